This is an optimization exercise on Yosys and OpenROAD, whose aim is small area, not a production implementation. The RTL was checked by simulation tests, not by an equivalence proof against the original design. Order is by start time. A run may have started before the one above it ended, and the first run may already hold edits. The series may have gaps, and a smaller design here may also do less where the tests do not look.

[design.v]
module cordic_update( input wire clk,
                      input wire signed [31:0] wantedAngle,
                      input wire [4:0] iterate,
                      input wire signed [31:0] x,
                      input wire signed [31:0] y,
                      input wire signed [31:0] currentAngle,
                      input wire signed [31:0] atan,
                      output reg signed [31:0] nx,
                      output reg signed [31:0] ny,
                      output reg signed [31:0] nangle);
                always @(posedge clk)
                begin
                      nx <= x - {dir ? -(y >>> iterate) : (y >>> iterate)};
                      ny <= y + {dir ? -(x >>> iterate) : (x >>> iterate)};
                      nangle <= currentAngle - {dir ? -atan : atan};
                end
              wire  [0:0] dir;
              assign dir = (currentAngle < wantedAngle) ;
endmodule
module  cordic  (
	input clk,
	input rst,
	input in_valid,
	input signed [WIDTH-1:0] angle,
	output reg out_valid,
	output reg signed [WIDTH-1:0] cosine,
	output reg signed [WIDTH-1:0] sine,
	output reg signed [WIDTH-1:0] finalAngle
);
parameter WIDTH = 32 ;
parameter FPSHIFT = 28 ;
wire [31:0] atan[0:30] ;
assign atan[00]  = 32'b0001100100100001111110110101010 ;
assign atan[01]  = 32'b0000111011010110001100111000001 ;
assign atan[02]  = 32'b0000011111010110110111010111111 ;
assign atan[03]  = 32'b0000001111111010101101110101001 ;
assign atan[04]  = 32'b0000000111111111010101011011101 ;
assign atan[05]  = 32'b0000000011111111111010101010110 ;
assign atan[06]  = 32'b0000000001111111111111010101010 ;
assign atan[07]  = 32'b0000000000111111111111111010101 ;
assign atan[08]  = 32'b0000000000011111111111111111010 ;
assign atan[09]  = 32'b0000000000001111111111111111111 ;
assign atan[10]  = 32'b0000000000000111111111111111111 ;
assign atan[11]  = 32'b0000000000000011111111111111111 ;
assign atan[12]  = 32'b0000000000000001111111111111111 ;
assign atan[13]  = 32'b0000000000000000111111111111111 ;
assign atan[14]  = 32'b0000000000000000011111111111111 ;
assign atan[15]  = 32'b0000000000000000001111111111111 ;
assign atan[16]  = 32'b0000000000000000000111111111111 ;
assign atan[17]  = 32'b0000000000000000000011111111111 ;
assign atan[18]  = 32'b0000000000000000000001111111111 ;
assign atan[19]  = 32'b0000000000000000000000111111111 ;
assign atan[20]  = 32'b0000000000000000000000011111111 ;
assign atan[21]  = 32'b0000000000000000000000001111111 ;
assign atan[22]  = 32'b0000000000000000000000000111111 ;
assign atan[23]  = 32'b0000000000000000000000000011111 ;
assign atan[24]  = 32'b0000000000000000000000000001111 ;
assign atan[25]  = 32'b0000000000000000000000000000111 ;
assign atan[26]  = 32'b0000000000000000000000000000011 ;
assign atan[27]  = 32'b0000000000000000000000000000010 ;
assign atan[28]  = 32'b0000000000000000000000000000001 ;
assign atan[29]  = 32'b0000000000000000000000000000000 ;
assign atan[30]  = 32'b0000000000000000000000000000000 ;
localparam signed [31:0] finalGainFP = 32'sd163008219 ;
localparam signed [31:0] zeroFP = 32'sd0 ;
wire [1:0] quad ;
wire  signed [31:0] vx,vy,startingAngle ;
wire signed [31:0] startVx, startVy ;
wire  signed [31:0] startingAngles [3:0] ;
wire signed [31:0] startingVx [3:0] ;
wire signed [31:0] startingVy [3:0] ;
assign quad = (angle > 32'sd1264972284 ? 2'd3 : (angle > 32'sd843314856 ? 2'd2 : (angle > 32'sd421657428 ? 2'd1 : 2'd0))) ;
assign startingAngles[0] = 32'sd0 ;
assign startingAngles[1] = 32'sd421657428 ;
assign startingAngles[2] = 32'sd843314857 ;
assign startingAngles[3] = 32'sd1264972285 ;
assign startingVx[0] = zeroFP ;
assign startingVx[1] = finalGainFP ;
assign startingVx[2] = zeroFP;
assign startingVx[3] = -finalGainFP ;
assign startingVy[0] = finalGainFP ;
assign startingVy[1] = zeroFP ;
assign startingVy[2] = -finalGainFP;
assign startingVy[3] = zeroFP ;
assign startVx = startingVx[quad] ;
assign startVy = startingVy[quad] ;
assign startingAngle = startingAngles[quad] ;
wire signed [31:0] x1,x2,x3,x4,x5,x6,x7,x8,x9,x10,x11,x12,x13,x14,x15,x16,x17,x18,x19,x20,x21,x22,x23,x24,x25,x26,x27,x28,x29,x30,x31 ;
wire signed [31:0] y1,y2,y3,y4,y5,y6,y7,y8,y9,y10,y11,y12,y13,y14,y15,y16,y17,y18,y19,y20,y21,y22,y23,y24,y25,y26,y27,y28,y29,y30,y31 ;
wire signed [31:0] angle1,angle2,angle3,angle4,angle5,angle6,angle7,angle8,angle9,angle10,angle11,angle12,angle13,angle14,angle15,angle16,angle17,angle18,angle19,angle20,angle21,angle22,angle23,angle24,angle25,angle26,angle27,angle28,angle29,angle30,angle31 ;
cordic_update cu0 (.clk(clk), .wantedAngle(wanted[0]),.iterate(0), .x(startVx), .y(startVy), .currentAngle(startingAngle), .atan(atan[0]), .nangle(angle1), .nx(x1), .ny(y1)) ;
cordic_update cu1 (.clk(clk), .wantedAngle(wanted[1]),.iterate(1), .x(x1), .y(y1), .currentAngle(angle1), .atan(atan[1]), .nangle(angle2), .nx(x2), .ny(y2)) ;
cordic_update cu2 (.clk(clk), .wantedAngle(wanted[2]),.iterate(2), .x(x2), .y(y2), .currentAngle(angle2), .atan(atan[2]), .nangle(angle3), .nx(x3), .ny(y3)) ;
cordic_update cu3 (.clk(clk), .wantedAngle(wanted[3]),.iterate(3), .x(x3), .y(y3), .currentAngle(angle3), .atan(atan[3]), .nangle(angle4), .nx(x4), .ny(y4)) ;
cordic_update cu4 (.clk(clk), .wantedAngle(wanted[4]),.iterate(4), .x(x4), .y(y4), .currentAngle(angle4), .atan(atan[4]), .nangle(angle5), .nx(x5), .ny(y5)) ;
cordic_update cu5 (.clk(clk), .wantedAngle(wanted[5]),.iterate(5), .x(x5), .y(y5), .currentAngle(angle5), .atan(atan[5]), .nangle(angle6), .nx(x6), .ny(y6)) ;
cordic_update cu6 (.clk(clk), .wantedAngle(wanted[6]),.iterate(6), .x(x6), .y(y6), .currentAngle(angle6), .atan(atan[6]), .nangle(angle7), .nx(x7), .ny(y7)) ;
cordic_update cu7 (.clk(clk), .wantedAngle(wanted[7]),.iterate(7), .x(x7), .y(y7), .currentAngle(angle7), .atan(atan[7]), .nangle(angle8), .nx(x8), .ny(y8)) ;
cordic_update cu8 (.clk(clk), .wantedAngle(wanted[8]),.iterate(8), .x(x8), .y(y8), .currentAngle(angle8), .atan(atan[8]), .nangle(angle9), .nx(x9), .ny(y9)) ;
cordic_update cu9 (.clk(clk), .wantedAngle(wanted[9]),.iterate(9), .x(x9), .y(y9), .currentAngle(angle9), .atan(atan[9]), .nangle(angle10), .nx(x10), .ny(y10)) ;
cordic_update cu10 (.clk(clk), .wantedAngle(wanted[10]),.iterate(10), .x(x10), .y(y10), .currentAngle(angle10), .atan(atan[10]), .nangle(angle11), .nx(x11), .ny(y11)) ;
cordic_update cu11 (.clk(clk), .wantedAngle(wanted[11]),.iterate(11), .x(x11), .y(y11), .currentAngle(angle11), .atan(atan[11]), .nangle(angle12), .nx(x12), .ny(y12)) ;
cordic_update cu12 (.clk(clk), .wantedAngle(wanted[12]),.iterate(12), .x(x12), .y(y12), .currentAngle(angle12), .atan(atan[12]), .nangle(angle13), .nx(x13), .ny(y13)) ;
cordic_update cu13 (.clk(clk), .wantedAngle(wanted[13]),.iterate(13), .x(x13), .y(y13), .currentAngle(angle13), .atan(atan[13]), .nangle(angle14), .nx(x14), .ny(y14)) ;
cordic_update cu14 (.clk(clk), .wantedAngle(wanted[14]),.iterate(14), .x(x14), .y(y14), .currentAngle(angle14), .atan(atan[14]), .nangle(angle15), .nx(x15), .ny(y15)) ;
cordic_update cu15 (.clk(clk), .wantedAngle(wanted[15]),.iterate(15), .x(x15), .y(y15), .currentAngle(angle15), .atan(atan[15]), .nangle(angle16), .nx(x16), .ny(y16)) ;
cordic_update cu16 (.clk(clk), .wantedAngle(wanted[16]),.iterate(16), .x(x16), .y(y16), .currentAngle(angle16), .atan(atan[16]), .nangle(angle17), .nx(x17), .ny(y17)) ;
cordic_update cu17 (.clk(clk), .wantedAngle(wanted[17]),.iterate(17), .x(x17), .y(y17), .currentAngle(angle17), .atan(atan[17]), .nangle(angle18), .nx(x18), .ny(y18)) ;
cordic_update cu18 (.clk(clk), .wantedAngle(wanted[18]),.iterate(18), .x(x18), .y(y18), .currentAngle(angle18), .atan(atan[18]), .nangle(angle19), .nx(x19), .ny(y19)) ;
cordic_update cu19 (.clk(clk), .wantedAngle(wanted[19]),.iterate(19), .x(x19), .y(y19), .currentAngle(angle19), .atan(atan[19]), .nangle(angle20), .nx(x20), .ny(y20)) ;
cordic_update cu20 (.clk(clk), .wantedAngle(wanted[20]),.iterate(20), .x(x20), .y(y20), .currentAngle(angle20), .atan(atan[20]), .nangle(angle21), .nx(x21), .ny(y21)) ;
cordic_update cu21 (.clk(clk), .wantedAngle(wanted[21]),.iterate(21), .x(x21), .y(y21), .currentAngle(angle21), .atan(atan[21]), .nangle(angle22), .nx(x22), .ny(y22)) ;
cordic_update cu22 (.clk(clk), .wantedAngle(wanted[22]),.iterate(22), .x(x22), .y(y22), .currentAngle(angle22), .atan(atan[22]), .nangle(angle23), .nx(x23), .ny(y23)) ;
cordic_update cu23 (.clk(clk), .wantedAngle(wanted[23]),.iterate(23), .x(x23), .y(y23), .currentAngle(angle23), .atan(atan[23]), .nangle(angle24), .nx(x24), .ny(y24)) ;
cordic_update cu24 (.clk(clk), .wantedAngle(wanted[24]),.iterate(24), .x(x24), .y(y24), .currentAngle(angle24), .atan(atan[24]), .nangle(angle25), .nx(x25), .ny(y25)) ;
cordic_update cu25 (.clk(clk), .wantedAngle(wanted[25]),.iterate(25), .x(x25), .y(y25), .currentAngle(angle25), .atan(atan[25]), .nangle(angle26), .nx(x26), .ny(y26)) ;
cordic_update cu26 (.clk(clk), .wantedAngle(wanted[26]),.iterate(26), .x(x26), .y(y26), .currentAngle(angle26), .atan(atan[26]), .nangle(angle27), .nx(x27), .ny(y27)) ;
cordic_update cu27 (.clk(clk), .wantedAngle(wanted[27]),.iterate(27), .x(x27), .y(y27), .currentAngle(angle27), .atan(atan[27]), .nangle(angle28), .nx(x28), .ny(y28)) ;
cordic_update cu28 (.clk(clk), .wantedAngle(wanted[28]),.iterate(28), .x(x28), .y(y28), .currentAngle(angle28), .atan(atan[28]), .nangle(angle29), .nx(x29), .ny(y29)) ;
cordic_update cu29 (.clk(clk), .wantedAngle(wanted[29]),.iterate(29), .x(x29), .y(y29), .currentAngle(angle29), .atan(atan[29]), .nangle(angle30), .nx(x30), .ny(y30)) ;
cordic_update cu30 (.clk(clk), .wantedAngle(wanted[30]),.iterate(30), .x(x30), .y(y30), .currentAngle(angle30), .atan(atan[30]), .nangle(angle31), .nx(x31), .ny(y31)) ;
wire signed [31:0] wanted [0:30] ;
assign wanted[0] = angle ;
genvar gi ;
generate
	for (gi = 1; gi <= 30; gi = gi + 1) begin : wpipe
		reg signed [31:0] w ;
		always @(posedge clk) w <= wanted[gi-1] ;
		assign wanted[gi] = w ;
	end
endgenerate
reg [30:0] vpipe ;
always @(posedge clk)
begin
	if (rst) begin
		vpipe <= 31'd0 ;
		out_valid <= 1'b0 ;
	end else begin
		vpipe <= {vpipe[29:0], in_valid} ;
		out_valid <= vpipe[30] ;
	end
end
always @(posedge clk)
begin
	sine <= x31 ;
	cosine <= y31 ;
	finalAngle <= angle31  ;
end
endmodule
[config.mk]
export PLATFORM = sky130hd
export DESIGN_NAME = cordic
export DESIGN_NICKNAME = cordic
export VERILOG_FILES = /design/flow/design.v
export SDC_FILE = /design/flow/constraint.sdc
export NUM_CORES = 4
export LEC_CHECK = 0
export CAP_MARGIN = 20
export CORE_MARGIN = 2
export CORE_UTILIZATION = 40
export SLEW_MARGIN = 20
[constraint.sdc]
create_clock -name core_clock -period 15.0 [get_ports {clk}]
set_input_delay 3.0000 -clock core_clock [delete_from_list [all_inputs] [get_ports {clk}]]
set_output_delay 3.0000 -clock core_clock [all_outputs]
set_load 0.01 [all_outputs]
[run.sh]
#!/bin/bash
# synth_recipe.tcl (not shown) runs the flow's synth.tcl, then flattens the netlist and writes it again
# the make line also repeats each setting of config.mk as NAME=value (left out here)
make -C /OpenROAD-flow-scripts/flow DESIGN_CONFIG=/design/flow/config.mk WORK_HOME=/design/flow/orfs CLKGATE_MAP_FILE= SYNTH_SCRIPT=/design/flow/synth_recipe.tcl finish
==> results of run 1 <==
[stage by stage]
stage	worst slack (ns)	hold slack, ns	cells
finish	5.47	0.270	37700
global placement	4.01	0.311	36800
CTS	5.40	0.252	37700
global route	4.87	0.263	37700
floorplan	6.21	0.310	28500
detailed placement	4.25	0.312	36800
[placed cells by master, fill, tap and decap left out, types with 1017 or more instances in the layout]
cell and count:
dfxtp_1 4030, ha_1 3874, a21oi_1 2589, xnor2_1 2279, nor2_1 1899, inv_1 1872
nand2_1 1492, o21ai_0 1473, a21o_1 1352, xor2_1 1017
[worst min-delay path by stage]
stage,cells past startpoint,slack [ns],start,to
finish,0,0.27,cu30.nangle[29]$_DFF_P_,finalAngle[29]$_DFF_P_
global route,0,0.26,cu30.nangle[29]$_DFF_P_,finalAngle[29]$_DFF_P_
CTS,0,0.25,cu30.nangle[29]$_DFF_P_,finalAngle[29]$_DFF_P_
detailed placement,0,0.31,cu30.ny[11]$_DFF_P_,cosine[11]$_DFF_P_
global placement,0,0.31,cu30.ny[11]$_DFF_P_,cosine[11]$_DFF_P_
floorplan,0,0.31,cu30.ny[0]$_DFF_P_,cosine[0]$_DFF_P_
[layout make-up]
type                       count  area, um^2
multi-input combinational  22300      167000
inverter                    1882        7060
antenna                        3        7.51
fill                       61500      353000
sequential                  4031       80700
clock inverter               247        3100
tap                         8407       10500
timing repair buffer         215        1940
clock buffer                 595       12800
[cell families after synthesis]
| group | count (synthesis) | share of synthesized area (%) |
|---|---|---|
| buffers and inverters | 2137 | 3.15 |
| AOI/OAI and AO/OA | 8163 | 20.5 |
| DFF | 4031 | 31.6 |
| and+or+nand+nor | 6648 | 12.8 |
| adders and majority gates | 3964 | 19.7 |
| xor gates and xnor gates | 3301 | 11.3 |
| muxes | 212 | 0.872 |
[per-layer routing]
layer	track usage, %	vias to the layer above
li1	-	103000
met3	1.65	995
met1	23.7	93400
met4	6.07	0
met5	0	-
met2	35.3	3184
==> flow_metrics.tcl, run 1 <==
set metrics [dict create \
    seq_area_frac_synth_pct 31.6 \
    fp-row-count 293 \
    reg2reg_depth 22 \
    crit_buf_inv 5 \
    wl_per_cell_um 17.1 \
    critPathCapture "cu0.nangle[16]$_DFF_P_" \
    dr_total_vias 201000 \
    syn_nets 32500 \
    crit_arrival_ns 10.46 \
    clk_pin_slew_ns 0.06 \
    post_cts_buffers 0 \
    worstReg2RegEnd "cu7.ny[30]$_DFF_P_" \
    rrSetupSlack_ns 7.54 \
    largest_reg_flops 960 \
    drt-met1-wl_um 286000 \
    area_growth_pct 10.9 \
    max_slew_margin_pct 28.2 \
    first_global_vias 197000 \
    finalWirelength_um 644000 \
    ctsLongestPathBuffers 4 \
    place.gp.congestion 0.885 \
    setup_tns_ns 0 \
    cts_max_level 5 \
    port_buffers 131 \
    top_register "wpipe.w" \
    synth.avg_cell_area_um2 8.96 \
    async_flop_share_pct 0 \
    yosys.area.top_type_share_pct 31.6 \
    layout-drive-gt1-share_pct 4.16 \
    cts_tree "built" \
    fmax_ghz 0.105 \
    worstPathMaxFanout 25 \
    finish.utilization_pct 44.4 \
    cp.depth 28 \
    crit_path_end_kind "flop" \
    synthFlopType "dfxtp_1" \
    cts-root-buf "clkbuf_16" \
    overflow 0 \
    worstMarginPinSlew_ns 1.06 \
    clock_skew_ns 0.0857 \
    first_iter_violations 10800 \
    place_area_um2 267000 \
    start_kind "input pin" \
    fin_nets 32900 \
    timing.final.crit_share_pct 63.5 \
    coreArea_um2 636000 \
    highest_layer "met4" \
    met2_length_um 316000 \
    ys_types 100 \
    grt_antenna_before_repair 5 \
    slowest_delay_ns 0.60 \
    netlist_instances 28500 \
    worstPathRequired_ns 15.93 \
    crit_path_frequent_cell "o21ai_0" \
    hold_violations 0 \
    maxSlewViolCount 0 \
    synth_warnings 2 \
    setup_viol_count_final 0 \
    avgViaCountPerCell 5.32 \
    worst-setup-path-type "input pin to flop" \
    post_cts_resized 0 \
    clock-sinks 4031 \
    stdcell_area_um2 283000 \
    synthTopCellsByArea "dfxtp_1, ha_1, xnor2_1, a21oi_1, a21o_1" \
    final.min_clock_period_ns 9.53 \
    dieWidth_um 802 \
    ios 132 \
    critPathSlowestCell "clkdlybuf4s50_1" \
    drc_errors 0 \
    wl_met3_um 19500 \
    die_area_um2 644000 \
    clk_latency_ns 1.05 \
    reg2reg_from "cu6.nangle[1]$_DFF_P_" \
    ys_ff_latch 4031 \
    synth_largest_area_cell "dfxtp_1" \
    cts_hold_buffers 0 \
    grt_max_degree 66 \
    synthesis.area_um2 255000 \
    synth_most_common_cell "dfxtp_1" \
    dp_hpwl_um 525000 \
    ant_nets 0 \
    crit_path_start "angle[31]" \
    ys_top_cells_by_count "dfxtp_1, ha_1, a21oi_1" \
    path_delay_family "compound AO/OA/AOI/OAI gates" \
    cts_made_buffers 456 \
    grt_pass1_wl_um 1030000 \
    status "complete, no violations" \
    track_usage_pct 19.2 \
    initial_core_util_pct 40.1 \
    dieHeight_um 802 \
    hold_path.class "flop to flop" \
    synth-edff-count 0 \
    firstDrtPassIters 6 \
    cap_violations 0 \
    rsz0062_at_grt "false" \
]
Power of run 1 is not shown: default switching activity piles up to over one toggle a cycle in this logic, so the estimate is an artifact.
==> run 2: changes to the inputs <==
==> design.v (replaced) <==
module cordic_cia #(parameter N = 30, parameter B = 8) (
	input [N-1:0] a,
	input [N-1:0] b,
	input cin,
	output [N-1:0] s
);
localparam NB = (N + B - 1) / B;
wire [NB:0] bc;           
assign bc[0] = cin;
genvar k, m;
generate
	for (m = 0; m < NB; m = m + 1) begin : blk
		localparam LO = B * m;
		localparam HI = (B * m + B - 1 < N) ? B * m + B - 1 : N - 1;
		localparam W = HI - LO + 1;
		wire [W:0] c;
		wire [W-1:0] s0;
		assign c[0] = (m == 0) ? cin : 1'b0;
		for (k = 0; k < W; k = k + 1) begin : fab
			assign s0[k] = a[LO+k] ^ b[LO+k] ^ c[k];
			assign c[k+1] = (a[LO+k] & b[LO+k]) | (a[LO+k] & c[k]) | (b[LO+k] & c[k]);
		end
		if (m == 0) begin : first
			assign s[HI:LO] = s0;
			assign bc[1] = c[W];
		end else begin : inc
			wire [W:0] p;         
			assign p[0] = 1'b1;
			for (k = 0; k < W; k = k + 1) begin : pa
				assign p[k+1] = p[k] & s0[k];
			end
			for (k = 0; k < W; k = k + 1) begin : sx
				assign s[LO+k] = s0[k] ^ (bc[m] & p[k]);
			end
			assign bc[m+1] = c[W] | (bc[m] & p[W]);
		end
	end
endgenerate
endmodule
module cordic (
	input clk,
	input rst,
	input in_valid,
	input signed [31:0] angle,
	output reg out_valid,
	output signed [31:0] cosine,
	output signed [31:0] sine,
	output signed [31:0] finalAngle
);
wire [30:0] a = angle[30:0];
wire [1:0] q = (a > 31'd1264972284) ? 2'd3 : (a > 31'd843314856) ? 2'd2 : (a > 31'd421657428) ? 2'd1 : 2'd0;
reg [31:0] c0;
always @* begin
	case (q)
	2'd0: c0 = 32'hffffffff;
	2'd1: c0 = 32'he6de04ab;
	2'd2: c0 = 32'hcdbc0956;
	2'd3: c0 = 32'hb49a0e02;
	endcase
end
wire [31:0] w0f = {1'b0, a} + c0;
wire [29:0] w0 = w0f[29:0];
wire [0:0] d0 = ~w0_s1[29];
wire [28:0] w1;
cordic_cia #(29, 8) ua0 (.a({w0_s1[28], w0_s1[27], w0_s1[26], w0_s1[25], w0_s1[24], w0_s1[23], w0_s1[22], w0_s1[21], w0_s1[20], w0_s1[19], w0_s1[18], w0_s1[17], w0_s1[16], w0_s1[15], w0_s1[14], w0_s1[13], w0_s1[12], w0_s1[11], w0_s1[10], w0_s1[9], w0_s1[8], w0_s1[7], w0_s1[6], w0_s1[5], w0_s1[4], w0_s1[3], w0_s1[2], w0_s1[1], w0_s1[0]}), .b({d0, ~d0, ~d0, d0, d0, ~d0, d0, d0, ~d0, d0, d0, d0, d0, ~d0, ~d0, ~d0, ~d0, ~d0, ~d0, d0, ~d0, ~d0, d0, ~d0, d0, ~d0, d0, ~d0, d0}), .cin(d0), .s(w1));
wire [0:0] d1 = ~w1[28];
wire [27:0] w2;
cordic_cia #(28, 8) ua1 (.a({w1[27], w1[26], w1[25], w1[24], w1[23], w1[22], w1[21], w1[20], w1[19], w1[18], w1[17], w1[16], w1[15], w1[14], w1[13], w1[12], w1[11], w1[10], w1[9], w1[8], w1[7], w1[6], w1[5], w1[4], w1[3], w1[2], w1[1], w1[0]}), .b({d1, ~d1, ~d1, ~d1, d1, ~d1, ~d1, d1, ~d1, d1, ~d1, ~d1, d1, d1, d1, ~d1, ~d1, d1, d1, ~d1, ~d1, ~d1, d1, d1, d1, d1, d1, ~d1}), .cin(d1), .s(w2));
wire [0:0] d2 = ~w2_s2[27];
wire [26:0] w3;
cordic_cia #(27, 8) ua2 (.a({w2_s2[26], w2_s2[25], w2_s2[24], w2_s2[23], w2_s2[22], w2_s2[21], w2_s2[20], w2_s2[19], w2_s2[18], w2_s2[17], w2_s2[16], w2_s2[15], w2_s2[14], w2_s2[13], w2_s2[12], w2_s2[11], w2_s2[10], w2_s2[9], w2_s2[8], w2_s2[7], w2_s2[6], w2_s2[5], w2_s2[4], w2_s2[3], w2_s2[2], w2_s2[1], w2_s2[0]}), .b({d2, ~d2, ~d2, ~d2, ~d2, ~d2, d2, ~d2, d2, ~d2, ~d2, d2, ~d2, ~d2, d2, ~d2, ~d2, ~d2, d2, ~d2, d2, ~d2, ~d2, ~d2, ~d2, ~d2, ~d2}), .cin(d2), .s(w3));
wire [0:0] d3 = ~w3[26];
wire [25:0] w4;
cordic_cia #(26, 8) ua3 (.a({w3[25], w3[24], w3[23], w3[22], w3[21], w3[20], w3[19], w3[18], w3[17], w3[16], w3[15], w3[14], w3[13], w3[12], w3[11], w3[10], w3[9], w3[8], w3[7], w3[6], w3[5], w3[4], w3[3], w3[2], w3[1], w3[0]}), .b({d3, ~d3, ~d3, ~d3, ~d3, ~d3, ~d3, ~d3, d3, ~d3, d3, ~d3, d3, ~d3, ~d3, d3, ~d3, ~d3, ~d3, d3, ~d3, d3, ~d3, d3, d3, ~d3}), .cin(d3), .s(w4));
wire [0:0] d4 = ~w4_s3[25];
wire [24:0] w5;
cordic_cia #(25, 8) ua4 (.a({w4_s3[24], w4_s3[23], w4_s3[22], w4_s3[21], w4_s3[20], w4_s3[19], w4_s3[18], w4_s3[17], w4_s3[16], w4_s3[15], w4_s3[14], w4_s3[13], w4_s3[12], w4_s3[11], w4_s3[10], w4_s3[9], w4_s3[8], w4_s3[7], w4_s3[6], w4_s3[5], w4_s3[4], w4_s3[3], w4_s3[2], w4_s3[1], w4_s3[0]}), .b({d4, ~d4, ~d4, ~d4, ~d4, ~d4, ~d4, ~d4, ~d4, ~d4, d4, ~d4, d4, ~d4, d4, ~d4, d4, ~d4, ~d4, d4, ~d4, ~d4, ~d4, d4, ~d4}), .cin(d4), .s(w5));
wire [0:0] d5 = ~w5[24];
wire [23:0] w6;
cordic_cia #(24, 8) ua5 (.a({w5[23], w5[22], w5[21], w5[20], w5[19], w5[18], w5[17], w5[16], w5[15], w5[14], w5[13], w5[12], w5[11], w5[10], w5[9], w5[8], w5[7], w5[6], w5[5], w5[4], w5[3], w5[2], w5[1], w5[0]}), .b({d5, ~d5, ~d5, ~d5, ~d5, ~d5, ~d5, ~d5, ~d5, ~d5, ~d5, ~d5, d5, ~d5, d5, ~d5, d5, ~d5, d5, ~d5, d5, ~d5, ~d5, d5}), .cin(d5), .s(w6));
wire [0:0] d6 = ~w6_s4[23];
wire [22:0] w7;
cordic_cia #(23, 8) ua6 (.a({w6_s4[22], w6_s4[21], w6_s4[20], w6_s4[19], w6_s4[18], w6_s4[17], w6_s4[16], w6_s4[15], w6_s4[14], w6_s4[13], w6_s4[12], w6_s4[11], w6_s4[10], w6_s4[9], w6_s4[8], w6_s4[7], w6_s4[6], w6_s4[5], w6_s4[4], w6_s4[3], w6_s4[2], w6_s4[1], w6_s4[0]}), .b({d6, ~d6, ~d6, ~d6, ~d6, ~d6, ~d6, ~d6, ~d6, ~d6, ~d6, ~d6, ~d6, ~d6, d6, ~d6, d6, ~d6, d6, ~d6, d6, ~d6, d6}), .cin(d6), .s(w7));
wire [0:0] d7 = ~w7[22];
wire [21:0] w8;
cordic_cia #(22, 8) ua7 (.a({w7[21], w7[20], w7[19], w7[18], w7[17], w7[16], w7[15], w7[14], w7[13], w7[12], w7[11], w7[10], w7[9], w7[8], w7[7], w7[6], w7[5], w7[4], w7[3], w7[2], w7[1], w7[0]}), .b({d7, ~d7, ~d7, ~d7, ~d7, ~d7, ~d7, ~d7, ~d7, ~d7, ~d7, ~d7, ~d7, ~d7, ~d7, ~d7, d7, ~d7, d7, ~d7, d7, ~d7}), .cin(d7), .s(w8));
wire [0:0] d8 = ~w8_s5[21];
wire [20:0] w9;
cordic_cia #(21, 8) ua8 (.a({w8_s5[20], w8_s5[19], w8_s5[18], w8_s5[17], w8_s5[16], w8_s5[15], w8_s5[14], w8_s5[13], w8_s5[12], w8_s5[11], w8_s5[10], w8_s5[9], w8_s5[8], w8_s5[7], w8_s5[6], w8_s5[5], w8_s5[4], w8_s5[3], w8_s5[2], w8_s5[1], w8_s5[0]}), .b({d8, ~d8, ~d8, ~d8, ~d8, ~d8, ~d8, ~d8, ~d8, ~d8, ~d8, ~d8, ~d8, ~d8, ~d8, ~d8, ~d8, ~d8, d8, ~d8, d8}), .cin(d8), .s(w9));
wire [0:0] d9 = ~w9[20];
wire [19:0] w10;
cordic_cia #(20, 8) ua9 (.a({w9[19], w9[18], w9[17], w9[16], w9[15], w9[14], w9[13], w9[12], w9[11], w9[10], w9[9], w9[8], w9[7], w9[6], w9[5], w9[4], w9[3], w9[2], w9[1], w9[0]}), .b({d9, ~d9, ~d9, ~d9, ~d9, ~d9, ~d9, ~d9, ~d9, ~d9, ~d9, ~d9, ~d9, ~d9, ~d9, ~d9, ~d9, ~d9, ~d9, ~d9}), .cin(d9), .s(w10));
wire [0:0] d10 = ~w10[19];
wire [18:0] w11;
cordic_cia #(19, 8) ua10 (.a({w10[18], w10[17], w10[16], w10[15], w10[14], w10[13], w10[12], w10[11], w10[10], w10[9], w10[8], w10[7], w10[6], w10[5], w10[4], w10[3], w10[2], w10[1], w10[0]}), .b({d10, ~d10, ~d10, ~d10, ~d10, ~d10, ~d10, ~d10, ~d10, ~d10, ~d10, ~d10, ~d10, ~d10, ~d10, ~d10, ~d10, ~d10, ~d10}), .cin(d10), .s(w11));
wire [0:0] d11 = ~w11_s6[18];
wire [18:0] w12;
cordic_cia #(19, 8) ua11 (.a({w11_s6[18], w11_s6[17], w11_s6[16], w11_s6[15], w11_s6[14], w11_s6[13], w11_s6[12], w11_s6[11], w11_s6[10], w11_s6[9], w11_s6[8], w11_s6[7], w11_s6[6], w11_s6[5], w11_s6[4], w11_s6[3], w11_s6[2], w11_s6[1], w11_s6[0]}), .b({d11, d11, ~d11, ~d11, ~d11, ~d11, ~d11, ~d11, ~d11, ~d11, ~d11, ~d11, ~d11, ~d11, ~d11, ~d11, ~d11, ~d11, ~d11}), .cin(d11), .s(w12));
wire [0:0] d12 = ~w12[18];
wire [17:0] w13;
cordic_cia #(18, 8) ua12 (.a({w12[17], w12[16], w12[15], w12[14], w12[13], w12[12], w12[11], w12[10], w12[9], w12[8], w12[7], w12[6], w12[5], w12[4], w12[3], w12[2], w12[1], w12[0]}), .b({d12, d12, ~d12, ~d12, ~d12, ~d12, ~d12, ~d12, ~d12, ~d12, ~d12, ~d12, ~d12, ~d12, ~d12, ~d12, ~d12, ~d12}), .cin(d12), .s(w13));
wire [0:0] d13 = ~w13[17];
wire [16:0] w14;
cordic_cia #(17, 8) ua13 (.a({w13[16], w13[15], w13[14], w13[13], w13[12], w13[11], w13[10], w13[9], w13[8], w13[7], w13[6], w13[5], w13[4], w13[3], w13[2], w13[1], w13[0]}), .b({d13, d13, ~d13, ~d13, ~d13, ~d13, ~d13, ~d13, ~d13, ~d13, ~d13, ~d13, ~d13, ~d13, ~d13, ~d13, ~d13}), .cin(d13), .s(w14));
wire [0:0] d14 = ~w14_s7[16];
wire [15:0] w15;
cordic_cia #(16, 8) ua14 (.a({w14_s7[15], w14_s7[14], w14_s7[13], w14_s7[12], w14_s7[11], w14_s7[10], w14_s7[9], w14_s7[8], w14_s7[7], w14_s7[6], w14_s7[5], w14_s7[4], w14_s7[3], w14_s7[2], w14_s7[1], w14_s7[0]}), .b({d14, d14, ~d14, ~d14, ~d14, ~d14, ~d14, ~d14, ~d14, ~d14, ~d14, ~d14, ~d14, ~d14, ~d14, ~d14}), .cin(d14), .s(w15));
wire [0:0] d15 = ~w15[15];
wire [14:0] w16;
cordic_cia #(15, 8) ua15 (.a({w15[14], w15[13], w15[12], w15[11], w15[10], w15[9], w15[8], w15[7], w15[6], w15[5], w15[4], w15[3], w15[2], w15[1], w15[0]}), .b({d15, d15, ~d15, ~d15, ~d15, ~d15, ~d15, ~d15, ~d15, ~d15, ~d15, ~d15, ~d15, ~d15, ~d15}), .cin(d15), .s(w16));
wire [0:0] d16 = ~w16[14];
wire [13:0] w17;
cordic_cia #(14, 8) ua16 (.a({w16[13], w16[12], w16[11], w16[10], w16[9], w16[8], w16[7], w16[6], w16[5], w16[4], w16[3], w16[2], w16[1], w16[0]}), .b({d16, d16, ~d16, ~d16, ~d16, ~d16, ~d16, ~d16, ~d16, ~d16, ~d16, ~d16, ~d16, ~d16}), .cin(d16), .s(w17));
wire [0:0] d17 = ~w17_s8[13];
wire [12:0] w18;
cordic_cia #(13, 8) ua17 (.a({w17_s8[12], w17_s8[11], w17_s8[10], w17_s8[9], w17_s8[8], w17_s8[7], w17_s8[6], w17_s8[5], w17_s8[4], w17_s8[3], w17_s8[2], w17_s8[1], w17_s8[0]}), .b({d17, d17, ~d17, ~d17, ~d17, ~d17, ~d17, ~d17, ~d17, ~d17, ~d17, ~d17, ~d17}), .cin(d17), .s(w18));
wire [0:0] d18 = ~w18[12];
wire [11:0] w19;
cordic_cia #(12, 8) ua18 (.a({w18[11], w18[10], w18[9], w18[8], w18[7], w18[6], w18[5], w18[4], w18[3], w18[2], w18[1], w18[0]}), .b({d18, d18, ~d18, ~d18, ~d18, ~d18, ~d18, ~d18, ~d18, ~d18, ~d18, ~d18}), .cin(d18), .s(w19));
wire [0:0] d19 = ~w19[11];
wire [10:0] w20;
cordic_cia #(11, 8) ua19 (.a({w19[10], w19[9], w19[8], w19[7], w19[6], w19[5], w19[4], w19[3], w19[2], w19[1], w19[0]}), .b({d19, d19, ~d19, ~d19, ~d19, ~d19, ~d19, ~d19, ~d19, ~d19, ~d19}), .cin(d19), .s(w20));
wire [0:0] d20 = ~w20_s9[10];
wire [9:0] w21;
cordic_cia #(10, 8) ua20 (.a({w20_s9[9], w20_s9[8], w20_s9[7], w20_s9[6], w20_s9[5], w20_s9[4], w20_s9[3], w20_s9[2], w20_s9[1], w20_s9[0]}), .b({d20, d20, ~d20, ~d20, ~d20, ~d20, ~d20, ~d20, ~d20, ~d20}), .cin(d20), .s(w21));
wire [0:0] d21 = ~w21[9];
wire [8:0] w22;
cordic_cia #(9, 8) ua21 (.a({w21[8], w21[7], w21[6], w21[5], w21[4], w21[3], w21[2], w21[1], w21[0]}), .b({d21, d21, ~d21, ~d21, ~d21, ~d21, ~d21, ~d21, ~d21}), .cin(d21), .s(w22));
wire [0:0] d22 = ~w22[8];
wire [7:0] w23;
cordic_cia #(8, 8) ua22 (.a({w22[7], w22[6], w22[5], w22[4], w22[3], w22[2], w22[1], w22[0]}), .b({d22, d22, ~d22, ~d22, ~d22, ~d22, ~d22, ~d22}), .cin(d22), .s(w23));
wire [0:0] d23 = ~w23[7];
wire [6:0] w24;
cordic_cia #(7, 8) ua23 (.a({w23[6], w23[5], w23[4], w23[3], w23[2], w23[1], w23[0]}), .b({d23, d23, ~d23, ~d23, ~d23, ~d23, ~d23}), .cin(d23), .s(w24));
wire [0:0] d24 = ~w24_s10[6];
wire [5:0] w25;
cordic_cia #(6, 8) ua24 (.a({w24_s10[5], w24_s10[4], w24_s10[3], w24_s10[2], w24_s10[1], w24_s10[0]}), .b({d24, d24, ~d24, ~d24, ~d24, ~d24}), .cin(d24), .s(w25));
wire [0:0] d25 = ~w25[5];
wire [5:0] w26;
cordic_cia #(6, 8) ua25 (.a({w25[5], w25[4], w25[3], w25[2], w25[1], w25[0]}), .b({d25, d25, d25, ~d25, ~d25, ~d25}), .cin(d25), .s(w26));
wire [0:0] d26 = ~w26[5];
wire [5:0] w27;
cordic_cia #(6, 8) ua26 (.a({w26[5], w26[4], w26[3], w26[2], w26[1], w26[0]}), .b({d26, d26, d26, d26, ~d26, ~d26}), .cin(d26), .s(w27));
wire [0:0] d27 = ~w27[5];
wire [5:0] w28;
cordic_cia #(6, 8) ua27 (.a({w27[5], w27[4], w27[3], w27[2], w27[1], w27[0]}), .b({d27, d27, d27, d27, ~d27, d27}), .cin(d27), .s(w28));
wire [0:0] d28 = ~w28[5];
wire [5:0] w29;
cordic_cia #(6, 8) ua28 (.a({w28[5], w28[4], w28[3], w28[2], w28[1], w28[0]}), .b({d28, d28, d28, d28, d28, ~d28}), .cin(d28), .s(w29));
wire [0:0] d29 = ~w29[5];
wire [5:0] w30 = w29;
wire [0:0] d30 = ~w30[5];
wire [5:0] w31 = w30;
wire [5:0] nw31 = ~w31;
wire [30:0] fin = a_s10 + {{25{nw31[5]}}, nw31};
reg [29:0] xF, yF;
always @* begin
	case ({q_s3, d0_s3, d1_s3, d2_s3})
	0: begin xF = 30'h30361fdd; yF = 30'h0136e9db; end
	1: begin xF = 30'h32a3f393; yF = 30'h088064ff; end
	2: begin xF = 30'h377f9b00; yF = 30'h0d5c0c6d; end
	3: begin xF = 30'h3ec91624; yF = 30'h0fc9e025; end
	4: begin xF = 30'h0136e9dc; yF = 30'h0fc9e023; end
	5: begin xF = 30'h08806500; yF = 30'h0d5c0c6d; end
	6: begin xF = 30'h0d5c0c6d; yF = 30'h08806500; end
	7: begin xF = 30'h0fc9e023; yF = 30'h0136e9dc; end
	8: begin xF = 30'h0136e9dc; yF = 30'h0fc9e023; end
	9: begin xF = 30'h08806500; yF = 30'h0d5c0c6d; end
	10: begin xF = 30'h0d5c0c6d; yF = 30'h08806500; end
	11: begin xF = 30'h0fc9e023; yF = 30'h0136e9dc; end
	12: begin xF = 30'h0fc9e025; yF = 30'h3ec91624; end
	13: begin xF = 30'h0d5c0c6d; yF = 30'h377f9b00; end
	14: begin xF = 30'h088064ff; yF = 30'h32a3f393; end
	15: begin xF = 30'h0136e9db; yF = 30'h30361fdd; end
	16: begin xF = 30'h0fc9e025; yF = 30'h3ec91624; end
	17: begin xF = 30'h0d5c0c6d; yF = 30'h377f9b00; end
	18: begin xF = 30'h088064ff; yF = 30'h32a3f393; end
	19: begin xF = 30'h0136e9db; yF = 30'h30361fdd; end
	20: begin xF = 30'h3ec91626; yF = 30'h30361fdb; end
	21: begin xF = 30'h377f9b00; yF = 30'h32a3f393; end
	22: begin xF = 30'h32a3f393; yF = 30'h377f9b00; end
	23: begin xF = 30'h30361fdb; yF = 30'h3ec91626; end
	24: begin xF = 30'h3ec91626; yF = 30'h30361fdb; end
	25: begin xF = 30'h377f9b00; yF = 30'h32a3f393; end
	26: begin xF = 30'h32a3f393; yF = 30'h377f9b00; end
	27: begin xF = 30'h30361fdb; yF = 30'h3ec91626; end
	28: begin xF = 30'h30361fdd; yF = 30'h0136e9db; end
	29: begin xF = 30'h32a3f393; yF = 30'h088064ff; end
	30: begin xF = 30'h377f9b00; yF = 30'h0d5c0c6d; end
	31: begin xF = 30'h3ec91624; yF = 30'h0fc9e025; end
	default: begin xF = 30'h0; yF = 30'h0; end
	endcase
end
wire [0:0] nd3 = ~d3_s3;
wire [29:0] x4;
wire [29:0] y4;
cordic_cia #(30, 8) ux3 (.a(xF), .b({{3{yF[29]}}, yF[29:3]} ^ {30{nd3}}), .cin(nd3), .s(x4));
cordic_cia #(30, 8) uy3 (.a(yF), .b({{3{xF[29]}}, xF[29:3]} ^ {30{d3_s3}}), .cin(d3_s3), .s(y4));
wire [0:0] nd4 = ~d4_s4;
wire [29:0] x5;
wire [29:0] y5;
cordic_cia #(30, 8) ux4 (.a(x4_s4), .b({{4{y4_s4[29]}}, y4_s4[29:4]} ^ {30{nd4}}), .cin(nd4), .s(x5));
cordic_cia #(30, 8) uy4 (.a(y4_s4), .b({{4{x4_s4[29]}}, x4_s4[29:4]} ^ {30{d4_s4}}), .cin(d4_s4), .s(y5));
wire [0:0] nd5 = ~d5_s4;
wire [29:0] x6;
wire [29:0] y6;
cordic_cia #(30, 8) ux5 (.a(x5), .b({{5{y5[29]}}, y5[29:5]} ^ {30{nd5}}), .cin(nd5), .s(x6));
cordic_cia #(30, 8) uy5 (.a(y5), .b({{5{x5[29]}}, x5[29:5]} ^ {30{d5_s4}}), .cin(d5_s4), .s(y6));
wire [0:0] nd6 = ~d6_s5;
wire [29:0] x7;
wire [29:0] y7;
cordic_cia #(30, 8) ux6 (.a(x6_s5), .b({{6{y6_s5[29]}}, y6_s5[29:6]} ^ {30{nd6}}), .cin(nd6), .s(x7));
cordic_cia #(30, 8) uy6 (.a(y6_s5), .b({{6{x6_s5[29]}}, x6_s5[29:6]} ^ {30{d6_s5}}), .cin(d6_s5), .s(y7));
wire [0:0] nd7 = ~d7_s5;
wire [29:0] x8;
wire [29:0] y8;
cordic_cia #(30, 8) ux7 (.a(x7), .b({{7{y7[29]}}, y7[29:7]} ^ {30{nd7}}), .cin(nd7), .s(x8));
cordic_cia #(30, 8) uy7 (.a(y7), .b({{7{x7[29]}}, x7[29:7]} ^ {30{d7_s5}}), .cin(d7_s5), .s(y8));
wire [0:0] nd8 = ~d8_s6;
wire [29:0] x9;
wire [29:0] y9;
cordic_cia #(30, 8) ux8 (.a(x8_s6), .b({{8{y8_s6[29]}}, y8_s6[29:8]} ^ {30{nd8}}), .cin(nd8), .s(x9));
cordic_cia #(30, 8) uy8 (.a(y8_s6), .b({{8{x8_s6[29]}}, x8_s6[29:8]} ^ {30{d8_s6}}), .cin(d8_s6), .s(y9));
wire [0:0] nd9 = ~d9_s6;
wire [29:0] x10;
wire [29:0] y10;
cordic_cia #(30, 8) ux9 (.a(x9), .b({{9{y9[29]}}, y9[29:9]} ^ {30{nd9}}), .cin(nd9), .s(x10));
cordic_cia #(30, 8) uy9 (.a(y9), .b({{9{x9[29]}}, x9[29:9]} ^ {30{d9_s6}}), .cin(d9_s6), .s(y10));
wire [0:0] nd10 = ~d10_s6;
wire [29:0] x11;
wire [29:0] y11;
cordic_cia #(30, 8) ux10 (.a(x10), .b({{10{y10[29]}}, y10[29:10]} ^ {30{nd10}}), .cin(nd10), .s(x11));
cordic_cia #(30, 8) uy10 (.a(y10), .b({{10{x10[29]}}, x10[29:10]} ^ {30{d10_s6}}), .cin(d10_s6), .s(y11));
wire [0:0] nd11 = ~d11_s7;
wire [29:0] x12;
wire [29:0] y12;
cordic_cia #(30, 8) ux11 (.a(x11_s7), .b({{11{y11_s7[29]}}, y11_s7[29:11]} ^ {30{nd11}}), .cin(nd11), .s(x12));
cordic_cia #(30, 8) uy11 (.a(y11_s7), .b({{11{x11_s7[29]}}, x11_s7[29:11]} ^ {30{d11_s7}}), .cin(d11_s7), .s(y12));
wire [0:0] nd12 = ~d12_s7;
wire [29:0] x13;
wire [29:0] y13;
cordic_cia #(30, 8) ux12 (.a(x12), .b({{12{y12[29]}}, y12[29:12]} ^ {30{nd12}}), .cin(nd12), .s(x13));
cordic_cia #(30, 8) uy12 (.a(y12), .b({{12{x12[29]}}, x12[29:12]} ^ {30{d12_s7}}), .cin(d12_s7), .s(y13));
wire [0:0] nd13 = ~d13_s8;
wire [29:0] x14;
wire [29:0] y14;
cordic_cia #(30, 8) ux13 (.a(x13_s8), .b({{13{y13_s8[29]}}, y13_s8[29:13]} ^ {30{nd13}}), .cin(nd13), .s(x14));
cordic_cia #(30, 8) uy13 (.a(y13_s8), .b({{13{x13_s8[29]}}, x13_s8[29:13]} ^ {30{d13_s8}}), .cin(d13_s8), .s(y14));
wire [0:0] nd14 = ~d14_s8;
wire [29:0] x15;
wire [29:0] y15;
cordic_cia #(30, 8) ux14 (.a(x14), .b({{14{y14[29]}}, y14[29:14]} ^ {30{nd14}}), .cin(nd14), .s(x15));
cordic_cia #(30, 8) uy14 (.a(y14), .b({{14{x14[29]}}, x14[29:14]} ^ {30{d14_s8}}), .cin(d14_s8), .s(y15));
wire [0:0] nd15 = ~d15_s9;
wire [29:0] x16;
wire [29:0] y16;
cordic_cia #(30, 8) ux15 (.a(x15_s9), .b({{15{y15_s9[29]}}, y15_s9[29:15]} ^ {30{nd15}}), .cin(nd15), .s(x16));
cordic_cia #(30, 8) uy15 (.a(y15_s9), .b({{15{x15_s9[29]}}, x15_s9[29:15]} ^ {30{d15_s9}}), .cin(d15_s9), .s(y16));
wire [0:0] nd16 = ~d16_s9;
wire [29:0] x17;
wire [29:0] y17;
cordic_cia #(30, 8) ux16 (.a(x16), .b({{16{y16[29]}}, y16[29:16]} ^ {30{nd16}}), .cin(nd16), .s(x17));
cordic_cia #(30, 8) uy16 (.a(y16), .b({{16{x16[29]}}, x16[29:16]} ^ {30{d16_s9}}), .cin(d16_s9), .s(y17));
wire [0:0] nd17 = ~d17_s10;
wire [29:0] x18;
wire [29:0] y18;
cordic_cia #(30, 8) ux17 (.a(x17_s10), .b({{17{y17_s10[29]}}, y17_s10[29:17]} ^ {30{nd17}}), .cin(nd17), .s(x18));
cordic_cia #(30, 8) uy17 (.a(y17_s10), .b({{17{x17_s10[29]}}, x17_s10[29:17]} ^ {30{d17_s10}}), .cin(d17_s10), .s(y18));
wire [0:0] nd18 = ~d18_s10;
wire [29:0] x19;
wire [29:0] y19;
cordic_cia #(30, 8) ux18 (.a(x18), .b({{18{y18[29]}}, y18[29:18]} ^ {30{nd18}}), .cin(nd18), .s(x19));
cordic_cia #(30, 8) uy18 (.a(y18), .b({{18{x18[29]}}, x18[29:18]} ^ {30{d18_s10}}), .cin(d18_s10), .s(y19));
wire [0:0] nd19 = ~d19_s11;
wire [29:0] x20;
wire [29:0] y20;
cordic_cia #(30, 8) ux19 (.a(x19_s11), .b({{19{y19_s11[29]}}, y19_s11[29:19]} ^ {30{nd19}}), .cin(nd19), .s(x20));
cordic_cia #(30, 8) uy19 (.a(y19_s11), .b({{19{x19_s11[29]}}, x19_s11[29:19]} ^ {30{d19_s11}}), .cin(d19_s11), .s(y20));
wire [0:0] nd20 = ~d20_s11;
wire [29:0] x21;
wire [29:0] y21;
cordic_cia #(30, 8) ux20 (.a(x20), .b({{20{y20[29]}}, y20[29:20]} ^ {30{nd20}}), .cin(nd20), .s(x21));
cordic_cia #(30, 8) uy20 (.a(y20), .b({{20{x20[29]}}, x20[29:20]} ^ {30{d20_s11}}), .cin(d20_s11), .s(y21));
wire [0:0] nd21 = ~d21_s12;
wire [29:0] x22;
wire [29:0] y22;
cordic_cia #(30, 8) ux21 (.a(x21_s12), .b({{21{y21_s12[29]}}, y21_s12[29:21]} ^ {30{nd21}}), .cin(nd21), .s(x22));
cordic_cia #(30, 8) uy21 (.a(y21_s12), .b({{21{x21_s12[29]}}, x21_s12[29:21]} ^ {30{d21_s12}}), .cin(d21_s12), .s(y22));
wire [0:0] nd22 = ~d22_s12;
wire [29:0] x23;
wire [29:0] y23;
cordic_cia #(30, 8) ux22 (.a(x22), .b({{22{y22[29]}}, y22[29:22]} ^ {30{nd22}}), .cin(nd22), .s(x23));
cordic_cia #(30, 8) uy22 (.a(y22), .b({{22{x22[29]}}, x22[29:22]} ^ {30{d22_s12}}), .cin(d22_s12), .s(y23));
wire [0:0] nd23 = ~d23_s13;
wire [29:0] x24;
wire [29:0] y24;
cordic_cia #(30, 8) ux23 (.a(x23_s13), .b({{23{y23_s13[29]}}, y23_s13[29:23]} ^ {30{nd23}}), .cin(nd23), .s(x24));
cordic_cia #(30, 8) uy23 (.a(y23_s13), .b({{23{x23_s13[29]}}, x23_s13[29:23]} ^ {30{d23_s13}}), .cin(d23_s13), .s(y24));
wire [0:0] nd24 = ~d24_s13;
wire [29:0] x25;
wire [29:0] y25;
cordic_cia #(30, 8) ux24 (.a(x24), .b({{24{y24[29]}}, y24[29:24]} ^ {30{nd24}}), .cin(nd24), .s(x25));
cordic_cia #(30, 8) uy24 (.a(y24), .b({{24{x24[29]}}, x24[29:24]} ^ {30{d24_s13}}), .cin(d24_s13), .s(y25));
wire [0:0] nd25 = ~d25_s14;
wire [29:0] x26;
wire [29:0] y26;
cordic_cia #(30, 8) ux25 (.a(x25_s14), .b({{25{y25_s14[29]}}, y25_s14[29:25]} ^ {30{nd25}}), .cin(nd25), .s(x26));
cordic_cia #(30, 8) uy25 (.a(y25_s14), .b({{25{x25_s14[29]}}, x25_s14[29:25]} ^ {30{d25_s14}}), .cin(d25_s14), .s(y26));
wire [0:0] nd26 = ~d26_s14;
wire [29:0] x27;
wire [29:0] y27;
cordic_cia #(30, 8) ux26 (.a(x26), .b({{26{y26[29]}}, y26[29:26]} ^ {30{nd26}}), .cin(nd26), .s(x27));
cordic_cia #(30, 8) uy26 (.a(y26), .b({{26{x26[29]}}, x26[29:26]} ^ {30{d26_s14}}), .cin(d26_s14), .s(y27));
wire [0:0] nd27 = ~d27_s15;
wire [29:0] x28;
wire [29:0] y28;
cordic_cia #(30, 8) ux27 (.a(x27_s15), .b({{27{y27_s15[29]}}, y27_s15[29:27]} ^ {30{nd27}}), .cin(nd27), .s(x28));
cordic_cia #(30, 8) uy27 (.a(y27_s15), .b({{27{x27_s15[29]}}, x27_s15[29:27]} ^ {30{d27_s15}}), .cin(d27_s15), .s(y28));
wire [0:0] nd28 = ~d28_s15;
wire [29:0] x29;
wire [29:0] y29;
cordic_cia #(30, 8) ux28 (.a(x28), .b({{28{y28[29]}}, y28[29:28]} ^ {30{nd28}}), .cin(nd28), .s(x29));
cordic_cia #(30, 8) uy28 (.a(y28), .b({{28{x28[29]}}, x28[29:28]} ^ {30{d28_s15}}), .cin(d28_s15), .s(y29));
wire [0:0] nd29 = ~d29_s16;
wire [29:0] x30;
wire [29:0] y30;
cordic_cia #(30, 8) ux29 (.a(x29_s16), .b({30{y29_s16[29]}} ^ {30{nd29}}), .cin(nd29), .s(x30));
cordic_cia #(30, 8) uy29 (.a(y29_s16), .b({30{x29_s16[29]}} ^ {30{d29_s16}}), .cin(d29_s16), .s(y30));
wire [0:0] nd30 = ~d30_s16;
wire [29:0] x31;
wire [29:0] y31;
cordic_cia #(30, 8) ux30 (.a(x30), .b({30{y30[29]}} ^ {30{nd30}}), .cin(nd30), .s(x31));
cordic_cia #(30, 8) uy30 (.a(y30), .b({30{x30[29]}} ^ {30{d30_s16}}), .cin(d30_s16), .s(y31));
assign sine = {{2{x31_s17[29]}}, x31_s17};
assign cosine = {{2{y31_s17[29]}}, y31_s17};
assign finalAngle = {1'b0, fin_s17};
reg [15:0] vpipe;
always @(posedge clk) begin
	if (rst) begin
		vpipe <= 16'd0;
		out_valid <= 1'b0;
	end else begin
		vpipe <= {vpipe[14:0], in_valid};
		out_valid <= vpipe[15];
	end
end
reg [29:0] w0_s1;
always @(posedge clk) w0_s1 <= w0;
reg [27:0] w2_s2;
always @(posedge clk) w2_s2 <= w2;
reg [25:0] w4_s3;
always @(posedge clk) w4_s3 <= w4;
reg [23:0] w6_s4;
always @(posedge clk) w6_s4 <= w6;
reg [21:0] w8_s5;
always @(posedge clk) w8_s5 <= w8;
reg [18:0] w11_s6;
always @(posedge clk) w11_s6 <= w11;
reg [16:0] w14_s7;
always @(posedge clk) w14_s7 <= w14;
reg [13:0] w17_s8;
always @(posedge clk) w17_s8 <= w17;
reg [10:0] w20_s9;
always @(posedge clk) w20_s9 <= w20;
reg [6:0] w24_s10;
always @(posedge clk) w24_s10 <= w24;
reg [30:0] a_s1;
always @(posedge clk) a_s1 <= a;
reg [30:0] a_s2;
always @(posedge clk) a_s2 <= a_s1;
reg [30:0] a_s3;
always @(posedge clk) a_s3 <= a_s2;
reg [30:0] a_s4;
always @(posedge clk) a_s4 <= a_s3;
reg [30:0] a_s5;
always @(posedge clk) a_s5 <= a_s4;
reg [30:0] a_s6;
always @(posedge clk) a_s6 <= a_s5;
reg [30:0] a_s7;
always @(posedge clk) a_s7 <= a_s6;
reg [30:0] a_s8;
always @(posedge clk) a_s8 <= a_s7;
reg [30:0] a_s9;
always @(posedge clk) a_s9 <= a_s8;
reg [30:0] a_s10;
always @(posedge clk) a_s10 <= a_s9;
reg [1:0] q_s1;
always @(posedge clk) q_s1 <= q;
reg [1:0] q_s2;
always @(posedge clk) q_s2 <= q_s1;
reg [1:0] q_s3;
always @(posedge clk) q_s3 <= q_s2;
reg [0:0] d0_s2;
always @(posedge clk) d0_s2 <= d0;
reg [0:0] d0_s3;
always @(posedge clk) d0_s3 <= d0_s2;
reg [0:0] d1_s2;
always @(posedge clk) d1_s2 <= d1;
reg [0:0] d1_s3;
always @(posedge clk) d1_s3 <= d1_s2;
reg [0:0] d2_s3;
always @(posedge clk) d2_s3 <= d2;
reg [0:0] d3_s3;
always @(posedge clk) d3_s3 <= d3;
reg [29:0] x4_s4;
always @(posedge clk) x4_s4 <= x4;
reg [29:0] y4_s4;
always @(posedge clk) y4_s4 <= y4;
reg [0:0] d4_s4;
always @(posedge clk) d4_s4 <= d4;
reg [0:0] d5_s4;
always @(posedge clk) d5_s4 <= d5;
reg [29:0] x6_s5;
always @(posedge clk) x6_s5 <= x6;
reg [29:0] y6_s5;
always @(posedge clk) y6_s5 <= y6;
reg [0:0] d6_s5;
always @(posedge clk) d6_s5 <= d6;
reg [0:0] d7_s5;
always @(posedge clk) d7_s5 <= d7;
reg [29:0] x8_s6;
always @(posedge clk) x8_s6 <= x8;
reg [29:0] y8_s6;
always @(posedge clk) y8_s6 <= y8;
reg [0:0] d8_s6;
always @(posedge clk) d8_s6 <= d8;
reg [0:0] d9_s6;
always @(posedge clk) d9_s6 <= d9;
reg [0:0] d10_s6;
always @(posedge clk) d10_s6 <= d10;
reg [29:0] x11_s7;
always @(posedge clk) x11_s7 <= x11;
reg [29:0] y11_s7;
always @(posedge clk) y11_s7 <= y11;
reg [0:0] d11_s7;
always @(posedge clk) d11_s7 <= d11;
reg [0:0] d12_s7;
always @(posedge clk) d12_s7 <= d12;
reg [29:0] x13_s8;
always @(posedge clk) x13_s8 <= x13;
reg [29:0] y13_s8;
always @(posedge clk) y13_s8 <= y13;
reg [0:0] d13_s7;
always @(posedge clk) d13_s7 <= d13;
reg [0:0] d13_s8;
always @(posedge clk) d13_s8 <= d13_s7;
reg [0:0] d14_s8;
always @(posedge clk) d14_s8 <= d14;
reg [29:0] x15_s9;
always @(posedge clk) x15_s9 <= x15;
reg [29:0] y15_s9;
always @(posedge clk) y15_s9 <= y15;
reg [0:0] d15_s8;
always @(posedge clk) d15_s8 <= d15;
reg [0:0] d15_s9;
always @(posedge clk) d15_s9 <= d15_s8;
reg [0:0] d16_s8;
always @(posedge clk) d16_s8 <= d16;
reg [0:0] d16_s9;
always @(posedge clk) d16_s9 <= d16_s8;
reg [29:0] x17_s10;
always @(posedge clk) x17_s10 <= x17;
reg [29:0] y17_s10;
always @(posedge clk) y17_s10 <= y17;
reg [0:0] d17_s9;
always @(posedge clk) d17_s9 <= d17;
reg [0:0] d17_s10;
always @(posedge clk) d17_s10 <= d17_s9;
reg [0:0] d18_s9;
always @(posedge clk) d18_s9 <= d18;
reg [0:0] d18_s10;
always @(posedge clk) d18_s10 <= d18_s9;
reg [29:0] x19_s11;
always @(posedge clk) x19_s11 <= x19;
reg [29:0] y19_s11;
always @(posedge clk) y19_s11 <= y19;
reg [0:0] d19_s9;
always @(posedge clk) d19_s9 <= d19;
reg [0:0] d19_s10;
always @(posedge clk) d19_s10 <= d19_s9;
reg [0:0] d19_s11;
always @(posedge clk) d19_s11 <= d19_s10;
reg [0:0] d20_s10;
always @(posedge clk) d20_s10 <= d20;
reg [0:0] d20_s11;
always @(posedge clk) d20_s11 <= d20_s10;
reg [29:0] x21_s12;
always @(posedge clk) x21_s12 <= x21;
reg [29:0] y21_s12;
always @(posedge clk) y21_s12 <= y21;
reg [0:0] d21_s10;
always @(posedge clk) d21_s10 <= d21;
reg [0:0] d21_s11;
always @(posedge clk) d21_s11 <= d21_s10;
reg [0:0] d21_s12;
always @(posedge clk) d21_s12 <= d21_s11;
reg [0:0] d22_s10;
always @(posedge clk) d22_s10 <= d22;
reg [0:0] d22_s11;
always @(posedge clk) d22_s11 <= d22_s10;
reg [0:0] d22_s12;
always @(posedge clk) d22_s12 <= d22_s11;
reg [29:0] x23_s13;
always @(posedge clk) x23_s13 <= x23;
reg [29:0] y23_s13;
always @(posedge clk) y23_s13 <= y23;
reg [0:0] d23_s10;
always @(posedge clk) d23_s10 <= d23;
reg [0:0] d23_s11;
always @(posedge clk) d23_s11 <= d23_s10;
reg [0:0] d23_s12;
always @(posedge clk) d23_s12 <= d23_s11;
reg [0:0] d23_s13;
always @(posedge clk) d23_s13 <= d23_s12;
reg [0:0] d24_s11;
always @(posedge clk) d24_s11 <= d24;
reg [0:0] d24_s12;
always @(posedge clk) d24_s12 <= d24_s11;
reg [0:0] d24_s13;
always @(posedge clk) d24_s13 <= d24_s12;
reg [29:0] x25_s14;
always @(posedge clk) x25_s14 <= x25;
reg [29:0] y25_s14;
always @(posedge clk) y25_s14 <= y25;
reg [0:0] d25_s11;
always @(posedge clk) d25_s11 <= d25;
reg [0:0] d25_s12;
always @(posedge clk) d25_s12 <= d25_s11;
reg [0:0] d25_s13;
always @(posedge clk) d25_s13 <= d25_s12;
reg [0:0] d25_s14;
always @(posedge clk) d25_s14 <= d25_s13;
reg [0:0] d26_s11;
always @(posedge clk) d26_s11 <= d26;
reg [0:0] d26_s12;
always @(posedge clk) d26_s12 <= d26_s11;
reg [0:0] d26_s13;
always @(posedge clk) d26_s13 <= d26_s12;
reg [0:0] d26_s14;
always @(posedge clk) d26_s14 <= d26_s13;
reg [29:0] x27_s15;
always @(posedge clk) x27_s15 <= x27;
reg [29:0] y27_s15;
always @(posedge clk) y27_s15 <= y27;
reg [0:0] d27_s11;
always @(posedge clk) d27_s11 <= d27;
reg [0:0] d27_s12;
always @(posedge clk) d27_s12 <= d27_s11;
reg [0:0] d27_s13;
always @(posedge clk) d27_s13 <= d27_s12;
reg [0:0] d27_s14;
always @(posedge clk) d27_s14 <= d27_s13;
reg [0:0] d27_s15;
always @(posedge clk) d27_s15 <= d27_s14;
reg [0:0] d28_s11;
always @(posedge clk) d28_s11 <= d28;
reg [0:0] d28_s12;
always @(posedge clk) d28_s12 <= d28_s11;
reg [0:0] d28_s13;
always @(posedge clk) d28_s13 <= d28_s12;
reg [0:0] d28_s14;
always @(posedge clk) d28_s14 <= d28_s13;
reg [0:0] d28_s15;
always @(posedge clk) d28_s15 <= d28_s14;
reg [29:0] x29_s16;
always @(posedge clk) x29_s16 <= x29;
reg [29:0] y29_s16;
always @(posedge clk) y29_s16 <= y29;
reg [0:0] d29_s11;
always @(posedge clk) d29_s11 <= d29;
reg [0:0] d29_s12;
always @(posedge clk) d29_s12 <= d29_s11;
reg [0:0] d29_s13;
always @(posedge clk) d29_s13 <= d29_s12;
reg [0:0] d29_s14;
always @(posedge clk) d29_s14 <= d29_s13;
reg [0:0] d29_s15;
always @(posedge clk) d29_s15 <= d29_s14;
reg [0:0] d29_s16;
always @(posedge clk) d29_s16 <= d29_s15;
reg [0:0] d30_s11;
always @(posedge clk) d30_s11 <= d30;
reg [0:0] d30_s12;
always @(posedge clk) d30_s12 <= d30_s11;
reg [0:0] d30_s13;
always @(posedge clk) d30_s13 <= d30_s12;
reg [0:0] d30_s14;
always @(posedge clk) d30_s14 <= d30_s13;
reg [0:0] d30_s15;
always @(posedge clk) d30_s15 <= d30_s14;
reg [0:0] d30_s16;
always @(posedge clk) d30_s16 <= d30_s15;
reg [29:0] x31_s17;
always @(posedge clk) x31_s17 <= x31;
reg [29:0] y31_s17;
always @(posedge clk) y31_s17 <= y31;
reg [30:0] fin_s11;
always @(posedge clk) fin_s11 <= fin;
reg [30:0] fin_s12;
always @(posedge clk) fin_s12 <= fin_s11;
reg [30:0] fin_s13;
always @(posedge clk) fin_s13 <= fin_s12;
reg [30:0] fin_s14;
always @(posedge clk) fin_s14 <= fin_s13;
reg [30:0] fin_s15;
always @(posedge clk) fin_s15 <= fin_s14;
reg [30:0] fin_s16;
always @(posedge clk) fin_s16 <= fin_s15;
reg [30:0] fin_s17;
always @(posedge clk) fin_s17 <= fin_s16;
endmodule
==> run 2 against run 1 <==
Still clean on timing, DRC and antenna. Cell count shrank 63%. First-iteration DRC count shrank 81%. Non-clock buffer count up 12. Die area fell by 55%. Design area fell by 55%. Critical path depth increased by 11. Highest routed layer unchanged. Wire length shrank 66%. Synthesized area down 55%.
==> flow_metrics.tcl, run 2 <==
set metrics [dict create \
    dieHeight_um 537 \
    first_global_vias 72500 \
    seq_area_frac_synth_pct 29.7 \
    clk_pin_slew_ns 0.06 \
    port_buffers 129 \
    maxSlewViolCount 0 \
    final.min_clock_period_ns 14.17 \
    critPathSlowestCell "xnor2_1" \
    final_cell_mix "dfxtp_1, fa_1, xnor2_1" \
    layout-drive-gt1-share_pct 6.60 \
    yosys.area.top_type_share_pct 29.7 \
    initial_core_util_pct 40.2 \
    cts_made_buffers 192 \
    cts_max_level 4 \
    overflow 0 \
    ys_top_cells_by_count "dfxtp_1, fa_1, xnor2_1" \
    crit_path_frequent_cell "fa_1" \
    synth_largest_area_cell "dfxtp_1" \
    hold_path.class "flop to flop" \
    worstMarginPinSlew_ns 1.00 \
    critPathCapture "w24_s10[6]$_DFF_P_" \
    synth_adder_area_share_pct 35.9 \
    synth.avg_cell_area_um2 11.5 \
    cts_tree "built" \
    dp_hpwl_um 185000 \
    yosys.area_share.simple_pct 9.11 \
    crit_path_start "w20_s9[10]$_DFF_P_" \
    setup_viol_count_final 0 \
    synth-compound-area-share_pct 3.79 \
    syn_nets 12200 \
    synthTopCellsByArea "dfxtp_1, fa_1, xnor2_1, xor2_1, ha_1" \
    setup_tns_ns 0 \
    avgViaCountPerCell 4.67 \
    die_area_um2 288000 \
    clock-sinks 1687 \
    clock_skew_ns 0.0362 \
    synthesis.area_um2 114000 \
    worstPathMaxFanout 9 \
    async_flop_share_pct 0 \
    finish.utilization_pct 44.9 \
    worstPathRequired_ns 15.68 \
    synth_most_common_cell "dfxtp_1" \
    grt_max_degree 53 \
    netlist_instances 9881 \
    fin_nets 12500 \
    grt_antenna_before_repair 3 \
    grt_pass1_wl_um 369000 \
    reg2reg_from "w20_s9[10]$_DFF_P_" \
    drc_errors 0 \
    max_slew_margin_pct 33.1 \
    final_common_cell "dfxtp_1" \
    worstReg2RegEnd "w24_s10[6]$_DFF_P_" \
    synth_top_family_by_area "adder cells" \
    firstDrtPassIters 5 \
    ant_nets 0 \
    start_kind "flop" \
    cap_violations 0 \
    fmax_ghz 0.0706 \
    area_growth_pct 11.5 \
    place.gp.congestion 0.863 \
    crit_arrival_ns 14.85 \
    hold_violations 0 \
    ios 132 \
    dieWidth_um 537 \
    crit_path_end_kind "flop" \
    wl_per_cell_um 15.6 \
    first_iter_violations 2029 \
    timing.final.crit_share_pct 94.5 \
    coreArea_um2 282000 \
    dr_total_vias 65700 \
    slowest_delay_ns 0.79 \
    track_usage_pct 15.7 \
    synthMuxAreaShare_pct 0.501 \
    finalWirelength_um 220000 \
    ys_ff_latch 1687 \
    rrSetupSlack_ns 0.83 \
    fp-row-count 195 \
    ctsLongestPathBuffers 4 \
    synth_warnings 1 \
    synth-edff-count 0 \
    rsz0062_at_grt "true" \
    clk_latency_ns 0.85 \
    reg2reg_depth 39 \
    synthFlopType "dfxtp_1" \
    cts-root-buf "clkbuf_16" \
    synth-xor-area-share_pct 17.1 \
    post_cts_buffers 0 \
    ys_types 102 \
    worst-setup-path-type "flop to flop" \
    status "complete, no violations" \
]
-- run 2: cell count changes after synthesis, moves of 357 or more --
cell / change
ha_1: -3203
dfxtp_1: -2344
a21o_1: -1333
nor2b_1: -357
xnor2_1: -1112
nand2b_1: -419
nand2_1: -1145
nor3_1: -389
a21oi_1: -2455
nor2_1: -1470
o21a_1: -406
fa_1: +1527
inv_1: -851
o21ai_0: -1362
-- run 2: worst max-delay path: cells and delay by family (launching register included) --
kind / cells / cell delay (ns)
adders and majority gates: 25 / 10.13
buffers and inverters: 6 / 1.23
DFF: 1 / 0.49
xor gates and xnor gates: 8 / 2.12
-- run 2: kinds of logic after synthesis --
| family | Yosys count |
|---|---|
| adder cells (fa/ha/maj) | 2288 |
| XOR/XNOR | 2212 |
| AND/OR/NAND/NOR | 1886 |
| flip-flops | 1687 |
| buffers and inverters | 1151 |
| AO/OA/AOI/OAI | 606 |
| multiplexers | 50 |
| other | 1 |
-- run 2: area by class of cell --
| cell class | instances | area (um^2) |
|---|---|---|
| diodes | 4 | 10.0 |
| clock buffers | 253 | 5440 |
| clock inverters | 99 | 1230 |
| fillers | 25900 | 156000 |
| inverters | 1023 | 3840 |
| multi-input cells | 7043 | 75600 |
| flip-flops and latches | 1687 | 33800 |
| well taps | 3743 | 4680 |
| repair buffers | 227 | 2030 |
-- run 2: how the worst min path moves through the flow --
| stage | start | endpoint | slack, ns | cells past startpoint |
|---|---|---|---|---|
| after detailed placement | a_s9[20]$_DFF_P_ | a_s10[20]$_DFF_P_ | 0.31 | 0 |
| after floorplan | a_s9[0]$_DFF_P_ | a_s10[0]$_DFF_P_ | 0.31 | 0 |
| after global routing | fin_s13[17]$_DFF_P_ | fin_s14[17]$_DFF_P_ | 0.30 | 0 |
| final | fin_s13[17]$_DFF_P_ | fin_s14[17]$_DFF_P_ | 0.30 | 0 |
| after global placement | a_s8[5]$_DFF_P_ | a_s9[5]$_DFF_P_ | 0.31 | 0 |
| after CTS | fin_s13[17]$_DFF_P_ | fin_s14[17]$_DFF_P_ | 0.29 | 0 |
-- run 2: through the flow --
step / setup WS (ns) / hold slack (ns) / instance area [um^2] / instances
6_report: 0.831 / 0.301 / 127000 / 14100
5_1_grt: -0.0447 / 0.304 / 127000 / 14100
4_1_cts: 0.555 / 0.293 / 127000 / 14100
3_5_place_dp: 0.555 / 0.312 / 120000 / 13700
3_3_place_gp: 0.704 / 0.310 / 120000 / 13700
2_1_floorplan: 0.870 / 0.310 / 114000 / 9881
-- run 2: timing repair --
action,in CTS,in global routing
hold buffers,0,0
setup endpoints to repair,0,5
resized for setup,0,3
-- run 2: routing by layer --
| layer | share of wire [%] | wire length [um] | up-vias | track usage, % |
|---|---|---|---|---|
| met5 | 0 | 0 | - | 0 |
| met4 | 3.3 | 7350 | 0 | 5.09 |
| met3 | 2.6 | 5630 | 340 | 1.80 |
| met2 | 53 | 118000 | 667 | 30.1 |
| met1 | 41 | 89600 | 32500 | 18.0 |
| li1 | - | - | 32300 | - |
Power of run 2 is left out for the same reason.
--- run 3: outline of the changes from run 2 ---
design.v: 611 -> 920 lines; modules unchanged: 1
  cordic: edited, 572 -> 881 lines, shown in part
==> module cordic, changes in run 3, first 34 of 1114 lines <==
@@ -20,99 +20,360 @@
 	endcase
 end
-wire [31:0] w0f = {1'b0, a} + c0;
+wire [31:0] w0f;
+cordic_cia #(32, 8) uw0 (.a({1'b0, a}), .b(c0), .cin(1'b0), .s(w0f));
 wire [29:0] w0 = w0f[29:0];
+wire signed [31:0] wx0 = {{2{w0_s1[29]}}, w0_s1};
 wire [0:0] d0 = ~w0_s1[29];
-wire [28:0] w1;
-cordic_cia #(29, 8) ua0 (.a({w0_s1[28], w0_s1[27], w0_s1[26], w0_s1[25], w0_s1[24], w0_s1[23], w0_s1[22], w0_s1[21], w0_s1[20], w0_s1[19], w0_s1[18], w0_s1[17], w0_s1[16], w0_s1[15], w0_s1[14], w0_s1[13], w0_s1[12], w0_s1[11], w0_s1[10], w0_s1[9], w0_s1[8], w0_s1[7], w0_s1[6], w0_s1[5], w0_s1[4], w0_s1[3], w0_s1[2], w0_s1[1], w0_s1[0]}), .b({d0, ~d0, ~d0, d0, d0, ~d0, d0, d0, ~d0, d0, d0, d0, d0, ~d0, ~d0, ~d0, ~d0, ~d0, ~d0, d0, ~d0, ~d0, d0, ~d0, d0, ~d0, d0, ~d0, d0}), .cin(d0), .s(w1));
-wire [0:0] d1 = ~w1[28];
-wire [27:0] w2;
-cordic_cia #(28, 8) ua1 (.a({w1[27], w1[26], w1[25], w1[24], w1[23], w1[22], w1[21], w1[20], w1[19], w1[18], w1[17], w1[16], w1[15], w1[14], w1[13], w1[12], w1[11], w1[10], w1[9], w1[8], w1[7], w1[6], w1[5], w1[4], w1[3], w1[2], w1[1], w1[0]}), .b({d1, ~d1, ~d1, ~d1, d1, ~d1, ~d1, d1, ~d1, d1, ~d1, ~d1, d1, d1, d1, ~d1, ~d1, d1, d1, ~d1, ~d1, ~d1, d1, d1, d1, d1, d1, ~d1}), .cin(d1), .s(w2));
-wire [0:0] d2 = ~w2_s2[27];
+wire [1:0] cm1;
+assign cm1[0] = wx0 >= -32'sd210828714;
+assign cm1[1] = wx0 >= 32'sd210828714;
+wire [0:0] d1 = cm1[{d0}];
+wire [3:0] cm2;
+assign cm2[0] = wx0 >= -32'sd335288171;
+assign cm2[1] = wx0 >= -32'sd86369257;
+assign cm2[2] = wx0 >= 32'sd86369257;
+assign cm2[3] = wx0 >= 32'sd335288171;
+wire [0:0] d2 = cm2[{d0, d1}];
+reg [26:0] kc0;
+always @* begin
+	case ({d0, d1, d2})
+	0: kc0 = 27'h7e7862a;
+	1: kc0 = 27'h10a8ac;
+	2: kc0 = 27'h11152a8;
+	3: kc0 = 27'h13a752a;
+	4: kc0 = 27'h6c58ad6;
+	5: kc0 = 27'h6eead58;
==> run 3 against run 2 <==
Synthesized area shrank 10%. Sequential share of layout area shrank 0.54 points. First-iteration DRC count grew 29%. Largest cell class unchanged. Worst setup slack gained 0.25 ns. Still clean. Global-route usage shrank 0.082 points. Clock skew grew 0.016 ns. Cell count shrank 7.2%. Highest routed layer is now met5. Critical path depth grew 6. Critical endpoint is now y9_s5[29]$_DFF_P_. Synthesized cell count shrank 4.9%.
==> flow_metrics.tcl, run 3 <==
set metrics [dict create \
    status "complete, no violations" \
    hold_violations 0 \
    cts_max_level 4 \
    synthTopCellsByArea "dfxtp_1, fa_1, xnor2_1, xor2_1, ha_1" \
    crit_arrival_ns 14.58 \
    yosys.area.top_type_share_pct 29.0 \
    grt_max_degree 56 \
    firstDrtPassIters 6 \
    clock_skew_ns 0.0521 \
    coreArea_um2 254000 \
    rsz0062_at_grt "false" \
    synth_largest_area_cell "dfxtp_1" \
    synth-edff-count 0 \
    overflow 0 \
    final_common_cell "dfxtp_1" \
    post_cts_resized 0 \
    cts_tree "built" \
    setup_tns_ns 0 \
    syn_nets 11300 \
    track_usage_pct 15.7 \
    max_slew_margin_pct 23.3 \
    crit_buf_inv 7 \
    drc_errors 0 \
    ys_ff_latch 1478 \
    hold_path.class "flop to flop" \
    synthFlopType "dfxtp_1" \
    ys_types 102 \
    synthesis.area_um2 102000 \
    ys_top_cells_by_count "dfxtp_1, fa_1, xnor2_1" \
    critPathSlowestCell "dfxtp_2" \
    die_area_um2 259000 \
    netlist_instances 9398 \
    first_iter_violations 2625 \
    ios 132 \
    fin_ws_ns 1.08 \
    clock-sinks 1478 \
    slowest_delay_ns 0.68 \
    fp-row-count 185 \
    ant_nets 0 \
    crit_path_frequent_cell "fa_1" \
    avgViaCountPerCell 4.77 \
    fillers 23700 \
    synth.avg_cell_area_um2 10.8 \
    grt_pass1_wl_um 332000 \
    grt_antenna_before_repair 10 \
    worst-setup-path-type "flop to flop" \
    setup_viol_count_final 0 \
    post_cts_buffers 0 \
    final_cell_mix "dfxtp_1, fa_1, xnor2_1" \
    dp_hpwl_um 166000 \
    timing.final.crit_share_pct 92.8 \
    worstPathRequired_ns 15.66 \
    crit_path_end_kind "flop" \
    fin_nets 11500 \
    wl_per_cell_um 15.2 \
    final.min_clock_period_ns 13.92 \
    cts-root-buf "clkbuf_16" \
    worstMarginPinSlew_ns 1.14 \
    clk_latency_ns 0.82 \
    area_growth_pct 11.1 \
    synth_warnings 1 \
    cts_made_buffers 162 \
    maxSlewViolCount 0 \
    async_flop_share_pct 0 \
    layout-drive-gt1-share_pct 5.64 \
    dieWidth_um 509 \
    dp_slack_ns 1.07 \
    stdcell_count 13100 \
    initial_core_util_pct 40.2 \
    fmax_ghz 0.0719 \
    clk_pin_slew_ns 0.06 \
    synth_most_common_cell "dfxtp_1" \
    cts_hold_buffers 0 \
    seq_area_frac_synth_pct 29.0 \
    port_buffers 129 \
    finalWirelength_um 198000 \
    place_inst 12800 \
    first_global_vias 66400 \
    ctsLongestPathBuffers 3 \
    dieHeight_um 509 \
    place.gp.congestion 0.837 \
    worstPathMaxFanout 29 \
    start_kind "flop" \
    dr_total_vias 62300 \
    path_delay_family "adder cells" \
    cap_violations 0 \
]
## run 3: cell count changes in the layout (fill, tap and decap cells not counted), sizes merged, moves of 95 or more
cell,before,now
a21oi,143,238
dfxtp,1687,1478
fa,1617,1341
ha,671,557
inv,1039,866
o21ai,117,275
## run 3: worst paths after layout
check	start	to	slack (ns)	depth (start not counted)
min reg2reg	a_s7[24]$_DFF_P_	a_s8[24]$_DFF_P_	0.32	0
min	a_s7[24]$_DFF_P_	a_s8[24]$_DFF_P_	0.32	0
max	d6_s4$_DFF_P_	y9_s5[29]$_DFF_P_	1.08	45
max reg2reg	d6_s4$_DFF_P_	y9_s5[29]$_DFF_P_	1.08	45
## run 3: cell families (layout without fill, tap and decap cells)
logic type,Yosys count,count (layout),share of synthesized area (%)
xor+xnor,2054,2054,17.7
buf+inv,1058,1360,3.93
simple gates,1899,1899,9.41
other cells,1,6,0.00368
fa+ha+maj,1907,1907,33.3
flops,1478,1478,29.0
compound gates,922,922,5.86
mux,79,79,0.811
## run 3: cell type report
type / count / area, um^2 / share of cell area, %
inverter: 857 / 3220 / 2.84
multi-input combinational: 6862 / 68500 / 60.5
clock inverter: 91 / 1330 / 1.17
antenna: 5 / 12.5 / 0.0110
tap: 3366 / 4210 / 3.72
clock buffer: 206 / 4480 / 3.96
sequential: 1478 / 29600 / 26.1
timing repair buffer: 206 / 1870 / 1.65
## run 3: per-layer routing
metal / GRT usage, % / share of wire (%) / vias to the layer above
li1: - / - / 30800
met1: 17.9 / 41 / 30400
met2: 30.3 / 54 / 799
met3: 2.09 / 2.8 / 270
met4: 4.03 / 2.2 / 4
met5: 0 / 0.013 / -
## run 3: through the flow
stage                     hold WS, ns  cell area [um^2]  util (%)
final                           0.322            113000      44.6
after global routing            0.322            113000      44.6
after CTS                       0.321            113000      44.6
after detailed placement        0.312            107000      42.3
after global placement          0.310            107000      42.3
after floorplan                 0.310            102000         -
## run 3: worst reg2reg max path: cells and delay by family (launching register included)
kind | cells | cell delay (ns)
AOI/OAI and AO/OA | 4 | 1.05
DFF | 1 | 0.68
buffers and inverters | 7 | 0.89
and+or+nand+nor | 7 | 2.45
xor gates and xnor gates | 6 | 1.24
adders and majority gates | 21 | 7.52
Power of run 3 is left out for the same reason.
==> run 4: changes to the inputs <==
--- a/config.mk
+++ b/config.mk
@@ -8,4 +8,5 @@
 export CAP_MARGIN = 20
 export CORE_MARGIN = 2
-export CORE_UTILIZATION = 40
+export CORE_UTILIZATION = 65
+export PLACE_DENSITY = 0.75
 export SLEW_MARGIN = 20
==> run 4 against run 3 <==
Still clean. Die area decreased by 38%. Non-clock buffer count is 4 lower. Via count grew 1.5%. Cell count shrank 10%. Count of clock-buffer cells in the layout fell by 16. Hold slack worse by 0.050 ns. Clock skew grew 0.016 ns. Synthesized area stayed put. Wire length fell by 1.2%. Largest cell class unchanged.
==> flow_metrics.tcl, run 4 <==
set metrics [dict create \
    start_kind "flop" \
    worst-setup-path-type "flop to flop" \
    cts-root-buf "clkbuf_16" \
    rsz0062_at_grt "false" \
    synth_warnings 1 \
    clock-sinks 1478 \
    final_cell_mix "dfxtp_1, fa_1, xnor2_1" \
    finalWirelength_um 196000 \
    dr_total_vias 63200 \
    worstMarginPinSlew_ns 1.06 \
    reg2reg_from "d27_s14$_DFF_P_" \
    cts_hold_buffers 0 \
    grt_max_degree 56 \
    stdcell_count 11700 \
    cts_tree "built" \
    avgViaCountPerCell 5.39 \
    final.min_clock_period_ns 14.18 \
    ctsLongestPathBuffers 3 \
    maxSlewViolCount 0 \
    grt_antenna_before_repair 4 \
    crit_path_frequent_cell "fa_1" \
    synth_most_common_cell "dfxtp_1" \
    die_area_um2 160000 \
    ant_nets 0 \
    hold_path.class "flop to flop" \
    path_delay_family "adder cells" \
    place.gp.congestion 0.870 \
    ios 132 \
    coreArea_um2 156000 \
    seq_area_frac_synth_pct 29.0 \
    ys_top_cells_by_count "dfxtp_1, fa_1, xnor2_1" \
    timing.final.crit_share_pct 94.5 \
    crit_path_end_kind "flop" \
    clk_latency_ns 0.81 \
    port_buffers 129 \
    fmax_ghz 0.0705 \
    cap_violations 0 \
    cp.depth 49 \
    initial_core_util_pct 65.3 \
    critPathSlowestCell "or4_1" \
    setup_tns_ns 0 \
    rrSetupSlack_ns 0.82 \
    first_global_vias 67700 \
    setup_viol_count_final 0 \
    clock_skew_ns 0.0681 \
    dieHeight_um 400 \
    crit_arrival_ns 14.77 \
    max_slew_margin_pct 29.0 \
    synthFlopType "dfxtp_1" \
    track_usage_pct 25.3 \
    synth.avg_cell_area_um2 10.8 \
    synthesis.area_um2 102000 \
    wl_per_cell_um 16.7 \
    dp_hpwl_um 158000 \
    overflow 0 \
    critPathCapture "x30_s15[27]$_DFF_P_" \
    syn_nets 11300 \
    area_growth_pct 9.23 \
    worstPathRequired_ns 15.59 \
    crit_buf_inv 5 \
    cts_max_level 4 \
    fp-row-count 145 \
    status "complete, no violations" \
    synth-edff-count 0 \
    fin_nets 11500 \
    synth_largest_area_cell "dfxtp_1" \
    hold_violations 0 \
    ys_types 102 \
    clk_pin_slew_ns 0.06 \
    post_cts_resized 0 \
    yosys.area.top_type_share_pct 29.0 \
    first_iter_violations 2852 \
    finish.utilization_pct 71.4 \
    async_flop_share_pct 0 \
    dieWidth_um 400 \
    layout-drive-gt1-share_pct 5.40 \
    cts_made_buffers 151 \
    synthTopCellsByArea "dfxtp_1, fa_1, xnor2_1, xor2_1, ha_1" \
    ys_ff_latch 1478 \
    worstPathMaxFanout 15 \
    grt_pass1_wl_um 328000 \
    post_cts_buffers 0 \
    firstDrtPassIters 5 \
    final_common_cell "dfxtp_1" \
    reg2reg_depth 49 \
    slowest_delay_ns 0.77 \
    crit_path_start "d27_s14$_DFF_P_" \
    worstReg2RegEnd "x30_s15[27]$_DFF_P_" \
    drc_errors 0 \
    place_inst 11500 \
    netlist_instances 9398 \
]
[run 4: cell counts after synthesis]
Identical to the previous run, type by type.
[run 4: cells by family after synthesis]
logic type,Yosys count,synth area share [%]
xor gates and xnor gates,2054,17.7
and+or+nand+nor,1899,9.41
buffers and inverters,1058,3.93
DFF,1478,29.0
adders and majority gates,1907,33.3
AOI/OAI and AO/OA,922,5.86
muxes,79,0.811
other,1,0.00368
[run 4: cell type report]
class | instances | area [um^2]
well taps | 2058 | 2570
flip-flops and latches | 1478 | 29600
multi-input cells | 6863 | 68600
clock inverters | 88 | 1430
clock buffers | 190 | 4130
repair buffers | 202 | 1850
inverters | 857 | 3220
fillers | 11300 | 44700
diodes | 1 | 2.50
[run 4: how the worst min path moves through the flow]
stage	startpoint	endpoint	cells past startpoint
6_report	fin_s14[17]$_DFF_P_	fin_s15[17]$_DFF_P_	0
4_1_cts	fin_s14[17]$_DFF_P_	fin_s15[17]$_DFF_P_	0
3_3_place_gp	a_s4[30]$_DFF_P_	a_s5[30]$_DFF_P_	0
3_5_place_dp	d11_s5$_DFF_P_	d11_s6$_DFF_P_	0
5_1_grt	fin_s14[17]$_DFF_P_	fin_s15[17]$_DFF_P_	0
2_1_floorplan	a_s1[0]$_DFF_P_	a_s2[0]$_DFF_P_	0
[run 4: stage by stage]
step                hold slack [ns]  worst slack [ns]  cell area (um^2)
finish                        0.271             0.822            111000
global route                  0.264            0.0722            111000
CTS                           0.265             0.645            111000
detailed placement            0.312             0.714            106000
global placement              0.310              1.13            106000
floorplan                     0.310              1.03            102000
[run 4: layer usage]
metal	part of all wire, %	GRT usage, %	vias to the layer above
met5	0.0066	0	-
met4	3.1	8.40	2
met3	3.1	3.10	394
met2	54	47.4	1089
met1	40	29.7	31000
li1	-	-	30800
Power of run 4 is left out for the same reason.
==> run 5: changes to the inputs <==
--- a/config.mk
+++ b/config.mk
@@ -8,5 +8,7 @@
 export CAP_MARGIN = 20
 export CORE_MARGIN = 2
-export CORE_UTILIZATION = 65
-export PLACE_DENSITY = 0.75
+export CORE_UTILIZATION = 40
+export CTS_BUF_LIST = sky130_fd_sc_hd__clkbuf_16
+export CTS_CLUSTER_DIAMETER = 150
+export CTS_CLUSTER_SIZE = 30
 export SLEW_MARGIN = 20
==> run 5 against run 4 <==
Hold slack gained 0.051 ns. Sequential share of layout area is 0.53 points higher. Register-to-register slack gained 0.31 ns. Non-clock buffer count is 4 higher. Via count is 2.9% lower. Flip-flop and latch count unchanged. Fmax increased by 2.2%. First-iteration DRC count decreased by 6.6%. Clock skew is 0.0018 ns lower. Worst setup slack improved by 0.31 ns. Die area up 62%. Highest routed layer unchanged.
==> flow_metrics.tcl, run 5 <==
set metrics [dict create \
    crit_path_start "d6_s4$_DFF_P_" \
    fin_ws_ns 1.13 \
    clk_latency_ns 0.78 \
    met2_length_um 106000 \
    grt_max_degree 56 \
    track_usage_pct 15.4 \
    overflow 0 \
    cts_tree "built" \
    rsz0062_at_grt "false" \
    dp_slack_ns 1.07 \
    ios 132 \
    dieHeight_um 509 \
    crit_path_end_kind "flop" \
    crit_path_frequent_cell "fa_1" \
    ys_ff_latch 1478 \
    critPathSlowestCell "dfxtp_2" \
    worstPathMaxFanout 29 \
    synth_most_common_cell "dfxtp_1" \
    grt_antenna_before_repair 8 \
    coreArea_um2 254000 \
    worstMarginPinSlew_ns 1.11 \
    reg2reg_from "d6_s4$_DFF_P_" \
    avgViaCountPerCell 4.78 \
    initial_core_util_pct 40.2 \
    final.min_clock_period_ns 13.87 \
    worst-setup-path-type "flop to flop" \
    slowest_delay_ns 0.69 \
    ys_types 102 \
    area_growth_pct 7.10 \
    syn_nets 11300 \
    port_buffers 129 \
    die_area_um2 259000 \
    synthFlopType "dfxtp_1" \
    async_flop_share_pct 0 \
    synthesis.area_um2 102000 \
    place.gp.congestion 0.837 \
    dieWidth_um 509 \
    fmax_ghz 0.0721 \
    ctsLongestPathBuffers 3 \
    synth_warnings 1 \
    hold_violations 0 \
    worstPathRequired_ns 15.71 \
    fin_nets 11400 \
    start_kind "flop" \
    first_global_vias 65200 \
    maxSlewViolCount 0 \
    synth_largest_area_cell "dfxtp_1" \
    min_from "a_s4[30]$_DFF_P_" \
    clock-sinks 1478 \
    first_iter_violations 2664 \
    crit_arrival_ns 14.58 \
    netlist_instances 9398 \
    timing.final.crit_share_pct 92.4 \
    clk_pin_slew_ns 0.11 \
    cts_hold_buffers 0 \
    synth-edff-count 0 \
    status "complete, no violations" \
    cts-root-buf "clkbuf_16" \
    final_cell_mix "dfxtp_1, fa_1, xnor2_1" \
    post_cts_resized 0 \
    ys_top_cells_by_count "dfxtp_1, fa_1, xnor2_1" \
    setup_tns_ns 0 \
    finalWirelength_um 196000 \
    firstDrtPassIters 8 \
    dr_total_vias 61400 \
    synth.avg_cell_area_um2 10.8 \
    dp_hpwl_um 166000 \
    cap_violations 0 \
    grt_pass1_wl_um 328000 \
    ant_nets 0 \
    drt-met1-wl_um 80700 \
    post_cts_buffers 0 \
    clock_skew_ns 0.0663 \
    cts_made_buffers 59 \
    wl_per_cell_um 15.2 \
    max_slew_margin_pct 25.0 \
    synthTopCellsByArea "dfxtp_1, fa_1, xnor2_1, xor2_1, ha_1" \
    final_common_cell "dfxtp_1" \
    layout-drive-gt1-share_pct 3.61 \
    yosys.area.top_type_share_pct 29.0 \
    drc_errors 0 \
    wl_met3_um 4930 \
    hold_path.class "flop to flop" \
    highest_layer "met5" \
    fp-row-count 185 \
    cts_max_level 2 \
    setup_viol_count_final 0 \
    seq_area_frac_synth_pct 29.0 \
]
-- run 5: path summary, 6_finish.rpt --
kind | to | slack, ns | depth (start not counted)
max | y9_s5[29]$_DFF_P_ | 1.13 | 45
max reg2reg | y9_s5[29]$_DFF_P_ | 1.13 | 45
min reg2reg | a_s5[30]$_DFF_P_ | 0.32 | 0
min | a_s5[30]$_DFF_P_ | 0.32 | 0
-- run 5: per-layer routing --
layer | vias up | GRT usage (%)
li1 | 30500 | -
met1 | 30100 | 17.8
met2 | 713 | 30.1
met3 | 191 | 1.50
met4 | 2 | 3.20
met5 | - | 0
-- run 5: cell families (layout without fill, tap and decap cells) --
logic type	count (synthesis)	count (layout)	synth area share, %
AND/OR/NAND/NOR	1899	1899	9.41
buffers and inverters	1058	1139	3.93
XOR/XNOR	2054	2054	17.7
flip-flops	1478	1478	29.0
AO/OA/AOI/OAI	922	922	5.86
other	1	6	0.00368
adder cells (fa/ha/maj)	1907	1907	33.3
multiplexers	79	79	0.811
-- run 5: cell type report --
| cell class | instances | area, um^2 |
|---|---|---|
| Fill cell | 24100 | 145000 |
| Clock buffer | 61 | 1530 |
| Inverter | 857 | 3220 |
| Sequential cell | 1478 | 29600 |
| Tap cell | 3366 | 4210 |
| Antenna cell | 5 | 12.5 |
| Clock inverter | 15 | 218 |
| Multi-Input combinational cell | 6862 | 68500 |
| Timing Repair Buffer | 206 | 1870 |
-- run 5: worst max-delay path: cells and delay by family, from the launching register on --
family | cells | cell delay [ns]
compound gates | 4 | 1.04
buf+inv | 7 | 0.88
flops | 1 | 0.69
fa+ha+maj | 21 | 7.52
simple gates | 7 | 2.36
xor+xnor | 6 | 1.30
-- run 5: per-stage QoR --
stage               hold WS, ns  cell area, um^2  utilization [%]  instances
floorplan                 0.310           102000                -       9398
global placement          0.310           107000             42.3      12800
detailed placement        0.312           107000             42.3      12800
CTS                       0.321           109000             43.0      12800
global route              0.318           109000             43.0      12800
finish                    0.322           109000             43.0      12900
Power of run 5 is left out for the same reason.
==> run 6: changes to the inputs <==
--- a/config.mk
+++ b/config.mk
@@ -9,6 +9,6 @@
 export CORE_MARGIN = 2
 export CORE_UTILIZATION = 40
-export CTS_BUF_LIST = sky130_fd_sc_hd__clkbuf_16
-export CTS_CLUSTER_DIAMETER = 150
-export CTS_CLUSTER_SIZE = 30
+export CTS_BUF_LIST = sky130_fd_sc_hd__clkbuf_8
+export CTS_CLUSTER_DIAMETER = 100
+export CTS_CLUSTER_SIZE = 18
 export SLEW_MARGIN = 20
==> run 6 against run 5 <==
Critical endpoint unchanged. Die area unchanged. Still clean on timing, DRC and antenna. Hold slack worse by 0.018 ns. Design area about the same. Wire length about the same.
==> flow_metrics.tcl, run 6 <==
set metrics [dict create \
    ant_nets 0 \
    synth_top_family_by_area "adder cells" \
    syn_nets 11300 \
    crit_path_end_kind "flop" \
    slowest_delay_ns 0.70 \
    synth.avg_cell_area_um2 10.8 \
    maxSlewViolCount 0 \
    timing.final.crit_share_pct 92.7 \
    ys_types 102 \
    final_common_cell "dfxtp_1" \
    synthesis.area_um2 102000 \
    layout-drive-gt1-share_pct 4.15 \
    cts-root-buf "clkbuf_8" \
    synth_adder_area_share_pct 33.3 \
    start_kind "flop" \
    fin_nets 11400 \
    wl_per_cell_um 15.2 \
    path_delay_family "adder cells" \
    avgViaCountPerCell 4.78 \
    finalWirelength_um 196000 \
    clk_pin_slew_ns 0.12 \
    dieHeight_um 509 \
    firstDrtPassIters 8 \
    post_cts_resized 0 \
    coreArea_um2 254000 \
    die_area_um2 259000 \
    ys_top_cells_by_count "dfxtp_1, fa_1, xnor2_1" \
    crit_path_frequent_cell "fa_1" \
    grt_max_degree 56 \
    place_inst 12800 \
    critPathSlowestCell "dfxtp_2" \
    synth_largest_area_cell "dfxtp_1" \
    stdcell_area_um2 109000 \
    cts_hold_buffers 0 \
    dieWidth_um 509 \
    synth-compound-area-share_pct 5.86 \
    cts_max_level 3 \
    worstPathRequired_ns 15.86 \
    fp-row-count 185 \
    setup_viol_count_final 0 \
    cts_tree "built" \
    synthFlopType "dfxtp_1" \
    cts_made_buffers 100 \
    synth-xor-area-share_pct 17.7 \
    port_buffers 129 \
    rsz0062_at_grt "false" \
    fmax_ghz 0.0719 \
    yosys.area.top_type_share_pct 29.0 \
    overflow 0 \
    dr_total_vias 61600 \
    place_area_um2 107000 \
    first_global_vias 65500 \
    worst-setup-path-type "flop to flop" \
    first_iter_violations 2460 \
    synth_most_common_cell "dfxtp_1" \
    place.gp.congestion 0.837 \
    crit_buf_inv 7 \
    ctsLongestPathBuffers 3 \
    area_growth_pct 7.08 \
    synth_warnings 1 \
    stdcell_count 12900 \
    clock-sinks 1478 \
    hold_ws_ns 0.305 \
    yosys.area_share.simple_pct 9.41 \
    post_cts_buffers 0 \
    final_cell_mix "dfxtp_1, fa_1, xnor2_1" \
    clk_latency_ns 0.92 \
    seq_area_frac_synth_pct 29.0 \
    track_usage_pct 15.4 \
    drc_errors 0 \
    ios 132 \
    initial_core_util_pct 40.2 \
    cap_violations 0 \
    hold_path.class "flop to flop" \
    crit_arrival_ns 14.76 \
    worstMarginPinSlew_ns 1.11 \
    synth-edff-count 0 \
    grt_pass1_wl_um 328000 \
    setup_tns_ns 0 \
    async_flop_share_pct 0 \
    synthTopCellsByArea "dfxtp_1, fa_1, xnor2_1, xor2_1, ha_1" \
    final.min_clock_period_ns 13.90 \
    hold_violations 0 \
    max_slew_margin_pct 25.1 \
    worstPathMaxFanout 29 \
    dp_hpwl_um 166000 \
    clock_skew_ns 0.0825 \
    synthMuxAreaShare_pct 0.811 \
    ys_ff_latch 1478 \
    status "complete, no violations" \
    grt_antenna_before_repair 9 \
    netlist_instances 9398 \
    fillers 24200 \
]
-- run 6: routing by layer --
layer	GRT usage, %	routed length (um)	vias to the layer above	share of wire (%)
li1	-	-	30500	-
met2	30.0	106000	769	54
met1	17.8	80700	30100	41
met4	3.78	4340	2	2.2
met3	1.62	4860	234	2.5
met5	0	11	-	0.0056
-- run 6: path summary, 6_finish.rpt --
check,from,endpoint,slack (ns),cells past startpoint
setup / recovery,d6_s4$_DFF_P_,y9_s5[29]$_DFF_P_,1.10,45
hold / removal,fin_s14[9]$_DFF_P_,fin_s15[9]$_DFF_P_,0.30,0
setup reg to reg,d6_s4$_DFF_P_,y9_s5[29]$_DFF_P_,1.10,45
hold reg to reg,fin_s14[9]$_DFF_P_,fin_s15[9]$_DFF_P_,0.30,0
-- run 6: worst reg2reg max path, delay by kind of cell (launching register included) --
kind | cells | cell delay [ns]
AO/OA/AOI/OAI | 4 | 1.05
XOR/XNOR | 6 | 1.29
adder cells (fa/ha/maj) | 21 | 7.51
buffers and inverters | 7 | 0.89
flip-flops | 1 | 0.70
AND/OR/NAND/NOR | 7 | 2.42
-- run 6: cell type report --
cell class / count / area [um^2] / share of cell area, %
timing repair buffer: 206 / 1870 / 1.71
clock inverter: 28 / 325 / 0.298
multi-input combinational: 6862 / 68500 / 62.8
tap: 3366 / 4210 / 3.86
inverter: 857 / 3220 / 2.95
clock buffer: 101 / 1390 / 1.27
antenna: 6 / 15.0 / 0.0138
sequential: 1478 / 29600 / 27.1
-- run 6: through the flow --
step	utilization [%]	worst slack, ns
2_1_floorplan	-	1.03
6_report	43.0	1.10
5_1_grt	43.0	0.0556
4_1_cts	43.0	1.00
3_5_place_dp	42.3	1.07
3_3_place_gp	42.3	1.11
-- run 6: kinds of logic after synthesis --
family | after synthesis
AOI/OAI and AO/OA | 922
xor gates and xnor gates | 2054
adders and majority gates | 1907
buffers and inverters | 1058
DFF | 1478
muxes | 79
other | 1
and+or+nand+nor | 1899
Power of run 6 is left out for the same reason.
==> run 7: changes to the inputs <==
--- a/design.v
+++ b/design.v
@@ -38,4 +38,36 @@
 endgenerate
 endmodule
+module cordic_sx #(parameter N = 30, parameter LO = 10, parameter B = 8) (
+	input [N-1:0] a,
+	input [LO:0] b,           
+	input sgn,
+	input cin,
+	output [N-1:0] s
+);
+wire cl;
+genvar k;
+generate
+	if (LO > 0) begin : lo
+		wire [LO-1:0] sl;
+		cordic_cia #(LO + 1, B) ulo (.a({1'b0, a[LO-1:0]}), .b({1'b0, b[LO-1:0]}), .cin(cin), .s({cl, sl}));
+		assign s[LO-1:0] = sl;
+	end else begin : nolo
+		assign cl = cin;
+	end
+endgenerate
+wire inc = cl & ~sgn;
+wire dec = ~cl & sgn;
+wire [N-LO:0] p1;        
+wire [N-LO:0] p0;        
+assign p1[0] = 1'b1;
+assign p0[0] = 1'b1;
+generate
+	for (k = 0; k < N - LO; k = k + 1) begin : hi
+		assign p1[k+1] = p1[k] & a[LO+k];
+		assign p0[k+1] = p0[k] & ~a[LO+k];
+		assign s[LO+k] = a[LO+k] ^ ((inc & p1[k]) | (dec & p0[k]));
+	end
+endgenerate
+endmodule
 module cordic (
 	input clk,
@@ -89,5 +121,5 @@
 end
 wire [26:0] w3;
-cordic_cia #(27, 8) ua0 (.a(wx0[26:0]), .b(kc0), .cin(1'b0), .s(w3));
+cordic_cia #(27, 32) ua0 (.a(wx0[26:0]), .b(kc0), .cin(1'b0), .s(w3));
 wire signed [31:0] wx3 = {{5{w3_s2[26]}}, w3_s2};
 wire [0:0] d3 = ~w3_s2[26];
@@ -135,5 +167,5 @@
 end
 wire [22:0] w7;
-cordic_cia #(23, 8) ua3 (.a(wx3[22:0]), .b(kc3), .cin(1'b0), .s(w7));
+cordic_cia #(23, 32) ua3 (.a(wx3[22:0]), .b(kc3), .cin(1'b0), .s(w7));
 wire signed [31:0] wx7 = {{9{w7_s3[22]}}, w7_s3};
 wire [0:0] d7 = ~w7_s3[22];
@@ -181,5 +213,5 @@
 end
 wire [18:0] w11;
-cordic_cia #(19, 8) ua7 (.a(wx7[18:0]), .b(kc7), .cin(1'b0), .s(w11));
+cordic_cia #(19, 32) ua7 (.a(wx7[18:0]), .b(kc7), .cin(1'b0), .s(w11));
 wire signed [31:0] wx11 = {{13{w11_s4[18]}}, w11_s4};
 wire [0:0] d11 = ~w11_s4[18];
@@ -227,5 +259,5 @@
 end
 wire [15:0] w15;
-cordic_cia #(16, 8) ua11 (.a(wx11[15:0]), .b(kc11), .cin(1'b0), .s(w15));
+cordic_cia #(16, 32) ua11 (.a(wx11[15:0]), .b(kc11), .cin(1'b0), .s(w15));
 wire signed [31:0] wx15 = {{16{w15_s5[15]}}, w15_s5};
 wire [0:0] d15 = ~w15_s5[15];
@@ -273,5 +305,5 @@
 end
 wire [11:0] w19;
-cordic_cia #(12, 8) ua15 (.a(wx15[11:0]), .b(kc15), .cin(1'b0), .s(w19));
+cordic_cia #(12, 32) ua15 (.a(wx15[11:0]), .b(kc15), .cin(1'b0), .s(w19));
 wire signed [31:0] wx19 = {{20{w19_s6[11]}}, w19_s6};
 wire [0:0] d19 = ~w19_s6[11];
@@ -319,5 +351,5 @@
 end
 wire [7:0] w23;
-cordic_cia #(8, 8) ua19 (.a(wx19[7:0]), .b(kc19), .cin(1'b0), .s(w23));
+cordic_cia #(8, 32) ua19 (.a(wx19[7:0]), .b(kc19), .cin(1'b0), .s(w23));
 wire signed [31:0] wx23 = {{24{w23_s7[7]}}, w23_s7};
 wire [0:0] d23 = ~w23_s7[7];
@@ -365,5 +397,5 @@
 end
 wire [5:0] w27;
-cordic_cia #(6, 8) ua23 (.a(wx23[5:0]), .b(kc23), .cin(1'b0), .s(w27));
+cordic_cia #(6, 32) ua23 (.a(wx23[5:0]), .b(kc23), .cin(1'b0), .s(w27));
 wire signed [31:0] wx27 = {{26{w27_s8[5]}}, w27_s8};
 wire [0:0] d27 = ~w27_s8[5];
@@ -411,5 +443,5 @@
 end
 wire [5:0] w31;
-cordic_cia #(6, 8) ua27 (.a(wx27[5:0]), .b(kc27), .cin(1'b0), .s(w31));
+cordic_cia #(6, 32) ua27 (.a(wx27[5:0]), .b(kc27), .cin(1'b0), .s(w31));
 wire [5:0] nw31 = ~w31;
 wire [30:0] fin;
@@ -456,152 +488,152 @@
 wire [29:0] x4;
 wire [29:0] y4;
-cordic_cia #(30, 8) ux3 (.a(xF), .b({{3{yF[29]}}, yF[29:3]} ^ {30{nd3}}), .cin(nd3), .s(x4));
-cordic_cia #(30, 8) uy3 (.a(yF), .b({{3{xF[29]}}, xF[29:3]} ^ {30{d3_s3}}), .cin(d3_s3), .s(y4));
+cordic_sx #(30, 26, 10) ux3 (.a(xF), .b({1'b0, yF[28:3]} ^ {27{nd3}}), .sgn(yF[29] ^ nd3), .cin(nd3), .s(x4));
+cordic_sx #(30, 26, 10) uy3 (.a(yF), .b({1'b0, xF[28:3]} ^ {27{d3_s3}}), .sgn(xF[29] ^ d3_s3), .cin(d3_s3), .s(y4));
 wire [0:0] nd4 = ~d4_s3;
 wire [29:0] x5;
 wire [29:0] y5;
-cordic_cia #(30, 8) ux4 (.a(x4), .b({{4{y4[29]}}, y4[29:4]} ^ {30{nd4}}), .cin(nd4), .s(x5));
-cordic_cia #(30, 8) uy4 (.a(y4), .b({{4{x4[29]}}, x4[29:4]} ^ {30{d4_s3}}), .cin(d4_s3), .s(y5));
+cordic_sx #(30, 25, 10) ux4 (.a(x4), .b({1'b0, y4[28:4]} ^ {26{nd4}}), .sgn(y4[29] ^ nd4), .cin(nd4), .s(x5));
+cordic_sx #(30, 25, 10) uy4 (.a(y4), .b({1'b0, x4[28:4]} ^ {26{d4_s3}}), .sgn(x4[29] ^ d4_s3), .cin(d4_s3), .s(y5));
 wire [0:0] nd5 = ~d5_s3;
 wire [29:0] x6;
 wire [29:0] y6;
-cordic_cia #(30, 8) ux5 (.a(x5), .b({{5{y5[29]}}, y5[29:5]} ^ {30{nd5}}), .cin(nd5), .s(x6));
-cordic_cia #(30, 8) uy5 (.a(y5), .b({{5{x5[29]}}, x5[29:5]} ^ {30{d5_s3}}), .cin(d5_s3), .s(y6));
+cordic_sx #(30, 24, 10) ux5 (.a(x5), .b({1'b0, y5[28:5]} ^ {25{nd5}}), .sgn(y5[29] ^ nd5), .cin(nd5), .s(x6));
+cordic_sx #(30, 24, 10) uy5 (.a(y5), .b({1'b0, x5[28:5]} ^ {25{d5_s3}}), .sgn(x5[29] ^ d5_s3), .cin(d5_s3), .s(y6));
 wire [0:0] nd6 = ~d6_s4;
 wire [29:0] x7;
 wire [29:0] y7;
-cordic_cia #(30, 8) ux6 (.a(x6_s4), .b({{6{y6_s4[29]}}, y6_s4[29:6]} ^ {30{nd6}}), .cin(nd6), .s(x7));
-cordic_cia #(30, 8) uy6 (.a(y6_s4), .b({{6{x6_s4[29]}}, x6_s4[29:6]} ^ {30{d6_s4}}), .cin(d6_s4), .s(y7));
+cordic_sx #(30, 23, 16) ux6 (.a(x6_s4), .b({1'b0, y6_s4[28:6]} ^ {24{nd6}}), .sgn(y6_s4[29] ^ nd6), .cin(nd6), .s(x7));
+cordic_sx #(30, 23, 16) uy6 (.a(y6_s4), .b({1'b0, x6_s4[28:6]} ^ {24{d6_s4}}), .sgn(x6_s4[29] ^ d6_s4), .cin(d6_s4), .s(y7));
 wire [0:0] nd7 = ~d7_s4;
 wire [29:0] x8;
 wire [29:0] y8;
-cordic_cia #(30, 8) ux7 (.a(x7), .b({{7{y7[29]}}, y7[29:7]} ^ {30{nd7}}), .cin(nd7), .s(x8));
-cordic_cia #(30, 8) uy7 (.a(y7), .b({{7{x7[29]}}, x7[29:7]} ^ {30{d7_s4}}), .cin(d7_s4), .s(y8));
-wire [0:0] nd8 = ~d8_s4;
+cordic_sx #(30, 22, 16) ux7 (.a(x7), .b({1'b0, y7[28:7]} ^ {23{nd7}}), .sgn(y7[29] ^ nd7), .cin(nd7), .s(x8));
+cordic_sx #(30, 22, 16) uy7 (.a(y7), .b({1'b0, x7[28:7]} ^ {23{d7_s4}}), .sgn(x7[29] ^ d7_s4), .cin(d7_s4), .s(y8));
+wire [0:0] nd8 = ~d8_s5;
 wire [29:0] x9;
 wire [29:0] y9;
-cordic_cia #(30, 8) ux8 (.a(x8), .b({{8{y8[29]}}, y8[29:8]} ^ {30{nd8}}), .cin(nd8), .s(x9));
-cordic_cia #(30, 8) uy8 (.a(y8), .b({{8{x8[29]}}, x8[29:8]} ^ {30{d8_s4}}), .cin(d8_s4), .s(y9));
+cordic_sx #(30, 21, 14) ux8 (.a(x8_s5), .b({1'b0, y8_s5[28:8]} ^ {22{nd8}}), .sgn(y8_s5[29] ^ nd8), .cin(nd8), .s(x9));
+cordic_sx #(30, 21, 14) uy8 (.a(y8_s5), .b({1'b0, x8_s5[28:8]} ^ {22{d8_s5}}), .sgn(x8_s5[29] ^ d8_s5), .cin(d8_s5), .s(y9));
 wire [0:0] nd9 = ~d9_s5;
 wire [29:0] x10;
 wire [29:0] y10;
-cordic_cia #(30, 8) ux9 (.a(x9_s5), .b({{9{y9_s5[29]}}, y9_s5[29:9]} ^ {30{nd9}}), .cin(nd9), .s(x10));
-cordic_cia #(30, 8) uy9 (.a(y9_s5), .b({{9{x9_s5[29]}}, x9_s5[29:9]} ^ {30{d9_s5}}), .cin(d9_s5), .s(y10));
-wire [0:0] nd10 = ~d10_s5;
+cordic_sx #(30, 20, 14) ux9 (.a(x9), .b({1'b0, y9[28:9]} ^ {21{nd9}}), .sgn(y9[29] ^ nd9), .cin(nd9), .s(x10));
+cordic_sx #(30, 20, 14) uy9 (.a(y9), .b({1'b0, x9[28:9]} ^ {21{d9_s5}}), .sgn(x9[29] ^ d9_s5), .cin(d9_s5), .s(y10));
+wire [0:0] nd10 = ~d10_s6;
 wire [29:0] x11;
 wire [29:0] y11;
-cordic_cia #(30, 8) ux10 (.a(x10), .b({{10{y10[29]}}, y10[29:10]} ^ {30{nd10}}), .cin(nd10), .s(x11));
-cordic_cia #(30, 8) uy10 (.a(y10), .b({{10{x10[29]}}, x10[29:10]} ^ {30{d10_s5}}), .cin(d10_s5), .s(y11));
+cordic_sx #(30, 19, 14) ux10 (.a(x10_s6), .b({1'b0, y10_s6[28:10]} ^ {20{nd10}}), .sgn(y10_s6[29] ^ nd10), .cin(nd10), .s(x11));
+cordic_sx #(30, 19, 14) uy10 (.a(y10_s6), .b({1'b0, x10_s6[28:10]} ^ {20{d10_s6}}), .sgn(x10_s6[29] ^ d10_s6), .cin(d10_s6), .s(y11));
 wire [0:0] nd11 = ~d11_s6;
 wire [29:0] x12;
 wire [29:0] y12;
-cordic_cia #(30, 8) ux11 (.a(x11_s6), .b({{11{y11_s6[29]}}, y11_s6[29:11]} ^ {30{nd11}}), .cin(nd11), .s(x12));
-cordic_cia #(30, 8) uy11 (.a(y11_s6), .b({{11{x11_s6[29]}}, x11_s6[29:11]} ^ {30{d11_s6}}), .cin(d11_s6), .s(y12));
-wire [0:0] nd12 = ~d12_s6;
+cordic_sx #(30, 18, 14) ux11 (.a(x11), .b({1'b0, y11[28:11]} ^ {19{nd11}}), .sgn(y11[29] ^ nd11), .cin(nd11), .s(x12));
+cordic_sx #(30, 18, 14) uy11 (.a(y11), .b({1'b0, x11[28:11]} ^ {19{d11_s6}}), .sgn(x11[29] ^ d11_s6), .cin(d11_s6), .s(y12));
+wire [0:0] nd12 = ~d12_s7;
 wire [29:0] x13;
 wire [29:0] y13;
-cordic_cia #(30, 8) ux12 (.a(x12), .b({{12{y12[29]}}, y12[29:12]} ^ {30{nd12}}), .cin(nd12), .s(x13));
-cordic_cia #(30, 8) uy12 (.a(y12), .b({{12{x12[29]}}, x12[29:12]} ^ {30{d12_s6}}), .cin(d12_s6), .s(y13));
+cordic_sx #(30, 17, 12) ux12 (.a(x12_s7), .b({1'b0, y12_s7[28:12]} ^ {18{nd12}}), .sgn(y12_s7[29] ^ nd12), .cin(nd12), .s(x13));
+cordic_sx #(30, 17, 12) uy12 (.a(y12_s7), .b({1'b0, x12_s7[28:12]} ^ {18{d12_s7}}), .sgn(x12_s7[29] ^ d12_s7), .cin(d12_s7), .s(y13));
 wire [0:0] nd13 = ~d13_s7;
 wire [29:0] x14;
 wire [29:0] y14;
-cordic_cia #(30, 8) ux13 (.a(x13_s7), .b({{13{y13_s7[29]}}, y13_s7[29:13]} ^ {30{nd13}}), .cin(nd13), .s(x14));
-cordic_cia #(30, 8) uy13 (.a(y13_s7), .b({{13{x13_s7[29]}}, x13_s7[29:13]} ^ {30{d13_s7}}), .cin(d13_s7), .s(y14));
-wire [0:0] nd14 = ~d14_s7;
+cordic_sx #(30, 16, 12) ux13 (.a(x13), .b({1'b0, y13[28:13]} ^ {17{nd13}}), .sgn(y13[29] ^ nd13), .cin(nd13), .s(x14));
+cordic_sx #(30, 16, 12) uy13 (.a(y13), .b({1'b0, x13[28:13]} ^ {17{d13_s7}}), .sgn(x13[29] ^ d13_s7), .cin(d13_s7), .s(y14));
+wire [0:0] nd14 = ~d14_s8;
 wire [29:0] x15;
 wire [29:0] y15;
-cordic_cia #(30, 8) ux14 (.a(x14), .b({{14{y14[29]}}, y14[29:14]} ^ {30{nd14}}), .cin(nd14), .s(x15));
-cordic_cia #(30, 8) uy14 (.a(y14), .b({{14{x14[29]}}, x14[29:14]} ^ {30{d14_s7}}), .cin(d14_s7), .s(y15));
+cordic_sx #(30, 15, 12) ux14 (.a(x14_s8), .b({1'b0, y14_s8[28:14]} ^ {16{nd14}}), .sgn(y14_s8[29] ^ nd14), .cin(nd14), .s(x15));
+cordic_sx #(30, 15, 12) uy14 (.a(y14_s8), .b({1'b0, x14_s8[28:14]} ^ {16{d14_s8}}), .sgn(x14_s8[29] ^ d14_s8), .cin(d14_s8), .s(y15));
 wire [0:0] nd15 = ~d15_s8;
 wire [29:0] x16;
 wire [29:0] y16;
-cordic_cia #(30, 8) ux15 (.a(x15_s8), .b({{15{y15_s8[29]}}, y15_s8[29:15]} ^ {30{nd15}}), .cin(nd15), .s(x16));
-cordic_cia #(30, 8) uy15 (.a(y15_s8), .b({{15{x15_s8[29]}}, x15_s8[29:15]} ^ {30{d15_s8}}), .cin(d15_s8), .s(y16));
-wire [0:0] nd16 = ~d16_s8;
+cordic_sx #(30, 14, 12) ux15 (.a(x15), .b({1'b0, y15[28:15]} ^ {15{nd15}}), .sgn(y15[29] ^ nd15), .cin(nd15), .s(x16));
+cordic_sx #(30, 14, 12) uy15 (.a(y15), .b({1'b0, x15[28:15]} ^ {15{d15_s8}}), .sgn(x15[29] ^ d15_s8), .cin(d15_s8), .s(y16));
+wire [0:0] nd16 = ~d16_s9;
 wire [29:0] x17;
 wire [29:0] y17;
-cordic_cia #(30, 8) ux16 (.a(x16), .b({{16{y16[29]}}, y16[29:16]} ^ {30{nd16}}), .cin(nd16), .s(x17));
-cordic_cia #(30, 8) uy16 (.a(y16), .b({{16{x16[29]}}, x16[29:16]} ^ {30{d16_s8}}), .cin(d16_s8), .s(y17));
+cordic_sx #(30, 13, 10) ux16 (.a(x16_s9), .b({1'b0, y16_s9[28:16]} ^ {14{nd16}}), .sgn(y16_s9[29] ^ nd16), .cin(nd16), .s(x17));
+cordic_sx #(30, 13, 10) uy16 (.a(y16_s9), .b({1'b0, x16_s9[28:16]} ^ {14{d16_s9}}), .sgn(x16_s9[29] ^ d16_s9), .cin(d16_s9), .s(y17));
 wire [0:0] nd17 = ~d17_s9;
 wire [29:0] x18;
 wire [29:0] y18;
-cordic_cia #(30, 8) ux17 (.a(x17_s9), .b({{17{y17_s9[29]}}, y17_s9[29:17]} ^ {30{nd17}}), .cin(nd17), .s(x18));
-cordic_cia #(30, 8) uy17 (.a(y17_s9), .b({{17{x17_s9[29]}}, x17_s9[29:17]} ^ {30{d17_s9}}), .cin(d17_s9), .s(y18));
-wire [0:0] nd18 = ~d18_s9;
+cordic_sx #(30, 12, 10) ux17 (.a(x17), .b({1'b0, y17[28:17]} ^ {13{nd17}}), .sgn(y17[29] ^ nd17), .cin(nd17), .s(x18));
+cordic_sx #(30, 12, 10) uy17 (.a(y17), .b({1'b0, x17[28:17]} ^ {13{d17_s9}}), .sgn(x17[29] ^ d17_s9), .cin(d17_s9), .s(y18));
+wire [0:0] nd18 = ~d18_s10;
 wire [29:0] x19;
 wire [29:0] y19;
-cordic_cia #(30, 8) ux18 (.a(x18), .b({{18{y18[29]}}, y18[29:18]} ^ {30{nd18}}), .cin(nd18), .s(x19));
-cordic_cia #(30, 8) uy18 (.a(y18), .b({{18{x18[29]}}, x18[29:18]} ^ {30{d18_s9}}), .cin(d18_s9), .s(y19));
+cordic_sx #(30, 11, 12) ux18 (.a(x18_s10), .b({1'b0, y18_s10[28:18]} ^ {12{nd18}}), .sgn(y18_s10[29] ^ nd18), .cin(nd18), .s(x19));
+cordic_sx #(30, 11, 12) uy18 (.a(y18_s10), .b({1'b0, x18_s10[28:18]} ^ {12{d18_s10}}), .sgn(x18_s10[29] ^ d18_s10), .cin(d18_s10), .s(y19));
 wire [0:0] nd19 = ~d19_s10;
 wire [29:0] x20;
 wire [29:0] y20;
-cordic_cia #(30, 8) ux19 (.a(x19_s10), .b({{19{y19_s10[29]}}, y19_s10[29:19]} ^ {30{nd19}}), .cin(nd19), .s(x20));
-cordic_cia #(30, 8) uy19 (.a(y19_s10), .b({{19{x19_s10[29]}}, x19_s10[29:19]} ^ {30{d19_s10}}), .cin(d19_s10), .s(y20));
-wire [0:0] nd20 = ~d20_s10;
+cordic_sx #(30, 10, 12) ux19 (.a(x19), .b({1'b0, y19[28:19]} ^ {11{nd19}}), .sgn(y19[29] ^ nd19), .cin(nd19), .s(x20));
+cordic_sx #(30, 10, 12) uy19 (.a(y19), .b({1'b0, x19[28:19]} ^ {11{d19_s10}}), .sgn(x19[29] ^ d19_s10), .cin(d19_s10), .s(y20));
+wire [0:0] nd20 = ~d20_s11;
 wire [29:0] x21;
 wire [29:0] y21;
-cordic_cia #(30, 8) ux20 (.a(x20), .b({{20{y20[29]}}, y20[29:20]} ^ {30{nd20}}), .cin(nd20), .s(x21));
-cordic_cia #(30, 8) uy20 (.a(y20), .b({{20{x20[29]}}, x20[29:20]} ^ {30{d20_s10}}), .cin(d20_s10), .s(y21));
+cordic_sx #(30, 9, 12) ux20 (.a(x20_s11), .b({1'b0, y20_s11[28:20]} ^ {10{nd20}}), .sgn(y20_s11[29] ^ nd20), .cin(nd20), .s(x21));
+cordic_sx #(30, 9, 12) uy20 (.a(y20_s11), .b({1'b0, x20_s11[28:20]} ^ {10{d20_s11}}), .sgn(x20_s11[29] ^ d20_s11), .cin(d20_s11), .s(y21));
 wire [0:0] nd21 = ~d21_s11;
 wire [29:0] x22;
 wire [29:0] y22;
-cordic_cia #(30, 8) ux21 (.a(x21_s11), .b({{21{y21_s11[29]}}, y21_s11[29:21]} ^ {30{nd21}}), .cin(nd21), .s(x22));
-cordic_cia #(30, 8) uy21 (.a(y21_s11), .b({{21{x21_s11[29]}}, x21_s11[29:21]} ^ {30{d21_s11}}), .cin(d21_s11), .s(y22));
-wire [0:0] nd22 = ~d22_s11;
+cordic_sx #(30, 8, 12) ux21 (.a(x21), .b({1'b0, y21[28:21]} ^ {9{nd21}}), .sgn(y21[29] ^ nd21), .cin(nd21), .s(x22));
+cordic_sx #(30, 8, 12) uy21 (.a(y21), .b({1'b0, x21[28:21]} ^ {9{d21_s11}}), .sgn(x21[29] ^ d21_s11), .cin(d21_s11), .s(y22));
+wire [0:0] nd22 = ~d22_s12;
 wire [29:0] x23;
 wire [29:0] y23;
-cordic_cia #(30, 8) ux22 (.a(x22), .b({{22{y22[29]}}, y22[29:22]} ^ {30{nd22}}), .cin(nd22), .s(x23));
-cordic_cia #(30, 8) uy22 (.a(y22), .b({{22{x22[29]}}, x22[29:22]} ^ {30{d22_s11}}), .cin(d22_s11), .s(y23));
+cordic_sx #(30, 7, 14) ux22 (.a(x22_s12), .b({1'b0, y22_s12[28:22]} ^ {8{nd22}}), .sgn(y22_s12[29] ^ nd22), .cin(nd22), .s(x23));
+cordic_sx #(30, 7, 14) uy22 (.a(y22_s12), .b({1'b0, x22_s12[28:22]} ^ {8{d22_s12}}), .sgn(x22_s12[29] ^ d22_s12), .cin(d22_s12), .s(y23));
 wire [0:0] nd23 = ~d23_s12;
 wire [29:0] x24;
 wire [29:0] y24;
-cordic_cia #(30, 8) ux23 (.a(x23_s12), .b({{23{y23_s12[29]}}, y23_s12[29:23]} ^ {30{nd23}}), .cin(nd23), .s(x24));
-cordic_cia #(30, 8) uy23 (.a(y23_s12), .b({{23{x23_s12[29]}}, x23_s12[29:23]} ^ {30{d23_s12}}), .cin(d23_s12), .s(y24));
-wire [0:0] nd24 = ~d24_s12;
+cordic_sx #(30, 6, 14) ux23 (.a(x23), .b({1'b0, y23[28:23]} ^ {7{nd23}}), .sgn(y23[29] ^ nd23), .cin(nd23), .s(x24));
+cordic_sx #(30, 6, 14) uy23 (.a(y23), .b({1'b0, x23[28:23]} ^ {7{d23_s12}}), .sgn(x23[29] ^ d23_s12), .cin(d23_s12), .s(y24));
+wire [0:0] nd24 = ~d24_s13;
 wire [29:0] x25;
 wire [29:0] y25;
-cordic_cia #(30, 8) ux24 (.a(x24), .b({{24{y24[29]}}, y24[29:24]} ^ {30{nd24}}), .cin(nd24), .s(x25));
-cordic_cia #(30, 8) uy24 (.a(y24), .b({{24{x24[29]}}, x24[29:24]} ^ {30{d24_s12}}), .cin(d24_s12), .s(y25));
+cordic_sx #(30, 5, 12) ux24 (.a(x24_s13), .b({1'b0, y24_s13[28:24]} ^ {6{nd24}}), .sgn(y24_s13[29] ^ nd24), .cin(nd24), .s(x25));
+cordic_sx #(30, 5, 12) uy24 (.a(y24_s13), .b({1'b0, x24_s13[28:24]} ^ {6{d24_s13}}), .sgn(x24_s13[29] ^ d24_s13), .cin(d24_s13), .s(y25));
 wire [0:0] nd25 = ~d25_s13;
 wire [29:0] x26;
 wire [29:0] y26;
-cordic_cia #(30, 8) ux25 (.a(x25_s13), .b({{25{y25_s13[29]}}, y25_s13[29:25]} ^ {30{nd25}}), .cin(nd25), .s(x26));
-cordic_cia #(30, 8) uy25 (.a(y25_s13), .b({{25{x25_s13[29]}}, x25_s13[29:25]} ^ {30{d25_s13}}), .cin(d25_s13), .s(y26));
+cordic_sx #(30, 4, 12) ux25 (.a(x25), .b({1'b0, y25[28:25]} ^ {5{nd25}}), .sgn(y25[29] ^ nd25), .cin(nd25), .s(x26));
+cordic_sx #(30, 4, 12) uy25 (.a(y25), .b({1'b0, x25[28:25]} ^ {5{d25_s13}}), .sgn(x25[29] ^ d25_s13), .cin(d25_s13), .s(y26));
 wire [0:0] nd26 = ~d26_s13;
 wire [29:0] x27;
 wire [29:0] y27;
-cordic_cia #(30, 8) ux26 (.a(x26), .b({{26{y26[29]}}, y26[29:26]} ^ {30{nd26}}), .cin(nd26), .s(x27));
-cordic_cia #(30, 8) uy26 (.a(y26), .b({{26{x26[29]}}, x26[29:26]} ^ {30{d26_s13}}), .cin(d26_s13), .s(y27));
+cordic_sx #(30, 3, 12) ux26 (.a(x26), .b({1'b0, y26[28:26]} ^ {4{nd26}}), .sgn(y26[29] ^ nd26), .cin(nd26), .s(x27));
+cordic_sx #(30, 3, 12) uy26 (.a(y26), .b({1'b0, x26[28:26]} ^ {4{d26_s13}}), .sgn(x26[29] ^ d26_s13), .cin(d26_s13), .s(y27));
 wire [0:0] nd27 = ~d27_s14;
 wire [29:0] x28;
 wire [29:0] y28;
-cordic_cia #(30, 8) ux27 (.a(x27_s14), .b({{27{y27_s14[29]}}, y27_s14[29:27]} ^ {30{nd27}}), .cin(nd27), .s(x28));
-cordic_cia #(30, 8) uy27 (.a(y27_s14), .b({{27{x27_s14[29]}}, x27_s14[29:27]} ^ {30{d27_s14}}), .cin(d27_s14), .s(y28));
+cordic_sx #(30, 2, 12) ux27 (.a(x27_s14), .b({1'b0, y27_s14[28:27]} ^ {3{nd27}}), .sgn(y27_s14[29] ^ nd27), .cin(nd27), .s(x28));
+cordic_sx #(30, 2, 12) uy27 (.a(y27_s14), .b({1'b0, x27_s14[28:27]} ^ {3{d27_s14}}), .sgn(x27_s14[29] ^ d27_s14), .cin(d27_s14), .s(y28));
 wire [0:0] nd28 = ~d28_s14;
 wire [29:0] x29;
 wire [29:0] y29;
-cordic_cia #(30, 8) ux28 (.a(x28), .b({{28{y28[29]}}, y28[29:28]} ^ {30{nd28}}), .cin(nd28), .s(x29));
-cordic_cia #(30, 8) uy28 (.a(y28), .b({{28{x28[29]}}, x28[29:28]} ^ {30{d28_s14}}), .cin(d28_s14), .s(y29));
+cordic_sx #(30, 1, 12) ux28 (.a(x28), .b({1'b0, y28[28:28]} ^ {2{nd28}}), .sgn(y28[29] ^ nd28), .cin(nd28), .s(x29));
+cordic_sx #(30, 1, 12) uy28 (.a(y28), .b({1'b0, x28[28:28]} ^ {2{d28_s14}}), .sgn(x28[29] ^ d28_s14), .cin(d28_s14), .s(y29));
 wire [0:0] nd29 = ~d29_s14;
 wire [29:0] x30;
 wire [29:0] y30;
-cordic_cia #(30, 8) ux29 (.a(x29), .b({30{y29[29]}} ^ {30{nd29}}), .cin(nd29), .s(x30));
-cordic_cia #(30, 8) uy29 (.a(y29), .b({30{x29[29]}} ^ {30{d29_s14}}), .cin(d29_s14), .s(y30));
-wire [0:0] nd30 = ~d30_s15;
+cordic_sx #(30, 0, 12) ux29 (.a(x29), .b(1'b0 ^ {1{nd29}}), .sgn(y29[29] ^ nd29), .cin(nd29), .s(x30));
+cordic_sx #(30, 0, 12) uy29 (.a(y29), .b(1'b0 ^ {1{d29_s14}}), .sgn(x29[29] ^ d29_s14), .cin(d29_s14), .s(y30));
+wire [0:0] nd30 = ~d30_s14;
 wire [29:0] x31;
 wire [29:0] y31;
-cordic_cia #(30, 8) ux30 (.a(x30_s15), .b({30{y30_s15[29]}} ^ {30{nd30}}), .cin(nd30), .s(x31));
-cordic_cia #(30, 8) uy30 (.a(y30_s15), .b({30{x30_s15[29]}} ^ {30{d30_s15}}), .cin(d30_s15), .s(y31));
+cordic_sx #(30, 0, 12) ux30 (.a(x30), .b(1'b0 ^ {1{nd30}}), .sgn(y30[29] ^ nd30), .cin(nd30), .s(x31));
+cordic_sx #(30, 0, 12) uy30 (.a(y30), .b(1'b0 ^ {1{d30_s14}}), .sgn(x30[29] ^ d30_s14), .cin(d30_s14), .s(y31));
 assign sine = {{2{x31[29]}}, x31};
 assign cosine = {{2{y31[29]}}, y31};
-assign finalAngle = {1'b0, fin_s15};
-reg [13:0] vpipe;
+assign finalAngle = {1'b0, fin_s14};
+reg [12:0] vpipe;
 always @(posedge clk) begin
 	if (rst) begin
-		vpipe <= 14'd0;
+		vpipe <= 13'd0;
 		out_valid <= 1'b0;
 	end else begin
-		vpipe <= {vpipe[12:0], in_valid};
-		out_valid <= vpipe[13];
+		vpipe <= {vpipe[11:0], in_valid};
+		out_valid <= vpipe[12];
 	end
 end
@@ -672,34 +704,40 @@
 reg [0:0] d7_s4;
 always @(posedge clk) d7_s4 <= d7;
+reg [29:0] x8_s5;
+always @(posedge clk) x8_s5 <= x8;
+reg [29:0] y8_s5;
+always @(posedge clk) y8_s5 <= y8;
 reg [0:0] d8_s4;
 always @(posedge clk) d8_s4 <= d8;
-reg [29:0] x9_s5;
-always @(posedge clk) x9_s5 <= x9;
-reg [29:0] y9_s5;
-always @(posedge clk) y9_s5 <= y9;
+reg [0:0] d8_s5;
+always @(posedge clk) d8_s5 <= d8_s4;
 reg [0:0] d9_s4;
 always @(posedge clk) d9_s4 <= d9;
 reg [0:0] d9_s5;
 always @(posedge clk) d9_s5 <= d9_s4;
+reg [29:0] x10_s6;
+always @(posedge clk) x10_s6 <= x10;
+reg [29:0] y10_s6;
+always @(posedge clk) y10_s6 <= y10;
 reg [0:0] d10_s4;
 always @(posedge clk) d10_s4 <= d10;
 reg [0:0] d10_s5;
 always @(posedge clk) d10_s5 <= d10_s4;
-reg [29:0] x11_s6;
-always @(posedge clk) x11_s6 <= x11;
-reg [29:0] y11_s6;
-always @(posedge clk) y11_s6 <= y11;
+reg [0:0] d10_s6;
+always @(posedge clk) d10_s6 <= d10_s5;
 reg [0:0] d11_s5;
 always @(posedge clk) d11_s5 <= d11;
 reg [0:0] d11_s6;
 always @(posedge clk) d11_s6 <= d11_s5;
+reg [29:0] x12_s7;
+always @(posedge clk) x12_s7 <= x12;
+reg [29:0] y12_s7;
+always @(posedge clk) y12_s7 <= y12;
 reg [0:0] d12_s5;
 always @(posedge clk) d12_s5 <= d12;
 reg [0:0] d12_s6;
 always @(posedge clk) d12_s6 <= d12_s5;
-reg [29:0] x13_s7;
-always @(posedge clk) x13_s7 <= x13;
-reg [29:0] y13_s7;
-always @(posedge clk) y13_s7 <= y13;
+reg [0:0] d12_s7;
+always @(posedge clk) d12_s7 <= d12_s6;
 reg [0:0] d13_s5;
 always @(posedge clk) d13_s5 <= d13;
@@ -708,4 +746,8 @@
 reg [0:0] d13_s7;
 always @(posedge clk) d13_s7 <= d13_s6;
+reg [29:0] x14_s8;
+always @(posedge clk) x14_s8 <= x14;
+reg [29:0] y14_s8;
+always @(posedge clk) y14_s8 <= y14;
 reg [0:0] d14_s5;
 always @(posedge clk) d14_s5 <= d14;
@@ -714,8 +756,6 @@
 reg [0:0] d14_s7;
 always @(posedge clk) d14_s7 <= d14_s6;
-reg [29:0] x15_s8;
-always @(posedge clk) x15_s8 <= x15;
-reg [29:0] y15_s8;
-always @(posedge clk) y15_s8 <= y15;
+reg [0:0] d14_s8;
+always @(posedge clk) d14_s8 <= d14_s7;
 reg [0:0] d15_s6;
 always @(posedge clk) d15_s6 <= d15;
@@ -724,4 +764,8 @@
 reg [0:0] d15_s8;
 always @(posedge clk) d15_s8 <= d15_s7;
+reg [29:0] x16_s9;
+always @(posedge clk) x16_s9 <= x16;
+reg [29:0] y16_s9;
+always @(posedge clk) y16_s9 <= y16;
 reg [0:0] d16_s6;
 always @(posedge clk) d16_s6 <= d16;
@@ -730,8 +774,6 @@
 reg [0:0] d16_s8;
 always @(posedge clk) d16_s8 <= d16_s7;
-reg [29:0] x17_s9;
-always @(posedge clk) x17_s9 <= x17;
-reg [29:0] y17_s9;
-always @(posedge clk) y17_s9 <= y17;
+reg [0:0] d16_s9;
+always @(posedge clk) d16_s9 <= d16_s8;
 reg [0:0] d17_s6;
 always @(posedge clk) d17_s6 <= d17;
@@ -742,4 +784,8 @@
 reg [0:0] d17_s9;
 always @(posedge clk) d17_s9 <= d17_s8;
+reg [29:0] x18_s10;
+always @(posedge clk) x18_s10 <= x18;
+reg [29:0] y18_s10;
+always @(posedge clk) y18_s10 <= y18;
 reg [0:0] d18_s6;
 always @(posedge clk) d18_s6 <= d18;
@@ -750,8 +796,6 @@
 reg [0:0] d18_s9;
 always @(posedge clk) d18_s9 <= d18_s8;
-reg [29:0] x19_s10;
-always @(posedge clk) x19_s10 <= x19;
-reg [29:0] y19_s10;
-always @(posedge clk) y19_s10 <= y19;
+reg [0:0] d18_s10;
+always @(posedge clk) d18_s10 <= d18_s9;
 reg [0:0] d19_s7;
 always @(posedge clk) d19_s7 <= d19;
@@ -762,4 +806,8 @@
 reg [0:0] d19_s10;
 always @(posedge clk) d19_s10 <= d19_s9;
+reg [29:0] x20_s11;
+always @(posedge clk) x20_s11 <= x20;
+reg [29:0] y20_s11;
+always @(posedge clk) y20_s11 <= y20;
 reg [0:0] d20_s7;
 always @(posedge clk) d20_s7 <= d20;
@@ -770,8 +818,6 @@
 reg [0:0] d20_s10;
 always @(posedge clk) d20_s10 <= d20_s9;
-reg [29:0] x21_s11;
-always @(posedge clk) x21_s11 <= x21;
-reg [29:0] y21_s11;
-always @(posedge clk) y21_s11 <= y21;
+reg [0:0] d20_s11;
+always @(posedge clk) d20_s11 <= d20_s10;
 reg [0:0] d21_s7;
 always @(posedge clk) d21_s7 <= d21;
@@ -784,4 +830,8 @@
 reg [0:0] d21_s11;
 always @(posedge clk) d21_s11 <= d21_s10;
+reg [29:0] x22_s12;
+always @(posedge clk) x22_s12 <= x22;
+reg [29:0] y22_s12;
+always @(posedge clk) y22_s12 <= y22;
 reg [0:0] d22_s7;
 always @(posedge clk) d22_s7 <= d22;
@@ -794,8 +844,6 @@
 reg [0:0] d22_s11;
 always @(posedge clk) d22_s11 <= d22_s10;
-reg [29:0] x23_s12;
-always @(posedge clk) x23_s12 <= x23;
-reg [29:0] y23_s12;
-always @(posedge clk) y23_s12 <= y23;
+reg [0:0] d22_s12;
+always @(posedge clk) d22_s12 <= d22_s11;
 reg [0:0] d23_s8;
 always @(posedge clk) d23_s8 <= d23;
@@ -808,4 +856,8 @@
 reg [0:0] d23_s12;
 always @(posedge clk) d23_s12 <= d23_s11;
+reg [29:0] x24_s13;
+always @(posedge clk) x24_s13 <= x24;
+reg [29:0] y24_s13;
+always @(posedge clk) y24_s13 <= y24;
 reg [0:0] d24_s8;
 always @(posedge clk) d24_s8 <= d24;
@@ -818,8 +870,6 @@
 reg [0:0] d24_s12;
 always @(posedge clk) d24_s12 <= d24_s11;
-reg [29:0] x25_s13;
-always @(posedge clk) x25_s13 <= x25;
-reg [29:0] y25_s13;
-always @(posedge clk) y25_s13 <= y25;
+reg [0:0] d24_s13;
+always @(posedge clk) d24_s13 <= d24_s12;
 reg [0:0] d25_s8;
 always @(posedge clk) d25_s8 <= d25;
@@ -886,8 +936,4 @@
 reg [0:0] d29_s14;
 always @(posedge clk) d29_s14 <= d29_s13;
-reg [29:0] x30_s15;
-always @(posedge clk) x30_s15 <= x30;
-reg [29:0] y30_s15;
-always @(posedge clk) y30_s15 <= y30;
 reg [0:0] d30_s9;
 always @(posedge clk) d30_s9 <= d30;
@@ -902,6 +948,4 @@
 reg [0:0] d30_s14;
 always @(posedge clk) d30_s14 <= d30_s13;
-reg [0:0] d30_s15;
-always @(posedge clk) d30_s15 <= d30_s14;
 reg [30:0] fin_s9;
 always @(posedge clk) fin_s9 <= fin;
@@ -916,5 +960,3 @@
 reg [30:0] fin_s14;
 always @(posedge clk) fin_s14 <= fin_s13;
-reg [30:0] fin_s15;
-always @(posedge clk) fin_s15 <= fin_s14;
 endmodule
--- a/config.mk
+++ b/config.mk
@@ -9,6 +9,6 @@
 export CORE_MARGIN = 2
 export CORE_UTILIZATION = 40
-export CTS_BUF_LIST = sky130_fd_sc_hd__clkbuf_8
-export CTS_CLUSTER_DIAMETER = 100
-export CTS_CLUSTER_SIZE = 18
+export CTS_BUF_LIST = sky130_fd_sc_hd__clkbuf_16
+export CTS_CLUSTER_DIAMETER = 150
+export CTS_CLUSTER_SIZE = 25
 export SLEW_MARGIN = 20
==> run 7 against run 6 <==
First-iteration DRC count grew 34%. Die area shrank 8.3%. Via count grew 7.3%. Sequential share of layout area grew 0.92 points. Flip-flop and latch count shrank 84. Wire length grew 6.5%. Fmax shrank 2.2%. Count of clock-buffer cells in the layout shrank 33. Cell count shrank 0.20%. Register-to-register slack lost 0.32 ns. Design area shrank 8.7%.
==> flow_metrics.tcl, run 7 <==
set metrics [dict create \
    synth_warnings 1 \
    grt_pass1_wl_um 342000 \
    post_cts_buffers 0 \
    ys_ff_latch 1394 \
    cts_made_buffers 66 \
    start_kind "flop" \
    first_global_vias 66400 \
    dieWidth_um 487 \
    netlist_instances 9909 \
    synthesis.area_um2 93400 \
    fmax_ghz 0.0703 \
    timing.final.crit_share_pct 94.8 \
    async_flop_share_pct 0 \
    synth_most_common_cell "dfxtp_1" \
    initial_core_util_pct 40.2 \
    max_slew_margin_pct 16.2 \
    cts_tree "built" \
    grt_max_degree 61 \
    seq_area_frac_synth_pct 29.9 \
    cap_violations 0 \
    syn_nets 11000 \
    ios 132 \
    crit_path_end_kind "flop" \
    worst-setup-path-type "flop to flop" \
    overflow 0 \
    layout-drive-gt1-share_pct 3.98 \
    track_usage_pct 17.4 \
    port_buffers 129 \
    dieHeight_um 487 \
    fin_nets 10900 \
    worstPathRequired_ns 15.58 \
    worstReg2RegEnd "y16_s9[29]$_DFF_P_" \
    clock_skew_ns 0.0585 \
    ys_top_cells_by_count "dfxtp_1, xnor2_1, xor2_1" \
    setup_tns_ns 0 \
    dp_hpwl_um 172000 \
    fp-row-count 177 \
    clock-sinks 1394 \
    synthTopCellsByArea "dfxtp_1, fa_1, xnor2_1, xor2_1, ha_1" \
    fillers 22400 \
    ctsLongestPathBuffers 3 \
    critPathCapture "y16_s9[29]$_DFF_P_" \
    final_common_cell "dfxtp_1" \
    die_area_um2 237000 \
    firstDrtPassIters 5 \
    status "complete, no violations" \
    cts_max_level 3 \
    hold_violations 0 \
    crit_arrival_ns 14.80 \
    reg2reg_depth 48 \
    yosys.area.top_type_share_pct 29.9 \
    cts-root-buf "clkbuf_16" \
    setup_viol_count_final 0 \
    ant_nets 0 \
    avgViaCountPerCell 5.13 \
    critPathSlowestCell "dfxtp_4" \
    grt_antenna_before_repair 1 \
    crit_path_start "d14_s8$_DFF_P_" \
    wl_per_cell_um 16.2 \
    slowest_delay_ns 0.52 \
    synth.avg_cell_area_um2 9.43 \
    ys_types 129 \
    synthFlopType "dfxtp_1" \
    post_cts_resized 0 \
    path_delay_family "adder cells" \
    reg2reg_from "d14_s8$_DFF_P_" \
    maxSlewViolCount 0 \
    coreArea_um2 232000 \
    crit_path_frequent_cell "fa_1" \
    first_iter_violations 3287 \
    place.gp.congestion 0.854 \
    rrSetupSlack_ns 0.78 \
    final.min_clock_period_ns 14.22 \
    synth-edff-count 0 \
    area_growth_pct 6.63 \
    final_cell_mix "dfxtp_1, xnor2_1, xor2_1" \
    hold_path.class "flop to flop" \
    clk_pin_slew_ns 0.10 \
    dr_total_vias 66100 \
    cp.depth 48 \
    finalWirelength_um 209000 \
    synth_largest_area_cell "dfxtp_1" \
    drc_errors 0 \
    rsz0062_at_grt "false" \
    cts_hold_buffers 0 \
    crit_buf_inv 2 \
    worstPathMaxFanout 15 \
    worstMarginPinSlew_ns 1.26 \
    clk_latency_ns 0.74 \
]
run 7: changes by cell type after synthesis, moves of 84 or more:
cell / delta
or3_1: +95
xor2_1: -194
inv_1: -105
nand2_1: +251
fa_1: -591
ha_1: -295
nor3_1: +99
mux2i_1: +97
clkbuf_1: +130
dfxtp_1: -84
nor2_1: +197
run 7: logic make-up (layout without fill, tap and decap cells):
| group | after synthesis | after routing | share of synthesized area, % |
|---|---|---|---|
| simple gates | 2954 | 2954 | 16.4 |
| xor+xnor | 1927 | 1927 | 18.2 |
| flops | 1394 | 1394 | 29.9 |
| compound gates | 1339 | 1339 | 9.36 |
| buf+inv | 1103 | 1026 | 4.53 |
| fa+ha+maj | 1014 | 1014 | 19.6 |
| mux | 177 | 177 | 2.01 |
| other cells | 1 | 4 | 0.00401 |
run 7: how the worst min path moves through the flow:
stage	start	to	slack (ns)	cells after the start
3_3_place_gp	fin_s10[8]$_DFF_P_	fin_s11[8]$_DFF_P_	0.31	0
6_report	fin_s11[27]$_DFF_P_	fin_s12[27]$_DFF_P_	0.28	0
5_1_grt	fin_s12[21]$_DFF_P_	fin_s13[21]$_DFF_P_	0.29	0
2_1_floorplan	a_s1[0]$_DFF_P_	a_s2[0]$_DFF_P_	0.31	0
3_5_place_dp	d14_s7$_DFF_P_	d14_s8$_DFF_P_	0.31	0
4_1_cts	fin_s11[27]$_DFF_P_	fin_s12[27]$_DFF_P_	0.27	0
run 7: worst reg2reg max path: cells and delay by family, from the launching register on:
kind | cells | cell delay [ns]
AO/OA/AOI/OAI | 2 | 0.37
flip-flops | 1 | 0.52
adder cells (fa/ha/maj) | 24 | 9.05
XOR/XNOR | 5 | 0.93
AND/OR/NAND/NOR | 15 | 3.10
buffers and inverters | 2 | 0.12
run 7: cell type report:
type                            count  area, um^2  area share (%)
Multi-Input combinational cell   7412       61400            61.6
Sequential cell                  1394       27900            28.0
Tap cell                         3043        3810            3.82
Inverter                          745        2800            2.81
Timing Repair Buffer              205        1860            1.87
Clock buffer                       68        1700            1.71
Clock inverter                      8         150           0.151
Antenna cell                        3        7.51         0.00754
run 7: routing by layer:
metal | GRT usage [%] | share of wire (%)
met1 | 19.6 | 40
met2 | 34.1 | 54
met3 | 1.41 | 2.6
met4 | 5.36 | 3.0
met5 | 0 | 0
run 7: through the flow:
stage | std cells | area [um^2] | worst slack [ns] | util [%] | hold WS (ns)
global route | 12900 | 99600 | 0.0260 | 42.9 | 0.288
finish | 12900 | 99600 | 0.781 | 42.9 | 0.277
floorplan | 9909 | 93400 | 1.24 | - | 0.310
detailed placement | 12800 | 97700 | 0.434 | 42.0 | 0.312
CTS | 12900 | 99500 | 0.400 | 42.8 | 0.274
global placement | 12800 | 97700 | 0.581 | 42.0 | 0.310
Power of run 7 is left out for the same reason.
==> run 8: changes to the inputs <==
--- a/design.v
+++ b/design.v
@@ -444,196 +444,196 @@
 wire [5:0] w31;
 cordic_cia #(6, 32) ua27 (.a(wx27[5:0]), .b(kc27), .cin(1'b0), .s(w31));
-wire [5:0] nw31 = ~w31;
+wire [5:0] nw31 = ~w31_s9;
 wire [30:0] fin;
-cordic_cia #(31, 8) ufin (.a(a_s8), .b({{25{nw31[5]}}, nw31}), .cin(1'b0), .s(fin));
-reg [29:0] xF, yF;
+cordic_cia #(31, 32) ufin (.a(a_s9), .b({{25{nw31[5]}}, nw31}), .cin(1'b0), .s(fin));
+reg [28:0] xF, yF;
 always @* begin
 	case ({q_s3, d0_s3, d1_s3, d2_s3})
-	0: begin xF = 30'h30361fdd; yF = 30'h0136e9db; end
-	1: begin xF = 30'h32a3f393; yF = 30'h088064ff; end
-	2: begin xF = 30'h377f9b00; yF = 30'h0d5c0c6d; end
-	3: begin xF = 30'h3ec91624; yF = 30'h0fc9e025; end
-	4: begin xF = 30'h0136e9dc; yF = 30'h0fc9e023; end
-	5: begin xF = 30'h08806500; yF = 30'h0d5c0c6d; end
-	6: begin xF = 30'h0d5c0c6d; yF = 30'h08806500; end
-	7: begin xF = 30'h0fc9e023; yF = 30'h0136e9dc; end
-	8: begin xF = 30'h0136e9dc; yF = 30'h0fc9e023; end
-	9: begin xF = 30'h08806500; yF = 30'h0d5c0c6d; end
-	10: begin xF = 30'h0d5c0c6d; yF = 30'h08806500; end
-	11: begin xF = 30'h0fc9e023; yF = 30'h0136e9dc; end
-	12: begin xF = 30'h0fc9e025; yF = 30'h3ec91624; end
-	13: begin xF = 30'h0d5c0c6d; yF = 30'h377f9b00; end
-	14: begin xF = 30'h088064ff; yF = 30'h32a3f393; end
-	15: begin xF = 30'h0136e9db; yF = 30'h30361fdd; end
-	16: begin xF = 30'h0fc9e025; yF = 30'h3ec91624; end
-	17: begin xF = 30'h0d5c0c6d; yF = 30'h377f9b00; end
-	18: begin xF = 30'h088064ff; yF = 30'h32a3f393; end
-	19: begin xF = 30'h0136e9db; yF = 30'h30361fdd; end
-	20: begin xF = 30'h3ec91626; yF = 30'h30361fdb; end
-	21: begin xF = 30'h377f9b00; yF = 30'h32a3f393; end
-	22: begin xF = 30'h32a3f393; yF = 30'h377f9b00; end
-	23: begin xF = 30'h30361fdb; yF = 30'h3ec91626; end
-	24: begin xF = 30'h3ec91626; yF = 30'h30361fdb; end
-	25: begin xF = 30'h377f9b00; yF = 30'h32a3f393; end
-	26: begin xF = 30'h32a3f393; yF = 30'h377f9b00; end
-	27: begin xF = 30'h30361fdb; yF = 30'h3ec91626; end
-	28: begin xF = 30'h30361fdd; yF = 30'h0136e9db; end
-	29: begin xF = 30'h32a3f393; yF = 30'h088064ff; end
-	30: begin xF = 30'h377f9b00; yF = 30'h0d5c0c6d; end
-	31: begin xF = 30'h3ec91624; yF = 30'h0fc9e025; end
-	default: begin xF = 30'h0; yF = 30'h0; end
+	0: begin xF = 29'h10361fdd; yF = 29'h0136e9db; end
+	1: begin xF = 29'h12a3f393; yF = 29'h088064ff; end
+	2: begin xF = 29'h177f9b00; yF = 29'h0d5c0c6d; end
+	3: begin xF = 29'h1ec91624; yF = 29'h0fc9e025; end
+	4: begin xF = 29'h0136e9dc; yF = 29'h0fc9e023; end
+	5: begin xF = 29'h08806500; yF = 29'h0d5c0c6d; end
+	6: begin xF = 29'h0d5c0c6d; yF = 29'h08806500; end
+	7: begin xF = 29'h0fc9e023; yF = 29'h0136e9dc; end
+	8: begin xF = 29'h0136e9dc; yF = 29'h0fc9e023; end
+	9: begin xF = 29'h08806500; yF = 29'h0d5c0c6d; end
+	10: begin xF = 29'h0d5c0c6d; yF = 29'h08806500; end
+	11: begin xF = 29'h0fc9e023; yF = 29'h0136e9dc; end
+	12: begin xF = 29'h0fc9e025; yF = 29'h1ec91624; end
+	13: begin xF = 29'h0d5c0c6d; yF = 29'h177f9b00; end
+	14: begin xF = 29'h088064ff; yF = 29'h12a3f393; end
+	15: begin xF = 29'h0136e9db; yF = 29'h10361fdd; end
+	16: begin xF = 29'h0fc9e025; yF = 29'h1ec91624; end
+	17: begin xF = 29'h0d5c0c6d; yF = 29'h177f9b00; end
+	18: begin xF = 29'h088064ff; yF = 29'h12a3f393; end
+	19: begin xF = 29'h0136e9db; yF = 29'h10361fdd; end
+	20: begin xF = 29'h1ec91626; yF = 29'h10361fdb; end
+	21: begin xF = 29'h177f9b00; yF = 29'h12a3f393; end
+	22: begin xF = 29'h12a3f393; yF = 29'h177f9b00; end
+	23: begin xF = 29'h10361fdb; yF = 29'h1ec91626; end
+	24: begin xF = 29'h1ec91626; yF = 29'h10361fdb; end
+	25: begin xF = 29'h177f9b00; yF = 29'h12a3f393; end
+	26: begin xF = 29'h12a3f393; yF = 29'h177f9b00; end
+	27: begin xF = 29'h10361fdb; yF = 29'h1ec91626; end
+	28: begin xF = 29'h10361fdd; yF = 29'h0136e9db; end
+	29: begin xF = 29'h12a3f393; yF = 29'h088064ff; end
+	30: begin xF = 29'h177f9b00; yF = 29'h0d5c0c6d; end
+	31: begin xF = 29'h1ec91624; yF = 29'h0fc9e025; end
+	default: begin xF = 29'h0; yF = 29'h0; end
 	endcase
 end
 wire [0:0] nd3 = ~d3_s3;
-wire [29:0] x4;
-wire [29:0] y4;
-cordic_sx #(30, 26, 10) ux3 (.a(xF), .b({1'b0, yF[28:3]} ^ {27{nd3}}), .sgn(yF[29] ^ nd3), .cin(nd3), .s(x4));
-cordic_sx #(30, 26, 10) uy3 (.a(yF), .b({1'b0, xF[28:3]} ^ {27{d3_s3}}), .sgn(xF[29] ^ d3_s3), .cin(d3_s3), .s(y4));
+wire [28:0] x4;
+wire [28:0] y4;
+cordic_sx #(29, 25, 8) ux3 (.a(xF), .b({1'b0, yF[27:3]} ^ {26{nd3}}), .sgn(yF[28] ^ nd3), .cin(nd3), .s(x4));
+cordic_sx #(29, 25, 8) uy3 (.a(yF), .b({1'b0, xF[27:3]} ^ {26{d3_s3}}), .sgn(xF[28] ^ d3_s3), .cin(d3_s3), .s(y4));
 wire [0:0] nd4 = ~d4_s3;
-wire [29:0] x5;
-wire [29:0] y5;
-cordic_sx #(30, 25, 10) ux4 (.a(x4), .b({1'b0, y4[28:4]} ^ {26{nd4}}), .sgn(y4[29] ^ nd4), .cin(nd4), .s(x5));
-cordic_sx #(30, 25, 10) uy4 (.a(y4), .b({1'b0, x4[28:4]} ^ {26{d4_s3}}), .sgn(x4[29] ^ d4_s3), .cin(d4_s3), .s(y5));
+wire [28:0] x5;
+wire [28:0] y5;
+cordic_sx #(29, 24, 8) ux4 (.a(x4), .b({1'b0, y4[27:4]} ^ {25{nd4}}), .sgn(y4[28] ^ nd4), .cin(nd4), .s(x5));
+cordic_sx #(29, 24, 8) uy4 (.a(y4), .b({1'b0, x4[27:4]} ^ {25{d4_s3}}), .sgn(x4[28] ^ d4_s3), .cin(d4_s3), .s(y5));
 wire [0:0] nd5 = ~d5_s3;
-wire [29:0] x6;
-wire [29:0] y6;
-cordic_sx #(30, 24, 10) ux5 (.a(x5), .b({1'b0, y5[28:5]} ^ {25{nd5}}), .sgn(y5[29] ^ nd5), .cin(nd5), .s(x6));
-cordic_sx #(30, 24, 10) uy5 (.a(y5), .b({1'b0, x5[28:5]} ^ {25{d5_s3}}), .sgn(x5[29] ^ d5_s3), .cin(d5_s3), .s(y6));
+wire [28:0] x6;
+wire [28:0] y6;
+cordic_sx #(29, 23, 8) ux5 (.a(x5), .b({1'b0, y5[27:5]} ^ {24{nd5}}), .sgn(y5[28] ^ nd5), .cin(nd5), .s(x6));
+cordic_sx #(29, 23, 8) uy5 (.a(y5), .b({1'b0, x5[27:5]} ^ {24{d5_s3}}), .sgn(x5[28] ^ d5_s3), .cin(d5_s3), .s(y6));
 wire [0:0] nd6 = ~d6_s4;
-wire [29:0] x7;
-wire [29:0] y7;
-cordic_sx #(30, 23, 16) ux6 (.a(x6_s4), .b({1'b0, y6_s4[28:6]} ^ {24{nd6}}), .sgn(y6_s4[29] ^ nd6), .cin(nd6), .s(x7));
-cordic_sx #(30, 23, 16) uy6 (.a(y6_s4), .b({1'b0, x6_s4[28:6]} ^ {24{d6_s4}}), .sgn(x6_s4[29] ^ d6_s4), .cin(d6_s4), .s(y7));
+wire [28:0] x7;
+wire [28:0] y7;
+cordic_sx #(29, 22, 6) ux6 (.a(x6_s4), .b({1'b0, y6_s4[27:6]} ^ {23{nd6}}), .sgn(y6_s4[28] ^ nd6), .cin(nd6), .s(x7));
+cordic_sx #(29, 22, 6) uy6 (.a(y6_s4), .b({1'b0, x6_s4[27:6]} ^ {23{d6_s4}}), .sgn(x6_s4[28] ^ d6_s4), .cin(d6_s4), .s(y7));
 wire [0:0] nd7 = ~d7_s4;
-wire [29:0] x8;
-wire [29:0] y8;
-cordic_sx #(30, 22, 16) ux7 (.a(x7), .b({1'b0, y7[28:7]} ^ {23{nd7}}), .sgn(y7[29] ^ nd7), .cin(nd7), .s(x8));
-cordic_sx #(30, 22, 16) uy7 (.a(y7), .b({1'b0, x7[28:7]} ^ {23{d7_s4}}), .sgn(x7[29] ^ d7_s4), .cin(d7_s4), .s(y8));
-wire [0:0] nd8 = ~d8_s5;
-wire [29:0] x9;
-wire [29:0] y9;
-cordic_sx #(30, 21, 14) ux8 (.a(x8_s5), .b({1'b0, y8_s5[28:8]} ^ {22{nd8}}), .sgn(y8_s5[29] ^ nd8), .cin(nd8), .s(x9));
-cordic_sx #(30, 21, 14) uy8 (.a(y8_s5), .b({1'b0, x8_s5[28:8]} ^ {22{d8_s5}}), .sgn(x8_s5[29] ^ d8_s5), .cin(d8_s5), .s(y9));
+wire [28:0] x8;
+wire [28:0] y8;
+cordic_sx #(29, 21, 6) ux7 (.a(x7), .b({1'b0, y7[27:7]} ^ {22{nd7}}), .sgn(y7[28] ^ nd7), .cin(nd7), .s(x8));
+cordic_sx #(29, 21, 6) uy7 (.a(y7), .b({1'b0, x7[27:7]} ^ {22{d7_s4}}), .sgn(x7[28] ^ d7_s4), .cin(d7_s4), .s(y8));
+wire [0:0] nd8 = ~d8_s4;
+wire [28:0] x9;
+wire [28:0] y9;
+cordic_sx #(29, 20, 6) ux8 (.a(x8), .b({1'b0, y8[27:8]} ^ {21{nd8}}), .sgn(y8[28] ^ nd8), .cin(nd8), .s(x9));
+cordic_sx #(29, 20, 6) uy8 (.a(y8), .b({1'b0, x8[27:8]} ^ {21{d8_s4}}), .sgn(x8[28] ^ d8_s4), .cin(d8_s4), .s(y9));
 wire [0:0] nd9 = ~d9_s5;
-wire [29:0] x10;
-wire [29:0] y10;
-cordic_sx #(30, 20, 14) ux9 (.a(x9), .b({1'b0, y9[28:9]} ^ {21{nd9}}), .sgn(y9[29] ^ nd9), .cin(nd9), .s(x10));
-cordic_sx #(30, 20, 14) uy9 (.a(y9), .b({1'b0, x9[28:9]} ^ {21{d9_s5}}), .sgn(x9[29] ^ d9_s5), .cin(d9_s5), .s(y10));
-wire [0:0] nd10 = ~d10_s6;
-wire [29:0] x11;
-wire [29:0] y11;
-cordic_sx #(30, 19, 14) ux10 (.a(x10_s6), .b({1'b0, y10_s6[28:10]} ^ {20{nd10}}), .sgn(y10_s6[29] ^ nd10), .cin(nd10), .s(x11));
-cordic_sx #(30, 19, 14) uy10 (.a(y10_s6), .b({1'b0, x10_s6[28:10]} ^ {20{d10_s6}}), .sgn(x10_s6[29] ^ d10_s6), .cin(d10_s6), .s(y11));
-wire [0:0] nd11 = ~d11_s6;
-wire [29:0] x12;
-wire [29:0] y12;
-cordic_sx #(30, 18, 14) ux11 (.a(x11), .b({1'b0, y11[28:11]} ^ {19{nd11}}), .sgn(y11[29] ^ nd11), .cin(nd11), .s(x12));
-cordic_sx #(30, 18, 14) uy11 (.a(y11), .b({1'b0, x11[28:11]} ^ {19{d11_s6}}), .sgn(x11[29] ^ d11_s6), .cin(d11_s6), .s(y12));
-wire [0:0] nd12 = ~d12_s7;
+wire [28:0] x10;
+wire [28:0] y10;
+cordic_sx #(29, 19, 6) ux9 (.a(x9_s5), .b({1'b0, y9_s5[27:9]} ^ {20{nd9}}), .sgn(y9_s5[28] ^ nd9), .cin(nd9), .s(x10));
+cordic_sx #(29, 19, 6) uy9 (.a(y9_s5), .b({1'b0, x9_s5[27:9]} ^ {20{d9_s5}}), .sgn(x9_s5[28] ^ d9_s5), .cin(d9_s5), .s(y10));
+wire [0:0] nd10 = ~d10_s5;
+wire [28:0] x11;
+wire [28:0] y11;
+cordic_sx #(29, 18, 6) ux10 (.a(x10), .b({1'b0, y10[27:10]} ^ {19{nd10}}), .sgn(y10[28] ^ nd10), .cin(nd10), .s(x11));
+cordic_sx #(29, 18, 6) uy10 (.a(y10), .b({1'b0, x10[27:10]} ^ {19{d10_s5}}), .sgn(x10[28] ^ d10_s5), .cin(d10_s5), .s(y11));
+wire [0:0] nd11 = ~d11_s5;
+wire [28:0] x12;
+wire [28:0] y12;
+cordic_sx #(29, 17, 6) ux11 (.a(x11), .b({1'b0, y11[27:11]} ^ {18{nd11}}), .sgn(y11[28] ^ nd11), .cin(nd11), .s(x12));
+cordic_sx #(29, 17, 6) uy11 (.a(y11), .b({1'b0, x11[27:11]} ^ {18{d11_s5}}), .sgn(x11[28] ^ d11_s5), .cin(d11_s5), .s(y12));
+wire [0:0] nd12 = ~d12_s6;
 wire [29:0] x13;
 wire [29:0] y13;
-cordic_sx #(30, 17, 12) ux12 (.a(x12_s7), .b({1'b0, y12_s7[28:12]} ^ {18{nd12}}), .sgn(y12_s7[29] ^ nd12), .cin(nd12), .s(x13));
-cordic_sx #(30, 17, 12) uy12 (.a(y12_s7), .b({1'b0, x12_s7[28:12]} ^ {18{d12_s7}}), .sgn(x12_s7[29] ^ d12_s7), .cin(d12_s7), .s(y13));
-wire [0:0] nd13 = ~d13_s7;
+cordic_sx #(30, 16, 12) ux12 (.a({x12_s6[28], x12_s6}), .b({1'b0, y12_s6[27:12]} ^ {17{nd12}}), .sgn(y12_s6[28] ^ nd12), .cin(nd12), .s(x13));
+cordic_sx #(30, 16, 12) uy12 (.a({y12_s6[28], y12_s6}), .b({1'b0, x12_s6[27:12]} ^ {17{d12_s6}}), .sgn(x12_s6[28] ^ d12_s6), .cin(d12_s6), .s(y13));
+wire [0:0] nd13 = ~d13_s6;
 wire [29:0] x14;
 wire [29:0] y14;
 cordic_sx #(30, 16, 12) ux13 (.a(x13), .b({1'b0, y13[28:13]} ^ {17{nd13}}), .sgn(y13[29] ^ nd13), .cin(nd13), .s(x14));
-cordic_sx #(30, 16, 12) uy13 (.a(y13), .b({1'b0, x13[28:13]} ^ {17{d13_s7}}), .sgn(x13[29] ^ d13_s7), .cin(d13_s7), .s(y14));
-wire [0:0] nd14 = ~d14_s8;
+cordic_sx #(30, 16, 12) uy13 (.a(y13), .b({1'b0, x13[28:13]} ^ {17{d13_s6}}), .sgn(x13[29] ^ d13_s6), .cin(d13_s6), .s(y14));
+wire [0:0] nd14 = ~d14_s7;
 wire [29:0] x15;
 wire [29:0] y15;
-cordic_sx #(30, 15, 12) ux14 (.a(x14_s8), .b({1'b0, y14_s8[28:14]} ^ {16{nd14}}), .sgn(y14_s8[29] ^ nd14), .cin(nd14), .s(x15));
-cordic_sx #(30, 15, 12) uy14 (.a(y14_s8), .b({1'b0, x14_s8[28:14]} ^ {16{d14_s8}}), .sgn(x14_s8[29] ^ d14_s8), .cin(d14_s8), .s(y15));
-wire [0:0] nd15 = ~d15_s8;
+cordic_sx #(30, 15, 12) ux14 (.a(x14_s7), .b({1'b0, y14_s7[28:14]} ^ {16{nd14}}), .sgn(y14_s7[29] ^ nd14), .cin(nd14), .s(x15));
+cordic_sx #(30, 15, 12) uy14 (.a(y14_s7), .b({1'b0, x14_s7[28:14]} ^ {16{d14_s7}}), .sgn(x14_s7[29] ^ d14_s7), .cin(d14_s7), .s(y15));
+wire [0:0] nd15 = ~d15_s7;
 wire [29:0] x16;
 wire [29:0] y16;
 cordic_sx #(30, 14, 12) ux15 (.a(x15), .b({1'b0, y15[28:15]} ^ {15{nd15}}), .sgn(y15[29] ^ nd15), .cin(nd15), .s(x16));
-cordic_sx #(30, 14, 12) uy15 (.a(y15), .b({1'b0, x15[28:15]} ^ {15{d15_s8}}), .sgn(x15[29] ^ d15_s8), .cin(d15_s8), .s(y16));
-wire [0:0] nd16 = ~d16_s9;
+cordic_sx #(30, 14, 12) uy15 (.a(y15), .b({1'b0, x15[28:15]} ^ {15{d15_s7}}), .sgn(x15[29] ^ d15_s7), .cin(d15_s7), .s(y16));
+wire [0:0] nd16 = ~d16_s8;
 wire [29:0] x17;
 wire [29:0] y17;
-cordic_sx #(30, 13, 10) ux16 (.a(x16_s9), .b({1'b0, y16_s9[28:16]} ^ {14{nd16}}), .sgn(y16_s9[29] ^ nd16), .cin(nd16), .s(x17));
-cordic_sx #(30, 13, 10) uy16 (.a(y16_s9), .b({1'b0, x16_s9[28:16]} ^ {14{d16_s9}}), .sgn(x16_s9[29] ^ d16_s9), .cin(d16_s9), .s(y17));
-wire [0:0] nd17 = ~d17_s9;
+cordic_sx #(30, 13, 10) ux16 (.a(x16_s8), .b({1'b0, y16_s8[28:16]} ^ {14{nd16}}), .sgn(y16_s8[29] ^ nd16), .cin(nd16), .s(x17));
+cordic_sx #(30, 13, 10) uy16 (.a(y16_s8), .b({1'b0, x16_s8[28:16]} ^ {14{d16_s8}}), .sgn(x16_s8[29] ^ d16_s8), .cin(d16_s8), .s(y17));
+wire [0:0] nd17 = ~d17_s8;
 wire [29:0] x18;
 wire [29:0] y18;
 cordic_sx #(30, 12, 10) ux17 (.a(x17), .b({1'b0, y17[28:17]} ^ {13{nd17}}), .sgn(y17[29] ^ nd17), .cin(nd17), .s(x18));
-cordic_sx #(30, 12, 10) uy17 (.a(y17), .b({1'b0, x17[28:17]} ^ {13{d17_s9}}), .sgn(x17[29] ^ d17_s9), .cin(d17_s9), .s(y18));
-wire [0:0] nd18 = ~d18_s10;
+cordic_sx #(30, 12, 10) uy17 (.a(y17), .b({1'b0, x17[28:17]} ^ {13{d17_s8}}), .sgn(x17[29] ^ d17_s8), .cin(d17_s8), .s(y18));
+wire [0:0] nd18 = ~d18_s9;
 wire [29:0] x19;
 wire [29:0] y19;
-cordic_sx #(30, 11, 12) ux18 (.a(x18_s10), .b({1'b0, y18_s10[28:18]} ^ {12{nd18}}), .sgn(y18_s10[29] ^ nd18), .cin(nd18), .s(x19));
-cordic_sx #(30, 11, 12) uy18 (.a(y18_s10), .b({1'b0, x18_s10[28:18]} ^ {12{d18_s10}}), .sgn(x18_s10[29] ^ d18_s10), .cin(d18_s10), .s(y19));
-wire [0:0] nd19 = ~d19_s10;
+cordic_sx #(30, 11, 12) ux18 (.a(x18_s9), .b({1'b0, y18_s9[28:18]} ^ {12{nd18}}), .sgn(y18_s9[29] ^ nd18), .cin(nd18), .s(x19));
+cordic_sx #(30, 11, 12) uy18 (.a(y18_s9), .b({1'b0, x18_s9[28:18]} ^ {12{d18_s9}}), .sgn(x18_s9[29] ^ d18_s9), .cin(d18_s9), .s(y19));
+wire [0:0] nd19 = ~d19_s9;
 wire [29:0] x20;
 wire [29:0] y20;
 cordic_sx #(30, 10, 12) ux19 (.a(x19), .b({1'b0, y19[28:19]} ^ {11{nd19}}), .sgn(y19[29] ^ nd19), .cin(nd19), .s(x20));
-cordic_sx #(30, 10, 12) uy19 (.a(y19), .b({1'b0, x19[28:19]} ^ {11{d19_s10}}), .sgn(x19[29] ^ d19_s10), .cin(d19_s10), .s(y20));
-wire [0:0] nd20 = ~d20_s11;
+cordic_sx #(30, 10, 12) uy19 (.a(y19), .b({1'b0, x19[28:19]} ^ {11{d19_s9}}), .sgn(x19[29] ^ d19_s9), .cin(d19_s9), .s(y20));
+wire [0:0] nd20 = ~d20_s10;
 wire [29:0] x21;
 wire [29:0] y21;
-cordic_sx #(30, 9, 12) ux20 (.a(x20_s11), .b({1'b0, y20_s11[28:20]} ^ {10{nd20}}), .sgn(y20_s11[29] ^ nd20), .cin(nd20), .s(x21));
-cordic_sx #(30, 9, 12) uy20 (.a(y20_s11), .b({1'b0, x20_s11[28:20]} ^ {10{d20_s11}}), .sgn(x20_s11[29] ^ d20_s11), .cin(d20_s11), .s(y21));
-wire [0:0] nd21 = ~d21_s11;
+cordic_sx #(30, 9, 12) ux20 (.a(x20_s10), .b({1'b0, y20_s10[28:20]} ^ {10{nd20}}), .sgn(y20_s10[29] ^ nd20), .cin(nd20), .s(x21));
+cordic_sx #(30, 9, 12) uy20 (.a(y20_s10), .b({1'b0, x20_s10[28:20]} ^ {10{d20_s10}}), .sgn(x20_s10[29] ^ d20_s10), .cin(d20_s10), .s(y21));
+wire [0:0] nd21 = ~d21_s10;
 wire [29:0] x22;
 wire [29:0] y22;
 cordic_sx #(30, 8, 12) ux21 (.a(x21), .b({1'b0, y21[28:21]} ^ {9{nd21}}), .sgn(y21[29] ^ nd21), .cin(nd21), .s(x22));
-cordic_sx #(30, 8, 12) uy21 (.a(y21), .b({1'b0, x21[28:21]} ^ {9{d21_s11}}), .sgn(x21[29] ^ d21_s11), .cin(d21_s11), .s(y22));
-wire [0:0] nd22 = ~d22_s12;
+cordic_sx #(30, 8, 12) uy21 (.a(y21), .b({1'b0, x21[28:21]} ^ {9{d21_s10}}), .sgn(x21[29] ^ d21_s10), .cin(d21_s10), .s(y22));
+wire [0:0] nd22 = ~d22_s11;
 wire [29:0] x23;
 wire [29:0] y23;
-cordic_sx #(30, 7, 14) ux22 (.a(x22_s12), .b({1'b0, y22_s12[28:22]} ^ {8{nd22}}), .sgn(y22_s12[29] ^ nd22), .cin(nd22), .s(x23));
-cordic_sx #(30, 7, 14) uy22 (.a(y22_s12), .b({1'b0, x22_s12[28:22]} ^ {8{d22_s12}}), .sgn(x22_s12[29] ^ d22_s12), .cin(d22_s12), .s(y23));
-wire [0:0] nd23 = ~d23_s12;
+cordic_sx #(30, 7, 14) ux22 (.a(x22_s11), .b({1'b0, y22_s11[28:22]} ^ {8{nd22}}), .sgn(y22_s11[29] ^ nd22), .cin(nd22), .s(x23));
+cordic_sx #(30, 7, 14) uy22 (.a(y22_s11), .b({1'b0, x22_s11[28:22]} ^ {8{d22_s11}}), .sgn(x22_s11[29] ^ d22_s11), .cin(d22_s11), .s(y23));
+wire [0:0] nd23 = ~d23_s11;
 wire [29:0] x24;
 wire [29:0] y24;
 cordic_sx #(30, 6, 14) ux23 (.a(x23), .b({1'b0, y23[28:23]} ^ {7{nd23}}), .sgn(y23[29] ^ nd23), .cin(nd23), .s(x24));
-cordic_sx #(30, 6, 14) uy23 (.a(y23), .b({1'b0, x23[28:23]} ^ {7{d23_s12}}), .sgn(x23[29] ^ d23_s12), .cin(d23_s12), .s(y24));
-wire [0:0] nd24 = ~d24_s13;
+cordic_sx #(30, 6, 14) uy23 (.a(y23), .b({1'b0, x23[28:23]} ^ {7{d23_s11}}), .sgn(x23[29] ^ d23_s11), .cin(d23_s11), .s(y24));
+wire [0:0] nd24 = ~d24_s12;
 wire [29:0] x25;
 wire [29:0] y25;
-cordic_sx #(30, 5, 12) ux24 (.a(x24_s13), .b({1'b0, y24_s13[28:24]} ^ {6{nd24}}), .sgn(y24_s13[29] ^ nd24), .cin(nd24), .s(x25));
-cordic_sx #(30, 5, 12) uy24 (.a(y24_s13), .b({1'b0, x24_s13[28:24]} ^ {6{d24_s13}}), .sgn(x24_s13[29] ^ d24_s13), .cin(d24_s13), .s(y25));
-wire [0:0] nd25 = ~d25_s13;
+cordic_sx #(30, 5, 12) ux24 (.a(x24_s12), .b({1'b0, y24_s12[28:24]} ^ {6{nd24}}), .sgn(y24_s12[29] ^ nd24), .cin(nd24), .s(x25));
+cordic_sx #(30, 5, 12) uy24 (.a(y24_s12), .b({1'b0, x24_s12[28:24]} ^ {6{d24_s12}}), .sgn(x24_s12[29] ^ d24_s12), .cin(d24_s12), .s(y25));
+wire [0:0] nd25 = ~d25_s12;
 wire [29:0] x26;
 wire [29:0] y26;
 cordic_sx #(30, 4, 12) ux25 (.a(x25), .b({1'b0, y25[28:25]} ^ {5{nd25}}), .sgn(y25[29] ^ nd25), .cin(nd25), .s(x26));
-cordic_sx #(30, 4, 12) uy25 (.a(y25), .b({1'b0, x25[28:25]} ^ {5{d25_s13}}), .sgn(x25[29] ^ d25_s13), .cin(d25_s13), .s(y26));
-wire [0:0] nd26 = ~d26_s13;
+cordic_sx #(30, 4, 12) uy25 (.a(y25), .b({1'b0, x25[28:25]} ^ {5{d25_s12}}), .sgn(x25[29] ^ d25_s12), .cin(d25_s12), .s(y26));
+wire [0:0] nd26 = ~d26_s12;
 wire [29:0] x27;
 wire [29:0] y27;
 cordic_sx #(30, 3, 12) ux26 (.a(x26), .b({1'b0, y26[28:26]} ^ {4{nd26}}), .sgn(y26[29] ^ nd26), .cin(nd26), .s(x27));
-cordic_sx #(30, 3, 12) uy26 (.a(y26), .b({1'b0, x26[28:26]} ^ {4{d26_s13}}), .sgn(x26[29] ^ d26_s13), .cin(d26_s13), .s(y27));
-wire [0:0] nd27 = ~d27_s14;
+cordic_sx #(30, 3, 12) uy26 (.a(y26), .b({1'b0, x26[28:26]} ^ {4{d26_s12}}), .sgn(x26[29] ^ d26_s12), .cin(d26_s12), .s(y27));
+wire [0:0] nd27 = ~d27_s13;
 wire [29:0] x28;
 wire [29:0] y28;
-cordic_sx #(30, 2, 12) ux27 (.a(x27_s14), .b({1'b0, y27_s14[28:27]} ^ {3{nd27}}), .sgn(y27_s14[29] ^ nd27), .cin(nd27), .s(x28));
-cordic_sx #(30, 2, 12) uy27 (.a(y27_s14), .b({1'b0, x27_s14[28:27]} ^ {3{d27_s14}}), .sgn(x27_s14[29] ^ d27_s14), .cin(d27_s14), .s(y28));
-wire [0:0] nd28 = ~d28_s14;
+cordic_sx #(30, 2, 12) ux27 (.a(x27_s13), .b({1'b0, y27_s13[28:27]} ^ {3{nd27}}), .sgn(y27_s13[29] ^ nd27), .cin(nd27), .s(x28));
+cordic_sx #(30, 2, 12) uy27 (.a(y27_s13), .b({1'b0, x27_s13[28:27]} ^ {3{d27_s13}}), .sgn(x27_s13[29] ^ d27_s13), .cin(d27_s13), .s(y28));
+wire [0:0] nd28 = ~d28_s13;
 wire [29:0] x29;
 wire [29:0] y29;
 cordic_sx #(30, 1, 12) ux28 (.a(x28), .b({1'b0, y28[28:28]} ^ {2{nd28}}), .sgn(y28[29] ^ nd28), .cin(nd28), .s(x29));
-cordic_sx #(30, 1, 12) uy28 (.a(y28), .b({1'b0, x28[28:28]} ^ {2{d28_s14}}), .sgn(x28[29] ^ d28_s14), .cin(d28_s14), .s(y29));
-wire [0:0] nd29 = ~d29_s14;
+cordic_sx #(30, 1, 12) uy28 (.a(y28), .b({1'b0, x28[28:28]} ^ {2{d28_s13}}), .sgn(x28[29] ^ d28_s13), .cin(d28_s13), .s(y29));
+wire [0:0] nd29 = ~d29_s13;
 wire [29:0] x30;
 wire [29:0] y30;
 cordic_sx #(30, 0, 12) ux29 (.a(x29), .b(1'b0 ^ {1{nd29}}), .sgn(y29[29] ^ nd29), .cin(nd29), .s(x30));
-cordic_sx #(30, 0, 12) uy29 (.a(y29), .b(1'b0 ^ {1{d29_s14}}), .sgn(x29[29] ^ d29_s14), .cin(d29_s14), .s(y30));
-wire [0:0] nd30 = ~d30_s14;
+cordic_sx #(30, 0, 12) uy29 (.a(y29), .b(1'b0 ^ {1{d29_s13}}), .sgn(x29[29] ^ d29_s13), .cin(d29_s13), .s(y30));
+wire [0:0] nd30 = ~d30_s13;
 wire [29:0] x31;
 wire [29:0] y31;
 cordic_sx #(30, 0, 12) ux30 (.a(x30), .b(1'b0 ^ {1{nd30}}), .sgn(y30[29] ^ nd30), .cin(nd30), .s(x31));
-cordic_sx #(30, 0, 12) uy30 (.a(y30), .b(1'b0 ^ {1{d30_s14}}), .sgn(x30[29] ^ d30_s14), .cin(d30_s14), .s(y31));
+cordic_sx #(30, 0, 12) uy30 (.a(y30), .b(1'b0 ^ {1{d30_s13}}), .sgn(x30[29] ^ d30_s13), .cin(d30_s13), .s(y31));
 assign sine = {{2{x31[29]}}, x31};
 assign cosine = {{2{y31[29]}}, y31};
-assign finalAngle = {1'b0, fin_s14};
-reg [12:0] vpipe;
+assign finalAngle = {1'b0, fin_s13};
+reg [11:0] vpipe;
 always @(posedge clk) begin
 	if (rst) begin
-		vpipe <= 13'd0;
+		vpipe <= 12'd0;
 		out_valid <= 1'b0;
 	end else begin
-		vpipe <= {vpipe[11:0], in_valid};
-		out_valid <= vpipe[12];
+		vpipe <= {vpipe[10:0], in_valid};
+		out_valid <= vpipe[11];
 	end
 end
@@ -654,4 +654,6 @@
 reg [5:0] w27_s8;
 always @(posedge clk) w27_s8 <= w27;
+reg [5:0] w31_s9;
+always @(posedge clk) w31_s9 <= w31;
 reg [30:0] a_s1;
 always @(posedge clk) a_s1 <= a;
@@ -670,4 +672,6 @@
 reg [30:0] a_s8;
 always @(posedge clk) a_s8 <= a_s7;
+reg [30:0] a_s9;
+always @(posedge clk) a_s9 <= a_s8;
 reg [1:0] q_s1;
 always @(posedge clk) q_s1 <= q;
@@ -694,7 +698,7 @@
 reg [0:0] d5_s3;
 always @(posedge clk) d5_s3 <= d5;
-reg [29:0] x6_s4;
+reg [28:0] x6_s4;
 always @(posedge clk) x6_s4 <= x6;
-reg [29:0] y6_s4;
+reg [28:0] y6_s4;
 always @(posedge clk) y6_s4 <= y6;
 reg [0:0] d6_s3;
@@ -704,50 +708,36 @@
 reg [0:0] d7_s4;
 always @(posedge clk) d7_s4 <= d7;
-reg [29:0] x8_s5;
-always @(posedge clk) x8_s5 <= x8;
-reg [29:0] y8_s5;
-always @(posedge clk) y8_s5 <= y8;
 reg [0:0] d8_s4;
 always @(posedge clk) d8_s4 <= d8;
-reg [0:0] d8_s5;
-always @(posedge clk) d8_s5 <= d8_s4;
+reg [28:0] x9_s5;
+always @(posedge clk) x9_s5 <= x9;
+reg [28:0] y9_s5;
+always @(posedge clk) y9_s5 <= y9;
 reg [0:0] d9_s4;
 always @(posedge clk) d9_s4 <= d9;
 reg [0:0] d9_s5;
 always @(posedge clk) d9_s5 <= d9_s4;
-reg [29:0] x10_s6;
-always @(posedge clk) x10_s6 <= x10;
-reg [29:0] y10_s6;
-always @(posedge clk) y10_s6 <= y10;
 reg [0:0] d10_s4;
 always @(posedge clk) d10_s4 <= d10;
 reg [0:0] d10_s5;
 always @(posedge clk) d10_s5 <= d10_s4;
-reg [0:0] d10_s6;
-always @(posedge clk) d10_s6 <= d10_s5;
 reg [0:0] d11_s5;
 always @(posedge clk) d11_s5 <= d11;
-reg [0:0] d11_s6;
-always @(posedge clk) d11_s6 <= d11_s5;
-reg [29:0] x12_s7;
-always @(posedge clk) x12_s7 <= x12;
-reg [29:0] y12_s7;
-always @(posedge clk) y12_s7 <= y12;
+reg [28:0] x12_s6;
+always @(posedge clk) x12_s6 <= x12;
+reg [28:0] y12_s6;
+always @(posedge clk) y12_s6 <= y12;
 reg [0:0] d12_s5;
 always @(posedge clk) d12_s5 <= d12;
 reg [0:0] d12_s6;
 always @(posedge clk) d12_s6 <= d12_s5;
-reg [0:0] d12_s7;
-always @(posedge clk) d12_s7 <= d12_s6;
 reg [0:0] d13_s5;
 always @(posedge clk) d13_s5 <= d13;
 reg [0:0] d13_s6;
 always @(posedge clk) d13_s6 <= d13_s5;
-reg [0:0] d13_s7;
-always @(posedge clk) d13_s7 <= d13_s6;
-reg [29:0] x14_s8;
-always @(posedge clk) x14_s8 <= x14;
-reg [29:0] y14_s8;
-always @(posedge clk) y14_s8 <= y14;
+reg [29:0] x14_s7;
+always @(posedge clk) x14_s7 <= x14;
+reg [29:0] y14_s7;
+always @(posedge clk) y14_s7 <= y14;
 reg [0:0] d14_s5;
 always @(posedge clk) d14_s5 <= d14;
@@ -756,16 +746,12 @@
 reg [0:0] d14_s7;
 always @(posedge clk) d14_s7 <= d14_s6;
-reg [0:0] d14_s8;
-always @(posedge clk) d14_s8 <= d14_s7;
 reg [0:0] d15_s6;
 always @(posedge clk) d15_s6 <= d15;
 reg [0:0] d15_s7;
 always @(posedge clk) d15_s7 <= d15_s6;
-reg [0:0] d15_s8;
-always @(posedge clk) d15_s8 <= d15_s7;
-reg [29:0] x16_s9;
-always @(posedge clk) x16_s9 <= x16;
-reg [29:0] y16_s9;
-always @(posedge clk) y16_s9 <= y16;
+reg [29:0] x16_s8;
+always @(posedge clk) x16_s8 <= x16;
+reg [29:0] y16_s8;
+always @(posedge clk) y16_s8 <= y16;
 reg [0:0] d16_s6;
 always @(posedge clk) d16_s6 <= d16;
@@ -774,6 +760,4 @@
 reg [0:0] d16_s8;
 always @(posedge clk) d16_s8 <= d16_s7;
-reg [0:0] d16_s9;
-always @(posedge clk) d16_s9 <= d16_s8;
 reg [0:0] d17_s6;
 always @(posedge clk) d17_s6 <= d17;
@@ -782,10 +766,8 @@
 reg [0:0] d17_s8;
 always @(posedge clk) d17_s8 <= d17_s7;
-reg [0:0] d17_s9;
-always @(posedge clk) d17_s9 <= d17_s8;
-reg [29:0] x18_s10;
-always @(posedge clk) x18_s10 <= x18;
-reg [29:0] y18_s10;
-always @(posedge clk) y18_s10 <= y18;
+reg [29:0] x18_s9;
+always @(posedge clk) x18_s9 <= x18;
+reg [29:0] y18_s9;
+always @(posedge clk) y18_s9 <= y18;
 reg [0:0] d18_s6;
 always @(posedge clk) d18_s6 <= d18;
@@ -796,6 +778,4 @@
 reg [0:0] d18_s9;
 always @(posedge clk) d18_s9 <= d18_s8;
-reg [0:0] d18_s10;
-always @(posedge clk) d18_s10 <= d18_s9;
 reg [0:0] d19_s7;
 always @(posedge clk) d19_s7 <= d19;
@@ -804,10 +784,8 @@
 reg [0:0] d19_s9;
 always @(posedge clk) d19_s9 <= d19_s8;
-reg [0:0] d19_s10;
-always @(posedge clk) d19_s10 <= d19_s9;
-reg [29:0] x20_s11;
-always @(posedge clk) x20_s11 <= x20;
-reg [29:0] y20_s11;
-always @(posedge clk) y20_s11 <= y20;
+reg [29:0] x20_s10;
+always @(posedge clk) x20_s10 <= x20;
+reg [29:0] y20_s10;
+always @(posedge clk) y20_s10 <= y20;
 reg [0:0] d20_s7;
 always @(posedge clk) d20_s7 <= d20;
@@ -818,6 +796,4 @@
 reg [0:0] d20_s10;
 always @(posedge clk) d20_s10 <= d20_s9;
-reg [0:0] d20_s11;
-always @(posedge clk) d20_s11 <= d20_s10;
 reg [0:0] d21_s7;
 always @(posedge clk) d21_s7 <= d21;
@@ -828,10 +804,8 @@
 reg [0:0] d21_s10;
 always @(posedge clk) d21_s10 <= d21_s9;
-reg [0:0] d21_s11;
-always @(posedge clk) d21_s11 <= d21_s10;
-reg [29:0] x22_s12;
-always @(posedge clk) x22_s12 <= x22;
-reg [29:0] y22_s12;
-always @(posedge clk) y22_s12 <= y22;
+reg [29:0] x22_s11;
+always @(posedge clk) x22_s11 <= x22;
+reg [29:0] y22_s11;
+always @(posedge clk) y22_s11 <= y22;
 reg [0:0] d22_s7;
 always @(posedge clk) d22_s7 <= d22;
@@ -844,6 +818,4 @@
 reg [0:0] d22_s11;
 always @(posedge clk) d22_s11 <= d22_s10;
-reg [0:0] d22_s12;
-always @(posedge clk) d22_s12 <= d22_s11;
 reg [0:0] d23_s8;
 always @(posedge clk) d23_s8 <= d23;
@@ -854,10 +826,8 @@
 reg [0:0] d23_s11;
 always @(posedge clk) d23_s11 <= d23_s10;
-reg [0:0] d23_s12;
-always @(posedge clk) d23_s12 <= d23_s11;
-reg [29:0] x24_s13;
-always @(posedge clk) x24_s13 <= x24;
-reg [29:0] y24_s13;
-always @(posedge clk) y24_s13 <= y24;
+reg [29:0] x24_s12;
+always @(posedge clk) x24_s12 <= x24;
+reg [29:0] y24_s12;
+always @(posedge clk) y24_s12 <= y24;
 reg [0:0] d24_s8;
 always @(posedge clk) d24_s8 <= d24;
@@ -870,6 +840,4 @@
 reg [0:0] d24_s12;
 always @(posedge clk) d24_s12 <= d24_s11;
-reg [0:0] d24_s13;
-always @(posedge clk) d24_s13 <= d24_s12;
 reg [0:0] d25_s8;
 always @(posedge clk) d25_s8 <= d25;
@@ -882,6 +850,4 @@
 reg [0:0] d25_s12;
 always @(posedge clk) d25_s12 <= d25_s11;
-reg [0:0] d25_s13;
-always @(posedge clk) d25_s13 <= d25_s12;
 reg [0:0] d26_s8;
 always @(posedge clk) d26_s8 <= d26;
@@ -894,10 +860,8 @@
 reg [0:0] d26_s12;
 always @(posedge clk) d26_s12 <= d26_s11;
-reg [0:0] d26_s13;
-always @(posedge clk) d26_s13 <= d26_s12;
-reg [29:0] x27_s14;
-always @(posedge clk) x27_s14 <= x27;
-reg [29:0] y27_s14;
-always @(posedge clk) y27_s14 <= y27;
+reg [29:0] x27_s13;
+always @(posedge clk) x27_s13 <= x27;
+reg [29:0] y27_s13;
+always @(posedge clk) y27_s13 <= y27;
 reg [0:0] d27_s9;
 always @(posedge clk) d27_s9 <= d27;
@@ -910,6 +874,4 @@
 reg [0:0] d27_s13;
 always @(posedge clk) d27_s13 <= d27_s12;
-reg [0:0] d27_s14;
-always @(posedge clk) d27_s14 <= d27_s13;
 reg [0:0] d28_s9;
 always @(posedge clk) d28_s9 <= d28;
@@ -922,6 +884,4 @@
 reg [0:0] d28_s13;
 always @(posedge clk) d28_s13 <= d28_s12;
-reg [0:0] d28_s14;
-always @(posedge clk) d28_s14 <= d28_s13;
 reg [0:0] d29_s9;
 always @(posedge clk) d29_s9 <= d29;
@@ -934,6 +894,4 @@
 reg [0:0] d29_s13;
 always @(posedge clk) d29_s13 <= d29_s12;
-reg [0:0] d29_s14;
-always @(posedge clk) d29_s14 <= d29_s13;
 reg [0:0] d30_s9;
 always @(posedge clk) d30_s9 <= d30;
@@ -946,10 +904,6 @@
 reg [0:0] d30_s13;
 always @(posedge clk) d30_s13 <= d30_s12;
-reg [0:0] d30_s14;
-always @(posedge clk) d30_s14 <= d30_s13;
-reg [30:0] fin_s9;
-always @(posedge clk) fin_s9 <= fin;
 reg [30:0] fin_s10;
-always @(posedge clk) fin_s10 <= fin_s9;
+always @(posedge clk) fin_s10 <= fin;
 reg [30:0] fin_s11;
 always @(posedge clk) fin_s11 <= fin_s10;
@@ -958,5 +912,3 @@
 reg [30:0] fin_s13;
 always @(posedge clk) fin_s13 <= fin_s12;
-reg [30:0] fin_s14;
-always @(posedge clk) fin_s14 <= fin_s13;
 endmodule
==> run 8 against run 7 <==
Flip-flop and latch count is 113 lower. Synthesized area is 0.85% lower. Still clean. Critical path type is now flop to output port. Cell count is 1.1% higher. Die area is 0.84% lower.
==> flow_metrics.tcl, run 8 <==
set metrics [dict create \
    cts-root-buf "clkbuf_16" \
    crit_path_end_kind "output port" \
    post_cts_buffers 0 \
    finalWirelength_um 210000 \
    place_area_um2 96800 \
    ys_ff_latch 1281 \
    cts_made_buffers 57 \
    grt_pass1_wl_um 347000 \
    avgViaCountPerCell 5.15 \
    final_common_cell "dfxtp_1" \
    dieHeight_um 485 \
    start_kind "flop" \
    fp-row-count 176 \
    area_growth_pct 6.26 \
    cap_violations 0 \
    dr_total_vias 67100 \
    drc_errors 0 \
    fillers 22300 \
    grt_max_degree 60 \
    first_global_vias 66900 \
    crit_buf_inv 3 \
    place.gp.congestion 0.877 \
    cts_tree "built" \
    synth-edff-count 0 \
    met3_usage_pct 1.27 \
    hold_depth 0 \
    initial_core_util_pct 40.3 \
    rsz0062_at_grt "false" \
    status "complete, no violations" \
    synthesis.area_um2 92600 \
    path_delay_family "simple AND/OR/NAND/NOR gates" \
    cts_max_level 2 \
    hold_path.class "flop to flop" \
    clk_latency_ns 0.77 \
    slowest_delay_ns 0.75 \
    critPathSlowestCell "or4_1" \
    fmax_ghz 0.0702 \
    max_slew_margin_pct 24.4 \
    yosys.area.top_type_share_pct 27.7 \
    first_iter_violations 3776 \
    dp_hpwl_um 174000 \
    port_buffers 129 \
    worstMarginPinSlew_ns 1.12 \
    synth.avg_cell_area_um2 9.18 \
    final.min_clock_period_ns 14.24 \
    fin_nets 11000 \
    clk_pin_slew_ns 0.09 \
    reg2reg_depth 43 \
    setup_viol_count_final 0 \
    ctsLongestPathBuffers 3 \
    ios 132 \
    worstPathMaxFanout 24 \
    synth_warnings 1 \
    clock_skew_ns 0.0734 \
    grt_antenna_before_repair 5 \
    grt_busiest_layer "met2" \
    layout-drive-gt1-share_pct 3.60 \
    final_cell_mix "dfxtp_1, xnor2_1, inv_1" \
    synthFlopType "dfxtp_1" \
    ys_top_cells_by_count "dfxtp_1, xnor2_1, inv_1" \
    hold_ws_ns 0.275 \
    synth_most_common_cell "dfxtp_1" \
    dieWidth_um 485 \
    setup_tns_ns 0 \
    syn_nets 11100 \
    rrSetupSlack_ns 0.85 \
    maxSlewViolCount 0 \
    seq_area_frac_synth_pct 27.7 \
    coreArea_um2 230000 \
    met2_usage_pct 33.1 \
    track_usage_pct 17.7 \
    synth_largest_area_cell "dfxtp_1" \
    worstPathRequired_ns 12.00 \
    wl_per_cell_um 16.2 \
    cts_hold_buffers 0 \
    timing.final.crit_share_pct 94.9 \
    async_flop_share_pct 0 \
    clock-sinks 1281 \
    grtUsageMet1_pct 21.6 \
    hold_violations 0 \
    synthTopCellsByArea "dfxtp_1, fa_1, xnor2_1, xor2_1, ha_1" \
    stdcell_area_um2 98400 \
    ant_nets 0 \
    cp.depth 28 \
    ys_types 124 \
    overflow 0 \
    die_area_um2 235000 \
    crit_arrival_ns 11.24 \
    netlist_instances 10100 \
    worst-setup-path-type "flop to output port" \
    firstDrtPassIters 8 \
]
[run 8: cell count changes in the layout (fill, tap and decap cells not counted), moves of 20 or more]
cell and delta:
inv_1 +112, or3_1 -34, ha_1 +22, mux2i_1 +20, fa_1 -30, xor2_1 +33, nor3_1 +38, dfxtp_1 -111
[run 8: metrics by stage]
stage / util, % / std cells / worst slack (ns)
2_1_floorplan: - / 10100 / 1.05
3_3_place_gp: 42.1 / 12900 / 0.472
3_5_place_dp: 42.1 / 12900 / 0.375
4_1_cts: 42.7 / 13000 / 0.292
5_1_grt: 42.8 / 13000 / 0.00879
6_report: 42.8 / 13000 / 0.761
[run 8: cells by family after synthesis]
group / synth area share [%]
AO/OA/AOI/OAI: 9.75
buffers and inverters: 5.06
adder cells (fa/ha/maj): 19.4
multiplexers: 2.35
XOR/XNOR: 18.7
other: 0.00405
AND/OR/NAND/NOR: 17.1
flip-flops: 27.7
[run 8: final timing paths]
| check | from | end |
|---|---|---|
| worst max-delay path | y27_s13[27]$_DFF_P_ | cosine[31] |
| worst min-delay path | d19_s8$_DFF_P_ | d19_s9$_DFF_P_ |
| worst max register to register | d18_s9$_DFF_P_ | x20_s10[29]$_DFF_P_ |
| worst min register to register | d19_s8$_DFF_P_ | d19_s9$_DFF_P_ |
[run 8: area by class of cell]
class	count	area (um^2)	area share, %
Antenna cell	3	7.51	0.00763
Clock buffer	57	1430	1.45
Clock inverter	6	141	0.144
Inverter	854	3210	3.26
Multi-Input combinational cell	7588	62400	63.4
Sequential cell	1281	25700	26.1
Tap cell	3026	3790	3.85
Timing Repair Buffer	200	1820	1.85
[run 8: routing by layer]
layer / routed length [um] / vias to the layer above / part of all wire (%)
met5: 0 / - / 0
met3: 5650 / 239 / 2.7
li1: - / 33600 / -
met1: 90900 / 32200 / 43
met4: 5180 / 0 / 2.5
met2: 109000 / 1092 / 52
[run 8: timing repair]
action | in CTS | in global routing
endpoints found under the hold margin | 0 | 0
gates resized for setup | 0 | 12
setup endpoints to repair | 0 | 24
Power of run 8 is left out for the same reason.
==> run 9: changes to the inputs <==
--- a/design.v
+++ b/design.v
@@ -70,4 +70,27 @@
 endgenerate
 endmodule
+module cordic_tsh #(parameter N = 15, parameter M = 0) (
+	input [N-1:0] h,
+	input inc,
+	input dec,
+	output [((N - M > 1) ? N - M : 1) - 1:0] t
+);
+localparam W = (N - M > 1) ? N - M : 1;
+localparam M1 = N - W;
+wire [N:0] p1;            
+wire [N:0] p0;            
+assign p1[0] = 1'b1;
+assign p0[0] = 1'b1;
+genvar k;
+generate
+	for (k = 0; k < N; k = k + 1) begin : pre
+		assign p1[k+1] = p1[k] & h[k];
+		assign p0[k+1] = p0[k] & ~h[k];
+	end
+	for (k = 0; k < W; k = k + 1) begin : ob
+		assign t[k] = h[M1+k] ^ ((inc & p1[M1+k]) | (dec & p0[M1+k]));
+	end
+endgenerate
+endmodule
 module cordic (
 	input clk,
@@ -545,84 +568,158 @@
 cordic_sx #(30, 15, 12) ux14 (.a(x14_s7), .b({1'b0, y14_s7[28:14]} ^ {16{nd14}}), .sgn(y14_s7[29] ^ nd14), .cin(nd14), .s(x15));
 cordic_sx #(30, 15, 12) uy14 (.a(y14_s7), .b({1'b0, x14_s7[28:14]} ^ {16{d14_s7}}), .sgn(x14_s7[29] ^ d14_s7), .cin(d14_s7), .s(y15));
+wire [14:0] XH = x15[29:15];
+wire [14:0] YH = y15[29:15];
+wire [16:0] lx15 = {2'b00, x15[14:0]};
+wire [16:0] ly15 = {2'b00, y15[14:0]};
 wire [0:0] nd15 = ~d15_s7;
-wire [29:0] x16;
-wire [29:0] y16;
-cordic_sx #(30, 14, 12) ux15 (.a(x15), .b({1'b0, y15[28:15]} ^ {15{nd15}}), .sgn(y15[29] ^ nd15), .cin(nd15), .s(x16));
-cordic_sx #(30, 14, 12) uy15 (.a(y15), .b({1'b0, x15[28:15]} ^ {15{d15_s7}}), .sgn(x15[29] ^ d15_s7), .cin(d15_s7), .s(y16));
+wire [14:0] tx15;
+wire [14:0] ty15;
+cordic_tsh #(15, 0) utx15 (.h(XH), .inc(~lx15[16] & lx15[15]), .dec(lx15[16] & lx15[15]), .t(tx15));
+cordic_tsh #(15, 0) uty15 (.h(YH), .inc(~ly15[16] & ly15[15]), .dec(ly15[16] & ly15[15]), .t(ty15));
+wire [16:0] lx16;
+wire [16:0] ly16;
+cordic_sx #(17, 14, 12) ulx15 (.a(lx15), .b({1'b0, ty15[13:0]} ^ {15{nd15}}), .sgn(ty15[14] ^ nd15), .cin(nd15), .s(lx16));
+cordic_sx #(17, 14, 12) uly15 (.a(ly15), .b({1'b0, tx15[13:0]} ^ {15{d15_s7}}), .sgn(tx15[14] ^ d15_s7), .cin(d15_s7), .s(ly16));
 wire [0:0] nd16 = ~d16_s8;
-wire [29:0] x17;
-wire [29:0] y17;
-cordic_sx #(30, 13, 10) ux16 (.a(x16_s8), .b({1'b0, y16_s8[28:16]} ^ {14{nd16}}), .sgn(y16_s8[29] ^ nd16), .cin(nd16), .s(x17));
-cordic_sx #(30, 13, 10) uy16 (.a(y16_s8), .b({1'b0, x16_s8[28:16]} ^ {14{d16_s8}}), .sgn(x16_s8[29] ^ d16_s8), .cin(d16_s8), .s(y17));
+wire [13:0] tx16;
+wire [13:0] ty16;
+cordic_tsh #(15, 1) utx16 (.h(XH_s8), .inc(~lx16_s8[16] & lx16_s8[15]), .dec(lx16_s8[16] & lx16_s8[15]), .t(tx16));
+cordic_tsh #(15, 1) uty16 (.h(YH_s8), .inc(~ly16_s8[16] & ly16_s8[15]), .dec(ly16_s8[16] & ly16_s8[15]), .t(ty16));
+wire [16:0] lx17;
+wire [16:0] ly17;
+cordic_sx #(17, 13, 10) ulx16 (.a(lx16_s8), .b({1'b0, ty16[12:0]} ^ {14{nd16}}), .sgn(ty16[13] ^ nd16), .cin(nd16), .s(lx17));
+cordic_sx #(17, 13, 10) uly16 (.a(ly16_s8), .b({1'b0, tx16[12:0]} ^ {14{d16_s8}}), .sgn(tx16[13] ^ d16_s8), .cin(d16_s8), .s(ly17));
 wire [0:0] nd17 = ~d17_s8;
-wire [29:0] x18;
-wire [29:0] y18;
-cordic_sx #(30, 12, 10) ux17 (.a(x17), .b({1'b0, y17[28:17]} ^ {13{nd17}}), .sgn(y17[29] ^ nd17), .cin(nd17), .s(x18));
-cordic_sx #(30, 12, 10) uy17 (.a(y17), .b({1'b0, x17[28:17]} ^ {13{d17_s8}}), .sgn(x17[29] ^ d17_s8), .cin(d17_s8), .s(y18));
+wire [12:0] tx17;
+wire [12:0] ty17;
+cordic_tsh #(15, 2) utx17 (.h(XH_s8), .inc(~lx17[16] & lx17[15]), .dec(lx17[16] & lx17[15]), .t(tx17));
+cordic_tsh #(15, 2) uty17 (.h(YH_s8), .inc(~ly17[16] & ly17[15]), .dec(ly17[16] & ly17[15]), .t(ty17));
+wire [16:0] lx18;
+wire [16:0] ly18;
+cordic_sx #(17, 12, 10) ulx17 (.a(lx17), .b({1'b0, ty17[11:0]} ^ {13{nd17}}), .sgn(ty17[12] ^ nd17), .cin(nd17), .s(lx18));
+cordic_sx #(17, 12, 10) uly17 (.a(ly17), .b({1'b0, tx17[11:0]} ^ {13{d17_s8}}), .sgn(tx17[12] ^ d17_s8), .cin(d17_s8), .s(ly18));
 wire [0:0] nd18 = ~d18_s9;
-wire [29:0] x19;
-wire [29:0] y19;
-cordic_sx #(30, 11, 12) ux18 (.a(x18_s9), .b({1'b0, y18_s9[28:18]} ^ {12{nd18}}), .sgn(y18_s9[29] ^ nd18), .cin(nd18), .s(x19));
-cordic_sx #(30, 11, 12) uy18 (.a(y18_s9), .b({1'b0, x18_s9[28:18]} ^ {12{d18_s9}}), .sgn(x18_s9[29] ^ d18_s9), .cin(d18_s9), .s(y19));
+wire [11:0] tx18;
+wire [11:0] ty18;
+cordic_tsh #(15, 3) utx18 (.h(XH_s9), .inc(~lx18_s9[16] & lx18_s9[15]), .dec(lx18_s9[16] & lx18_s9[15]), .t(tx18));
+cordic_tsh #(15, 3) uty18 (.h(YH_s9), .inc(~ly18_s9[16] & ly18_s9[15]), .dec(ly18_s9[16] & ly18_s9[15]), .t(ty18));
+wire [16:0] lx19;
+wire [16:0] ly19;
+cordic_sx #(17, 11, 12) ulx18 (.a(lx18_s9), .b({1'b0, ty18[10:0]} ^ {12{nd18}}), .sgn(ty18[11] ^ nd18), .cin(nd18), .s(lx19));
+cordic_sx #(17, 11, 12) uly18 (.a(ly18_s9), .b({1'b0, tx18[10:0]} ^ {12{d18_s9}}), .sgn(tx18[11] ^ d18_s9), .cin(d18_s9), .s(ly19));
 wire [0:0] nd19 = ~d19_s9;
-wire [29:0] x20;
-wire [29:0] y20;
-cordic_sx #(30, 10, 12) ux19 (.a(x19), .b({1'b0, y19[28:19]} ^ {11{nd19}}), .sgn(y19[29] ^ nd19), .cin(nd19), .s(x20));
-cordic_sx #(30, 10, 12) uy19 (.a(y19), .b({1'b0, x19[28:19]} ^ {11{d19_s9}}), .sgn(x19[29] ^ d19_s9), .cin(d19_s9), .s(y20));
+wire [10:0] tx19;
+wire [10:0] ty19;
+cordic_tsh #(15, 4) utx19 (.h(XH_s9), .inc(~lx19[16] & lx19[15]), .dec(lx19[16] & lx19[15]), .t(tx19));
+cordic_tsh #(15, 4) uty19 (.h(YH_s9), .inc(~ly19[16] & ly19[15]), .dec(ly19[16] & ly19[15]), .t(ty19));
+wire [16:0] lx20;
+wire [16:0] ly20;
+cordic_sx #(17, 10, 12) ulx19 (.a(lx19), .b({1'b0, ty19[9:0]} ^ {11{nd19}}), .sgn(ty19[10] ^ nd19), .cin(nd19), .s(lx20));
+cordic_sx #(17, 10, 12) uly19 (.a(ly19), .b({1'b0, tx19[9:0]} ^ {11{d19_s9}}), .sgn(tx19[10] ^ d19_s9), .cin(d19_s9), .s(ly20));
 wire [0:0] nd20 = ~d20_s10;
-wire [29:0] x21;
-wire [29:0] y21;
-cordic_sx #(30, 9, 12) ux20 (.a(x20_s10), .b({1'b0, y20_s10[28:20]} ^ {10{nd20}}), .sgn(y20_s10[29] ^ nd20), .cin(nd20), .s(x21));
-cordic_sx #(30, 9, 12) uy20 (.a(y20_s10), .b({1'b0, x20_s10[28:20]} ^ {10{d20_s10}}), .sgn(x20_s10[29] ^ d20_s10), .cin(d20_s10), .s(y21));
+wire [9:0] tx20;
+wire [9:0] ty20;
+cordic_tsh #(15, 5) utx20 (.h(XH_s10), .inc(~lx20_s10[16] & lx20_s10[15]), .dec(lx20_s10[16] & lx20_s10[15]), .t(tx20));
+cordic_tsh #(15, 5) uty20 (.h(YH_s10), .inc(~ly20_s10[16] & ly20_s10[15]), .dec(ly20_s10[16] & ly20_s10[15]), .t(ty20));
+wire [16:0] lx21;
+wire [16:0] ly21;
+cordic_sx #(17, 9, 12) ulx20 (.a(lx20_s10), .b({1'b0, ty20[8:0]} ^ {10{nd20}}), .sgn(ty20[9] ^ nd20), .cin(nd20), .s(lx21));
+cordic_sx #(17, 9, 12) uly20 (.a(ly20_s10), .b({1'b0, tx20[8:0]} ^ {10{d20_s10}}), .sgn(tx20[9] ^ d20_s10), .cin(d20_s10), .s(ly21));
 wire [0:0] nd21 = ~d21_s10;
-wire [29:0] x22;
-wire [29:0] y22;
-cordic_sx #(30, 8, 12) ux21 (.a(x21), .b({1'b0, y21[28:21]} ^ {9{nd21}}), .sgn(y21[29] ^ nd21), .cin(nd21), .s(x22));
-cordic_sx #(30, 8, 12) uy21 (.a(y21), .b({1'b0, x21[28:21]} ^ {9{d21_s10}}), .sgn(x21[29] ^ d21_s10), .cin(d21_s10), .s(y22));
+wire [8:0] tx21;
+wire [8:0] ty21;
+cordic_tsh #(15, 6) utx21 (.h(XH_s10), .inc(~lx21[16] & lx21[15]), .dec(lx21[16] & lx21[15]), .t(tx21));
+cordic_tsh #(15, 6) uty21 (.h(YH_s10), .inc(~ly21[16] & ly21[15]), .dec(ly21[16] & ly21[15]), .t(ty21));
+wire [16:0] lx22;
+wire [16:0] ly22;
+cordic_sx #(17, 8, 12) ulx21 (.a(lx21), .b({1'b0, ty21[7:0]} ^ {9{nd21}}), .sgn(ty21[8] ^ nd21), .cin(nd21), .s(lx22));
+cordic_sx #(17, 8, 12) uly21 (.a(ly21), .b({1'b0, tx21[7:0]} ^ {9{d21_s10}}), .sgn(tx21[8] ^ d21_s10), .cin(d21_s10), .s(ly22));
 wire [0:0] nd22 = ~d22_s11;
-wire [29:0] x23;
-wire [29:0] y23;
-cordic_sx #(30, 7, 14) ux22 (.a(x22_s11), .b({1'b0, y22_s11[28:22]} ^ {8{nd22}}), .sgn(y22_s11[29] ^ nd22), .cin(nd22), .s(x23));
-cordic_sx #(30, 7, 14) uy22 (.a(y22_s11), .b({1'b0, x22_s11[28:22]} ^ {8{d22_s11}}), .sgn(x22_s11[29] ^ d22_s11), .cin(d22_s11), .s(y23));
+wire [7:0] tx22;
+wire [7:0] ty22;
+cordic_tsh #(15, 7) utx22 (.h(XH_s11), .inc(~lx22_s11[16] & lx22_s11[15]), .dec(lx22_s11[16] & lx22_s11[15]), .t(tx22));
+cordic_tsh #(15, 7) uty22 (.h(YH_s11), .inc(~ly22_s11[16] & ly22_s11[15]), .dec(ly22_s11[16] & ly22_s11[15]), .t(ty22));
+wire [16:0] lx23;
+wire [16:0] ly23;
+cordic_sx #(17, 7, 14) ulx22 (.a(lx22_s11), .b({1'b0, ty22[6:0]} ^ {8{nd22}}), .sgn(ty22[7] ^ nd22), .cin(nd22), .s(lx23));
+cordic_sx #(17, 7, 14) uly22 (.a(ly22_s11), .b({1'b0, tx22[6:0]} ^ {8{d22_s11}}), .sgn(tx22[7] ^ d22_s11), .cin(d22_s11), .s(ly23));
 wire [0:0] nd23 = ~d23_s11;
-wire [29:0] x24;
-wire [29:0] y24;
-cordic_sx #(30, 6, 14) ux23 (.a(x23), .b({1'b0, y23[28:23]} ^ {7{nd23}}), .sgn(y23[29] ^ nd23), .cin(nd23), .s(x24));
-cordic_sx #(30, 6, 14) uy23 (.a(y23), .b({1'b0, x23[28:23]} ^ {7{d23_s11}}), .sgn(x23[29] ^ d23_s11), .cin(d23_s11), .s(y24));
+wire [6:0] tx23;
+wire [6:0] ty23;
+cordic_tsh #(15, 8) utx23 (.h(XH_s11), .inc(~lx23[16] & lx23[15]), .dec(lx23[16] & lx23[15]), .t(tx23));
+cordic_tsh #(15, 8) uty23 (.h(YH_s11), .inc(~ly23[16] & ly23[15]), .dec(ly23[16] & ly23[15]), .t(ty23));
+wire [16:0] lx24;
+wire [16:0] ly24;
+cordic_sx #(17, 6, 14) ulx23 (.a(lx23), .b({1'b0, ty23[5:0]} ^ {7{nd23}}), .sgn(ty23[6] ^ nd23), .cin(nd23), .s(lx24));
+cordic_sx #(17, 6, 14) uly23 (.a(ly23), .b({1'b0, tx23[5:0]} ^ {7{d23_s11}}), .sgn(tx23[6] ^ d23_s11), .cin(d23_s11), .s(ly24));
 wire [0:0] nd24 = ~d24_s12;
-wire [29:0] x25;
-wire [29:0] y25;
-cordic_sx #(30, 5, 12) ux24 (.a(x24_s12), .b({1'b0, y24_s12[28:24]} ^ {6{nd24}}), .sgn(y24_s12[29] ^ nd24), .cin(nd24), .s(x25));
-cordic_sx #(30, 5, 12) uy24 (.a(y24_s12), .b({1'b0, x24_s12[28:24]} ^ {6{d24_s12}}), .sgn(x24_s12[29] ^ d24_s12), .cin(d24_s12), .s(y25));
+wire [5:0] tx24;
+wire [5:0] ty24;
+cordic_tsh #(15, 9) utx24 (.h(XH_s12), .inc(~lx24_s12[16] & lx24_s12[15]), .dec(lx24_s12[16] & lx24_s12[15]), .t(tx24));
+cordic_tsh #(15, 9) uty24 (.h(YH_s12), .inc(~ly24_s12[16] & ly24_s12[15]), .dec(ly24_s12[16] & ly24_s12[15]), .t(ty24));
+wire [16:0] lx25;
+wire [16:0] ly25;
+cordic_sx #(17, 5, 12) ulx24 (.a(lx24_s12), .b({1'b0, ty24[4:0]} ^ {6{nd24}}), .sgn(ty24[5] ^ nd24), .cin(nd24), .s(lx25));
+cordic_sx #(17, 5, 12) uly24 (.a(ly24_s12), .b({1'b0, tx24[4:0]} ^ {6{d24_s12}}), .sgn(tx24[5] ^ d24_s12), .cin(d24_s12), .s(ly25));
 wire [0:0] nd25 = ~d25_s12;
-wire [29:0] x26;
-wire [29:0] y26;
-cordic_sx #(30, 4, 12) ux25 (.a(x25), .b({1'b0, y25[28:25]} ^ {5{nd25}}), .sgn(y25[29] ^ nd25), .cin(nd25), .s(x26));
-cordic_sx #(30, 4, 12) uy25 (.a(y25), .b({1'b0, x25[28:25]} ^ {5{d25_s12}}), .sgn(x25[29] ^ d25_s12), .cin(d25_s12), .s(y26));
+wire [4:0] tx25;
+wire [4:0] ty25;
+cordic_tsh #(15, 10) utx25 (.h(XH_s12), .inc(~lx25[16] & lx25[15]), .dec(lx25[16] & lx25[15]), .t(tx25));
+cordic_tsh #(15, 10) uty25 (.h(YH_s12), .inc(~ly25[16] & ly25[15]), .dec(ly25[16] & ly25[15]), .t(ty25));
+wire [16:0] lx26;
+wire [16:0] ly26;
+cordic_sx #(17, 4, 12) ulx25 (.a(lx25), .b({1'b0, ty25[3:0]} ^ {5{nd25}}), .sgn(ty25[4] ^ nd25), .cin(nd25), .s(lx26));
+cordic_sx #(17, 4, 12) uly25 (.a(ly25), .b({1'b0, tx25[3:0]} ^ {5{d25_s12}}), .sgn(tx25[4] ^ d25_s12), .cin(d25_s12), .s(ly26));
 wire [0:0] nd26 = ~d26_s12;
-wire [29:0] x27;
-wire [29:0] y27;
-cordic_sx #(30, 3, 12) ux26 (.a(x26), .b({1'b0, y26[28:26]} ^ {4{nd26}}), .sgn(y26[29] ^ nd26), .cin(nd26), .s(x27));
-cordic_sx #(30, 3, 12) uy26 (.a(y26), .b({1'b0, x26[28:26]} ^ {4{d26_s12}}), .sgn(x26[29] ^ d26_s12), .cin(d26_s12), .s(y27));
+wire [3:0] tx26;
+wire [3:0] ty26;
+cordic_tsh #(15, 11) utx26 (.h(XH_s12), .inc(~lx26[16] & lx26[15]), .dec(lx26[16] & lx26[15]), .t(tx26));
+cordic_tsh #(15, 11) uty26 (.h(YH_s12), .inc(~ly26[16] & ly26[15]), .dec(ly26[16] & ly26[15]), .t(ty26));
+wire [16:0] lx27;
+wire [16:0] ly27;
+cordic_sx #(17, 3, 12) ulx26 (.a(lx26), .b({1'b0, ty26[2:0]} ^ {4{nd26}}), .sgn(ty26[3] ^ nd26), .cin(nd26), .s(lx27));
+cordic_sx #(17, 3, 12) uly26 (.a(ly26), .b({1'b0, tx26[2:0]} ^ {4{d26_s12}}), .sgn(tx26[3] ^ d26_s12), .cin(d26_s12), .s(ly27));
 wire [0:0] nd27 = ~d27_s13;
-wire [29:0] x28;
-wire [29:0] y28;
-cordic_sx #(30, 2, 12) ux27 (.a(x27_s13), .b({1'b0, y27_s13[28:27]} ^ {3{nd27}}), .sgn(y27_s13[29] ^ nd27), .cin(nd27), .s(x28));
-cordic_sx #(30, 2, 12) uy27 (.a(y27_s13), .b({1'b0, x27_s13[28:27]} ^ {3{d27_s13}}), .sgn(x27_s13[29] ^ d27_s13), .cin(d27_s13), .s(y28));
+wire [2:0] tx27;
+wire [2:0] ty27;
+cordic_tsh #(15, 12) utx27 (.h(XH_s13), .inc(~lx27_s13[16] & lx27_s13[15]), .dec(lx27_s13[16] & lx27_s13[15]), .t(tx27));
+cordic_tsh #(15, 12) uty27 (.h(YH_s13), .inc(~ly27_s13[16] & ly27_s13[15]), .dec(ly27_s13[16] & ly27_s13[15]), .t(ty27));
+wire [16:0] lx28;
+wire [16:0] ly28;
+cordic_sx #(17, 2, 12) ulx27 (.a(lx27_s13), .b({1'b0, ty27[1:0]} ^ {3{nd27}}), .sgn(ty27[2] ^ nd27), .cin(nd27), .s(lx28));
+cordic_sx #(17, 2, 12) uly27 (.a(ly27_s13), .b({1'b0, tx27[1:0]} ^ {3{d27_s13}}), .sgn(tx27[2] ^ d27_s13), .cin(d27_s13), .s(ly28));
 wire [0:0] nd28 = ~d28_s13;
-wire [29:0] x29;
-wire [29:0] y29;
-cordic_sx #(30, 1, 12) ux28 (.a(x28), .b({1'b0, y28[28:28]} ^ {2{nd28}}), .sgn(y28[29] ^ nd28), .cin(nd28), .s(x29));
-cordic_sx #(30, 1, 12) uy28 (.a(y28), .b({1'b0, x28[28:28]} ^ {2{d28_s13}}), .sgn(x28[29] ^ d28_s13), .cin(d28_s13), .s(y29));
+wire [1:0] tx28;
+wire [1:0] ty28;
+cordic_tsh #(15, 13) utx28 (.h(XH_s13), .inc(~lx28[16] & lx28[15]), .dec(lx28[16] & lx28[15]), .t(tx28));
+cordic_tsh #(15, 13) uty28 (.h(YH_s13), .inc(~ly28[16] & ly28[15]), .dec(ly28[16] & ly28[15]), .t(ty28));
+wire [16:0] lx29;
+wire [16:0] ly29;
+cordic_sx #(17, 1, 12) ulx28 (.a(lx28), .b({1'b0, ty28[0:0]} ^ {2{nd28}}), .sgn(ty28[1] ^ nd28), .cin(nd28), .s(lx29));
+cordic_sx #(17, 1, 12) uly28 (.a(ly28), .b({1'b0, tx28[0:0]} ^ {2{d28_s13}}), .sgn(tx28[1] ^ d28_s13), .cin(d28_s13), .s(ly29));
 wire [0:0] nd29 = ~d29_s13;
-wire [29:0] x30;
-wire [29:0] y30;
-cordic_sx #(30, 0, 12) ux29 (.a(x29), .b(1'b0 ^ {1{nd29}}), .sgn(y29[29] ^ nd29), .cin(nd29), .s(x30));
-cordic_sx #(30, 0, 12) uy29 (.a(y29), .b(1'b0 ^ {1{d29_s13}}), .sgn(x29[29] ^ d29_s13), .cin(d29_s13), .s(y30));
+wire [0:0] tx29;
+wire [0:0] ty29;
+cordic_tsh #(15, 14) utx29 (.h(XH_s13), .inc(~lx29[16] & lx29[15]), .dec(lx29[16] & lx29[15]), .t(tx29));
+cordic_tsh #(15, 14) uty29 (.h(YH_s13), .inc(~ly29[16] & ly29[15]), .dec(ly29[16] & ly29[15]), .t(ty29));
+wire [16:0] lx30;
+wire [16:0] ly30;
+cordic_sx #(17, 0, 12) ulx29 (.a(lx29), .b(1'b0 ^ {1{nd29}}), .sgn(ty29[0] ^ nd29), .cin(nd29), .s(lx30));
+cordic_sx #(17, 0, 12) uly29 (.a(ly29), .b(1'b0 ^ {1{d29_s13}}), .sgn(tx29[0] ^ d29_s13), .cin(d29_s13), .s(ly30));
 wire [0:0] nd30 = ~d30_s13;
-wire [29:0] x31;
-wire [29:0] y31;
-cordic_sx #(30, 0, 12) ux30 (.a(x30), .b(1'b0 ^ {1{nd30}}), .sgn(y30[29] ^ nd30), .cin(nd30), .s(x31));
-cordic_sx #(30, 0, 12) uy30 (.a(y30), .b(1'b0 ^ {1{d30_s13}}), .sgn(x30[29] ^ d30_s13), .cin(d30_s13), .s(y31));
+wire [0:0] tx30;
+wire [0:0] ty30;
+cordic_tsh #(15, 14) utx30 (.h(XH_s13), .inc(~lx30[16] & lx30[15]), .dec(lx30[16] & lx30[15]), .t(tx30));
+cordic_tsh #(15, 14) uty30 (.h(YH_s13), .inc(~ly30[16] & ly30[15]), .dec(ly30[16] & ly30[15]), .t(ty30));
+wire [16:0] lx31;
+wire [16:0] ly31;
+cordic_sx #(17, 0, 12) ulx30 (.a(lx30), .b(1'b0 ^ {1{nd30}}), .sgn(ty30[0] ^ nd30), .cin(nd30), .s(lx31));
+cordic_sx #(17, 0, 12) uly30 (.a(ly30), .b(1'b0 ^ {1{d30_s13}}), .sgn(tx30[0] ^ d30_s13), .cin(d30_s13), .s(ly31));
+wire [14:0] XR;
+wire [14:0] YR;
+cordic_tsh #(15, 0) urx (.h(XH_s13), .inc(~lx31[16] & lx31[15]), .dec(lx31[16] & lx31[15]), .t(XR));
+cordic_tsh #(15, 0) ury (.h(YH_s13), .inc(~ly31[16] & ly31[15]), .dec(ly31[16] & ly31[15]), .t(YR));
+wire [29:0] x31 = {XR, lx31[14:0]};
+wire [29:0] y31 = {YR, ly31[14:0]};
 assign sine = {{2{x31[29]}}, x31};
 assign cosine = {{2{y31[29]}}, y31};
@@ -750,8 +847,12 @@
 reg [0:0] d15_s7;
 always @(posedge clk) d15_s7 <= d15_s6;
-reg [29:0] x16_s8;
-always @(posedge clk) x16_s8 <= x16;
-reg [29:0] y16_s8;
-always @(posedge clk) y16_s8 <= y16;
+reg [14:0] XH_s8;
+always @(posedge clk) XH_s8 <= XH;
+reg [14:0] YH_s8;
+always @(posedge clk) YH_s8 <= YH;
+reg [16:0] lx16_s8;
+always @(posedge clk) lx16_s8 <= lx16;
+reg [16:0] ly16_s8;
+always @(posedge clk) ly16_s8 <= ly16;
 reg [0:0] d16_s6;
 always @(posedge clk) d16_s6 <= d16;
@@ -766,8 +867,12 @@
 reg [0:0] d17_s8;
 always @(posedge clk) d17_s8 <= d17_s7;
-reg [29:0] x18_s9;
-always @(posedge clk) x18_s9 <= x18;
-reg [29:0] y18_s9;
-always @(posedge clk) y18_s9 <= y18;
+reg [14:0] XH_s9;
+always @(posedge clk) XH_s9 <= XH_s8;
+reg [14:0] YH_s9;
+always @(posedge clk) YH_s9 <= YH_s8;
+reg [16:0] lx18_s9;
+always @(posedge clk) lx18_s9 <= lx18;
+reg [16:0] ly18_s9;
+always @(posedge clk) ly18_s9 <= ly18;
 reg [0:0] d18_s6;
 always @(posedge clk) d18_s6 <= d18;
@@ -784,8 +889,12 @@
 reg [0:0] d19_s9;
 always @(posedge clk) d19_s9 <= d19_s8;
-reg [29:0] x20_s10;
-always @(posedge clk) x20_s10 <= x20;
-reg [29:0] y20_s10;
-always @(posedge clk) y20_s10 <= y20;
+reg [14:0] XH_s10;
+always @(posedge clk) XH_s10 <= XH_s9;
+reg [14:0] YH_s10;
+always @(posedge clk) YH_s10 <= YH_s9;
+reg [16:0] lx20_s10;
+always @(posedge clk) lx20_s10 <= lx20;
+reg [16:0] ly20_s10;
+always @(posedge clk) ly20_s10 <= ly20;
 reg [0:0] d20_s7;
 always @(posedge clk) d20_s7 <= d20;
@@ -804,8 +913,12 @@
 reg [0:0] d21_s10;
 always @(posedge clk) d21_s10 <= d21_s9;
-reg [29:0] x22_s11;
-always @(posedge clk) x22_s11 <= x22;
-reg [29:0] y22_s11;
-always @(posedge clk) y22_s11 <= y22;
+reg [14:0] XH_s11;
+always @(posedge clk) XH_s11 <= XH_s10;
+reg [14:0] YH_s11;
+always @(posedge clk) YH_s11 <= YH_s10;
+reg [16:0] lx22_s11;
+always @(posedge clk) lx22_s11 <= lx22;
+reg [16:0] ly22_s11;
+always @(posedge clk) ly22_s11 <= ly22;
 reg [0:0] d22_s7;
 always @(posedge clk) d22_s7 <= d22;
@@ -826,8 +939,12 @@
 reg [0:0] d23_s11;
 always @(posedge clk) d23_s11 <= d23_s10;
-reg [29:0] x24_s12;
-always @(posedge clk) x24_s12 <= x24;
-reg [29:0] y24_s12;
-always @(posedge clk) y24_s12 <= y24;
+reg [14:0] XH_s12;
+always @(posedge clk) XH_s12 <= XH_s11;
+reg [14:0] YH_s12;
+always @(posedge clk) YH_s12 <= YH_s11;
+reg [16:0] lx24_s12;
+always @(posedge clk) lx24_s12 <= lx24;
+reg [16:0] ly24_s12;
+always @(posedge clk) ly24_s12 <= ly24;
 reg [0:0] d24_s8;
 always @(posedge clk) d24_s8 <= d24;
@@ -860,8 +977,12 @@
 reg [0:0] d26_s12;
 always @(posedge clk) d26_s12 <= d26_s11;
-reg [29:0] x27_s13;
-always @(posedge clk) x27_s13 <= x27;
-reg [29:0] y27_s13;
-always @(posedge clk) y27_s13 <= y27;
+reg [14:0] XH_s13;
+always @(posedge clk) XH_s13 <= XH_s12;
+reg [14:0] YH_s13;
+always @(posedge clk) YH_s13 <= YH_s12;
+reg [16:0] lx27_s13;
+always @(posedge clk) lx27_s13 <= lx27;
+reg [16:0] ly27_s13;
+always @(posedge clk) ly27_s13 <= ly27;
 reg [0:0] d27_s9;
 always @(posedge clk) d27_s9 <= d27;
==> run 9 against run 8 <==
Critical path type unchanged. Largest cell class unchanged. Critical path depth increased by 4. Sequential share of layout area increased by 2.7 points. Count of clock-buffer cells in the layout increased by 2. Cell count decreased by 10%. Fmax decreased by 1.2%. Register-to-register slack improved by 0.06 ns.
==> flow_metrics.tcl, run 9 <==
set metrics [dict create \
    initial_core_util_pct 40.2 \
    synth_warnings 1 \
    netlist_instances 8913 \
    final_common_cell "dfxtp_1" \
    first_iter_violations 3265 \
    seq_area_frac_synth_pct 30.6 \
    synth_most_common_cell "dfxtp_1" \
    crit_path_end_kind "output port" \
    dieHeight_um 466 \
    syn_nets 9952 \
    synth_top_family_by_area "adder cells" \
    yosys.area_share.simple_pct 14.5 \
    ios 132 \
    ant_nets 0 \
    cts_made_buffers 59 \
    firstDrtPassIters 24 \
    port_buffers 129 \
    wl_per_cell_um 15.9 \
    slowest_delay_ns 0.72 \
    final.min_clock_period_ns 14.41 \
    drc_errors 0 \
    track_usage_pct 17.0 \
    grt_pass1_wl_um 305000 \
    fillers 20400 \
    grt_max_degree 54 \
    worstPathRequired_ns 12.00 \
    final_cell_mix "dfxtp_1, xnor2_1, inv_1" \
    avgViaCountPerCell 4.98 \
    finalWirelength_um 186000 \
    timing.final.crit_share_pct 96.1 \
    critPathSlowestCell "or4_1" \
    async_flop_share_pct 0 \
    cap_violations 0 \
    synth_largest_area_cell "dfxtp_1" \
    synthFlopType "dfxtp_1" \
    grt_antenna_before_repair 1 \
    coreArea_um2 212000 \
    first_global_vias 58700 \
    clock-sinks 1305 \
    synthTopCellsByArea "dfxtp_1, fa_1, xnor2_1, xor2_1, ha_1" \
    hold_violations 0 \
    synthesis.area_um2 85300 \
    synth_adder_area_share_pct 21.1 \
    max_slew_margin_pct 31.7 \
    synth-compound-area-share_pct 7.86 \
    worstMarginPinSlew_ns 1.02 \
    fin_ws_ns 0.591 \
    crit_arrival_ns 11.41 \
    clk_latency_ns 0.72 \
    synthMuxAreaShare_pct 2.49 \
    ctsLongestPathBuffers 3 \
    cts_max_level 2 \
    worst-setup-path-type "flop to output port" \
    fp-row-count 169 \
    dieWidth_um 466 \
    clock_skew_ns 0.0365 \
    setup_viol_count_final 0 \
    hold_path.class "flop to flop" \
    overflow 0 \
    dr_total_vias 58100 \
    worstPathMaxFanout 11 \
    dp_slack_ns 0.391 \
    ys_top_cells_by_count "dfxtp_1, xnor2_1, inv_1" \
    clk_pin_slew_ns 0.09 \
    start_kind "flop" \
    crit_path_frequent_cell "xnor2_1" \
    fmax_ghz 0.0694 \
    layout-drive-gt1-share_pct 3.91 \
    maxSlewViolCount 0 \
    cts_tree "built" \
    status "complete, no violations" \
    fin_nets 9860 \
    synth-xor-area-share_pct 18.3 \
    place.gp.congestion 0.885 \
    dp_hpwl_um 153000 \
    die_area_um2 217000 \
    area_growth_pct 6.67 \
    synth-edff-count 0 \
    cts-root-buf "clkbuf_16" \
    ys_types 117 \
    yosys.area.top_type_share_pct 30.6 \
    synth.avg_cell_area_um2 9.57 \
    ys_ff_latch 1305 \
    cts_hold_buffers 0 \
]
run 9: cell count changes in the layout (fill, tap and decap cells not counted), sizes merged, moves of 58 or more:
| cell | previous run | this run |
|---|---|---|
| o21ai | 352 | 294 |
| nand2 | 644 | 571 |
| nor2 | 639 | 528 |
| nor3 | 291 | 222 |
| xnor2 | 1159 | 1085 |
| xor2 | 808 | 694 |
| inv | 853 | 792 |
run 9: final timing paths:
check	start	end	slack [ns]	cells after the start
worst max-delay path	XH_s13[1]$_DFF_P_	cosine[27]	0.59	32
worst min-delay path	d24_s11$_DFF_P_	d24_s12$_DFF_P_	0.33	0
worst max register to register	d9_s5$_DFF_P_	y12_s6[28]$_DFF_P_	0.91	55
worst min register to register	d24_s11$_DFF_P_	d24_s12$_DFF_P_	0.33	0
run 9: cell families (layout without fill, tap and decap cells):
logic type	count (synthesis)	count (layout)
fa+ha+maj	1005	1005
compound gates	1058	1058
xor+xnor	1781	1781
flops	1305	1305
mux	206	206
buf+inv	1136	1051
other cells	1	5
simple gates	2421	2421
run 9: routing by layer:
metal	wire length [um]	vias to the layer above	GRT usage [%]
li1	-	29000	-
met1	83100	28100	21.5
met2	94600	767	31.3
met3	4370	188	1.38
met4	3710	0	3.45
met5	0	-	0
run 9: timing repair:
| action | in CTS | in global routing |
|---|---|---|
| hold endpoints to repair | 0 | 0 |
| setup buffers | 3 | 4 |
| cloned | 0 | 0 |
| endpoints found under the setup margin | 25 | 47 |
| gates resized for setup | 7 | 33 |
| pin swaps | 2 | 2 |
run 9: metrics by stage:
| step | instance area [um^2] | instances | TNS, ns | util (%) | hold slack (ns) |
|---|---|---|---|---|---|
| after floorplan | 85300 | 8913 | 0 | - | 0.310 |
| after global placement | 89100 | 11600 | 0 | 42.0 | 0.310 |
| after detailed placement | 89100 | 11600 | 0 | 42.0 | 0.312 |
| after CTS | 90800 | 11600 | 0 | 42.8 | 0.325 |
| after global routing | 91000 | 11700 | -0.0362 | 42.9 | 0.333 |
| final | 91000 | 11700 | 0 | 42.9 | 0.326 |
run 9: layout make-up:
class	count	area (um^2)	share of cell area, %
Tap cell	2821	3530	3.88
Sequential cell	1305	26100	28.7
Timing Repair Buffer	190	1750	1.92
Clock inverter	9	104	0.114
Clock buffer	59	1480	1.62
Multi-Input combinational cell	6472	55000	60.5
Inverter	793	2980	3.27
Antenna cell	4	10.0	0.0110
run 9: worst max-delay path, delay by kind of cell, from the launching register on:
kind	cells	cell delay [ns]
and+or+nand+nor	16	5.51
AOI/OAI and AO/OA	4	0.77
muxes	3	1.20
DFF	1	0.40
adders and majority gates	2	0.47
xor gates and xnor gates	4	1.33
buffers and inverters	3	1.00
Power of run 9 is left out for the same reason.
==> run 10: changes to the inputs <==
--- a/design.v
+++ b/design.v
@@ -588,6 +588,6 @@
 wire [16:0] lx17;
 wire [16:0] ly17;
-cordic_sx #(17, 13, 10) ulx16 (.a(lx16_s8), .b({1'b0, ty16[12:0]} ^ {14{nd16}}), .sgn(ty16[13] ^ nd16), .cin(nd16), .s(lx17));
-cordic_sx #(17, 13, 10) uly16 (.a(ly16_s8), .b({1'b0, tx16[12:0]} ^ {14{d16_s8}}), .sgn(tx16[13] ^ d16_s8), .cin(d16_s8), .s(ly17));
+cordic_sx #(17, 13, 6) ulx16 (.a(lx16_s8), .b({1'b0, ty16[12:0]} ^ {14{nd16}}), .sgn(ty16[13] ^ nd16), .cin(nd16), .s(lx17));
+cordic_sx #(17, 13, 6) uly16 (.a(ly16_s8), .b({1'b0, tx16[12:0]} ^ {14{d16_s8}}), .sgn(tx16[13] ^ d16_s8), .cin(d16_s8), .s(ly17));
 wire [0:0] nd17 = ~d17_s8;
 wire [12:0] tx17;
@@ -597,140 +597,186 @@
 wire [16:0] lx18;
 wire [16:0] ly18;
-cordic_sx #(17, 12, 10) ulx17 (.a(lx17), .b({1'b0, ty17[11:0]} ^ {13{nd17}}), .sgn(ty17[12] ^ nd17), .cin(nd17), .s(lx18));
-cordic_sx #(17, 12, 10) uly17 (.a(ly17), .b({1'b0, tx17[11:0]} ^ {13{d17_s8}}), .sgn(tx17[12] ^ d17_s8), .cin(d17_s8), .s(ly18));
-wire [0:0] nd18 = ~d18_s9;
+cordic_sx #(17, 12, 6) ulx17 (.a(lx17), .b({1'b0, ty17[11:0]} ^ {13{nd17}}), .sgn(ty17[12] ^ nd17), .cin(nd17), .s(lx18));
+cordic_sx #(17, 12, 6) uly17 (.a(ly17), .b({1'b0, tx17[11:0]} ^ {13{d17_s8}}), .sgn(tx17[12] ^ d17_s8), .cin(d17_s8), .s(ly18));
+wire [0:0] nd18 = ~d18_s8;
 wire [11:0] tx18;
 wire [11:0] ty18;
-cordic_tsh #(15, 3) utx18 (.h(XH_s9), .inc(~lx18_s9[16] & lx18_s9[15]), .dec(lx18_s9[16] & lx18_s9[15]), .t(tx18));
-cordic_tsh #(15, 3) uty18 (.h(YH_s9), .inc(~ly18_s9[16] & ly18_s9[15]), .dec(ly18_s9[16] & ly18_s9[15]), .t(ty18));
+cordic_tsh #(15, 3) utx18 (.h(XH_s8), .inc(~lx18[16] & lx18[15]), .dec(lx18[16] & lx18[15]), .t(tx18));
+cordic_tsh #(15, 3) uty18 (.h(YH_s8), .inc(~ly18[16] & ly18[15]), .dec(ly18[16] & ly18[15]), .t(ty18));
 wire [16:0] lx19;
 wire [16:0] ly19;
-cordic_sx #(17, 11, 12) ulx18 (.a(lx18_s9), .b({1'b0, ty18[10:0]} ^ {12{nd18}}), .sgn(ty18[11] ^ nd18), .cin(nd18), .s(lx19));
-cordic_sx #(17, 11, 12) uly18 (.a(ly18_s9), .b({1'b0, tx18[10:0]} ^ {12{d18_s9}}), .sgn(tx18[11] ^ d18_s9), .cin(d18_s9), .s(ly19));
+cordic_sx #(17, 11, 6) ulx18 (.a(lx18), .b({1'b0, ty18[10:0]} ^ {12{nd18}}), .sgn(ty18[11] ^ nd18), .cin(nd18), .s(lx19));
+cordic_sx #(17, 11, 6) uly18 (.a(ly18), .b({1'b0, tx18[10:0]} ^ {12{d18_s8}}), .sgn(tx18[11] ^ d18_s8), .cin(d18_s8), .s(ly19));
 wire [0:0] nd19 = ~d19_s9;
 wire [10:0] tx19;
 wire [10:0] ty19;
-cordic_tsh #(15, 4) utx19 (.h(XH_s9), .inc(~lx19[16] & lx19[15]), .dec(lx19[16] & lx19[15]), .t(tx19));
-cordic_tsh #(15, 4) uty19 (.h(YH_s9), .inc(~ly19[16] & ly19[15]), .dec(ly19[16] & ly19[15]), .t(ty19));
+cordic_tsh #(15, 4) utx19 (.h(XH_s9), .inc(~lx19_s9[16] & lx19_s9[15]), .dec(lx19_s9[16] & lx19_s9[15]), .t(tx19));
+cordic_tsh #(15, 4) uty19 (.h(YH_s9), .inc(~ly19_s9[16] & ly19_s9[15]), .dec(ly19_s9[16] & ly19_s9[15]), .t(ty19));
 wire [16:0] lx20;
 wire [16:0] ly20;
-cordic_sx #(17, 10, 12) ulx19 (.a(lx19), .b({1'b0, ty19[9:0]} ^ {11{nd19}}), .sgn(ty19[10] ^ nd19), .cin(nd19), .s(lx20));
-cordic_sx #(17, 10, 12) uly19 (.a(ly19), .b({1'b0, tx19[9:0]} ^ {11{d19_s9}}), .sgn(tx19[10] ^ d19_s9), .cin(d19_s9), .s(ly20));
-wire [0:0] nd20 = ~d20_s10;
+cordic_sx #(17, 10, 6) ulx19 (.a(lx19_s9), .b({1'b0, ty19[9:0]} ^ {11{nd19}}), .sgn(ty19[10] ^ nd19), .cin(nd19), .s(lx20));
+cordic_sx #(17, 10, 6) uly19 (.a(ly19_s9), .b({1'b0, tx19[9:0]} ^ {11{d19_s9}}), .sgn(tx19[10] ^ d19_s9), .cin(d19_s9), .s(ly20));
+wire [0:0] nd20 = ~d20_s9;
 wire [9:0] tx20;
 wire [9:0] ty20;
-cordic_tsh #(15, 5) utx20 (.h(XH_s10), .inc(~lx20_s10[16] & lx20_s10[15]), .dec(lx20_s10[16] & lx20_s10[15]), .t(tx20));
-cordic_tsh #(15, 5) uty20 (.h(YH_s10), .inc(~ly20_s10[16] & ly20_s10[15]), .dec(ly20_s10[16] & ly20_s10[15]), .t(ty20));
+cordic_tsh #(15, 5) utx20 (.h(XH_s9), .inc(~lx20[16] & lx20[15]), .dec(lx20[16] & lx20[15]), .t(tx20));
+cordic_tsh #(15, 5) uty20 (.h(YH_s9), .inc(~ly20[16] & ly20[15]), .dec(ly20[16] & ly20[15]), .t(ty20));
 wire [16:0] lx21;
 wire [16:0] ly21;
-cordic_sx #(17, 9, 12) ulx20 (.a(lx20_s10), .b({1'b0, ty20[8:0]} ^ {10{nd20}}), .sgn(ty20[9] ^ nd20), .cin(nd20), .s(lx21));
-cordic_sx #(17, 9, 12) uly20 (.a(ly20_s10), .b({1'b0, tx20[8:0]} ^ {10{d20_s10}}), .sgn(tx20[9] ^ d20_s10), .cin(d20_s10), .s(ly21));
-wire [0:0] nd21 = ~d21_s10;
+cordic_sx #(17, 9, 6) ulx20 (.a(lx20), .b({1'b0, ty20[8:0]} ^ {10{nd20}}), .sgn(ty20[9] ^ nd20), .cin(nd20), .s(lx21));
+cordic_sx #(17, 9, 6) uly20 (.a(ly20), .b({1'b0, tx20[8:0]} ^ {10{d20_s9}}), .sgn(tx20[9] ^ d20_s9), .cin(d20_s9), .s(ly21));
+wire [0:0] nd21 = ~d21_s9;
 wire [8:0] tx21;
 wire [8:0] ty21;
-cordic_tsh #(15, 6) utx21 (.h(XH_s10), .inc(~lx21[16] & lx21[15]), .dec(lx21[16] & lx21[15]), .t(tx21));
-cordic_tsh #(15, 6) uty21 (.h(YH_s10), .inc(~ly21[16] & ly21[15]), .dec(ly21[16] & ly21[15]), .t(ty21));
+cordic_tsh #(15, 6) utx21 (.h(XH_s9), .inc(~lx21[16] & lx21[15]), .dec(lx21[16] & lx21[15]), .t(tx21));
+cordic_tsh #(15, 6) uty21 (.h(YH_s9), .inc(~ly21[16] & ly21[15]), .dec(ly21[16] & ly21[15]), .t(ty21));
 wire [16:0] lx22;
 wire [16:0] ly22;
-cordic_sx #(17, 8, 12) ulx21 (.a(lx21), .b({1'b0, ty21[7:0]} ^ {9{nd21}}), .sgn(ty21[8] ^ nd21), .cin(nd21), .s(lx22));
-cordic_sx #(17, 8, 12) uly21 (.a(ly21), .b({1'b0, tx21[7:0]} ^ {9{d21_s10}}), .sgn(tx21[8] ^ d21_s10), .cin(d21_s10), .s(ly22));
-wire [0:0] nd22 = ~d22_s11;
+cordic_sx #(17, 8, 6) ulx21 (.a(lx21), .b({1'b0, ty21[7:0]} ^ {9{nd21}}), .sgn(ty21[8] ^ nd21), .cin(nd21), .s(lx22));
+cordic_sx #(17, 8, 6) uly21 (.a(ly21), .b({1'b0, tx21[7:0]} ^ {9{d21_s9}}), .sgn(tx21[8] ^ d21_s9), .cin(d21_s9), .s(ly22));
+wire [8:0] LXH = lx22[16:8];
+wire [8:0] LYH = ly22[16:8];
+wire [9:0] mx22 = {2'b00, lx22[7:0]};
+wire [9:0] my22 = {2'b00, ly22[7:0]};
+wire [0:0] nd22 = ~d22_s10;
+wire [1:0] kx22;
+wire [1:0] ky22;
+cordic_tsh #(9, 7) ukx22 (.h(LXH_s10), .inc(~mx22_s10[9] & mx22_s10[8]), .dec(mx22_s10[9] & mx22_s10[8]), .t(kx22));
+cordic_tsh #(9, 7) uky22 (.h(LYH_s10), .inc(~my22_s10[9] & my22_s10[8]), .dec(my22_s10[9] & my22_s10[8]), .t(ky22));
 wire [7:0] tx22;
 wire [7:0] ty22;
-cordic_tsh #(15, 7) utx22 (.h(XH_s11), .inc(~lx22_s11[16] & lx22_s11[15]), .dec(lx22_s11[16] & lx22_s11[15]), .t(tx22));
-cordic_tsh #(15, 7) uty22 (.h(YH_s11), .inc(~ly22_s11[16] & ly22_s11[15]), .dec(ly22_s11[16] & ly22_s11[15]), .t(ty22));
-wire [16:0] lx23;
-wire [16:0] ly23;
-cordic_sx #(17, 7, 14) ulx22 (.a(lx22_s11), .b({1'b0, ty22[6:0]} ^ {8{nd22}}), .sgn(ty22[7] ^ nd22), .cin(nd22), .s(lx23));
-cordic_sx #(17, 7, 14) uly22 (.a(ly22_s11), .b({1'b0, tx22[6:0]} ^ {8{d22_s11}}), .sgn(tx22[7] ^ d22_s11), .cin(d22_s11), .s(ly23));
-wire [0:0] nd23 = ~d23_s11;
+cordic_tsh #(15, 7) utx22 (.h(XH_s10), .inc(~kx22[1] & kx22[0]), .dec(kx22[1] & kx22[0]), .t(tx22));
+cordic_tsh #(15, 7) uty22 (.h(YH_s10), .inc(~ky22[1] & ky22[0]), .dec(ky22[1] & ky22[0]), .t(ty22));
+wire [9:0] mx23;
+wire [9:0] my23;
+cordic_sx #(10, 7, 6) ulx22 (.a(mx22_s10), .b({1'b0, ty22[6:0]} ^ {8{nd22}}), .sgn(ty22[7] ^ nd22), .cin(nd22), .s(mx23));
+cordic_sx #(10, 7, 6) uly22 (.a(my22_s10), .b({1'b0, tx22[6:0]} ^ {8{d22_s10}}), .sgn(tx22[7] ^ d22_s10), .cin(d22_s10), .s(my23));
+wire [0:0] nd23 = ~d23_s10;
+wire [1:0] kx23;
+wire [1:0] ky23;
+cordic_tsh #(9, 7) ukx23 (.h(LXH_s10), .inc(~mx23[9] & mx23[8]), .dec(mx23[9] & mx23[8]), .t(kx23));
+cordic_tsh #(9, 7) uky23 (.h(LYH_s10), .inc(~my23[9] & my23[8]), .dec(my23[9] & my23[8]), .t(ky23));
 wire [6:0] tx23;
 wire [6:0] ty23;
-cordic_tsh #(15, 8) utx23 (.h(XH_s11), .inc(~lx23[16] & lx23[15]), .dec(lx23[16] & lx23[15]), .t(tx23));
-cordic_tsh #(15, 8) uty23 (.h(YH_s11), .inc(~ly23[16] & ly23[15]), .dec(ly23[16] & ly23[15]), .t(ty23));
-wire [16:0] lx24;
-wire [16:0] ly24;
-cordic_sx #(17, 6, 14) ulx23 (.a(lx23), .b({1'b0, ty23[5:0]} ^ {7{nd23}}), .sgn(ty23[6] ^ nd23), .cin(nd23), .s(lx24));
-cordic_sx #(17, 6, 14) uly23 (.a(ly23), .b({1'b0, tx23[5:0]} ^ {7{d23_s11}}), .sgn(tx23[6] ^ d23_s11), .cin(d23_s11), .s(ly24));
-wire [0:0] nd24 = ~d24_s12;
+cordic_tsh #(15, 8) utx23 (.h(XH_s10), .inc(~kx23[1] & kx23[0]), .dec(kx23[1] & kx23[0]), .t(tx23));
+cordic_tsh #(15, 8) uty23 (.h(YH_s10), .inc(~ky23[1] & ky23[0]), .dec(ky23[1] & ky23[0]), .t(ty23));
+wire [9:0] mx24;
+wire [9:0] my24;
+cordic_sx #(10, 6, 6) ulx23 (.a(mx23), .b({1'b0, ty23[5:0]} ^ {7{nd23}}), .sgn(ty23[6] ^ nd23), .cin(nd23), .s(mx24));
+cordic_sx #(10, 6, 6) uly23 (.a(my23), .b({1'b0, tx23[5:0]} ^ {7{d23_s10}}), .sgn(tx23[6] ^ d23_s10), .cin(d23_s10), .s(my24));
+wire [0:0] nd24 = ~d24_s10;
+wire [1:0] kx24;
+wire [1:0] ky24;
+cordic_tsh #(9, 7) ukx24 (.h(LXH_s10), .inc(~mx24[9] & mx24[8]), .dec(mx24[9] & mx24[8]), .t(kx24));
+cordic_tsh #(9, 7) uky24 (.h(LYH_s10), .inc(~my24[9] & my24[8]), .dec(my24[9] & my24[8]), .t(ky24));
 wire [5:0] tx24;
 wire [5:0] ty24;
-cordic_tsh #(15, 9) utx24 (.h(XH_s12), .inc(~lx24_s12[16] & lx24_s12[15]), .dec(lx24_s12[16] & lx24_s12[15]), .t(tx24));
-cordic_tsh #(15, 9) uty24 (.h(YH_s12), .inc(~ly24_s12[16] & ly24_s12[15]), .dec(ly24_s12[16] & ly24_s12[15]), .t(ty24));
-wire [16:0] lx25;
-wire [16:0] ly25;
-cordic_sx #(17, 5, 12) ulx24 (.a(lx24_s12), .b({1'b0, ty24[4:0]} ^ {6{nd24}}), .sgn(ty24[5] ^ nd24), .cin(nd24), .s(lx25));
-cordic_sx #(17, 5, 12) uly24 (.a(ly24_s12), .b({1'b0, tx24[4:0]} ^ {6{d24_s12}}), .sgn(tx24[5] ^ d24_s12), .cin(d24_s12), .s(ly25));
-wire [0:0] nd25 = ~d25_s12;
+cordic_tsh #(15, 9) utx24 (.h(XH_s10), .inc(~kx24[1] & kx24[0]), .dec(kx24[1] & kx24[0]), .t(tx24));
+cordic_tsh #(15, 9) uty24 (.h(YH_s10), .inc(~ky24[1] & ky24[0]), .dec(ky24[1] & ky24[0]), .t(ty24));
+wire [9:0] mx25;
+wire [9:0] my25;
+cordic_sx #(10, 5, 6) ulx24 (.a(mx24), .b({1'b0, ty24[4:0]} ^ {6{nd24}}), .sgn(ty24[5] ^ nd24), .cin(nd24), .s(mx25));
+cordic_sx #(10, 5, 6) uly24 (.a(my24), .b({1'b0, tx24[4:0]} ^ {6{d24_s10}}), .sgn(tx24[5] ^ d24_s10), .cin(d24_s10), .s(my25));
+wire [0:0] nd25 = ~d25_s10;
+wire [1:0] kx25;
+wire [1:0] ky25;
+cordic_tsh #(9, 7) ukx25 (.h(LXH_s10), .inc(~mx25[9] & mx25[8]), .dec(mx25[9] & mx25[8]), .t(kx25));
+cordic_tsh #(9, 7) uky25 (.h(LYH_s10), .inc(~my25[9] & my25[8]), .dec(my25[9] & my25[8]), .t(ky25));
 wire [4:0] tx25;
 wire [4:0] ty25;
-cordic_tsh #(15, 10) utx25 (.h(XH_s12), .inc(~lx25[16] & lx25[15]), .dec(lx25[16] & lx25[15]), .t(tx25));
-cordic_tsh #(15, 10) uty25 (.h(YH_s12), .inc(~ly25[16] & ly25[15]), .dec(ly25[16] & ly25[15]), .t(ty25));
-wire [16:0] lx26;
-wire [16:0] ly26;
-cordic_sx #(17, 4, 12) ulx25 (.a(lx25), .b({1'b0, ty25[3:0]} ^ {5{nd25}}), .sgn(ty25[4] ^ nd25), .cin(nd25), .s(lx26));
-cordic_sx #(17, 4, 12) uly25 (.a(ly25), .b({1'b0, tx25[3:0]} ^ {5{d25_s12}}), .sgn(tx25[4] ^ d25_s12), .cin(d25_s12), .s(ly26));
-wire [0:0] nd26 = ~d26_s12;
+cordic_tsh #(15, 10) utx25 (.h(XH_s10), .inc(~kx25[1] & kx25[0]), .dec(kx25[1] & kx25[0]), .t(tx25));
+cordic_tsh #(15, 10) uty25 (.h(YH_s10), .inc(~ky25[1] & ky25[0]), .dec(ky25[1] & ky25[0]), .t(ty25));
+wire [9:0] mx26;
+wire [9:0] my26;
+cordic_sx #(10, 4, 6) ulx25 (.a(mx25), .b({1'b0, ty25[3:0]} ^ {5{nd25}}), .sgn(ty25[4] ^ nd25), .cin(nd25), .s(mx26));
+cordic_sx #(10, 4, 6) uly25 (.a(my25), .b({1'b0, tx25[3:0]} ^ {5{d25_s10}}), .sgn(tx25[4] ^ d25_s10), .cin(d25_s10), .s(my26));
+wire [0:0] nd26 = ~d26_s11;
+wire [1:0] kx26;
+wire [1:0] ky26;
+cordic_tsh #(9, 7) ukx26 (.h(LXH_s11), .inc(~mx26_s11[9] & mx26_s11[8]), .dec(mx26_s11[9] & mx26_s11[8]), .t(kx26));
+cordic_tsh #(9, 7) uky26 (.h(LYH_s11), .inc(~my26_s11[9] & my26_s11[8]), .dec(my26_s11[9] & my26_s11[8]), .t(ky26));
 wire [3:0] tx26;
 wire [3:0] ty26;
-cordic_tsh #(15, 11) utx26 (.h(XH_s12), .inc(~lx26[16] & lx26[15]), .dec(lx26[16] & lx26[15]), .t(tx26));
-cordic_tsh #(15, 11) uty26 (.h(YH_s12), .inc(~ly26[16] & ly26[15]), .dec(ly26[16] & ly26[15]), .t(ty26));
-wire [16:0] lx27;
-wire [16:0] ly27;
-cordic_sx #(17, 3, 12) ulx26 (.a(lx26), .b({1'b0, ty26[2:0]} ^ {4{nd26}}), .sgn(ty26[3] ^ nd26), .cin(nd26), .s(lx27));
-cordic_sx #(17, 3, 12) uly26 (.a(ly26), .b({1'b0, tx26[2:0]} ^ {4{d26_s12}}), .sgn(tx26[3] ^ d26_s12), .cin(d26_s12), .s(ly27));
-wire [0:0] nd27 = ~d27_s13;
+cordic_tsh #(15, 11) utx26 (.h(XH_s11), .inc(~kx26[1] & kx26[0]), .dec(kx26[1] & kx26[0]), .t(tx26));
+cordic_tsh #(15, 11) uty26 (.h(YH_s11), .inc(~ky26[1] & ky26[0]), .dec(ky26[1] & ky26[0]), .t(ty26));
+wire [9:0] mx27;
+wire [9:0] my27;
+cordic_sx #(10, 3, 8) ulx26 (.a(mx26_s11), .b({1'b0, ty26[2:0]} ^ {4{nd26}}), .sgn(ty26[3] ^ nd26), .cin(nd26), .s(mx27));
+cordic_sx #(10, 3, 8) uly26 (.a(my26_s11), .b({1'b0, tx26[2:0]} ^ {4{d26_s11}}), .sgn(tx26[3] ^ d26_s11), .cin(d26_s11), .s(my27));
+wire [0:0] nd27 = ~d27_s11;
+wire [1:0] kx27;
+wire [1:0] ky27;
+cordic_tsh #(9, 7) ukx27 (.h(LXH_s11), .inc(~mx27[9] & mx27[8]), .dec(mx27[9] & mx27[8]), .t(kx27));
+cordic_tsh #(9, 7) uky27 (.h(LYH_s11), .inc(~my27[9] & my27[8]), .dec(my27[9] & my27[8]), .t(ky27));
 wire [2:0] tx27;
 wire [2:0] ty27;
-cordic_tsh #(15, 12) utx27 (.h(XH_s13), .inc(~lx27_s13[16] & lx27_s13[15]), .dec(lx27_s13[16] & lx27_s13[15]), .t(tx27));
-cordic_tsh #(15, 12) uty27 (.h(YH_s13), .inc(~ly27_s13[16] & ly27_s13[15]), .dec(ly27_s13[16] & ly27_s13[15]), .t(ty27));
-wire [16:0] lx28;
-wire [16:0] ly28;
-cordic_sx #(17, 2, 12) ulx27 (.a(lx27_s13), .b({1'b0, ty27[1:0]} ^ {3{nd27}}), .sgn(ty27[2] ^ nd27), .cin(nd27), .s(lx28));
-cordic_sx #(17, 2, 12) uly27 (.a(ly27_s13), .b({1'b0, tx27[1:0]} ^ {3{d27_s13}}), .sgn(tx27[2] ^ d27_s13), .cin(d27_s13), .s(ly28));
-wire [0:0] nd28 = ~d28_s13;
+cordic_tsh #(15, 12) utx27 (.h(XH_s11), .inc(~kx27[1] & kx27[0]), .dec(kx27[1] & kx27[0]), .t(tx27));
+cordic_tsh #(15, 12) uty27 (.h(YH_s11), .inc(~ky27[1] & ky27[0]), .dec(ky27[1] & ky27[0]), .t(ty27));
+wire [9:0] mx28;
+wire [9:0] my28;
+cordic_sx #(10, 2, 8) ulx27 (.a(mx27), .b({1'b0, ty27[1:0]} ^ {3{nd27}}), .sgn(ty27[2] ^ nd27), .cin(nd27), .s(mx28));
+cordic_sx #(10, 2, 8) uly27 (.a(my27), .b({1'b0, tx27[1:0]} ^ {3{d27_s11}}), .sgn(tx27[2] ^ d27_s11), .cin(d27_s11), .s(my28));
+wire [0:0] nd28 = ~d28_s11;
+wire [1:0] kx28;
+wire [1:0] ky28;
+cordic_tsh #(9, 7) ukx28 (.h(LXH_s11), .inc(~mx28[9] & mx28[8]), .dec(mx28[9] & mx28[8]), .t(kx28));
+cordic_tsh #(9, 7) uky28 (.h(LYH_s11), .inc(~my28[9] & my28[8]), .dec(my28[9] & my28[8]), .t(ky28));
 wire [1:0] tx28;
 wire [1:0] ty28;
-cordic_tsh #(15, 13) utx28 (.h(XH_s13), .inc(~lx28[16] & lx28[15]), .dec(lx28[16] & lx28[15]), .t(tx28));
-cordic_tsh #(15, 13) uty28 (.h(YH_s13), .inc(~ly28[16] & ly28[15]), .dec(ly28[16] & ly28[15]), .t(ty28));
-wire [16:0] lx29;
-wire [16:0] ly29;
-cordic_sx #(17, 1, 12) ulx28 (.a(lx28), .b({1'b0, ty28[0:0]} ^ {2{nd28}}), .sgn(ty28[1] ^ nd28), .cin(nd28), .s(lx29));
-cordic_sx #(17, 1, 12) uly28 (.a(ly28), .b({1'b0, tx28[0:0]} ^ {2{d28_s13}}), .sgn(tx28[1] ^ d28_s13), .cin(d28_s13), .s(ly29));
-wire [0:0] nd29 = ~d29_s13;
+cordic_tsh #(15, 13) utx28 (.h(XH_s11), .inc(~kx28[1] & kx28[0]), .dec(kx28[1] & kx28[0]), .t(tx28));
+cordic_tsh #(15, 13) uty28 (.h(YH_s11), .inc(~ky28[1] & ky28[0]), .dec(ky28[1] & ky28[0]), .t(ty28));
+wire [9:0] mx29;
+wire [9:0] my29;
+cordic_sx #(10, 1, 8) ulx28 (.a(mx28), .b({1'b0, ty28[0:0]} ^ {2{nd28}}), .sgn(ty28[1] ^ nd28), .cin(nd28), .s(mx29));
+cordic_sx #(10, 1, 8) uly28 (.a(my28), .b({1'b0, tx28[0:0]} ^ {2{d28_s11}}), .sgn(tx28[1] ^ d28_s11), .cin(d28_s11), .s(my29));
+wire [0:0] nd29 = ~d29_s12;
+wire [1:0] kx29;
+wire [1:0] ky29;
+cordic_tsh #(9, 7) ukx29 (.h(LXH_s12), .inc(~mx29_s12[9] & mx29_s12[8]), .dec(mx29_s12[9] & mx29_s12[8]), .t(kx29));
+cordic_tsh #(9, 7) uky29 (.h(LYH_s12), .inc(~my29_s12[9] & my29_s12[8]), .dec(my29_s12[9] & my29_s12[8]), .t(ky29));
 wire [0:0] tx29;
 wire [0:0] ty29;
-cordic_tsh #(15, 14) utx29 (.h(XH_s13), .inc(~lx29[16] & lx29[15]), .dec(lx29[16] & lx29[15]), .t(tx29));
-cordic_tsh #(15, 14) uty29 (.h(YH_s13), .inc(~ly29[16] & ly29[15]), .dec(ly29[16] & ly29[15]), .t(ty29));
-wire [16:0] lx30;
-wire [16:0] ly30;
-cordic_sx #(17, 0, 12) ulx29 (.a(lx29), .b(1'b0 ^ {1{nd29}}), .sgn(ty29[0] ^ nd29), .cin(nd29), .s(lx30));
-cordic_sx #(17, 0, 12) uly29 (.a(ly29), .b(1'b0 ^ {1{d29_s13}}), .sgn(tx29[0] ^ d29_s13), .cin(d29_s13), .s(ly30));
-wire [0:0] nd30 = ~d30_s13;
+cordic_tsh #(15, 14) utx29 (.h(XH_s12), .inc(~kx29[1] & kx29[0]), .dec(kx29[1] & kx29[0]), .t(tx29));
+cordic_tsh #(15, 14) uty29 (.h(YH_s12), .inc(~ky29[1] & ky29[0]), .dec(ky29[1] & ky29[0]), .t(ty29));
+wire [9:0] mx30;
+wire [9:0] my30;
+cordic_sx #(10, 0, 8) ulx29 (.a(mx29_s12), .b(1'b0 ^ {1{nd29}}), .sgn(ty29[0] ^ nd29), .cin(nd29), .s(mx30));
+cordic_sx #(10, 0, 8) uly29 (.a(my29_s12), .b(1'b0 ^ {1{d29_s12}}), .sgn(tx29[0] ^ d29_s12), .cin(d29_s12), .s(my30));
+wire [0:0] nd30 = ~d30_s12;
+wire [1:0] kx30;
+wire [1:0] ky30;
+cordic_tsh #(9, 7) ukx30 (.h(LXH_s12), .inc(~mx30[9] & mx30[8]), .dec(mx30[9] & mx30[8]), .t(kx30));
+cordic_tsh #(9, 7) uky30 (.h(LYH_s12), .inc(~my30[9] & my30[8]), .dec(my30[9] & my30[8]), .t(ky30));
 wire [0:0] tx30;
 wire [0:0] ty30;
-cordic_tsh #(15, 14) utx30 (.h(XH_s13), .inc(~lx30[16] & lx30[15]), .dec(lx30[16] & lx30[15]), .t(tx30));
-cordic_tsh #(15, 14) uty30 (.h(YH_s13), .inc(~ly30[16] & ly30[15]), .dec(ly30[16] & ly30[15]), .t(ty30));
-wire [16:0] lx31;
-wire [16:0] ly31;
-cordic_sx #(17, 0, 12) ulx30 (.a(lx30), .b(1'b0 ^ {1{nd30}}), .sgn(ty30[0] ^ nd30), .cin(nd30), .s(lx31));
-cordic_sx #(17, 0, 12) uly30 (.a(ly30), .b(1'b0 ^ {1{d30_s13}}), .sgn(tx30[0] ^ d30_s13), .cin(d30_s13), .s(ly31));
+cordic_tsh #(15, 14) utx30 (.h(XH_s12), .inc(~kx30[1] & kx30[0]), .dec(kx30[1] & kx30[0]), .t(tx30));
+cordic_tsh #(15, 14) uty30 (.h(YH_s12), .inc(~ky30[1] & ky30[0]), .dec(ky30[1] & ky30[0]), .t(ty30));
+wire [9:0] mx31;
+wire [9:0] my31;
+cordic_sx #(10, 0, 8) ulx30 (.a(mx30), .b(1'b0 ^ {1{nd30}}), .sgn(ty30[0] ^ nd30), .cin(nd30), .s(mx31));
+cordic_sx #(10, 0, 8) uly30 (.a(my30), .b(1'b0 ^ {1{d30_s12}}), .sgn(tx30[0] ^ d30_s12), .cin(d30_s12), .s(my31));
+wire [8:0] GXR;
+wire [8:0] GYR;
+cordic_tsh #(9, 0) ugx (.h(LXH_s12), .inc(~mx31[9] & mx31[8]), .dec(mx31[9] & mx31[8]), .t(GXR));
+cordic_tsh #(9, 0) ugy (.h(LYH_s12), .inc(~my31[9] & my31[8]), .dec(my31[9] & my31[8]), .t(GYR));
+wire [16:0] lx31 = {GXR, mx31[7:0]};
+wire [16:0] ly31 = {GYR, my31[7:0]};
 wire [14:0] XR;
 wire [14:0] YR;
-cordic_tsh #(15, 0) urx (.h(XH_s13), .inc(~lx31[16] & lx31[15]), .dec(lx31[16] & lx31[15]), .t(XR));
-cordic_tsh #(15, 0) ury (.h(YH_s13), .inc(~ly31[16] & ly31[15]), .dec(ly31[16] & ly31[15]), .t(YR));
+cordic_tsh #(15, 0) urx (.h(XH_s12), .inc(~lx31[16] & lx31[15]), .dec(lx31[16] & lx31[15]), .t(XR));
+cordic_tsh #(15, 0) ury (.h(YH_s12), .inc(~ly31[16] & ly31[15]), .dec(ly31[16] & ly31[15]), .t(YR));
 wire [29:0] x31 = {XR, lx31[14:0]};
 wire [29:0] y31 = {YR, ly31[14:0]};
 assign sine = {{2{x31[29]}}, x31};
 assign cosine = {{2{y31[29]}}, y31};
-assign finalAngle = {1'b0, fin_s13};
-reg [11:0] vpipe;
+assign finalAngle = {1'b0, fin_s12};
+reg [10:0] vpipe;
 always @(posedge clk) begin
 	if (rst) begin
-		vpipe <= 12'd0;
+		vpipe <= 11'd0;
 		out_valid <= 1'b0;
 	end else begin
-		vpipe <= {vpipe[10:0], in_valid};
-		out_valid <= vpipe[11];
+		vpipe <= {vpipe[9:0], in_valid};
+		out_valid <= vpipe[10];
 	end
 end
@@ -851,8 +897,4 @@
 reg [14:0] YH_s8;
 always @(posedge clk) YH_s8 <= YH;
-reg [16:0] lx16_s8;
-always @(posedge clk) lx16_s8 <= lx16;
-reg [16:0] ly16_s8;
-always @(posedge clk) ly16_s8 <= ly16;
 reg [0:0] d16_s6;
 always @(posedge clk) d16_s6 <= d16;
@@ -861,4 +903,8 @@
 reg [0:0] d16_s8;
 always @(posedge clk) d16_s8 <= d16_s7;
+reg [16:0] lx16_s8;
+always @(posedge clk) lx16_s8 <= lx16;
+reg [16:0] ly16_s8;
+always @(posedge clk) ly16_s8 <= ly16;
 reg [0:0] d17_s6;
 always @(posedge clk) d17_s6 <= d17;
@@ -867,12 +913,4 @@
 reg [0:0] d17_s8;
 always @(posedge clk) d17_s8 <= d17_s7;
-reg [14:0] XH_s9;
-always @(posedge clk) XH_s9 <= XH_s8;
-reg [14:0] YH_s9;
-always @(posedge clk) YH_s9 <= YH_s8;
-reg [16:0] lx18_s9;
-always @(posedge clk) lx18_s9 <= lx18;
-reg [16:0] ly18_s9;
-always @(posedge clk) ly18_s9 <= ly18;
 reg [0:0] d18_s6;
 always @(posedge clk) d18_s6 <= d18;
@@ -881,6 +919,8 @@
 reg [0:0] d18_s8;
 always @(posedge clk) d18_s8 <= d18_s7;
-reg [0:0] d18_s9;
-always @(posedge clk) d18_s9 <= d18_s8;
+reg [14:0] XH_s9;
+always @(posedge clk) XH_s9 <= XH_s8;
+reg [14:0] YH_s9;
+always @(posedge clk) YH_s9 <= YH_s8;
 reg [0:0] d19_s7;
 always @(posedge clk) d19_s7 <= d19;
@@ -889,12 +929,8 @@
 reg [0:0] d19_s9;
 always @(posedge clk) d19_s9 <= d19_s8;
-reg [14:0] XH_s10;
-always @(posedge clk) XH_s10 <= XH_s9;
-reg [14:0] YH_s10;
-always @(posedge clk) YH_s10 <= YH_s9;
-reg [16:0] lx20_s10;
-always @(posedge clk) lx20_s10 <= lx20;
-reg [16:0] ly20_s10;
-always @(posedge clk) ly20_s10 <= ly20;
+reg [16:0] lx19_s9;
+always @(posedge clk) lx19_s9 <= lx19;
+reg [16:0] ly19_s9;
+always @(posedge clk) ly19_s9 <= ly19;
 reg [0:0] d20_s7;
 always @(posedge clk) d20_s7 <= d20;
@@ -903,6 +939,4 @@
 reg [0:0] d20_s9;
 always @(posedge clk) d20_s9 <= d20_s8;
-reg [0:0] d20_s10;
-always @(posedge clk) d20_s10 <= d20_s9;
 reg [0:0] d21_s7;
 always @(posedge clk) d21_s7 <= d21;
@@ -911,14 +945,8 @@
 reg [0:0] d21_s9;
 always @(posedge clk) d21_s9 <= d21_s8;
-reg [0:0] d21_s10;
-always @(posedge clk) d21_s10 <= d21_s9;
-reg [14:0] XH_s11;
-always @(posedge clk) XH_s11 <= XH_s10;
-reg [14:0] YH_s11;
-always @(posedge clk) YH_s11 <= YH_s10;
-reg [16:0] lx22_s11;
-always @(posedge clk) lx22_s11 <= lx22;
-reg [16:0] ly22_s11;
-always @(posedge clk) ly22_s11 <= ly22;
+reg [14:0] XH_s10;
+always @(posedge clk) XH_s10 <= XH_s9;
+reg [14:0] YH_s10;
+always @(posedge clk) YH_s10 <= YH_s9;
 reg [0:0] d22_s7;
 always @(posedge clk) d22_s7 <= d22;
@@ -929,6 +957,12 @@
 reg [0:0] d22_s10;
 always @(posedge clk) d22_s10 <= d22_s9;
-reg [0:0] d22_s11;
-always @(posedge clk) d22_s11 <= d22_s10;
+reg [9:0] mx22_s10;
+always @(posedge clk) mx22_s10 <= mx22;
+reg [9:0] my22_s10;
+always @(posedge clk) my22_s10 <= my22;
+reg [8:0] LXH_s10;
+always @(posedge clk) LXH_s10 <= LXH;
+reg [8:0] LYH_s10;
+always @(posedge clk) LYH_s10 <= LYH;
 reg [0:0] d23_s8;
 always @(posedge clk) d23_s8 <= d23;
@@ -937,14 +971,4 @@
 reg [0:0] d23_s10;
 always @(posedge clk) d23_s10 <= d23_s9;
-reg [0:0] d23_s11;
-always @(posedge clk) d23_s11 <= d23_s10;
-reg [14:0] XH_s12;
-always @(posedge clk) XH_s12 <= XH_s11;
-reg [14:0] YH_s12;
-always @(posedge clk) YH_s12 <= YH_s11;
-reg [16:0] lx24_s12;
-always @(posedge clk) lx24_s12 <= lx24;
-reg [16:0] ly24_s12;
-always @(posedge clk) ly24_s12 <= ly24;
 reg [0:0] d24_s8;
 always @(posedge clk) d24_s8 <= d24;
@@ -953,8 +977,4 @@
 reg [0:0] d24_s10;
 always @(posedge clk) d24_s10 <= d24_s9;
-reg [0:0] d24_s11;
-always @(posedge clk) d24_s11 <= d24_s10;
-reg [0:0] d24_s12;
-always @(posedge clk) d24_s12 <= d24_s11;
 reg [0:0] d25_s8;
 always @(posedge clk) d25_s8 <= d25;
@@ -963,8 +983,8 @@
 reg [0:0] d25_s10;
 always @(posedge clk) d25_s10 <= d25_s9;
-reg [0:0] d25_s11;
-always @(posedge clk) d25_s11 <= d25_s10;
-reg [0:0] d25_s12;
-always @(posedge clk) d25_s12 <= d25_s11;
+reg [14:0] XH_s11;
+always @(posedge clk) XH_s11 <= XH_s10;
+reg [14:0] YH_s11;
+always @(posedge clk) YH_s11 <= YH_s10;
 reg [0:0] d26_s8;
 always @(posedge clk) d26_s8 <= d26;
@@ -975,14 +995,12 @@
 reg [0:0] d26_s11;
 always @(posedge clk) d26_s11 <= d26_s10;
-reg [0:0] d26_s12;
-always @(posedge clk) d26_s12 <= d26_s11;
-reg [14:0] XH_s13;
-always @(posedge clk) XH_s13 <= XH_s12;
-reg [14:0] YH_s13;
-always @(posedge clk) YH_s13 <= YH_s12;
-reg [16:0] lx27_s13;
-always @(posedge clk) lx27_s13 <= lx27;
-reg [16:0] ly27_s13;
-always @(posedge clk) ly27_s13 <= ly27;
+reg [9:0] mx26_s11;
+always @(posedge clk) mx26_s11 <= mx26;
+reg [9:0] my26_s11;
+always @(posedge clk) my26_s11 <= my26;
+reg [8:0] LXH_s11;
+always @(posedge clk) LXH_s11 <= LXH_s10;
+reg [8:0] LYH_s11;
+always @(posedge clk) LYH_s11 <= LYH_s10;
 reg [0:0] d27_s9;
 always @(posedge clk) d27_s9 <= d27;
@@ -991,8 +1009,4 @@
 reg [0:0] d27_s11;
 always @(posedge clk) d27_s11 <= d27_s10;
-reg [0:0] d27_s12;
-always @(posedge clk) d27_s12 <= d27_s11;
-reg [0:0] d27_s13;
-always @(posedge clk) d27_s13 <= d27_s12;
 reg [0:0] d28_s9;
 always @(posedge clk) d28_s9 <= d28;
@@ -1001,8 +1015,8 @@
 reg [0:0] d28_s11;
 always @(posedge clk) d28_s11 <= d28_s10;
-reg [0:0] d28_s12;
-always @(posedge clk) d28_s12 <= d28_s11;
-reg [0:0] d28_s13;
-always @(posedge clk) d28_s13 <= d28_s12;
+reg [14:0] XH_s12;
+always @(posedge clk) XH_s12 <= XH_s11;
+reg [14:0] YH_s12;
+always @(posedge clk) YH_s12 <= YH_s11;
 reg [0:0] d29_s9;
 always @(posedge clk) d29_s9 <= d29;
@@ -1013,6 +1027,12 @@
 reg [0:0] d29_s12;
 always @(posedge clk) d29_s12 <= d29_s11;
-reg [0:0] d29_s13;
-always @(posedge clk) d29_s13 <= d29_s12;
+reg [9:0] mx29_s12;
+always @(posedge clk) mx29_s12 <= mx29;
+reg [9:0] my29_s12;
+always @(posedge clk) my29_s12 <= my29;
+reg [8:0] LXH_s12;
+always @(posedge clk) LXH_s12 <= LXH_s11;
+reg [8:0] LYH_s12;
+always @(posedge clk) LYH_s12 <= LYH_s11;
 reg [0:0] d30_s9;
 always @(posedge clk) d30_s9 <= d30;
@@ -1023,6 +1043,4 @@
 reg [0:0] d30_s12;
 always @(posedge clk) d30_s12 <= d30_s11;
-reg [0:0] d30_s13;
-always @(posedge clk) d30_s13 <= d30_s12;
 reg [30:0] fin_s10;
 always @(posedge clk) fin_s10 <= fin;
@@ -1031,5 +1049,3 @@
 reg [30:0] fin_s12;
 always @(posedge clk) fin_s12 <= fin_s11;
-reg [30:0] fin_s13;
-always @(posedge clk) fin_s13 <= fin_s12;
 endmodule
==> run 10 against run 9 <==
Wire length decreased by 7.5%. Cell count down 4.6%. Synthesized area down 6.0%. Count of clock-buffer cells in the layout decreased by 4. Utilization increased by 0.96 points. Sequential share of layout area shrank 1.2 points. Still clean. Synthesized cell count fell by 5.9%. Clock skew down 0.0057 ns. Register-to-register slack worse by 0.74 ns. Design area fell by 3.8%. First-iteration DRC count down 17%.
==> flow_metrics.tcl, run 10 <==
set metrics [dict create \
    status "complete, no violations" \
    cts-root-buf "clkbuf_16" \
    hold_violations 0 \
    fmax_ghz 0.0674 \
    cts_hold_buffers 0 \
    synth-edff-count 0 \
    synth.avg_cell_area_um2 9.56 \
    netlist_instances 8383 \
    reg2reg_from "XH_s10[5]$_DFF_P_" \
    clk_latency_ns 0.70 \
    setup_viol_count_final 0 \
    dp_slack_ns -0.921 \
    ctsLongestPathBuffers 3 \
    critPathSlowestCell "or4b_4" \
    worstPathRequired_ns 15.63 \
    grt_max_degree 52 \
    crit_arrival_ns 15.47 \
    syn_nets 9431 \
    rrSetupSlack_ns 0.17 \
    dieHeight_um 452 \
    crit_path_start "XH_s10[5]$_DFF_P_" \
    worstMarginPinSlew_ns 0.972 \
    fin_ws_ns 0.168 \
    layout-drive-gt1-share_pct 7.05 \
    synth_most_common_cell "dfxtp_1" \
    stdcell_area_um2 87500 \
    place.gp.congestion 0.876 \
    grt_pass1_wl_um 282000 \
    finalWirelength_um 172000 \
    critPathCapture "mx26_s11[9]$_DFF_P_" \
    seq_area_frac_synth_pct 30.0 \
    met2_usage_pct 32.0 \
    reg2reg_depth 72 \
    start_kind "flop" \
    ant_nets 0 \
    cts_tree "built" \
    finish.utilization_pct 43.9 \
    timing.final.crit_share_pct 98.9 \
    crit_path_frequent_cell "fa_2" \
    cts_made_buffers 55 \
    slowest_delay_ns 0.48 \
    worst-setup-path-type "flop to flop" \
    final.min_clock_period_ns 14.83 \
    maxSlewViolCount 0 \
    worstPathMaxFanout 3 \
    first_iter_violations 2708 \
    clock_skew_ns 0.0308 \
    firstDrtPassIters 7 \
    area_growth_pct 9.13 \
    clk_pin_slew_ns 0.10 \
    final_cell_mix "dfxtp_1, xnor2_1, inv_1" \
    overflow 0 \
    final_common_cell "dfxtp_1" \
    synth_warnings 1 \
    ys_top_cells_by_count "dfxtp_1, xnor2_1, inv_1" \
    track_usage_pct 16.7 \
    first_global_vias 55500 \
    max_slew_margin_pct 35.2 \
    dieWidth_um 452 \
    crit_path_end_kind "flop" \
    synth_largest_area_cell "dfxtp_1" \
    clock-sinks 1202 \
    rsz0062_at_grt "true" \
    avgViaCountPerCell 4.89 \
    fin_nets 9500 \
    dp_hpwl_um 142000 \
    ys_types 95 \
    hold_depth 0 \
    grt_busiest_layer "met2" \
    wl_per_cell_um 15.5 \
    async_flop_share_pct 0 \
    initial_core_util_pct 40.2 \
    grtUsageMet1_pct 19.6 \
    port_buffers 129 \
    yosys.area.top_type_share_pct 30.0 \
    drc_errors 0 \
    synthFlopType "dfxtp_1" \
    worstReg2RegEnd "mx26_s11[9]$_DFF_P_" \
    dr_total_vias 54400 \
    synthTopCellsByArea "dfxtp_1, fa_1, xnor2_1, xor2_1, ha_1" \
    fp-row-count 164 \
    cts_max_level 2 \
    ios 132 \
    coreArea_um2 199000 \
    met3_usage_pct 1.58 \
    synthesis.area_um2 80200 \
    die_area_um2 204000 \
    cap_violations 0 \
    hold_path.class "flop to flop" \
    place_area_um2 84900 \
    ys_ff_latch 1202 \
    grt_antenna_before_repair 2 \
]
-- run 10: stage by stage --
| stage | instances | hold WS (ns) | setup TNS [ns] |
|---|---|---|---|
| 2_1_floorplan | 8383 | 0.310 | 0 |
| 3_3_place_gp | 11000 | 0.310 | -4.01 |
| 3_5_place_dp | 11000 | 0.312 | -5.66 |
| 4_1_cts | 11100 | 0.319 | -0.00804 |
| 5_1_grt | 11100 | 0.321 | -4.57 |
| 6_report | 11100 | 0.317 | 0 |
-- run 10: what timing repair did --
action                                  CTS  global route
pin swaps                                31            90
resized for setup                        73           162
endpoints found under the setup margin   14            42
buffers inserted                          8            19
-- run 10: routing by layer --
layer	vias up	share of wire, %
met1	26200	42
met3	206	2.6
met2	774	53
met4	0	2.5
met5	-	0
li1	27200	-
-- run 10: how the worst min path moves through the flow --
stage	start	end	slack, ns
after global routing	a_s8[6]$_DFF_P_	a_s9[6]$_DFF_P_	0.32
after floorplan	a_s1[0]$_DFF_P_	a_s2[0]$_DFF_P_	0.31
after detailed placement	d14_s6$_DFF_P_	d14_s7$_DFF_P_	0.31
after global placement	a_s3[28]$_DFF_P_	a_s4[28]$_DFF_P_	0.31
final	a_s8[6]$_DFF_P_	a_s9[6]$_DFF_P_	0.32
after CTS	a_s8[6]$_DFF_P_	a_s9[6]$_DFF_P_	0.32
-- run 10: critical path, delay by kind of cell, from the launching register on --
kind	cells	cell delay [ns]
AO/OA/AOI/OAI	6	0.74
XOR/XNOR	8	1.42
adder cells (fa/ha/maj)	22	7.21
buffers and inverters	9	0.76
flip-flops	1	0.34
multiplexers	6	1.16
AND/OR/NAND/NOR	21	3.14
-- run 10: final cells by class --
type	instances	area [um^2]
tap	2656	3320
clock buffer	55	1380
fill	19300	112000
sequential	1202	24100
antenna	2	5.00
clock inverter	9	123
inverter	825	3100
timing repair buffer	320	2750
multi-input combinational	6048	52700
-- run 10: cells by family after synthesis --
logic type	after synthesis	share of synthesized area, %
simple gates	2205	13.6
xor+xnor	1732	19.0
flops	1202	30.0
buf+inv	1133	5.35
fa+ha+maj	1015	22.5
compound gates	893	6.95
mux	202	2.62
other cells	1	0.00468
Power of run 10 is left out for the same reason.
==> run 11: too many edits to list; what changed since run 10 <==
design.v: 1051 -> 1015 lines; modules unchanged: 3
  cordic: edited, 957 -> 921 lines, shown in part
==> module cordic, changes in run 11, first 21 of 541 lines <==
@@ -462,16 +462,16 @@
 wire [29:0] x13;
 wire [29:0] y13;
-cordic_sx #(30, 16, 12) ux12 (.a({x12_s6[28], x12_s6}), .b({1'b0, y12_s6[27:12]} ^ {17{nd12}}), .sgn(y12_s6[28] ^ nd12), .cin(nd12), .s(x13));
-cordic_sx #(30, 16, 12) uy12 (.a({y12_s6[28], y12_s6}), .b({1'b0, x12_s6[27:12]} ^ {17{d12_s6}}), .sgn(x12_s6[28] ^ d12_s6), .cin(d12_s6), .s(y13));
+cordic_sx #(30, 16, 6) ux12 (.a({x12_s6[28], x12_s6}), .b({1'b0, y12_s6[27:12]} ^ {17{nd12}}), .sgn(y12_s6[28] ^ nd12), .cin(nd12), .s(x13));
+cordic_sx #(30, 16, 6) uy12 (.a({y12_s6[28], y12_s6}), .b({1'b0, x12_s6[27:12]} ^ {17{d12_s6}}), .sgn(x12_s6[28] ^ d12_s6), .cin(d12_s6), .s(y13));
 wire [0:0] nd13 = ~d13_s6;
 wire [29:0] x14;
 wire [29:0] y14;
-cordic_sx #(30, 16, 12) ux13 (.a(x13), .b({1'b0, y13[28:13]} ^ {17{nd13}}), .sgn(y13[29] ^ nd13), .cin(nd13), .s(x14));
-cordic_sx #(30, 16, 12) uy13 (.a(y13), .b({1'b0, x13[28:13]} ^ {17{d13_s6}}), .sgn(x13[29] ^ d13_s6), .cin(d13_s6), .s(y14));
-wire [0:0] nd14 = ~d14_s7;
+cordic_sx #(30, 16, 6) ux13 (.a(x13), .b({1'b0, y13[28:13]} ^ {17{nd13}}), .sgn(y13[29] ^ nd13), .cin(nd13), .s(x14));
+cordic_sx #(30, 16, 6) uy13 (.a(y13), .b({1'b0, x13[28:13]} ^ {17{d13_s6}}), .sgn(x13[29] ^ d13_s6), .cin(d13_s6), .s(y14));
+wire [0:0] nd14 = ~d14_s6;
 wire [29:0] x15;
 wire [29:0] y15;
-cordic_sx #(30, 15, 12) ux14 (.a(x14_s7), .b({1'b0, y14_s7[28:14]} ^ {16{nd14}}), .sgn(y14_s7[29] ^ nd14), .cin(nd14), .s(x15));
-cordic_sx #(30, 15, 12) uy14 (.a(y14_s7), .b({1'b0, x14_s7[28:14]} ^ {16{d14_s7}}), .sgn(x14_s7[29] ^ d14_s7), .cin(d14_s7), .s(y15));
+cordic_sx #(30, 15, 6) ux14 (.a(x14), .b({1'b0, y14[28:14]} ^ {16{nd14}}), .sgn(y14[29] ^ nd14), .cin(nd14), .s(x15));
==> run 11 against run 10 <==
Now fails the layout checks on setup timing. Clock skew down 0.0056 ns. First-iteration DRC count rose by 5.3%. Wire length increased by 3.1%. Critical endpoint is now my25_s10[9]$_DFF_P_.
==> flow_metrics.tcl, run 11 <==
set metrics [dict create \
    status "complete, but fails checks" \
    check.faults "setup timing" \
    ys_top_cells_by_count "dfxtp_1, xnor2_1, inv_1" \
    fp-row-count 163 \
    max_slew_margin_pct 28.1 \
    crit_path_frequent_cell "fa_2" \
    synth_largest_area_cell "dfxtp_1" \
    netlist_instances 8438 \
    synth_most_common_cell "dfxtp_1" \
    worstPathMaxFanout 4 \
    clk_latency_ns 0.69 \
    path_delay_family "adder cells" \
    track_usage_pct 17.3 \
    cp.depth 71 \
    fillers 19100 \
    timing.final.crit_share_pct 101 \
    critPathCapture "my25_s10[9]$_DFF_P_" \
    finish.utilization_pct 44.3 \
    hold_path.class "flop to flop" \
    reg2reg_depth 71 \
    seq_area_frac_synth_pct 27.7 \
    initial_core_util_pct 40.2 \
    crit_buf_inv 6 \
    worstMarginPinSlew_ns 1.07 \
    synth-edff-count 0 \
    layout-drive-gt1-share_pct 8.36 \
    fin_ws_ns -0.212 \
    synth.avg_cell_area_um2 9.37 \
    cts-root-buf "clkbuf_16" \
    slowest_delay_ns 0.40 \
    crit_path_end_kind "flop" \
    final.min_clock_period_ns 15.21 \
    fmax_ghz 0.0657 \
    synth_warnings 1 \
    firstDrtPassIters 8 \
    reg2reg_from "YH_s9[0]$_DFF_P_" \
    drc_errors 0 \
    coreArea_um2 197000 \
    ant_nets 0 \
    worst-setup-path-type "flop to flop" \
    maxSlewViolCount 0 \
    final_common_cell "dfxtp_1" \
    grt_max_degree 55 \
    grt_antenna_before_repair 2 \
    wl_per_cell_um 15.8 \
    grt_pass1_wl_um 289000 \
    setup_viol_count_final 4 \
    clk_pin_slew_ns 0.10 \
    yosys.area.top_type_share_pct 27.7 \
    syn_nets 9496 \
    first_iter_violations 2852 \
    cap_violations 0 \
    cts_made_buffers 50 \
    place_area_um2 84200 \
    die_area_um2 201000 \
    clock_skew_ns 0.0252 \
    crit_path_start "YH_s9[0]$_DFF_P_" \
    worstReg2RegEnd "my25_s10[9]$_DFF_P_" \
    port_buffers 129 \
    finalWirelength_um 177000 \
    final_cell_mix "dfxtp_1, xnor2_1, inv_1" \
    synthesis.area_um2 79100 \
    async_flop_share_pct 0 \
    place.gp.congestion 0.894 \
    avgViaCountPerCell 4.93 \
    ctsLongestPathBuffers 3 \
    worstPathRequired_ns 15.61 \
    synthTopCellsByArea "dfxtp_1, fa_1, xnor2_1, xor2_1, ha_1" \
    cts_tree "built" \
    dieHeight_um 449 \
    start_kind "flop" \
    critPathSlowestCell "fa_2" \
    fin_nets 9628 \
    ios 132 \
    crit_arrival_ns 15.82 \
    ys_types 102 \
    synthFlopType "dfxtp_1" \
    ys_ff_latch 1094 \
    overflow 0 \
    stdcell_area_um2 87200 \
    hold_violations 0 \
    clock-sinks 1094 \
    dp_hpwl_um 146000 \
    area_growth_pct 10.3 \
    first_global_vias 55900 \
    rsz0062_at_grt "true" \
    dr_total_vias 55400 \
    dieWidth_um 449 \
    cts_max_level 2 \
    rrSetupSlack_ns -0.21 \
]
run 11: cells by family after synthesis:
logic type / share of synthesized area [%]
AND/OR/NAND/NOR: 14.2
XOR/XNOR: 19.4
buffers and inverters: 5.74
flip-flops: 27.7
adder cells (fa/ha/maj): 22.9
AO/OA/AOI/OAI: 7.69
multiplexers: 2.40
other: 0.00474
run 11: routing by layer:
layer	global-route usage (%)	vias up	share of wire, %
li1	-	27600	-
met1	21.2	26700	43
met2	32.4	882	52
met3	1.27	211	2.6
met4	4.30	0	2.4
met5	0	-	0
run 11: worst min-delay path by stage:
| stage | from | to | slack [ns] | depth (start not counted) |
|---|---|---|---|---|
| after floorplan | a_s1[0]$_DFF_P_ | a_s2[0]$_DFF_P_ | 0.31 | 0 |
| after global placement | a_s7[14]$_DFF_P_ | a_s8[14]$_DFF_P_ | 0.31 | 0 |
| after detailed placement | a_s1[15]$_DFF_P_ | a_s2[15]$_DFF_P_ | 0.31 | 0 |
| after CTS | a_s7[2]$_DFF_P_ | a_s8[2]$_DFF_P_ | 0.32 | 0 |
| after global routing | a_s7[2]$_DFF_P_ | a_s8[2]$_DFF_P_ | 0.32 | 0 |
| final | a_s6[0]$_DFF_P_ | a_s7[0]$_DFF_P_ | 0.33 | 0 |
run 11: what timing repair did:
| item | in CTS | in global routing |
|---|---|---|
| hold buffers | 0 | 0 |
| buffers inserted | 21 | 32 |
| resized for setup | 79 | 206 |
| pin swaps | 38 | 70 |
| endpoints found under the setup margin | 18 | 59 |
run 11: stage by stage:
| stage | hold WS, ns | setup WS [ns] | std cells | setup TNS [ns] |
|---|---|---|---|---|
| after floorplan | 0.310 | -0.0146 | 8438 | -0.0146 |
| after CTS | 0.322 | -0.180 | 11200 | -0.436 |
| after global routing | 0.325 | -0.904 | 11200 | -6.11 |
| after detailed placement | 0.312 | -0.892 | 11100 | -7.57 |
| final | 0.325 | -0.212 | 11200 | -0.488 |
| after global placement | 0.310 | -0.732 | 11100 | -4.80 |
run 11: area by class of cell:
| type | count | area, um^2 | share of cell area (%) |
|---|---|---|---|
| multi-input combinational | 6156 | 54000 | 61.9 |
| antenna | 2 | 5.00 | 0.00574 |
| clock buffer | 50 | 1250 | 1.44 |
| timing repair buffer | 394 | 3320 | 3.81 |
| clock inverter | 9 | 104 | 0.119 |
| tap | 2640 | 3300 | 3.79 |
| inverter | 874 | 3280 | 3.77 |
| sequential | 1094 | 21900 | 25.2 |
Power of run 11 is left out for the same reason.
==> run 12: changes to the inputs <==
--- a/config.mk
+++ b/config.mk
@@ -12,3 +12,4 @@
 export CTS_CLUSTER_DIAMETER = 150
 export CTS_CLUSTER_SIZE = 25
+export SETUP_SLACK_MARGIN = 0.15
 export SLEW_MARGIN = 20
==> run 12 against run 11 <==
Still fails the layout checks on setup timing. Synthesized area unchanged. Count of clock-buffer cells in the layout stayed put. Design area down 0.17%. Utilization decreased by 0.073 points. Worst setup slack better by 0.067 ns. Via count shrank 0.48%. Cell count down 0.11%. Hold slack worse by 0.014 ns. Die area unchanged. Sequential share of layout area is essentially flat. Global-route usage down 0.11 points. Critical path depth grew 2. Highest routed layer unchanged.
==> flow_metrics.tcl, run 12 <==
set metrics [dict create \
    status "complete, but fails checks" \
    check.faults "setup timing" \
    crit_path_frequent_cell "fa_2" \
    synth-xor-area-share_pct 19.4 \
    first_iter_violations 2704 \
    cts_max_level 2 \
    met2_length_um 91600 \
    dieHeight_um 449 \
    rsz0062_at_grt "true" \
    wl_per_cell_um 15.7 \
    synthesis.area_um2 79100 \
    crit_path_end_kind "flop" \
    synth.avg_cell_area_um2 9.37 \
    max_slew_margin_pct 25.5 \
    synth-compound-area-share_pct 7.69 \
    crit_arrival_ns 15.75 \
    clk_latency_ns 0.70 \
    stdcell_area_um2 87000 \
    fillers 18900 \
    ys_ff_latch 1094 \
    layout-drive-gt1-share_pct 8.13 \
    drt-met1-wl_um 75100 \
    synth_adder_area_share_pct 22.9 \
    grt_antenna_before_repair 1 \
    dr_total_vias 55100 \
    synthTopCellsByArea "dfxtp_1, fa_1, xnor2_1, xor2_1, ha_1" \
    cts_made_buffers 50 \
    stdcell_count 11200 \
    overflow 0 \
    cts_hold_buffers 0 \
    port_buffers 129 \
    crit_buf_inv 7 \
    track_usage_pct 17.2 \
    avgViaCountPerCell 4.92 \
    ios 132 \
    finalWirelength_um 176000 \
    area_growth_pct 10.1 \
    dp_hpwl_um 145000 \
    fin_nets 9615 \
    place_area_um2 84200 \
    cts_tree "built" \
    final_common_cell "dfxtp_1" \
    fin_ws_ns -0.145 \
    synth_top_family_by_area "adder cells" \
    first_global_vias 55800 \
    clk_pin_slew_ns 0.11 \
    final.min_clock_period_ns 15.15 \
    synthMuxAreaShare_pct 2.40 \
    netlist_instances 8438 \
    synth-edff-count 0 \
    timing.final.crit_share_pct 101 \
    final_cell_mix "dfxtp_1, xnor2_1, inv_1" \
    seq_area_frac_synth_pct 27.7 \
    worstPathMaxFanout 4 \
    fp-row-count 163 \
    worstMarginPinSlew_ns 1.11 \
    drc_errors 0 \
    ys_types 102 \
    critPathSlowestCell "fa_2" \
    maxSlewViolCount 0 \
    worst-setup-path-type "flop to flop" \
    die_area_um2 201000 \
    synthFlopType "dfxtp_1" \
    clock_skew_ns 0.0334 \
    coreArea_um2 197000 \
    yosys.area_share.simple_pct 14.2 \
    async_flop_share_pct 0 \
    synth_most_common_cell "dfxtp_1" \
    place_inst 11100 \
    start_kind "flop" \
    slowest_delay_ns 0.39 \
    cts-root-buf "clkbuf_16" \
    place.gp.congestion 0.893 \
    path_delay_family "adder cells" \
    ctsLongestPathBuffers 3 \
    ys_top_cells_by_count "dfxtp_1, xnor2_1, inv_1" \
    synth_warnings 1 \
    yosys.area.top_type_share_pct 27.7 \
    worstPathRequired_ns 15.61 \
    clock-sinks 1094 \
    hold_path.class "flop to flop" \
    synth_largest_area_cell "dfxtp_1" \
    firstDrtPassIters 7 \
    cap_violations 0 \
    initial_core_util_pct 40.2 \
    syn_nets 9496 \
    fmax_ghz 0.0660 \
    ant_nets 0 \
    wl_met3_um 4860 \
    grt_pass1_wl_um 287000 \
    hold_violations 0 \
    dieWidth_um 449 \
    highest_layer "met4" \
    grt_max_degree 55 \
    setup_viol_count_final 3 \
]
## run 12: cell type report
type	count	area [um^2]	share of cell area, %
multi-input combinational	6156	53900	62.0
sequential	1094	21900	25.2
tap	2640	3300	3.80
inverter	874	3280	3.77
timing repair buffer	381	3210	3.68
clock buffer	50	1250	1.44
clock inverter	9	104	0.119
antenna	3	7.51	0.00863
## run 12: worst paths after layout
kind / startpoint / endpoint / slack [ns] / cells past startpoint
setup reg to reg: YH_s9[0]$_DFF_P_ / my25_s10[9]$_DFF_P_ / -0.15 / 73
setup / recovery: YH_s9[0]$_DFF_P_ / my25_s10[9]$_DFF_P_ / -0.15 / 73
hold reg to reg: d14_s5$_DFF_P_ / d14_s6$_DFF_P_ / 0.31 / 0
hold / removal: d14_s5$_DFF_P_ / d14_s6$_DFF_P_ / 0.31 / 0
## run 12: repair_timing
| item | 4_1_cts | 5_1_grt |
|---|---|---|
| resized for setup | 53 | 198 |
| endpoints found under the setup margin | 23 | 62 |
| endpoints found under the hold margin | 0 | 0 |
| setup buffers | 11 | 33 |
| pin swaps | 28 | 51 |
## run 12: cell families after synthesis
| family | Yosys count |
|---|---|
| compound gates | 955 |
| xor+xnor | 1747 |
| fa+ha+maj | 1025 |
| buf+inv | 1188 |
| flops | 1094 |
| mux | 178 |
| other cells | 1 |
| simple gates | 2250 |
## run 12: worst reg2reg max path: cells and delay by family, from the launching register on
kind	cells	cell delay, ns
AND/OR/NAND/NOR	20	3.04
flip-flops	1	0.36
AO/OA/AOI/OAI	7	0.89
buffers and inverters	7	0.42
XOR/XNOR	8	1.55
multiplexers	7	1.52
adder cells (fa/ha/maj)	24	7.31
## run 12: through the flow
| step | hold WS [ns] | TNS (ns) | setup slack, ns | util, % |
|---|---|---|---|---|
| global route | 0.321 | -7.00 | -0.955 | 44.2 |
| finish | 0.311 | -0.286 | -0.145 | 44.2 |
| global placement | 0.310 | -3.86 | -0.712 | 42.8 |
| floorplan | 0.310 | 0 | 0.131 | - |
| detailed placement | 0.312 | -5.27 | -0.784 | 42.8 |
| CTS | 0.311 | -0.872 | -0.269 | 43.6 |
## run 12: routing by layer
layer  global-route usage [%]  vias to the layer above
met5                        0                        -
met4                     4.47                        0
met3                     1.35                      189
met2                     32.2                      832
met1                     20.9                    26500
li1                         -                    27600
Power of run 12 is left out for the same reason.
==> run 13: changes to the inputs <==
--- a/design.v
+++ b/design.v
@@ -665,22 +665,22 @@
 cordic_sx #(10, 6, 6) ulx23 (.a(mx23), .b({1'b0, ty23[5:0]} ^ {7{nd23}}), .sgn(ty23[6] ^ nd23), .cin(nd23), .s(mx24));
 cordic_sx #(10, 6, 6) uly23 (.a(my23), .b({1'b0, tx23[5:0]} ^ {7{d23_s9}}), .sgn(tx23[6] ^ d23_s9), .cin(d23_s9), .s(my24));
-wire [0:0] nd24 = ~d24_s9;
+wire [0:0] nd24 = ~d24_s10;
 wire [1:0] kx24;
 wire [1:0] ky24;
-cordic_tsh #(9, 7) ukx24 (.h(LXH), .inc(~mx24[9] & mx24[8]), .dec(mx24[9] & mx24[8]), .t(kx24));
-cordic_tsh #(9, 7) uky24 (.h(LYH), .inc(~my24[9] & my24[8]), .dec(my24[9] & my24[8]), .t(ky24));
+cordic_tsh #(9, 7) ukx24 (.h(LXH_s10), .inc(~mx24_s10[9] & mx24_s10[8]), .dec(mx24_s10[9] & mx24_s10[8]), .t(kx24));
+cordic_tsh #(9, 7) uky24 (.h(LYH_s10), .inc(~my24_s10[9] & my24_s10[8]), .dec(my24_s10[9] & my24_s10[8]), .t(ky24));
 wire [5:0] tx24;
 wire [5:0] ty24;
-cordic_tsh #(15, 9) utx24 (.h(XH_s9), .inc(~kx24[1] & kx24[0]), .dec(kx24[1] & kx24[0]), .t(tx24));
-cordic_tsh #(15, 9) uty24 (.h(YH_s9), .inc(~ky24[1] & ky24[0]), .dec(ky24[1] & ky24[0]), .t(ty24));
+cordic_tsh #(15, 9) utx24 (.h(XH_s10), .inc(~kx24[1] & kx24[0]), .dec(kx24[1] & kx24[0]), .t(tx24));
+cordic_tsh #(15, 9) uty24 (.h(YH_s10), .inc(~ky24[1] & ky24[0]), .dec(ky24[1] & ky24[0]), .t(ty24));
 wire [9:0] mx25;
 wire [9:0] my25;
-cordic_sx #(10, 5, 6) ulx24 (.a(mx24), .b({1'b0, ty24[4:0]} ^ {6{nd24}}), .sgn(ty24[5] ^ nd24), .cin(nd24), .s(mx25));
-cordic_sx #(10, 5, 6) uly24 (.a(my24), .b({1'b0, tx24[4:0]} ^ {6{d24_s9}}), .sgn(tx24[5] ^ d24_s9), .cin(d24_s9), .s(my25));
+cordic_sx #(10, 5, 6) ulx24 (.a(mx24_s10), .b({1'b0, ty24[4:0]} ^ {6{nd24}}), .sgn(ty24[5] ^ nd24), .cin(nd24), .s(mx25));
+cordic_sx #(10, 5, 6) uly24 (.a(my24_s10), .b({1'b0, tx24[4:0]} ^ {6{d24_s10}}), .sgn(tx24[5] ^ d24_s10), .cin(d24_s10), .s(my25));
 wire [0:0] nd25 = ~d25_s10;
 wire [1:0] kx25;
 wire [1:0] ky25;
-cordic_tsh #(9, 7) ukx25 (.h(LXH_s10), .inc(~mx25_s10[9] & mx25_s10[8]), .dec(mx25_s10[9] & mx25_s10[8]), .t(kx25));
-cordic_tsh #(9, 7) uky25 (.h(LYH_s10), .inc(~my25_s10[9] & my25_s10[8]), .dec(my25_s10[9] & my25_s10[8]), .t(ky25));
+cordic_tsh #(9, 7) ukx25 (.h(LXH_s10), .inc(~mx25[9] & mx25[8]), .dec(mx25[9] & mx25[8]), .t(kx25));
+cordic_tsh #(9, 7) uky25 (.h(LYH_s10), .inc(~my25[9] & my25[8]), .dec(my25[9] & my25[8]), .t(ky25));
 wire [4:0] tx25;
 wire [4:0] ty25;
@@ -689,6 +689,6 @@
 wire [9:0] mx26;
 wire [9:0] my26;
-cordic_sx #(10, 4, 8) ulx25 (.a(mx25_s10), .b({1'b0, ty25[3:0]} ^ {5{nd25}}), .sgn(ty25[4] ^ nd25), .cin(nd25), .s(mx26));
-cordic_sx #(10, 4, 8) uly25 (.a(my25_s10), .b({1'b0, tx25[3:0]} ^ {5{d25_s10}}), .sgn(tx25[4] ^ d25_s10), .cin(d25_s10), .s(my26));
+cordic_sx #(10, 4, 6) ulx25 (.a(mx25), .b({1'b0, ty25[3:0]} ^ {5{nd25}}), .sgn(ty25[4] ^ nd25), .cin(nd25), .s(mx26));
+cordic_sx #(10, 4, 6) uly25 (.a(my25), .b({1'b0, tx25[3:0]} ^ {5{d25_s10}}), .sgn(tx25[4] ^ d25_s10), .cin(d25_s10), .s(my26));
 wire [0:0] nd26 = ~d26_s10;
 wire [1:0] kx26;
@@ -702,6 +702,6 @@
 wire [9:0] mx27;
 wire [9:0] my27;
-cordic_sx #(10, 3, 8) ulx26 (.a(mx26), .b({1'b0, ty26[2:0]} ^ {4{nd26}}), .sgn(ty26[3] ^ nd26), .cin(nd26), .s(mx27));
-cordic_sx #(10, 3, 8) uly26 (.a(my26), .b({1'b0, tx26[2:0]} ^ {4{d26_s10}}), .sgn(tx26[3] ^ d26_s10), .cin(d26_s10), .s(my27));
+cordic_sx #(10, 3, 6) ulx26 (.a(mx26), .b({1'b0, ty26[2:0]} ^ {4{nd26}}), .sgn(ty26[3] ^ nd26), .cin(nd26), .s(mx27));
+cordic_sx #(10, 3, 6) uly26 (.a(my26), .b({1'b0, tx26[2:0]} ^ {4{d26_s10}}), .sgn(tx26[3] ^ d26_s10), .cin(d26_s10), .s(my27));
 wire [0:0] nd27 = ~d27_s10;
 wire [1:0] kx27;
@@ -715,24 +715,24 @@
 wire [9:0] mx28;
 wire [9:0] my28;
-cordic_sx #(10, 2, 8) ulx27 (.a(mx27), .b({1'b0, ty27[1:0]} ^ {3{nd27}}), .sgn(ty27[2] ^ nd27), .cin(nd27), .s(mx28));
-cordic_sx #(10, 2, 8) uly27 (.a(my27), .b({1'b0, tx27[1:0]} ^ {3{d27_s10}}), .sgn(tx27[2] ^ d27_s10), .cin(d27_s10), .s(my28));
-wire [0:0] nd28 = ~d28_s10;
+cordic_sx #(10, 2, 6) ulx27 (.a(mx27), .b({1'b0, ty27[1:0]} ^ {3{nd27}}), .sgn(ty27[2] ^ nd27), .cin(nd27), .s(mx28));
+cordic_sx #(10, 2, 6) uly27 (.a(my27), .b({1'b0, tx27[1:0]} ^ {3{d27_s10}}), .sgn(tx27[2] ^ d27_s10), .cin(d27_s10), .s(my28));
+wire [0:0] nd28 = ~d28_s11;
 wire [1:0] kx28;
 wire [1:0] ky28;
-cordic_tsh #(9, 7) ukx28 (.h(LXH_s10), .inc(~mx28[9] & mx28[8]), .dec(mx28[9] & mx28[8]), .t(kx28));
-cordic_tsh #(9, 7) uky28 (.h(LYH_s10), .inc(~my28[9] & my28[8]), .dec(my28[9] & my28[8]), .t(ky28));
+cordic_tsh #(9, 7) ukx28 (.h(LXH_s11), .inc(~mx28_s11[9] & mx28_s11[8]), .dec(mx28_s11[9] & mx28_s11[8]), .t(kx28));
+cordic_tsh #(9, 7) uky28 (.h(LYH_s11), .inc(~my28_s11[9] & my28_s11[8]), .dec(my28_s11[9] & my28_s11[8]), .t(ky28));
 wire [1:0] tx28;
 wire [1:0] ty28;
-cordic_tsh #(15, 13) utx28 (.h(XH_s10), .inc(~kx28[1] & kx28[0]), .dec(kx28[1] & kx28[0]), .t(tx28));
-cordic_tsh #(15, 13) uty28 (.h(YH_s10), .inc(~ky28[1] & ky28[0]), .dec(ky28[1] & ky28[0]), .t(ty28));
+cordic_tsh #(15, 13) utx28 (.h(XH_s11), .inc(~kx28[1] & kx28[0]), .dec(kx28[1] & kx28[0]), .t(tx28));
+cordic_tsh #(15, 13) uty28 (.h(YH_s11), .inc(~ky28[1] & ky28[0]), .dec(ky28[1] & ky28[0]), .t(ty28));
 wire [9:0] mx29;
 wire [9:0] my29;
-cordic_sx #(10, 1, 8) ulx28 (.a(mx28), .b({1'b0, ty28[0:0]} ^ {2{nd28}}), .sgn(ty28[1] ^ nd28), .cin(nd28), .s(mx29));
-cordic_sx #(10, 1, 8) uly28 (.a(my28), .b({1'b0, tx28[0:0]} ^ {2{d28_s10}}), .sgn(tx28[1] ^ d28_s10), .cin(d28_s10), .s(my29));
+cordic_sx #(10, 1, 8) ulx28 (.a(mx28_s11), .b({1'b0, ty28[0:0]} ^ {2{nd28}}), .sgn(ty28[1] ^ nd28), .cin(nd28), .s(mx29));
+cordic_sx #(10, 1, 8) uly28 (.a(my28_s11), .b({1'b0, tx28[0:0]} ^ {2{d28_s11}}), .sgn(tx28[1] ^ d28_s11), .cin(d28_s11), .s(my29));
 wire [0:0] nd29 = ~d29_s11;
 wire [1:0] kx29;
 wire [1:0] ky29;
-cordic_tsh #(9, 7) ukx29 (.h(LXH_s11), .inc(~mx29_s11[9] & mx29_s11[8]), .dec(mx29_s11[9] & mx29_s11[8]), .t(kx29));
-cordic_tsh #(9, 7) uky29 (.h(LYH_s11), .inc(~my29_s11[9] & my29_s11[8]), .dec(my29_s11[9] & my29_s11[8]), .t(ky29));
+cordic_tsh #(9, 7) ukx29 (.h(LXH_s11), .inc(~mx29[9] & mx29[8]), .dec(mx29[9] & mx29[8]), .t(kx29));
+cordic_tsh #(9, 7) uky29 (.h(LYH_s11), .inc(~my29[9] & my29[8]), .dec(my29[9] & my29[8]), .t(ky29));
 wire [0:0] tx29;
 wire [0:0] ty29;
@@ -741,6 +741,6 @@
 wire [9:0] mx30;
 wire [9:0] my30;
-cordic_sx #(10, 0, 8) ulx29 (.a(mx29_s11), .b(1'b0 ^ {1{nd29}}), .sgn(ty29[0] ^ nd29), .cin(nd29), .s(mx30));
-cordic_sx #(10, 0, 8) uly29 (.a(my29_s11), .b(1'b0 ^ {1{d29_s11}}), .sgn(tx29[0] ^ d29_s11), .cin(d29_s11), .s(my30));
+cordic_sx #(10, 0, 8) ulx29 (.a(mx29), .b(1'b0 ^ {1{nd29}}), .sgn(ty29[0] ^ nd29), .cin(nd29), .s(mx30));
+cordic_sx #(10, 0, 8) uly29 (.a(my29), .b(1'b0 ^ {1{d29_s11}}), .sgn(tx29[0] ^ d29_s11), .cin(d29_s11), .s(my30));
 wire [0:0] nd30 = ~d30_s11;
 wire [1:0] kx30;
@@ -949,12 +949,22 @@
 reg [0:0] d23_s9;
 always @(posedge clk) d23_s9 <= d23_s8;
-reg [0:0] d24_s8;
-always @(posedge clk) d24_s8 <= d24;
-reg [0:0] d24_s9;
-always @(posedge clk) d24_s9 <= d24_s8;
 reg [14:0] XH_s10;
 always @(posedge clk) XH_s10 <= XH_s9;
 reg [14:0] YH_s10;
 always @(posedge clk) YH_s10 <= YH_s9;
+reg [0:0] d24_s8;
+always @(posedge clk) d24_s8 <= d24;
+reg [0:0] d24_s9;
+always @(posedge clk) d24_s9 <= d24_s8;
+reg [0:0] d24_s10;
+always @(posedge clk) d24_s10 <= d24_s9;
+reg [9:0] mx24_s10;
+always @(posedge clk) mx24_s10 <= mx24;
+reg [9:0] my24_s10;
+always @(posedge clk) my24_s10 <= my24;
+reg [8:0] LXH_s10;
+always @(posedge clk) LXH_s10 <= LXH;
+reg [8:0] LYH_s10;
+always @(posedge clk) LYH_s10 <= LYH;
 reg [0:0] d25_s8;
 always @(posedge clk) d25_s8 <= d25;
@@ -963,12 +973,4 @@
 reg [0:0] d25_s10;
 always @(posedge clk) d25_s10 <= d25_s9;
-reg [9:0] mx25_s10;
-always @(posedge clk) mx25_s10 <= mx25;
-reg [9:0] my25_s10;
-always @(posedge clk) my25_s10 <= my25;
-reg [8:0] LXH_s10;
-always @(posedge clk) LXH_s10 <= LXH;
-reg [8:0] LYH_s10;
-always @(posedge clk) LYH_s10 <= LYH;
 reg [0:0] d26_s8;
 always @(posedge clk) d26_s8 <= d26;
@@ -981,12 +983,22 @@
 reg [0:0] d27_s10;
 always @(posedge clk) d27_s10 <= d27_s9;
-reg [0:0] d28_s9;
-always @(posedge clk) d28_s9 <= d28;
-reg [0:0] d28_s10;
-always @(posedge clk) d28_s10 <= d28_s9;
 reg [14:0] XH_s11;
 always @(posedge clk) XH_s11 <= XH_s10;
 reg [14:0] YH_s11;
 always @(posedge clk) YH_s11 <= YH_s10;
+reg [0:0] d28_s9;
+always @(posedge clk) d28_s9 <= d28;
+reg [0:0] d28_s10;
+always @(posedge clk) d28_s10 <= d28_s9;
+reg [0:0] d28_s11;
+always @(posedge clk) d28_s11 <= d28_s10;
+reg [9:0] mx28_s11;
+always @(posedge clk) mx28_s11 <= mx28;
+reg [9:0] my28_s11;
+always @(posedge clk) my28_s11 <= my28;
+reg [8:0] LXH_s11;
+always @(posedge clk) LXH_s11 <= LXH_s10;
+reg [8:0] LYH_s11;
+always @(posedge clk) LYH_s11 <= LYH_s10;
 reg [0:0] d29_s9;
 always @(posedge clk) d29_s9 <= d29;
@@ -995,12 +1007,4 @@
 reg [0:0] d29_s11;
 always @(posedge clk) d29_s11 <= d29_s10;
-reg [9:0] mx29_s11;
-always @(posedge clk) mx29_s11 <= mx29;
-reg [9:0] my29_s11;
-always @(posedge clk) my29_s11 <= my29;
-reg [8:0] LXH_s11;
-always @(posedge clk) LXH_s11 <= LXH_s10;
-reg [8:0] LYH_s11;
-always @(posedge clk) LYH_s11 <= LYH_s10;
 reg [0:0] d30_s9;
 always @(posedge clk) d30_s9 <= d30;
--- a/config.mk
+++ b/config.mk
@@ -12,4 +12,3 @@
 export CTS_CLUSTER_DIAMETER = 150
 export CTS_CLUSTER_SIZE = 25
-export SETUP_SLACK_MARGIN = 0.15
 export SLEW_MARGIN = 20
==> run 13 against run 12 <==
The run now finishes clean. Utilization decreased by 0.35 points. Synthesized area increased by 0.77%. Sequential share of layout area increased by 0.13 points. Die area increased by 0.76%. Critical endpoint is now cosine[30]. Clock skew increased by 0.019 ns. Design area decreased by 0.38%. Global-route usage increased by 0.74 points. Hold slack improved by 0.0026 ns. Critical path type is now flop to output port. Flip-flop and latch count increased by 2.
==> flow_metrics.tcl, run 13 <==
set metrics [dict create \
    dieWidth_um 450 \
    worst-setup-path-type "flop to output port" \
    cts_tree "built" \
    stdcell_area_um2 86700 \
    setup_viol_count_final 0 \
    place.gp.congestion 0.893 \
    multi_input_area_um2 53800 \
    start_kind "flop" \
    synth_largest_area_cell "dfxtp_1" \
    final_cell_mix "dfxtp_1, xnor2_1, inv_1" \
    synthesis.area_um2 79700 \
    ios 132 \
    ys_top_cells_by_count "dfxtp_1, xnor2_1, inv_1" \
    die_area_um2 203000 \
    ys_types 95 \
    fmax_ghz 0.0703 \
    grt_antenna_before_repair 5 \
    firstDrtPassIters 9 \
    synthFlopType "dfxtp_1" \
    port_buffers 129 \
    coreArea_um2 198000 \
    synth_most_common_cell "dfxtp_1" \
    track_usage_pct 17.9 \
    grt_pass1_wl_um 298000 \
    cts_made_buffers 51 \
    timing.final.crit_share_pct 94.9 \
    clock-sinks 1096 \
    synthTopCellsByArea "dfxtp_1, fa_1, xnor2_1, xor2_1, ha_1" \
    wl_per_cell_um 16.3 \
    syn_nets 9658 \
    first_iter_violations 3592 \
    fin_nets 9725 \
    clock_skew_ns 0.0520 \
    dieHeight_um 450 \
    grt_max_degree 52 \
    cap_violations 0 \
    overflow 0 \
    first_global_vias 56200 \
    netlist_instances 8602 \
    hold_violations 0 \
    crit_path_end_kind "output port" \
    layout.area.seq_um2 22000 \
    layout-drive-gt1-share_pct 6.07 \
    finish.utilization_pct 43.9 \
    synth_warnings 1 \
    rsz0062_at_grt "true" \
    worstPathRequired_ns 12.00 \
    final_common_cell "dfxtp_1" \
    drc_errors 0 \
    finalWirelength_um 185000 \
    worstPathMaxFanout 28 \
    yosys.area.top_type_share_pct 27.5 \
    avgViaCountPerCell 5.01 \
    final.min_clock_period_ns 14.23 \
    initial_core_util_pct 40.3 \
    dr_total_vias 56700 \
    seq_area_frac_synth_pct 27.5 \
    max_slew_margin_pct 28.8 \
    cts-root-buf "clkbuf_16" \
    fp-row-count 163 \
    worstMarginPinSlew_ns 1.07 \
    place_area_um2 84400 \
    synth.avg_cell_area_um2 9.26 \
    cts_max_level 2 \
    area_growth_pct 8.82 \
    ant_nets 0 \
    async_flop_share_pct 0 \
    synth-edff-count 0 \
    maxSlewViolCount 0 \
    ys_ff_latch 1096 \
    place_inst 11200 \
    dp_hpwl_um 152000 \
    status "complete, no violations" \
    stdcell_count 11300 \
    cts_hold_buffers 0 \
    hold_path.class "flop to flop" \
    clk_pin_slew_ns 0.10 \
    clk_latency_ns 0.72 \
    crit_arrival_ns 11.23 \
    ctsLongestPathBuffers 3 \
    fillers 19000 \
]
==> run 13: cell count changes after synthesis, sizes merged, moves of 24 or more <==
cell	delta
o21ai	+24
and2	-24
or3	+33
nor3	+31
nand2	+30
==> run 13: layout make-up <==
type | count | share of cell area, %
Inverter | 900 | 3.90
Clock inverter | 10 | 0.216
Sequential cell | 1096 | 25.3
Timing Repair Buffer | 330 | 3.24
Tap cell | 2640 | 3.81
Clock buffer | 51 | 1.47
Multi-Input combinational cell | 6290 | 62.0
Antenna cell | 3 | 0.00866
==> run 13: timing repair <==
action | in CTS | in global routing
setup buffers | 0 | 16
pin swaps | 0 | 33
gates resized for setup | 2 | 160
setup endpoints to repair | 2 | 54
==> run 13: routing by layer <==
metal / vias to the layer above / track usage, % / wire, um
li1: 28000 / - / -
met3: 189 / 1.49 / 5830
met1: 27500 / 23.7 / 83800
met2: 980 / 31.8 / 91400
met5: - / 0 / 0
met4: 0 / 3.59 / 3520
==> run 13: cells by family (layout without fill, tap and decap cells) <==
logic type / Yosys count / after routing / share of synthesized area, %
mux: 171 / 171 / 2.27
buf+inv: 1216 / 1291 / 5.82
simple gates: 2360 / 2360 / 14.6
xor+xnor: 1740 / 1740 / 19.2
compound gates: 994 / 994 / 7.82
fa+ha+maj: 1024 / 1024 / 22.7
flops: 1096 / 1096 / 27.5
other cells: 1 / 4 / 0.00471
==> run 13: per-stage QoR <==
| step | TNS [ns] | hold WS [ns] | setup slack (ns) |
|---|---|---|---|
| after floorplan | 0 | 0.310 | 0.532 |
| after global placement | 0 | 0.310 | 0.282 |
| after detailed placement | 0 | 0.312 | 0.0282 |
| after CTS | 0 | 0.314 | 0.0498 |
| after global routing | -0.422 | 0.328 | -0.0964 |
| final | 0 | 0.314 | 0.769 |
==> run 13: worst max-delay path: stages (launching register included) <==
cell             delay [ns]
dfxtp_1                0.38
nor4_1                 0.56
nand4_1                0.55
nand2b_1               0.53
a21oi_1                0.35
o21ai_0                0.21
nand3_1                0.16
nor2_1                 0.05
nor2_1                 0.16
ha_1                   0.25
or4b_1                 0.62
or4_1                  0.55
and4_1                 0.30
or4b_4                 0.57
o221ai_1               0.23
a211oi_1               0.15
a211oi_4               0.73
nor3_1                 0.17
nor2_1                 0.50
a221oi_1               0.23
a32oi_4                0.30
xnor2_2                0.22
o31ai_2                0.52
and2_1                 0.91
o32ai_1                0.22
o22ai_1                0.22
xnor2_1                0.23
clkdlybuf4s50_1        0.61
==> run 13: worst paths after layout <==
kind              slack (ns)                from  cells past startpoint                  end
setup / recovery        0.77   XH_s11[1]$_DFF_P_                     27           cosine[30]
hold / removal          0.31      d18_s7$_DFF_P_                      0       d18_s8$_DFF_P_
setup reg to reg        0.78  LYH_s10[5]$_DFF_P_                     76  my28_s11[8]$_DFF_P_
hold reg to reg         0.31      d18_s7$_DFF_P_                      0       d18_s8$_DFF_P_
Power of run 13 is left out for the same reason.
==> run 14: changes to the inputs <==
--- a/design.v
+++ b/design.v
@@ -541,31 +541,31 @@
 wire [28:0] x10;
 wire [28:0] y10;
-cordic_sx #(29, 19, 6) ux9 (.a(x9_s5), .b({1'b0, y9_s5[27:9]} ^ {20{nd9}}), .sgn(y9_s5[28] ^ nd9), .cin(nd9), .s(x10));
-cordic_sx #(29, 19, 6) uy9 (.a(y9_s5), .b({1'b0, x9_s5[27:9]} ^ {20{d9_s5}}), .sgn(x9_s5[28] ^ d9_s5), .cin(d9_s5), .s(y10));
+cordic_sx #(29, 19, 5) ux9 (.a(x9_s5), .b({1'b0, y9_s5[27:9]} ^ {20{nd9}}), .sgn(y9_s5[28] ^ nd9), .cin(nd9), .s(x10));
+cordic_sx #(29, 19, 5) uy9 (.a(y9_s5), .b({1'b0, x9_s5[27:9]} ^ {20{d9_s5}}), .sgn(x9_s5[28] ^ d9_s5), .cin(d9_s5), .s(y10));
 wire [0:0] nd10 = ~d10_s5;
 wire [28:0] x11;
 wire [28:0] y11;
-cordic_sx #(29, 18, 6) ux10 (.a(x10), .b({1'b0, y10[27:10]} ^ {19{nd10}}), .sgn(y10[28] ^ nd10), .cin(nd10), .s(x11));
-cordic_sx #(29, 18, 6) uy10 (.a(y10), .b({1'b0, x10[27:10]} ^ {19{d10_s5}}), .sgn(x10[28] ^ d10_s5), .cin(d10_s5), .s(y11));
+cordic_sx #(29, 18, 5) ux10 (.a(x10), .b({1'b0, y10[27:10]} ^ {19{nd10}}), .sgn(y10[28] ^ nd10), .cin(nd10), .s(x11));
+cordic_sx #(29, 18, 5) uy10 (.a(y10), .b({1'b0, x10[27:10]} ^ {19{d10_s5}}), .sgn(x10[28] ^ d10_s5), .cin(d10_s5), .s(y11));
 wire [0:0] nd11 = ~d11_s5;
 wire [28:0] x12;
 wire [28:0] y12;
-cordic_sx #(29, 17, 6) ux11 (.a(x11), .b({1'b0, y11[27:11]} ^ {18{nd11}}), .sgn(y11[28] ^ nd11), .cin(nd11), .s(x12));
-cordic_sx #(29, 17, 6) uy11 (.a(y11), .b({1'b0, x11[27:11]} ^ {18{d11_s5}}), .sgn(x11[28] ^ d11_s5), .cin(d11_s5), .s(y12));
+cordic_sx #(29, 17, 5) ux11 (.a(x11), .b({1'b0, y11[27:11]} ^ {18{nd11}}), .sgn(y11[28] ^ nd11), .cin(nd11), .s(x12));
+cordic_sx #(29, 17, 5) uy11 (.a(y11), .b({1'b0, x11[27:11]} ^ {18{d11_s5}}), .sgn(x11[28] ^ d11_s5), .cin(d11_s5), .s(y12));
 wire [0:0] nd12 = ~d12_s6;
 wire [29:0] x13;
 wire [29:0] y13;
-cordic_sx #(30, 16, 6) ux12 (.a({x12_s6[28], x12_s6}), .b({1'b0, y12_s6[27:12]} ^ {17{nd12}}), .sgn(y12_s6[28] ^ nd12), .cin(nd12), .s(x13));
-cordic_sx #(30, 16, 6) uy12 (.a({y12_s6[28], y12_s6}), .b({1'b0, x12_s6[27:12]} ^ {17{d12_s6}}), .sgn(x12_s6[28] ^ d12_s6), .cin(d12_s6), .s(y13));
+cordic_sx #(30, 16, 4) ux12 (.a({x12_s6[28], x12_s6}), .b({1'b0, y12_s6[27:12]} ^ {17{nd12}}), .sgn(y12_s6[28] ^ nd12), .cin(nd12), .s(x13));
+cordic_sx #(30, 16, 4) uy12 (.a({y12_s6[28], y12_s6}), .b({1'b0, x12_s6[27:12]} ^ {17{d12_s6}}), .sgn(x12_s6[28] ^ d12_s6), .cin(d12_s6), .s(y13));
 wire [0:0] nd13 = ~d13_s6;
 wire [29:0] x14;
 wire [29:0] y14;
-cordic_sx #(30, 16, 6) ux13 (.a(x13), .b({1'b0, y13[28:13]} ^ {17{nd13}}), .sgn(y13[29] ^ nd13), .cin(nd13), .s(x14));
-cordic_sx #(30, 16, 6) uy13 (.a(y13), .b({1'b0, x13[28:13]} ^ {17{d13_s6}}), .sgn(x13[29] ^ d13_s6), .cin(d13_s6), .s(y14));
+cordic_sx #(30, 16, 4) ux13 (.a(x13), .b({1'b0, y13[28:13]} ^ {17{nd13}}), .sgn(y13[29] ^ nd13), .cin(nd13), .s(x14));
+cordic_sx #(30, 16, 4) uy13 (.a(y13), .b({1'b0, x13[28:13]} ^ {17{d13_s6}}), .sgn(x13[29] ^ d13_s6), .cin(d13_s6), .s(y14));
 wire [0:0] nd14 = ~d14_s6;
 wire [29:0] x15;
 wire [29:0] y15;
-cordic_sx #(30, 15, 6) ux14 (.a(x14), .b({1'b0, y14[28:14]} ^ {16{nd14}}), .sgn(y14[29] ^ nd14), .cin(nd14), .s(x15));
-cordic_sx #(30, 15, 6) uy14 (.a(y14), .b({1'b0, x14[28:14]} ^ {16{d14_s6}}), .sgn(x14[29] ^ d14_s6), .cin(d14_s6), .s(y15));
+cordic_sx #(30, 15, 4) ux14 (.a(x14), .b({1'b0, y14[28:14]} ^ {16{nd14}}), .sgn(y14[29] ^ nd14), .cin(nd14), .s(x15));
+cordic_sx #(30, 15, 4) uy14 (.a(y14), .b({1'b0, x14[28:14]} ^ {16{d14_s6}}), .sgn(x14[29] ^ d14_s6), .cin(d14_s6), .s(y15));
 wire [14:0] XH = x15[29:15];
 wire [14:0] YH = y15[29:15];
@@ -579,6 +579,6 @@
 wire [16:0] lx16;
 wire [16:0] ly16;
-cordic_sx #(17, 14, 6) ulx15 (.a(lx15_s7), .b({1'b0, ty15[13:0]} ^ {15{nd15}}), .sgn(ty15[14] ^ nd15), .cin(nd15), .s(lx16));
-cordic_sx #(17, 14, 6) uly15 (.a(ly15_s7), .b({1'b0, tx15[13:0]} ^ {15{d15_s7}}), .sgn(tx15[14] ^ d15_s7), .cin(d15_s7), .s(ly16));
+cordic_sx #(17, 14, 5) ulx15 (.a(lx15_s7), .b({1'b0, ty15[13:0]} ^ {15{nd15}}), .sgn(ty15[14] ^ nd15), .cin(nd15), .s(lx16));
+cordic_sx #(17, 14, 5) uly15 (.a(ly15_s7), .b({1'b0, tx15[13:0]} ^ {15{d15_s7}}), .sgn(tx15[14] ^ d15_s7), .cin(d15_s7), .s(ly16));
 wire [0:0] nd16 = ~d16_s7;
 wire [13:0] tx16;
@@ -588,6 +588,6 @@
 wire [16:0] lx17;
 wire [16:0] ly17;
-cordic_sx #(17, 13, 6) ulx16 (.a(lx16), .b({1'b0, ty16[12:0]} ^ {14{nd16}}), .sgn(ty16[13] ^ nd16), .cin(nd16), .s(lx17));
-cordic_sx #(17, 13, 6) uly16 (.a(ly16), .b({1'b0, tx16[12:0]} ^ {14{d16_s7}}), .sgn(tx16[13] ^ d16_s7), .cin(d16_s7), .s(ly17));
+cordic_sx #(17, 13, 5) ulx16 (.a(lx16), .b({1'b0, ty16[12:0]} ^ {14{nd16}}), .sgn(ty16[13] ^ nd16), .cin(nd16), .s(lx17));
+cordic_sx #(17, 13, 5) uly16 (.a(ly16), .b({1'b0, tx16[12:0]} ^ {14{d16_s7}}), .sgn(tx16[13] ^ d16_s7), .cin(d16_s7), .s(ly17));
 wire [0:0] nd17 = ~d17_s7;
 wire [12:0] tx17;
@@ -597,6 +597,6 @@
 wire [16:0] lx18;
 wire [16:0] ly18;
-cordic_sx #(17, 12, 6) ulx17 (.a(lx17), .b({1'b0, ty17[11:0]} ^ {13{nd17}}), .sgn(ty17[12] ^ nd17), .cin(nd17), .s(lx18));
-cordic_sx #(17, 12, 6) uly17 (.a(ly17), .b({1'b0, tx17[11:0]} ^ {13{d17_s7}}), .sgn(tx17[12] ^ d17_s7), .cin(d17_s7), .s(ly18));
+cordic_sx #(17, 12, 5) ulx17 (.a(lx17), .b({1'b0, ty17[11:0]} ^ {13{nd17}}), .sgn(ty17[12] ^ nd17), .cin(nd17), .s(lx18));
+cordic_sx #(17, 12, 5) uly17 (.a(ly17), .b({1'b0, tx17[11:0]} ^ {13{d17_s7}}), .sgn(tx17[12] ^ d17_s7), .cin(d17_s7), .s(ly18));
 wire [0:0] nd18 = ~d18_s8;
 wire [11:0] tx18;
@@ -606,6 +606,6 @@
 wire [16:0] lx19;
 wire [16:0] ly19;
-cordic_sx #(17, 11, 6) ulx18 (.a(lx18_s8), .b({1'b0, ty18[10:0]} ^ {12{nd18}}), .sgn(ty18[11] ^ nd18), .cin(nd18), .s(lx19));
-cordic_sx #(17, 11, 6) uly18 (.a(ly18_s8), .b({1'b0, tx18[10:0]} ^ {12{d18_s8}}), .sgn(tx18[11] ^ d18_s8), .cin(d18_s8), .s(ly19));
+cordic_sx #(17, 11, 5) ulx18 (.a(lx18_s8), .b({1'b0, ty18[10:0]} ^ {12{nd18}}), .sgn(ty18[11] ^ nd18), .cin(nd18), .s(lx19));
+cordic_sx #(17, 11, 5) uly18 (.a(ly18_s8), .b({1'b0, tx18[10:0]} ^ {12{d18_s8}}), .sgn(tx18[11] ^ d18_s8), .cin(d18_s8), .s(ly19));
 wire [0:0] nd19 = ~d19_s8;
 wire [10:0] tx19;
@@ -615,6 +615,6 @@
 wire [16:0] lx20;
 wire [16:0] ly20;
-cordic_sx #(17, 10, 6) ulx19 (.a(lx19), .b({1'b0, ty19[9:0]} ^ {11{nd19}}), .sgn(ty19[10] ^ nd19), .cin(nd19), .s(lx20));
-cordic_sx #(17, 10, 6) uly19 (.a(ly19), .b({1'b0, tx19[9:0]} ^ {11{d19_s8}}), .sgn(tx19[10] ^ d19_s8), .cin(d19_s8), .s(ly20));
+cordic_sx #(17, 10, 5) ulx19 (.a(lx19), .b({1'b0, ty19[9:0]} ^ {11{nd19}}), .sgn(ty19[10] ^ nd19), .cin(nd19), .s(lx20));
+cordic_sx #(17, 10, 5) uly19 (.a(ly19), .b({1'b0, tx19[9:0]} ^ {11{d19_s8}}), .sgn(tx19[10] ^ d19_s8), .cin(d19_s8), .s(ly20));
 wire [0:0] nd20 = ~d20_s8;
 wire [9:0] tx20;
@@ -624,6 +624,6 @@
 wire [16:0] lx21;
 wire [16:0] ly21;
-cordic_sx #(17, 9, 6) ulx20 (.a(lx20), .b({1'b0, ty20[8:0]} ^ {10{nd20}}), .sgn(ty20[9] ^ nd20), .cin(nd20), .s(lx21));
-cordic_sx #(17, 9, 6) uly20 (.a(ly20), .b({1'b0, tx20[8:0]} ^ {10{d20_s8}}), .sgn(tx20[9] ^ d20_s8), .cin(d20_s8), .s(ly21));
+cordic_sx #(17, 9, 5) ulx20 (.a(lx20), .b({1'b0, ty20[8:0]} ^ {10{nd20}}), .sgn(ty20[9] ^ nd20), .cin(nd20), .s(lx21));
+cordic_sx #(17, 9, 5) uly20 (.a(ly20), .b({1'b0, tx20[8:0]} ^ {10{d20_s8}}), .sgn(tx20[9] ^ d20_s8), .cin(d20_s8), .s(ly21));
 wire [0:0] nd21 = ~d21_s9;
 wire [8:0] tx21;
@@ -676,6 +676,6 @@
 wire [9:0] mx25;
 wire [9:0] my25;
-cordic_sx #(10, 5, 6) ulx24 (.a(mx24_s10), .b({1'b0, ty24[4:0]} ^ {6{nd24}}), .sgn(ty24[5] ^ nd24), .cin(nd24), .s(mx25));
-cordic_sx #(10, 5, 6) uly24 (.a(my24_s10), .b({1'b0, tx24[4:0]} ^ {6{d24_s10}}), .sgn(tx24[5] ^ d24_s10), .cin(d24_s10), .s(my25));
+cordic_sx #(10, 5, 4) ulx24 (.a(mx24_s10), .b({1'b0, ty24[4:0]} ^ {6{nd24}}), .sgn(ty24[5] ^ nd24), .cin(nd24), .s(mx25));
+cordic_sx #(10, 5, 4) uly24 (.a(my24_s10), .b({1'b0, tx24[4:0]} ^ {6{d24_s10}}), .sgn(tx24[5] ^ d24_s10), .cin(d24_s10), .s(my25));
 wire [0:0] nd25 = ~d25_s10;
 wire [1:0] kx25;
@@ -689,6 +689,6 @@
 wire [9:0] mx26;
 wire [9:0] my26;
-cordic_sx #(10, 4, 6) ulx25 (.a(mx25), .b({1'b0, ty25[3:0]} ^ {5{nd25}}), .sgn(ty25[4] ^ nd25), .cin(nd25), .s(mx26));
-cordic_sx #(10, 4, 6) uly25 (.a(my25), .b({1'b0, tx25[3:0]} ^ {5{d25_s10}}), .sgn(tx25[4] ^ d25_s10), .cin(d25_s10), .s(my26));
+cordic_sx #(10, 4, 4) ulx25 (.a(mx25), .b({1'b0, ty25[3:0]} ^ {5{nd25}}), .sgn(ty25[4] ^ nd25), .cin(nd25), .s(mx26));
+cordic_sx #(10, 4, 4) uly25 (.a(my25), .b({1'b0, tx25[3:0]} ^ {5{d25_s10}}), .sgn(tx25[4] ^ d25_s10), .cin(d25_s10), .s(my26));
 wire [0:0] nd26 = ~d26_s10;
 wire [1:0] kx26;
@@ -702,6 +702,6 @@
 wire [9:0] mx27;
 wire [9:0] my27;
-cordic_sx #(10, 3, 6) ulx26 (.a(mx26), .b({1'b0, ty26[2:0]} ^ {4{nd26}}), .sgn(ty26[3] ^ nd26), .cin(nd26), .s(mx27));
-cordic_sx #(10, 3, 6) uly26 (.a(my26), .b({1'b0, tx26[2:0]} ^ {4{d26_s10}}), .sgn(tx26[3] ^ d26_s10), .cin(d26_s10), .s(my27));
+cordic_sx #(10, 3, 4) ulx26 (.a(mx26), .b({1'b0, ty26[2:0]} ^ {4{nd26}}), .sgn(ty26[3] ^ nd26), .cin(nd26), .s(mx27));
+cordic_sx #(10, 3, 4) uly26 (.a(my26), .b({1'b0, tx26[2:0]} ^ {4{d26_s10}}), .sgn(tx26[3] ^ d26_s10), .cin(d26_s10), .s(my27));
 wire [0:0] nd27 = ~d27_s10;
 wire [1:0] kx27;
@@ -715,6 +715,6 @@
 wire [9:0] mx28;
 wire [9:0] my28;
-cordic_sx #(10, 2, 6) ulx27 (.a(mx27), .b({1'b0, ty27[1:0]} ^ {3{nd27}}), .sgn(ty27[2] ^ nd27), .cin(nd27), .s(mx28));
-cordic_sx #(10, 2, 6) uly27 (.a(my27), .b({1'b0, tx27[1:0]} ^ {3{d27_s10}}), .sgn(tx27[2] ^ d27_s10), .cin(d27_s10), .s(my28));
+cordic_sx #(10, 2, 4) ulx27 (.a(mx27), .b({1'b0, ty27[1:0]} ^ {3{nd27}}), .sgn(ty27[2] ^ nd27), .cin(nd27), .s(mx28));
+cordic_sx #(10, 2, 4) uly27 (.a(my27), .b({1'b0, tx27[1:0]} ^ {3{d27_s10}}), .sgn(tx27[2] ^ d27_s10), .cin(d27_s10), .s(my28));
 wire [0:0] nd28 = ~d28_s11;
 wire [1:0] kx28;
==> run 14 against run 13 <==
Count of clock-buffer cells in the layout down 1. Register-to-register slack worse by 0.04 ns. Clock skew up 0.011 ns. Design area down 1.1%. Non-clock buffer count down 101. Wire length down 5.2%. Global-route usage down 0.85 points. Sequential share of layout area up 0.29 points. First-iteration DRC count down 18%. Synthesized cell count down 0.30%. Critical path depth up 51.
==> flow_metrics.tcl, run 14 <==
set metrics [dict create \
    synth.avg_cell_area_um2 9.32 \
    synth_largest_area_cell "dfxtp_1" \
    fp-row-count 164 \
    timing.final.crit_share_pct 95.1 \
    initial_core_util_pct 40.1 \
    cts_tree "built" \
    drc_errors 0 \
    ctsLongestPathBuffers 3 \
    hold_path.class "flop to flop" \
    setup_viol_count_final 0 \
    yosys.area.top_type_share_pct 27.5 \
    cap_violations 0 \
    hold_violations 0 \
    synthesis.area_um2 79900 \
    final_cell_mix "dfxtp_1, xnor2_1, inv_1" \
    clk_latency_ns 0.72 \
    fmax_ghz 0.0701 \
    wl_per_cell_um 15.6 \
    place.gp.congestion 0.867 \
    grt_pass1_wl_um 288000 \
    layout-drive-gt1-share_pct 4.40 \
    finalWirelength_um 175000 \
    status "complete, no violations" \
    netlist_instances 8576 \
    hold_ws_ns 0.290 \
    async_flop_share_pct 0 \
    slowest_delay_ns 0.54 \
    dr_total_vias 55800 \
    cts-root-buf "clkbuf_16" \
    crit_arrival_ns 14.86 \
    area_growth_pct 7.24 \
    crit_path_end_kind "flop" \
    dp_slack_ns 0.268 \
    maxSlewViolCount 0 \
    ant_nets 0 \
    setup_tns_ns 0 \
    port_buffers 129 \
    clock_skew_ns 0.0631 \
    fin_ws_ns 0.739 \
    avgViaCountPerCell 4.98 \
    synth_warnings 1 \
    final_common_cell "dfxtp_1" \
    first_global_vias 56000 \
    overflow 0 \
    ios 132 \
    ys_top_cells_by_count "dfxtp_1, xnor2_1, inv_1" \
    worstPathRequired_ns 15.60 \
    max_slew_margin_pct 28.9 \
    synthFlopType "dfxtp_1" \
    crit_path_frequent_cell "fa_2" \
    clock-sinks 1096 \
    fillers 19300 \
    fin_nets 9608 \
    syn_nets 9648 \
    worstMarginPinSlew_ns 1.07 \
    critPathSlowestCell "or4_4" \
    coreArea_um2 199000 \
    synthTopCellsByArea "dfxtp_1, fa_1, xnor2_1, xor2_1, ha_1" \
    rsz0062_at_grt "true" \
    firstDrtPassIters 6 \
    path_delay_family "simple AND/OR/NAND/NOR gates" \
    grt_antenna_before_repair 1 \
    start_kind "flop" \
    cts_max_level 2 \
    synth_most_common_cell "dfxtp_1" \
    ys_types 103 \
    dieWidth_um 451 \
    first_iter_violations 2935 \
    worstPathMaxFanout 6 \
    cts_made_buffers 50 \
    die_area_um2 203000 \
    clk_pin_slew_ns 0.11 \
    stdcell_area_um2 85700 \
    crit_buf_inv 7 \
    ys_ff_latch 1096 \
    synth-edff-count 0 \
    dieHeight_um 451 \
    track_usage_pct 17.0 \
    grt_max_degree 52 \
    seq_area_frac_synth_pct 27.5 \
    place_area_um2 83900 \
    final.min_clock_period_ns 14.26 \
    worst-setup-path-type "flop to flop" \
    dp_hpwl_um 145000 \
]
-- run 14: cell count changes in the layout (fill, tap and decap cells not counted), moves of 16 or more --
cell,change
or3_1,-16
nand2_1,-29
nand3_1,-23
fa_1,-18
xor2_1,+29
buf_4,-99
ha_1,+30
nor2_1,-46
o221ai_1,+25
-- run 14: final cells by class --
| class | count | area (um^2) | area share, % |
|---|---|---|---|
| clock inverter | 6 | 97.6 | 0.114 |
| clock buffer | 50 | 1250 | 1.46 |
| sequential | 1096 | 22000 | 25.6 |
| tap | 2656 | 3320 | 3.88 |
| multi-input combinational | 6252 | 53600 | 62.6 |
| timing repair buffer | 229 | 2040 | 2.38 |
| inverter | 907 | 3400 | 3.97 |
| antenna | 1 | 2.50 | 0.00292 |
-- run 14: stage by stage --
| step | utilization (%) | cells |
|---|---|---|
| 6_report | 43.0 | 11200 |
| 5_1_grt | 43.0 | 11200 |
| 4_1_cts | 42.8 | 11200 |
| 3_5_place_dp | 42.1 | 11100 |
| 3_3_place_gp | 42.1 | 11100 |
| 2_1_floorplan | - | 8576 |
-- run 14: logic make-up (layout without fill, tap and decap cells) --
logic type               count (synthesis)  in the layout  synth area share, %
flip-flops                            1096           1096                 27.5
AND/OR/NAND/NOR                       2238           2238                 14.0
other                                    1              2              0.00469
buffers and inverters                 1228           1192                 5.88
AO/OA/AOI/OAI                         1038           1038                 8.27
XOR/XNOR                              1759           1759                 19.3
multiplexers                           179            179                 2.35
adder cells (fa/ha/maj)               1037           1037                 22.7
-- run 14: worst register-to-register path, delay by kind of cell (launching register included) --
kind	cells	cell delay, ns
buffers and inverters	7	0.62
AO/OA/AOI/OAI	10	1.02
AND/OR/NAND/NOR	31	5.20
XOR/XNOR	10	1.97
flip-flops	1	0.34
multiplexers	6	1.15
adder cells (fa/ha/maj)	14	3.93
-- run 14: repair_timing --
| action | in CTS | in global routing |
|---|---|---|
| endpoints found under the setup margin | 0 | 33 |
| gates resized for setup | 0 | 82 |
| hold buffers | 0 | 0 |
| buffers inserted | 0 | 11 |
| hold endpoints to repair | 0 | 0 |
-- run 14: routing by layer --
layer	GRT usage (%)	vias up	part of all wire [%]
met5	0	-	0
met4	4.64	0	2.7
met3	1.34	219	2.7
met2	31.5	878	51
met1	21.1	26800	43
li1	-	27800	-
-- run 14: final timing paths --
path	from	end	slack, ns	cells after the start
worst max-delay path	LXH_s10[3]$_DFF_P_	mx28_s11[9]$_DFF_P_	0.74	78
worst min-delay path	d18_s7$_DFF_P_	d18_s8$_DFF_P_	0.29	0
worst max register to register	LXH_s10[3]$_DFF_P_	mx28_s11[9]$_DFF_P_	0.74	78
worst min register to register	d18_s7$_DFF_P_	d18_s8$_DFF_P_	0.29	0
Power of run 14 is left out for the same reason.
==> run 15: changes to the inputs <==
--- a/design.v
+++ b/design.v
@@ -132,17 +132,17 @@
 always @* begin
 	case ({d0, d1, d2})
-	0: kc0 = 27'h7e7862a;
-	1: kc0 = 27'h10a8ac;
-	2: kc0 = 27'h11152a8;
-	3: kc0 = 27'h13a752a;
-	4: kc0 = 27'h6c58ad6;
-	5: kc0 = 27'h6eead58;
-	6: kc0 = 27'h7ef5754;
-	7: kc0 = 27'h1879d6;
+	0: kc0 = 27'h1879d5;
+	1: kc0 = 27'h7ef5753;
+	2: kc0 = 27'h6eead57;
+	3: kc0 = 27'h6c58ad5;
+	4: kc0 = 27'h13a7529;
+	5: kc0 = 27'h11152a7;
+	6: kc0 = 27'h10a8ab;
+	7: kc0 = 27'h7e78629;
 	default: kc0 = 27'h0;
 	endcase
 end
 wire [26:0] w3;
-cordic_cia #(27, 32) ua0 (.a(wx0[26:0]), .b(kc0), .cin(1'b0), .s(w3));
+cordic_cia #(27, 32) ua0 (.a(wx0[26:0]), .b(~kc0), .cin(1'b0), .s(w3));
 wire signed [31:0] wx3 = {{5{w3_s2[26]}}, w3_s2};
 wire [0:0] d3 = ~w3_s2[26];
@@ -170,25 +170,25 @@
 always @* begin
 	case ({d3, d4, d5, d6})
-	0: kc3 = 23'h3cfa86;
-	1: kc3 = 23'h3cfd32;
-	2: kc3 = 23'h3d0fda;
-	3: kc3 = 23'h3d1286;
-	4: kc3 = 23'h3da4cc;
-	5: kc3 = 23'h3da778;
-	6: kc3 = 23'h3dba20;
-	7: kc3 = 23'h3dbccc;
-	8: kc3 = 23'h424334;
-	9: kc3 = 23'h4245e0;
-	10: kc3 = 23'h425888;
-	11: kc3 = 23'h425b34;
-	12: kc3 = 23'h42ed7a;
-	13: kc3 = 23'h42f026;
-	14: kc3 = 23'h4302ce;
-	15: kc3 = 23'h43057a;
+	0: kc3 = 23'h430579;
+	1: kc3 = 23'h4302cd;
+	2: kc3 = 23'h42f025;
+	3: kc3 = 23'h42ed79;
+	4: kc3 = 23'h425b33;
+	5: kc3 = 23'h425887;
+	6: kc3 = 23'h4245df;
+	7: kc3 = 23'h424333;
+	8: kc3 = 23'h3dbccb;
+	9: kc3 = 23'h3dba1f;
+	10: kc3 = 23'h3da777;
+	11: kc3 = 23'h3da4cb;
+	12: kc3 = 23'h3d1285;
+	13: kc3 = 23'h3d0fd9;
+	14: kc3 = 23'h3cfd31;
+	15: kc3 = 23'h3cfa85;
 	default: kc3 = 23'h0;
 	endcase
 end
 wire [22:0] w7;
-cordic_cia #(23, 32) ua3 (.a(wx3[22:0]), .b(kc3), .cin(1'b0), .s(w7));
+cordic_cia #(23, 32) ua3 (.a(wx3[22:0]), .b(~kc3), .cin(1'b0), .s(w7));
 wire signed [31:0] wx7 = {{9{w7_s3[22]}}, w7_s3};
 wire [0:0] d7 = ~w7_s3[22];
@@ -216,25 +216,25 @@
 always @* begin
 	case ({d7, d8, d9, d10})
-	0: kc7 = 19'h3ffcd;
-	1: kc7 = 19'h3ffcf;
-	2: kc7 = 19'h3ffcf;
-	3: kc7 = 19'h3ffd1;
-	4: kc7 = 19'h3ffd9;
-	5: kc7 = 19'h3ffdb;
-	6: kc7 = 19'h3ffdb;
-	7: kc7 = 19'h3ffdd;
-	8: kc7 = 19'h40023;
-	9: kc7 = 19'h40025;
-	10: kc7 = 19'h40025;
-	11: kc7 = 19'h40027;
-	12: kc7 = 19'h4002f;
-	13: kc7 = 19'h40031;
-	14: kc7 = 19'h40031;
-	15: kc7 = 19'h40033;
+	0: kc7 = 19'h40032;
+	1: kc7 = 19'h40030;
+	2: kc7 = 19'h40030;
+	3: kc7 = 19'h4002e;
+	4: kc7 = 19'h40026;
+	5: kc7 = 19'h40024;
+	6: kc7 = 19'h40024;
+	7: kc7 = 19'h40022;
+	8: kc7 = 19'h3ffdc;
+	9: kc7 = 19'h3ffda;
+	10: kc7 = 19'h3ffda;
+	11: kc7 = 19'h3ffd8;
+	12: kc7 = 19'h3ffd0;
+	13: kc7 = 19'h3ffce;
+	14: kc7 = 19'h3ffce;
+	15: kc7 = 19'h3ffcc;
 	default: kc7 = 19'h0;
 	endcase
 end
 wire [18:0] w11;
-cordic_cia #(19, 32) ua7 (.a(wx7[18:0]), .b(kc7), .cin(1'b0), .s(w11));
+cordic_cia #(19, 32) ua7 (.a(wx7[18:0]), .b(~kc7), .cin(1'b0), .s(w11));
 wire signed [31:0] wx11 = {{13{w11_s4[18]}}, w11_s4};
 wire [0:0] d11 = ~w11_s4[18];
@@ -262,25 +262,25 @@
 always @* begin
 	case ({d11, d12, d13, d14})
-	0: kc11 = 16'hbffc;
-	1: kc11 = 16'h3ffe;
-	2: kc11 = 16'hbffe;
-	3: kc11 = 16'h4000;
-	4: kc11 = 16'hbffe;
-	5: kc11 = 16'h4000;
-	6: kc11 = 16'hc000;
-	7: kc11 = 16'h4002;
-	8: kc11 = 16'hbffe;
-	9: kc11 = 16'h4000;
-	10: kc11 = 16'hc000;
-	11: kc11 = 16'h4002;
-	12: kc11 = 16'hc000;
-	13: kc11 = 16'h4002;
-	14: kc11 = 16'hc002;
-	15: kc11 = 16'h4004;
+	0: kc11 = 16'h4003;
+	1: kc11 = 16'hc001;
+	2: kc11 = 16'h4001;
+	3: kc11 = 16'hbfff;
+	4: kc11 = 16'h4001;
+	5: kc11 = 16'hbfff;
+	6: kc11 = 16'h3fff;
+	7: kc11 = 16'hbffd;
+	8: kc11 = 16'h4001;
+	9: kc11 = 16'hbfff;
+	10: kc11 = 16'h3fff;
+	11: kc11 = 16'hbffd;
+	12: kc11 = 16'h3fff;
+	13: kc11 = 16'hbffd;
+	14: kc11 = 16'h3ffd;
+	15: kc11 = 16'hbffb;
 	default: kc11 = 16'h0;
 	endcase
 end
 wire [15:0] w15;
-cordic_cia #(16, 32) ua11 (.a(wx11[15:0]), .b(kc11), .cin(1'b0), .s(w15));
+cordic_cia #(16, 32) ua11 (.a(wx11[15:0]), .b(~kc11), .cin(1'b0), .s(w15));
 wire signed [31:0] wx15 = {{16{w15_s5[15]}}, w15_s5};
 wire [0:0] d15 = ~w15_s5[15];
@@ -308,25 +308,25 @@
 always @* begin
 	case ({d15, d16, d17, d18})
-	0: kc15 = 12'hbfc;
-	1: kc15 = 12'h3fe;
-	2: kc15 = 12'hbfe;
-	3: kc15 = 12'h400;
-	4: kc15 = 12'hbfe;
-	5: kc15 = 12'h400;
-	6: kc15 = 12'hc00;
-	7: kc15 = 12'h402;
-	8: kc15 = 12'hbfe;
-	9: kc15 = 12'h400;
-	10: kc15 = 12'hc00;
-	11: kc15 = 12'h402;
-	12: kc15 = 12'hc00;
-	13: kc15 = 12'h402;
-	14: kc15 = 12'hc02;
-	15: kc15 = 12'h404;
+	0: kc15 = 12'h403;
+	1: kc15 = 12'hc01;
+	2: kc15 = 12'h401;
+	3: kc15 = 12'hbff;
+	4: kc15 = 12'h401;
+	5: kc15 = 12'hbff;
+	6: kc15 = 12'h3ff;
+	7: kc15 = 12'hbfd;
+	8: kc15 = 12'h401;
+	9: kc15 = 12'hbff;
+	10: kc15 = 12'h3ff;
+	11: kc15 = 12'hbfd;
+	12: kc15 = 12'h3ff;
+	13: kc15 = 12'hbfd;
+	14: kc15 = 12'h3fd;
+	15: kc15 = 12'hbfb;
 	default: kc15 = 12'h0;
 	endcase
 end
 wire [11:0] w19;
-cordic_cia #(12, 32) ua15 (.a(wx15[11:0]), .b(kc15), .cin(1'b0), .s(w19));
+cordic_cia #(12, 32) ua15 (.a(wx15[11:0]), .b(~kc15), .cin(1'b0), .s(w19));
 wire signed [31:0] wx19 = {{20{w19_s6[11]}}, w19_s6};
 wire [0:0] d19 = ~w19_s6[11];
@@ -354,25 +354,25 @@
 always @* begin
 	case ({d19, d20, d21, d22})
-	0: kc19 = 8'hbc;
-	1: kc19 = 8'h3e;
-	2: kc19 = 8'hbe;
-	3: kc19 = 8'h40;
-	4: kc19 = 8'hbe;
-	5: kc19 = 8'h40;
-	6: kc19 = 8'hc0;
-	7: kc19 = 8'h42;
-	8: kc19 = 8'hbe;
-	9: kc19 = 8'h40;
-	10: kc19 = 8'hc0;
-	11: kc19 = 8'h42;
-	12: kc19 = 8'hc0;
-	13: kc19 = 8'h42;
-	14: kc19 = 8'hc2;
-	15: kc19 = 8'h44;
+	0: kc19 = 8'h43;
+	1: kc19 = 8'hc1;
+	2: kc19 = 8'h41;
+	3: kc19 = 8'hbf;
+	4: kc19 = 8'h41;
+	5: kc19 = 8'hbf;
+	6: kc19 = 8'h3f;
+	7: kc19 = 8'hbd;
+	8: kc19 = 8'h41;
+	9: kc19 = 8'hbf;
+	10: kc19 = 8'h3f;
+	11: kc19 = 8'hbd;
+	12: kc19 = 8'h3f;
+	13: kc19 = 8'hbd;
+	14: kc19 = 8'h3d;
+	15: kc19 = 8'hbb;
 	default: kc19 = 8'h0;
 	endcase
 end
 wire [7:0] w23;
-cordic_cia #(8, 32) ua19 (.a(wx19[7:0]), .b(kc19), .cin(1'b0), .s(w23));
+cordic_cia #(8, 32) ua19 (.a(wx19[7:0]), .b(~kc19), .cin(1'b0), .s(w23));
 wire signed [31:0] wx23 = {{24{w23_s7[7]}}, w23_s7};
 wire [0:0] d23 = ~w23_s7[7];
@@ -400,25 +400,25 @@
 always @* begin
 	case ({d23, d24, d25, d26})
-	0: kc23 = 6'h38;
-	1: kc23 = 6'h32;
-	2: kc23 = 6'h2a;
-	3: kc23 = 6'h24;
-	4: kc23 = 6'h1a;
-	5: kc23 = 6'h14;
-	6: kc23 = 6'hc;
-	7: kc23 = 6'h6;
-	8: kc23 = 6'h3a;
-	9: kc23 = 6'h34;
-	10: kc23 = 6'h2c;
-	11: kc23 = 6'h26;
-	12: kc23 = 6'h1c;
-	13: kc23 = 6'h16;
-	14: kc23 = 6'he;
-	15: kc23 = 6'h8;
+	0: kc23 = 6'h7;
+	1: kc23 = 6'hd;
+	2: kc23 = 6'h15;
+	3: kc23 = 6'h1b;
+	4: kc23 = 6'h25;
+	5: kc23 = 6'h2b;
+	6: kc23 = 6'h33;
+	7: kc23 = 6'h39;
+	8: kc23 = 6'h5;
+	9: kc23 = 6'hb;
+	10: kc23 = 6'h13;
+	11: kc23 = 6'h19;
+	12: kc23 = 6'h23;
+	13: kc23 = 6'h29;
+	14: kc23 = 6'h31;
+	15: kc23 = 6'h37;
 	default: kc23 = 6'h0;
 	endcase
 end
 wire [5:0] w27;
-cordic_cia #(6, 32) ua23 (.a(wx23[5:0]), .b(kc23), .cin(1'b0), .s(w27));
+cordic_cia #(6, 32) ua23 (.a(wx23[5:0]), .b(~kc23), .cin(1'b0), .s(w27));
 wire signed [31:0] wx27 = {{26{w27_s8[5]}}, w27_s8};
 wire [0:0] d27 = ~w27_s8[5];
@@ -446,25 +446,25 @@
 always @* begin
 	case ({d27, d28, d29, d30})
-	0: kc27 = 6'h3;
-	1: kc27 = 6'h3;
-	2: kc27 = 6'h3;
-	3: kc27 = 6'h3;
-	4: kc27 = 6'h1;
-	5: kc27 = 6'h1;
-	6: kc27 = 6'h1;
-	7: kc27 = 6'h1;
-	8: kc27 = 6'h3f;
-	9: kc27 = 6'h3f;
-	10: kc27 = 6'h3f;
-	11: kc27 = 6'h3f;
-	12: kc27 = 6'h3d;
-	13: kc27 = 6'h3d;
-	14: kc27 = 6'h3d;
-	15: kc27 = 6'h3d;
+	0: kc27 = 6'h3c;
+	1: kc27 = 6'h3c;
+	2: kc27 = 6'h3c;
+	3: kc27 = 6'h3c;
+	4: kc27 = 6'h3e;
+	5: kc27 = 6'h3e;
+	6: kc27 = 6'h3e;
+	7: kc27 = 6'h3e;
+	8: kc27 = 6'h0;
+	9: kc27 = 6'h0;
+	10: kc27 = 6'h0;
+	11: kc27 = 6'h0;
+	12: kc27 = 6'h2;
+	13: kc27 = 6'h2;
+	14: kc27 = 6'h2;
+	15: kc27 = 6'h2;
 	default: kc27 = 6'h0;
 	endcase
 end
 wire [5:0] w31;
-cordic_cia #(6, 32) ua27 (.a(wx27[5:0]), .b(kc27), .cin(1'b0), .s(w31));
+cordic_cia #(6, 32) ua27 (.a(wx27[5:0]), .b(~kc27), .cin(1'b0), .s(w31));
 wire [5:0] nw31 = ~w31_s9;
 wire [30:0] fin;
@@ -511,60 +511,84 @@
 wire [28:0] x4;
 wire [28:0] y4;
-cordic_sx #(29, 25, 8) ux3 (.a(xF), .b({1'b0, yF[27:3]} ^ {26{nd3}}), .sgn(yF[28] ^ nd3), .cin(nd3), .s(x4));
+wire [28:0] qx4;
+cordic_sx #(29, 25, 8) ux3 (.a(~xF), .b({1'b0, yF[27:3]} ^ {26{d3_s3}}), .sgn(yF[28] ^ d3_s3), .cin(d3_s3), .s(qx4));
+assign x4 = ~qx4;
 cordic_sx #(29, 25, 8) uy3 (.a(yF), .b({1'b0, xF[27:3]} ^ {26{d3_s3}}), .sgn(xF[28] ^ d3_s3), .cin(d3_s3), .s(y4));
 wire [0:0] nd4 = ~d4_s3;
 wire [28:0] x5;
 wire [28:0] y5;
-cordic_sx #(29, 24, 8) ux4 (.a(x4), .b({1'b0, y4[27:4]} ^ {25{nd4}}), .sgn(y4[28] ^ nd4), .cin(nd4), .s(x5));
+wire [28:0] qx5;
+cordic_sx #(29, 24, 8) ux4 (.a(~x4), .b({1'b0, y4[27:4]} ^ {25{d4_s3}}), .sgn(y4[28] ^ d4_s3), .cin(d4_s3), .s(qx5));
+assign x5 = ~qx5;
 cordic_sx #(29, 24, 8) uy4 (.a(y4), .b({1'b0, x4[27:4]} ^ {25{d4_s3}}), .sgn(x4[28] ^ d4_s3), .cin(d4_s3), .s(y5));
 wire [0:0] nd5 = ~d5_s3;
 wire [28:0] x6;
 wire [28:0] y6;
-cordic_sx #(29, 23, 8) ux5 (.a(x5), .b({1'b0, y5[27:5]} ^ {24{nd5}}), .sgn(y5[28] ^ nd5), .cin(nd5), .s(x6));
+wire [28:0] qx6;
+cordic_sx #(29, 23, 8) ux5 (.a(~x5), .b({1'b0, y5[27:5]} ^ {24{d5_s3}}), .sgn(y5[28] ^ d5_s3), .cin(d5_s3), .s(qx6));
+assign x6 = ~qx6;
 cordic_sx #(29, 23, 8) uy5 (.a(y5), .b({1'b0, x5[27:5]} ^ {24{d5_s3}}), .sgn(x5[28] ^ d5_s3), .cin(d5_s3), .s(y6));
 wire [0:0] nd6 = ~d6_s4;
 wire [28:0] x7;
 wire [28:0] y7;
-cordic_sx #(29, 22, 6) ux6 (.a(x6_s4), .b({1'b0, y6_s4[27:6]} ^ {23{nd6}}), .sgn(y6_s4[28] ^ nd6), .cin(nd6), .s(x7));
+wire [28:0] qx7;
+cordic_sx #(29, 22, 6) ux6 (.a(~x6_s4), .b({1'b0, y6_s4[27:6]} ^ {23{d6_s4}}), .sgn(y6_s4[28] ^ d6_s4), .cin(d6_s4), .s(qx7));
+assign x7 = ~qx7;
 cordic_sx #(29, 22, 6) uy6 (.a(y6_s4), .b({1'b0, x6_s4[27:6]} ^ {23{d6_s4}}), .sgn(x6_s4[28] ^ d6_s4), .cin(d6_s4), .s(y7));
 wire [0:0] nd7 = ~d7_s4;
 wire [28:0] x8;
 wire [28:0] y8;
-cordic_sx #(29, 21, 6) ux7 (.a(x7), .b({1'b0, y7[27:7]} ^ {22{nd7}}), .sgn(y7[28] ^ nd7), .cin(nd7), .s(x8));
+wire [28:0] qx8;
+cordic_sx #(29, 21, 6) ux7 (.a(~x7), .b({1'b0, y7[27:7]} ^ {22{d7_s4}}), .sgn(y7[28] ^ d7_s4), .cin(d7_s4), .s(qx8));
+assign x8 = ~qx8;
 cordic_sx #(29, 21, 6) uy7 (.a(y7), .b({1'b0, x7[27:7]} ^ {22{d7_s4}}), .sgn(x7[28] ^ d7_s4), .cin(d7_s4), .s(y8));
 wire [0:0] nd8 = ~d8_s4;
 wire [28:0] x9;
 wire [28:0] y9;
-cordic_sx #(29, 20, 6) ux8 (.a(x8), .b({1'b0, y8[27:8]} ^ {21{nd8}}), .sgn(y8[28] ^ nd8), .cin(nd8), .s(x9));
+wire [28:0] qx9;
+cordic_sx #(29, 20, 6) ux8 (.a(~x8), .b({1'b0, y8[27:8]} ^ {21{d8_s4}}), .sgn(y8[28] ^ d8_s4), .cin(d8_s4), .s(qx9));
+assign x9 = ~qx9;
 cordic_sx #(29, 20, 6) uy8 (.a(y8), .b({1'b0, x8[27:8]} ^ {21{d8_s4}}), .sgn(x8[28] ^ d8_s4), .cin(d8_s4), .s(y9));
 wire [0:0] nd9 = ~d9_s5;
 wire [28:0] x10;
 wire [28:0] y10;
-cordic_sx #(29, 19, 5) ux9 (.a(x9_s5), .b({1'b0, y9_s5[27:9]} ^ {20{nd9}}), .sgn(y9_s5[28] ^ nd9), .cin(nd9), .s(x10));
+wire [28:0] qx10;
+cordic_sx #(29, 19, 5) ux9 (.a(~x9_s5), .b({1'b0, y9_s5[27:9]} ^ {20{d9_s5}}), .sgn(y9_s5[28] ^ d9_s5), .cin(d9_s5), .s(qx10));
+assign x10 = ~qx10;
 cordic_sx #(29, 19, 5) uy9 (.a(y9_s5), .b({1'b0, x9_s5[27:9]} ^ {20{d9_s5}}), .sgn(x9_s5[28] ^ d9_s5), .cin(d9_s5), .s(y10));
 wire [0:0] nd10 = ~d10_s5;
 wire [28:0] x11;
 wire [28:0] y11;
-cordic_sx #(29, 18, 5) ux10 (.a(x10), .b({1'b0, y10[27:10]} ^ {19{nd10}}), .sgn(y10[28] ^ nd10), .cin(nd10), .s(x11));
+wire [28:0] qx11;
+cordic_sx #(29, 18, 5) ux10 (.a(~x10), .b({1'b0, y10[27:10]} ^ {19{d10_s5}}), .sgn(y10[28] ^ d10_s5), .cin(d10_s5), .s(qx11));
+assign x11 = ~qx11;
 cordic_sx #(29, 18, 5) uy10 (.a(y10), .b({1'b0, x10[27:10]} ^ {19{d10_s5}}), .sgn(x10[28] ^ d10_s5), .cin(d10_s5), .s(y11));
 wire [0:0] nd11 = ~d11_s5;
 wire [28:0] x12;
 wire [28:0] y12;
-cordic_sx #(29, 17, 5) ux11 (.a(x11), .b({1'b0, y11[27:11]} ^ {18{nd11}}), .sgn(y11[28] ^ nd11), .cin(nd11), .s(x12));
+wire [28:0] qx12;
+cordic_sx #(29, 17, 5) ux11 (.a(~x11), .b({1'b0, y11[27:11]} ^ {18{d11_s5}}), .sgn(y11[28] ^ d11_s5), .cin(d11_s5), .s(qx12));
+assign x12 = ~qx12;
 cordic_sx #(29, 17, 5) uy11 (.a(y11), .b({1'b0, x11[27:11]} ^ {18{d11_s5}}), .sgn(x11[28] ^ d11_s5), .cin(d11_s5), .s(y12));
 wire [0:0] nd12 = ~d12_s6;
 wire [29:0] x13;
 wire [29:0] y13;
-cordic_sx #(30, 16, 4) ux12 (.a({x12_s6[28], x12_s6}), .b({1'b0, y12_s6[27:12]} ^ {17{nd12}}), .sgn(y12_s6[28] ^ nd12), .cin(nd12), .s(x13));
+wire [29:0] qx13;
+cordic_sx #(30, 16, 4) ux12 (.a(~{x12_s6[28], x12_s6}), .b({1'b0, y12_s6[27:12]} ^ {17{d12_s6}}), .sgn(y12_s6[28] ^ d12_s6), .cin(d12_s6), .s(qx13));
+assign x13 = ~qx13;
 cordic_sx #(30, 16, 4) uy12 (.a({y12_s6[28], y12_s6}), .b({1'b0, x12_s6[27:12]} ^ {17{d12_s6}}), .sgn(x12_s6[28] ^ d12_s6), .cin(d12_s6), .s(y13));
 wire [0:0] nd13 = ~d13_s6;
 wire [29:0] x14;
 wire [29:0] y14;
-cordic_sx #(30, 16, 4) ux13 (.a(x13), .b({1'b0, y13[28:13]} ^ {17{nd13}}), .sgn(y13[29] ^ nd13), .cin(nd13), .s(x14));
+wire [29:0] qx14;
+cordic_sx #(30, 16, 4) ux13 (.a(~x13), .b({1'b0, y13[28:13]} ^ {17{d13_s6}}), .sgn(y13[29] ^ d13_s6), .cin(d13_s6), .s(qx14));
+assign x14 = ~qx14;
 cordic_sx #(30, 16, 4) uy13 (.a(y13), .b({1'b0, x13[28:13]} ^ {17{d13_s6}}), .sgn(x13[29] ^ d13_s6), .cin(d13_s6), .s(y14));
 wire [0:0] nd14 = ~d14_s6;
 wire [29:0] x15;
 wire [29:0] y15;
-cordic_sx #(30, 15, 4) ux14 (.a(x14), .b({1'b0, y14[28:14]} ^ {16{nd14}}), .sgn(y14[29] ^ nd14), .cin(nd14), .s(x15));
+wire [29:0] qx15;
+cordic_sx #(30, 15, 4) ux14 (.a(~x14), .b({1'b0, y14[28:14]} ^ {16{d14_s6}}), .sgn(y14[29] ^ d14_s6), .cin(d14_s6), .s(qx15));
+assign x15 = ~qx15;
 cordic_sx #(30, 15, 4) uy14 (.a(y14), .b({1'b0, x14[28:14]} ^ {16{d14_s6}}), .sgn(x14[29] ^ d14_s6), .cin(d14_s6), .s(y15));
 wire [14:0] XH = x15[29:15];
@@ -579,5 +603,7 @@
 wire [16:0] lx16;
 wire [16:0] ly16;
-cordic_sx #(17, 14, 5) ulx15 (.a(lx15_s7), .b({1'b0, ty15[13:0]} ^ {15{nd15}}), .sgn(ty15[14] ^ nd15), .cin(nd15), .s(lx16));
+wire [16:0] qlx16;
+cordic_sx #(17, 14, 5) ulx15 (.a(~lx15_s7), .b({1'b0, ty15[13:0]} ^ {15{d15_s7}}), .sgn(ty15[14] ^ d15_s7), .cin(d15_s7), .s(qlx16));
+assign lx16 = ~qlx16;
 cordic_sx #(17, 14, 5) uly15 (.a(ly15_s7), .b({1'b0, tx15[13:0]} ^ {15{d15_s7}}), .sgn(tx15[14] ^ d15_s7), .cin(d15_s7), .s(ly16));
 wire [0:0] nd16 = ~d16_s7;
@@ -588,5 +614,7 @@
 wire [16:0] lx17;
 wire [16:0] ly17;
-cordic_sx #(17, 13, 5) ulx16 (.a(lx16), .b({1'b0, ty16[12:0]} ^ {14{nd16}}), .sgn(ty16[13] ^ nd16), .cin(nd16), .s(lx17));
+wire [16:0] qlx17;
+cordic_sx #(17, 13, 5) ulx16 (.a(~lx16), .b({1'b0, ty16[12:0]} ^ {14{d16_s7}}), .sgn(ty16[13] ^ d16_s7), .cin(d16_s7), .s(qlx17));
+assign lx17 = ~qlx17;
 cordic_sx #(17, 13, 5) uly16 (.a(ly16), .b({1'b0, tx16[12:0]} ^ {14{d16_s7}}), .sgn(tx16[13] ^ d16_s7), .cin(d16_s7), .s(ly17));
 wire [0:0] nd17 = ~d17_s7;
@@ -597,5 +625,7 @@
 wire [16:0] lx18;
 wire [16:0] ly18;
-cordic_sx #(17, 12, 5) ulx17 (.a(lx17), .b({1'b0, ty17[11:0]} ^ {13{nd17}}), .sgn(ty17[12] ^ nd17), .cin(nd17), .s(lx18));
+wire [16:0] qlx18;
+cordic_sx #(17, 12, 5) ulx17 (.a(~lx17), .b({1'b0, ty17[11:0]} ^ {13{d17_s7}}), .sgn(ty17[12] ^ d17_s7), .cin(d17_s7), .s(qlx18));
+assign lx18 = ~qlx18;
 cordic_sx #(17, 12, 5) uly17 (.a(ly17), .b({1'b0, tx17[11:0]} ^ {13{d17_s7}}), .sgn(tx17[12] ^ d17_s7), .cin(d17_s7), .s(ly18));
 wire [0:0] nd18 = ~d18_s8;
@@ -606,5 +636,7 @@
 wire [16:0] lx19;
 wire [16:0] ly19;
-cordic_sx #(17, 11, 5) ulx18 (.a(lx18_s8), .b({1'b0, ty18[10:0]} ^ {12{nd18}}), .sgn(ty18[11] ^ nd18), .cin(nd18), .s(lx19));
+wire [16:0] qlx19;
+cordic_sx #(17, 11, 5) ulx18 (.a(~lx18_s8), .b({1'b0, ty18[10:0]} ^ {12{d18_s8}}), .sgn(ty18[11] ^ d18_s8), .cin(d18_s8), .s(qlx19));
+assign lx19 = ~qlx19;
 cordic_sx #(17, 11, 5) uly18 (.a(ly18_s8), .b({1'b0, tx18[10:0]} ^ {12{d18_s8}}), .sgn(tx18[11] ^ d18_s8), .cin(d18_s8), .s(ly19));
 wire [0:0] nd19 = ~d19_s8;
@@ -615,5 +647,7 @@
 wire [16:0] lx20;
 wire [16:0] ly20;
-cordic_sx #(17, 10, 5) ulx19 (.a(lx19), .b({1'b0, ty19[9:0]} ^ {11{nd19}}), .sgn(ty19[10] ^ nd19), .cin(nd19), .s(lx20));
+wire [16:0] qlx20;
+cordic_sx #(17, 10, 5) ulx19 (.a(~lx19), .b({1'b0, ty19[9:0]} ^ {11{d19_s8}}), .sgn(ty19[10] ^ d19_s8), .cin(d19_s8), .s(qlx20));
+assign lx20 = ~qlx20;
 cordic_sx #(17, 10, 5) uly19 (.a(ly19), .b({1'b0, tx19[9:0]} ^ {11{d19_s8}}), .sgn(tx19[10] ^ d19_s8), .cin(d19_s8), .s(ly20));
 wire [0:0] nd20 = ~d20_s8;
@@ -624,5 +658,7 @@
 wire [16:0] lx21;
 wire [16:0] ly21;
-cordic_sx #(17, 9, 5) ulx20 (.a(lx20), .b({1'b0, ty20[8:0]} ^ {10{nd20}}), .sgn(ty20[9] ^ nd20), .cin(nd20), .s(lx21));
+wire [16:0] qlx21;
+cordic_sx #(17, 9, 5) ulx20 (.a(~lx20), .b({1'b0, ty20[8:0]} ^ {10{d20_s8}}), .sgn(ty20[9] ^ d20_s8), .cin(d20_s8), .s(qlx21));
+assign lx21 = ~qlx21;
 cordic_sx #(17, 9, 5) uly20 (.a(ly20), .b({1'b0, tx20[8:0]} ^ {10{d20_s8}}), .sgn(tx20[9] ^ d20_s8), .cin(d20_s8), .s(ly21));
 wire [0:0] nd21 = ~d21_s9;
@@ -633,5 +669,7 @@
 wire [16:0] lx22;
 wire [16:0] ly22;
-cordic_sx #(17, 8, 6) ulx21 (.a(lx21_s9), .b({1'b0, ty21[7:0]} ^ {9{nd21}}), .sgn(ty21[8] ^ nd21), .cin(nd21), .s(lx22));
+wire [16:0] qlx22;
+cordic_sx #(17, 8, 6) ulx21 (.a(~lx21_s9), .b({1'b0, ty21[7:0]} ^ {9{d21_s9}}), .sgn(ty21[8] ^ d21_s9), .cin(d21_s9), .s(qlx22));
+assign lx22 = ~qlx22;
 cordic_sx #(17, 8, 6) uly21 (.a(ly21_s9), .b({1'b0, tx21[7:0]} ^ {9{d21_s9}}), .sgn(tx21[8] ^ d21_s9), .cin(d21_s9), .s(ly22));
 wire [8:0] LXH = lx22[16:8];
@@ -650,5 +688,7 @@
 wire [9:0] mx23;
 wire [9:0] my23;
-cordic_sx #(10, 7, 6) ulx22 (.a(mx22), .b({1'b0, ty22[6:0]} ^ {8{nd22}}), .sgn(ty22[7] ^ nd22), .cin(nd22), .s(mx23));
+wire [9:0] qmx23;
+cordic_sx #(10, 7, 6) ulx22 (.a(~mx22), .b({1'b0, ty22[6:0]} ^ {8{d22_s9}}), .sgn(ty22[7] ^ d22_s9), .cin(d22_s9), .s(qmx23));
+assign mx23 = ~qmx23;
 cordic_sx #(10, 7, 6) uly22 (.a(my22), .b({1'b0, tx22[6:0]} ^ {8{d22_s9}}), .sgn(tx22[7] ^ d22_s9), .cin(d22_s9), .s(my23));
 wire [0:0] nd23 = ~d23_s9;
@@ -663,5 +703,7 @@
 wire [9:0] mx24;
 wire [9:0] my24;
-cordic_sx #(10, 6, 6) ulx23 (.a(mx23), .b({1'b0, ty23[5:0]} ^ {7{nd23}}), .sgn(ty23[6] ^ nd23), .cin(nd23), .s(mx24));
+wire [9:0] qmx24;
+cordic_sx #(10, 6, 6) ulx23 (.a(~mx23), .b({1'b0, ty23[5:0]} ^ {7{d23_s9}}), .sgn(ty23[6] ^ d23_s9), .cin(d23_s9), .s(qmx24));
+assign mx24 = ~qmx24;
 cordic_sx #(10, 6, 6) uly23 (.a(my23), .b({1'b0, tx23[5:0]} ^ {7{d23_s9}}), .sgn(tx23[6] ^ d23_s9), .cin(d23_s9), .s(my24));
 wire [0:0] nd24 = ~d24_s10;
@@ -676,5 +718,7 @@
 wire [9:0] mx25;
 wire [9:0] my25;
-cordic_sx #(10, 5, 4) ulx24 (.a(mx24_s10), .b({1'b0, ty24[4:0]} ^ {6{nd24}}), .sgn(ty24[5] ^ nd24), .cin(nd24), .s(mx25));
+wire [9:0] qmx25;
+cordic_sx #(10, 5, 4) ulx24 (.a(~mx24_s10), .b({1'b0, ty24[4:0]} ^ {6{d24_s10}}), .sgn(ty24[5] ^ d24_s10), .cin(d24_s10), .s(qmx25));
+assign mx25 = ~qmx25;
 cordic_sx #(10, 5, 4) uly24 (.a(my24_s10), .b({1'b0, tx24[4:0]} ^ {6{d24_s10}}), .sgn(tx24[5] ^ d24_s10), .cin(d24_s10), .s(my25));
 wire [0:0] nd25 = ~d25_s10;
@@ -689,5 +733,7 @@
 wire [9:0] mx26;
 wire [9:0] my26;
-cordic_sx #(10, 4, 4) ulx25 (.a(mx25), .b({1'b0, ty25[3:0]} ^ {5{nd25}}), .sgn(ty25[4] ^ nd25), .cin(nd25), .s(mx26));
+wire [9:0] qmx26;
+cordic_sx #(10, 4, 4) ulx25 (.a(~mx25), .b({1'b0, ty25[3:0]} ^ {5{d25_s10}}), .sgn(ty25[4] ^ d25_s10), .cin(d25_s10), .s(qmx26));
+assign mx26 = ~qmx26;
 cordic_sx #(10, 4, 4) uly25 (.a(my25), .b({1'b0, tx25[3:0]} ^ {5{d25_s10}}), .sgn(tx25[4] ^ d25_s10), .cin(d25_s10), .s(my26));
 wire [0:0] nd26 = ~d26_s10;
@@ -702,5 +748,7 @@
 wire [9:0] mx27;
 wire [9:0] my27;
-cordic_sx #(10, 3, 4) ulx26 (.a(mx26), .b({1'b0, ty26[2:0]} ^ {4{nd26}}), .sgn(ty26[3] ^ nd26), .cin(nd26), .s(mx27));
+wire [9:0] qmx27;
+cordic_sx #(10, 3, 4) ulx26 (.a(~mx26), .b({1'b0, ty26[2:0]} ^ {4{d26_s10}}), .sgn(ty26[3] ^ d26_s10), .cin(d26_s10), .s(qmx27));
+assign mx27 = ~qmx27;
 cordic_sx #(10, 3, 4) uly26 (.a(my26), .b({1'b0, tx26[2:0]} ^ {4{d26_s10}}), .sgn(tx26[3] ^ d26_s10), .cin(d26_s10), .s(my27));
 wire [0:0] nd27 = ~d27_s10;
@@ -715,5 +763,7 @@
 wire [9:0] mx28;
 wire [9:0] my28;
-cordic_sx #(10, 2, 4) ulx27 (.a(mx27), .b({1'b0, ty27[1:0]} ^ {3{nd27}}), .sgn(ty27[2] ^ nd27), .cin(nd27), .s(mx28));
+wire [9:0] qmx28;
+cordic_sx #(10, 2, 4) ulx27 (.a(~mx27), .b({1'b0, ty27[1:0]} ^ {3{d27_s10}}), .sgn(ty27[2] ^ d27_s10), .cin(d27_s10), .s(qmx28));
+assign mx28 = ~qmx28;
 cordic_sx #(10, 2, 4) uly27 (.a(my27), .b({1'b0, tx27[1:0]} ^ {3{d27_s10}}), .sgn(tx27[2] ^ d27_s10), .cin(d27_s10), .s(my28));
 wire [0:0] nd28 = ~d28_s11;
@@ -728,5 +778,7 @@
 wire [9:0] mx29;
 wire [9:0] my29;
-cordic_sx #(10, 1, 8) ulx28 (.a(mx28_s11), .b({1'b0, ty28[0:0]} ^ {2{nd28}}), .sgn(ty28[1] ^ nd28), .cin(nd28), .s(mx29));
+wire [9:0] qmx29;
+cordic_sx #(10, 1, 8) ulx28 (.a(~mx28_s11), .b({1'b0, ty28[0:0]} ^ {2{d28_s11}}), .sgn(ty28[1] ^ d28_s11), .cin(d28_s11), .s(qmx29));
+assign mx29 = ~qmx29;
 cordic_sx #(10, 1, 8) uly28 (.a(my28_s11), .b({1'b0, tx28[0:0]} ^ {2{d28_s11}}), .sgn(tx28[1] ^ d28_s11), .cin(d28_s11), .s(my29));
 wire [0:0] nd29 = ~d29_s11;
@@ -741,5 +793,7 @@
 wire [9:0] mx30;
 wire [9:0] my30;
-cordic_sx #(10, 0, 8) ulx29 (.a(mx29), .b(1'b0 ^ {1{nd29}}), .sgn(ty29[0] ^ nd29), .cin(nd29), .s(mx30));
+wire [9:0] qmx30;
+cordic_sx #(10, 0, 8) ulx29 (.a(~mx29), .b(1'b0 ^ {1{d29_s11}}), .sgn(ty29[0] ^ d29_s11), .cin(d29_s11), .s(qmx30));
+assign mx30 = ~qmx30;
 cordic_sx #(10, 0, 8) uly29 (.a(my29), .b(1'b0 ^ {1{d29_s11}}), .sgn(tx29[0] ^ d29_s11), .cin(d29_s11), .s(my30));
 wire [0:0] nd30 = ~d30_s11;
@@ -754,5 +808,7 @@
 wire [9:0] mx31;
 wire [9:0] my31;
-cordic_sx #(10, 0, 8) ulx30 (.a(mx30), .b(1'b0 ^ {1{nd30}}), .sgn(ty30[0] ^ nd30), .cin(nd30), .s(mx31));
+wire [9:0] qmx31;
+cordic_sx #(10, 0, 8) ulx30 (.a(~mx30), .b(1'b0 ^ {1{d30_s11}}), .sgn(ty30[0] ^ d30_s11), .cin(d30_s11), .s(qmx31));
+assign mx31 = ~qmx31;
 cordic_sx #(10, 0, 8) uly30 (.a(my30), .b(1'b0 ^ {1{d30_s11}}), .sgn(tx30[0] ^ d30_s11), .cin(d30_s11), .s(my31));
 wire [8:0] GXR;
==> run 15 against run 14 <==
Critical path depth down 50. Design area is 0.89% lower. First-iteration DRC count grew 9.9%. Synthesized cell count fell by 1.6%. Cell count decreased by 1.3%. Synthesized area decreased by 0.89%. Global-route usage rose by 0.48 points. Die area is 0.88% lower. Highest routed layer unchanged.
==> flow_metrics.tcl, run 15 <==
set metrics [dict create \
    avgViaCountPerCell 5.00 \
    seq_area_frac_synth_pct 27.7 \
    synth.avg_cell_area_um2 9.39 \
    coreArea_um2 197000 \
    cts-root-buf "clkbuf_16" \
    yosys.area.top_type_share_pct 27.7 \
    syn_nets 9503 \
    clock-sinks 1096 \
    synthTopCellsByArea "dfxtp_1, fa_1, xnor2_1, xor2_1, ha_1" \
    first_global_vias 55600 \
    synth_most_common_cell "dfxtp_1" \
    final_cell_mix "dfxtp_1, xnor2_1, inv_1" \
    fillers 19200 \
    grt_antenna_before_repair 4 \
    setup_viol_count_final 0 \
    ant_nets 0 \
    worstPathMaxFanout 14 \
    dieWidth_um 449 \
    hold_path.class "flop to flop" \
    final_common_cell "dfxtp_1" \
    ys_types 111 \
    critPathSlowestCell "or4_1" \
    worstMarginPinSlew_ns 1.12 \
    grt_max_degree 53 \
    finalWirelength_um 179000 \
    clock_skew_ns 0.0609 \
    worstPathRequired_ns 12.00 \
    ios 132 \
    place_inst 11000 \
    synth-edff-count 0 \
    fp-row-count 163 \
    synthFlopType "dfxtp_1" \
    crit_path_frequent_cell "mux2i_1" \
    place.gp.congestion 0.873 \
    slowest_delay_ns 0.69 \
    cts_max_level 2 \
    clk_pin_slew_ns 0.10 \
    initial_core_util_pct 40.2 \
    track_usage_pct 17.5 \
    status "complete, no violations" \
    netlist_instances 8437 \
    clk_latency_ns 0.70 \
    start_kind "flop" \
    synth_warnings 1 \
    ys_ff_latch 1096 \
    firstDrtPassIters 9 \
    ctsLongestPathBuffers 3 \
    area_growth_pct 7.24 \
    synthesis.area_um2 79200 \
    grt_pass1_wl_um 293000 \
    die_area_um2 202000 \
    crit_arrival_ns 11.14 \
    cts_made_buffers 50 \
    async_flop_share_pct 0 \
    layout-drive-gt1-share_pct 3.97 \
    dr_total_vias 55200 \
    timing.final.crit_share_pct 94.2 \
    hold_depth 0 \
    fmax_ghz 0.0707 \
    layout.area.seq_um2 22000 \
    rsz0062_at_grt "true" \
    cts_tree "built" \
    drc_errors 0 \
    final.min_clock_period_ns 14.14 \
    ys_top_cells_by_count "dfxtp_1, xnor2_1, inv_1" \
    fin_nets 9470 \
    port_buffers 129 \
    worst-setup-path-type "flop to output port" \
    reg2reg_depth 69 \
    dieHeight_um 449 \
    cts_hold_buffers 0 \
    synth_largest_area_cell "dfxtp_1" \
    cap_violations 0 \
    multi_input_area_um2 53500 \
    maxSlewViolCount 0 \
    max_slew_margin_pct 24.8 \
    first_iter_violations 3226 \
    dp_hpwl_um 147000 \
    overflow 0 \
    crit_path_end_kind "output port" \
    stdcell_count 11100 \
    hold_violations 0 \
    wl_per_cell_um 16.2 \
]
## run 15: cell count changes after synthesis, sizes merged, moves of 14 or more
cell / before / now
o21ai: 303 / 289
nand2b: 101 / 124
nor2: 478 / 539
o221ai: 34 / 11
xnor2: 1020 / 1003
nand4: 83 / 57
and2: 36 / 50
inv: 903 / 754
## run 15: metrics by stage
| stage | instance area, um^2 | utilization (%) | hold slack, ns | setup TNS [ns] | setup WS [ns] |
|---|---|---|---|---|---|
| 2_1_floorplan | 79200 | - | 0.310 | 0 | 1.88 |
| 6_report | 84900 | 43.1 | 0.291 | 0 | 0.864 |
| 4_1_cts | 84600 | 43.0 | 0.288 | 0 | 0.368 |
| 3_5_place_dp | 83200 | 42.2 | 0.312 | 0 | 0.452 |
| 3_3_place_gp | 83200 | 42.2 | 0.310 | 0 | 0.556 |
| 5_1_grt | 84900 | 43.1 | 0.300 | -0.0790 | -0.0790 |
## run 15: worst max-delay path: cells and delay by family (launching register included)
family	cells	cell delay, ns
adders and majority gates	1	0.27
and+or+nand+nor	10	3.43
AOI/OAI and AO/OA	8	2.77
DFF	1	0.38
xor gates and xnor gates	4	1.61
muxes	4	1.33
buffers and inverters	1	0.63
## run 15: layout make-up
class	instances	area share (%)
inverter	758	3.35
antenna	2	0.00589
tap	2640	3.89
multi-input combinational	6280	63.0
timing repair buffer	218	2.31
sequential	1096	25.9
clock buffer	50	1.47
clock inverter	7	0.168
## run 15: kinds of logic after synthesis
logic type / after synthesis / share of synthesized area, %
and+or+nand+nor: 2299 / 14.4
xor gates and xnor gates: 1746 / 19.4
DFF: 1096 / 27.7
buffers and inverters: 1061 / 5.11
adders and majority gates: 1035 / 22.9
AOI/OAI and AO/OA: 1023 / 8.26
muxes: 176 / 2.34
other: 1 / 0.00473
## run 15: path summary, 6_finish.rpt
kind	startpoint	to	slack (ns)
max	LXH_s11[3]$_DFF_P_	cosine[29]	0.86
max reg2reg	LXH_s10[3]$_DFF_P_	mx28_s11[9]$_DFF_P_	0.95
min reg2reg	d19_s7$_DFF_P_	d19_s8$_DFF_P_	0.29
min	d19_s7$_DFF_P_	d19_s8$_DFF_P_	0.29
## run 15: repair_timing
item,4_1_cts,5_1_grt
setup endpoints to repair,0,42
gates resized for setup,0,53
setup buffers,0,8
## run 15: metal layers
layer	track usage [%]	up-vias	wire [um]
met4	3.34	0	2970
li1	-	27500	-
met5	0	-	0
met2	31.0	885	88300
met3	1.29	161	5080
met1	23.5	26700	82500
Power of run 15 is left out for the same reason.
==> run 16: changes to the inputs <==
--- a/config.mk
+++ b/config.mk
@@ -8,5 +8,5 @@
 export CAP_MARGIN = 20
 export CORE_MARGIN = 2
-export CORE_UTILIZATION = 40
+export CORE_UTILIZATION = 60
 export CTS_BUF_LIST = sky130_fd_sc_hd__clkbuf_16
 export CTS_CLUSTER_DIAMETER = 150
==> run 16 against run 15 <==
First-iteration DRC count rose by 9.6%. Flip-flop and latch count did not move. Synthesized area did not move. Critical path depth fell by 1. Count of clock-buffer cells in the layout did not move. Fmax fell by 1.2%. Worst setup slack got worse by 0.17 ns. Register-to-register slack barely moved. Die area fell by 33%.
==> flow_metrics.tcl, run 16 <==
set metrics [dict create \
    status "complete, no violations" \
    synthFlopType "dfxtp_1" \
    synthTopCellsByArea "dfxtp_1, fa_1, xnor2_1, xor2_1, ha_1" \
    place.gp.congestion 0.909 \
    worstPathMaxFanout 13 \
    grt_antenna_before_repair 4 \
    synth_largest_area_cell "dfxtp_1" \
    timing.final.crit_share_pct 95.4 \
    cap_violations 0 \
    crit_arrival_ns 11.31 \
    fp-row-count 133 \
    critPathCapture "cosine[19]" \
    cts_tree "built" \
    ys_types 111 \
    stdcell_area_um2 84000 \
    yosys.area.top_type_share_pct 27.7 \
    die_area_um2 135000 \
    area_growth_pct 6.00 \
    first_global_vias 54600 \
    ant_nets 0 \
    ys_top_cells_by_count "dfxtp_1, xnor2_1, inv_1" \
    cts-root-buf "clkbuf_16" \
    wl_per_cell_um 17.6 \
    dr_total_vias 55900 \
    cts_max_level 2 \
    drc_errors 0 \
    synth.avg_cell_area_um2 9.39 \
    slowest_delay_ns 0.86 \
    hold_path.class "flop to flop" \
    final_cell_mix "dfxtp_1, xnor2_1, inv_1" \
    initial_core_util_pct 60.3 \
    rrSetupSlack_ns 0.95 \
    first_iter_violations 3535 \
    finalWirelength_um 179000 \
    clk_latency_ns 0.73 \
    dieWidth_um 367 \
    dieHeight_um 367 \
    antenna_cells 0 \
    critPathSlowestCell "a211oi_1" \
    fmax_ghz 0.0699 \
    fin_nets 9480 \
    final_common_cell "dfxtp_1" \
    maxSlewViolCount 0 \
    crit_path_frequent_cell "nor2_1" \
    firstDrtPassIters 5 \
    synth_most_common_cell "dfxtp_1" \
    reg2reg_from "LXH_s10[3]$_DFF_P_" \
    overflow 0 \
    clock-sinks 1096 \
    crit_path_start "YH_s11[0]$_DFF_P_" \
    ctsLongestPathBuffers 3 \
    syn_nets 9503 \
    clk_pin_slew_ns 0.09 \
    synthesis.area_um2 79200 \
    worst-setup-path-type "flop to output port" \
    worstPathRequired_ns 12.00 \
    crit_path_end_kind "output port" \
    track_usage_pct 26.4 \
    netlist_instances 8437 \
    dp_hpwl_um 147000 \
    cts_hold_buffers 0 \
    place_area_um2 82200 \
    port_buffers 129 \
    start_kind "flop" \
    layout-drive-gt1-share_pct 4.34 \
    async_flop_share_pct 0 \
    max_slew_margin_pct 30.5 \
    setup_tns_ns 0 \
    grtUsageMet1_pct 38.9 \
    worstReg2RegEnd "mx28_s11[9]$_DFF_P_" \
    cts_made_buffers 50 \
    ys_ff_latch 1096 \
    ios 132 \
    clock_skew_ns 0.0680 \
    seq_area_frac_synth_pct 27.7 \
    setup_viol_count_final 0 \
    met2_usage_pct 42.9 \
    reg2reg_depth 68 \
    grt_busiest_layer "met2" \
    grt_pass1_wl_um 291000 \
    worstMarginPinSlew_ns 1.03 \
    synth-edff-count 0 \
    avgViaCountPerCell 5.49 \
    synth_warnings 1 \
    met3_usage_pct 2.60 \
    final.min_clock_period_ns 14.31 \
    hold_violations 0 \
    grt_max_degree 53 \
    coreArea_um2 131000 \
]
[run 16: logic make-up (layout without fill, tap and decap cells)]
group                      after synthesis  count (layout)  share of synthesized area [%]
buffers and inverters                 1061            1042                           5.11
adders and majority gates             1035            1035                           22.9
xor gates and xnor gates              1746            1746                           19.4
DFF                                   1096            1096                           27.7
and+or+nand+nor                       2299            2299                           14.4
muxes                                  176             176                           2.34
AOI/OAI and AO/OA                     1023            1023                           8.26
other                                    1               1                        0.00473
[run 16: worst min-delay path by stage]
stage                     depth (start not counted)          endpoint              from  slack (ns)
final                                             0    d21_s8$_DFF_P_    d21_s7$_DFF_P_        0.30
after global routing                              0    d21_s8$_DFF_P_    d21_s7$_DFF_P_        0.32
after CTS                                         0    d21_s8$_DFF_P_    d21_s7$_DFF_P_        0.28
after detailed placement                          0   q_s2[1]$_DFF_P_   q_s1[1]$_DFF_P_        0.31
after global placement                            0  a_s4[16]$_DFF_P_  a_s3[16]$_DFF_P_        0.31
after floorplan                                   0   a_s2[0]$_DFF_P_   a_s1[0]$_DFF_P_        0.31
[run 16: cell type report]
type                            instances  area, um^2
Tap cell                             1755        2200
Inverter                              758        2850
Multi-Input combinational cell       6280       53500
Clock buffer                           50        1250
Fill cell                           11100       47300
Sequential cell                      1096       22000
Clock inverter                          6         138
Timing Repair Buffer                  228        2030
[run 16: per-stage QoR]
stage / utilization [%] / hold WS [ns] / instances / setup WS, ns
finish: 64.0 / 0.300 / 10200 / 0.693
global route: 64.0 / 0.315 / 10200 / -0.0949
CTS: 63.7 / 0.281 / 10200 / 0.316
detailed placement: 62.6 / 0.312 / 10100 / 0.431
global placement: 62.6 / 0.310 / 10100 / 0.561
floorplan: - / 0.310 / 8437 / 1.88
[run 16: what timing repair did]
action	CTS	global route
setup endpoints to repair	0	46
gates resized for setup	0	74
buffers inserted	0	11
[run 16: worst max-delay path: cells and delay by family, from the launching register on]
kind / cells / cell delay, ns
muxes: 2 / 0.62
xor gates and xnor gates: 4 / 1.51
and+or+nand+nor: 12 / 3.83
AOI/OAI and AO/OA: 7 / 3.15
buffers and inverters: 1 / 0.61
adders and majority gates: 1 / 0.30
DFF: 1 / 0.60
[run 16: metal layers]
metal	vias to the layer above	routed length, um	part of all wire [%]
met2	1139	82600	46
met4	2	2390	1.3
met5	-	19	0.011
li1	27500	-	-
met1	27100	86000	48
met3	139	8070	4.5
Power of run 16 is left out for the same reason.

## separate check: timing with driven ports
No port has a modelled driver above. Below, the same layouts with a new extraction and two added sets of constraints. Step 1 (the two cells are an assumption about what drives the block):
set clk [get_ports {clk}]
set_driving_cell -lib_cell sky130_fd_sc_hd__clkbuf_16 $clk
set_driving_cell -lib_cell sky130_fd_sc_hd__buf_2 [delete_from_list [all_inputs] $clk]
Step 2 adds t to the input delays and takes it off the output delays; t is the mean of the earliest and latest rising clock arrival at the registers after step 1. Input paths then give back, and output paths get back, about the clock's delay inside the block. a / b / c = no drivers / after step 1 / after step 2; a / b = the first two.
| run | t, ns | slack for setup (ns) | worst hold slack (ns) |
|---|---|---|---|
| run 1 | 1.135 | 5.471 / 5.579 / 4.443 | 0.270 / 0.270 / 0.270 |
| run 2 | 0.928 | 0.831 / 0.831 / 0.831 | 0.301 / 0.301 / 0.301 |
| run 3 | 0.882 | 1.085 / 1.085 / 1.085 | 0.322 / 0.322 / 0.322 |
| run 4 | 0.857 | 0.822 / 0.822 / 0.822 | 0.271 / 0.271 / 0.271 |
| run 5 | 0.839 | 1.133 / 1.133 / 1.133 | 0.322 / 0.322 / 0.322 |
| run 6 | 0.968 | 1.098 / 1.098 / 1.098 | 0.305 / 0.305 / 0.305 |
| run 7 | 0.785 | 0.781 / 0.777 / 0.781 | 0.277 / 0.277 / 0.277 |
| run 8 | 0.826 | 0.761 / 0.673 / 0.853 | 0.275 / 0.275 / 0.275 |
| run 9 | 0.786 | 0.591 / 0.507 / 0.906 | 0.326 / 0.326 / 0.326 |
| run 10 | 0.769 | 0.168 / 0.168 / 0.168 | 0.317 / 0.317 / 0.317 |
| run 11 | 0.762 | -0.212 / -0.212 / -0.212 | 0.325 / 0.325 / 0.325 |
| run 12 | 0.770 | -0.145 / -0.145 / -0.145 | 0.311 / 0.311 / 0.311 |
| run 13 | 0.777 | 0.769 / 0.687 / 0.779 | 0.314 / 0.314 / 0.314 |
| run 14 | 0.762 | 0.739 / 0.739 / 0.739 | 0.290 / 0.290 / 0.290 |
| run 15 | 0.754 | 0.864 / 0.784 / 0.948 | 0.291 / 0.291 / 0.291 |
| run 16 | 0.774 | 0.693 / 0.612 / 0.947 | 0.300 / 0.300 / 0.300 |
For run 1, which loses most, drivers alone change the setup slack by +0.108 ns; drivers and shift together by -1.028 ns.
